This is an optimization exercise on Yosys and OpenROAD, whose aim is small area and a short achievable clock period, not a production implementation. RTL that was checked went through simulation tests only; none was proved equivalent to the original. The runs stand in the order in which they began. Some may have run side by side, so a run need not build on the results above it, and the first need not be the original design. The series may have gaps, and a smaller design here may also do less where the tests do not look. No functional check of the RTL was part of runs 2, 3, 5, 6, 9 to 14, 18, 20, 21, 23 to 26, 50, 51 and 53 to 55. Power and IR drop assume default switching activity.

==> design/flow/run.sh <==
#!/bin/bash
# synth_recipe.tcl (not shown) runs the flow's synth.tcl, then flattens the netlist and writes it again
# the make line also repeats each setting of config.mk as NAME=value (left out here)
make -C /OpenROAD-flow-scripts/flow DESIGN_CONFIG=/design/flow/config.mk WORK_HOME=/design/flow/orfs CLKGATE_MAP_FILE= SYNTH_SCRIPT=/design/flow/synth_recipe.tcl finish
==> design/flow/config.mk <==
export PLATFORM = sky130hd
export DESIGN_NAME = work_zyq
export DESIGN_NICKNAME = work_zyq
export VERILOG_FILES = /design/flow/design.v
export SDC_FILE = /design/flow/constraint.sdc
export NUM_CORES = 8
export LEC_CHECK = 0
export CAP_MARGIN = 20
export CORE_MARGIN = 2
export CORE_UTILIZATION = 40
export SLEW_MARGIN = 20
==> design/flow/constraint.sdc <==
create_clock -name core_clock -period 220.0 [get_ports {CLK}]
set_input_delay 44.0000 -clock core_clock [delete_from_list [all_inputs] [get_ports {CLK}]]
set_output_delay 44.0000 -clock core_clock [all_outputs]
set_load 0.01 [all_outputs]
==> design/flow/design.v <==
module work_zyq(CLK,rst,keystat,dataout);
	input CLK;
	input rst;
	input [4:0]keystat;
	output [31:0]dataout;
	reg [31:0]dataout;
	reg [3:0]preop;
	reg [4:0]prestat;
	reg err,neg;
	integer first,second,ans;
	integer i ;
	always@(posedge CLK)
	begin
		if(rst)
		begin
			dataout = 32'b00000000000000000000000000000000;
			preop = 4'b0000;
			prestat = 5'b10000;
			first = 0;
		end
		else if((keystat!=prestat))
		begin
			prestat <= keystat;
				if(keystat==5'b01110)
				begin
					dataout = 32'b00000000000000000000000000000000;
				end
				else if(keystat==5'h0||keystat==5'h1||keystat==5'h2||keystat==5'h3||keystat==5'h4||keystat==5'h5||keystat==5'h6||keystat==5'h7||keystat==5'h8||keystat==5'h9)
				begin
					dataout[31:4] = dataout[27:0];
					dataout[3:0] = keystat[3:0];
				end
				else if(keystat==5'b01010||keystat==5'b01011||keystat == 5'b01100||keystat==5'b01101) 
				begin
					first = 0 ;
					for(i=0;i<4;i=i+1) begin
						first = first * 10;
						first = first + {dataout[15-4*i],dataout[14-4*i],dataout[13-4*i],dataout[12-4*i]};
					end
					dataout = 32'b00000000000000000000000000000000;
					preop = keystat[3:0];
				end
				else if(keystat==4'b1111)
				begin
					second = 0 ;
					for(i=0;i<4;i=i+1) begin
						second = second * 10;
						second = second + {dataout[15-4*i],dataout[14-4*i],dataout[13-4*i],dataout[12-4*i]};
					end
					dataout = 32'b00000000000000000000000000000000;
					err = 1'b0;
					neg = 1'b0;
					case(preop)
						4'b1010: 
						begin
							ans = first + second;
						end
						4'b1011: 
						begin
							if(first>second)
							begin
								ans = first - second;
							end
							else 
							begin
								ans = second-first;
								neg = 1'b1;
							end
						end
						4'b1100: 
						begin
							ans = first * second;
						end
						4'b1101: 
						begin
							if(second==0)
							begin
								err=1'b1;
							end
							else 
							begin
								ans = first/second;
							end
						end
						default:ans = first;
					endcase
					dataout = 32'b00000000000000000000000000000000;
					case(err)
					1'b0:
					begin
						for(i = 0 ; i < 8 ; i = i + 1)
						begin
							{dataout[4*i+3],dataout[4*i+2],dataout[4*i+1],dataout[4*i]} = ans%10;
							ans=ans/10;
						end
						ans = 0 ;
						for(i = 0 ; i < 8 ; i = i + 1)
						begin
							if({dataout[4*i+3],dataout[4*i+2],dataout[4*i+1],dataout[4*i]}!=4'b0000)	
							begin
								ans = i;
							end
						end
						if(neg==1'b1&&ans<7)
						begin
							ans = ans+1;
							dataout[4*ans +: 4] = 4'b1111;
						end
					end
					1'b1:
						dataout = {4'b0000,4'b0000,4'b0000,4'b0000,4'b0000,4'b1110,4'b1101,4'b1101};
					default:dataout=dataout;
					endcase
				end
		end
	end
endmodule
==> results of run 1 <==
-- cells in the mapped netlist, types with 108 or more instances --
| master | count |
|---|---|
| a211oi_1 | 227 |
| a21o_1 | 135 |
| a21o_2 | 135 |
| a21oi_1 | 1132 |
| a21oi_2 | 166 |
| a31oi_1 | 290 |
| and2_1 | 132 |
| and2_2 | 151 |
| and3_1 | 114 |
| and3_2 | 144 |
| buf_6 | 406 |
| clkbuf_8 | 257 |
| fa_1 | 280 |
| ha_1 | 711 |
| inv_1 | 719 |
| mux2_2 | 131 |
| mux2i_1 | 232 |
| nand2_1 | 1782 |
| nand3_1 | 636 |
| nand4_1 | 348 |
| nor2_1 | 1842 |
| nor2_2 | 132 |
| nor3_1 | 710 |
| nor4_1 | 245 |
| o2111ai_1 | 151 |
| o211ai_1 | 212 |
| o21a_1 | 225 |
| o21ai_0 | 735 |
| o21ai_1 | 225 |
| o22ai_1 | 120 |
| o31ai_1 | 210 |
| or2_2 | 118 |
| or3_1 | 116 |
| or3_2 | 108 |
| xnor2_1 | 961 |
| xnor2_2 | 127 |
| xor2_1 | 416 |
-- metal layers --
layer / vias up / routed length [um]
li1: 79911 / -
met5: - / 54
met4: 8 / 18700
met2: 6756 / 274000
met1: 82547 / 271000
met3: 1059 / 40200
-- sequential cells by signal, summed over array words and instances, names as in the netlist --
signal,count
preop,4
dataout,32
ans,32
prestat,5
first,19
-- timing repair --
| item | 4_1_cts | 5_1_grt |
|---|---|---|
| pin swaps | 28 | 615 |
| setup endpoints to repair | 32 | 32 |
| setup buffers | 33 | 693 |
| hold buffers | 0 | 0 |
| cloned | 1 | 33 |
| gates resized for setup | 119 | 1386 |
-- logic make-up after synthesis --
family | Yosys count | share of synthesized area [%]
adder cells (fa/ha/maj) | 1027 | 9.41
AO/OA/AOI/OAI | 6705 | 35.2
multiplexers | 442 | 3.12
buffers and inverters | 1947 | 10.6
XOR/XNOR | 1573 | 9.79
other | 2 | 0.00475
AND/OR/NAND/NOR | 8301 | 30.5
flip-flops | 92 | 1.37
-- cell usage in the layout (no fill, tap or decap), types with 232 or more instances in the layout --
cell,n
nor2_1,1797
o21ai_1,234
nor3_1,670
a21oi_2,232
o21ai_0,691
nand3_1,613
xor2_1,382
fa_1,278
inv_1,711
buf_4,2372
a21oi_1,1045
xnor2_1,869
nand2_1,1756
nand4_1,348
a31oi_1,266
ha_1,689
-- per-stage QoR --
| stage | utilization (%) | setup WS [ps] | cell area (um^2) |
|---|---|---|---|
| floorplan | - | 17.9 | 158000 |
| global placement | 42.1 | -4080 | 166000 |
| detailed placement | 42.1 | -5290 | 166000 |
| CTS | 42.5 | 36.4 | 167000 |
| global route | 46.0 | -1960 | 181000 |
| finish | 46.0 | 7780 | 181000 |
-- area by class of cell --
cell class | count | area (um^2)
clock inverter | 7 | 66.3
fill | 39565 | 212000
antenna | 2 | 5.00
tap | 5220 | 6530
timing repair buffer | 2529 | 19900
inverter | 785 | 3120
clock buffer | 9 | 225
sequential | 92 | 2160
multi-input combinational | 18120 | 149000
==> metrics.md, run 1 <==
| Metric | Value |
|---|---|
| MaxCap Viol Count | `0` |
| Vias in the first global route | `154683` |
| CTS Buffer Depth | `2` |
| CP bufs+invs | `96` |
| Ys Warns | `1` |
| Hold WS | `479 ps` |
| Initial antenna violation count | `9` |
| Post-synthesis cell type count | `260` |
| Htree depth | `3` |
| CTS tree | `done` |
| Starting Density | `40.2%` |
| Via Count | `170281` |
| Critical Path Start | `dataout[13]$_SDFFE_PP0P_` |
| Reg2reg end | `dataout[9]$_SDFFE_PP0P_` |
| Clock root cell | `clkbuf_16` |
| CP Data Required Time | `220300 ps` |
| Register bit total from synthesis | `92` |
| Final hold vios | `0` |
| Fin crit share | `96.5%` |
| Critical path's top delay family | `compound AO/OA/AOI/OAI gates` |
| Rel. slew slack | `7.97%` |
| Worst Setup End Kind | `flop` |
| Area of the mapped netlist | `158000 um^2` |
| TNS Setup | `0 ps` |
| Element type at the critical path start | `flop` |
| Ports | `39` |
| Clk sinks | `92` |
| Tmin final | `212220 ps` |
| Overall routing resource usage | `27.6%` |
| Die Wd | `633 um` |
| Net count, final | `22535` |
| Hold path endpoint | `preop[2]$_SDFFE_PP0P_` |
| Clock transition at path regs | `90 ps` |
| Largest net degree at the start of global routing | `58` |
| CP most frequent cell | `o21a_1` |
| Sequential area share after synthesis | `1.37%` |
| Final clock skew | `19.8 ps` |
| Worst-Skew Late Latency | `400 ps` |
| First-pass GRT wire length | `911 mm` |
| Hold path depth | `2` |
| CP Max Fanout | `16` |
| GRT overflow | `0` |
| Wire per inst | `22.6 um` |
| Area leader, netlist | `ha_1` |
| Global placer's final weighted congestion | `0.988` |
| Placed insts | `25986` |
| Cell Rows | `230` |
| Critical path class | `flop to flop` |
| I/O Buffers | `38` |
| Routed Antenna Nets | `0` |
| Worst EP arrival | `212520 ps` |
| CP max stage cell | `or4_4` |
| Pre-antenna DRT Iters | `9` |
| GR peak layer | `met2` |
| Max Clock Freq | `4.71 MHz` |
| Setup violations, final | `0` |
| HP Class | `flop to flop` |
| Met2 usage | `45.0%` |
| Syn Area/Cell | `7.87 um^2` |
| Mapped Cells | `20089` |
| CP endpoint | `dataout[9]$_SDFFE_PP0P_` |
| GRT met3 Usage | `2.68%` |
| Die Y-Extent | `633 um` |
| RR Startpoint | `dataout[13]$_SDFFE_PP0P_` |
| Die area | `400000 um^2` |
| Via-to-Cell Ratio | `6.36` |
| FF-to-FF setup slack | `7780 ps` |
| Met1 usage | `38.8%` |
| Post-route DRC violation count | `0` |
| CP Depth | `890` |
| Dominant synthesized flop cell | `dfxtp_1` |
| Status | `complete, no violations` |
| Core Area | `393000 um^2` |
| DRT iter0 DRCs | `16728` |
| Final wirelength | `604 mm` |
| Top cell type's share of synthesized area | `5.63%` |
| Worst hold start | `preop[2]$_SDFFE_PP0P_` |
| Dpl hpwl | `469 mm` |
| Register-to-Register Path Depth | `948` |
| Slowest stage delay, CP | `660 ps` |
| Area contributors post-synth | `ha_1 (5.6%), xnor2_1 (5.3%), nor2_1 (4.4%), nand2_1 (4.2%), a21oi_1 (3.6%)` |
| Slew of the pin with the lowest slew margin | `1380 ps` |
| Share of cells above drive strength 1 | `33.8%` |
| Num CTS Buffers | `9` |
| EDFF count, synth | `32` |
| Fin cells | `26764` |
| Area growth syn-to-layout | `14.3%` |
| Final Max Tran Viols | `0` |
| Ys async rst share | `0%` |
Power of run 1 is not shown: the default activity estimate is doubtful for this run.
==> inputs of run 2 (changes only) <==
==> design/flow/design.v (replaced) <==
module work_zyq(CLK,rst,keystat,dataout);
	input CLK;
	input rst;
	input [4:0]keystat;
	output [31:0]dataout;
	reg [31:0]dataout;
	reg [14:0]first;       
	reg [2:0]preop;        
	reg [4:0]prestat;      
	wire [14:0] second;
	zq_v4 uv(.d(dataout[15:0]), .v(second));
	wire [15:0] t;
	wire tco;
	zq_rca #(15) usub(.a(first), .b(~second), .ci(1'b1), .s(t[14:0]), .co(tco));
	wire tz = ~|t[14:0];
	wire gt = tco & ~tz;
	wire [14:0] mag;       
	zq_cneg #(15) uneg(.x(t[14:0]), .n(~tco), .y(mag));
	wire [15:0] sum;
	zq_rca #(15) uadd(.a(first), .b(second), .ci(1'b0), .s(sum[14:0]), .co(sum[15]));
	wire [28:0] prod;
	zq_mul15 umul(.a(first), .b(second), .p(prod));
	wire [14:0] quo;
	zq_div15 udiv(.n(first), .d(second), .q(quo));
	wire is_add = preop == 3'b110;
	wire is_sub = preop == 3'b111;
	wire is_mul = preop == 3'b100;
	wire is_div = preop == 3'b101;
	wire is_none = ~preop[2];
	wire [28:0] ans = ({29{is_add}} & {13'd0, sum}) |
	                  ({29{is_sub}} & {14'd0, mag}) |
	                  ({29{is_mul}} & prod) |
	                  ({29{is_div}} & {14'd0, quo}) |
	                  ({29{is_none}} & {14'd0, first});
	wire [31:0] bcd;
	zq_bcd29 ubcd(.b(ans), .d(bcd));
	wire neg = is_sub & ~gt;
	wire ge10    = mag >= 15'd10;
	wire ge100   = mag >= 15'd100;
	wire ge1000  = mag >= 15'd1000;
	wire ge10000 = mag >= 15'd10000;
	wire [5:1] sgn;
	assign sgn[1] = neg & ~ge10;
	assign sgn[2] = neg & ge10 & ~ge100;
	assign sgn[3] = neg & ge100 & ~ge1000;
	assign sgn[4] = neg & ge1000 & ~ge10000;
	assign sgn[5] = neg & ge10000;
	wire dz = is_div & ~|second;
	wire [31:0] res = dz ? 32'h00000EDD :
		bcd | {8'd0, {4{sgn[5]}}, {4{sgn[4]}}, {4{sgn[3]}}, {4{sgn[2]}}, {4{sgn[1]}}, 4'd0};
	wire edge_ = keystat != prestat;
	wire k_dig = keystat <= 5'd9;
	wire k_op  = keystat[4:1] == 4'b0101 || keystat[4:1] == 4'b0110;
	wire k_clr = keystat == 5'h0E;
	wire k_eq  = keystat == 5'h0F;
	always @(posedge CLK) begin
		if (rst) begin
			dataout <= 32'd0;
			preop <= 3'd0;
			prestat <= 5'h10;
			first <= 15'd0;
		end else if (edge_) begin
			prestat <= keystat;
			if (k_clr)
				dataout <= 32'd0;
			else if (k_dig)
				dataout <= {dataout[27:0], keystat[3:0]};
			else if (k_op) begin
				first <= second;
				dataout <= 32'd0;
				preop <= {1'b1, keystat[1:0]};
			end else if (k_eq)
				dataout <= res;
		end
	end
endmodule
module zq_fa(a, b, c, s, co);
	input a, b, c;
	output s, co;
	assign s = a ^ b ^ c;
	assign co = (a & b) | (a & c) | (b & c);
endmodule
module zq_rca(a, b, ci, s, co);
	parameter W = 8;
	input [W-1:0] a, b;
	input ci;
	output [W-1:0] s;
	output co;
	wire [W:0] c;
	assign c[0] = ci;
	genvar i;
	generate for (i = 0; i < W; i = i + 1) begin : g
		zq_fa f(.a(a[i]), .b(b[i]), .c(c[i]), .s(s[i]), .co(c[i+1]));
	end endgenerate
	assign co = c[W];
endmodule
module zq_cneg(x, n, y);
	parameter W = 8;
	input [W-1:0] x;
	input n;
	output [W-1:0] y;
	wire [W:0] c;
	assign c[0] = n;
	genvar i;
	generate for (i = 0; i < W; i = i + 1) begin : g
		wire xi = x[i] ^ n;
		assign y[i] = xi ^ c[i];
		assign c[i+1] = xi & c[i];
	end endgenerate
endmodule
module zq_v4(d, v);
	input [15:0] d;
	output [14:0] v;
	wire [7:0] x, y;    
	assign x = {1'b0, d[15:12], 3'b0} + {3'b0, d[15:12], 1'b0} + {4'b0, d[11:8]};
	assign y = {1'b0, d[7:4], 3'b0} + {3'b0, d[7:4], 1'b0} + {4'b0, d[3:0]};
	assign v = {x, 6'b0} + {1'b0, x, 5'b0} + {4'b0, x, 2'b0} + {7'b0, y};
endmodule
module zq_mul15(a, b, p);
	input [14:0] a, b;
	output [28:0] p;
	reg [29:0] s, c, pp;
	reg [29:0] ns, nc;
	integer i;
	always @* begin
		s = {15'd0, a & {15{b[0]}}};
		c = 30'd0;
		for (i = 1; i < 15; i = i + 1) begin
			pp = {15'd0, a & {15{b[i]}}} << i;
			ns = s ^ c ^ pp;
			nc = ((s & c) | (s & pp) | (c & pp)) << 1;
			s = ns;
			c = nc;
		end
	end
	wire co;
	zq_rca #(29) uf(.a(s[28:0]), .b(c[28:0]), .ci(1'b0), .s(p), .co(co));
endmodule
module zq_div15(n, d, q);
	input [14:0] n, d;
	output [14:0] q;
	wire [14:0] r [15:0];
	assign r[15] = n;
	genvar j;
	generate for (j = 14; j >= 0; j = j - 1) begin : row
		localparam W = 15 - j;
		wire [W-1:0] t;
		wire co;
		zq_rca #(W) u(.a(r[j+1][14:j]), .b(~d[W-1:0]), .ci(1'b1), .s(t), .co(co));
		if (j == 0) begin : last
			assign q[j] = co;
		end else begin : mid
			assign q[j] = co & ~|d[14:W];
		end
		if (j > 0) begin : nx
			assign r[j] = {q[j] ? t : r[j+1][14:j], r[j+1][j-1:0]};
		end else begin : nx0
			assign r[j] = 15'd0;
		end
	end endgenerate
endmodule
module zq_bcd29(b, d);
	input [28:0] b;
	output [31:0] d;
	function [3:0] add3;
		input [3:0] a;
		begin
			add3[3] = a[3] | (a[2] & (a[1] | a[0]));
			add3[2] = add3[3] ? (a[3] & a[0]) : a[2];
			add3[1] = add3[3] ? ~(a[1] ^ a[0]) : a[1];
			add3[0] = a[0] ^ add3[3];
		end
	endfunction
	function [31:0] conv;
		input [28:0] b;
		reg [35:0] x;
		integer i, k;
		begin
			x = 36'd0;
			for (i = 28; i >= 0; i = i - 1) begin
				for (k = 0; k < 8; k = k + 1)
					x[4*k +: 4] = add3(x[4*k +: 4]);
				x = {x[34:0], b[i]};
			end
			conv = x[31:0];
		end
	endfunction
	assign d = conv(b);
endmodule
--- a/design/flow/config.mk
+++ b/design/flow/config.mk
@@ -5,6 +5,7 @@
 export SDC_FILE = /design/flow/constraint.sdc
 export NUM_CORES = 8
 export LEC_CHECK = 0
+export ABC_AREA = 1
 export CAP_MARGIN = 20
 export CORE_MARGIN = 2
 export CORE_UTILIZATION = 40
==> metrics.md, run 2 <==
| Metric | Value |
|---|---|
| Status | `complete, no violations` |
| Share of cells above drive strength 1 | `17.0% (-17 points)` |
| Pre-antenna DRT Iters | `5 (-4)` |
| EDFF count, synth | `0 (-100%)` |
| Top cell type's share of synthesized area | `26.1% (+20 points)` |
| TNS Setup | `0 ps (unchanged)` |
| Clk sinks | `55 (-40%)` |
| FF-to-FF setup slack | `164780 ps (+156990 ps)` |
| Clock transition at path regs | `70 ps (-20 ps)` |
| Via Count | `20475 (-88%)` |
| Die area | `63300 um^2 (-84%)` |
| Htree depth | `2 (-1)` |
| Ys Warns | `4 (+3)` |
| Rel. slew slack | `33.8% (+26 points)` |
| Mapped Cells | `3408 (-83%)` |
| Dpl hpwl | `47.2 mm (-90%)` |
| Ports | `39 (unchanged)` |
| Area of the mapped netlist | `24500 um^2 (-84%)` |
| Worst-Skew Late Latency | `320 ps (-80 ps)` |
| GRT overflow | `0 (unchanged)` |
| CP most frequent cell | `fa_1` |
| Element type at the critical path start | `flop` |
| Cell Rows | `90 (-61%)` |
| Core Area | `60500 um^2 (-85%)` |
| Finished Core Util | `42.8% (-3.2 points)` |
| Hold_buf cts | `0 (unchanged)` |
| Fill cells | `6339 (-84%)` |
| Post-synthesis cell type count | `74 (-72%)` |
| Net count, final | `3963 (-82%)` |
| HP Class | `flop to flop` |
| Overall routing resource usage | `18.1% (-9.6 points)` |
| Dominant synthesized flop cell | `dfxtp_1` |
| Starting Density | `40.6% (+0.34 points)` |
| Routed Antenna Nets | `0 (unchanged)` |
| MaxCap Viol Count | `0 (unchanged)` |
| Most frequent cells after synthesis | `nand2_1 (977), inv_1 (457), fa_1 (320), ha_1 (234), nand3_1 (202)` |
| Syn Area/Cell | `7.20 um^2 (-8.6%)` |
| Final clock skew | `12.6 ps (-7.15 ps)` |
| Die Wd | `252 um (-60%)` |
| Slew of the pin with the lowest slew margin | `968 ps (-412 ps)` |
| Vias in the first global route | `20301 (-87%)` |
| Worst Setup End Kind | `flop` |
| Post-route DRC violation count | `0 (unchanged)` |
| Cts repair resizes | `0 (-100%)` |
| First-pass GRT wire length | `96.2 mm (-89%)` |
| Final hold vios | `0 (unchanged)` |
| Biggest register | `dataout` |
| Sequential area share after synthesis | `4.49% (+3.1 points)` |
| Most common library cell in the layout ignoring fill and taps | `nand2_1` |
| Setup repair bufs after CTS | `0 (-100%)` |
| Largest register FFs | `32` |
| Placed cell areas | `25700 um^2 (-84%)` |
| Hold WS | `468 ps (-11.0 ps)` |
| Diode count | `0 (-2)` |
| Setup violations, final | `0 (unchanged)` |
| Area contributors post-synth | `fa_1 (26%), nand2_1 (15%), ha_1 (12%), inv_1 (7.0%), nand2_2 (4.7%)` |
| Wire per inst | `13.3 um (-41%)` |
| Unrepaired setup endpoints after global routing | `no` |
| CP Max Fanout | `23 (+7)` |
| Final instance area | `25900 um^2 (-86%)` |
| CP Data Required Time | `220240 ps (-60 ps)` |
| Most frequent cell after synthesis | `nand2_1` |
| Largest net degree at the start of global routing | `42 (-28%)` |
| Area leader, netlist | `fa_1` |
| Tmin final | `55220 ps (-156990 ps)` |
| Final Max Tran Viols | `0 (unchanged)` |
| Most frequent cells in the layout | `nand2_1 (977), inv_1 (457), fa_1 (320), ha_1 (234), nand3_1 (202)` |
| Area growth syn-to-layout | `5.58%` |
| Slowest stage delay, CP | `600 ps (-60 ps)` |
| Max Clock Freq | `18.1 MHz (+280%)` |
| Via-to-Cell Ratio | `4.89 (-23%)` |
| DRT iter0 DRCs | `1055 (-94%)` |
| I/O Buffers | `38 (unchanged)` |
| Clock root cell | `clkbuf_16` |
| Global placer's final weighted congestion | `0.899 (-9.0%)` |
| Fin crit share | `25.1% (-71 points)` |
| Initial antenna violation count | `1 (-8)` |
| CTS Buffer Depth | `2 (unchanged)` |
| CP max stage cell | `fa_1` |
| Die Y-Extent | `252 um (-60%)` |
| Num CTS Buffers | `5 (-4)` |
| Worst EP arrival | `55460 ps (-157060 ps)` |
| Register bit total from synthesis | `55 (-40%)` |
| Critical path class | `flop to flop` |
| CTS tree | `done` |
| Ys async rst share | `0% (unchanged)` |
| Final wirelength | `55.5 mm (-91%)` |
## run 2: path summary, 6_finish.rpt
path | startpoint | end | depth (start not counted)
worst max-delay path | dataout[11]$_SDFFE_PP0P_ | dataout[0]$_SDFFE_PP0P_ | 179
worst min-delay path | dataout[28]$_SDFFE_PP0P_ | dataout[28]$_SDFFE_PP0P_ | 2
worst max register to register | dataout[11]$_SDFFE_PP0P_ | dataout[0]$_SDFFE_PP0P_ | 179
worst min register to register | dataout[28]$_SDFFE_PP0P_ | dataout[28]$_SDFFE_PP0P_ | 2
## run 2: cell families after synthesis
logic type | share of synthesized area, %
buffers and inverters | 11.2
muxes | 0.719
and+or+nand+nor | 34.9
AOI/OAI and AO/OA | 7.41
adders and majority gates | 38.4
xor gates and xnor gates | 2.86
DFF | 4.49
## run 2: cell type report
class                   count  area, um^2  share of cell area, %
repair buffers             67         593                   2.29
flip-flops and latches     55        1100                   4.25
multi-input cells        2666       20700                   79.9
clock buffers               6         129                  0.498
clock inverters             2        60.1                  0.232
well taps                 782         978                   3.78
inverters                 607        2340                   9.03
## run 2: layer usage
metal | part of all wire [%] | global-route usage (%)
met1 | 49 | 24.6
met2 | 46 | 31.3
met3 | 3.7 | 2.36
met4 | 1.5 | 2.36
met5 | 0.016 | 0
## run 2: critical path, delay by kind of cell (launching register included)
family,cells,cell delay [ps]
buf+inv,12,1500
flops,1,350
compound gates,34,6020
simple gates,29,6740
fa+ha+maj,104,40480
## run 2: through the flow
| step | std cells | worst slack [ps] |
|---|---|---|
| global route | 4185 | 161520 |
| CTS | 4185 | 164980 |
| detailed placement | 4177 | 165120 |
| floorplan | 3408 | 170980 |
| finish | 4185 | 164780 |
| global placement | 4177 | 165870 |
Power of run 2 is not shown: default switching activity piles up to over one toggle a cycle in this logic, so the estimate is an artifact.
==> inputs of run 3 (changes only) <==
--- a/design/flow/config.mk
+++ b/design/flow/config.mk
@@ -5,7 +5,6 @@
 export SDC_FILE = /design/flow/constraint.sdc
 export NUM_CORES = 8
 export LEC_CHECK = 0
-export ABC_AREA = 1
 export CAP_MARGIN = 20
 export CORE_MARGIN = 2
 export CORE_UTILIZATION = 40
==> metrics.md, run 3 <==
| Metric | Value |
|---|---|
| Top cell type's share of synthesized area | `25.4% (-0.69 points)` |
| Most frequent cells after synthesis | `fa_1 (320), nand2_1 (311), inv_1 (273), ha_1 (234), nor2_1 (220)` |
| CP max stage cell | `nor4_1` |
| I/O Buffers | `38 (unchanged)` |
| CTS Buffer Depth | `2 (unchanged)` |
| Worst Setup End Kind | `flop` |
| Cts repair resizes | `0 (unchanged)` |
| Post-synthesis cell type count | `154 (+110%)` |
| Area contributors post-synth | `fa_1 (25%), ha_1 (12%), mux2_2 (4.6%), nand2_1 (4.6%), dfxtp_1 (4.4%)` |
| Worst-Skew Late Latency | `320 ps (about the same)` |
| Die Y-Extent | `255 um (+1.3%)` |
| Via Count | `21942 (+7.2%)` |
| CP Data Required Time | `220250 ps (about the same)` |
| Share of cells above drive strength 1 | `10.7% (-6.2 points)` |
| Via-to-Cell Ratio | `5.85 (+20%)` |
| CP most frequent cell | `fa_1` |
| Dpl hpwl | `55.6 mm (+18%)` |
| Die Wd | `255 um (+1.3%)` |
| Setup repair bufs after CTS | `0 (unchanged)` |
| Die area | `65000 um^2 (+2.7%)` |
| Ports | `39 (unchanged)` |
| Register-to-Register Path Depth | `172 (-3.9%)` |
| Post-route DRC violation count | `0 (unchanged)` |
| Htree depth | `2 (unchanged)` |
| Final Max Tran Viols | `0 (unchanged)` |
| Area of the mapped netlist | `25200 um^2 (+2.7%)` |
| Most frequent cells in the layout | `fa_1 (320), nand2_1 (311), inv_1 (273), ha_1 (234), nor2_1 (220)` |
| Num CTS Buffers | `5 (unchanged)` |
| Critical path class | `flop to flop` |
| Setup violations, final | `0 (unchanged)` |
| Vias in the first global route | `22091 (+8.8%)` |
| Slew of the pin with the lowest slew margin | `1040 ps (+73.8 ps)` |
| Mapped Cells | `2926 (-14%)` |
| Cell Rows | `91 (+1.1%)` |
| Final hold vios | `0 (unchanged)` |
| Starting Density | `40.7% (+0.11 points)` |
| Overall routing resource usage | `21.1% (+3.0 points)` |
| Status | `complete, no violations` |
| Tmin final | `56800 ps (+1570 ps)` |
| Area growth syn-to-layout | `5.89%` |
| Global placer's final weighted congestion | `0.944 (+5.0%)` |
| Syn Area/Cell | `8.61 um^2 (+20%)` |
| EDFF count, synth | `0 (unchanged)` |
| Max Clock Freq | `17.6 MHz (-2.8%)` |
| Clock transition at path regs | `80 ps (about the same)` |
| Hold path depth | `2 (unchanged)` |
| FF-to-FF setup slack | `163200 ps (-1570 ps)` |
| HP Class | `flop to flop` |
| Largest register FFs | `32 (unchanged)` |
| Final wirelength | `68.7 mm (+24%)` |
| Initial antenna violation count | `0 (-1)` |
| GRT overflow | `0 (unchanged)` |
| Area leader, netlist | `fa_1` |
| CP Max Fanout | `24 (+4.3%)` |
| Clock root cell | `clkbuf_16` |
| MaxCap Viol Count | `0 (unchanged)` |
| Final clock skew | `5.05 ps (-7.58 ps)` |
| Core Area | `61900 um^2 (+2.4%)` |
| Worst EP arrival | `57050 ps (+1590 ps)` |
| Sequential area share after synthesis | `4.37% (-0.12 points)` |
| CTS tree | `done` |
| Unrepaired setup endpoints after global routing | `no` |
| Clk sinks | `55 (unchanged)` |
| Rel. slew slack | `30.4% (-3.4 points)` |
| Net count, final | `3473 (-12%)` |
| Most common library cell in the layout ignoring fill and taps | `fa_1` |
| Biggest register | `dataout` |
| First-pass GRT wire length | `113 mm (+17%)` |
| Register bit total from synthesis | `55 (unchanged)` |
| Ys Warns | `4 (unchanged)` |
| Diode count | `0 (unchanged)` |
| Dominant synthesized flop cell | `dfxtp_1` |
| Fin crit share | `25.8% (+0.72 points)` |
| Pre-antenna DRT Iters | `6 (+1)` |
| Most frequent cell after synthesis | `fa_1` |
| Slowest stage delay, CP | `780 ps (+180 ps)` |
| Hold_buf cts | `0 (unchanged)` |
| Routed Antenna Nets | `0 (unchanged)` |
| TNS Setup | `0 ps (unchanged)` |
| Wire per inst | `18.3 um (+38%)` |
| Element type at the critical path start | `flop` |
| Largest net degree at the start of global routing | `49 (+17%)` |
| Ys async rst share | `0% (unchanged)` |
| DRT iter0 DRCs | `1544 (+46%)` |
-- run 3: cell types whose count changed in the layout (fill, tap and decap cells not counted), moves of 123 or more --
cell	before	now
nand3_1	202	48
inv_1	457	273
nand2_2	186	2
nand2_1	977	311
nor2_1	97	220
-- run 3: cells by family after synthesis --
family | count (synthesis) | synth area share (%)
buf+inv | 393 | 6.36
compound gates | 715 | 21.6
simple gates | 861 | 16.7
mux | 187 | 8.05
flops | 55 | 4.37
xor+xnor | 149 | 5.42
fa+ha+maj | 566 | 37.5
-- run 3: final timing paths --
path | to | startpoint
setup reg to reg | dataout[0]$_SDFFE_PP0P_ | dataout[12]$_SDFFE_PP0P_
hold / removal | dataout[30]$_SDFFE_PP0P_ | dataout[30]$_SDFFE_PP0P_
setup / recovery | dataout[0]$_SDFFE_PP0P_ | dataout[12]$_SDFFE_PP0P_
hold reg to reg | dataout[30]$_SDFFE_PP0P_ | dataout[30]$_SDFFE_PP0P_
-- run 3: critical path: cells and delay by family, from the launching register on --
kind            cells  cell delay, ps
xor+xnor            1              90
buf+inv             9             820
flops               1             440
simple gates       24            7750
compound gates     30            6220
fa+ha+maj         108           41440
-- run 3: final cells by class --
| type | instances | area (um^2) |
|---|---|---|
| Clock buffer | 5 | 125 |
| Clock inverter | 3 | 33.8 |
| Fill cell | 6102 | 35300 |
| Inverter | 292 | 1100 |
| Multi-Input combinational cell | 2478 | 22600 |
| Sequential cell | 55 | 1100 |
| Tap cell | 837 | 1050 |
| Timing Repair Buffer | 80 | 691 |
-- run 3: metrics by stage --
stage,cells,setup WS [ps],hold WS (ps),cell area (um^2),util [%]
floorplan,2926,169120,524,25200,-
finish,3750,163200,498,26700,43.1
global route,3750,160170,536,26700,43.1
detailed placement,3742,163390,480,26500,42.8
global placement,3742,165140,468,26500,42.8
CTS,3750,163230,501,26700,43.1
-- run 3: metal layers --
layer / global-route usage (%) / vias to the layer above / part of all wire (%)
li1: - / 10386 / -
met1: 28.0 / 10922 / 45
met3: 1.98 / 85 / 4.5
met5: 0 / - / 0
met4: 5.35 / 0 / 2.3
met2: 36.8 / 549 / 48
Power of run 3 is left out for the same reason.
--- run 4: outline of the changes from run 3 ---
design/flow/design.v: 189 -> 1715 lines; modules unchanged: 2
  work_zyq: edited, 76 -> 75 lines, not shown
  zq_rca: edited, 14 -> 15 lines
  zq_v4: edited, 8 -> 166 lines, not shown
  zq_mul15: edited, 20 -> 691 lines, not shown
  zq_div15: edited, 23 -> 726 lines, not shown
  removed: zq_fa
==> module zq_rca as of run 4 <==
module zq_rca(a, b, ci, s, co);
	parameter W = 8;
	input [W-1:0] a, b;
	input ci;
	output [W-1:0] s;
	output co;
	wire [W:0] c;
	assign c[0] = ci;
	genvar i;
	generate for (i = 0; i < W; i = i + 1) begin : g
		assign s[i] = a[i] ^ b[i] ^ c[i];
		assign c[i+1] = (a[i] & b[i]) | (a[i] & c[i]) | (b[i] & c[i]);
	end endgenerate
	assign co = c[W];
endmodule
==> metrics.md, run 4 <==
| Metric | Value |
|---|---|
| Die Wd | `261 um (+2.3%)` |
| Via Count | `23486 (+7.0%)` |
| Die Y-Extent | `261 um (+2.3%)` |
| Syn Area/Cell | `7.97 um^2 (-7.5%)` |
| Dpl hpwl | `58.9 mm (+6.0%)` |
| TNS Setup | `0 ps (unchanged)` |
| Top cell type's share of synthesized area | `22.1% (-3.3 points)` |
| Most frequent cell after synthesis | `inv_1` |
| Element type at the critical path start | `input pin` |
| Via-to-Cell Ratio | `5.66 (-3.3%)` |
| CTS tree | `done` |
| Sequential area share after synthesis | `4.17% (-0.20 points)` |
| Share of cells above drive strength 1 | `8.40% (-2.3 points)` |
| Final instance area | `27900 um^2 (+4.4%)` |
| Fin cells | `4151 (+11%)` |
| First-pass GRT wire length | `121 mm (+7.5%)` |
| Area leader, netlist | `fa_1` |
| Die area | `68000 um^2 (+4.6%)` |
| Placed insts | `4144 (+11%)` |
| Largest register FFs | `32 (unchanged)` |
| Max Clock Freq | `21.4 MHz (+21%)` |
| Area growth syn-to-layout | `5.64%` |
| Pre-antenna DRT Iters | `7 (+1)` |
| Starting Density | `40.3% (-0.41 points)` |
| Clk sinks | `55 (unchanged)` |
| Register bit total from synthesis | `55 (unchanged)` |
| Mapped Cells | `3310 (+13%)` |
| Final hold vios | `0 (unchanged)` |
| FF-to-FF setup slack | `174940 ps (+11740 ps)` |
| Cts repair resizes | `0 (unchanged)` |
| CP Data Required Time | `220190 ps (-60 ps)` |
| Clock root cell | `clkbuf_16` |
| Wire per inst | `18.0 um (-1.9%)` |
| Worst EP arrival | `46950 ps (-10100 ps)` |
| Global placer's final weighted congestion | `0.908 (-3.8%)` |
| Setup repair bufs after CTS | `0 (unchanged)` |
| Num CTS Buffers | `5 (unchanged)` |
| Tmin final | `46760 ps (-10040 ps)` |
| Overall routing resource usage | `22.0% (+0.89 points)` |
| MaxCap Viol Count | `0 (unchanged)` |
| Largest net degree at the start of global routing | `43 (-12%)` |
| Vias in the first global route | `22874 (+3.5%)` |
| Ports | `39 (unchanged)` |
| Post-route DRC violation count | `0 (unchanged)` |
| CP Max Fanout | `24 (unchanged)` |
| Final Max Tran Viols | `0 (unchanged)` |
| Critical path class | `input pin to flop` |
| Hold WS | `476 ps (-21.5 ps)` |
| Htree depth | `2 (unchanged)` |
| Slew of the pin with the lowest slew margin | `1040 ps (+2.71 ps)` |
| Unrepaired setup endpoints after global routing | `no` |
| Ys async rst share | `0% (unchanged)` |
| Diode count | `0 (unchanged)` |
| Most frequent cells in the layout | `inv_1 (462), nor2_1 (360), fa_1 (290), ha_1 (280), nand2_1 (242)` |
| EDFF count, synth | `0 (unchanged)` |
| Rel. slew slack | `29.7% (-0.69 points)` |
| Most frequent cells after synthesis | `inv_1 (462), nor2_1 (361), fa_1 (291), ha_1 (280), nand2_1 (242)` |
| Net count, final | `3865 (+11%)` |
| I/O Buffers | `38 (unchanged)` |
| HP Class | `flop to flop` |
| DRT iter0 DRCs | `1633 (+5.8%)` |
| Area contributors post-synth | `fa_1 (22%), ha_1 (13%), inv_1 (6.6%), nor2_1 (5.1%), dfxtp_1 (4.2%)` |
| Worst Setup End Kind | `flop` |
| Placed cell areas | `27700 um^2 (+4.5%)` |
| Dominant synthesized flop cell | `dfxtp_1` |
| GRT overflow | `0 (unchanged)` |
| Cell Rows | `94 (+3.3%)` |
| Final clock skew | `12.9 ps (+7.85 ps)` |
| Hold_buf cts | `0 (unchanged)` |
| Core Area | `65500 um^2 (+5.8%)` |
| Ys Warns | `2 (-2)` |
| Post-synthesis cell type count | `128 (-17%)` |
| Biggest register | `dataout` |
| Fin crit share | `21.3% (-4.6 points)` |
| Clock transition at path regs | `80 ps (about the same)` |
| Worst-Skew Late Latency | `300 ps (-20 ps)` |
| Most common library cell in the layout ignoring fill and taps | `inv_1` |
| Status | `complete, no violations` |
| CTS Buffer Depth | `2 (unchanged)` |
| Final wirelength | `74.7 mm (+8.6%)` |
| Routed Antenna Nets | `0 (unchanged)` |
| Area of the mapped netlist | `26400 um^2 (+4.7%)` |
| Setup violations, final | `0 (unchanged)` |
| Initial antenna violation count | `2 (+2)` |
==> run 4: cell types whose count changed after synthesis, sizes merged, moves of 12 or more <==
cell   delta
a21oi    +57
a31oi    +16
fa       -29
ha       +46
inv     +192
mux2     -45
nand2    -71
nor2    +140
nor2b    +12
o21ai    +19
xor2     +18
==> run 4: worst max-delay path, stage by stage <==
cell and delay (ps):
clkdlybuf4s50_1 710, xnor2_1 180, a41o_1 750, inv_1 220
o21ai_1 510, nor2_1 120, nand2_1 140, a21oi_1 50
a221o_1 260
==> run 4: path summary, 6_finish.rpt <==
check,from,end,cells after the start
max,keystat[1],dataout[4]$_SDFFE_PP0P_,9
min,dataout[21]$_SDFFE_PP0P_,dataout[21]$_SDFFE_PP0P_,2
max reg2reg,dataout[14]$_SDFFE_PP0P_,dataout[0]$_SDFFE_PP0P_,172
min reg2reg,dataout[21]$_SDFFE_PP0P_,dataout[21]$_SDFFE_PP0P_,2
==> run 4: cell families (layout without fill, tap and decap cells) <==
kind of cell	count (synthesis)	after routing	synth area share (%)
multiplexers	152	152	6.19
buffers and inverters	601	578	8.93
flip-flops	55	55	4.17
AO/OA/AOI/OAI	814	814	22.4
adder cells (fa/ha/maj)	572	572	35.4
AND/OR/NAND/NOR	941	941	16.7
XOR/XNOR	175	175	6.16
==> run 4: final cells by class <==
| class | instances | area, um^2 |
|---|---|---|
| Clock buffer | 6 | 139 |
| Inverter | 487 | 1830 |
| Clock inverter | 1 | 8.76 |
| Fill cell | 6777 | 37600 |
| Sequential cell | 55 | 1100 |
| Tap cell | 864 | 1080 |
| Timing Repair Buffer | 84 | 726 |
| Multi-Input combinational cell | 2654 | 23000 |
==> run 4: stage by stage <==
stage | utilization (%) | setup WS, ps
finish | 42.5 | 173240
global route | 42.5 | 171960
CTS | 42.5 | 173040
detailed placement | 42.3 | 172730
global placement | 42.3 | 172780
floorplan | - | 174260
==> run 4: metal layers <==
layer	global-route usage, %	routed length (um)	vias to the layer above
met5	0	27	-
li1	-	-	11399
met2	36.4	33800	667
met3	2.32	4510	117
met1	30.4	34000	11299
met4	5.97	2310	4
Power of run 4 is left out for the same reason.
--- run 5: outline of the changes from run 4 ---
design/flow/design.v: 1715 -> 1487 lines; modules unchanged: 6
  zq_div15: edited, 726 -> 498 lines, shown in part
==> module zq_div15 as of run 5, first 11 of 498 lines <==
module zq_div15(n, d, q);
	input [14:0] n, d;
	output [14:0] q;
	wire q_1, q_2, q_3, q_4, q_5, q_6, q_7, q_8, q_9, q_10, q_11, q_12, q_13, q_14, q_15, q_16;
	wire q_17, q_18, q_19, q_20, q_21, q_22, q_23, q_24, q_25, q_26, q_27, q_28, q_29, q_30, q_31, q_32;
	wire q_33, q_34, q_35, q_36, q_37, q_38, q_39, q_40, q_41, q_42, q_43, q_44, q_45, q_46, q_47, q_48;
	wire q_49, q_50, q_51, q_52, q_53, q_54, q_55, q_56, q_57, q_58, q_59, q_60, q_61, q_62, q_63, q_64;
	wire q_65, q_66, q_67, q_68, q_69, q_70, q_71, q_72, q_73, q_74, q_75, q_76, q_77, q_78, q_79, q_80;
	wire q_81, q_82, q_83, q_84, q_85, q_86, q_87, q_88, q_89, q_90, q_91, q_92, q_93, q_94, q_95, q_96;
	wire q_97, q_98, q_99, q_100, q_101, q_102, q_103, q_104, q_105, q_106, q_107, q_108, q_109, q_110, q_111, q_112;
	wire q_113, q_114, q_115, q_116, q_117, q_118, q_119, q_120, q_121, q_122, q_123, q_124, q_125, q_126, q_127, q_128;
==> metrics.md, run 5 <==
| Metric | Value |
|---|---|
| Met1 usage | `31.4% (+1.0 points)` |
| Area of the mapped netlist | `25700 um^2 (-2.6%)` |
| Max Clock Freq | `19.0 MHz (-11%)` |
| HP Class | `flop to flop` |
| Pre-antenna DRT Iters | `5 (-2)` |
| Rel. slew slack | `24.7% (-5.0 points)` |
| Dpl hpwl | `57.5 mm (-2.4%)` |
| Net count, final | `3657 (-5.4%)` |
| Tmin final | `52730 ps (+5980 ps)` |
| Post-route DRC violation count | `0 (unchanged)` |
| Area contributors post-synth | `fa_1 (26%), ha_1 (11%), inv_1 (6.8%), nor2_1 (4.8%), dfxtp_1 (4.3%)` |
| First-pass GRT wire length | `119 mm (-2.0%)` |
| Dominant synthesized flop cell | `dfxtp_1` |
| Setup violations, final | `0 (unchanged)` |
| GRT met3 Usage | `2.41% (+0.092 points)` |
| Die Y-Extent | `257 um (-1.3%)` |
| CP max stage cell | `fa_1` |
| Via Count | `22347 (-4.8%)` |
| Fin crit share | `24.0% (+2.7 points)` |
| Diode count | `0 (unchanged)` |
| Wire per inst | `18.2 um (+1.4%)` |
| Register bit total from synthesis | `55 (unchanged)` |
| Ys async rst share | `0% (unchanged)` |
| EDFF count, synth | `0 (unchanged)` |
| Sequential area share after synthesis | `4.28% (+0.11 points)` |
| Hold_buf cts | `0 (unchanged)` |
| Post-synthesis cell type count | `142 (+11%)` |
| Area growth syn-to-layout | `6.06%` |
| Htree depth | `2 (unchanged)` |
| GR peak layer | `met2` |
| Core Area | `63300 um^2 (-3.4%)` |
| Clock root cell | `clkbuf_16` |
| Ys Warns | `2 (unchanged)` |
| Final hold vios | `0 (unchanged)` |
| GRT overflow | `0 (unchanged)` |
| CP Max Fanout | `17 (-29%)` |
| Via-to-Cell Ratio | `5.67 (+0.20%)` |
| Die area | `66300 um^2 (-2.5%)` |
| Area leader, netlist | `fa_1` |
| CTS tree | `done` |
| Most common library cell in the layout ignoring fill and taps | `inv_1` |
| TNS Setup | `0 ps (unchanged)` |
| Biggest register | `dataout` |
| Footprint of the multi-input gates | `22400 um^2 (-2.4%)` |
| Setup repair bufs after CTS | `0 (unchanged)` |
| Worst EP arrival | `52980 ps (+6030 ps)` |
| Cts repair resizes | `0 (unchanged)` |
| DRT iter0 DRCs | `1633 (unchanged)` |
| Routed Antenna Nets | `0 (unchanged)` |
| Fill cells | `6514 (-3.9%)` |
| Final Max Tran Viols | `0 (unchanged)` |
| Met2 usage | `35.5% (-0.82 points)` |
| Sequential Area | `1100 um^2 (unchanged)` |
| Share of cells above drive strength 1 | `9.82% (+1.4 points)` |
| Critical path's top delay family | `adder cells` |
| Most frequent cell after synthesis | `inv_1` |
| Overall routing resource usage | `21.9% (-0.11 points)` |
| Starting Density | `40.6% (+0.34 points)` |
| Element type at the critical path start | `flop` |
| Vias in the first global route | `22014 (-3.8%)` |
| Final clock skew | `21.9 ps (+9.03 ps)` |
| Global placer's final weighted congestion | `0.937 (+3.1%)` |
| Status | `complete, no violations` |
| Largest register FFs | `32 (unchanged)` |
| Initial antenna violation count | `0 (-2)` |
| Slew of the pin with the lowest slew margin | `1120 ps (+72.1 ps)` |
| Unrepaired setup endpoints after global routing | `no` |
| Slowest stage delay, CP | `560 ps (-190 ps)` |
| CP most frequent cell | `fa_1` |
| CP Data Required Time | `220250 ps (+60 ps)` |
| I/O Buffers | `38 (unchanged)` |
| CP bufs+invs | `9 (+7)` |
| Largest net degree at the start of global routing | `39 (-9.3%)` |
| Worst Setup End Kind | `flop` |
| Most frequent cells in the layout | `inv_1 (463), nor2_1 (329), fa_1 (329), ha_1 (225), nand2_1 (217)` |
| MaxCap Viol Count | `0 (unchanged)` |
| Num CTS Buffers | `5 (unchanged)` |
| Ports | `39 (unchanged)` |
| Cell Rows | `92 (-2.1%)` |
| Worst-Skew Late Latency | `330 ps (+30 ps)` |
| Syn Area/Cell | `8.28 um^2 (+3.9%)` |
| Mapped Cells | `3105 (-6.2%)` |
| CTS Buffer Depth | `2 (unchanged)` |
| Top cell type's share of synthesized area | `25.7% (+3.6 points)` |
| Die Wd | `257 um (-1.3%)` |
| Most frequent cells after synthesis | `inv_1 (463), fa_1 (330), nor2_1 (329), ha_1 (225), nand2_1 (217)` |
| Clk sinks | `55 (unchanged)` |
| Clock transition at path regs | `90 ps (about the same)` |
| Critical path class | `flop to flop` |
| Final wirelength | `71.9 mm (-3.7%)` |
[run 5: cell count changes in the layout (fill, tap and decap cells not counted), moves of 25 or more]
cell,delta
ha_1,-55
nand2_1,-25
mux2_2,+31
a21oi_1,-39
nor2_1,-31
fa_1,+39
[run 5: layer usage]
metal  wire length (um)  vias up
met5                  0        -
li1                   -    10721
met2              32400      633
met3               4340       95
met4               1580        0
met1              33600    10898
[run 5: layout make-up]
type                            instances  share of cell area [%]
Sequential cell                        55                    4.04
Clock inverter                          3                   0.101
Clock buffer                            5                   0.459
Timing Repair Buffer                   78                    2.50
Multi-Input combinational cell       2464                    82.3
Tap cell                              846                    3.88
Inverter                              491                    6.77
[run 5: path summary, 6_finish.rpt]
kind | startpoint | to | slack [ps] | cells after the start
max | dataout[12]$_SDFFE_PP0P_ | dataout[0]$_SDFFE_PP0P_ | 167270 | 168
min | dataout[26]$_SDFFE_PP0P_ | dataout[26]$_SDFFE_PP0P_ | 490 | 2
max reg2reg | dataout[12]$_SDFFE_PP0P_ | dataout[0]$_SDFFE_PP0P_ | 167270 | 168
min reg2reg | dataout[26]$_SDFFE_PP0P_ | dataout[26]$_SDFFE_PP0P_ | 490 | 2
[run 5: cells by family (layout without fill, tap and decap cells)]
kind of cell | Yosys count | count (layout) | synth area share (%)
xor+xnor | 145 | 145 | 5.13
buf+inv | 586 | 577 | 8.73
flops | 55 | 55 | 4.28
compound gates | 726 | 726 | 21.6
simple gates | 855 | 855 | 15.9
fa+ha+maj | 563 | 563 | 37.0
mux | 175 | 175 | 7.38
[run 5: worst min-delay path: cells and delay by family (launching register included)]
family	cells	cell delay, ps
flops	1	330
compound gates	1	60
simple gates	1	50
[run 5: metrics by stage]
stage	instance area, um^2	utilization [%]	cells	hold WS (ps)	worst slack [ps]
floorplan	25700	-	3105	487	172580
global placement	27100	42.8	3934	474	168470
detailed placement	27100	42.8	3934	478	167510
CTS	27300	43.1	3942	493	167400
global route	27300	43.1	3942	531	164560
finish	27300	43.1	3942	492	167270
Power of run 5 is left out for the same reason.
==> inputs of run 6 (changes only) <==
==> design/flow/flow/run.sh (new file) <==
#!/bin/bash
# Own layout flow: the standard synthesis and layout, except that Yosys maps the
# logic with the area-oriented ABC script in flow/abc.script (no gate upsizing), then
# the standard layout (standard.sh) from floorplan to finish.
# Each tool's full output goes to a log file in the work folder.
set -euo pipefail
WORK=$(pwd)
FL=$WORK/flow

# synthesis script: synth_recipe.tcl with ORFS's synth.tcl swapped for a copy whose
# ABC call uses flow/abc.script
sed "s#^source \$::env(SCRIPTS_DIR)/synth_preamble.tcl#source \$::env(SCRIPTS_DIR)/synth_preamble.tcl\nset abc_args [lreplace \$abc_args 1 1 $FL/abc.script]#" \
  "$FLOW_HOME/scripts/synth.tcl" > "$WORK/own_synth.tcl"
grep -q "lreplace \$abc_args 1 1" "$WORK/own_synth.tcl"
sed "s#\$::env(SCRIPTS_DIR)/synth.tcl#$WORK/own_synth.tcl#" "$WORK/synth_recipe.tcl" > "$WORK/own_synth_recipe.tcl"
grep -q "own_synth.tcl" "$WORK/own_synth_recipe.tcl"
sed "s#SYNTH_SCRIPT=[^ ]*#SYNTH_SCRIPT=$WORK/own_synth_recipe.tcl#" "$WORK/standard.sh" > "$WORK/own_synth.sh"
grep -q "own_synth_recipe.tcl" "$WORK/own_synth.sh"

bash "$WORK/own_synth.sh" synth > "$WORK/synth.log" 2>&1
bash "$WORK/standard.sh" > "$WORK/layout.log" 2>&1
test -f "$WORK/out/final.def"
==> design/flow/flow/abc.script (new file) <==
strash
dch
amap
topo
==> design/flow/standard.sh (new file) <==
#!/bin/bash
# synth_recipe.tcl (not shown) runs the flow's synth.tcl, then flattens the netlist and writes it again
# the make line also repeats each setting of config.mk as NAME=value (left out here)
make -C /OpenROAD-flow-scripts/flow DESIGN_CONFIG=/design/flow/config.mk WORK_HOME=/design/flow/orfs CLKGATE_MAP_FILE= SYNTH_SCRIPT=/design/flow/synth_recipe.tcl "${@:-finish}"
removed: design/flow/run.sh
==> metrics.md, run 6 <==
| Metric | Value |
|---|---|
| I/O Buffers | `38 (unchanged)` |
| Max Clock Freq | `18.2 MHz (-4.1%)` |
| Vias in the first global route | `17994 (-18%)` |
| Most frequent cells in the layout | `clkinv_1 (491), nor2_1 (338), fa_1 (329), o22a_1 (232), ha_1 (225)` |
| Via-to-Cell Ratio | `5.72 (+0.92%)` |
| Slowest stage delay, CP | `550 ps (about the same)` |
| TNS Setup | `0 ps (unchanged)` |
| Slew of the pin with the lowest slew margin | `1170 ps (+48.1 ps)` |
| Biggest register | `dataout` |
| GRT overflow | `0 (unchanged)` |
| Syn Area/Cell | `8.27 um^2 (-0.12%)` |
| Cell Rows | `81 (-12%)` |
| Clock root cell | `clkbuf_16` |
| Die area | `51500 um^2 (-22%)` |
| HP Class | `flop to flop` |
| Diode count | `0 (unchanged)` |
| Setup violations, final | `0 (unchanged)` |
| Worst Setup End Kind | `flop` |
| Dpl hpwl | `46.6 mm (-19%)` |
| Ys async rst share | `0% (unchanged)` |
| Post-synthesis cell type count | `39 (-73%)` |
| Most frequent cells after synthesis | `clkinv_1 (491), nor2_1 (338), fa_1 (330), o22a_1 (232), ha_1 (225)` |
| RR Startpoint | `dataout[12]$_SDFFE_PP0P_` |
| Final wirelength | `59.7 mm (-17%)` |
| Routed Antenna Nets | `0 (unchanged)` |
| Worst hold start | `dataout[28]$_SDFFE_PP0P_` |
| DRT iter0 DRCs | `1177 (-28%)` |
| Mapped Cells | `2403 (-23%)` |
| CTS tree | `done` |
| Critical Path Start | `dataout[12]$_SDFFE_PP0P_` |
| Rel. slew slack | `22.3% (-2.4 points)` |
| Dominant synthesized flop cell | `dfxtp_1` |
| Share of cells above drive strength 1 | `2.33% (-7.5 points)` |
| CP most frequent cell | `fa_1` |
| Core Area | `49000 um^2 (-23%)` |
| Fill cells | `4888 (-25%)` |
| Starting Density | `40.6% (about the same)` |
| Largest net degree at the start of global routing | `56 (+44%)` |
| Critical path class | `flop to flop` |
| Final hold vios | `0 (unchanged)` |
| Ports | `39 (unchanged)` |
| Tmin final | `55000 ps (+2260 ps)` |
| CP Data Required Time | `220250 ps (about the same)` |
| Top cell type's share of synthesized area | `33.3% (+7.5 points)` |
| Post-route DRC violation count | `0 (unchanged)` |
| Final Max Tran Viols | `0 (unchanged)` |
| Die Wd | `227 um (-12%)` |
| MaxCap Viol Count | `0 (unchanged)` |
| Cts repair resizes | `0 (unchanged)` |
| Unrepaired setup endpoints after global routing | `no` |
| Final clock skew | `8.06 ps (-13.9 ps)` |
| Largest register FFs | `32 (unchanged)` |
| Global placer's final weighted congestion | `0.949 (+1.3%)` |
| Initial antenna violation count | `0 (unchanged)` |
| Ys Warns | `2 (unchanged)` |
| Area leader, netlist | `fa_1` |
| Area of the mapped netlist | `19900 um^2 (-23%)` |
| First-pass GRT wire length | `97.0 mm (-18%)` |
| Worst-Skew Late Latency | `310 ps (-20 ps)` |
| Pre-antenna DRT Iters | `5 (unchanged)` |
| CTS Buffer Depth | `2 (unchanged)` |
| Hold_buf cts | `0 (unchanged)` |
| CP Max Fanout | `22 (+5)` |
| CP max stage cell | `fa_1` |
| Setup repair bufs after CTS | `0 (unchanged)` |
| Net count, final | `3053 (-17%)` |
| Num CTS Buffers | `5 (unchanged)` |
| Worst EP arrival | `55240 ps (+2260 ps)` |
| Fin crit share | `25.0% (+1.0 points)` |
| Element type at the critical path start | `flop` |
| Most frequent cell after synthesis | `clkinv_1` |
| Overall routing resource usage | `24.0% (+2.2 points)` |
| Via Count | `18056 (-19%)` |
| Area growth syn-to-layout | `8.63%` |
| Wire per inst | `18.9 um (+3.7%)` |
| Clock transition at path regs | `80 ps (about the same)` |
| Status | `complete, no violations` |
| Clk sinks | `55 (unchanged)` |
| Die Y-Extent | `227 um (-12%)` |
| Register bit total from synthesis | `55 (unchanged)` |
| Area contributors post-synth | `fa_1 (33%), ha_1 (14%), o22a_1 (10%), clkinv_1 (9.3%), nor2_1 (6.4%)` |
| Htree depth | `2 (unchanged)` |
| Most common library cell in the layout ignoring fill and taps | `clkinv_1` |
| EDFF count, synth | `0 (unchanged)` |
| Sequential area share after synthesis | `5.54% (+1.3 points)` |
run 6: cell count changes in the layout (fill, tap and decap cells not counted), moves of 71 or more:
| cell | before | now |
|---|---|---|
| xnor2_1 | 114 | 0 |
| mux2i_1 | 71 | 0 |
| o22ai_1 | 13 | 133 |
| inv_1 | 463 | 0 |
| mux2_2 | 93 | 0 |
| clkinv_1 | 11 | 491 |
| nand2_1 | 217 | 131 |
| o22a_1 | 5 | 232 |
run 6: worst max-delay path, delay by kind of cell, from the launching register on:
family	cells	cell delay, ps
compound gates	42	6800
buf+inv	16	3820
flops	1	430
fa+ha+maj	90	34680
simple gates	48	9180
run 6: logic make-up after synthesis:
| group | share of synthesized area [%] |
|---|---|
| AOI/OAI and AO/OA | 27.1 |
| xor gates and xnor gates | 0.0441 |
| adders and majority gates | 47.4 |
| buffers and inverters | 9.28 |
| DFF | 5.54 |
| and+or+nand+nor | 10.6 |
run 6: path summary, 6_finish.rpt:
path	to	slack, ps	cells past startpoint
setup / recovery	dataout[0]$_SDFFE_PP0P_	165000	196
hold / removal	dataout[28]$_SDFFE_PP0P_	500	2
setup reg to reg	dataout[0]$_SDFFE_PP0P_	165000	196
hold reg to reg	dataout[28]$_SDFFE_PP0P_	500	2
run 6: layout make-up:
| class | count | area [um^2] | share of cell area (%) |
|---|---|---|---|
| repair buffers | 81 | 701 | 3.25 |
| clock buffers | 5 | 125 | 0.580 |
| flip-flops and latches | 55 | 1100 | 5.10 |
| clock inverters | 3 | 22.5 | 0.104 |
| multi-input cells | 1857 | 17000 | 78.6 |
| well taps | 664 | 831 | 3.85 |
| inverters | 491 | 1840 | 8.54 |
run 6: layer usage:
metal / part of all wire [%] / wire (um) / global-route usage [%] / vias up
met1: 45 / 26700 / 33.6 / 8781
li1: - / - / - / 8564
met2: 44 / 26500 / 38.5 / 574
met5: 0 / 0 / 0 / -
met4: 4.0 / 2390 / 7.89 / 0
met3: 6.8 / 4090 / 2.99 / 137
run 6: per-stage QoR:
stage | util (%) | setup slack (ps) | cells | hold slack, ps | area, um^2
floorplan | - | 169490 | 2403 | 457 | 19900
global placement | 43.8 | 166770 | 3148 | 468 | 21400
detailed placement | 43.8 | 165620 | 3148 | 485 | 21400
CTS | 44.1 | 165490 | 3156 | 503 | 21600
global route | 44.1 | 161730 | 3156 | 533 | 21600
finish | 44.1 | 165000 | 3156 | 502 | 21600
Power of run 6 is left out for the same reason.
==> inputs of run 7 (changes only) <==
==> design/flow/design.v: back to that of run 4 <==
==> metrics.md, run 7 <==
| Metric | Value |
|---|---|
| Status | `complete, no violations` |
| Core Area | `52300 um^2 (+6.9%)` |
| Cts repair resizes | `0 (unchanged)` |
| TNS Setup | `0 ps (unchanged)` |
| CP max stage cell | `clkdlybuf4s50_1` |
| Worst Setup End Kind | `flop` |
| First-pass GRT wire length | `102 mm (+5.5%)` |
| Fin crit share | `21.3% (-3.7 points)` |
| Most frequent cells after synthesis | `clkinv_1 (521), nor2_1 (457), fa_1 (291), ha_1 (280), o22a_1 (254)` |
| Unrepaired setup endpoints after global routing | `no` |
| Critical path class | `input pin to flop` |
| Critical-path cell list | `clkdlybuf4s50_1 -> clkinv_1 -> nor2_1 -> nor3_1 -> or2_0 -> nor2_1 -> clkinv_1 -> a221oi_1 -> a21oi_1 -> nor2_1 -> a21oi_1 -> nor2_1` |
| Via-to-Cell Ratio | `5.83 (+1.9%)` |
| Largest net degree at the start of global routing | `56 (unchanged)` |
| Initial antenna violation count | `0 (unchanged)` |
| Setup violations, final | `0 (unchanged)` |
| Fin cells | `3463 (+9.7%)` |
| Area leader, netlist | `fa_1` |
| DRT iter0 DRCs | `1205 (+2.4%)` |
| I/O Buffers | `38 (unchanged)` |
| GRT overflow | `0 (unchanged)` |
| CTS tree | `done` |
| Post-route DRC violation count | `0 (unchanged)` |
| Register bit total from synthesis | `55 (unchanged)` |
| Area growth syn-to-layout | `8.37%` |
| Mapped Cells | `2687 (+12%)` |
| CP most frequent cell | `nor2_1` |
| Critical path's top delay family | `simple AND/OR/NAND/NOR gates` |
| CTS Buffer Depth | `2 (unchanged)` |
| Final wirelength | `62.2 mm (+4.2%)` |
| Rel. slew slack | `28.4% (+6.1 points)` |
| Clk sinks | `55 (unchanged)` |
| HP Class | `flop to flop` |
| Post-synthesis cell type count | `46 (+18%)` |
| Area of the mapped netlist | `21100 um^2 (+6.0%)` |
| CP Max Fanout | `16 (-27%)` |
| Diode count | `0 (unchanged)` |
| Starting Density | `40.2% (-0.36 points)` |
| Global placer's final weighted congestion | `0.903 (-4.9%)` |
| Routed Antenna Nets | `0 (unchanged)` |
| Final clock skew | `15.8 ps (+7.74 ps)` |
| Most common library cell in the layout ignoring fill and taps | `clkinv_1` |
| Area contributors post-synth | `fa_1 (28%), ha_1 (17%), o22a_1 (11%), clkinv_1 (9.3%), nor2_1 (8.1%)` |
| MaxCap Viol Count | `0 (unchanged)` |
| Overall routing resource usage | `23.3% (-0.74 points)` |
| Ys Warns | `2 (unchanged)` |
| Clock root cell | `clkbuf_16` |
| Worst-Skew Late Latency | `320 ps (about the same)` |
| Hold_buf cts | `0 (unchanged)` |
| Tmin final | `46760 ps (-8230 ps)` |
| Dominant synthesized flop cell | `dfxtp_1` |
| Dpl hpwl | `48.5 mm (+4.0%)` |
| Worst EP arrival | `47020 ps (-8220 ps)` |
| CP Data Required Time | `220250 ps (about the same)` |
| Slowest stage delay, CP | `500 ps (-50 ps)` |
| Biggest register | `dataout` |
| Most frequent cell after synthesis | `clkinv_1` |
| Num CTS Buffers | `5 (unchanged)` |
| Hold WS | `498 ps (-3.27 ps)` |
| Die Wd | `233 um (+2.9%)` |
| Setup repair bufs after CTS | `0 (unchanged)` |
| Cell Rows | `84 (+3.7%)` |
| Most frequent cells in the layout | `clkinv_1 (521), nor2_1 (457), fa_1 (290), ha_1 (280), o22a_1 (254)` |
| Htree depth | `2 (unchanged)` |
| Final Max Tran Viols | `0 (unchanged)` |
| Slew of the pin with the lowest slew margin | `1060 ps (-102 ps)` |
| Share of cells above drive strength 1 | `2.05% (-0.27 points)` |
| Sequential area share after synthesis | `5.23% (-0.31 points)` |
| Net count, final | `3352 (+9.8%)` |
| Die area | `54500 um^2 (+5.9%)` |
| Die Y-Extent | `233 um (+2.9%)` |
| Element type at the critical path start | `input pin` |
| Ys async rst share | `0% (unchanged)` |
| CP bufs+invs | `3 (-13)` |
| Wire per inst | `18.0 um (-5.1%)` |
| Syn Area/Cell | `7.84 um^2 (-5.2%)` |
| Pre-antenna DRT Iters | `5 (unchanged)` |
| Ports | `39 (unchanged)` |
| Max Clock Freq | `21.4 MHz (+18%)` |
| Placed insts | `3455 (+9.8%)` |
| Via Count | `20179 (+12%)` |
| Vias in the first global route | `20176 (+12%)` |
| Largest register FFs | `32 (unchanged)` |
| Clock transition at path regs | `80 ps (about the same)` |
| Final hold vios | `0 (unchanged)` |
| EDFF count, synth | `0 (unchanged)` |
| Fill cells | `5321 (+8.9%)` |
| Top cell type's share of synthesized area | `27.7% (-5.6 points)` |
==> run 7: cell count changes after synthesis, moves of 6 or more <==
cell / before / now
fa_1: 330 / 291
clkinv_1: 491 / 521
nor2_1: 338 / 457
o22a_1: 232 / 254
a22o_1: 52 / 23
ha_1: 225 / 280
o22ai_1: 133 / 180
nor3_1: 17 / 27
or4_1: 1 / 7
a211oi_1: 7 / 13
a21oi_1: 104 / 140
nand2_1: 132 / 126
==> run 7: worst min-delay path, cell delays in order (launching register included) <==
cell and delay, ps:
dfxtp_1 340, a21oi_1 60, nor2_1 70
==> run 7: final timing paths <==
| check | from | end | slack (ps) | cells past startpoint |
|---|---|---|---|---|
| hold reg to reg | dataout[29]$_SDFFE_PP0P_ | dataout[29]$_SDFFE_PP0P_ | 500 | 2 |
| hold / removal | dataout[29]$_SDFFE_PP0P_ | dataout[29]$_SDFFE_PP0P_ | 500 | 2 |
| setup reg to reg | dataout[12]$_SDFFE_PP0P_ | dataout[2]$_SDFFE_PP0P_ | 175850 | 162 |
| setup / recovery | keystat[1] | dataout[1]$_SDFFE_PP0P_ | 173240 | 12 |
==> run 7: kinds of logic (layout without fill, tap and decap cells) <==
family	Yosys count	in the layout	share of synthesized area (%)
and+or+nand+nor	665	665	12.7
DFF	55	55	5.23
adders and majority gates	571	571	44.3
buffers and inverters	521	609	9.29
xor gates and xnor gates	1	1	0.0416
AOI/OAI and AO/OA	874	874	28.4
==> run 7: area by class of cell <==
type                            count  area, um^2  area share, %
Clock buffer                        5         125          0.548
Clock inverter                      3        46.3          0.203
Inverter                          521        1960           8.57
Multi-Input combinational cell   2111       18000           79.0
Sequential cell                    55        1100           4.83
Tap cell                          688         861           3.77
Timing Repair Buffer               80         693           3.04
==> run 7: through the flow <==
step / cell area [um^2] / setup WS (ps) / utilization (%)
floorplan: 21100 / 172790 / -
global placement: 22600 / 172940 / 43.3
detailed placement: 22600 / 172850 / 43.3
CTS: 22800 / 173170 / 43.6
global route: 22800 / 170810 / 43.6
finish: 22800 / 173240 / 43.6
==> run 7: routing by layer <==
| layer | GRT usage (%) | part of all wire, % |
|---|---|---|
| met1 | 30.4 | 43 |
| met2 | 40.0 | 47 |
| met3 | 3.25 | 6.8 |
| met4 | 6.84 | 2.8 |
| met5 | 0 | 0 |
Power of run 7 is left out for the same reason.
==> inputs of run 8 (changes only) <==
--- a/design/flow/flow/run.sh
+++ b/design/flow/flow/run.sh
@@ -1,7 +1,7 @@
 #!/bin/bash
 # Own layout flow: the standard synthesis and layout, except that Yosys maps the
 # logic with the area-oriented ABC script in flow/abc.script (no gate upsizing), then
-# the standard layout (standard.sh) from floorplan to finish.
+# the standard layout (standard.sh) from floorplan to finish, with buf_2 port buffers.
 # Each tool's full output goes to a log file in the work folder.
 set -euo pipefail
 WORK=$(pwd)
@@ -18,5 +18,6 @@
 grep -q "own_synth_recipe.tcl" "$WORK/own_synth.sh"
 
 bash "$WORK/own_synth.sh" synth > "$WORK/synth.log" 2>&1
+export BUFFER_PORTS_ARGS="-buffer_cell sky130_fd_sc_hd__buf_2"
 bash "$WORK/standard.sh" > "$WORK/layout.log" 2>&1
 test -f "$WORK/out/final.def"
==> metrics.md, run 8 <==
| Metric | Value |
|---|---|
| Status | `complete, no violations` |
| Critical path's top delay family | `simple AND/OR/NAND/NOR gates` |
| Setup repair bufs after CTS | `0 (unchanged)` |
| Starting Density | `40.2% (unchanged)` |
| Hold path endpoint | `dataout[31]$_SDFFE_PP0P_` |
| Top cell type's share of synthesized area | `27.7% (unchanged)` |
| Area leader, netlist | `fa_1` |
| RR Startpoint | `dataout[12]$_SDFFE_PP0P_` |
| Net count, final | `3351 (-0.030%)` |
| Critical path class | `input pin to flop` |
| Hold_buf cts | `0 (unchanged)` |
| Simple-Gate Fraction of Synth Area | `12.7% (unchanged)` |
| Most frequent cells after synthesis | `clkinv_1 (521), nor2_1 (457), fa_1 (291), ha_1 (280), o22a_1 (254)` |
| Placed cell areas | `22500 um^2 (-0.85%)` |
| CP most frequent cell | `nor2_1` |
| Setup violations, final | `0 (unchanged)` |
| Mapped Cells | `2687 (unchanged)` |
| Fill cells | `5334 (+0.24%)` |
| Adder-cell area share of the yosys netlist | `44.3% (unchanged)` |
| Die Wd | `233 um (unchanged)` |
| Post-synthesis cell type count | `46 (unchanged)` |
| Worst Setup End Kind | `flop` |
| Slowest stage delay, CP | `450 ps (-50 ps)` |
| Global placer's final weighted congestion | `0.905 (+0.28%)` |
| CP bufs+invs | `3 (unchanged)` |
| MaxCap Viol Count | `0 (unchanged)` |
| CP Depth | `12 (unchanged)` |
| Clk sinks | `55 (unchanged)` |
| CP Max Fanout | `16 (unchanged)` |
| Die Y-Extent | `233 um (unchanged)` |
| Die area | `54500 um^2 (unchanged)` |
| Dominant synthesized flop cell | `dfxtp_1` |
| Hold path depth | `2 (unchanged)` |
| CTS Buffer Depth | `2 (unchanged)` |
| CP max stage cell | `clkinv_1` |
| Ports | `39 (unchanged)` |
| Num CTS Buffers | `5 (unchanged)` |
| Most frequent cells in the layout | `clkinv_1 (521), nor2_1 (457), fa_1 (290), ha_1 (280), o22a_1 (254)` |
| Area growth syn-to-layout | `7.45%` |
| Cell Rows | `84 (unchanged)` |
| Dpl hpwl | `47.4 mm (-2.2%)` |
| First-pass GRT wire length | `102 mm (-0.49%)` |
| Syn Area/Cell | `7.84 um^2 (unchanged)` |
| Sequential area share after synthesis | `5.23% (unchanged)` |
| Area contributors post-synth | `fa_1 (28%), ha_1 (17%), o22a_1 (11%), clkinv_1 (9.3%), nor2_1 (8.1%)` |
| DRT iter0 DRCs | `1136 (-5.7%)` |
| Via Count | `19858 (-1.6%)` |
| Share of cells above drive strength 1 | `3.35% (+1.3 points)` |
| Diode count | `0 (unchanged)` |
| Final clock skew | `15.5 ps (-0.332 ps)` |
| Via-to-Cell Ratio | `5.74 (-1.6%)` |
| Ys async rst share | `0% (unchanged)` |
| Largest register FFs | `32 (unchanged)` |
| Rel. slew slack | `20.2% (-8.3 points)` |
| Clock transition at path regs | `80 ps (about the same)` |
| Largest net degree at the start of global routing | `56 (unchanged)` |
| Register bit total from synthesis | `55 (unchanged)` |
| Max Clock Freq | `21.6 MHz (+0.87%)` |
| Register-to-Register Path Depth | `161 (-0.62%)` |
| EDFF count, synth | `0 (unchanged)` |
| Placed insts | `3454 (-0.029%)` |
| GRT overflow | `0 (unchanged)` |
| Area of the mapped netlist | `21100 um^2 (unchanged)` |
| Ys Warns | `2 (unchanged)` |
| I/O Buffers | `38 (unchanged)` |
| Unrepaired setup endpoints after global routing | `no` |
| Vias in the first global route | `19845 (-1.6%)` |
| Xor and xnor area share after synthesis | `0.0416% (unchanged)` |
| Mux share of post-synthesis cell area | `0% (unchanged)` |
| Pre-antenna DRT Iters | `6 (+1)` |
| Htree depth | `2 (unchanged)` |
| Reg2reg end | `dataout[9]$_SDFFE_PP0P_` |
| Biggest register | `dataout` |
| Fin cells | `3462 (-0.029%)` |
| Final instance area | `22600 um^2 (-0.86%)` |
| Routed Antenna Nets | `0 (unchanged)` |
| CP Data Required Time | `220240 ps (about the same)` |
| Fin crit share | `21.1% (-0.18 points)` |
| Initial antenna violation count | `0 (unchanged)` |
| Most common library cell in the layout ignoring fill and taps | `clkinv_1` |
| Element type at the critical path start | `input pin` |
| Overall routing resource usage | `23.1% (-0.14 points)` |
| Core Area | `52300 um^2 (unchanged)` |
| Final hold vios | `0 (unchanged)` |
| Worst-Skew Late Latency | `310 ps (about the same)` |
| Worst hold start | `dataout[31]$_SDFFE_PP0P_` |
| Slew of the pin with the lowest slew margin | `1190 ps (+123 ps)` |
| Most frequent cell after synthesis | `clkinv_1` |
| Tmin final | `46360 ps (-401 ps)` |
| Critical-path cell list | `buf_2 -> clkinv_1 -> nor2_1 -> nor3_1 -> or2_0 -> nor2_1 -> clkinv_1 -> a221oi_1 -> a21oi_1 -> nor2_1 -> a21oi_1 -> nor2_1` |
| Worst EP arrival | `46610 ps (-410 ps)` |
| TNS Setup | `0 ps (unchanged)` |
| CTS tree | `done` |
| HP Class | `flop to flop` |
| Clock root cell | `clkbuf_16` |
| Final wirelength | `60.8 mm (-2.3%)` |
| Cts repair resizes | `0 (unchanged)` |
| Post-synthesis compound-gate area fraction | `28.4% (unchanged)` |
| Post-route DRC violation count | `0 (unchanged)` |
| Wire per inst | `17.5 um (-2.3%)` |
| Combinational family with the most area after synthesis | `adder cells` |
| FF-to-FF setup slack | `175390 ps (-460 ps)` |
| Final Max Tran Viols | `0 (unchanged)` |
==> run 8: worst min-delay path, delay by kind of cell (launching register included) <==
kind | cells | cell delay, ps
DFF | 1 | 330
and+or+nand+nor | 1 | 70
AOI/OAI and AO/OA | 1 | 60
==> run 8: worst max path at each step <==
stage,start,to
after detailed placement,keystat[1],dataout[1]$_SDFFE_PP0P_
after CTS,keystat[1],dataout[1]$_SDFFE_PP0P_
final,keystat[1],dataout[1]$_SDFFE_PP0P_
after global placement,keystat[1],dataout[30]$_SDFFE_PP0P_
after global routing,dataout[12]$_SDFFE_PP0P_,dataout[5]$_SDFFE_PP0P_
after floorplan,keystat[0],first[1]$_SDFFE_PP0P_
==> run 8: logic make-up after synthesis <==
kind of cell,Yosys count
buf+inv,521
xor+xnor,1
compound gates,874
fa+ha+maj,571
simple gates,665
flops,55
==> run 8: per-stage QoR <==
| step | utilization, % | setup WS, ps | hold slack [ps] |
|---|---|---|---|
| after floorplan | - | 172790 | 457 |
| after global placement | 42.9 | 173380 | 469 |
| after detailed placement | 42.9 | 173270 | 483 |
| after CTS | 43.2 | 173600 | 503 |
| after global routing | 43.2 | 169610 | 521 |
| final | 43.2 | 173640 | 495 |
==> run 8: metal layers <==
layer	share of wire, %	global-route usage [%]	vias to the layer above
met3	6.7	3.81	123
met4	2.9	6.35	0
li1	-	-	9655
met2	46	38.9	544
met1	44	30.7	9536
met5	0	0	-
==> run 8: final cells by class <==
type                       instances  area [um^2]  area share (%)
clock inverter                     3         46.3           0.205
multi-input combinational       2111        18000            79.7
clock buffer                       5          125           0.553
tap                              688          861            3.81
sequential                        55         1100            4.87
timing repair buffer              79          498            2.20
inverter                         521         1960            8.64
Power of run 8 is left out for the same reason.
==> inputs of run 9 (changes only) <==
--- a/design/flow/design.v
+++ b/design/flow/design.v
@@ -48,29 +48,22 @@
 	wire [31:0] res = dz ? 32'h00000EDD :
 		bcd | {8'd0, {4{sgn[5]}}, {4{sgn[4]}}, {4{sgn[3]}}, {4{sgn[2]}}, {4{sgn[1]}}, 4'd0};
 	wire kedge = keystat != prestat;
-	wire k_dig = keystat <= 5'd9;
-	wire k_op  = keystat[4:1] == 4'b0101 || keystat[4:1] == 4'b0110;
-	wire k_clr = keystat == 5'h0E;
+	wire k_num = ~keystat[4];                         
+	wire k_dig = k_num & ~(keystat[3] & (keystat[2] | keystat[1]));
+	wire k_op  = k_num & keystat[3] & (keystat[2] ^ keystat[1]);
 	wire k_eq  = keystat == 5'h0F;
+	wire run = ~rst & kedge;
+	wire d_keep  = ~rst & ~(kedge & k_num);
+	wire d_shift = run & k_dig;
+	wire d_res   = run & k_eq;
+	wire f_load  = run & k_op;
+	wire f_keep  = ~rst & ~f_load;
 	always @(posedge CLK) begin
-		if (rst) begin
-			dataout <= 32'd0;
-			preop <= 3'd0;
-			prestat <= 5'h10;
-			first <= 15'd0;
-		end else if (kedge) begin
-			prestat <= keystat;
-			if (k_clr)
-				dataout <= 32'd0;
-			else if (k_dig)
-				dataout <= {dataout[27:0], keystat[3:0]};
-			else if (k_op) begin
-				first <= second;
-				dataout <= 32'd0;
-				preop <= {1'b1, keystat[1:0]};
-			end else if (k_eq)
-				dataout <= res;
-		end
+		dataout <= ({32{d_keep}} & dataout) | ({32{d_shift}} & {dataout[27:0], keystat[3:0]}) |
+		           ({32{d_res}} & res);
+		first <= ({15{f_keep}} & first) | ({15{f_load}} & second);
+		preop <= ({3{f_keep}} & preop) | ({3{f_load}} & {1'b1, keystat[1:0]});
+		prestat <= rst ? 5'h10 : keystat;
 	end
 endmodule
 module zq_rca(a, b, ci, s, co);
==> metrics.md, run 9 <==
| Metric | Value |
|---|---|
| Ys Warns | `2 (unchanged)` |
| CTS Buffer Depth | `2 (unchanged)` |
| Slew of the pin with the lowest slew margin | `967 ps (-219 ps)` |
| Most common library cell in the layout ignoring fill and taps | `clkinv_1` |
| Met1 usage | `30.4% (-0.28 points)` |
| Ports | `39 (unchanged)` |
| Starting Density | `40.4% (+0.19 points)` |
| Worst EP arrival | `46840 ps (+230 ps)` |
| Setup repair bufs after CTS | `0 (unchanged)` |
| GRT overflow | `0 (unchanged)` |
| Area leader, netlist | `fa_1` |
| Cts repair resizes | `0 (unchanged)` |
| Die Wd | `232 um (-0.75%)` |
| First-pass GRT wire length | `98.8 mm (-3.0%)` |
| Syn Area/Cell | `7.96 um^2 (+1.5%)` |
| Tmin final | `46610 ps (+251 ps)` |
| HP Class | `flop to flop` |
| Core Area | `51300 um^2 (-2.0%)` |
| Vias in the first global route | `19057 (-4.0%)` |
| Slowest stage delay, CP | `490 ps (+40 ps)` |
| TNS Setup | `0 ps (unchanged)` |
| FF-to-FF setup slack | `175390 ps (about the same)` |
| Status | `complete, no violations` |
| Area growth syn-to-layout | `7.36% (about the same)` |
| Sequential Area | `1100 um^2 (unchanged)` |
| Initial antenna violation count | `1 (+1)` |
| Register bit total from synthesis | `55 (unchanged)` |
| Cell Rows | `83 (-1.2%)` |
| Via-to-Cell Ratio | `5.75 (+0.28%)` |
| Area contributors post-synth | `fa_1 (28%), ha_1 (17%), o22a_1 (11%), clkinv_1 (9.5%), nor2_1 (6.6%)` |
| Fill cells | `5283 (-0.96%)` |
| Max Clock Freq | `21.5 MHz (-0.54%)` |
| DRT iter0 DRCs | `1281 (+13%)` |
| GRT met3 Usage | `2.41% (-1.4 points)` |
| Final clock skew | `12.2 ps (-3.24 ps)` |
| Clock root cell | `clkbuf_16` |
| Num CTS Buffers | `5 (unchanged)` |
| Final hold vios | `0 (unchanged)` |
| Clk sinks | `55 (unchanged)` |
| Routed Antenna Nets | `0 (unchanged)` |
| Largest register FFs | `32 (unchanged)` |
| Critical path's top delay family | `simple AND/OR/NAND/NOR gates` |
| Element type at the critical path start | `input pin` |
| Worst Setup End Kind | `flop` |
| MaxCap Viol Count | `0 (unchanged)` |
| Sequential area share after synthesis | `5.31% (+0.081 points)` |
| Dominant synthesized flop cell | `dfxtp_1` |
| Final Max Tran Viols | `0 (unchanged)` |
| Wire per inst | `17.6 um (+0.51%)` |
| Mapped Cells | `2606 (-3.0%)` |
| Setup violations, final | `0 (unchanged)` |
| Biggest register | `dataout` |
| Htree depth | `2 (unchanged)` |
| CP bufs+invs | `4 (+1)` |
| Largest net degree at the start of global routing | `33 (-41%)` |
| Worst-Skew Late Latency | `310 ps (about the same)` |
| Via Count | `19378 (-2.4%)` |
| CP max stage cell | `clkinv_1` |
| Net count, final | `3266 (-2.5%)` |
| Dpl hpwl | `46.6 mm (-1.6%)` |
| Die area | `53700 um^2 (-1.5%)` |
| Fin crit share | `21.2% (+0.11 points)` |
| Critical-path cell list | `buf_2 -> clkinv_1 -> nor2_1 -> a21oi_1 -> o211ai_1 -> nor4_1 -> or2_0 -> nor3_1 -> clkinv_1 -> nor2_1 -> clkinv_1 -> nor2_1 -> a222oi_1 -> o31ai_1` |
| Pre-antenna DRT Iters | `8 (+2)` |
| CP Data Required Time | `220220 ps (-20 ps)` |
| I/O Buffers | `38 (unchanged)` |
| Share of cells above drive strength 1 | `3.46% (+0.11 points)` |
| Hold_buf cts | `0 (unchanged)` |
| Ys async rst share | `0% (unchanged)` |
| Clock transition at path regs | `80 ps (about the same)` |
| Overall routing resource usage | `22.7% (-0.40 points)` |
| EDFF count, synth | `0 (unchanged)` |
| Most frequent cell after synthesis | `clkinv_1` |
| Most frequent cells in the layout | `clkinv_1 (524), nor2_1 (364), fa_1 (290), ha_1 (280), o22a_1 (254)` |
| Rel. slew slack | `34.9% (+15 points)` |
| Global placer's final weighted congestion | `0.917 (+1.3%)` |
| CP Depth | `14 (+2)` |
| Most frequent cells after synthesis | `clkinv_1 (524), nor2_1 (364), fa_1 (291), ha_1 (280), o22a_1 (254)` |
| CP Max Fanout | `18 (+2)` |
| Footprint of the multi-input gates | `17700 um^2 (-1.7%)` |
| Die Y-Extent | `232 um (-0.75%)` |
| Hold path depth | `1 (-1)` |
| Area of the mapped netlist | `20700 um^2 (-1.5%)` |
| Critical path class | `input pin to flop` |
| Post-route DRC violation count | `0 (unchanged)` |
| Unrepaired setup endpoints after global routing | `no` |
| Diode count | `0 (unchanged)` |
| CTS tree | `done` |
| Top cell type's share of synthesized area | `28.1% (+0.43 points)` |
| Post-synthesis cell type count | `43 (-6.5%)` |
| GR peak layer | `met2` |
| Register-to-Register Path Depth | `171 (+6.2%)` |
| Final wirelength | `59.4 mm (-2.2%)` |
| Met2 usage | `39.1% (+0.26 points)` |
-- run 9: path summary, 6_finish.rpt --
kind / startpoint / to
hold / removal: dataout[30]$_DFF_P_ / dataout[30]$_DFF_P_
setup reg to reg: dataout[12]$_DFF_P_ / dataout[0]$_DFF_P_
hold reg to reg: dataout[30]$_DFF_P_ / dataout[30]$_DFF_P_
setup / recovery: keystat[1] / dataout[25]$_DFF_P_
-- run 9: layer usage --
layer	vias to the layer above	wire (um)
li1	9398	-
met1	9370	26500
met2	509	27800
met3	101	3400
met4	0	1730
met5	-	0
-- run 9: area by class of cell --
| type | instances | area share [%] |
|---|---|---|
| clock inverter | 3 | 0.124 |
| sequential | 55 | 4.95 |
| timing repair buffer | 75 | 2.09 |
| inverter | 524 | 8.84 |
| tap | 680 | 3.82 |
| clock buffer | 5 | 0.562 |
| multi-input combinational | 2027 | 79.6 |
-- run 9: kinds of logic (layout without fill, tap and decap cells) --
logic type	count (synthesis)	after routing	synth area share (%)
AO/OA/AOI/OAI	855	855	28.4
XOR/XNOR	1	1	0.0422
flip-flops	55	55	5.31
adder cells (fa/ha/maj)	571	571	45.0
AND/OR/NAND/NOR	600	600	11.8
buffers and inverters	524	607	9.49
-- run 9: stage by stage --
| stage | util, % | hold WS (ps) | std cells | setup slack, ps | area [um^2] |
|---|---|---|---|---|---|
| finish | 43.4 | 497 | 3369 | 173390 | 22300 |
| global route | 43.4 | 505 | 3369 | 171760 | 22300 |
| CTS | 43.4 | 495 | 3368 | 173390 | 22300 |
| detailed placement | 43.1 | 478 | 3360 | 173100 | 22100 |
| global placement | 43.1 | 465 | 3360 | 173200 | 22100 |
| floorplan | - | 466 | 2606 | 173160 | 20700 |
Power of run 9 is not shown: the default activity estimate is doubtful for this run.
==> inputs of run 10 (changes only) <==
--- a/design/flow/flow/run.sh
+++ b/design/flow/flow/run.sh
@@ -19,5 +19,7 @@
 
 bash "$WORK/own_synth.sh" synth > "$WORK/synth.log" 2>&1
 export BUFFER_PORTS_ARGS="-buffer_cell sky130_fd_sc_hd__buf_2"
+# repair timing toward a 45.0 ns period (the SDC's 220 ns clock is unchanged)
+export SETUP_SLACK_MARGIN=175.0
 bash "$WORK/standard.sh" > "$WORK/layout.log" 2>&1
 test -f "$WORK/out/final.def"
==> metrics.md, run 10 <==
| Metric | Value |
|---|---|
| Worst EP arrival | `45710 ps (-1130 ps)` |
| Die Y-Extent | `232 um (unchanged)` |
| Via-to-Cell Ratio | `5.79 (+0.75%)` |
| Register-to-Register Path Depth | `172 (+0.58%)` |
| Fill cells | `5095 (-3.6%)` |
| Core Area | `51300 um^2 (unchanged)` |
| Hold WS | `490 ps (-6.91 ps)` |
| Area contributors post-synth | `fa_1 (28%), ha_1 (17%), o22a_1 (11%), clkinv_1 (9.5%), nor2_1 (6.6%)` |
| Setup violations, final | `0 (unchanged)` |
| Hold path endpoint | `dataout[30]$_DFF_P_` |
| Met2 wire len | `28.9 mm (+4.3%)` |
| Initial antenna violation count | `0 (-1)` |
| Syn Area/Cell | `7.96 um^2 (unchanged)` |
| Clock transition at path regs | `70 ps (about the same)` |
| CTS Buffer Depth | `2 (unchanged)` |
| CP max stage cell | `or3_4` |
| CP Data Required Time | `220260 ps (+40 ps)` |
| Global placer's final weighted congestion | `0.909 (-0.81%)` |
| Top layer in use | `met4` |
| Final Max Tran Viols | `0 (unchanged)` |
| Largest net degree at the start of global routing | `35 (+6.1%)` |
| Area growth syn-to-layout | `12.1%` |
| Slowest stage delay, CP | `350 ps (-140 ps)` |
| Dpl hpwl | `47.2 mm (+1.1%)` |
| CP Max Fanout | `11 (-7)` |
| Via Count | `19737 (+1.9%)` |
| Top cell type's share of synthesized area | `28.1% (unchanged)` |
| Dominant synthesized flop cell | `dfxtp_1` |
| Tmin final | `45450 ps (-1160 ps)` |
| Die Wd | `232 um (unchanged)` |
| TNS Setup | `0 ps (unchanged)` |
| EDFF count, synth | `0 (unchanged)` |
| Hold path depth | `1 (unchanged)` |
| DRT iter0 DRCs | `1212 (-5.4%)` |
| Element type at the critical path start | `input pin` |
| Most frequent cell after synthesis | `clkinv_1` |
| Ports | `39 (unchanged)` |
| Footprint of the multi-input gates | `18100 um^2 (+2.2%)` |
| Worst-Skew Late Latency | `310 ps (about the same)` |
| Htree depth | `2 (unchanged)` |
| Wire per inst | `18.3 um (+3.5%)` |
| Sequential Area | `1100 um^2 (+0.34%)` |
| Share of cells above drive strength 1 | `7.67% (+4.2 points)` |
| DRT met1 WL | `27.4 mm (+3.2%)` |
| Die area | `53700 um^2 (unchanged)` |
| Rel. slew slack | `27.3% (-7.7 points)` |
| Final clock skew | `10.3 ps (-1.91 ps)` |
| Worst hold start | `dataout[30]$_DFF_P_` |
| HP Class | `flop to flop` |
| Area leader, netlist | `fa_1` |
| Biggest register | `dataout` |
| Final wirelength | `62.2 mm (+4.6%)` |
| Reg2reg end | `dataout[0]$_DFF_P_` |
| Post-synthesis cell type count | `43 (unchanged)` |
| Unrepaired setup endpoints after global routing | `yes` |
| Status | `complete, no violations` |
| Critical-path cell list | `buf_8 -> clkinv_8 -> or2_0 -> or3_4 -> nor3_4 -> clkinv_4 -> buf_4 -> buf_12 -> a221oi_1 -> a221o_1` |
| Pre-antenna DRT Iters | `5 (-3)` |
| Most common library cell in the layout ignoring fill and taps | `clkinv_1` |
| Max Clock Freq | `22.0 MHz (+2.6%)` |
| Num CTS Buffers | `5 (unchanged)` |
| GRT overflow | `0 (unchanged)` |
| FF-to-FF setup slack | `177740 ps (+2350 ps)` |
| Starting Density | `40.4% (unchanged)` |
| Routed Antenna Nets | `0 (unchanged)` |
| First-pass GRT wire length | `102 mm (+2.9%)` |
| Net count, final | `3303 (+1.1%)` |
| I/O Buffers | `38 (unchanged)` |
| Final hold vios | `0 (unchanged)` |
| Post-route DRC violation count | `0 (unchanged)` |
| Overall routing resource usage | `23.5% (+0.76 points)` |
| MaxCap Viol Count | `0 (unchanged)` |
| Clk sinks | `55 (unchanged)` |
| Critical path class | `input pin to flop` |
| Sequential area share after synthesis | `5.31% (unchanged)` |
| CTS tree | `done` |
| Ys Warns | `2 (unchanged)` |
| Largest register FFs | `32 (unchanged)` |
| Slew of the pin with the lowest slew margin | `1080 ps (+114 ps)` |
| Most frequent cells in the layout | `clkinv_1 (511), nor2_1 (357), fa_1 (290), ha_1 (280), o22a_1 (254)` |
| Mapped Cells | `2606 (unchanged)` |
| Ys async rst share | `0% (unchanged)` |
| Fin crit share | `20.7% (-0.53 points)` |
| RR Startpoint | `dataout[13]$_DFF_P_` |
| Vias in the first global route | `19717 (+3.5%)` |
| Cell Rows | `83 (unchanged)` |
| Diode count | `0 (unchanged)` |
| Clock root cell | `clkbuf_16` |
| Most frequent cells after synthesis | `clkinv_1 (524), nor2_1 (364), fa_1 (291), ha_1 (280), o22a_1 (254)` |
| Met3 wire length | `3.66 mm (+7.4%)` |
| Worst Setup End Kind | `flop` |
| Area of the mapped netlist | `20700 um^2 (unchanged)` |
| Register bit total from synthesis | `55 (unchanged)` |
[run 10: worst max path at each step]
stage	to	start	slack, ps
2_1_floorplan	dataout[3]$_DFF_P_	keystat[1]	174330
3_3_place_gp	dataout[25]$_DFF_P_	keystat[1]	173880
4_1_cts	dataout[27]$_DFF_P_	keystat[3]	174530
5_1_grt	dataout[25]$_DFF_P_	keystat[3]	174440
6_report	dataout[30]$_DFF_P_	keystat[3]	174550
3_5_place_dp	dataout[25]$_DFF_P_	keystat[1]	173830
[run 10: per-stage QoR]
stage	cell area (um^2)	util (%)	worst slack, ps	instances
floorplan	20900	-	174330	2606
global placement	22200	43.3	173880	3361
detailed placement	22200	43.3	173830	3361
CTS	22800	44.4	174530	3387
global route	23200	45.3	174440	3406
finish	23200	45.3	174550	3406
[run 10: metal layers]
layer | vias up | global-route usage, %
li1 | 9485 | -
met1 | 9527 | 30.6
met2 | 585 | 40.0
met3 | 140 | 2.99
met4 | 0 | 8.17
met5 | - | 0
[run 10: cells by family (layout without fill, tap and decap cells)]
| kind of cell | Yosys count | count (layout) | synth area share, % |
|---|---|---|---|
| fa+ha+maj | 571 | 571 | 45.0 |
| flops | 55 | 55 | 5.31 |
| buf+inv | 524 | 643 | 9.49 |
| compound gates | 855 | 855 | 28.4 |
| xor+xnor | 1 | 1 | 0.0422 |
| simple gates | 600 | 601 | 11.8 |
[run 10: timing repair]
action / CTS / global route
pin swaps: 18 / 12
hold buffers: 0 / 0
resized for setup: 51 / 122
cloned: 4 / 3
setup buffers: 14 / 16
setup endpoints to repair: 52 / 51
[run 10: critical path, delay by kind of cell]
kind / cells / cell delay (ps)
buffers and inverters: 5 / 520
AO/OA/AOI/OAI: 2 / 390
AND/OR/NAND/NOR: 3 / 790
[run 10: cell type report]
| type | count | share of cell area [%] |
|---|---|---|
| Tap cell | 680 | 3.66 |
| Clock buffer | 5 | 0.538 |
| Timing Repair inverter | 2 | 0.118 |
| Clock inverter | 3 | 0.199 |
| Sequential cell | 55 | 4.75 |
| Inverter | 524 | 8.83 |
| Timing Repair Buffer | 109 | 3.97 |
| Multi-Input combinational cell | 2028 | 77.9 |
Power of run 10 is not shown: the default activity estimate is doubtful for this run.
==> inputs of run 11 (changes only) <==
--- a/design/flow/flow/run.sh
+++ b/design/flow/flow/run.sh
@@ -19,7 +19,7 @@
 
 bash "$WORK/own_synth.sh" synth > "$WORK/synth.log" 2>&1
 export BUFFER_PORTS_ARGS="-buffer_cell sky130_fd_sc_hd__buf_2"
-# repair timing toward a 45.0 ns period (the SDC's 220 ns clock is unchanged)
-export SETUP_SLACK_MARGIN=175.0
+# repair timing toward a 46.0 ns period (the SDC's 220 ns clock is unchanged)
+export SETUP_SLACK_MARGIN=174.0
 bash "$WORK/standard.sh" > "$WORK/layout.log" 2>&1
 test -f "$WORK/out/final.def"
==> metrics.md, run 11 <==
| Metric | Value |
|---|---|
| Adder-cell area share of the yosys netlist | `45.0% (unchanged)` |
| Element type at the critical path start | `input pin` |
| Final clock skew | `11.3 ps (+1.02 ps)` |
| Die Y-Extent | `232 um (unchanged)` |
| Largest net degree at the start of global routing | `35 (unchanged)` |
| TNS Setup | `0 ps (unchanged)` |
| Starting Density | `40.4% (unchanged)` |
| HP Class | `flop to flop` |
| Share of cells above drive strength 1 | `4.34% (-3.3 points)` |
| Clock transition at path regs | `80 ps (about the same)` |
| Post-synthesis cell type count | `43 (unchanged)` |
| Sequential area share after synthesis | `5.31% (unchanged)` |
| Hold WS | `491 ps (+1.14 ps)` |
| Mapped Cells | `2606 (unchanged)` |
| Xor and xnor area share after synthesis | `0.0422% (unchanged)` |
| RR Startpoint | `dataout[12]$_DFF_P_` |
| Via-to-Cell Ratio | `5.77 (-0.35%)` |
| Setup violations, final | `0 (unchanged)` |
| Register bit total from synthesis | `55 (unchanged)` |
| CTS tree | `done` |
| Fill cells | `5260 (+3.2%)` |
| Unrepaired setup endpoints after global routing | `yes` |
| CP Data Required Time | `220170 ps (-90 ps)` |
| Cell Rows | `83 (unchanged)` |
| Net count, final | `3272 (-0.94%)` |
| DRT iter0 DRCs | `1211 (-0.083%)` |
| Worst-Skew Late Latency | `310 ps (about the same)` |
| Post-synthesis compound-gate area fraction | `28.4% (unchanged)` |
| Critical path class | `input pin to flop` |
| GRT overflow | `0 (unchanged)` |
| Status | `complete, no violations` |
| Most frequent cell after synthesis | `clkinv_1` |
| Biggest register | `dataout` |
| Most frequent cells in the layout | `clkinv_1 (516), nor2_1 (361), fa_1 (290), ha_1 (280), o22a_1 (254)` |
| Global placer's final weighted congestion | `0.897 (-1.4%)` |
| Combinational family with the most area after synthesis | `adder cells` |
| Wire per inst | `18.0 um (-1.5%)` |
| Diode count | `0 (unchanged)` |
| Most frequent cells after synthesis | `clkinv_1 (524), nor2_1 (364), fa_1 (291), ha_1 (280), o22a_1 (254)` |
| Simple-Gate Fraction of Synth Area | `11.8% (unchanged)` |
| MaxCap Viol Count | `0 (unchanged)` |
| Reg2reg end | `dataout[0]$_DFF_P_` |
| Clock root cell | `clkbuf_16` |
| Largest register FFs | `32 (unchanged)` |
| Critical Path Start | `keystat[1]` |
| Vias in the first global route | `19253 (-2.4%)` |
| Worst hold start | `dataout[30]$_DFF_P_` |
| Post-route DRC violation count | `0 (unchanged)` |
| Rel. slew slack | `34.7% (+7.5 points)` |
| CP Max Fanout | `19 (+8)` |
| Area contributors post-synth | `fa_1 (28%), ha_1 (17%), o22a_1 (11%), clkinv_1 (9.5%), nor2_1 (6.6%)` |
| CTS Buffer Depth | `2 (unchanged)` |
| Dpl hpwl | `47.0 mm (-0.27%)` |
| Initial antenna violation count | `0 (unchanged)` |
| Area leader, netlist | `fa_1` |
| Dominant synthesized flop cell | `dfxtp_1` |
| Final hold vios | `0 (unchanged)` |
| Area of the mapped netlist | `20700 um^2 (unchanged)` |
| Fin crit share | `20.8% (+0.15 points)` |
| Via Count | `19488 (-1.3%)` |
| I/O Buffers | `38 (unchanged)` |
| Slew of the pin with the lowest slew margin | `970 ps (-111 ps)` |
| CP endpoint | `first[10]$_DFF_P_` |
| Routed Antenna Nets | `0 (unchanged)` |
| Most common library cell in the layout ignoring fill and taps | `clkinv_1` |
| Final Max Tran Viols | `0 (unchanged)` |
| Top cell type's share of synthesized area | `28.1% (unchanged)` |
| Pre-antenna DRT Iters | `5 (unchanged)` |
| Htree depth | `2 (unchanged)` |
| Max Clock Freq | `21.8 MHz (-0.70%)` |
| Clk sinks | `55 (unchanged)` |
| FF-to-FF setup slack | `177070 ps (-670 ps)` |
| Overall routing resource usage | `23.0% (-0.53 points)` |
| Ys async rst share | `0% (unchanged)` |
| Die area | `53700 um^2 (unchanged)` |
| Ports | `39 (unchanged)` |
| Die Wd | `232 um (unchanged)` |
| Syn Area/Cell | `7.96 um^2 (unchanged)` |
| Ys Warns | `2 (unchanged)` |
| Worst Setup End Kind | `flop` |
| Worst EP arrival | `45940 ps (+230 ps)` |
| Final wirelength | `60.7 mm (-2.4%)` |
| Mux share of post-synthesis cell area | `0% (unchanged)` |
| Register-to-Register Path Depth | `171 (-0.58%)` |
| Num CTS Buffers | `5 (unchanged)` |
| Area growth syn-to-layout | `8.16%` |
| First-pass GRT wire length | `99.0 mm (-2.6%)` |
| EDFF count, synth | `0 (unchanged)` |
| Tmin final | `45770 ps (+320 ps)` |
| Core Area | `51300 um^2 (unchanged)` |
==> run 11: changes by cell type in the layout (fill, tap and decap cells not counted), sizes merged <==
cell    delta
buf       -26
inv        -3
clkbuf     -2
clkinv     +1
nand2      -1
==> run 11: how the worst min path moves through the flow <==
stage | endpoint | cells past startpoint
detailed placement | dataout[30]$_DFF_P_ | 1
floorplan | preop[1]$_DFF_P_ | 2
global route | dataout[30]$_DFF_P_ | 1
CTS | dataout[30]$_DFF_P_ | 1
global placement | dataout[29]$_DFF_P_ | 2
finish | dataout[30]$_DFF_P_ | 1
==> run 11: kinds of logic after synthesis <==
kind of cell	after synthesis
AOI/OAI and AO/OA	855
and+or+nand+nor	600
adders and majority gates	571
buffers and inverters	524
DFF	55
xor gates and xnor gates	1
==> run 11: repair_timing <==
item | in CTS | in global routing
gates resized for setup | 6 | 54
hold buffers | 0 | 0
endpoints found under the setup margin | 44 | 50
pin swaps | 0 | 1
buffers inserted | 1 | 6
==> run 11: per-stage QoR <==
step           setup slack (ps)  util (%)  instances  area (um^2)
2_1_floorplan            174010         -       2606        20700
3_3_place_gp             173400      43.1       3360        22100
3_5_place_dp             173270      43.1       3360        22100
4_1_cts                  174050      43.5       3369        22300
5_1_grt                  173870      43.7       3375        22400
6_report                 174230      43.7       3375        22400
==> run 11: critical path: stages <==
cell	delay [ps]
buf_2	100
clkinvlp_4	150
nor2_1	140
a21oi_1	50
o211ai_1	110
nor4_2	90
or2_1	280
or3b_4	540
nand2_2	340
o22ai_1	120
==> run 11: layout make-up <==
type	instances	area [um^2]	area share [%]
clock buffers	5	125	0.558
clock inverters	3	47.5	0.212
inverters	524	1990	8.87
multi-input cells	2027	17800	79.4
flip-flops and latches	55	1100	4.91
well taps	680	851	3.79
repair buffers	81	513	2.29
==> run 11: per-layer routing <==
| metal | part of all wire [%] | track usage, % |
|---|---|---|
| met3 | 5.7 | 2.72 |
| met5 | 0 | 0 |
| met4 | 3.1 | 6.85 |
| met2 | 47 | 39.8 |
| met1 | 44 | 29.9 |
Power of run 11 is not shown: the default activity estimate is doubtful for this run.
==> inputs of run 12 (changes only) <==
--- a/design/flow/design.v
+++ b/design/flow/design.v
@@ -9,14 +9,14 @@
 	reg [4:0]prestat;      
 	wire [14:0] second;
 	zq_v4 uv(.d(dataout[15:0]), .v(second));
-	wire [14:0] t;
-	wire tco;              
-	zq_rca #(15) usub(.a(first), .b(~second), .ci(1'b1), .s(t), .co(tco));
-	wire gt = tco & |t;
+	wire subm = preop[0];
+	wire [14:0] u;
+	wire uco;              
+	zq_rca #(15) uas(.a(first), .b(second ^ {15{subm}}), .ci(subm), .s(u), .co(uco));
+	wire gt = uco & |u;
 	wire [14:0] mag;       
-	zq_cneg #(15) uneg(.x(t), .n(~tco), .y(mag));
-	wire [15:0] sum;
-	zq_rca #(15) uadd(.a(first), .b(second), .ci(1'b0), .s(sum[14:0]), .co(sum[15]));
+	zq_cneg #(15) uneg(.x(u), .n(~uco), .y(mag));
+	wire [15:0] sum = {uco, u};
 	wire [28:0] prod;
 	zq_mul15 umul(.a(first), .b(second), .p(prod));
 	wire [14:0] quo;
==> metrics.md, run 12 <==
| Metric | Value |
|---|---|
| Final instance area | `22000 um^2 (-2.0%)` |
| CP Data Required Time | `220250 ps (+80 ps)` |
| Simple-Gate Fraction of Synth Area | `11.9% (+0.068 points)` |
| Via-to-Cell Ratio | `5.78 (+0.17%)` |
| Overall routing resource usage | `22.7% (-0.24 points)` |
| Most frequent cell after synthesis | `clkinv_1` |
| Worst EP arrival | `46060 ps (+120 ps)` |
| Post-route DRC violation count | `0 (unchanged)` |
| Max Clock Freq | `21.8 MHz (about the same)` |
| DRT iter0 DRCs | `1377 (+14%)` |
| Critical-path cell list | `buf_2 -> clkinv_1 -> o22ai_1 -> a2111oi_2 -> o2111a_1 -> or2_4 -> nor3_4 -> inv_4 -> nor2_2 -> clkinv_4 -> a221oi_1 -> a221o_1` |
| Final hold vios | `0 (unchanged)` |
| CTS tree | `done` |
| Dpl hpwl | `46.9 mm (-0.32%)` |
| Final wirelength | `59.1 mm (-2.6%)` |
| Mapped Cells | `2607 (+0.038%)` |
| Area growth syn-to-layout | `7.96%` |
| Post-synthesis compound-gate area fraction | `29.5% (+1.2 points)` |
| Diode count | `0 (unchanged)` |
| HP Class | `flop to flop` |
| Final Max Tran Viols | `0 (unchanged)` |
| CP bufs+invs | `4 (+2)` |
| Slowest stage delay, CP | `270 ps (-270 ps)` |
| Sequential area share after synthesis | `5.41% (+0.097 points)` |
| Ys Warns | `2 (unchanged)` |
| EDFF count, synth | `0 (unchanged)` |
| Ports | `39 (unchanged)` |
| Clk sinks | `55 (unchanged)` |
| Via Count | `19475 (-0.067%)` |
| Hold WS | `485 ps (-5.75 ps)` |
| Worst Setup End Kind | `flop` |
| CTS Buffer Depth | `2 (unchanged)` |
| Area leader, netlist | `fa_1` |
| Num CTS Buffers | `5 (unchanged)` |
| Biggest register | `dataout` |
| Die Wd | `230 um (-0.88%)` |
| Area of the mapped netlist | `20400 um^2 (-1.8%)` |
| Global placer's final weighted congestion | `0.917 (+2.2%)` |
| Slew of the pin with the lowest slew margin | `912 ps (-58.2 ps)` |
| Critical path class | `input pin to flop` |
| Core Area | `50200 um^2 (-2.2%)` |
| Vias in the first global route | `19444 (+0.99%)` |
| Routed Antenna Nets | `0 (unchanged)` |
| Setup violations, final | `0 (unchanged)` |
| Status | `complete, no violations` |
| Die Y-Extent | `230 um (-0.88%)` |
| CP Max Fanout | `21 (+2)` |
| Pre-antenna DRT Iters | `5 (unchanged)` |
| Fin crit share | `20.8% (about the same)` |
| Rel. slew slack | `39.1% (+4.3 points)` |
| Die area | `52700 um^2 (-1.8%)` |
| Xor and xnor area share after synthesis | `0.0860% (+0.044 points)` |
| Worst-Skew Late Latency | `310 ps (about the same)` |
| Clock transition at path regs | `70 ps (about the same)` |
| Element type at the critical path start | `input pin` |
| Hold_buf cts | `0 (unchanged)` |
| CP max stage cell | `or2_4` |
| Syn Area/Cell | `7.81 um^2 (-1.8%)` |
| Finished Core Util | `43.8% (+0.10 points)` |
| Largest register FFs | `32 (unchanged)` |
| Final clock skew | `9.57 ps (-1.77 ps)` |
| Net count, final | `3243 (-0.89%)` |
| GRT overflow | `0 (unchanged)` |
| Unrepaired setup endpoints after global routing | `no` |
| TNS Setup | `0 ps (unchanged)` |
| Top cell type's share of synthesized area | `27.2% (-0.86 points)` |
| I/O Buffers | `38 (unchanged)` |
| Largest net degree at the start of global routing | `37 (+5.7%)` |
| Most common library cell in the layout ignoring fill and taps | `clkinv_1` |
| Ys async rst share | `0% (unchanged)` |
| Critical path's top delay family | `compound AO/OA/AOI/OAI gates` |
| Most frequent cells in the layout | `clkinv_1 (515), nor2_1 (372), fa_1 (275), ha_1 (265), o22a_1 (254)` |
| Adder-cell area share of the yosys netlist | `43.5% (-1.5 points)` |
| Htree depth | `2 (unchanged)` |
| Most frequent cells after synthesis | `clkinv_1 (520), nor2_1 (375), fa_1 (277), ha_1 (265), o22a_1 (254)` |
| Starting Density | `40.6% (+0.17 points)` |
| Dominant synthesized flop cell | `dfxtp_1` |
| Share of cells above drive strength 1 | `4.12% (-0.22 points)` |
| MaxCap Viol Count | `0 (unchanged)` |
| Post-synthesis cell type count | `46 (+7.0%)` |
| Placed cell areas | `21700 um^2 (-1.6%)` |
| Wire per inst | `17.6 um (-2.4%)` |
| Combinational family with the most area after synthesis | `adder cells` |
| Mux share of post-synthesis cell area | `0% (unchanged)` |
| Cell Rows | `82 (-1.2%)` |
| First-pass GRT wire length | `98.6 mm (-0.40%)` |
| Register bit total from synthesis | `55 (unchanged)` |
| Tmin final | `45810 ps (+42.0 ps)` |
| Area contributors post-synth | `fa_1 (27%), ha_1 (16%), o22a_1 (11%), clkinv_1 (9.6%), nor2_1 (6.9%)` |
| Clock root cell | `clkbuf_16` |
| Initial antenna violation count | `0 (unchanged)` |
==> run 12: routing by layer <==
layer / wire, um / track usage [%]
met5: 0 / 0
met4: 1700 / 6.57
met2: 27600 / 39.0
met1: 26100 / 30.1
met3: 3650 / 2.49
==> run 12: cell families (layout without fill, tap and decap cells) <==
family / Yosys count / after routing
buffers and inverters: 520 / 608
and+or+nand+nor: 603 / 603
xor gates and xnor gates: 2 / 2
AOI/OAI and AO/OA: 885 / 885
DFF: 55 / 55
adders and majority gates: 542 / 542
==> run 12: path summary, 6_finish.rpt <==
kind | start | to | slack, ps | cells after the start
worst max-delay path | keystat[3] | dataout[26]$_DFF_P_ | 174190 | 12
worst min-delay path | dataout[29]$_DFF_P_ | dataout[29]$_DFF_P_ | 490 | 2
worst max register to register | dataout[12]$_DFF_P_ | dataout[0]$_DFF_P_ | 177250 | 173
worst min register to register | dataout[29]$_DFF_P_ | dataout[29]$_DFF_P_ | 490 | 2
==> run 12: stage by stage <==
| stage | setup slack [ps] | instances |
|---|---|---|
| after floorplan | 174000 | 2607 |
| after global placement | 173100 | 3355 |
| after detailed placement | 172970 | 3355 |
| after CTS | 174040 | 3363 |
| after global routing | 174030 | 3367 |
| final | 174190 | 3367 |
==> run 12: layout make-up <==
type                            instances  area (um^2)
Sequential cell                        55         1100
Clock buffer                            5          125
Fill cell                            5055        28200
Clock inverter                          3         28.8
Tap cell                              672          841
Timing Repair Buffer                   80          503
Inverter                              520         1970
Multi-Input combinational cell       2032        17400
==> run 12: tightest hold or removal path, delay by kind of cell, from the launching register on <==
family / cells / cell delay (ps)
AO/OA/AOI/OAI: 2 / 130
flip-flops: 1 / 330
==> run 12: what timing repair did <==
item                                    in CTS  in global routing
pin swaps                                    0                  2
endpoints found under the setup margin      49                 32
buffers inserted                             0                  3
gates resized for setup                     13                 43
Power of run 12 is not shown: the default activity estimate is doubtful for this run.
==> inputs of run 13 (changes only) <==
--- a/design/flow/design.v
+++ b/design/flow/design.v
@@ -47,23 +47,18 @@
 	wire dz = is_div & ~|second;
 	wire [31:0] res = dz ? 32'h00000EDD :
 		bcd | {8'd0, {4{sgn[5]}}, {4{sgn[4]}}, {4{sgn[3]}}, {4{sgn[2]}}, {4{sgn[1]}}, 4'd0};
-	wire kedge = keystat != prestat;
-	wire k_num = ~keystat[4];                         
-	wire k_dig = k_num & ~(keystat[3] & (keystat[2] | keystat[1]));
-	wire k_op  = k_num & keystat[3] & (keystat[2] ^ keystat[1]);
-	wire k_eq  = keystat == 5'h0F;
-	wire run = ~rst & kedge;
-	wire d_keep  = ~rst & ~(kedge & k_num);
-	wire d_shift = run & k_dig;
-	wire d_res   = run & k_eq;
-	wire f_load  = run & k_op;
-	wire f_keep  = ~rst & ~f_load;
+	wire [31:0] d_nx;
+	wire [14:0] f_nx;
+	wire [2:0] p_nx;
+	wire [4:0] k_nx;
+	zq_ctl uctl(.rst(rst), .keystat(keystat), .prestat(prestat), .dataout(dataout), .res(res),
+		.first(first), .second(second), .preop(preop),
+		.d_nx(d_nx), .f_nx(f_nx), .p_nx(p_nx), .k_nx(k_nx));
 	always @(posedge CLK) begin
-		dataout <= ({32{d_keep}} & dataout) | ({32{d_shift}} & {dataout[27:0], keystat[3:0]}) |
-		           ({32{d_res}} & res);
-		first <= ({15{f_keep}} & first) | ({15{f_load}} & second);
-		preop <= ({3{f_keep}} & preop) | ({3{f_load}} & {1'b1, keystat[1:0]});
-		prestat <= rst ? 5'h10 : keystat;
+		dataout <= d_nx;
+		first <= f_nx;
+		preop <= p_nx;
+		prestat <= k_nx;
 	end
 endmodule
 module zq_rca(a, b, ci, s, co);
@@ -123,6 +118,33 @@
 	endfunction
 	assign d = conv(b);
 endmodule
+module zq_ctl(rst, keystat, prestat, dataout, res, first, second, preop, d_nx, f_nx, p_nx, k_nx);
+	input rst;
+	input [4:0] keystat, prestat;
+	input [31:0] dataout, res;
+	input [14:0] first, second;
+	input [2:0] preop;
+	output [31:0] d_nx;
+	output [14:0] f_nx;
+	output [2:0] p_nx;
+	output [4:0] k_nx;
+	wire kedge = keystat != prestat;
+	wire k_num = ~keystat[4];                         
+	wire k_dig = k_num & ~(keystat[3] & (keystat[2] | keystat[1]));
+	wire k_op  = k_num & keystat[3] & (keystat[2] ^ keystat[1]);
+	wire k_eq  = keystat == 5'h0F;
+	wire run = ~rst & kedge;
+	wire d_keep  = ~rst & ~(kedge & k_num);
+	wire d_shift = run & k_dig;
+	wire d_res   = run & k_eq;
+	wire f_load  = run & k_op;
+	wire f_keep  = ~rst & ~f_load;
+	assign d_nx = ({32{d_keep}} & dataout) | ({32{d_shift}} & {dataout[27:0], keystat[3:0]}) |
+	              ({32{d_res}} & res);
+	assign f_nx = ({15{f_keep}} & first) | ({15{f_load}} & second);
+	assign p_nx = ({3{f_keep}} & preop) | ({3{f_load}} & {1'b1, keystat[1:0]});
+	assign k_nx = rst ? 5'h10 : keystat;
+endmodule
 module zq_v4(d, v);
 	input [15:0] d;
 	output [14:0] v;
==> design/flow/flow/run.sh (replaced) <==
#!/bin/bash
# Own layout flow: the standard synthesis and layout, except that
#  - Yosys maps the logic with the area-oriented ABC script in flow/abc.script (no gate
#    upsizing), and the next-state logic module zq_ctl (kept apart during mapping, then
#    flattened like the rest) with ORFS's speed script;
#  - port buffers are buf_2 cells;
#  - the resizer's repair_timing aims at slack SETUP_SLACK_MARGIN below (the SDC's clock is
#    unchanged).
# Each tool's full output goes to a log file in the work folder.
set -euo pipefail
WORK=$(pwd)
FL=$WORK/flow
MARGIN=$(cat "$FL/margin.txt")

sed -e "s#^source \$::env(SCRIPTS_DIR)/synth_preamble.tcl#source \$::env(SCRIPTS_DIR)/synth_preamble.tcl\nset abc_fast \$abc_args\nset abc_args [lreplace \$abc_args 1 1 $FL/abc.script]#" \
    -e "s#^  log_cmd abc {\*}\$abc_args\$#  log_cmd abc {*}\$abc_fast zq_ctl\n  log_cmd abc {*}\$abc_args \$::env(DESIGN_NAME)#" \
  "$FLOW_HOME/scripts/synth.tcl" > "$WORK/own_synth.tcl"
grep -q "lreplace \$abc_args 1 1" "$WORK/own_synth.tcl"
grep -q "abc_fast zq_ctl" "$WORK/own_synth.tcl"
sed "s#\$::env(SCRIPTS_DIR)/synth.tcl#$WORK/own_synth.tcl#" "$WORK/synth_recipe.tcl" > "$WORK/own_synth_recipe.tcl"
grep -q "own_synth.tcl" "$WORK/own_synth_recipe.tcl"
sed "s#SYNTH_SCRIPT=[^ ]*#SYNTH_SCRIPT=$WORK/own_synth_recipe.tcl#" "$WORK/standard.sh" > "$WORK/own_synth.sh"
grep -q "own_synth_recipe.tcl" "$WORK/own_synth.sh"

SYNTH_KEEP_MODULES=zq_ctl bash "$WORK/own_synth.sh" synth > "$WORK/synth.log" 2>&1
export BUFFER_PORTS_ARGS="-buffer_cell sky130_fd_sc_hd__buf_2"
export SETUP_SLACK_MARGIN=$MARGIN
bash "$WORK/standard.sh" > "$WORK/layout.log" 2>&1
test -f "$WORK/out/final.def"
==> design/flow/flow/margin.txt (new file) <==
174.0
==> metrics.md, run 13 <==
| Metric | Value |
|---|---|
| Status | `complete, no violations` |
| EDFF count, synth | `0 (unchanged)` |
| Num CTS Buffers | `5 (unchanged)` |
| Net count, final | `3371 (+3.9%)` |
| Clock root cell | `clkbuf_16` |
| Share of cells above drive strength 1 | `4.71% (+0.59 points)` |
| Register bit total from synthesis | `55 (unchanged)` |
| Dpl hpwl | `48.8 mm (+4.1%)` |
| TNS Setup | `0 ps (unchanged)` |
| Die area | `55700 um^2 (+5.6%)` |
| Initial antenna violation count | `0 (unchanged)` |
| Mapped Cells | `2762 (+5.9%)` |
| Element type at the critical path start | `input pin` |
| I/O Buffers | `38 (unchanged)` |
| Final instance area | `23200 um^2 (+5.3%)` |
| Dominant synthesized flop cell | `dfxtp_1` |
| CTS Buffer Depth | `2 (unchanged)` |
| Placed cell areas | `22900 um^2 (+5.2%)` |
| Clock transition at path regs | `90 ps (+20 ps)` |
| Core Area | `53500 um^2 (+6.6%)` |
| Ports | `39 (unchanged)` |
| Ys Warns | `2 (unchanged)` |
| HP Class | `flop to flop` |
| Max Clock Freq | `21.9 MHz (+0.28%)` |
| Worst EP arrival | `45870 ps (-190 ps)` |
| CTS tree | `done` |
| Largest register FFs | `32 (unchanged)` |
| DRT iter0 DRCs | `1212 (-12%)` |
| Biggest register | `dataout` |
| Area of the mapped netlist | `21500 um^2 (+5.7%)` |
| Rel. slew slack | `32.2% (-6.9 points)` |
| Syn Area/Cell | `7.80 um^2 (-0.20%)` |
| Area leader, netlist | `fa_1` |
| Ys async rst share | `0% (unchanged)` |
| Largest net degree at the start of global routing | `57 (+54%)` |
| Global placer's final weighted congestion | `0.926 (+1.0%)` |
| Sequential area share after synthesis | `5.11% (-0.29 points)` |
| Worst Setup End Kind | `flop` |
| Wire per inst | `18.1 um (+3.2%)` |
| Via Count | `20860 (+7.1%)` |
| GRT overflow | `0 (unchanged)` |
| Most common library cell in the layout ignoring fill and taps | `clkinv_1` |
| Starting Density | `40.3% (-0.34 points)` |
| Via-to-Cell Ratio | `5.93 (+2.5%)` |
| Vias in the first global route | `20653 (+6.2%)` |
| Critical path class | `input pin to flop` |
| Slew of the pin with the lowest slew margin | `1000 ps (+91.9 ps)` |
| Unrepaired setup endpoints after global routing | `no` |
| Fill cells | `5404 (+6.9%)` |
| Overall routing resource usage | `22.8% (+0.062 points)` |
| Most frequent cell after synthesis | `clkinv_1` |
| Post-route DRC violation count | `0 (unchanged)` |
| Most frequent cells in the layout | `clkinv_1 (502), nor2_1 (383), fa_1 (276), ha_1 (266), o22a_1 (249)` |
| Final clock skew | `16.0 ps (+6.38 ps)` |
| Top cell type's share of synthesized area | `25.8% (-1.5 points)` |
| Final wirelength | `63.7 mm (+7.8%)` |
| Pre-antenna DRT Iters | `5 (unchanged)` |
| Final Max Tran Viols | `0 (unchanged)` |
| CP Data Required Time | `220180 ps (-70 ps)` |
| Final hold vios | `0 (unchanged)` |
| Die Wd | `236 um (+2.8%)` |
| Tmin final | `45690 ps (-127 ps)` |
| Worst-Skew Late Latency | `310 ps (about the same)` |
| Die Y-Extent | `236 um (+2.8%)` |
| Most frequent cells after synthesis | `clkinv_1 (506), nor2_1 (388), fa_1 (277), ha_1 (266), o22a_1 (249)` |
| Routed Antenna Nets | `0 (unchanged)` |
| Cell Rows | `85 (+3.7%)` |
| CP Max Fanout | `48 (+130%)` |
| MaxCap Viol Count | `0 (unchanged)` |
| Post-synthesis cell type count | `52 (+13%)` |
| Area contributors post-synth | `fa_1 (26%), ha_1 (15%), o22a_1 (10%), clkinv_1 (8.8%), nor2_1 (6.8%)` |
| First-pass GRT wire length | `104 mm (+5.9%)` |
| Hold WS | `545 ps (+59.9 ps)` |
| Diode count | `0 (unchanged)` |
| Fin crit share | `20.8% (-0.058 points)` |
| Clk sinks | `55 (unchanged)` |
| Area growth syn-to-layout | `7.54%` |
| Htree depth | `2 (unchanged)` |
| Setup violations, final | `0 (unchanged)` |
## run 13: worst paths after layout
check,from,to,slack [ps],cells past startpoint
worst max-delay path,keystat[0],dataout[9]$_DFF_P_,174310,6
worst min-delay path,dataout[27]$_DFF_P_,dataout[31]$_DFF_P_,550,2
worst max register to register,dataout[13]$_DFF_P_,dataout[0]$_DFF_P_,177110,164
worst min register to register,dataout[27]$_DFF_P_,dataout[31]$_DFF_P_,550,2
## run 13: area by class of cell
cell class / count / area (um^2) / share of cell area [%]
multi-input combinational: 2156 / 18500 / 79.8
inverter: 512 / 1930 / 8.35
sequential: 55 / 1100 / 4.76
tap: 696 / 871 / 3.76
timing repair buffer: 91 / 621 / 2.68
clock buffer: 5 / 125 / 0.540
clock inverter: 3 / 28.8 / 0.124
## run 13: Yosys stat by module (local to each module, per instance)
module / cells inside / copies in the design
work_zyq: 2500 / 1
zq_ctl: 262 / 1
## run 13: kinds of logic (layout without fill, tap and decap cells)
kind of cell               Yosys count  after routing  share of synthesized area [%]
and+or+nand+nor                    651            651                           12.8
muxes                               17             17                          0.883
DFF                                 55             55                           5.11
xor gates and xnor gates             6              6                          0.244
AOI/OAI and AO/OA                  939            939                           30.1
buffers and inverters              551            611                           9.66
adders and majority gates          543            543                           41.2
## run 13: stage by stage
step	util, %	setup slack, ps	instances
global placement	42.7	173550	3504
floorplan	-	174670	2762
CTS	43.0	174120	3512
detailed placement	42.7	173880	3504
finish	43.3	174310	3518
global route	43.3	174010	3518
## run 13: what timing repair did
action / CTS / global route
buffers inserted: 0 / 4
resized for setup: 1 / 43
cloned: 0 / 0
hold buffers: 0 / 0
endpoints found under the setup margin: 1 / 32
## run 13: per-layer routing
metal | vias to the layer above | part of all wire [%] | GRT usage (%)
met3 | 148 | 7.2 | 3.98
met5 | - | 0 | 0
met1 | 10098 | 43 | 29.4
li1 | 9990 | - | -
met2 | 624 | 46 | 38.9
met4 | 0 | 3.2 | 6.66
## run 13: worst max-delay path, cell delays in order
cell and delay, ps:
buf_2 150, xnor2_1 210, nand4_1 580, buf_4 530, o211ai_1 270, o211ai_1 110
Power of run 13 is not shown: the default activity estimate is doubtful for this run.
==> run 14: too many edits to list; what changed since run 13 <==
design/flow/design.v: 1730 -> 1595 lines; modules unchanged: 7
  zq_div15: edited, 726 -> 591 lines, shown in part
==> module zq_div15 as of run 14, first 10 of 591 lines <==
module zq_div15(n, d, q);
	input [14:0] n, d;
	output [14:0] q;
	wire q_1, q_2, q_3, q_4, q_5, q_6, q_7, q_8, q_9, q_10, q_11, q_12, q_13, q_14, q_15, q_16;
	wire q_17, q_18, q_19, q_20, q_21, q_22, q_23, q_24, q_25, q_26, q_27, q_28, q_29, q_30, q_31, q_32;
	wire q_33, q_34, q_35, q_36, q_37, q_38, q_39, q_40, q_41, q_42, q_43, q_44, q_45, q_46, q_47, q_48;
	wire q_49, q_50, q_51, q_52, q_53, q_54, q_55, q_56, q_57, q_58, q_59, q_60, q_61, q_62, q_63, q_64;
	wire q_65, q_66, q_67, q_68, q_69, q_70, q_71, q_72, q_73, q_74, q_75, q_76, q_77, q_78, q_79, q_80;
	wire q_81, q_82, q_83, q_84, q_85, q_86, q_87, q_88, q_89, q_90, q_91, q_92, q_93, q_94, q_95, q_96;
	wire q_97, q_98, q_99, q_100, q_101, q_102, q_103, q_104, q_105, q_106, q_107, q_108, q_109, q_110, q_111, q_112;
changed, not shown: design/flow/flow/run.sh
==> design/flow/flow/fa_modules.txt (new file) <==
zq_mul15 zq_v4
==> metrics.md, run 14 <==
| Metric | Value |
|---|---|
| Status | `complete, no violations` |
| Placed cell areas | `18600 um^2 (-19%)` |
| Most frequent cells in the layout | `nor2_1 (674), o21ai_0 (269), clkinv_1 (255), fa_1 (218), a21oi_1 (194)` |
| Routed Antenna Nets | `0 (unchanged)` |
| Final Power | `0.139 mW` |
| Fin cells | `3285 (-6.6%)` |
| Clk sinks | `55 (unchanged)` |
| Hold WS | `477 ps (-68.6 ps)` |
| Fin crit share | `20.8% (about the same)` |
| Syn Area/Cell | `6.71 um^2 (-14%)` |
| Post-synthesis cell type count | `61 (+17%)` |
| Via Count | `18979 (-9.0%)` |
| DRT iter0 DRCs | `1192 (-1.7%)` |
| Max VDD drop | `0.0124 mV` |
| Final instance area | `19400 um^2 (-16%)` |
| CP Max Fanout | `56 (+17%)` |
| GRT overflow | `0 (unchanged)` |
| I/O Buffers | `38 (unchanged)` |
| Largest net degree at the start of global routing | `57 (unchanged)` |
| Sequential area share after synthesis | `6.17% (+1.1 points)` |
| Hold_buf cts | `0 (unchanged)` |
| Die Y-Extent | `215 um (-8.8%)` |
| Post-route DRC violation count | `0 (unchanged)` |
| Gate power share | `86.5%` |
| Max Clock Freq | `21.9 MHz (about the same)` |
| Ys async rst share | `0% (unchanged)` |
| Most frequent cell after synthesis | `nor2_1` |
| Mapped Cells | `2657 (-3.8%)` |
| Area growth syn-to-layout | `8.74%` |
| Die area | `46300 um^2 (-17%)` |
| Wire per inst | `16.7 um (-7.9%)` |
| Register bit total from synthesis | `55 (unchanged)` |
| Htree depth | `2 (unchanged)` |
| Cts repair resizes | `9 (+8)` |
| HP Class | `flop to flop` |
| MaxCap Viol Count | `0 (unchanged)` |
| Core Area | `44100 um^2 (-18%)` |
| Die Wd | `215 um (-8.8%)` |
| Via-to-Cell Ratio | `5.78 (-2.6%)` |
| Critical path class | `input pin to flop` |
| TNS Setup | `0 ps (unchanged)` |
| Clock share of power | `6.0%` |
| Net switching power | `0.0811 mW` |
| Net count, final | `2954 (-12%)` |
| Ys Warns | `2 (unchanged)` |
| Clock root cell | `clkbuf_16` |
| Final hold vios | `0 (unchanged)` |
| EDFF count, synth | `0 (unchanged)` |
| CTS tree | `done` |
| Share of cells above drive strength 1 | `8.58% (+3.9 points)` |
| Most frequent cells after synthesis | `nor2_1 (686), o21ai_0 (295), clkinv_1 (257), a21oi_1 (225), fa_1 (218)` |
| Most common library cell in the layout ignoring fill and taps | `nor2_1` |
| Unrepaired setup endpoints after global routing | `no` |
| Dpl hpwl | `41.2 mm (-16%)` |
| Setup WS post-layout | `174270 ps (-41.0 ps)` |
| Final wirelength | `54.8 mm (-14%)` |
| Area contributors post-synth | `fa_1 (24%), nor2_1 (14%), o21ai_0 (8.3%), a21oi_1 (6.3%), dfxtp_1 (6.2%)` |
| Biggest register | `dataout` |
| Tmin final | `45730 ps (+41.0 ps)` |
| Overall routing resource usage | `23.0% (+0.21 points)` |
| PwrDens | `7.16 nW/um^2` |
| Finished Core Util | `43.9% (+0.66 points)` |
| Largest register FFs | `32 (unchanged)` |
| CP Data Required Time | `220130 ps (-50 ps)` |
| Setup repair bufs after CTS | `1 (+1)` |
| Pre-CTS setup slack | `172530 ps (-1350 ps)` |
| Rel. slew slack | `31.6% (-0.66 points)` |
| Ports | `39 (unchanged)` |
| First-pass GRT wire length | `88.5 mm (-15%)` |
| CTS Buffer Depth | `2 (unchanged)` |
| Cell Rows | `77 (-9.4%)` |
| Pre-antenna DRT Iters | `5 (unchanged)` |
| Vias in the first global route | `18176 (-12%)` |
| P_leak | `7.74 nW` |
| Slew of the pin with the lowest slew margin | `1030 ps (+23.0 ps)` |
| Top cell type's share of synthesized area | `24.5% (-1.3 points)` |
| Diode count | `0 (unchanged)` |
| Area leader, netlist | `fa_1` |
| Clock transition at path regs | `70 ps (-20 ps)` |
| Area of the mapped netlist | `17800 um^2 (-17%)` |
| Worst Setup End Kind | `flop` |
| Dominant synthesized flop cell | `dfxtp_1` |
| Element type at the critical path start | `input pin` |
| Sw Ratio | `58.4%` |
| Int Pwr | `0.0578 mW` |
| Placed insts | `3252 (-7.2%)` |
| Global placer's final weighted congestion | `0.887 (-4.2%)` |
| Worst-Skew Late Latency | `300 ps (about the same)` |
| Final clock skew | `9.01 ps (-6.95 ps)` |
| FF-to-FF setup slack | `178180 ps (+1070 ps)` |
| Final Max Tran Viols | `0 (unchanged)` |
| Setup violations, final | `0 (unchanged)` |
| Worst EP arrival | `45860 ps (about the same)` |
| Initial antenna violation count | `0 (unchanged)` |
| Starting Density | `40.4% (+0.17 points)` |
| Num CTS Buffers | `5 (unchanged)` |
| Reg power frac | `7.5%` |
==> run 14: cell count changes in the layout (fill, tap and decap cells not counted), sizes merged, moves of 76 or more <==
cell and delta:
a211oi +76, clkinv -248, o22a -197, o21ai +111, o211ai -91, nor2 +300
a21oi +119, ha -229, o22ai -91
==> run 14: final timing paths <==
kind                       startpoint  cells after the start                  end
setup / recovery                  rst                      5  dataout[14]$_DFF_P_
hold / removal    dataout[28]$_DFF_P_                      2  dataout[28]$_DFF_P_
setup reg to reg  dataout[12]$_DFF_P_                    287   dataout[0]$_DFF_P_
hold reg to reg   dataout[28]$_DFF_P_                      2  dataout[28]$_DFF_P_
==> run 14: final cells by class <==
type | instances | area [um^2]
multi-input combinational | 2247 | 15700
timing repair buffer | 93 | 603
clock buffer | 5 | 125
inverter | 290 | 1100
clock inverter | 3 | 27.5
sequential | 55 | 1110
fill | 4596 | 24700
tap | 592 | 741
==> run 14: power by group through the flow <==
stage / Clock, mW / Sequential (mW) / Combinational (mW)
after CTS: 0.00849 / 0.0105 / 0.108
after detailed placement: 0 / 0.0107 / 0.107
after floorplan: 0 / 0.0107 / 0.0853
after global placement: 0 / 0.0107 / 0.104
after global routing: 0.00889 / 0.0105 / 0.135
final: 0.00828 / 0.0105 / 0.120
==> run 14: metal layers <==
layer	wire, um	track usage, %	vias to the layer above
met5	0	0	-
met4	1540	7.75	0
met3	2650	2.05	102
met2	26000	39.5	516
met1	24600	30.4	9009
li1	-	-	9352
==> run 14: modules after synthesis, one instance, submodules excluded <==
module / times used / cells / area (um^2) / flip-flops and latches
zq_ctl: 1 / 175 / 1270 / 0
zq_v4: 1 / 108 / 1090 / 0
work_zyq: 1 / 1878 / 10200 / 55
zq_mul15: 1 / 496 / 5260 / 0
==> run 14: cells by family (layout without fill, tap and decap cells) <==
group           Yosys count  in the layout  share of synthesized area, %
flops                    55             55                          6.17
buf+inv                 355            391                          8.58
mux                      17             17                          1.26
simple gates           1003           1003                          22.6
compound gates          910            910                          31.3
xor+xnor                 62             62                          3.04
fa+ha+maj               255            255                          27.1
==> run 14: critical path: stages <==
cell and delay, ps:
buf_2 750, and4bb_2 320, and3_2 420, a22oi_1 230, o32ai_1 120
--- run 15: outline of the changes from run 14 ---
design/flow/design.v: 1595 -> 1642 lines; modules unchanged: 7
  zq_div15: edited, 591 -> 638 lines, shown in part
==> module zq_div15, changes in run 15, first 10 of 450 lines <==
@@ -35,7 +35,10 @@
 	wire q_497, q_498, q_499, q_500, q_501, q_502, q_503, q_504, q_505, q_506, q_507, q_508, q_509, q_510, q_511, q_512;
 	wire q_513, q_514, q_515, q_516, q_517, q_518, q_519, q_520, q_521, q_522, q_523, q_524, q_525, q_526, q_527, q_528;
 	wire q_529, q_530, q_531, q_532, q_533, q_534, q_535, q_536, q_537, q_538, q_539, q_540, q_541, q_542, q_543, q_544;
-	wire q_545, q_546, q_547, q_548, q_549, q_550, q_551;
+	wire q_545, q_546, q_547, q_548, q_549, q_550, q_551, q_552, q_553, q_554, q_555, q_556, q_557, q_558, q_559, q_560;
+	wire q_561, q_562, q_563, q_564, q_565, q_566, q_567, q_568, q_569, q_570, q_571, q_572, q_573, q_574, q_575, q_576;
+	wire q_577, q_578, q_579, q_580, q_581, q_582, q_583, q_584, q_585, q_586, q_587, q_588, q_589, q_590, q_591, q_592;
+	wire q_593, q_594, q_595;
 	assign q_1 = ~d[0];
==> design/flow/flow/fa_modules.txt (replaced) <==
zq_mul15
==> metrics.md, run 15 <==
| Metric | Value |
|---|---|
| Int Pwr | `0.0653 mW (+13%)` |
| Slew of the pin with the lowest slew margin | `999 ps (-27.4 ps)` |
| Biggest register | `dataout` |
| Mapped Cells | `2804 (+5.5%)` |
| Placed cell areas | `18600 um^2 (+0.38%)` |
| Final instance area | `19000 um^2 (-2.0%)` |
| Simple-Gate Fraction of Synth Area | `24.6% (+2.0 points)` |
| Core Area | `44100 um^2 (unchanged)` |
| Most common library cell in the layout ignoring fill and taps | `nor2_1` |
| Mux share of post-synthesis cell area | `1.26% (about the same)` |
| Setup WS post-layout | `174280 ps (+5.00 ps)` |
| Unrepaired setup endpoints after global routing | `no` |
| P_leak | `7.32 nW (-5.4%)` |
| Sw Ratio | `60.2% (+1.8 points)` |
| First-pass GRT wire length | `91.6 mm (+3.5%)` |
| Footprint of the multi-input gates | `15300 um^2 (-2.2%)` |
| Global placer's final weighted congestion | `0.884 (-0.43%)` |
| Ys Warns | `2 (unchanged)` |
| Rel. slew slack | `33.4% (+1.8 points)` |
| Status | `complete, no violations` |
| Post-route DRC violation count | `0 (unchanged)` |
| Initial antenna violation count | `0 (unchanged)` |
| Sequential area share after synthesis | `6.18% (about the same)` |
| Largest net degree at the start of global routing | `57 (unchanged)` |
| CTS Buffer Depth | `2 (unchanged)` |
| Routed Antenna Nets | `0 (unchanged)` |
| Tmin final | `45720 ps (-5.00 ps)` |
| Net count, final | `3051 (+3.3%)` |
| EDFF count, synth | `0 (unchanged)` |
| CTS tree | `done` |
| Critical path's top delay family | `buffers and inverters` |
| Final wirelength | `55.0 mm (+0.36%)` |
| Pre-CTS setup slack | `173740 ps (+1210 ps)` |
| I/O Buffers | `38 (unchanged)` |
| PwrDens | `8.63 nW/um^2 (+20%)` |
| GRT overflow | `0 (unchanged)` |
| Die Y-Extent | `215 um (about the same)` |
| Adder-cell area share of the yosys netlist | `22.8% (-4.2 points)` |
| Reg power frac | `6.4% (-1.1 points)` |
| Sequential Area | `1100 um^2 (-1.1%)` |
| CP max stage cell | `buf_2` |
| Overall routing resource usage | `23.5% (+0.51 points)` |
| Critical-path cell list | `buf_2 -> and4bb_2 -> and3_2 -> a22oi_1 -> o32ai_1` |
| Register bit total from synthesis | `55 (unchanged)` |
| Final hold vios | `0 (unchanged)` |
| Syn Area/Cell | `6.36 um^2 (-5.3%)` |
| Ys async rst share | `0% (unchanged)` |
| Critical path class | `input pin to flop` |
| Fill cells | `4641 (+0.98%)` |
| Setup violations, final | `0 (unchanged)` |
| Worst Setup End Kind | `flop` |
| Final Max Tran Viols | `0 (unchanged)` |
| CP Max Fanout | `56 (unchanged)` |
| Placed insts | `3407 (+4.8%)` |
| Net switching power | `0.0987 mW (+22%)` |
| Element type at the critical path start | `input pin` |
| Pre-antenna DRT Iters | `8 (+3)` |
| Die area | `46300 um^2 (about the same)` |
| Area leader, netlist | `fa_1` |
| Dominant synthesized flop cell | `dfxtp_1` |
| Dpl hpwl | `41.9 mm (+1.6%)` |
| Most frequent cell after synthesis | `nor2_1` |
| Combinational family with the most area after synthesis | `compound AO/OA/AOI/OAI gates` |
| MaxCap Viol Count | `0 (unchanged)` |
| Hold_buf cts | `0 (unchanged)` |
| Worst-Skew Late Latency | `290 ps (about the same)` |
| Htree depth | `2 (unchanged)` |
| HP Class | `flop to flop` |
| Clock root cell | `clkbuf_16` |
| Register-to-Register Path Depth | `255 (-11%)` |
| Worst EP arrival | `45860 ps (about the same)` |
run 15: cell types whose count changed after synthesis, moves of 8 or more:
cell | previous run | this run
nor2_1 | 686 | 780
o21ai_0 | 295 | 314
xor2_1 | 51 | 43
a21oi_1 | 225 | 274
a211oi_1 | 79 | 71
clkinv_1 | 257 | 289
ha_1 | 37 | 15
o21a_1 | 20 | 5
nor3_1 | 54 | 32
nand2_1 | 191 | 212
o22ai_1 | 99 | 127
fa_1 | 218 | 194
o22a_1 | 52 | 39
buf_4 | 44 | 29
run 15: repair_timing:
action / 4_1_cts / 5_1_grt
setup buffers: 0 / 13
setup endpoints to repair: 0 / 5
gates resized for setup: 0 / 33
run 15: metal layers:
| layer | routed length [um] | share of wire [%] | track usage, % |
|---|---|---|---|
| met5 | 0 | 0 | 0 |
| met2 | 25600 | 46 | 40.2 |
| met3 | 3320 | 6.0 | 2.15 |
| met1 | 24800 | 45 | 31.8 |
| met4 | 1300 | 2.4 | 6.46 |
run 15: power groups by stage:
| stage | Clock, mW | Sequential (mW) | Combinational [mW] |
|---|---|---|---|
| final | 0.00912 | 0.0105 | 0.144 |
| after CTS | 0.00922 | 0.0105 | 0.138 |
| after global placement | 0 | 0.0107 | 0.133 |
| after floorplan | 0 | 0.0107 | 0.110 |
| after detailed placement | 0 | 0.0107 | 0.137 |
| after global routing | 0.00965 | 0.0106 | 0.164 |
run 15: layout make-up:
class | count | share of cell area, %
clock buffers | 6 | 0.678
inverters | 322 | 6.38
clock inverters | 2 | 0.204
flip-flops and latches | 55 | 5.80
multi-input cells | 2377 | 80.6
repair buffers | 74 | 2.42
well taps | 592 | 3.90
run 15: worst paths after layout:
| check | from | slack [ps] | to |
|---|---|---|---|
| worst max-delay path | rst | 174280 | dataout[27]$_DFF_P_ |
| worst min-delay path | dataout[31]$_DFF_P_ | 480 | dataout[31]$_DFF_P_ |
| worst max register to register | dataout[13]$_DFF_P_ | 179860 | dataout[0]$_DFF_P_ |
| worst min register to register | dataout[31]$_DFF_P_ | 480 | dataout[31]$_DFF_P_ |
run 15: modules after synthesis, one instance, submodules excluded:
module	cells	cell area [um^2]
work_zyq	2133	11300
zq_ctl	175	1270
zq_mul15	496	5260
run 15: worst min-delay path, delay by kind of cell, from the launching register on:
family                 cells  cell delay, ps
buffers and inverters      1              50
DFF                        1             310
AOI/OAI and AO/OA          1              70
==> inputs of run 16 (changes only) <==
==> design/flow/flow/margin.txt (replaced) <==
174.6
==> metrics.md, run 16 <==
| Metric | Value |
|---|---|
| Status | `complete, no violations` |
| Ports | `39` |
| Hold WS | `479 ps` |
| Critical path's top delay family | `simple AND/OR/NAND/NOR gates` |
| Max VDD drop | `0.0145 mV` |
| Rel. slew slack | `46.8% (+13 points)` |
| Fin crit share | `20.6%` |
| MaxCap Viol Count | `0 (unchanged)` |
| Met2 usage | `40.2% (about the same)` |
| Most frequent cell after synthesis | `nor2_1` |
| I/O Buffers | `38 (unchanged)` |
| Num CTS Buffers | `5` |
| CTS tree | `done` |
| Setup violations, final | `0 (unchanged)` |
| Die Y-Extent | `215 um (unchanged)` |
| Final Max Tran Viols | `0 (unchanged)` |
| Top cell type's share of synthesized area | `21.8%` |
| DRT iter0 DRCs | `1519` |
| P_leak | `7.39 nW (+0.93%)` |
| Largest register FFs | `32` |
| GRT overflow | `0 (unchanged)` |
| Routed Antenna Nets | `0 (unchanged)` |
| Final clock skew | `9.65 ps` |
| Hold path depth | `2` |
| EDFF count, synth | `0 (unchanged)` |
| Worst-Skew Late Latency | `300 ps (about the same)` |
| Clock root cell | `clkbuf_16` |
| Largest net degree at the start of global routing | `57 (unchanged)` |
| Critical path class | `input pin to flop` |
| Share of cells above drive strength 1 | `5.31%` |
| Htree depth | `2 (unchanged)` |
| TNS Setup | `0 ps` |
| Hold_buf cts | `0 (unchanged)` |
| Mapped Cells | `2804 (unchanged)` |
| Overall routing resource usage | `23.5% (about the same)` |
| Cell Rows | `77` |
| First-pass GRT wire length | `91.7 mm (about the same)` |
| CP bufs+invs | `1` |
| Area leader, netlist | `fa_1` |
| Starting Density | `40.4%` |
| Pre-antenna DRT Iters | `8 (unchanged)` |
| Wire per inst | `16.1 um` |
| Global placer's final weighted congestion | `0.884 (unchanged)` |
| Unrepaired setup endpoints after global routing | `no` |
| Worst EP arrival | `45550 ps (-310 ps)` |
| Dpl hpwl | `41.9 mm (unchanged)` |
| Die Wd | `215 um` |
| Most frequent cells in the layout | `nor2_1 (778), o21ai_0 (302), clkinv_1 (285), a21oi_1 (267), nand2_1 (212)` |
| Area of the mapped netlist | `17800 um^2` |
| Via Count | `19750` |
| PwrDens | `8.63 nW/um^2 (about the same)` |
| Tmin final | `45350 ps (-367 ps)` |
| FF-to-FF setup slack | `180450 ps (+590 ps)` |
| Most frequent cells after synthesis | `nor2_1 (780), o21ai_0 (314), clkinv_1 (289), a21oi_1 (274), nand2_1 (212)` |
| Most common library cell in the layout ignoring fill and taps | `nor2_1` |
| Initial antenna violation count | `0 (unchanged)` |
| Max Clock Freq | `22.0 MHz` |
| Post-synthesis cell type count | `65` |
| Via-to-Cell Ratio | `5.74` |
| Vias in the first global route | `18746` |
| Diode count | `0` |
| CTS Buffer Depth | `2 (unchanged)` |
| Dominant synthesized flop cell | `dfxtp_1` |
| Clock transition at path regs | `70 ps` |
| Ys async rst share | `0% (unchanged)` |
| Syn Area/Cell | `6.36 um^2 (unchanged)` |
| Biggest register | `dataout` |
| Final hold vios | `0 (unchanged)` |
| CP Max Fanout | `56 (unchanged)` |
| CP max stage cell | `nor2_2` |
| Register bit total from synthesis | `55 (unchanged)` |
| CP Data Required Time | `220190 ps` |
| Register-to-Register Path Depth | `259 (+1.6%)` |
| CP Depth | `5` |
| Setup WS post-layout | `174650 ps (+367 ps)` |
| Final Power | `0.165 mW` |
| Die area | `46300 um^2 (unchanged)` |
| Clk sinks | `55` |
| GR peak layer | `met2` |
| GRT met3 Usage | `2.15% (unchanged)` |
| Finished Core Util | `43.4%` |
| Met1 usage | `31.8% (about the same)` |
| Fill cells | `4627 (-0.30%)` |
| Final wirelength | `55.3 mm (+0.51%)` |
| Slowest stage delay, CP | `610 ps` |
| Slew of the pin with the lowest slew margin | `793 ps (-207 ps)` |
| Sequential area share after synthesis | `6.18% (unchanged)` |
| Ys Warns | `2 (unchanged)` |
| HP Class | `flop to flop` |
| Pre-CTS setup slack | `173740 ps (unchanged)` |
| Net count, final | `3061 (+0.33%)` |
| Worst Setup End Kind | `flop` |
| Critical-path cell list | `buf_6 -> or2_4 -> nor2_2 -> a22oi_1 -> o32ai_1` |
| Core Area | `44100 um^2 (unchanged)` |
| Area growth syn-to-layout | `7.54%` |
| Element type at the critical path start | `input pin` |
| Post-route DRC violation count | `0 (unchanged)` |
| Area contributors post-synth | `fa_1 (22%), nor2_1 (16%), o21ai_0 (8.8%), a21oi_1 (7.7%), dfxtp_1 (6.2%)` |
run 16: cell count changes in the layout (fill, tap and decap cells not counted), sizes merged:
cell	previous run	this run
clkinv	287	285
buf	74	83
clkinvlp	1	3
nor2	782	783
run 16: per-module statistics from Yosys, one instance, submodules excluded:
module / times used / cell area, um^2 / flip-flops and latches
zq_ctl: 1 / 1270 / 0
zq_mul15: 1 / 5260 / 0
work_zyq: 1 / 11300 / 55
run 16: layout make-up:
type	instances	area [um^2]	area share (%)
Clock buffer	6	129	0.672
Clock inverter	2	38.8	0.202
Inverter	322	1220	6.36
Multi-Input combinational cell	2378	15400	80.3
Sequential cell	55	1100	5.75
Tap cell	592	741	3.86
Timing Repair Buffer	83	551	2.87
run 16: kinds of logic (layout without fill, tap and decap cells):
| group | Yosys count | in the layout | share of synthesized area [%] |
|---|---|---|---|
| AOI/OAI and AO/OA | 992 | 992 | 33.6 |
| xor gates and xnor gates | 59 | 59 | 2.90 |
| adders and majority gates | 209 | 209 | 22.8 |
| buffers and inverters | 372 | 413 | 8.63 |
| DFF | 55 | 55 | 6.18 |
| muxes | 17 | 17 | 1.26 |
| and+or+nand+nor | 1100 | 1101 | 24.6 |
run 16: power by group:
part / switching, mW / internal [mW]
registers: 0.000379 / 0.0102
clock network: 0.00371 / 0.00543
logic: 0.0953 / 0.0505
total: 0.0994 / 0.0661
run 16: final timing paths:
kind	start	end
hold reg to reg	dataout[31]$_DFF_P_	dataout[31]$_DFF_P_
setup / recovery	rst	dataout[27]$_DFF_P_
hold / removal	dataout[31]$_DFF_P_	dataout[31]$_DFF_P_
setup reg to reg	dataout[12]$_DFF_P_	dataout[0]$_DFF_P_
run 16: per-layer routing:
| metal | vias up | part of all wire (%) |
|---|---|---|
| li1 | 9888 | - |
| met1 | 9185 | 45 |
| met2 | 589 | 47 |
| met3 | 88 | 5.6 |
| met4 | 0 | 2.0 |
| met5 | - | 0 |
run 16: per-stage QoR:
step                      cells  cell area [um^2]
after floorplan            2804             17800
after global placement     3407             18600
after detailed placement   3407             18600
after CTS                  3416             18800
after global routing       3438             19200
final                      3438             19200
run 16: timing repair:
item,CTS,global route
pin swaps,2,10
setup endpoints to repair,50,12
cloned,0,1
hold endpoints to repair,0,0
setup buffers,1,21
resized for setup,3,46
==> inputs of run 17 (changes only) <==
==> design/flow/flow/margin.txt (replaced) <==
175.0
==> metrics.md, run 17 <==
| Metric | Value |
|---|---|
| Htree depth | `2 (unchanged)` |
| Final Power | `0.167 mW (+1.1%)` |
| Status | `complete, no violations` |
| Critical Path Start | `keystat[3]` |
| Net count, final | `3089 (+0.91%)` |
| Vias in the first global route | `19085 (+1.8%)` |
| Starting Density | `40.4% (unchanged)` |
| CP Max Fanout | `6 (-89%)` |
| Most frequent cells in the layout | `nor2_1 (778), o21ai_0 (300), clkinv_1 (286), a21oi_1 (268), nand2_1 (211)` |
| Dpl hpwl | `42.3 mm (+0.90%)` |
| I/O Buffers | `38 (unchanged)` |
| GRT overflow | `0 (unchanged)` |
| Global placer's final weighted congestion | `0.886 (+0.26%)` |
| Mapped Cells | `2804 (unchanged)` |
| Ys Warns | `2 (unchanged)` |
| Ports | `39 (unchanged)` |
| Share of cells above drive strength 1 | `7.83% (+2.5 points)` |
| Via-to-Cell Ratio | `5.78 (+0.68%)` |
| Wire per inst | `16.7 um (+3.7%)` |
| Slew of the pin with the lowest slew margin | `787 ps (-5.83 ps)` |
| Sequential area share after synthesis | `6.18% (unchanged)` |
| Final instance area | `20000 um^2 (+4.4%)` |
| TNS Setup | `0 ps (unchanged)` |
| Final Max Tran Viols | `0 (unchanged)` |
| Area contributors post-synth | `fa_1 (22%), nor2_1 (16%), o21ai_0 (8.8%), a21oi_1 (7.7%), dfxtp_1 (6.2%)` |
| Cell Rows | `77 (unchanged)` |
| Setup violations, final | `0 (unchanged)` |
| Register-to-Register Path Depth | `254 (-1.9%)` |
| Die area | `46300 um^2 (unchanged)` |
| Hold_buf cts | `0 (unchanged)` |
| Top cell type's share of synthesized area | `21.8% (unchanged)` |
| Finished Core Util | `45.3% (+1.9 points)` |
| RR Startpoint | `dataout[14]$_DFF_P_` |
| Via Count | `20046 (+1.5%)` |
| FF-to-FF setup slack | `180390 ps (-60 ps)` |
| Clock root cell | `clkbuf_16` |
| Worst EP arrival | `45310 ps (-240 ps)` |
| Diode count | `0 (unchanged)` |
| Clock transition at path regs | `70 ps (about the same)` |
| Tmin final | `45130 ps (-230 ps)` |
| Die Y-Extent | `215 um (unchanged)` |
| Routed Antenna Nets | `0 (unchanged)` |
| Area leader, netlist | `fa_1` |
| Register bit total from synthesis | `55 (unchanged)` |
| EDFF count, synth | `0 (unchanged)` |
| Ys async rst share | `0% (unchanged)` |
| Area growth syn-to-layout | `12.2%` |
| Placed cell areas | `18800 um^2 (+0.83%)` |
| Worst-Skew Late Latency | `300 ps (about the same)` |
| CTS tree | `done` |
| First-pass GRT wire length | `93.7 mm (+2.2%)` |
| Largest register FFs | `32 (unchanged)` |
| Most frequent cells after synthesis | `nor2_1 (780), o21ai_0 (314), clkinv_1 (289), a21oi_1 (274), nand2_1 (212)` |
| Core Area | `44100 um^2 (unchanged)` |
| Most frequent cell after synthesis | `nor2_1` |
| Max Clock Freq | `22.2 MHz (+0.51%)` |
| Reg2reg end | `dataout[0]$_DFF_P_` |
| Post-route DRC violation count | `0 (unchanged)` |
| Setup WS post-layout | `174880 ps (+230 ps)` |
| CP Data Required Time | `220180 ps (about the same)` |
| Num CTS Buffers | `5 (unchanged)` |
| Max VDD drop | `0.0139 mV (-4.2%)` |
| Worst hold start | `dataout[30]$_DFF_P_` |
| MaxCap Viol Count | `0 (unchanged)` |
| Biggest register | `dataout` |
| Final clock skew | `6.50 ps (-3.15 ps)` |
| P_leak | `7.71 nW (+4.3%)` |
| Die Wd | `215 um (unchanged)` |
| Overall routing resource usage | `24.2% (+0.70 points)` |
| Post-synthesis cell type count | `65 (unchanged)` |
| Clk sinks | `55 (unchanged)` |
| Pre-antenna DRT Iters | `6 (-2)` |
| Syn Area/Cell | `6.36 um^2 (unchanged)` |
| Largest net degree at the start of global routing | `40 (-30%)` |
| Area of the mapped netlist | `17800 um^2 (unchanged)` |
| CTS Buffer Depth | `2 (unchanged)` |
| Pre-CTS setup slack | `173680 ps (-52.0 ps)` |
| Hold WS | `479 ps (+0.421 ps)` |
| Worst Setup End Kind | `flop` |
| Placed insts | `3407 (unchanged)` |
| Fin crit share | `20.5% (-0.10 points)` |
| Fin cells | `3466 (+0.81%)` |
| Rel. slew slack | `47.0% (+0.16 points)` |
| Final wirelength | `57.8 mm (+4.5%)` |
| CP endpoint | `first[8]$_DFF_P_` |
| Initial antenna violation count | `0 (unchanged)` |
| Fill cells | `4541 (-1.9%)` |
| PwrDens | `8.36 nW/um^2 (-3.1%)` |
| Final hold vios | `0 (unchanged)` |
| Element type at the critical path start | `input pin` |
| Dominant synthesized flop cell | `dfxtp_1` |
| Critical path class | `input pin to flop` |
| HP Class | `flop to flop` |
| Unrepaired setup endpoints after global routing | `yes` |
| DRT iter0 DRCs | `1520 (+0.066%)` |
| Most common library cell in the layout ignoring fill and taps | `nor2_1` |
## run 17: cell counts after synthesis
Identical to the previous run, type by type.
## run 17: where the power goes
group / internal (mW) / switching [mW]
clock: 0.00573 / 0.00384
sequential: 0.0102 / 0.000433
combinational: 0.0511 / 0.0961
## run 17: logic make-up (layout without fill, tap and decap cells)
| group | count (synthesis) | in the layout | share of synthesized area (%) |
|---|---|---|---|
| mux | 17 | 17 | 1.26 |
| compound gates | 992 | 992 | 33.6 |
| xor+xnor | 59 | 59 | 2.90 |
| buf+inv | 372 | 440 | 8.63 |
| simple gates | 1100 | 1102 | 24.6 |
| flops | 55 | 55 | 6.18 |
| fa+ha+maj | 209 | 209 | 22.8 |
## run 17: critical path, cell delays in order
cell      delay, ps
buf_12          120
xnor2_4         180
nand3_4         120
o211ai_4        210
buf_6           170
buf_12          110
buf_16          110
mux2_4          290
## run 17: how the worst min path moves through the flow
| stage | to | slack (ps) | cells after the start |
|---|---|---|---|
| after floorplan | preop[2]$_DFF_P_ | 490 | 2 |
| final | dataout[30]$_DFF_P_ | 480 | 2 |
| after global placement | dataout[31]$_DFF_P_ | 460 | 2 |
| after detailed placement | dataout[31]$_DFF_P_ | 470 | 2 |
| after CTS | dataout[31]$_DFF_P_ | 480 | 2 |
| after global routing | dataout[30]$_DFF_P_ | 500 | 2 |
## run 17: modules after synthesis (local to each module, per instance)
module / cells / times used / cell area, um^2
work_zyq: 2133 / 1 / 11300
zq_ctl: 175 / 1 / 1270
zq_mul15: 496 / 1 / 5260
## run 17: final cells by class
type                            count  area (um^2)  share of cell area (%)
Multi-Input combinational cell   2379        15700                    78.6
Inverter                          322         1220                    6.08
Sequential cell                    55         1110                    5.57
Timing Repair Buffer              109         1030                    5.17
Tap cell                          592          741                    3.70
Clock buffer                        6          139                   0.694
Clock inverter                      2         38.8                   0.194
Timing Repair inverter              1         7.51                  0.0375
## run 17: per-layer routing
layer	vias up	share of wire, %	track usage (%)
met3	93	6.0	2.35
met4	0	2.2	5.68
met5	-	0	0
li1	9936	-	-
met2	585	47	43.1
met1	9432	44	31.6
## run 17: timing repair
item                       CTS  global route
cloned                       6             2
pin swaps                   12            15
setup endpoints to repair   59            51
setup buffers               22            21
hold endpoints to repair     0             0
resized for setup           43            74
==> inputs of run 18 (changes only) <==
==> design/flow/design.v: back to that of run 14 <==
==> design/flow/flow/margin.txt (replaced) <==
174.0
==> metrics.md, run 18 <==
| Metric | Value |
|---|---|
| Worst hold start | `dataout[29]$_DFF_P_` |
| HP Class | `flop to flop` |
| Post-route DRC violation count | `0 (unchanged)` |
| Die Wd | `214 um (-0.65%)` |
| Vias in the first global route | `18161 (-4.8%)` |
| GRT overflow | `0 (unchanged)` |
| Clock transition at path regs | `70 ps (about the same)` |
| Most frequent cells in the layout | `nor2_1 (732), clkinv_1 (280), o21ai_0 (274), a21oi_1 (233), nand2_1 (210)` |
| Max VDD drop | `0.00954 mV (-31%)` |
| Htree depth | `2 (unchanged)` |
| Area growth syn-to-layout | `9.66%` |
| Post-synthesis compound-gate area fraction | `33.5% (-0.079 points)` |
| Fin cells | `3388 (-2.3%)` |
| Gate power share | `85.0% (-2.9 points)` |
| DRT iter0 DRCs | `1343 (-12%)` |
| Ys Warns | `2 (unchanged)` |
| Combinational family with the most area after synthesis | `compound AO/OA/AOI/OAI gates` |
| Final hold vios | `0 (unchanged)` |
| Starting Density | `40.7% (+0.26 points)` |
| Slew of the pin with the lowest slew margin | `1010 ps (+226 ps)` |
| CTS Buffer Depth | `2 (unchanged)` |
| Worst Setup End Kind | `flop` |
| Share of cells above drive strength 1 | `8.38% (+0.56 points)` |
| Final Max Tran Viols | `0 (unchanged)` |
| Num CTS Buffers | `5 (unchanged)` |
| Hold path endpoint | `dataout[29]$_DFF_P_` |
| Net switching power | `0.0754 mW (-25%)` |
| Die Y-Extent | `214 um (-0.65%)` |
| Dpl hpwl | `41.9 mm (-0.76%)` |
| Area of the mapped netlist | `17600 um^2 (-1.3%)` |
| Syn Area/Cell | `6.41 um^2 (+0.85%)` |
| Placed insts | `3341 (-1.9%)` |
| RR Startpoint | `dataout[12]$_DFF_P_` |
| CP Max Fanout | `56 (+50)` |
| Setup WS post-layout | `174240 ps (-638 ps)` |
| Biggest register | `dataout` |
| Initial antenna violation count | `0 (unchanged)` |
| Mapped Cells | `2744 (-2.1%)` |
| Post-synthesis cell type count | `60 (-7.7%)` |
| Ports | `39 (unchanged)` |
| Worst EP arrival | `45900 ps (+590 ps)` |
| Die area | `45700 um^2 (-1.3%)` |
| Fin crit share | `20.8% (+0.29 points)` |
| Status | `complete, no violations` |
| Core Area | `43300 um^2 (-1.9%)` |
| Largest net degree at the start of global routing | `57 (+43%)` |
| Reg2reg end | `dataout[0]$_DFF_P_` |
| Net count, final | `3018 (-2.3%)` |
| Largest register FFs | `32 (unchanged)` |
| Most frequent cell after synthesis | `nor2_1` |
| Max Clock Freq | `21.9 MHz (-1.4%)` |
| Overall routing resource usage | `24.1% (-0.12 points)` |
| Simple-Gate Fraction of Synth Area | `24.1% (-0.52 points)` |
| Final clock skew | `8.66 ps (+2.16 ps)` |
| Via Count | `19656 (-1.9%)` |
| Setup violations, final | `0 (unchanged)` |
| CP Data Required Time | `220130 ps (-50 ps)` |
| Via-to-Cell Ratio | `5.80 (+0.31%)` |
| Global placer's final weighted congestion | `0.906 (+2.2%)` |
| Tmin final | `45760 ps (+638 ps)` |
| PwrDens | `6.84 nW/um^2 (-18%)` |
| Critical path class | `input pin to flop` |
| Unrepaired setup endpoints after global routing | `no` |
| Hold path depth | `2 (unchanged)` |
| Register-to-Register Path Depth | `291 (+15%)` |
| Final Power | `0.132 mW (-21%)` |
| Routed Antenna Nets | `0 (unchanged)` |
| CTS tree | `done` |
| First-pass GRT wire length | `89.9 mm (-4.1%)` |
| P_leak | `7.47 nW (-3.1%)` |
| Area contributors post-synth | `fa_1 (22%), nor2_1 (16%), o21ai_0 (8.7%), a21oi_1 (7.4%), dfxtp_1 (6.3%)` |
-- run 18: changes by cell type after synthesis, moves of 9 or more --
cell,change
a21oi_1,-14
a211oi_1,+11
o22a_1,+11
nor2_1,-35
o21ai_0,-9
o22ai_1,-15
-- run 18: area by class of cell --
type | instances | area [um^2]
clock buffer | 6 | 139
clock inverter | 2 | 35.0
fill | 4487 | 24000
inverter | 317 | 1200
multi-input combinational | 2322 | 15400
sequential | 55 | 1110
tap | 585 | 732
timing repair buffer | 101 | 663
-- run 18: what timing repair did --
action,CTS,global route
pin swaps,1,38
setup buffers,1,38
setup endpoints to repair,4,9
gates resized for setup,6,126
-- run 18: Yosys stat by module (local to each module, per instance) --
module    copies in the design  cells inside  flops+latches
work_zyq                     1          2073             55
zq_mul15                     1           496              0
zq_ctl                       1           175              0
-- run 18: critical path, cell delays in order --
cell	delay [ps]
buf_2	750
and4bb_2	320
and3_2	410
a22oi_1	270
o32ai_1	120
-- run 18: routing by layer --
layer	up-vias	wire (um)	GRT usage [%]
met1	9297	24900	32.1
met3	91	3190	1.99
met5	-	0	0
met4	0	1460	6.87
met2	559	26200	41.8
li1	9709	-	-
-- run 18: kinds of logic after synthesis --
family          count (synthesis)
flops                          55
simple gates                 1065
compound gates                969
mux                            17
fa+ha+maj                     209
xor+xnor                       62
buf+inv                       367
-- run 18: metrics by stage --
stage	cell area, um^2	utilization, %
floorplan	17600	-
global placement	18400	42.5
detailed placement	18400	42.5
CTS	18600	43.0
global route	19300	44.6
finish	19300	44.6
-- run 18: worst max-delay path by stage --
stage                              from             endpoint  slack, ps  cells after the start
CTS                 dataout[12]$_DFF_P_   dataout[0]$_DFF_P_     174010                    287
global placement                    rst   dataout[3]$_DFF_P_     173730                      5
detailed placement  dataout[12]$_DFF_P_   dataout[0]$_DFF_P_     173090                    286
finish                              rst  dataout[13]$_DFF_P_     174240                      5
global route        dataout[12]$_DFF_P_   dataout[0]$_DFF_P_     173730                    291
floorplan                    keystat[1]     first[7]$_DFF_P_     174690                      6
-- run 18: power groups by stage --
stage | sequential (mW) | clock, mW | combinational (mW)
finish | 0.0106 | 0.00918 | 0.112
global route | 0.0106 | 0.00972 | 0.126
CTS | 0.0106 | 0.00926 | 0.101
detailed placement | 0.0108 | 0 | 0.100
global placement | 0.0108 | 0 | 0.0980
floorplan | 0.0107 | 0 | 0.0804
--- run 19: outline of the changes from run 18 ---
design/flow/design.v: 1595 -> 1598 lines; modules unchanged: 4
  work_zyq: edited, 63 -> 65 lines, not shown
  zq_bcd29: edited, 28 -> 66 lines, not shown
  zq_mul15: edited, 691 -> 607 lines, shown in part
  zq_div15: edited, 591 -> 638 lines, not shown
==> module zq_mul15 as of run 19, first 9 of 607 lines <==
module zq_mul15(a, b, p);
	input [14:0] a, b;
	output [28:0] p;
	wire m_1, m_2, m_3, m_4, m_5, m_6, m_7, m_8, m_9, m_10, m_11, m_12, m_13, m_14, m_15, m_16;
	wire m_17, m_18, m_19, m_20, m_21, m_22, m_23, m_24, m_25, m_26, m_27, m_28, m_29, m_30, m_31, m_32;
	wire m_33, m_34, m_35, m_36, m_37, m_38, m_39, m_40, m_41, m_42, m_43, m_44, m_45, m_46, m_47, m_48;
	wire m_49, m_50, m_51, m_52, m_53, m_54, m_55, m_56, m_57, m_58, m_59, m_60, m_61, m_62, m_63, m_64;
	wire m_65, m_66, m_67, m_68, m_69, m_70, m_71, m_72, m_73, m_74, m_75, m_76, m_77, m_78, m_79, m_80;
	wire m_81, m_82, m_83, m_84, m_85, m_86, m_87, m_88, m_89, m_90, m_91, m_92, m_93, m_94, m_95, m_96;
changed, not shown: design/flow/flow/run.sh
==> design/flow/flow/fast_modules.txt (new file) <==
==> design/flow/flow/margin.txt (replaced) <==
174.6
==> metrics.md, run 19 <==
| Metric | Value |
|---|---|
| Status | `complete, no violations` |
| Dpl hpwl | `40.5 mm (-3.3%)` |
| Clk sinks | `55` |
| Max Clock Freq | `22.0 MHz (+0.76%)` |
| CP Max Fanout | `9 (-84%)` |
| Area leader, netlist | `fa_1` |
| Rel. slew slack | `43.7%` |
| Area growth syn-to-layout | `11.8%` |
| Wire per inst | `16.5 um` |
| Final instance area | `18300 um^2 (-5.1%)` |
| Syn Area/Cell | `6.20 um^2 (-3.3%)` |
| Pre-antenna DRT Iters | `5` |
| Ys Warns | `2 (unchanged)` |
| Placed insts | `3208 (-4.0%)` |
| Cell Rows | `74` |
| Most frequent cells in the layout | `nor2_1 (721), clkinv_1 (289), o21ai_0 (279), a21oi_1 (247), nand2_1 (219)` |
| Area contributors post-synth | `fa_1 (21%), nor2_1 (17%), o21ai_0 (9.3%), a21oi_1 (8.4%), clkinv_1 (7.1%)` |
| Biggest register | `dataout` |
| Unrepaired setup endpoints after global routing | `yes` |
| Clock root cell | `clkbuf_16` |
| Slew of the pin with the lowest slew margin | `837 ps (-175 ps)` |
| Most frequent cells after synthesis | `nor2_1 (736), clkinv_1 (308), o21ai_0 (303), a21oi_1 (274), nand2_1 (221)` |
| Setup violations, final | `0 (unchanged)` |
| Area of the mapped netlist | `16400 um^2 (-6.9%)` |
| Die Wd | `206 um (-3.4%)` |
| Pre-CTS setup slack | `173790 ps` |
| Dominant synthesized flop cell | `dfxtp_1` |
| Fin crit share | `20.6% (-0.16 points)` |
| Largest register FFs | `32 (unchanged)` |
| Overall routing resource usage | `24.5% (+0.38 points)` |
| GRT overflow | `0 (unchanged)` |
| Finished Core Util | `45.0% (+0.46 points)` |
| Hold WS | `485 ps` |
| Top cell type's share of synthesized area | `20.5%` |
| Global placer's final weighted congestion | `0.908 (+0.22%)` |
| Most common library cell in the layout ignoring fill and taps | `nor2_1` |
| Net count, final | `2913 (-3.5%)` |
| Fill cells | `4245 (-5.4%)` |
| Die area | `42600 um^2 (-6.8%)` |
| Starting Density | `40.3% (-0.36 points)` |
| Final clock skew | `15.7 ps (+7.03 ps)` |
| PwrDens | `9.04 nW/um^2 (+32%)` |
| CTS tree | `done` |
| Fin cells | `3258 (-3.8%)` |
| TNS Setup | `0 ps` |
| Final hold vios | `0 (unchanged)` |
| Worst Setup End Kind | `flop` |
| Tmin final | `45420 ps (-345 ps)` |
| Ys async rst share | `0%` |
| HP Class | `flop to flop` |
| P_leak | `6.96 nW (-6.9%)` |
| Element type at the critical path start | `input pin` |
| First-pass GRT wire length | `84.9 mm (-5.5%)` |
| Clock transition at path regs | `80 ps (about the same)` |
| DRT iter0 DRCs | `1499 (+12%)` |
| Post-synthesis cell type count | `45 (-25%)` |
| Sequential area share after synthesis | `6.72%` |
| Footprint of the multi-input gates | `14400 um^2 (-6.3%)` |
| Die Y-Extent | `206 um (-3.4%)` |
| I/O Buffers | `38` |
| Worst EP arrival | `45600 ps (-300 ps)` |
| Num CTS Buffers | `5 (unchanged)` |
| Mapped Cells | `2641 (-3.8%)` |
| Vias in the first global route | `17380 (-4.3%)` |
| Critical path class | `input pin to flop` |
| Via Count | `19015 (-3.3%)` |
| Worst-Skew Late Latency | `310 ps` |
| Post-route DRC violation count | `0 (unchanged)` |
| EDFF count, synth | `0` |
| Via-to-Cell Ratio | `5.84 (+0.60%)` |
| Final Power | `0.166 mW (+25%)` |
| CTS Buffer Depth | `2 (unchanged)` |
| MaxCap Viol Count | `0` |
| Placed cell areas | `17300 um^2 (-5.8%)` |
| Final wirelength | `53.7 mm` |
| Setup WS post-layout | `174580 ps (+345 ps)` |
| Max VDD drop | `0.0104 mV (+9.3%)` |
| Share of cells above drive strength 1 | `8.08% (-0.31 points)` |
| Ports | `39 (unchanged)` |
| Most frequent cell after synthesis | `nor2_1` |
| Initial antenna violation count | `2 (+2)` |
| Htree depth | `2 (unchanged)` |
| Routed Antenna Nets | `0 (unchanged)` |
| Largest net degree at the start of global routing | `39 (-32%)` |
| Sequential Area | `1110 um^2 (+0.57%)` |
| CP Data Required Time | `220180 ps (+50 ps)` |
| Core Area | `40600 um^2 (-6.1%)` |
| Register bit total from synthesis | `55` |
| Final Max Tran Viols | `0 (unchanged)` |
## run 19: layout make-up
type | instances | share of cell area, %
antenna | 2 | 0.0273
clock buffer | 5 | 0.683
clock inverter | 3 | 0.130
inverter | 308 | 6.62
multi-input combinational | 2252 | 78.9
sequential | 55 | 6.08
tap | 532 | 3.64
timing repair buffer | 101 | 3.95
## run 19: repair_timing
action,CTS,global route
hold buffers,0,0
pin swaps,5,23
endpoints found under the hold margin,0,0
setup buffers,8,29
gates cloned,1,2
setup endpoints to repair,50,47
gates resized for setup,7,132
## run 19: power breakdown
part / switching, mW / internal, mW / leakage [nW]
registers: 0.000434 / 0.0101 / 0.448
clock network: 0.00412 / 0.00428 / 0.0665
logic: 0.0946 / 0.0520 / 6.44
total: 0.0991 / 0.0664 / 6.96
## run 19: worst paths after layout
check,startpoint,endpoint,slack [ps],cells after the start
max,keystat[0],dataout[3]$_DFF_P_,174580,11
min,dataout[29]$_DFF_P_,dataout[29]$_DFF_P_,490,2
max reg2reg,dataout[10]$_DFF_P_,dataout[0]$_DFF_P_,179230,286
min reg2reg,dataout[29]$_DFF_P_,dataout[29]$_DFF_P_,490,2
## run 19: modules after synthesis, one instance, submodules excluded
module	cell area, um^2	flip-flops and latches	times used	cells
zq_mul15	4720	0	1	445
work_zyq	11700	55	1	2196
## run 19: cells by family after synthesis
family	synth area share [%]
flops	6.72
buf+inv	8.39
simple gates	24.6
compound gates	36.3
xor+xnor	2.30
fa+ha+maj	21.7
## run 19: worst max-delay path: stages
cell and delay [ps]:
buf_12 100, clkinv_16 60, nand2_8 60, o21ai_4 60
a2111oi_4 390, a31oi_4 180, nand4_1 210, buf_4 220
a31oi_1 70, a21oi_1 120, o21ai_0 100
## run 19: routing by layer
metal / vias up / routed length (um) / part of all wire, % / GRT usage [%]
met2: 545 / 24800 / 46 / 41.1
met4: 0 / 1530 / 2.9 / 7.83
met5: - / 0 / 0 / 0
met1: 8854 / 23500 / 44 / 31.5
met3: 103 / 3880 / 7.2 / 4.89
li1: 9513 / - / - / -
## Run 20: large edit since run 19, in outline
design/flow/design.v: 1598 -> 1551 lines; modules unchanged: 7
  zq_div15: edited, 638 -> 591 lines, shown in part
==> module zq_div15, changes in run 20, first 11 of 450 lines <==
@@ -35,10 +35,7 @@
 	wire q_497, q_498, q_499, q_500, q_501, q_502, q_503, q_504, q_505, q_506, q_507, q_508, q_509, q_510, q_511, q_512;
 	wire q_513, q_514, q_515, q_516, q_517, q_518, q_519, q_520, q_521, q_522, q_523, q_524, q_525, q_526, q_527, q_528;
 	wire q_529, q_530, q_531, q_532, q_533, q_534, q_535, q_536, q_537, q_538, q_539, q_540, q_541, q_542, q_543, q_544;
-	wire q_545, q_546, q_547, q_548, q_549, q_550, q_551, q_552, q_553, q_554, q_555, q_556, q_557, q_558, q_559, q_560;
-	wire q_561, q_562, q_563, q_564, q_565, q_566, q_567, q_568, q_569, q_570, q_571, q_572, q_573, q_574, q_575, q_576;
-	wire q_577, q_578, q_579, q_580, q_581, q_582, q_583, q_584, q_585, q_586, q_587, q_588, q_589, q_590, q_591, q_592;
-	wire q_593, q_594, q_595;
+	wire q_545, q_546, q_547, q_548, q_549, q_550, q_551;
 	assign q_1 = ~d[0];
 	assign q_2 = n[14] ^ q_1 ^ 1'b1;
==> metrics.md, run 20 <==
| Metric | Value |
|---|---|
| Biggest register | `dataout` |
| Max VDD drop | `0.00878 mV (-16%)` |
| Tmin final | `45400 ps (-20.0 ps)` |
| RR Startpoint | `dataout[12]$_DFF_P_` |
| Hold path depth | `2 (unchanged)` |
| Register-to-Register Path Depth | `313 (+9.4%)` |
| Unrepaired setup endpoints after global routing | `no` |
| CP max stage cell | `or2_2` |
| PwrDens | `7.67 nW/um^2 (-15%)` |
| TNS Setup | `0 ps (unchanged)` |
| Largest net degree at the start of global routing | `45 (+15%)` |
| Area of the mapped netlist | `16100 um^2 (-1.5%)` |
| Post-route DRC violation count | `0 (unchanged)` |
| I/O Buffers | `38 (unchanged)` |
| Share of cells above drive strength 1 | `12.0% (+3.9 points)` |
| CP Max Fanout | `5 (-4)` |
| Starting Density | `40.5% (+0.22 points)` |
| CTS Buffer Depth | `2 (unchanged)` |
| CP Depth | `9 (-2)` |
| Most frequent cells after synthesis | `nor2_1 (725), o21ai_0 (285), clkinv_1 (275), a21oi_1 (265), nand2_1 (210)` |
| Fill cells | `4131 (-2.7%)` |
| Status | `complete, no violations` |
| Critical path's top delay family | `simple AND/OR/NAND/NOR gates` |
| Wire per inst | `16.3 um (-0.72%)` |
| Clock share of power | `6.3% (+1.2 points)` |
| Top cell type's share of synthesized area | `20.8% (+0.31 points)` |
| Initial antenna violation count | `0 (-2)` |
| Gate power share | `86.4% (-2.1 points)` |
| Core Area | `39800 um^2 (-2.0%)` |
| Via-to-Cell Ratio | `5.80 (-0.54%)` |
| Ports | `39 (unchanged)` |
| Die Wd | `205 um (-0.73%)` |
| Final clock skew | `16.8 ps (+1.14 ps)` |
| Slowest stage delay, CP | `370 ps (-20 ps)` |
| Worst-Skew Late Latency | `320 ps (about the same)` |
| DRT iter0 DRCs | `1156 (-23%)` |
| Overall routing resource usage | `24.2% (-0.23 points)` |
| FF-to-FF setup slack | `178090 ps (-1140 ps)` |
| Fin cells | `3212 (-1.4%)` |
| Placed cell areas | `17100 um^2 (-1.4%)` |
| Max Clock Freq | `22.0 MHz (about the same)` |
| Worst EP arrival | `45630 ps (+30 ps)` |
| Ys Warns | `2 (unchanged)` |
| Final hold vios | `0 (unchanged)` |
| Hold path endpoint | `dataout[28]$_DFF_P_` |
| First-pass GRT wire length | `83.7 mm (-1.4%)` |
| Cell Rows | `73 (-1.4%)` |
| Element type at the critical path start | `input pin` |
| Placed insts | `3130 (-2.4%)` |
| Reg2reg end | `dataout[0]$_DFF_P_` |
| Critical path class | `input pin to flop` |
| Net switching power | `0.0800 mW (-19%)` |
| Mapped Cells | `2571 (-2.7%)` |
| Clock root cell | `clkbuf_16` |
| Most frequent cell after synthesis | `nor2_1` |
| Vias in the first global route | `17051 (-1.9%)` |
| Global placer's final weighted congestion | `0.888 (-2.2%)` |
| Die Y-Extent | `205 um (-0.73%)` |
| Htree depth | `2 (unchanged)` |
| Area contributors post-synth | `fa_1 (21%), nor2_1 (17%), o21ai_0 (8.8%), a21oi_1 (8.2%), dfxtp_1 (6.8%)` |
| Pre-antenna DRT Iters | `6 (+1)` |
| Setup violations, final | `0 (unchanged)` |
| Final wirelength | `52.5 mm (-2.1%)` |
| Net count, final | `2876 (-1.3%)` |
| Sequential area share after synthesis | `6.82% (+0.10 points)` |
| Worst Setup End Kind | `flop` |
| Via Count | `18645 (-1.9%)` |
| Num CTS Buffers | `5 (unchanged)` |
| Dominant synthesized flop cell | `dfxtp_1` |
| GRT overflow | `0 (unchanged)` |
| Int Pwr | `0.0628 mW (-5.5%)` |
==> run 20: timing repair <==
action,in CTS,in global routing
cloned,4,0
setup endpoints to repair,50,35
pin swaps,6,53
setup buffers,7,63
hold buffers,0,0
gates resized for setup,23,194
==> run 20: worst reg2reg max path: cells and delay by family (launching register included) <==
family	cells	cell delay, ps
AOI/OAI and AO/OA	127	18520
buffers and inverters	40	4610
DFF	1	410
and+or+nand+nor	146	18310
==> run 20: cell type report <==
class,count,area share [%]
clock buffer,5,0.673
multi-input combinational,2216,78.4
inverter,275,5.98
tap,525,3.53
clock inverter,3,0.182
timing repair buffer,133,5.19
sequential,55,6.04
==> run 20: cell families (layout without fill, tap and decap cells) <==
family | after synthesis | count (layout) | synth area share (%)
AOI/OAI and AO/OA | 961 | 961 | 36.0
xor gates and xnor gates | 52 | 52 | 2.82
and+or+nand+nor | 1016 | 1020 | 24.6
DFF | 55 | 55 | 6.82
buffers and inverters | 304 | 416 | 7.74
adders and majority gates | 183 | 183 | 22.0
==> run 20: power by group through the flow <==
stage	Combinational (mW)	Clock [mW]	Sequential, mW
floorplan	0.0872	0	0.0107
global placement	0.104	0	0.0107
detailed placement	0.107	0	0.0107
CTS	0.108	0.00898	0.0105
global route	0.137	0.00927	0.0105
finish	0.123	0.00893	0.0105
==> run 20: through the flow <==
step,util [%],setup slack [ps],hold slack [ps]
floorplan,-,174410,488
global placement,42.9,173900,456
detailed placement,42.9,173080,475
CTS,43.8,174610,494
global route,46.7,173840,516
finish,46.7,174600,486
==> run 20: routing by layer <==
layer  track usage (%)  up-vias  wire length, um
li1                  -     9359                -
met1              32.1     8760            23600
met2              41.8      436            25000
met3              2.64       90             2430
met4              6.65        0             1520
met5                 0        -                0
==> run 20: modules after synthesis, one instance, submodules excluded <==
| module | copies in the design | flops+latches | cells inside | area [um^2] |
|---|---|---|---|---|
| work_zyq | 1 | 55 | 2126 | 11400 |
| zq_mul15 | 1 | 0 | 445 | 4720 |
==> inputs of run 21 (changes only) <==
==> design/flow/flow/run.sh (replaced) <==
#!/bin/bash
# Own layout flow: the standard synthesis and layout, except that
#  - Yosys skips the quick ABC pass inside synth (-noabc), extracts full/half adder
#    cells only in the modules listed in flow/fa_modules.txt (kept apart until mapping,
#    then flattened like the rest), and maps the logic with the area-oriented ABC script
#    in flow/abc.script (no gate upsizing); the next-state module zq_ctl is mapped with
#    ORFS's speed script;
#  - port buffers are buf_2 cells;
#  - the resizer's repair_timing aims at the slack in flow/margin.txt (the SDC's clock is
#    unchanged).
# Each tool's full output goes to a log file in the work folder.
set -euo pipefail
WORK=$(pwd)
FL=$WORK/flow
MARGIN=$(cat "$FL/margin.txt")
FAMODS=$(cat "$FL/fa_modules.txt")

sed -e "s#^source \$::env(SCRIPTS_DIR)/synth_preamble.tcl#source \$::env(SCRIPTS_DIR)/synth_preamble.tcl\nset abc_fast \$abc_args\nset abc_args [lreplace \$abc_args 1 1 $FL/abc.script]#" \
    -e "s#^  extract_fa {\*}\[dont_use_extract_fa_args\]\$#  extract_fa {*}[dont_use_extract_fa_args] $FAMODS#" \
    -e "s#^  log_cmd abc {\*}\$abc_args\$#  log_cmd abc {*}\$abc_fast zq_ctl\n  log_cmd abc {*}\$abc_args \$::env(DESIGN_NAME) $FAMODS#" \
  "$FLOW_HOME/scripts/synth.tcl" > "$WORK/own_synth.tcl"
grep -q "lreplace \$abc_args 1 1" "$WORK/own_synth.tcl"
grep -q "abc_fast zq_ctl" "$WORK/own_synth.tcl"
grep -q "extract_fa {\*}\[dont_use_extract_fa_args\] $FAMODS" "$WORK/own_synth.tcl"
sed "s#\$::env(SCRIPTS_DIR)/synth.tcl#$WORK/own_synth.tcl#" "$WORK/synth_recipe.tcl" > "$WORK/own_synth_recipe.tcl"
grep -q "own_synth.tcl" "$WORK/own_synth_recipe.tcl"
sed "s#SYNTH_SCRIPT=[^ ]*#SYNTH_SCRIPT=$WORK/own_synth_recipe.tcl#" "$WORK/standard.sh" > "$WORK/own_synth.sh"
grep -q "own_synth_recipe.tcl" "$WORK/own_synth.sh"

SYNTH_KEEP_MODULES="zq_ctl $FAMODS" SYNTH_ARGS=-noabc bash "$WORK/own_synth.sh" synth > "$WORK/synth.log" 2>&1
export BUFFER_PORTS_ARGS="-buffer_cell sky130_fd_sc_hd__buf_2"
export SETUP_SLACK_MARGIN=$MARGIN
bash "$WORK/standard.sh" > "$WORK/layout.log" 2>&1
test -f "$WORK/out/final.def"
removed: design/flow/flow/fast_modules.txt
==> metrics.md, run 21 <==
| Metric | Value |
|---|---|
| Largest net degree at the start of global routing | `57 (+27%)` |
| Fill cells | `4227 (+2.3%)` |
| Ports | `39 (unchanged)` |
| PwrDens | `7.51 nW/um^2 (-2.2%)` |
| Share of cells above drive strength 1 | `10.8% (-1.2 points)` |
| Die Wd | `208 um (+1.7%)` |
| Pre-CTS setup slack | `173550 ps (+473 ps)` |
| CP Data Required Time | `220150 ps` |
| Worst Setup End Kind | `flop` |
| Leading cell kind | `multi-input combinational cells` |
| Hold_buf cts | `0 (unchanged)` |
| Biggest register | `dataout` |
| Seq area share | `6.01% (-0.030 points)` |
| TNS Setup | `0 ps (unchanged)` |
| Final hold vios | `0 (unchanged)` |
| Overall routing resource usage | `23.7% (-0.55 points)` |
| Tapcell count | `532 (+1.3%)` |
| Fraction of area in multi-input gates | `79.3% (+0.89 points)` |
| Dominant synthesized flop cell | `dfxtp_1` |
| Global placer's final weighted congestion | `0.925 (+4.2%)` |
| Vias in the first global route | `17219 (+0.99%)` |
| Mapped Cells | `2631 (+2.3%)` |
| CP Max Fanout | `56 (+51)` |
| Unrepaired setup endpoints after global routing | `yes` |
| Final wirelength | `54.3 mm (+3.3%)` |
| Wire per inst | `16.8 um (+2.8%)` |
| Inverters | `303 (+10%)` |
| Num sequential | `55 (unchanged)` |
| Most frequent cell after synthesis | `nor2_1` |
| Ys Warns | `2 (unchanged)` |
| Area of the mapped netlist | `16700 um^2 (+3.6%)` |
| Met2 usage | `41.5% (-0.27 points)` |
| Register-to-Register Path Depth | `291 (-7.0%)` |
| RR Startpoint | `dataout[12]$_DFF_P_` |
| Initial antenna violation count | `1 (+1)` |
| Top cell type's share of synthesized area | `20.1% (-0.72 points)` |
| Non-clk bufs | `108 (-19%)` |
| I/O Buffers | `38 (unchanged)` |
| Post-route DRC violation count | `0 (unchanged)` |
| Most frequent cells after synthesis | `nor2_1 (687), o21ai_0 (295), clkinv_1 (270), a21oi_1 (255), nand2_1 (208)` |
| Max VDD drop | `0.00975 mV (+11%)` |
| Sequential area share after synthesis | `6.59% (-0.24 points)` |
| Element type at the critical path start | `input pin` |
| Clock transition at path regs | `70 ps` |
| Via-to-Cell Ratio | `5.86 (+1.0%)` |
| Net count, final | `2886 (+0.35%)` |
| Buffer share of cell area | `3.96% (-1.2 points)` |
| Finished Core Util | `45.5% (-1.2 points)` |
| Count of multi-input gates | `2223 (+0.32%)` |
| GR peak layer | `met2` |
| Htree depth | `2 (unchanged)` |
| DRT iter0 DRCs | `1428 (+24%)` |
| Setup WS post-layout | `174680 ps (+82.0 ps)` |
| GRT overflow | `0 (unchanged)` |
| Reg2reg end | `dataout[0]$_DFF_P_` |
| First-pass GRT wire length | `85.7 mm (+2.3%)` |
| Pre-antenna DRT Iters | `7 (+1)` |
| Placed cell areas | `17500 um^2 (+2.4%)` |
| Die Y-Extent | `208 um (+1.7%)` |
| Status | `complete, no violations` |
| Clock root cell | `clkbuf_16` |
| FF-to-FF setup slack | `178220 ps (+130 ps)` |
| Max Clock Freq | `22.1 MHz (+0.18%)` |
| Cell Rows | `74 (+1.4%)` |
| Area contributors post-synth | `fa_1 (20%), nor2_1 (15%), o21ai_0 (8.8%), a21oi_1 (7.6%), dfxtp_1 (6.6%)` |
| Num CTS Buffers | `5 (unchanged)` |
| Worst EP arrival | `45470 ps (-160 ps)` |
| GRT met3 Usage | `2.51% (-0.14 points)` |
| Final clock skew | `12.2 ps (-4.64 ps)` |
| Tmin final | `45320 ps (-82.0 ps)` |
| Met1 usage | `31.1% (-1.0 points)` |
==> run 21: changes by cell type after synthesis, sizes merged, moves of 17 or more <==
cell	previous run	this run
a22oi	21	48
inv	0	33
mux2	0	17
nor2	725	689
o221ai	29	7
o32ai	1	33
==> run 21: metrics by stage <==
stage,total power [mW],hold WS (ps),std cells
floorplan,0.0948,492,2631
global placement,0.114,460,3180
detailed placement,0.117,463,3180
CTS,0.126,474,3189
global route,0.153,498,3228
finish,0.140,472,3228
==> run 21: timing repair <==
item	in CTS	in global routing
resized for setup	11	197
buffers inserted	2	39
setup endpoints to repair	50	33
pin swaps	2	55
==> run 21: where the power goes <==
group	internal (mW)	switching, mW	total [mW]
Sequential	0.0101	0.000381	0.0105
Combinational	0.0443	0.0761	0.120
Clock	0.00532	0.00378	0.00910
Total	0.0598	0.0803	0.140
==> run 21: cell families (layout without fill, tap and decap cells) <==
group	Yosys count	in the layout	synth area share, %
xor+xnor	60	60	3.14
fa+ha+maj	183	183	21.2
compound gates	961	961	35.0
mux	17	17	1.35
buf+inv	353	418	8.77
flops	55	55	6.59
simple gates	1002	1002	23.9
==> run 21: critical path, stage by stage <==
cell and delay [ps]:
buf_6 340, and4bb_2 290, and3_2 410, a22oi_1 280, o32ai_1 120
==> run 21: layer usage <==
| metal | up-vias | wire length, um |
|---|---|---|
| li1 | 9393 | - |
| met1 | 8900 | 23600 |
| met2 | 534 | 26200 |
| met3 | 97 | 3190 |
| met4 | 2 | 1240 |
| met5 | - | 12 |
==> run 21: worst min path at each step <==
stage / startpoint / end / cells past startpoint / slack (ps)
4_1_cts: dataout[28]$_DFF_P_ / dataout[28]$_DFF_P_ / 2 / 470
6_report: dataout[28]$_DFF_P_ / dataout[28]$_DFF_P_ / 2 / 470
3_5_place_dp: dataout[28]$_DFF_P_ / dataout[28]$_DFF_P_ / 2 / 460
3_3_place_gp: dataout[31]$_DFF_P_ / dataout[31]$_DFF_P_ / 2 / 460
5_1_grt: dataout[28]$_DFF_P_ / dataout[28]$_DFF_P_ / 2 / 500
2_1_floorplan: preop[2]$_DFF_P_ / preop[2]$_DFF_P_ / 2 / 490
==> run 21: Yosys stat by module (local to each module, per instance) <==
module / cells / area [um^2] / times used
zq_mul15: 445 / 4720 / 1
work_zyq: 2011 / 10700 / 1
zq_ctl: 175 / 1270 / 1
==> inputs of run 22 (changes only) <==
==> design/flow/design.v: back to that of run 19 <==
==> metrics.md, run 22 <==
| Metric | Value |
|---|---|
| Status | `complete, no violations` |
| Cell Rows | `75 (+1.4%)` |
| Via-to-Cell Ratio | `5.80 (-1.0%)` |
| Biggest register | `dataout` |
| Pre-antenna DRT Iters | `6 (-1)` |
| PwrDens | `8.82 nW/um^2 (+17%)` |
| Register-to-Register Path Depth | `262 (-10%)` |
| Most frequent cells in the layout | `nor2_1 (704), o21ai_0 (295), clkinv_1 (270), a21oi_1 (255), nand2_1 (206)` |
| HP Class | `flop to flop` |
| Via Count | `18898` |
| Final wirelength | `51.7 mm (-4.7%)` |
| Wire per inst | `15.9 um (-5.5%)` |
| Final Max Tran Viols | `0` |
| Area growth syn-to-layout | `7.27%` |
| Most frequent cell after synthesis | `nor2_1` |
| Final hold vios | `0 (unchanged)` |
| Most common library cell in the layout ignoring fill and taps | `nor2_1` |
| Num CTS Buffers | `5 (unchanged)` |
| Area of the mapped netlist | `17000 um^2 (+1.4%)` |
| P_leak | `6.97 nW` |
| Critical-path cell list | `buf_2` |
| Ports | `39 (unchanged)` |
| Share of cells above drive strength 1 | `5.41% (-5.4 points)` |
| Global placer's final weighted congestion | `0.886 (-4.3%)` |
| CP max stage cell | `dfxtp_1` |
| DRT iter0 DRCs | `1400 (-2.0%)` |
| Hold path depth | `2 (unchanged)` |
| Worst-Skew Late Latency | `300 ps` |
| I/O Buffers | `38 (unchanged)` |
| Clk sinks | `55` |
| Dpl hpwl | `39.9 mm` |
| RR Startpoint | `dataout[11]$_DFF_P_` |
| Element type at the critical path start | `flop` |
| Clock transition at path regs | `80 ps (about the same)` |
| Hold path endpoint | `dataout[29]$_DFF_P_` |
| Fin cells | `3257 (+0.90%)` |
| Syn Area/Cell | `6.32 um^2` |
| FF-to-FF setup slack | `180250 ps (+2030 ps)` |
| Final clock skew | `10.6 ps (-1.55 ps)` |
| Clock root cell | `clkbuf_16` |
| Fin crit share | `20.6%` |
| Worst EP arrival | `1240 ps (-44230 ps)` |
| Ys async rst share | `0%` |
| Tmin final | `45240 ps (-78.0 ps)` |
| MaxCap Viol Count | `0` |
| CP bufs+invs | `1 (unchanged)` |
| Max Clock Freq | `22.1 MHz (+0.17%)` |
| Net count, final | `2907 (+0.73%)` |
| Worst Setup End Kind | `primary output` |
| Mapped Cells | `2680 (+1.9%)` |
| Dominant synthesized flop cell | `dfxtp_1` |
| Post-synthesis cell type count | `59` |
| Area contributors post-synth | `fa_1 (20%), nor2_1 (16%), o21ai_0 (9.2%), a21oi_1 (7.6%), dfxtp_1 (6.5%)` |
| Diode count | `0` |
| Starting Density | `40.5%` |
| Pre-CTS setup slack | `173690 ps (+137 ps)` |
| CP Max Fanout | `11 (-80%)` |
| First-pass GRT wire length | `84.6 mm (-1.2%)` |
| CP Data Required Time | `176000 ps (-44150 ps)` |
| CTS tree | `done` |
| Worst hold start | `dataout[29]$_DFF_P_` |
| Core Area | `41900 um^2` |
| Slew of the pin with the lowest slew margin | `889 ps` |
| EDFF count, synth | `0` |
| Placed cell areas | `17700 um^2 (+1.3%)` |
| Die area | `44000 um^2` |
| Critical path's top delay family | `flip-flops` |
| Max VDD drop | `0.0131 mV (+35%)` |
| Die Y-Extent | `210 um (+0.68%)` |
| Unrepaired setup endpoints after global routing | `no` |
| Rel. slew slack | `40.5%` |
| Overall routing resource usage | `23.1% (-0.60 points)` |
| Critical path class | `flop to primary output` |
| Hold_buf cts | `0 (unchanged)` |
| Ys Warns | `2 (unchanged)` |
| Post-route DRC violation count | `0 (unchanged)` |
| Largest register FFs | `32` |
| Final instance area | `18200 um^2` |
| CTS Buffer Depth | `2` |
| TNS Setup | `0 ps (unchanged)` |
| Htree depth | `2 (unchanged)` |
| Slowest stage delay, CP | `670 ps (+260 ps)` |
| Initial antenna violation count | `0 (-1)` |
| Top cell type's share of synthesized area | `19.8% (-0.27 points)` |
| Placed insts | `3235 (+1.7%)` |
| Routed Antenna Nets | `0` |
| GRT overflow | `0 (unchanged)` |
| Setup WS post-layout | `174760 ps (+78.0 ps)` |
| Sequential area share after synthesis | `6.50% (-0.090 points)` |
| Final Power | `0.160 mW (+14%)` |
| Area leader, netlist | `fa_1` |
| Most frequent cells after synthesis | `nor2_1 (707), o21ai_0 (310), clkinv_1 (273), a21oi_1 (259), nand2_1 (206)` |
| Vias in the first global route | `17304 (+0.49%)` |
| Register bit total from synthesis | `55` |
| Setup violations, final | `0` |
| Reg2reg end | `dataout[0]$_DFF_P_` |
| Largest net degree at the start of global routing | `57 (unchanged)` |
| Die Wd | `210 um (+0.68%)` |
## run 22: cell count changes in the layout (fill, tap and decap cells not counted), moves of 16 or more
cell     delta
o22ai_1    +17
nor2_2     -17
o21ai_0    +37
o21ai_2    -16
a21oi_2    -29
buf_4      -27
nor2_1     +39
a21oi_1    +33
## run 22: routing by layer
| layer | vias to the layer above | part of all wire, % | track usage [%] |
|---|---|---|---|
| met1 | 8821 | 45 | 31.3 |
| met4 | 0 | 2.1 | 5.62 |
| li1 | 9503 | - | - |
| met5 | - | 0 | 0 |
| met3 | 78 | 5.0 | 1.35 |
| met2 | 496 | 48 | 40.3 |
## run 22: modules after synthesis, one instance, submodules excluded
module	area, um^2	cells inside
work_zyq	11000	2060
zq_mul15	4720	445
zq_ctl	1270	175
## run 22: metrics by stage
step	hold slack (ps)	util [%]
global route	498	43.4
floorplan	481	-
global placement	460	42.3
CTS	475	42.7
detailed placement	463	42.3
finish	474	43.4
## run 22: kinds of logic after synthesis
logic type	Yosys count	share of synthesized area, %
buffers and inverters	356	8.72
XOR/XNOR	58	3.00
flip-flops	55	6.50
AND/OR/NAND/NOR	1032	24.5
multiplexers	17	1.33
AO/OA/AOI/OAI	979	35.0
adder cells (fa/ha/maj)	183	20.9
## run 22: layout make-up
type | count | area [um^2]
Fill cell | 4327 | 23700
Multi-Input combinational cell | 2269 | 14600
Inverter | 306 | 1150
Sequential cell | 55 | 1110
Tap cell | 539 | 674
Timing Repair Buffer | 80 | 524
Clock buffer | 6 | 139
Clock inverter | 2 | 20.0
## run 22: worst max path at each step
stage               slack, ps  cells past startpoint                  end               start
floorplan              174690                      6    first[10]$_DFF_P_          keystat[1]
finish                 174760                      1           dataout[0]  dataout[0]$_DFF_P_
detailed placement     173690                      5  dataout[26]$_DFF_P_                 rst
CTS                    174640                      5     first[3]$_DFF_P_          keystat[3]
global route           174470                    263   dataout[0]$_DFF_P_  dataout[9]$_DFF_P_
global placement       173780                      5  dataout[30]$_DFF_P_                 rst
## run 22: what timing repair did
item / CTS / global route
resized for setup: 3 / 52
setup buffers: 0 / 14
cloned: 0 / 0
pin swaps: 0 / 12
setup endpoints to repair: 50 / 25
## run 22: power by group
| part | internal, mW | switching, mW |
|---|---|---|
| Combinational | 0.0506 | 0.0904 |
| Clock | 0.00465 | 0.00409 |
| Sequential | 0.0101 | 0.000394 |
--- run 23: outline of the changes from run 22 ---
design/flow/design.v: 1598 -> 1618 lines; modules unchanged: 6
  work_zyq: edited, 65 -> 65 lines, not shown
  zq_div15: edited, 638 -> 658 lines, shown in part
==> module zq_div15, changes in run 23, first 13 of 615 lines <==
@@ -38,7 +38,8 @@
 	wire q_545, q_546, q_547, q_548, q_549, q_550, q_551, q_552, q_553, q_554, q_555, q_556, q_557, q_558, q_559, q_560;
 	wire q_561, q_562, q_563, q_564, q_565, q_566, q_567, q_568, q_569, q_570, q_571, q_572, q_573, q_574, q_575, q_576;
 	wire q_577, q_578, q_579, q_580, q_581, q_582, q_583, q_584, q_585, q_586, q_587, q_588, q_589, q_590, q_591, q_592;
-	wire q_593, q_594, q_595;
+	wire q_593, q_594, q_595, q_596, q_597, q_598, q_599, q_600, q_601, q_602, q_603, q_604, q_605, q_606, q_607, q_608;
+	wire q_609, q_610, q_611, q_612, q_613, q_614;
 	assign q_1 = ~d[0];
 	assign q_2 = n[14] ^ q_1 ^ 1'b1;
 	assign q_3 = (n[14] & q_1) | (n[14] & 1'b1) | (q_1 & 1'b1);
@@ -338,8 +339,8 @@
 	assign q_297 = (q_268 & q_280) | (q_268 & q_295) | (q_280 & q_295);
 	assign q_298 = q_269 ^ q_281 ^ q_297;
==> metrics.md, run 23 <==
| Metric | Value |
|---|---|
| Status | `complete, no violations` |
| Die Y-Extent | `210 um (about the same)` |
| Starting Density | `40.5% (-0.043 points)` |
| Most frequent cell after synthesis | `nor2_1` |
| Net count, final | `2913 (+0.21%)` |
| Rel. slew slack | `37.0% (-3.6 points)` |
| Most frequent cells in the layout | `nor2_1 (681), o21ai_0 (322), clkinv_1 (278), a21oi_1 (245), nand2_1 (227)` |
| CTS Buffer Depth | `2 (unchanged)` |
| EDFF count, synth | `0 (unchanged)` |
| Worst Setup End Kind | `flop` |
| Initial antenna violation count | `0 (unchanged)` |
| GRT overflow | `0 (unchanged)` |
| Diode count | `0 (unchanged)` |
| Clock root cell | `clkbuf_16` |
| Overall routing resource usage | `23.4% (+0.34 points)` |
| CTS tree | `done` |
| Syn Area/Cell | `6.29 um^2 (-0.48%)` |
| Num CTS Buffers | `5 (unchanged)` |
| CP Max Fanout | `32 (+21)` |
| Core Area | `41900 um^2 (+0.22%)` |
| Area contributors post-synth | `fa_1 (20%), nor2_1 (15%), o21ai_0 (9.9%), a21oi_1 (7.3%), dfxtp_1 (6.5%)` |
| P_leak | `6.77 nW (-3.0%)` |
| DRT iter0 DRCs | `1506 (+7.6%)` |
| Critical path class | `input pin to flop` |
| Final clock skew | `10.3 ps (-0.380 ps)` |
| Slew of the pin with the lowest slew margin | `922 ps (+32.8 ps)` |
| Dominant synthesized flop cell | `dfxtp_1` |
| MaxCap Viol Count | `0 (unchanged)` |
| Die area | `44100 um^2 (+0.12%)` |
| Biggest register | `dataout` |
| Reg2reg end | `dataout[0]$_DFF_P_` |
| Area of the mapped netlist | `17000 um^2 (+0.12%)` |
| Final hold vios | `0 (unchanged)` |
| Via-to-Cell Ratio | `5.83 (+0.42%)` |
| Register-to-Register Path Depth | `249 (-5.0%)` |
| Ports | `39 (unchanged)` |
| Htree depth | `2 (unchanged)` |
| Post-synthesis cell type count | `61 (+3.4%)` |
| Unrepaired setup endpoints after global routing | `no` |
| Via Count | `19013 (+0.61%)` |
| Worst-Skew Late Latency | `290 ps (about the same)` |
| Sequential area share after synthesis | `6.49% (-0.0077 points)` |
| Worst hold start | `dataout[29]$_DFF_P_` |
| Ys Warns | `2 (unchanged)` |
| Pre-antenna DRT Iters | `6 (unchanged)` |
| Element type at the critical path start | `input pin` |
| Mapped Cells | `2696 (+0.60%)` |
| Worst EP arrival | `45360 ps (+44120 ps)` |
| Clk sinks | `55 (unchanged)` |
| Cell Rows | `75 (unchanged)` |
| Max VDD drop | `0.0124 mV (-5.8%)` |
| Ys async rst share | `0% (unchanged)` |
| Share of cells above drive strength 1 | `4.63% (-0.78 points)` |
| TNS Setup | `0 ps (unchanged)` |
| Global placer's final weighted congestion | `0.884 (-0.21%)` |
| Hold path endpoint | `dataout[29]$_DFF_P_` |
| FF-to-FF setup slack | `180390 ps (+140 ps)` |
| Final Power | `0.161 mW (+0.18%)` |
| Area growth syn-to-layout | `6.21%` |
| Most common library cell in the layout ignoring fill and taps | `nor2_1` |
| I/O Buffers | `38 (unchanged)` |
| Most frequent cells after synthesis | `nor2_1 (683), o21ai_0 (337), clkinv_1 (281), a21oi_1 (248), nand2_1 (228)` |
| Largest net degree at the start of global routing | `57 (unchanged)` |
| Hold WS | `478 ps (+3.42 ps)` |
| Max Clock Freq | `22.1 MHz (+0.13%)` |
| Die Wd | `210 um (about the same)` |
| Final Max Tran Viols | `0 (unchanged)` |
| First-pass GRT wire length | `86.0 mm (+1.6%)` |
| Dpl hpwl | `40.4 mm (+1.4%)` |
| Tmin final | `45180 ps (-61.0 ps)` |
| Setup violations, final | `0 (unchanged)` |
| RR Startpoint | `dataout[9]$_DFF_P_` |
| Fin crit share | `20.5% (-0.028 points)` |
| Hold path depth | `2 (unchanged)` |
| PwrDens | `8.91 nW/um^2 (+1.1%)` |
| Vias in the first global route | `17808 (+2.9%)` |
| HP Class | `flop to flop` |
| Register bit total from synthesis | `55 (unchanged)` |
| Post-route DRC violation count | `0 (unchanged)` |
| Largest register FFs | `32 (unchanged)` |
| Hold_buf cts | `0 (unchanged)` |
| Top cell type's share of synthesized area | `19.8% (-0.023 points)` |
| Area leader, netlist | `fa_1` |
| Final wirelength | `52.3 mm (+1.0%)` |
| Clock transition at path regs | `70 ps (about the same)` |
| Routed Antenna Nets | `0 (unchanged)` |
| CP Data Required Time | `220180 ps (+44180 ps)` |
| Fill cells | `4343 (+0.37%)` |
| Wire per inst | `16.0 um (+0.86%)` |
-- run 23: layer usage --
metal	routed length (um)	vias up	GRT usage, %
met4	1260	0	5.89
met2	24900	537	41.8
met5	0	-	0
met1	23000	8840	30.5
li1	-	9551	-
met3	3160	85	2.16
-- run 23: cell families after synthesis --
group,share of synthesized area [%]
buf+inv,8.88
mux,1.33
simple gates,24.4
xor+xnor,2.63
flops,6.49
compound gates,35.3
fa+ha+maj,20.9
-- run 23: cell type report --
class	count	area, um^2	area share, %
clock buffer	7	133	0.736
clock inverter	1	5.00	0.0278
tap	539	674	3.74
multi-input combinational	2277	14500	80.3
timing repair buffer	70	449	2.49
inverter	314	1180	6.54
sequential	55	1100	6.12
-- run 23: worst max path at each step --
stage / slack, ps / to / depth (start not counted) / start
finish: 174820 / dataout[22]$_DFF_P_ / 5 / keystat[2]
global route: 174600 / dataout[0]$_DFF_P_ / 250 / dataout[9]$_DFF_P_
CTS: 174710 / dataout[22]$_DFF_P_ / 5 / rst
detailed placement: 173690 / dataout[22]$_DFF_P_ / 5 / rst
global placement: 173770 / dataout[30]$_DFF_P_ / 5 / rst
floorplan: 174690 / first[10]$_DFF_P_ / 6 / keystat[1]
-- run 23: power breakdown --
part | total, mW | internal (mW) | leakage (nW) | switching (mW)
Combinational | 0.142 | 0.0491 | 6.25 | 0.0934
Clock | 0.00770 | 0.00422 | 0.0679 | 0.00348
Sequential | 0.0105 | 0.0102 | 0.446 | 0.000340
-- run 23: Yosys stat by module, one instance, submodules excluded --
module,flops+latches,copies in the design,cell area (um^2),cells
work_zyq,55,1,11000,2076
zq_ctl,0,1,1270,175
zq_mul15,0,1,4720,445
-- run 23: through the flow --
step / cell area [um^2] / worst slack (ps) / std cells / utilization (%)
4_1_cts: 17900 / 174710 / 3258 / 42.6
6_report: 18000 / 174820 / 3263 / 43.0
5_1_grt: 18000 / 174600 / 3263 / 43.0
3_3_place_gp: 17700 / 173770 / 3249 / 42.2
3_5_place_dp: 17700 / 173690 / 3249 / 42.2
2_1_floorplan: 17000 / 174690 / 2696 / -
-- run 23: timing repair --
item                       CTS  global route
pin swaps                    1             4
setup buffers                1             5
resized for setup            3            37
setup endpoints to repair   50            17
-- run 23: critical path, cell delays in order --
cell	delay, ps
buf_2	140
xnor2_1	220
nand3_2	160
o21ba_2	470
o32ai_1	350
--- run 24: outline of the changes from run 23 ---
design/flow/design.v: 1618 -> 1598 lines; modules unchanged: 7
  zq_div15: edited, 658 -> 638 lines, shown in part
==> module zq_div15 as of run 24, first 11 of 638 lines <==
module zq_div15(n, d, q);
	input [14:0] n, d;
	output [14:0] q;
	wire q_1, q_2, q_3, q_4, q_5, q_6, q_7, q_8, q_9, q_10, q_11, q_12, q_13, q_14, q_15, q_16;
	wire q_17, q_18, q_19, q_20, q_21, q_22, q_23, q_24, q_25, q_26, q_27, q_28, q_29, q_30, q_31, q_32;
	wire q_33, q_34, q_35, q_36, q_37, q_38, q_39, q_40, q_41, q_42, q_43, q_44, q_45, q_46, q_47, q_48;
	wire q_49, q_50, q_51, q_52, q_53, q_54, q_55, q_56, q_57, q_58, q_59, q_60, q_61, q_62, q_63, q_64;
	wire q_65, q_66, q_67, q_68, q_69, q_70, q_71, q_72, q_73, q_74, q_75, q_76, q_77, q_78, q_79, q_80;
	wire q_81, q_82, q_83, q_84, q_85, q_86, q_87, q_88, q_89, q_90, q_91, q_92, q_93, q_94, q_95, q_96;
	wire q_97, q_98, q_99, q_100, q_101, q_102, q_103, q_104, q_105, q_106, q_107, q_108, q_109, q_110, q_111, q_112;
	wire q_113, q_114, q_115, q_116, q_117, q_118, q_119, q_120, q_121, q_122, q_123, q_124, q_125, q_126, q_127, q_128;
==> metrics.md, run 24 <==
| Metric | Value |
|---|---|
| Die Y-Extent | `209 um (-0.31%)` |
| Worst Setup End Kind | `primary output` |
| Sequential area share after synthesis | `6.53% (+0.041 points)` |
| Element type at the critical path start | `flop` |
| Area contributors post-synth | `fa_1 (20%), nor2_1 (16%), o21ai_0 (9.4%), a21oi_1 (7.6%), dfxtp_1 (6.5%)` |
| First-pass GRT wire length | `85.3 mm (-0.81%)` |
| Worst-Skew Late Latency | `300 ps (about the same)` |
| Clk sinks | `55 (unchanged)` |
| Rel. slew slack | `36.1% (-0.87 points)` |
| Die area | `43800 um^2 (-0.62%)` |
| Pre-antenna DRT Iters | `6 (unchanged)` |
| Post-synthesis cell type count | `63 (+3.3%)` |
| Most frequent cell after synthesis | `nor2_1` |
| Starting Density | `40.4% (-0.073 points)` |
| Post-route DRC violation count | `0 (unchanged)` |
| Hold_buf cts | `0 (unchanged)` |
| Mapped Cells | `2666 (-1.1%)` |
| Initial antenna violation count | `0 (unchanged)` |
| Final instance area | `18000 um^2 (-0.12%)` |
| Vias in the first global route | `17500 (-1.7%)` |
| Wire per inst | `16.2 um (+1.1%)` |
| Hold WS | `477 ps (-0.716 ps)` |
| Ys async rst share | `0% (unchanged)` |
| Via Count | `18922 (-0.48%)` |
| Ys Warns | `2 (unchanged)` |
| Final hold vios | `0 (unchanged)` |
| TNS Setup | `0 ps (unchanged)` |
| Tmin final | `45230 ps (+53.0 ps)` |
| Finished Core Util | `43.1% (+0.14 points)` |
| Gate power share | `88.1% (-0.6 points)` |
| Placed insts | `3218 (-0.95%)` |
| GRT overflow | `0 (unchanged)` |
| Critical-path cell list | `buf_2` |
| Clock share of power | `5.3% (+0.5 points)` |
| Fin crit share | `20.6% (+0.024 points)` |
| Net switching power | `0.0961 mW (-1.1%)` |
| Routed Antenna Nets | `0 (unchanged)` |
| Clock root cell | `clkbuf_16` |
| Syn Area/Cell | `6.33 um^2 (+0.49%)` |
| Final Power | `0.160 mW (-0.50%)` |
| Cell Rows | `75 (unchanged)` |
| Max VDD drop | `0.0107 mV (-13%)` |
| Most common library cell in the layout ignoring fill and taps | `nor2_1` |
| Unrepaired setup endpoints after global routing | `yes` |
| Area of the mapped netlist | `16900 um^2 (-0.63%)` |
| Fill cells | `4343 (unchanged)` |
| P_leak | `6.83 nW (+0.95%)` |
| CP max stage cell | `dfxtp_1` |
| Clock transition at path regs | `70 ps (about the same)` |
| Slew of the pin with the lowest slew margin | `934 ps (+12.7 ps)` |
| Num CTS Buffers | `5 (unchanged)` |
| Reg power frac | `6.6% (about the same)` |
| Register bit total from synthesis | `55 (unchanged)` |
| Share of cells above drive strength 1 | `5.07% (+0.45 points)` |
| Critical path class | `flop to primary output` |
| Global placer's final weighted congestion | `0.881 (-0.25%)` |
| Final clock skew | `7.38 ps (-2.88 ps)` |
| Ports | `39 (unchanged)` |
| Most frequent cells in the layout | `nor2_1 (696), o21ai_0 (302), clkinv_1 (276), a21oi_1 (249), nand2_1 (206)` |
| Slowest stage delay, CP | `660 ps (+190 ps)` |
| Dominant synthesized flop cell | `dfxtp_1` |
| Area leader, netlist | `fa_1` |
| Biggest register | `dataout` |
| Status | `complete, no violations` |
| CTS Buffer Depth | `2 (unchanged)` |
| Largest register FFs | `32 (unchanged)` |
| CP bufs+invs | `1 (unchanged)` |
| Most frequent cells after synthesis | `nor2_1 (699), o21ai_0 (318), clkinv_1 (280), a21oi_1 (255), nand2_1 (206)` |
| I/O Buffers | `38 (unchanged)` |
| CTS tree | `done` |
| Max Clock Freq | `22.1 MHz (-0.12%)` |
run 24: changes by cell type after synthesis, sizes merged, moves of 4 or more:
cell    change
a31oi       -5
nor2       +16
a311oi      +4
nor3        -7
o31ai       -4
nand2      -22
o22ai       -4
o21ai      -19
a21oi       +7
run 24: power groups by stage:
stage / registers, mW / clock network (mW) / logic [mW]
final: 0.0105 / 0.00845 / 0.141
after global routing: 0.0105 / 0.00889 / 0.159
after CTS: 0.0105 / 0.00854 / 0.136
after detailed placement: 0.0107 / 0 / 0.136
after global placement: 0.0107 / 0 / 0.131
after floorplan: 0.0107 / 0 / 0.109
run 24: tightest hold or removal path, stage by stage (launching register included):
cell and delay [ps]:
dfxtp_1 310, inv_1 50, o32ai_1 70
run 24: kinds of logic after synthesis:
group | synth area share [%]
XOR/XNOR | 2.70
AO/OA/AOI/OAI | 35.4
multiplexers | 1.34
buffers and inverters | 8.92
adder cells (fa/ha/maj) | 21.1
AND/OR/NAND/NOR | 24.0
flip-flops | 6.53
run 24: worst paths after layout:
| kind | start | end | cells after the start |
|---|---|---|---|
| worst min register to register | dataout[29]$_DFF_P_ | dataout[29]$_DFF_P_ | 2 |
| worst max-delay path | dataout[0]$_DFF_P_ | dataout[0] | 1 |
| worst max register to register | dataout[12]$_DFF_P_ | dataout[0]$_DFF_P_ | 257 |
| worst min-delay path | dataout[29]$_DFF_P_ | dataout[29]$_DFF_P_ | 2 |
run 24: metal layers:
metal	vias up	part of all wire, %	track usage [%]
met3	104	5.9	2.50
met2	564	47	41.2
li1	9476	-	-
met5	-	0	0
met1	8778	44	30.3
met4	0	2.7	7.24
run 24: per-module statistics from Yosys, one instance, submodules excluded:
module / cells inside / flip-flops and latches
work_zyq: 2046 / 55
zq_ctl: 175 / 0
zq_mul15: 445 / 0
run 24: layout make-up:
type	count	area [um^2]	share of cell area, %
clock buffers	6	139	0.771
clock inverters	2	16.3	0.0904
inverters	313	1170	6.53
multi-input cells	2248	14400	79.9
flip-flops and latches	55	1100	6.13
well taps	539	674	3.75
repair buffers	77	502	2.79
run 24: timing repair:
action | 4_1_cts | 5_1_grt
gates resized for setup | 2 | 43
pin swaps | 0 | 8
setup endpoints to repair | 49 | 40
setup buffers | 0 | 14
--- run 25: outline of the changes from run 24 ---
design/flow/design.v: 1598 -> 1574 lines; modules unchanged: 7
  zq_div15: edited, 638 -> 614 lines, shown in part
==> module zq_div15, changes in run 25, first 12 of 471 lines <==
@@ -36,9 +36,7 @@
 	wire q_513, q_514, q_515, q_516, q_517, q_518, q_519, q_520, q_521, q_522, q_523, q_524, q_525, q_526, q_527, q_528;
 	wire q_529, q_530, q_531, q_532, q_533, q_534, q_535, q_536, q_537, q_538, q_539, q_540, q_541, q_542, q_543, q_544;
 	wire q_545, q_546, q_547, q_548, q_549, q_550, q_551, q_552, q_553, q_554, q_555, q_556, q_557, q_558, q_559, q_560;
-	wire q_561, q_562, q_563, q_564, q_565, q_566, q_567, q_568, q_569, q_570, q_571, q_572, q_573, q_574, q_575, q_576;
-	wire q_577, q_578, q_579, q_580, q_581, q_582, q_583, q_584, q_585, q_586, q_587, q_588, q_589, q_590, q_591, q_592;
-	wire q_593, q_594, q_595;
+	wire q_561, q_562, q_563, q_564, q_565, q_566, q_567, q_568, q_569, q_570, q_571, q_572, q_573;
 	assign q_1 = ~d[0];
 	assign q_2 = n[14] ^ q_1 ^ 1'b1;
 	assign q_3 = (n[14] & q_1) | (n[14] & 1'b1) | (q_1 & 1'b1);
@@ -388,8 +386,8 @@
==> metrics.md, run 25 <==
| Metric | Value |
|---|---|
| Final clock skew | `9.31 ps (+1.93 ps)` |
| CP bufs+invs | `1 (unchanged)` |
| Register bit total from synthesis | `55 (unchanged)` |
| Placed insts | `3191 (-0.84%)` |
| Dominant synthesized flop cell | `dfxtp_1` |
| Area of the mapped netlist | `16800 um^2 (-0.53%)` |
| Pre-antenna DRT Iters | `6 (unchanged)` |
| Overall routing resource usage | `23.2%` |
| Post-synthesis cell type count | `64 (+1.6%)` |
| Area contributors post-synth | `fa_1 (20%), nor2_1 (15%), o21ai_0 (9.1%), a21oi_1 (7.5%), dfxtp_1 (6.6%)` |
| Critical path class | `input pin to flop` |
| Slowest stage delay, CP | `420 ps (-240 ps)` |
| Num CTS Buffers | `5 (unchanged)` |
| Hold_buf cts | `0 (unchanged)` |
| Biggest register | `dataout` |
| Rel. slew slack | `39.4% (+3.3 points)` |
| MaxCap Viol Count | `0` |
| CP max stage cell | `and3_2` |
| I/O Buffers | `38 (unchanged)` |
| Dpl hpwl | `39.6 mm` |
| Largest net degree at the start of global routing | `57` |
| Via-to-Cell Ratio | `5.81` |
| Footprint of the multi-input gates | `14400 um^2 (+0.18%)` |
| Sequential area share after synthesis | `6.56% (+0.035 points)` |
| Starting Density | `40.3% (-0.12 points)` |
| Finished Core Util | `43.4% (+0.27 points)` |
| EDFF count, synth | `0` |
| GRT overflow | `0 (unchanged)` |
| Final wirelength | `51.9 mm` |
| Status | `complete, no violations` |
| Final Max Tran Viols | `0` |
| Vias in the first global route | `17324 (-1.0%)` |
| Mapped Cells | `2645 (-0.79%)` |
| Element type at the critical path start | `input pin` |
| Initial antenna violation count | `2 (+2)` |
| First-pass GRT wire length | `84.4 mm (-0.97%)` |
| TNS Setup | `0 ps (unchanged)` |
| Worst EP arrival | `45450 ps` |
| Clock root cell | `clkbuf_16` |
| Area growth syn-to-layout | `7.73%` |
| Cell Rows | `75 (unchanged)` |
| Sequential Area | `1110 um^2 (+0.34%)` |
| DRT iter0 DRCs | `1395` |
| Unrepaired setup endpoints after global routing | `yes` |
| Area leader, netlist | `fa_1` |
| Critical path's top delay family | `simple AND/OR/NAND/NOR gates` |
| Critical-path cell list | `buf_6 -> and4bb_2 -> and3_2 -> a22oi_1 -> o32ai_1` |
| Max Clock Freq | `22.1 MHz (-0.17%)` |
| Final Power | `0.137 mW (-14%)` |
| Post-route DRC violation count | `0 (unchanged)` |
| Syn Area/Cell | `6.34 um^2 (+0.26%)` |
| Ys Warns | `2 (unchanged)` |
| Most frequent cells after synthesis | `nor2_1 (686), o21ai_0 (305), clkinv_1 (279), a21oi_1 (253), nand2_1 (202)` |
| Share of cells above drive strength 1 | `6.26% (+1.2 points)` |
| Fin crit share | `20.6% (+0.036 points)` |
| Slew of the pin with the lowest slew margin | `907 ps (-27.2 ps)` |
| PwrDens | `7.57 nW/um^2` |
| Clk sinks | `55 (unchanged)` |
| Fill cells | `4382 (+0.90%)` |
| P_leak | `6.92 nW (+1.3%)` |
| Die Wd | `209 um` |
| CP Data Required Time | `220140 ps` |
| Most frequent cells in the layout | `nor2_1 (680), clkinv_1 (275), o21ai_0 (270), a21oi_1 (244), nand2_1 (200)` |
| Core Area | `41700 um^2` |
| Worst-Skew Late Latency | `300 ps (about the same)` |
| Final hold vios | `0 (unchanged)` |
| Fin cells | `3223` |
| Via Count | `18710 (-1.1%)` |
| CP Max Fanout | `56` |
| Worst Setup End Kind | `flop` |
| Htree depth | `2` |
| Die area | `43600 um^2 (-0.52%)` |
| Most common library cell in the layout ignoring fill and taps | `nor2_1` |
| CTS tree | `done` |
| Ys async rst share | `0% (unchanged)` |
| Routed Antenna Nets | `0 (unchanged)` |
| Most frequent cell after synthesis | `nor2_1` |
| Largest register FFs | `32 (unchanged)` |
| Net count, final | `2872` |
| Max VDD drop | `0.00988 mV (-8.0%)` |
| Ports | `39 (unchanged)` |
| Top cell type's share of synthesized area | `20.0%` |
| CTS Buffer Depth | `2 (unchanged)` |
| Die Y-Extent | `209 um (-0.26%)` |
| Final instance area | `18100 um^2 (+0.39%)` |
| Placed cell areas | `17500 um^2` |
| Tmin final | `45310 ps (+79.0 ps)` |
| Setup violations, final | `0` |
| Clock transition at path regs | `70 ps (about the same)` |
| Wire per inst | `16.1 um (-0.62%)` |
| Global placer's final weighted congestion | `0.925 (+4.9%)` |
| HP Class | `flop to flop` |
run 25: worst register-to-register path, delay by kind of cell, from the launching register on:
kind / cells / cell delay [ps]
flops: 1 / 390
simple gates: 107 / 13260
xor+xnor: 4 / 1040
compound gates: 118 / 20780
buf+inv: 39 / 4900
run 25: area by class of cell:
type	count	area share, %
timing repair buffer	79	2.86
inverter	312	6.50
antenna	1	0.0138
clock buffer	6	0.768
multi-input combinational	2229	79.8
clock inverter	2	0.215
tap	539	3.73
sequential	55	6.13
run 25: path summary, 6_finish.rpt:
path / from / endpoint / slack, ps / cells after the start
worst max-delay path: rst / dataout[28]$_DFF_P_ / 174690 / 5
worst min-delay path: dataout[31]$_DFF_P_ / dataout[31]$_DFF_P_ / 480 / 2
worst max register to register: dataout[12]$_DFF_P_ / dataout[0]$_DFF_P_ / 179430 / 268
worst min register to register: dataout[31]$_DFF_P_ / dataout[31]$_DFF_P_ / 480 / 2
run 25: Yosys stat by module (local to each module, per instance):
module | area [um^2] | flops+latches
work_zyq | 10800 | 55
zq_ctl | 1270 | 0
zq_mul15 | 4720 | 0
run 25: cells by family (layout without fill, tap and decap cells):
kind of cell    after synthesis  count (layout)  share of synthesized area [%]
simple gates                997             998                           23.8
other cells                   0               1                              0
xor+xnor                     64              64                           3.34
flops                        55              55                           6.56
compound gates              967             967                           34.9
fa+ha+maj                   183             183                           21.2
buf+inv                     362             399                           8.94
mux                          17              17                           1.34
run 25: power by group:
group	switching (mW)	internal [mW]
registers	0.000319	0.0102
clock network	0.00368	0.00573
logic	0.0756	0.0413
total	0.0796	0.0572
run 25: routing by layer:
layer	vias up	GRT usage (%)	wire length (um)
met1	8776	30.4	23200
met5	-	0	0
li1	9388	-	-
met4	0	5.47	1110
met3	83	2.43	2600
met2	463	40.9	25000
run 25: repair_timing:
action                                  4_1_cts  5_1_grt
hold endpoints to repair                      0        0
gates cloned                                  0        1
pin swaps                                     2       17
endpoints found under the setup margin       50       38
setup buffers                                 0       22
gates resized for setup                       7       84
run 25: stage by stage:
stage	hold slack [ps]	setup WS (ps)
after floorplan	495	174690
after global placement	465	173690
after detailed placement	469	173710
after CTS	480	174610
after global routing	514	174200
final	476	174690
==> run 26: too many edits to list; what changed since run 25 <==
design/flow/design.v: 1574 -> 1598 lines; modules unchanged: 6
  work_zyq: edited, 65 -> 65 lines
  zq_div15: edited, 614 -> 638 lines, shown in part
==> module work_zyq, changes in run 26 <==
@@ -30,7 +30,7 @@
 	                  ({29{is_add | is_sub}} & {14'd0, mag}) |
 	                  ({29{is_mul}} & prod) |
 	                  ({29{is_div}} & {14'd0, quo}) |
-	                  ({29{is_none}} & {14'd0, first});
+	                  29'd0;    
 	wire [31:0] bcd;
 	zq_bcd29 ubcd(.b(ans), .d(bcd));
 	wire neg = is_sub & ~gt;
==> module zq_div15, changes in run 26, first 5 of 471 lines <==
@@ -36,7 +36,9 @@
 	wire q_513, q_514, q_515, q_516, q_517, q_518, q_519, q_520, q_521, q_522, q_523, q_524, q_525, q_526, q_527, q_528;
 	wire q_529, q_530, q_531, q_532, q_533, q_534, q_535, q_536, q_537, q_538, q_539, q_540, q_541, q_542, q_543, q_544;
 	wire q_545, q_546, q_547, q_548, q_549, q_550, q_551, q_552, q_553, q_554, q_555, q_556, q_557, q_558, q_559, q_560;
-	wire q_561, q_562, q_563, q_564, q_565, q_566, q_567, q_568, q_569, q_570, q_571, q_572, q_573;
==> metrics.md, run 26 <==
| Metric | Value |
|---|---|
| Most common library cell in the layout ignoring fill and taps | `nor2_1` |
| Reg power frac | `7.2% (-0.5 points)` |
| Fin cells | `3227 (+0.12%)` |
| Ys async rst share | `0% (unchanged)` |
| Mapped Cells | `2662 (+0.64%)` |
| Share of cells above drive strength 1 | `4.65% (-1.6 points)` |
| CP max stage cell | `and3_2` |
| Core Area | `41800 um^2 (+0.23%)` |
| Max VDD drop | `0.0122 mV (+24%)` |
| GRT overflow | `0 (unchanged)` |
| Max Clock Freq | `22.1 MHz (about the same)` |
| Critical path class | `input pin to flop` |
| Most frequent cells in the layout | `nor2_1 (668), o21ai_0 (306), clkinv_1 (268), a21oi_1 (245), nand2_1 (229)` |
| Area contributors post-synth | `fa_1 (20%), nor2_1 (15%), o21ai_0 (9.5%), a21oi_1 (7.5%), dfxtp_1 (6.5%)` |
| Via-to-Cell Ratio | `5.77 (-0.68%)` |
| Gate power share | `86.6% (+1.1 points)` |
| Clock transition at path regs | `70 ps (about the same)` |
| Diode count | `0 (-1)` |
| Biggest register | `dataout` |
| CP Max Fanout | `56 (unchanged)` |
| Die Y-Extent | `209 um (+0.18%)` |
| Most frequent cells after synthesis | `nor2_1 (669), o21ai_0 (320), clkinv_1 (269), a21oi_1 (252), nand2_1 (229)` |
| Status | `complete, no violations` |
| DRT iter0 DRCs | `1400 (+0.36%)` |
| Overall routing resource usage | `23.3% (+0.094 points)` |
| Area growth syn-to-layout | `6.37%` |
| First-pass GRT wire length | `85.3 mm (+0.98%)` |
| Unrepaired setup endpoints after global routing | `yes` |
| Htree depth | `2 (unchanged)` |
| Finished Core Util | `42.9% (-0.49 points)` |
| Worst-Skew Late Latency | `300 ps (about the same)` |
| Area leader, netlist | `fa_1` |
| Area of the mapped netlist | `16800 um^2 (+0.37%)` |
| Net count, final | `2878 (+0.21%)` |
| CTS Buffer Depth | `2 (unchanged)` |
| Initial antenna violation count | `0 (-2)` |
| Via Count | `18605 (-0.56%)` |
| Largest net degree at the start of global routing | `57 (unchanged)` |
| Cell Rows | `75 (unchanged)` |
| Placed insts | `3215 (+0.75%)` |
| EDFF count, synth | `0 (unchanged)` |
| Dominant synthesized flop cell | `dfxtp_1` |
| Comb power | `0.125 mW (+7%)` |
| TNS Setup | `0 ps (unchanged)` |
| Clock share of power | `6.2% (-0.7 points)` |
| Dpl hpwl | `39.2 mm (-1.2%)` |
| Net switching power | `0.0858 mW (+7.8%)` |
| Worst EP arrival | `45450 ps (about the same)` |
| Num CTS Buffers | `5 (unchanged)` |
| Final Max Tran Viols | `0 (unchanged)` |
| CTS tree | `done` |
| Largest power group | `combinational logic` |
| Slew of the pin with the lowest slew margin | `940 ps (+32.6 ps)` |
| Setup violations, final | `0 (unchanged)` |
| Final clock skew | `7.60 ps (-1.70 ps)` |
| Sequential area share after synthesis | `6.54% (-0.024 points)` |
| Wire per inst | `15.9 um (-1.0%)` |
| Worst Setup End Kind | `flop` |
| Placed cell areas | `17600 um^2 (+0.64%)` |
| P_seq | `0.0104 mW (about the same)` |
| Sw Ratio | `59.2% (+1.0 points)` |
| Final wirelength | `51.4 mm (-0.90%)` |
| Element type at the critical path start | `input pin` |
| Final instance area | `17900 um^2 (-0.91%)` |
| Syn Area/Cell | `6.32 um^2 (-0.28%)` |
| Setup WS post-layout | `174710 ps (+22.0 ps)` |
| Register-to-Register Path Depth | `250 (-6.7%)` |
| I/O Buffers | `38 (unchanged)` |
| Die Wd | `209 um (+0.18%)` |
| Rel. slew slack | `37.1% (-2.3 points)` |
| Tmin final | `45290 ps (-22.0 ps)` |
[run 26: cell count changes in the layout (fill, tap and decap cells not counted), moves of 11 or more]
| cell | previous run | this run |
|---|---|---|
| o21ai_0 | 270 | 306 |
| nand2_1 | 200 | 229 |
| o21ai_1 | 23 | 10 |
| nor2_1 | 680 | 668 |
| nor2b_1 | 28 | 40 |
| buf_4 | 40 | 29 |
[run 26: layer usage]
metal / vias up / share of wire (%) / GRT usage [%]
li1: 9426 / - / -
met1: 8589 / 45 / 31.3
met2: 528 / 47 / 40.5
met3: 62 / 6.3 / 2.86
met4: 0 / 1.6 / 4.11
met5: - / 0 / 0
[run 26: final timing paths]
path / from / to / slack (ps)
max: rst / dataout[1]$_DFF_P_ / 174710
min reg2reg: preop[2]$_DFF_P_ / preop[2]$_DFF_P_ / 470
max reg2reg: dataout[12]$_DFF_P_ / dataout[0]$_DFF_P_ / 180330
min: preop[2]$_DFF_P_ / preop[2]$_DFF_P_ / 470
[run 26: critical path, delay by kind of cell]
family          cells  cell delay (ps)
compound gates      2              380
simple gates        2              710
buf+inv             1              340
[run 26: cell families after synthesis]
kind of cell               Yosys count  synth area share, %
adders and majority gates          183                 21.1
AOI/OAI and AO/OA                  976                 35.0
buffers and inverters              352                 8.69
xor gates and xnor gates            52                 2.71
muxes                               17                 1.34
DFF                                 55                 6.54
and+or+nand+nor                   1027                 24.6
[run 26: area by class of cell]
type	instances	area (um^2)	area share, %
tap	539	674	3.77
timing repair buffer	68	434	2.42
sequential	55	1100	6.16
inverter	302	1130	6.33
clock inverter	2	37.5	0.210
multi-input combinational	2256	14400	80.4
clock buffer	5	125	0.699
[run 26: timing repair]
action | CTS | global route
setup buffers | 0 | 4
gates cloned | 0 | 1
gates resized for setup | 2 | 35
pin swaps | 0 | 4
endpoints found under the setup margin | 50 | 40
hold buffers | 0 | 0
[run 26: stage by stage]
| step | power (mW) | hold WS [ps] |
|---|---|---|
| finish | 0.145 | 465 |
| detailed placement | 0.132 | 451 |
| global route | 0.163 | 490 |
| floorplan | 0.109 | 434 |
| CTS | 0.142 | 466 |
| global placement | 0.129 | 456 |
[run 26: modules after synthesis, one instance, submodules excluded]
module / flops+latches / cell area, um^2
work_zyq: 55 / 10800
zq_ctl: 0 / 1270
zq_mul15: 0 / 4720
==> inputs of run 27 (changes only) <==
--- a/design/flow/design.v
+++ b/design/flow/design.v
@@ -49,17 +49,15 @@
 	wire dz = is_div & ~|second;
 	wire [31:0] res = dz ? 32'h00000EDD :
 		bcd | {8'd0, {4{sgn[5]}}, {4{sgn[4]}}, {4{sgn[3]}}, {4{sgn[2]}}, {4{sgn[1]}}, 4'd0};
-	wire [31:0] d_nx;
-	wire [14:0] f_nx;
-	wire [2:0] p_nx;
+	wire d_keep, d_shift, d_res, f_load, f_keep;
 	wire [4:0] k_nx;
-	zq_ctl uctl(.rst(rst), .keystat(keystat), .prestat(prestat), .dataout(dataout), .res(res),
-		.first(first), .second(second), .preop(preop),
-		.d_nx(d_nx), .f_nx(f_nx), .p_nx(p_nx), .k_nx(k_nx));
+	zq_ctl uctl(.rst(rst), .keystat(keystat), .prestat(prestat),
+		.d_keep(d_keep), .d_shift(d_shift), .d_res(d_res), .f_load(f_load), .f_keep(f_keep), .k_nx(k_nx));
 	always @(posedge CLK) begin
-		dataout <= d_nx;
-		first <= f_nx;
-		preop <= p_nx;
+		dataout <= ({32{d_keep}} & dataout) | ({32{d_shift}} & {dataout[27:0], keystat[3:0]}) |
+		           ({32{d_res}} & res);
+		first <= ({15{f_keep}} & first) | ({15{f_load}} & second);
+		preop <= ({3{f_keep}} & preop) | ({3{f_load}} & {1'b1, keystat[1:0]});
 		prestat <= k_nx;
 	end
 endmodule
@@ -158,15 +156,10 @@
 	endfunction
 	assign d = conv(b);
 endmodule
-module zq_ctl(rst, keystat, prestat, dataout, res, first, second, preop, d_nx, f_nx, p_nx, k_nx);
+module zq_ctl(rst, keystat, prestat, d_keep, d_shift, d_res, f_load, f_keep, k_nx);
 	input rst;
 	input [4:0] keystat, prestat;
-	input [31:0] dataout, res;
-	input [14:0] first, second;
-	input [2:0] preop;
-	output [31:0] d_nx;
-	output [14:0] f_nx;
-	output [2:0] p_nx;
+	output d_keep, d_shift, d_res, f_load, f_keep;
 	output [4:0] k_nx;
 	wire kedge = keystat != prestat;
 	wire k_num = ~keystat[4];                         
@@ -174,15 +167,11 @@
 	wire k_op  = k_num & keystat[3] & (keystat[2] ^ keystat[1]);
 	wire k_eq  = keystat == 5'h0F;
 	wire run = ~rst & kedge;
-	wire d_keep  = ~rst & ~(kedge & k_num);
-	wire d_shift = run & k_dig;
-	wire d_res   = run & k_eq;
-	wire f_load  = run & k_op;
-	wire f_keep  = ~rst & ~f_load;
-	assign d_nx = ({32{d_keep}} & dataout) | ({32{d_shift}} & {dataout[27:0], keystat[3:0]}) |
-	              ({32{d_res}} & res);
-	assign f_nx = ({15{f_keep}} & first) | ({15{f_load}} & second);
-	assign p_nx = ({3{f_keep}} & preop) | ({3{f_load}} & {1'b1, keystat[1:0]});
+	assign d_keep  = ~rst & ~(kedge & k_num);
+	assign d_shift = run & k_dig;
+	assign d_res   = run & k_eq;
+	assign f_load  = run & k_op;
+	assign f_keep  = ~rst & ~f_load;
 	assign k_nx = rst ? 5'h10 : keystat;
 endmodule
 module zq_v4(d, v);
==> design/flow/flow/run.sh (replaced) <==
#!/bin/bash
# Own layout flow: the standard synthesis and layout, except that
#  - Yosys skips the quick ABC pass inside synth (-noabc) and extracts full/half adder
#    cells only in the modules listed in flow/fa_modules.txt (kept apart until mapping,
#    then flattened like the rest);
#  - ABC maps the logic with the area-oriented script flow/abc.script (no gate upsizing),
#    except the modules in flow/fast_modules.txt (if any), mapped with ORFS's speed script;
#  - port buffers are buf_2 cells;
#  - the resizer's repair_timing aims at the slack in flow/margin.txt (the SDC's clock is
#    unchanged).
# Each tool's full output goes to a log file in the work folder.
set -euo pipefail
WORK=$(pwd)
FL=$WORK/flow
MARGIN=$(cat "$FL/margin.txt")
FAMODS=$(cat "$FL/fa_modules.txt")
FASTMODS=$(cat "$FL/fast_modules.txt" 2>/dev/null || true)

ABCCALL="  log_cmd abc {*}\$abc_args \$::env(DESIGN_NAME) $FAMODS"
if [[ -n "$FASTMODS" ]]; then
  ABCCALL="  log_cmd abc {*}\$abc_fast $FASTMODS\n$ABCCALL"
fi
sed -e "s#^source \$::env(SCRIPTS_DIR)/synth_preamble.tcl#source \$::env(SCRIPTS_DIR)/synth_preamble.tcl\nset abc_fast \$abc_args\nset abc_args [lreplace \$abc_args 1 1 $FL/abc.script]#" \
    -e "s#^  extract_fa {\*}\[dont_use_extract_fa_args\]\$#  extract_fa {*}[dont_use_extract_fa_args] $FAMODS#" \
    -e "s#^  log_cmd abc {\*}\$abc_args\$#$ABCCALL#" \
  "$FLOW_HOME/scripts/synth.tcl" > "$WORK/own_synth.tcl"
grep -q "lreplace \$abc_args 1 1" "$WORK/own_synth.tcl"
grep -q "log_cmd abc {\*}\$abc_args \$::env(DESIGN_NAME)" "$WORK/own_synth.tcl"
grep -q "extract_fa {\*}\[dont_use_extract_fa_args\] $FAMODS" "$WORK/own_synth.tcl"
sed "s#\$::env(SCRIPTS_DIR)/synth.tcl#$WORK/own_synth.tcl#" "$WORK/synth_recipe.tcl" > "$WORK/own_synth_recipe.tcl"
grep -q "own_synth.tcl" "$WORK/own_synth_recipe.tcl"
sed "s#SYNTH_SCRIPT=[^ ]*#SYNTH_SCRIPT=$WORK/own_synth_recipe.tcl#" "$WORK/standard.sh" > "$WORK/own_synth.sh"
grep -q "own_synth_recipe.tcl" "$WORK/own_synth.sh"

SYNTH_KEEP_MODULES="$FASTMODS $FAMODS" SYNTH_ARGS=-noabc bash "$WORK/own_synth.sh" synth > "$WORK/synth.log" 2>&1
export BUFFER_PORTS_ARGS="-buffer_cell sky130_fd_sc_hd__buf_2"
export SETUP_SLACK_MARGIN=$MARGIN
bash "$WORK/standard.sh" > "$WORK/layout.log" 2>&1
test -f "$WORK/out/final.def"
==> metrics.md, run 27 <==
| Metric | Value |
|---|---|
| Hold path endpoint | `dataout[31]$_DFF_P_` |
| Area growth syn-to-layout | `11.5%` |
| HP Class | `flop to flop` |
| Slew of the pin with the lowest slew margin | `986 ps (+46.5 ps)` |
| Clk sinks | `55` |
| Max Clock Freq | `22.0 MHz (-0.35%)` |
| Post-route DRC violation count | `0` |
| Met2 usage | `42.5% (+2.0 points)` |
| Diode count | `0 (unchanged)` |
| Vias in the first global route | `17259` |
| Setup violations, final | `0 (unchanged)` |
| Syn Area/Cell | `6.20 um^2 (-2.0%)` |
| Met1 usage | `32.1% (+0.85 points)` |
| TNS Setup | `0 ps (unchanged)` |
| Ports | `39` |
| Area of the mapped netlist | `16300 um^2 (-2.9%)` |
| Pre-antenna DRT Iters | `6` |
| Final Max Tran Viols | `0 (unchanged)` |
| Dominant synthesized flop cell | `dfxtp_1` |
| Area contributors post-synth | `fa_1 (21%), nor2_1 (17%), o21ai_0 (9.9%), a21oi_1 (7.5%), clkinv_1 (7.0%)` |
| Unrepaired setup endpoints after global routing | `yes` |
| Core Area | `40600 um^2 (-2.9%)` |
| Top layer in use | `met4` |
| Global placer's final weighted congestion | `0.876` |
| Max VDD drop | `0.0183 mV (+50%)` |
| First-pass GRT wire length | `85.1 mm (-0.19%)` |
| Initial antenna violation count | `0 (unchanged)` |
| Routed Antenna Nets | `0` |
| Starting Density | `40.3%` |
| Fin crit share | `20.7%` |
| CTS Buffer Depth | `2 (unchanged)` |
| Most frequent cell after synthesis | `nor2_1` |
| Most frequent cells after synthesis | `nor2_1 (723), o21ai_0 (324), clkinv_1 (307), a21oi_1 (245), nand2_1 (206)` |
| Num CTS Buffers | `5 (unchanged)` |
| Hold_buf cts | `0 (unchanged)` |
| Biggest register | `dataout` |
| Die area | `42500 um^2` |
| Met3 wire length | `3.16 mm (-2.8%)` |
| Die Wd | `206 um (-1.4%)` |
| Overall routing resource usage | `24.5% (+1.2 points)` |
| Most frequent cells in the layout | `nor2_1 (719), o21ai_0 (297), clkinv_1 (295), a21oi_1 (238), nand2_1 (200)` |
| Largest register FFs | `32` |
| FF-to-FF setup slack | `179780 ps (-550 ps)` |
| Sequential area share after synthesis | `6.74% (+0.20 points)` |
| EDFF count, synth | `0 (unchanged)` |
| Met2 wire len | `25.4 mm (+4.8%)` |
| Share of cells above drive strength 1 | `6.95% (+2.3 points)` |
| Status | `complete, no violations` |
| GRT met3 Usage | `2.96% (+0.11 points)` |
| Post-synthesis cell type count | `47` |
| Worst Setup End Kind | `flop` |
| Clock transition at path regs | `70 ps (about the same)` |
| Largest net degree at the start of global routing | `38 (-33%)` |
| Cell Rows | `74 (-1.3%)` |
| Reg2reg end | `dataout[0]$_DFF_P_` |
| Clock root cell | `clkbuf_16` |
| DRT met1 WL | `23.6 mm (+2.2%)` |
| I/O Buffers | `38 (unchanged)` |
| CP Max Fanout | `5 (-91%)` |
| MaxCap Viol Count | `0` |
| CP Data Required Time | `220210 ps` |
| Register bit total from synthesis | `55` |
| Top cell type's share of synthesized area | `20.6%` |
| Most common library cell in the layout ignoring fill and taps | `nor2_1` |
| Htree depth | `2 (unchanged)` |
| Net count, final | `2909 (+1.1%)` |
| Ys Warns | `2` |
| Via-to-Cell Ratio | `5.82 (+0.95%)` |
| Mapped Cells | `2638 (-0.90%)` |
| Dpl hpwl | `40.1 mm (+2.3%)` |
| Hold path depth | `2` |
| Worst-Skew Late Latency | `300 ps (about the same)` |
| Die Y-Extent | `206 um (-1.4%)` |
| CTS tree | `done` |
| Register-to-Register Path Depth | `263 (+5.2%)` |
| Wire per inst | `16.4 um (+2.6%)` |
| Worst EP arrival | `45650 ps (+200 ps)` |
| Rel. slew slack | `34.0% (-3.1 points)` |
| Via Count | `18922 (+1.7%)` |
| Ys async rst share | `0% (unchanged)` |
| PwrDens | `10.9 nW/um^2` |
| Critical path class | `input pin to flop` |
| Tmin final | `45440 ps (+157 ps)` |
| Area leader, netlist | `fa_1` |
| P_leak | `6.89 nW` |
| DRT iter0 DRCs | `1468 (+4.9%)` |
| GR peak layer | `met2` |
| Final Power | `0.198 mW (+37%)` |
| Element type at the critical path start | `input pin` |
| Worst hold start | `dataout[31]$_DFF_P_` |
| Final clock skew | `6.29 ps (-1.32 ps)` |
| Final hold vios | `0` |
| Final wirelength | `53.2 mm (+3.4%)` |
| GRT overflow | `0 (unchanged)` |
| RR Startpoint | `dataout[13]$_DFF_P_` |
[run 27: worst max-delay path, cell delays in order]
cell,delay [ps]
buf_12,100
clkinv_16,50
nand2_4,40
o21ai_2,50
a221oi_2,180
o221ai_2,150
a2111oi_4,230
or3_4,240
nor3_4,80
or2_4,340
o22ai_1,160
[run 27: worst max-delay path by stage]
stage | startpoint | to | slack (ps)
after floorplan | keystat[1] | dataout[28]$_DFF_P_ | 174360
after global placement | keystat[1] | dataout[28]$_DFF_P_ | 173790
after detailed placement | keystat[1] | dataout[25]$_DFF_P_ | 173720
after CTS | keystat[1] | dataout[25]$_DFF_P_ | 174580
after global routing | dataout[13]$_DFF_P_ | dataout[0]$_DFF_P_ | 174160
final | keystat[1] | first[3]$_DFF_P_ | 174560
[run 27: area by class of cell]
class                      count  area [um^2]
timing repair inverter         3         36.3
fill                        4154        22300
clock inverter                 2         13.8
sequential                    55         1100
clock buffer                   5          125
multi-input combinational   2255        14300
timing repair buffer          92          718
tap                          532          666
inverter                     307         1220
[run 27: where the power goes]
part / switching (mW) / internal (mW)
Combinational: 0.117 / 0.0625
Sequential: 0.000380 / 0.0102
Clock: 0.00400 / 0.00418
[run 27: modules after synthesis (local to each module, per instance)]
module	flops+latches	cells	times used	cell area, um^2
work_zyq	55	2193	1	11600
zq_mul15	0	445	1	4720
[run 27: timing repair]
| action | CTS | global route |
|---|---|---|
| gates resized for setup | 29 | 100 |
| pin swaps | 6 | 25 |
| buffers inserted | 10 | 18 |
| setup endpoints to repair | 50 | 50 |
| cloned | 6 | 7 |
[run 27: logic make-up (layout without fill, tap and decap cells)]
| group | after synthesis | after routing | share of synthesized area, % |
|---|---|---|---|
| and+or+nand+nor | 1037 | 1045 | 25.0 |
| AOI/OAI and AO/OA | 979 | 979 | 35.6 |
| xor gates and xnor gates | 48 | 48 | 2.57 |
| DFF | 55 | 55 | 6.74 |
| buffers and inverters | 336 | 409 | 8.38 |
| adders and majority gates | 183 | 183 | 21.7 |
[run 27: stage by stage]
step	hold WS (ps)	utilization (%)	worst slack (ps)	instance area, um^2	cells
6_report	487	44.9	174560	18200	3251
5_1_grt	509	44.9	174160	18200	3251
4_1_cts	479	43.5	174580	17700	3226
3_5_place_dp	463	42.6	173720	17300	3203
3_3_place_gp	452	42.6	173790	17300	3203
2_1_floorplan	471	-	174360	16400	2638
==> inputs of run 28 (changes only) <==
==> design/flow/flow/run.sh (replaced) <==
#!/bin/bash
# Own layout flow: the standard synthesis and layout, except that
#  - Yosys skips the quick ABC pass inside synth (-noabc), extracts full/half adder
#    cells only in the modules listed in flow/fa_modules.txt (kept apart until mapping,
#    then flattened like the rest), and maps the logic with the area-oriented ABC script
#    in flow/abc.script (no gate upsizing); the next-state module zq_ctl is mapped with
#    ORFS's speed script;
#  - port buffers are buf_2 cells;
#  - the resizer's repair_timing aims at the slack in flow/margin.txt (the SDC's clock is
#    unchanged).
# Each tool's full output goes to a log file in the work folder.
set -euo pipefail
WORK=$(pwd)
FL=$WORK/flow
MARGIN=$(cat "$FL/margin.txt")
FAMODS=$(cat "$FL/fa_modules.txt")

sed -e "s#^source \$::env(SCRIPTS_DIR)/synth_preamble.tcl#source \$::env(SCRIPTS_DIR)/synth_preamble.tcl\nset abc_fast \$abc_args\nset abc_args [lreplace \$abc_args 1 1 $FL/abc.script]#" \
    -e "s#^  extract_fa {\*}\[dont_use_extract_fa_args\]\$#  extract_fa {*}[dont_use_extract_fa_args] $FAMODS#" \
    -e "s#^  log_cmd abc {\*}\$abc_args\$#  log_cmd abc {*}\$abc_fast zq_ctl\n  log_cmd abc {*}\$abc_args \$::env(DESIGN_NAME) $FAMODS#" \
  "$FLOW_HOME/scripts/synth.tcl" > "$WORK/own_synth.tcl"
grep -q "lreplace \$abc_args 1 1" "$WORK/own_synth.tcl"
grep -q "abc_fast zq_ctl" "$WORK/own_synth.tcl"
grep -q "extract_fa {\*}\[dont_use_extract_fa_args\] $FAMODS" "$WORK/own_synth.tcl"
sed "s#\$::env(SCRIPTS_DIR)/synth.tcl#$WORK/own_synth.tcl#" "$WORK/synth_recipe.tcl" > "$WORK/own_synth_recipe.tcl"
grep -q "own_synth.tcl" "$WORK/own_synth_recipe.tcl"
sed "s#SYNTH_SCRIPT=[^ ]*#SYNTH_SCRIPT=$WORK/own_synth_recipe.tcl#" "$WORK/standard.sh" > "$WORK/own_synth.sh"
grep -q "own_synth_recipe.tcl" "$WORK/own_synth.sh"

SYNTH_KEEP_MODULES="zq_ctl $FAMODS" SYNTH_ARGS=-noabc bash "$WORK/own_synth.sh" synth > "$WORK/synth.log" 2>&1
export BUFFER_PORTS_ARGS="-buffer_cell sky130_fd_sc_hd__buf_2"
export SETUP_SLACK_MARGIN=$MARGIN
bash "$WORK/standard.sh" > "$WORK/layout.log" 2>&1
test -f "$WORK/out/final.def"
==> metrics.md, run 28 <==
| Metric | Value |
|---|---|
| Status | `complete, no violations` |
| Net count, final | `2878 (-1.1%)` |
| Clock transition at path regs | `80 ps (about the same)` |
| Tmin final | `45360 ps (-84.0 ps)` |
| Via-to-Cell Ratio | `5.83 (+0.15%)` |
| Register-to-Register Path Depth | `259 (-1.5%)` |
| CTS Buffer Depth | `2 (unchanged)` |
| Ys async rst share | `0% (unchanged)` |
| Dominant synthesized flop cell | `dfxtp_1` |
| Reg2reg end | `dataout[0]$_DFF_P_` |
| Most frequent cell after synthesis | `nor2_1` |
| GRT overflow | `0 (unchanged)` |
| Clk sinks | `55 (unchanged)` |
| EDFF count, synth | `0 (unchanged)` |
| Footprint of the multi-input gates | `14100 um^2 (-1.3%)` |
| Xor and xnor area share after synthesis | `2.73% (+0.16 points)` |
| Int Pwr | `0.0566 mW (-26%)` |
| Pre-CTS setup slack | `173790 ps (+73.0 ps)` |
| Register bit total from synthesis | `55 (unchanged)` |
| Share of cells above drive strength 1 | `5.43% (-1.5 points)` |
| HP Class | `flop to flop` |
| CP endpoint | `dataout[29]$_DFF_P_` |
| FF-to-FF setup slack | `179830 ps (+50 ps)` |
| Fin crit share | `20.6% (-0.038 points)` |
| Final Power | `0.139 mW (-30%)` |
| Sequential Area | `1100 um^2 (-0.11%)` |
| Worst-Skew Late Latency | `300 ps (about the same)` |
| Overall routing resource usage | `24.9% (+0.43 points)` |
| Rel. slew slack | `41.6% (+7.6 points)` |
| Clock root cell | `clkbuf_16` |
| Critical Path Start | `keystat[1]` |
| Final instance area | `17700 um^2 (-2.7%)` |
| RR Startpoint | `dataout[12]$_DFF_P_` |
| Biggest register | `dataout` |
| Critical path class | `input pin to flop` |
| Die Y-Extent | `206 um (-0.14%)` |
| Mux share of post-synthesis cell area | `0% (unchanged)` |
| Cell Rows | `73 (-1.4%)` |
| Most frequent cells in the layout | `nor2_1 (701), o21ai_0 (328), clkinv_1 (280), a21oi_1 (255), nand2_1 (225)` |
| Sw Ratio | `59.1% (-2.1 points)` |
| Die area | `42400 um^2 (-0.29%)` |
| Ys Warns | `2 (unchanged)` |
| DRT iter0 DRCs | `1582 (+7.8%)` |
| Max Clock Freq | `22.0 MHz (+0.18%)` |
| Final Max Tran Viols | `0 (unchanged)` |
| Hold_buf cts | `0 (unchanged)` |
| Top cell type's share of synthesized area | `20.6% (+0.060 points)` |
| Die Wd | `206 um (-0.14%)` |
| CP Max Fanout | `7 (+2)` |
| Clock share of power | `5.9% (+1.8 points)` |
| Fill cells | `4148 (-0.14%)` |
| Pre-antenna DRT Iters | `8 (+2)` |
| Sequential area share after synthesis | `6.76% (+0.020 points)` |
| CTS tree | `done` |
| Ports | `39 (unchanged)` |
| Most frequent cells after synthesis | `nor2_1 (703), o21ai_0 (341), clkinv_1 (290), a21oi_1 (261), nand2_1 (228)` |
| Largest net degree at the start of global routing | `38 (unchanged)` |
| Most common library cell in the layout ignoring fill and taps | `nor2_1` |
| Routed Antenna Nets | `0 (unchanged)` |
| Final hold vios | `0 (unchanged)` |
| Post-synthesis compound-gate area fraction | `36.0% (+0.40 points)` |
| Reg power frac | `7.6% (+2.3 points)` |
| CP Data Required Time | `220240 ps (+30 ps)` |
| Core Area | `40000 um^2 (-1.4%)` |
| Adder-cell area share of the yosys netlist | `21.8% (+0.063 points)` |
| Final clock skew | `7.51 ps (+1.23 ps)` |
| Gate power share | `86.5% (-4.0 points)` |
| Num CTS Buffers | `5 (unchanged)` |
| Element type at the critical path start | `input pin` |
| PwrDens | `7.81 nW/um^2 (-28%)` |
| I/O Buffers | `38 (unchanged)` |
[run 28: what timing repair did]
action | in CTS | in global routing
setup endpoints to repair | 50 | 47
setup buffers | 4 | 18
resized for setup | 10 | 57
pin swaps | 3 | 6
cloned | 3 | 0
[run 28: stage by stage]
step	hold slack, ps	instances
floorplan	455	2623
global placement	460	3181
detailed placement	472	3181
CTS	490	3196
global route	507	3214
finish	488	3214
[run 28: cell type report]
type | instances | area share, %
Multi-Input combinational cell | 2250 | 79.8
Inverter | 291 | 6.31
Sequential cell | 55 | 6.23
Tap cell | 525 | 3.71
Timing Repair Buffer | 84 | 3.09
Clock buffer | 6 | 0.727
Clock inverter | 2 | 0.0918
Timing Repair inverter | 1 | 0.0423
[run 28: modules after synthesis, one instance, submodules excluded]
module    cell area, um^2  flip-flops and latches
work_zyq            11400                      55
zq_ctl                173                       0
zq_mul15             4720                       0
[run 28: power by group through the flow]
stage	logic (mW)	clock network (mW)	registers, mW
2_1_floorplan	0.0926	0	0.0106
6_report	0.120	0.00822	0.0105
4_1_cts	0.115	0.00824	0.0104
3_3_place_gp	0.111	0	0.0107
5_1_grt	0.136	0.00867	0.0105
3_5_place_dp	0.114	0	0.0107
[run 28: worst min path at each step]
stage,start,to,slack [ps],depth (start not counted)
after floorplan,preop[2]$_DFF_P_,preop[2]$_DFF_P_,460,2
after global placement,dataout[31]$_DFF_P_,dataout[31]$_DFF_P_,460,2
after detailed placement,dataout[28]$_DFF_P_,dataout[28]$_DFF_P_,470,2
after CTS,dataout[28]$_DFF_P_,dataout[28]$_DFF_P_,490,2
after global routing,preop[2]$_DFF_P_,preop[2]$_DFF_P_,510,2
final,dataout[28]$_DFF_P_,dataout[28]$_DFF_P_,490,2
[run 28: logic make-up after synthesis]
kind of cell | count (synthesis)
adders and majority gates | 183
xor gates and xnor gates | 50
DFF | 55
buffers and inverters | 320
and+or+nand+nor | 1024
AOI/OAI and AO/OA | 991
[run 28: worst max-delay path, stage by stage]
cell      delay, ps
buf_2           250
xnor2_2         130
and3_4          210
a211oi_4        370
nand2_2         200
a211oi_1        270
a221o_1         150
[run 28: per-layer routing]
metal / track usage, % / vias to the layer above / routed length (um)
met5: 0 / - / 0
met4: 7.19 / 0 / 1450
met3: 3.42 / 93 / 3660
met2: 41.7 / 570 / 24400
met1: 33.5 / 8713 / 23600
li1: - / 9359 / -
==> inputs of run 29 (changes only) <==
--- a/design/flow/flow/run.sh
+++ b/design/flow/flow/run.sh
@@ -5,6 +5,7 @@
 #    then flattened like the rest), and maps the logic with the area-oriented ABC script
 #    in flow/abc.script (no gate upsizing); the next-state module zq_ctl is mapped with
 #    ORFS's speed script;
+#  - no buffers for module pass-through wires (modules are flattened after mapping);
 #  - port buffers are buf_2 cells;
 #  - the resizer's repair_timing aims at the slack in flow/margin.txt (the SDC's clock is
 #    unchanged).
@@ -27,7 +28,7 @@
 sed "s#SYNTH_SCRIPT=[^ ]*#SYNTH_SCRIPT=$WORK/own_synth_recipe.tcl#" "$WORK/standard.sh" > "$WORK/own_synth.sh"
 grep -q "own_synth_recipe.tcl" "$WORK/own_synth.sh"
 
-SYNTH_KEEP_MODULES="zq_ctl $FAMODS" SYNTH_ARGS=-noabc bash "$WORK/own_synth.sh" synth > "$WORK/synth.log" 2>&1
+SYNTH_KEEP_MODULES="zq_ctl $FAMODS" SYNTH_ARGS=-noabc SYNTH_INSBUF=0 bash "$WORK/own_synth.sh" synth > "$WORK/synth.log" 2>&1
 export BUFFER_PORTS_ARGS="-buffer_cell sky130_fd_sc_hd__buf_2"
 export SETUP_SLACK_MARGIN=$MARGIN
 bash "$WORK/standard.sh" > "$WORK/layout.log" 2>&1
==> metrics.md, run 29 <==
| Metric | Value |
|---|---|
| Sequential area share after synthesis | `6.85% (+0.091 points)` |
| Most frequent cell after synthesis | `nor2_1` |
| Clock root cell | `clkbuf_16` |
| Setup WS post-layout | `174640 ps` |
| CP Data Required Time | `220250 ps (about the same)` |
| Wire per inst | `16.5 um` |
| CTS Buffer Depth | `2 (unchanged)` |
| Slew of the pin with the lowest slew margin | `889 ps` |
| Via Count | `18743` |
| Pre-CTS setup slack | `173780 ps (-10.0 ps)` |
| Hold_buf cts | `0 (unchanged)` |
| Routed Antenna Nets | `0 (unchanged)` |
| Num CTS Buffers | `5 (unchanged)` |
| Die Y-Extent | `205 um (-0.66%)` |
| First-pass GRT wire length | `87.0 mm` |
| Dominant synthesized flop cell | `dfxtp_1` |
| Cell Rows | `73 (unchanged)` |
| EDFF count, synth | `0 (unchanged)` |
| HP Class | `flop to flop` |
| Clock transition at path regs | `80 ps (about the same)` |
| Register bit total from synthesis | `55 (unchanged)` |
| DRT met1 WL | `24.0 mm (+2.0%)` |
| Diode count | `0` |
| Clk sinks | `55 (unchanged)` |
| Initial antenna violation count | `0` |
| Final instance area | `17700 um^2 (-0.32%)` |
| Status | `complete, no violations` |
| Most frequent cells after synthesis | `nor2_1 (703), o21ai_0 (341), clkinv_1 (290), a21oi_1 (261), nand2_1 (228)` |
| Worst-Skew Late Latency | `300 ps (about the same)` |
| P_leak | `6.64 nW` |
| Fill cells | `4186 (+0.92%)` |
| Global placer's final weighted congestion | `0.893` |
| Hold path depth | `1 (-1)` |
| Area growth syn-to-layout | `9.88%` |
| Overall routing resource usage | `25.3% (+0.42 points)` |
| Max VDD drop | `0.00989 mV` |
| CTS tree | `done` |
| Largest net degree at the start of global routing | `38 (unchanged)` |
| CP Max Fanout | `7 (unchanged)` |
| Area leader, netlist | `fa_1` |
| Net count, final | `2872 (-0.21%)` |
| Setup violations, final | `0` |
| Area of the mapped netlist | `16100 um^2` |
| Fin crit share | `20.6% (about the same)` |
| Final wirelength | `53.0 mm` |
| Mapped Cells | `2594` |
| Rel. slew slack | `40.5% (-1.1 points)` |
| Worst Setup End Kind | `flop` |
| Element type at the critical path start | `input pin` |
| Die area | `41800 um^2 (-1.3%)` |
| Share of cells above drive strength 1 | `4.96% (-0.47 points)` |
| Placed cell areas | `17100 um^2` |
| Most frequent cells in the layout | `nor2_1 (702), o21ai_0 (322), clkinv_1 (279), a21oi_1 (257), nand2_1 (225)` |
| Final Max Tran Viols | `0 (unchanged)` |
| Die Wd | `205 um (-0.66%)` |
| Ys Warns | `2 (unchanged)` |
| Dpl hpwl | `40.9 mm` |
| Via-to-Cell Ratio | `5.84 (+0.23%)` |
| Vias in the first global route | `17622` |
| Final clock skew | `11.0 ps (+3.47 ps)` |
| Core Area | `39700 um^2 (-0.68%)` |
| Largest register FFs | `32` |
| Footprint of the multi-input gates | `14100 um^2 (-0.14%)` |
| Unrepaired setup endpoints after global routing | `yes` |
| Htree depth | `2` |
| Final hold vios | `0 (unchanged)` |
| Sequential Area | `1100 um^2 (unchanged)` |
| Max Clock Freq | `22.0 MHz (about the same)` |
| MaxCap Viol Count | `0` |
| Pre-antenna DRT Iters | `6 (-2)` |
| PwrDens | `7.85 nW/um^2 (+0.42%)` |
| Area contributors post-synth | `fa_1 (21%), nor2_1 (16%), o21ai_0 (11%), a21oi_1 (8.1%), dfxtp_1 (6.8%)` |
| Tmin final | `45360 ps (-2.00 ps)` |
| Biggest register | `dataout` |
| Post-synthesis cell type count | `53` |
| GRT overflow | `0 (unchanged)` |
| Ports | `39 (unchanged)` |
| Worst EP arrival | `45610 ps` |
| Most common library cell in the layout ignoring fill and taps | `nor2_1` |
| Critical path class | `input pin to flop` |
| TNS Setup | `0 ps` |
| Met2 wire len | `24.9 mm (+2.1%)` |
| DRT iter0 DRCs | `1537 (-2.8%)` |
| Starting Density | `40.5%` |
| Top cell type's share of synthesized area | `20.9% (+0.28 points)` |
| I/O Buffers | `38 (unchanged)` |
| Top layer in use | `met4` |
| Register-to-Register Path Depth | `258 (-0.39%)` |
| Met3 wire length | `3.22 mm (-12%)` |
| Post-route DRC violation count | `0` |
| Syn Area/Cell | `6.20 um^2` |
| Ys async rst share | `0% (unchanged)` |
-- run 29: power breakdown --
part	total [mW]	internal, mW	leakage [nW]	switching [mW]
Combinational	0.120	0.0419	6.12	0.0779
Sequential	0.0105	0.0101	0.446	0.000318
Clock	0.00837	0.00429	0.0675	0.00408
Total	0.139	0.0563	6.64	0.0823
-- run 29: worst paths after layout --
| kind | startpoint | endpoint | slack, ps |
|---|---|---|---|
| worst max-delay path | keystat[1] | dataout[29]$_DFF_P_ | 174640 |
| worst min-delay path | dataout[30]$_DFF_P_ | dataout[30]$_DFF_P_ | 490 |
| worst max register to register | dataout[12]$_DFF_P_ | dataout[0]$_DFF_P_ | 180120 |
| worst min register to register | dataout[30]$_DFF_P_ | dataout[30]$_DFF_P_ | 490 |
-- run 29: cell families after synthesis --
logic type | count (synthesis) | synth area share, %
simple gates | 1024 | 25.0
compound gates | 991 | 36.5
buf+inv | 291 | 6.79
fa+ha+maj | 183 | 22.1
flops | 55 | 6.85
xor+xnor | 50 | 2.77
-- run 29: worst max-delay path, cell delays in order --
cell	delay, ps
buf_2	260
xnor2_2	140
and3_4	210
a211oi_4	370
nand2_2	220
a211oi_1	260
a221o_1	130
-- run 29: per-stage QoR --
step / hold WS [ps] / utilization, % / power (mW) / std cells
floorplan: 455 / - / 0.103 / 2594
global placement: 462 / 43.1 / 0.122 / 3178
finish: 487 / 44.5 / 0.139 / 3208
CTS: 487 / 43.8 / 0.134 / 3195
detailed placement: 470 / 43.1 / 0.125 / 3179
global route: 520 / 44.5 / 0.155 / 3208
-- run 29: final cells by class --
class / count / share of cell area (%)
clock buffer: 6 / 0.729
sequential: 55 / 6.25
tap: 525 / 3.72
timing repair buffer: 79 / 2.94
inverter: 291 / 6.33
clock inverter: 2 / 0.0920
multi-input combinational: 2250 / 79.9
-- run 29: Yosys stat by module (local to each module, per instance) --
module,copies in the design,area [um^2]
zq_mul15,1,4500
work_zyq,1,11400
zq_ctl,1,173
-- run 29: what timing repair did --
item	in CTS	in global routing
gates resized for setup	9	60
pin swaps	2	8
setup buffers	6	13
endpoints found under the setup margin	50	46
cloned	2	0
hold endpoints to repair	0	0
-- run 29: routing by layer --
layer  vias up  track usage (%)
met5         -                0
met4         0             5.31
met3        64             2.47
met2       543             43.8
met1      8751             34.2
li1       9385                -
==> inputs of run 30 (changes only) <==
--- a/design/flow/config.mk
+++ b/design/flow/config.mk
@@ -8,4 +8,5 @@
 export CAP_MARGIN = 20
 export CORE_MARGIN = 2
 export CORE_UTILIZATION = 40
+export CTS_BUF_LIST = sky130_fd_sc_hd__clkbuf_8
 export SLEW_MARGIN = 20
==> metrics.md, run 30 <==
| Metric | Value |
|---|---|
| Status | `complete, no violations` |
| Ports | `39 (unchanged)` |
| Final clock skew | `16.1 ps (+5.10 ps)` |
| Area leader, netlist | `fa_1` |
| HP Class | `flop to flop` |
| Fin crit share | `20.6% (about the same)` |
| Via Count | `18742 (-0.0053%)` |
| Global placer's final weighted congestion | `0.893 (unchanged)` |
| Post-route DRC violation count | `0 (unchanged)` |
| Max VDD drop | `0.00993 mV (+0.38%)` |
| Setup violations, final | `0 (unchanged)` |
| Fill cells | `4207 (+0.50%)` |
| Clock transition at path regs | `110 ps (+30 ps)` |
| Max Clock Freq | `22.1 MHz (about the same)` |
| Element type at the critical path start | `input pin` |
| FF-to-FF setup slack | `180040 ps (-80 ps)` |
| Sequential area share after synthesis | `6.85% (unchanged)` |
| Num CTS Buffers | `5 (unchanged)` |
| Mapped Cells | `2594 (unchanged)` |
| Vias in the first global route | `17637 (+0.085%)` |
| Largest net degree at the start of global routing | `38 (unchanged)` |
| Die Wd | `205 um (unchanged)` |
| GRT overflow | `0 (unchanged)` |
| Most common library cell in the layout ignoring fill and taps | `nor2_1` |
| Hold WS | `497 ps (+9.99 ps)` |
| Most frequent cells in the layout | `nor2_1 (702), o21ai_0 (322), clkinv_1 (279), a21oi_1 (257), nand2_1 (225)` |
| MaxCap Viol Count | `0 (unchanged)` |
| Worst EP arrival | `45600 ps (about the same)` |
| Ys Warns | `2 (unchanged)` |
| Critical path class | `input pin to flop` |
| Starting Density | `40.5% (unchanged)` |
| Post-synthesis cell type count | `53 (unchanged)` |
| Slowest stage delay, CP | `520 ps (+150 ps)` |
| Met3 wire length | `2.97 mm (-7.9%)` |
| Worst hold start | `dataout[30]$_DFF_P_` |
| TNS Setup | `0 ps (unchanged)` |
| Top layer in use | `met4` |
| DRT iter0 DRCs | `1524 (-0.85%)` |
| Register-to-Register Path Depth | `259 (+0.39%)` |
| Hold path endpoint | `dataout[30]$_DFF_P_` |
| Unrepaired setup endpoints after global routing | `yes` |
| Dominant synthesized flop cell | `dfxtp_1` |
| Clk sinks | `55 (unchanged)` |
| CP Data Required Time | `220260 ps (about the same)` |
| Biggest register | `dataout` |
| Core Area | `39700 um^2 (unchanged)` |
| Hold path depth | `1 (unchanged)` |
| Setup WS post-layout | `174670 ps (+24.0 ps)` |
| Final hold vios | `0 (unchanged)` |
| Cell Rows | `73 (unchanged)` |
| Share of cells above drive strength 1 | `4.92% (-0.035 points)` |
| Syn Area/Cell | `6.20 um^2 (unchanged)` |
| Worst Setup End Kind | `flop` |
| Top cell type's share of synthesized area | `20.9% (unchanged)` |
| DRT met1 WL | `24.2 mm (+0.48%)` |
| Overall routing resource usage | `25.2% (-0.065 points)` |
| CTS tree | `done` |
| Final Max Tran Viols | `0 (unchanged)` |
| Area growth syn-to-layout | `9.44%` |
| Die Y-Extent | `205 um (unchanged)` |
| Final instance area | `17600 um^2 (-0.40%)` |
| Rel. slew slack | `41.8% (+1.3 points)` |
| RR Startpoint | `dataout[12]$_DFF_P_` |
| Clock root cell | `clkbuf_8` |
| Die area | `41800 um^2 (unchanged)` |
| Initial antenna violation count | `0 (unchanged)` |
| Register bit total from synthesis | `55 (unchanged)` |
| Slew of the pin with the lowest slew margin | `869 ps (-19.5 ps)` |
| Via-to-Cell Ratio | `5.84 (about the same)` |
| Most frequent cell after synthesis | `nor2_1` |
| Tmin final | `45330 ps (-24.0 ps)` |
-- run 30: Yosys stat by module, one instance, submodules excluded --
module,cell area (um^2),copies in the design,cells inside,flops+latches
work_zyq,11400,1,2154,55
zq_ctl,173,1,24,0
zq_mul15,4500,1,416,0
-- run 30: report_power, final --
part	leakage, nW	internal, mW	switching, mW
logic	6.11	0.0419	0.0778
registers	0.447	0.0101	0.000315
clock network	0.0460	0.00226	0.00379
total	6.61	0.0543	0.0819
-- run 30: timing repair --
item	CTS	global route
pin swaps	2	8
buffers inserted	4	14
setup endpoints to repair	48	43
gates resized for setup	9	59
cloned	2	0
hold buffers	0	0
-- run 30: worst max-delay path: cells and delay by family --
family / cells / cell delay (ps)
compound gates: 3 / 760
xor+xnor: 1 / 190
buf+inv: 1 / 150
simple gates: 1 / 500
-- run 30: through the flow --
step,util [%],total power [mW],std cells
after floorplan,-,0.103,2594
after global placement,43.1,0.122,3178
after detailed placement,43.1,0.125,3179
after CTS,43.6,0.132,3193
after global routing,44.3,0.153,3207
final,44.3,0.136,3207
-- run 30: kinds of logic after synthesis --
| logic type | after synthesis | share of synthesized area, % |
|---|---|---|
| flops | 55 | 6.85 |
| xor+xnor | 50 | 2.77 |
| buf+inv | 291 | 6.79 |
| fa+ha+maj | 183 | 22.1 |
| simple gates | 1024 | 25.0 |
| compound gates | 991 | 36.5 |
-- run 30: worst max-delay path by stage --
| stage | startpoint | end | slack [ps] |
|---|---|---|---|
| final | keystat[2] | dataout[15]$_DFF_P_ | 174670 |
| after global routing | dataout[13]$_DFF_P_ | dataout[0]$_DFF_P_ | 174490 |
| after CTS | keystat[2] | first[9]$_DFF_P_ | 174540 |
| after detailed placement | keystat[1] | dataout[17]$_DFF_P_ | 173780 |
| after global placement | keystat[1] | dataout[3]$_DFF_P_ | 173800 |
| after floorplan | keystat[2] | first[1]$_DFF_P_ | 174590 |
-- run 30: cell type report --
cell class              instances  area (um^2)  share of cell area [%]
inverters                     291         1120                    6.36
well taps                     525          657                    3.73
clock buffers                   5         68.8                   0.391
repair buffers                 78          512                    2.91
clock inverters                 3         20.0                   0.114
multi-input cells            2250        14100                    80.2
flip-flops and latches         55         1100                    6.28
-- run 30: per-layer routing --
layer | track usage [%] | up-vias
li1 | - | 9375
met5 | 0 | -
met1 | 33.9 | 8779
met2 | 43.7 | 524
met3 | 2.53 | 64
met4 | 5.62 | 0
==> inputs of run 31 (changes only) <==
--- a/design/flow/design.v
+++ b/design/flow/design.v
@@ -7,6 +7,11 @@
 	reg [14:0]first;       
 	reg [2:0]preop;        
 	reg [4:0]prestat;      
+	wire is_add = preop == 3'b110;
+	wire is_sub = preop == 3'b111;
+	wire is_mul = preop == 3'b100;
+	wire is_div = preop == 3'b101;
+	wire is_none = ~preop[2];
 	wire [14:0] second;
 	zq_v4 uv(.d(dataout[15:0]), .v(second));
 	wire subm = preop[0];
@@ -18,17 +23,12 @@
 	zq_cneg #(15) uneg(.x(u), .n(subm & ~uco), .y(mag));
 	wire [15:0] sum = {uco, mag};
 	wire [28:0] prod;
-	zq_mul15 umul(.a(first), .b(second), .p(prod));
+	zq_mul15 umul(.a(first), .b(second & {15{is_mul}}), .p(prod));
 	wire [14:0] quo;
 	zq_div15 udiv(.n(first), .d(second), .q(quo));
-	wire is_add = preop == 3'b110;
-	wire is_sub = preop == 3'b111;
-	wire is_mul = preop == 3'b100;
-	wire is_div = preop == 3'b101;
-	wire is_none = ~preop[2];
 	wire [28:0] ans = ({29{is_add}} & {13'd0, uco, 15'd0}) |
 	                  ({29{is_add | is_sub}} & {14'd0, mag}) |
-	                  ({29{is_mul}} & prod) |
+	                  prod |
 	                  ({29{is_div}} & {14'd0, quo}) |
 	                  29'd0;    
 	wire [31:0] bcd;
@@ -47,15 +47,14 @@
 	assign sgn[4] = neg & nz[3] & ~nz[4];
 	assign sgn[5] = neg & nz[4];
 	wire dz = is_div & ~|second;
-	wire [31:0] res = dz ? 32'h00000EDD :
-		bcd | {8'd0, {4{sgn[5]}}, {4{sgn[4]}}, {4{sgn[3]}}, {4{sgn[2]}}, {4{sgn[1]}}, 4'd0};
-	wire d_keep, d_shift, d_res, f_load, f_keep;
+	wire [31:0] res = bcd | {8'd0, {4{sgn[5]}}, {4{sgn[4]}}, {4{sgn[3]}}, {4{sgn[2]}}, {4{sgn[1]}}, 4'd0};
+	wire d_keep, d_shift, d_res, d_err, f_load, f_keep;
 	wire [4:0] k_nx;
-	zq_ctl uctl(.rst(rst), .keystat(keystat), .prestat(prestat),
-		.d_keep(d_keep), .d_shift(d_shift), .d_res(d_res), .f_load(f_load), .f_keep(f_keep), .k_nx(k_nx));
+	zq_ctl uctl(.rst(rst), .keystat(keystat), .prestat(prestat), .dz(dz),
+		.d_keep(d_keep), .d_shift(d_shift), .d_res(d_res), .d_err(d_err), .f_load(f_load), .f_keep(f_keep), .k_nx(k_nx));
 	always @(posedge CLK) begin
 		dataout <= ({32{d_keep}} & dataout) | ({32{d_shift}} & {dataout[27:0], keystat[3:0]}) |
-		           ({32{d_res}} & res);
+		           ({32{d_res}} & res) | ({32{d_err}} & 32'h00000EDD);
 		first <= ({15{f_keep}} & first) | ({15{f_load}} & second);
 		preop <= ({3{f_keep}} & preop) | ({3{f_load}} & {1'b1, keystat[1:0]});
 		prestat <= k_nx;
@@ -156,10 +155,11 @@
 	endfunction
 	assign d = conv(b);
 endmodule
-module zq_ctl(rst, keystat, prestat, d_keep, d_shift, d_res, f_load, f_keep, k_nx);
+module zq_ctl(rst, keystat, prestat, dz, d_keep, d_shift, d_res, d_err, f_load, f_keep, k_nx);
 	input rst;
 	input [4:0] keystat, prestat;
-	output d_keep, d_shift, d_res, f_load, f_keep;
+	input dz;
+	output d_keep, d_shift, d_res, d_err, f_load, f_keep;
 	output [4:0] k_nx;
 	wire kedge = keystat != prestat;
 	wire k_num = ~keystat[4];                         
@@ -169,7 +169,8 @@
 	wire run = ~rst & kedge;
 	assign d_keep  = ~rst & ~(kedge & k_num);
 	assign d_shift = run & k_dig;
-	assign d_res   = run & k_eq;
+	assign d_res   = run & k_eq & ~dz;
+	assign d_err   = run & k_eq & dz;
 	assign f_load  = run & k_op;
 	assign f_keep  = ~rst & ~f_load;
 	assign k_nx = rst ? 5'h10 : keystat;
@@ -178,167 +179,164 @@
 	input [15:0] d;
 	output [14:0] v;
 	wire [3:0] d3 = d[15:12], d2 = d[11:8], d1 = d[7:4], d0 = d[3:0];
+	wire [7:0] x, y;
+	wire x_1, x_2, x_3, x_4, x_5, x_6, x_7, x_8, x_9, x_10, x_11, x_12, x_13, x_14, x_15, x_16;
+	wire x_17, x_18;
+	assign x_1 = d3[2] ^ d3[0];
+	assign x_2 = d3[2] & d3[0];
+	assign x_3 = d3[3] ^ d3[1];
+	assign x_4 = d3[3] & d3[1];
+	assign x_5 = d3[0] ^ d2[1];
+	assign x_6 = d3[0] & d2[1];
+	assign x_7 = d3[1] ^ d2[2] ^ x_6;
+	assign x_8 = (d3[1] & d2[2]) | (d3[1] & x_6) | (d2[2] & x_6);
+	assign x_9 = x_1 ^ d2[3] ^ x_8;
+	assign x_10 = (x_1 & d2[3]) | (x_1 & x_8) | (d2[3] & x_8);
+	assign x_11 = x_3 ^ x_2 ^ x_10;
+	assign x_12 = (x_3 & x_2) | (x_3 & x_10) | (x_2 & x_10);
+	assign x_13 = d3[2] ^ x_4 ^ x_12;
+	assign x_14 = (d3[2] & x_4) | (d3[2] & x_12) | (x_4 & x_12);
+	assign x_15 = d3[3] ^ x_14;
+	assign x_16 = d3[3] & x_14;
+	assign x_17 = 1'b0 ^ x_16;
+	assign x_18 = 1'b0 & x_16;
+	assign x = {x_17, x_15, x_13, x_11, x_9, x_7, x_5, d2[0]};
+	wire y_1, y_2, y_3, y_4, y_5, y_6, y_7, y_8, y_9, y_10, y_11, y_12, y_13, y_14, y_15, y_16;
+	wire y_17, y_18;
+	assign y_1 = d1[2] ^ d1[0];
+	assign y_2 = d1[2] & d1[0];
+	assign y_3 = d1[3] ^ d1[1];
+	assign y_4 = d1[3] & d1[1];
+	assign y_5 = d1[0] ^ d0[1];
+	assign y_6 = d1[0] & d0[1];
+	assign y_7 = d1[1] ^ d0[2] ^ y_6;
+	assign y_8 = (d1[1] & d0[2]) | (d1[1] & y_6) | (d0[2] & y_6);
+	assign y_9 = y_1 ^ d0[3] ^ y_8;
+	assign y_10 = (y_1 & d0[3]) | (y_1 & y_8) | (d0[3] & y_8);
+	assign y_11 = y_3 ^ y_2 ^ y_10;
+	assign y_12 = (y_3 & y_2) | (y_3 & y_10) | (y_2 & y_10);
+	assign y_13 = d1[2] ^ y_4 ^ y_12;
+	assign y_14 = (d1[2] & y_4) | (d1[2] & y_12) | (y_4 & y_12);
+	assign y_15 = d1[3] ^ y_14;
+	assign y_16 = d1[3] & y_14;
+	assign y_17 = 1'b0 ^ y_16;
+	assign y_18 = 1'b0 & y_16;
+	assign y = {y_17, y_15, y_13, y_11, y_9, y_7, y_5, d0[0]};
 	wire v_1, v_2, v_3, v_4, v_5, v_6, v_7, v_8, v_9, v_10, v_11, v_12, v_13, v_14, v_15, v_16;
 	wire v_17, v_18, v_19, v_20, v_21, v_22, v_23, v_24, v_25, v_26, v_27, v_28, v_29, v_30, v_31, v_32;
 	wire v_33, v_34, v_35, v_36, v_37, v_38, v_39, v_40, v_41, v_42, v_43, v_44, v_45, v_46, v_47, v_48;
 	wire v_49, v_50, v_51, v_52, v_53, v_54, v_55, v_56, v_57, v_58, v_59, v_60, v_61, v_62, v_63, v_64;
 	wire v_65, v_66, v_67, v_68, v_69, v_70, v_71, v_72, v_73, v_74, v_75, v_76, v_77, v_78, v_79, v_80;
 	wire v_81, v_82, v_83, v_84, v_85, v_86, v_87, v_88, v_89, v_90, v_91, v_92, v_93, v_94, v_95, v_96;
-	wire v_97, v_98, v_99, v_100, v_101, v_102, v_103, v_104, v_105, v_106, v_107, v_108, v_109, v_110, v_111, v_112;
-	wire v_113, v_114, v_115, v_116, v_117, v_118, v_119, v_120, v_121, v_122, v_123, v_124, v_125, v_126, v_127, v_128;
-	wire v_129, v_130, v_131, v_132, v_133, v_134, v_135, v_136, v_137, v_138, v_139, v_140, v_141, v_142, v_143, v_144;
-	wire v_145, v_146, v_147, v_148, v_149, v_150;
-	assign v_1 = d3[0] ^ d2[1];
-	assign v_2 = d3[0] & d2[1];
-	assign v_3 = d3[1] ^ d2[2];
-	assign v_4 = d3[1] & d2[2];
-	assign v_5 = d3[2] ^ d3[0] ^ d2[3];
-	assign v_6 = (d3[2] & d3[0]) | (d3[2] & d2[3]) | (d3[0] & d2[3]);
-	assign v_7 = d3[3] ^ d3[1] ^ d3[0];
-	assign v_8 = (d3[3] & d3[1]) | (d3[3] & d3[0]) | (d3[1] & d3[0]);
-	assign v_9 = d2[1] ^ d2[0];
-	assign v_10 = d2[1] & d2[0];
-	assign v_11 = d3[2] ^ d3[1] ^ d3[0];
-	assign v_12 = (d3[2] & d3[1]) | (d3[2] & d3[0]) | (d3[1] & d3[0]);
-	assign v_13 = d2[2] ^ d2[1];
-	assign v_14 = d2[2] & d2[1];
-	assign v_15 = d3[3] ^ d3[2] ^ d3[1];
-	assign v_16 = (d3[3] & d3[2]) | (d3[3] & d3[1]) | (d3[2] & d3[1]);
-	assign v_17 = d3[0] ^ d2[3] ^ d2[2];
-	assign v_18 = (d3[0] & d2[3]) | (d3[0] & d2[2]) | (d2[3] & d2[2]);
-	assign v_19 = d3[3] ^ d3[2] ^ d3[1];
-	assign v_20 = (d3[3] & d3[2]) | (d3[3] & d3[1]) | (d3[2] & d3[1]);
-	assign v_21 = d3[0] ^ d2[3];
-	assign v_22 = d3[0] & d2[3];
-	assign v_23 = d3[3] ^ d3[2];
-	assign v_24 = d3[3] & d3[2];
-	assign v_25 = v_1 ^ d1[2];
-	assign v_26 = v_1 & d1[2];
-	assign v_27 = v_3 ^ d1[3] ^ d1[1];
-	assign v_28 = (v_3 & d1[3]) | (v_3 & d1[1]) | (d1[3] & d1[1]);
-	assign v_29 = v_5 ^ d2[0] ^ d1[2];
-	assign v_30 = (v_5 & d2[0]) | (v_5 & d1[2]) | (d2[0] & d1[2]);
-	assign v_31 = v_7 ^ v_9 ^ d1[3];
-	assign v_32 = (v_7 & v_9) | (v_7 & d1[3]) | (v_9 & d1[3]);
-	assign v_33 = v_11 ^ v_13 ^ v_8;
-	assign v_34 = (v_11 & v_13) | (v_11 & v_8) | (v_13 & v_8);
-	assign v_35 = v_15 ^ v_17 ^ v_12;
-	assign v_36 = (v_15 & v_17) | (v_15 & v_12) | (v_17 & v_12);
-	assign v_37 = v_19 ^ v_21 ^ v_16;
-	assign v_38 = (v_19 & v_21) | (v_19 & v_16) | (v_21 & v_16);
-	assign v_39 = v_23 ^ d3[1] ^ v_20;
-	assign v_40 = (v_23 & d3[1]) | (v_23 & v_20) | (d3[1] & v_20);
-	assign v_41 = d3[3] ^ d3[2];
-	assign v_42 = d3[3] & d3[2];
-	assign v_43 = d2[0] ^ d1[1];
-	assign v_44 = d2[0] & d1[1];
-	assign v_45 = v_25 ^ d1[0] ^ d0[3];
-	assign v_46 = (v_25 & d1[0]) | (v_25 & d0[3]) | (d1[0] & d0[3]);
-	assign v_47 = v_27 ^ v_2 ^ v_26;
-	assign v_48 = (v_27 & v_2) | (v_27 & v_26) | (v_2 & v_26);
-	assign v_49 = v_29 ^ v_4 ^ v_28;
-	assign v_50 = (v_29 & v_4) | (v_29 & v_28) | (v_4 & v_28);
-	assign v_51 = v_31 ^ v_6 ^ v_30;
-	assign v_52 = (v_31 & v_6) | (v_31 & v_30) | (v_6 & v_30);
-	assign v_53 = v_33 ^ v_10 ^ v_32;
-	assign v_54 = (v_33 & v_10) | (v_33 & v_32) | (v_10 & v_32);
-	assign v_55 = v_35 ^ v_14 ^ v_34;
-	assign v_56 = (v_35 & v_14) | (v_35 & v_34) | (v_14 & v_34);
-	assign v_57 = v_37 ^ v_18 ^ v_36;
-	assign v_58 = (v_37 & v_18) | (v_37 & v_36) | (v_18 & v_36);
-	assign v_59 = v_39 ^ v_22 ^ v_38;
-	assign v_60 = (v_39 & v_22) | (v_39 & v_38) | (v_22 & v_38);
-	assign v_61 = v_41 ^ v_24 ^ v_40;
-	assign v_62 = (v_41 & v_24) | (v_41 & v_40) | (v_24 & v_40);
-	assign v_63 = d3[3] ^ v_42;
-	assign v_64 = d3[3] & v_42;
-	assign v_65 = d1[0] & d0[1];
-	assign v_66 = d1[0] ^ d0[1];
-	assign v_67 = v_43 & d0[2];
-	assign v_68 = v_43 ^ d0[2];
-	assign v_69 = v_45 & v_44;
-	assign v_70 = v_45 ^ v_44;
-	assign v_71 = v_47 & v_46;
-	assign v_72 = v_47 ^ v_46;
-	assign v_73 = v_49 & v_48;
-	assign v_74 = v_49 ^ v_48;
-	assign v_75 = v_51 & v_50;
-	assign v_76 = v_51 ^ v_50;
-	assign v_77 = v_53 & v_52;
-	assign v_78 = v_53 ^ v_52;
-	assign v_79 = v_55 & v_54;
-	assign v_80 = v_55 ^ v_54;
-	assign v_81 = v_57 & v_56;
-	assign v_82 = v_57 ^ v_56;
-	assign v_83 = v_59 & v_58;
-	assign v_84 = v_59 ^ v_58;
-	assign v_85 = v_61 & v_60;
-	assign v_86 = v_61 ^ v_60;
-	assign v_87 = v_63 & v_62;
-	assign v_88 = v_63 ^ v_62;
-	assign v_89 = v_66 & d0[0];
-	assign v_90 = v_69 | (v_70 & v_67);
-	assign v_91 = v_70 & v_68;
-	assign v_92 = v_73 | (v_74 & v_71);
-	assign v_93 = v_74 & v_72;
-	assign v_94 = v_77 | (v_78 & v_75);
-	assign v_95 = v_78 & v_76;
-	assign v_96 = v_81 | (v_82 & v_79);
-	assign v_97 = v_82 & v_80;
-	assign v_98 = v_85 | (v_86 & v_83);
-	assign v_99 = v_86 & v_84;
-	assign v_100 = v_64 & v_87;
-	assign v_101 = v_64 & v_88;
-	assign v_102 = v_67 | (v_68 & v_65);
-	assign v_103 = v_68 & v_89;
-	assign v_104 = v_90 | (v_91 & v_65);
-	assign v_105 = v_91 & v_89;
-	assign v_106 = v_75 | (v_76 & v_92);
-	assign v_107 = v_76 & v_93;
-	assign v_108 = v_94 | (v_95 & v_92);
-	assign v_109 = v_95 & v_93;
-	assign v_110 = v_83 | (v_84 & v_96);
-	assign v_111 = v_84 & v_97;
-	assign v_112 = v_98 | (v_99 & v_96);
-	assign v_113 = v_99 & v_97;
-	assign v_114 = v_71 | (v_72 & v_104);
-	assign v_115 = v_72 & v_105;
-	assign v_116 = v_92 | (v_93 & v_104);
-	assign v_117 = v_93 & v_105;
-	assign v_118 = v_106 | (v_107 & v_104);
-	assign v_119 = v_107 & v_105;
-	assign v_120 = v_108 | (v_109 & v_104);
-	assign v_121 = v_109 & v_105;
-	assign v_122 = v_87 | (v_88 & v_112);
-	assign v_123 = v_88 & v_113;
-	assign v_124 = v_100 | (v_101 & v_112);
-	assign v_125 = v_101 & v_113;
-	assign v_126 = v_79 | (v_80 & v_120);
-	assign v_127 = v_80 & v_121;
-	assign v_128 = v_96 | (v_97 & v_120);
-	assign v_129 = v_97 & v_121;
-	assign v_130 = v_110 | (v_111 & v_120);
-	assign v_131 = v_111 & v_121;
-	assign v_132 = v_112 | (v_113 & v_120);
-	assign v_133 = v_113 & v_121;
-	assign v_134 = v_122 | (v_123 & v_120);
-	assign v_135 = v_123 & v_121;
-	assign v_136 = v_124 | (v_125 & v_120);
-	assign v_137 = v_125 & v_121;
-	assign v_138 = v_68 ^ v_65;
-	assign v_139 = v_70 ^ v_102;
-	assign v_140 = v_72 ^ v_104;
-	assign v_141 = v_74 ^ v_114;
-	assign v_142 = v_76 ^ v_116;
-	assign v_143 = v_78 ^ v_118;
-	assign v_144 = v_80 ^ v_120;
-	assign v_145 = v_82 ^ v_126;
-	assign v_146 = v_84 ^ v_128;
-	assign v_147 = v_86 ^ v_130;
-	assign v_148 = v_88 ^ v_132;
-	assign v_149 = v_64 ^ v_134;
-	assign v_150 = 1'b0 ^ v_136;
-	assign v = {v_150, v_149, v_148, v_147, v_146, v_145, v_144, v_143, v_142, v_141, v_140, v_139, v_138, v_66, d0[0]};
+	wire v_97, v_98, v_99, v_100, v_101, v_102, v_103, v_104, v_105, v_106, v_107;
+	assign v_1 = x[4] ^ x[1];
+	assign v_2 = x[4] & x[1];
+	assign v_3 = x[5] ^ x[2] ^ x[1];
+	assign v_4 = (x[5] & x[2]) | (x[5] & x[1]) | (x[2] & x[1]);
+	assign v_5 = x[6] ^ x[3];
+	assign v_6 = x[6] & x[3];
+	assign v_7 = x[7] ^ x[4];
+	assign v_8 = x[7] & x[4];
+	assign v_9 = x[3] ^ x[0];
+	assign v_10 = x[3] & x[0];
+	assign v_11 = v_1 ^ x[0] ^ y[6];
+	assign v_12 = (v_1 & x[0]) | (v_1 & y[6]) | (x[0] & y[6]);
+	assign v_13 = v_3 ^ y[7] ^ v_2;
+	assign v_14 = (v_3 & y[7]) | (v_3 & v_2) | (y[7] & v_2);
+	assign v_15 = v_5 ^ x[2] ^ v_4;
+	assign v_16 = (v_5 & x[2]) | (v_5 & v_4) | (x[2] & v_4);
+	assign v_17 = v_7 ^ x[3] ^ v_6;
+	assign v_18 = (v_7 & x[3]) | (v_7 & v_6) | (x[3] & v_6);
+	assign v_19 = x[5] ^ x[4] ^ v_8;
+	assign v_20 = (x[5] & x[4]) | (x[5] & v_8) | (x[4] & v_8);
+	assign v_21 = x[6] ^ x[5];
+	assign v_22 = x[6] & x[5];
+	assign v_23 = x[7] ^ x[6];
+	assign v_24 = x[7] & x[6];
+	assign v_25 = x[0] & y[2];
+	assign v_26 = x[0] ^ y[2];
+	assign v_27 = x[1] & y[3];
+	assign v_28 = x[1] ^ y[3];
+	assign v_29 = x[2] & y[4];
+	assign v_30 = x[2] ^ y[4];
+	assign v_31 = v_9 & y[5];
+	assign v_32 = v_9 ^ y[5];
+	assign v_33 = v_11 & v_10;
+	assign v_34 = v_11 ^ v_10;
+	assign v_35 = v_13 & v_12;
+	assign v_36 = v_13 ^ v_12;
+	assign v_37 = v_15 & v_14;
+	assign v_38 = v_15 ^ v_14;
+	assign v_39 = v_17 & v_16;
+	assign v_40 = v_17 ^ v_16;
+	assign v_41 = v_19 & v_18;
+	assign v_42 = v_19 ^ v_18;
+	assign v_43 = v_21 & v_20;
+	assign v_44 = v_21 ^ v_20;
+	assign v_45 = v_23 & v_22;
+	assign v_46 = v_23 ^ v_22;
+	assign v_47 = x[7] & v_24;
+	assign v_48 = x[7] ^ v_24;
+	assign v_49 = y[1] & y[0];
+	assign v_50 = v_27 | (v_28 & v_25);
+	assign v_51 = v_28 & v_26;
+	assign v_52 = v_31 | (v_32 & v_29);
+	assign v_53 = v_32 & v_30;
+	assign v_54 = v_35 | (v_36 & v_33);
+	assign v_55 = v_36 & v_34;
+	assign v_56 = v_39 | (v_40 & v_37);
+	assign v_57 = v_40 & v_38;
+	assign v_58 = v_43 | (v_44 & v_41);
+	assign v_59 = v_44 & v_42;
+	assign v_60 = v_47 | (v_48 & v_45);
+	assign v_61 = v_48 & v_46;
+	assign v_62 = v_26 & v_49;
+	assign v_63 = v_51 & v_49;
+	assign v_64 = v_33 | (v_34 & v_52);
+	assign v_65 = v_34 & v_53;
+	assign v_66 = v_54 | (v_55 & v_52);
+	assign v_67 = v_55 & v_53;
+	assign v_68 = v_41 | (v_42 & v_56);
+	assign v_69 = v_42 & v_57;
+	assign v_70 = v_58 | (v_59 & v_56);
+	assign v_71 = v_59 & v_57;
+	assign v_72 = v_29 | (v_30 & v_50);
+	assign v_73 = v_30 & v_63;
+	assign v_74 = v_52 | (v_53 & v_50);
+	assign v_75 = v_53 & v_63;
+	assign v_76 = v_64 | (v_65 & v_50);
+	assign v_77 = v_65 & v_63;
+	assign v_78 = v_66 | (v_67 & v_50);
+	assign v_79 = v_67 & v_63;
+	assign v_80 = v_45 | (v_46 & v_70);
+	assign v_81 = v_46 & v_71;
+	assign v_82 = v_60 | (v_61 & v_70);
+	assign v_83 = v_61 & v_71;
+	assign v_84 = v_37 | (v_38 & v_78);
+	assign v_85 = v_38 & v_79;
+	assign v_86 = v_56 | (v_57 & v_78);
+	assign v_87 = v_57 & v_79;
+	assign v_88 = v_68 | (v_69 & v_78);
+	assign v_89 = v_69 & v_79;
+	assign v_90 = v_70 | (v_71 & v_78);
+	assign v_91 = v_71 & v_79;
+	assign v_92 = v_80 | (v_81 & v_78);
+	assign v_93 = v_81 & v_79;
+	assign v_94 = v_82 | (v_83 & v_78);
+	assign v_95 = v_83 & v_79;
+	assign v_96 = v_28 ^ v_25;
+	assign v_97 = v_30 ^ v_50;
+	assign v_98 = v_32 ^ v_72;
+	assign v_99 = v_34 ^ v_74;
+	assign v_100 = v_36 ^ v_76;
+	assign v_101 = v_38 ^ v_78;
+	assign v_102 = v_40 ^ v_84;
+	assign v_103 = v_42 ^ v_86;
+	assign v_104 = v_44 ^ v_88;
+	assign v_105 = v_46 ^ v_90;
+	assign v_106 = v_48 ^ v_92;
+	assign v_107 = 1'b0 ^ v_94;
+	assign v = {v_107, v_106, v_105, v_104, v_103, v_102, v_101, v_100, v_99, v_98, v_97, v_96, v_26, y[1], y[0]};
 endmodule
 module zq_mul15(a, b, p);
 	input [14:0] a, b;
--- a/design/flow/config.mk
+++ b/design/flow/config.mk
@@ -7,6 +7,6 @@
 export LEC_CHECK = 0
 export CAP_MARGIN = 20
 export CORE_MARGIN = 2
-export CORE_UTILIZATION = 40
-export CTS_BUF_LIST = sky130_fd_sc_hd__clkbuf_8
+export CORE_UTILIZATION = 55
+export PLACE_DENSITY = 0.7
 export SLEW_MARGIN = 20
==> metrics.md, run 31 <==
| Metric | Value |
|---|---|
| Setup repair bufs after CTS | `1 (-3)` |
| Fin cells | `3038 (-5.3%)` |
| Slew of the pin with the lowest slew margin | `1070 ps (+204 ps)` |
| Starting Density | `55.7% (+15 points)` |
| Clock transition at path regs | `70 ps (-40 ps)` |
| Area leader, netlist | `fa_1` |
| Finished Core Util | `60.9% (+17 points)` |
| Slowest stage delay, CP | `450 ps (-70 ps)` |
| DRT iter0 DRCs | `1616 (+6.0%)` |
| Tmin final | `45350 ps (+11.0 ps)` |
| Biggest register | `dataout` |
| Final hold vios | `0 (unchanged)` |
| Critical path's top delay family | `compound AO/OA/AOI/OAI gates` |
| Vias in the first global route | `16764 (-4.9%)` |
| Via Count | `18705 (-0.20%)` |
| Max VDD drop | `0.0203 mV (+100%)` |
| Ports | `39 (unchanged)` |
| Placed insts | `2996 (-5.8%)` |
| Dominant synthesized flop cell | `dfxtp_1` |
| CP bufs+invs | `2 (+1)` |
| HP Class | `flop to flop` |
| Via-to-Cell Ratio | `6.16 (+5.4%)` |
| Die Y-Extent | `174 um (-15%)` |
| FF-to-FF setup slack | `179090 ps (-950 ps)` |
| Hold WS | `473 ps (-24.3 ps)` |
| Reg power frac | `7.4% (-0.3 points)` |
| CP Data Required Time | `220220 ps (-40 ps)` |
| Hold path depth | `2 (+1)` |
| Register bit total from synthesis | `55 (unchanged)` |
| Sw Ratio | `59.1% (-1.0 points)` |
| Int Pwr | `0.0575 mW (+6.0%)` |
| Post-synthesis cell type count | `49 (-7.5%)` |
| Net switching power | `0.0832 mW (+1.5%)` |
| Mapped Cells | `2559 (-1.3%)` |
| Cts repair resizes | `1 (-8)` |
| Gate power share | `87.1% (-0.8 points)` |
| RR Startpoint | `dataout[12]$_DFF_P_` |
| Worst EP arrival | `45560 ps (-40 ps)` |
| Clock share of power | `5.5% (+1.1 points)` |
| Critical path class | `input pin to flop` |
| Max Clock Freq | `22.1 MHz (about the same)` |
| Die area | `30400 um^2 (-27%)` |
| Final clock skew | `7.59 ps (-8.50 ps)` |
| Rel. slew slack | `28.0% (-14 points)` |
| Sequential area share after synthesis | `6.91% (+0.063 points)` |
| Worst Setup End Kind | `flop` |
| Setup WS post-layout | `174660 ps (-11.0 ps)` |
| Core Area | `28600 um^2 (-28%)` |
| Die Wd | `174 um (-15%)` |
| Final Max Tran Viols | `0 (unchanged)` |
| Worst hold start | `dataout[29]$_DFF_P_` |
| Top cell type's share of synthesized area | `21.1% (+0.19 points)` |
| Overall routing resource usage | `31.8% (+6.5 points)` |
| Clk sinks | `55 (unchanged)` |
| Element type at the critical path start | `input pin` |
| Global placer's final weighted congestion | `0.957 (+7.2%)` |
| CTS tree | `done` |
| Share of cells above drive strength 1 | `5.88% (+0.96 points)` |
| TNS Setup | `0 ps (unchanged)` |
| Setup violations, final | `0 (unchanged)` |
| Unrepaired setup endpoints after global routing | `yes` |
| Largest net degree at the start of global routing | `38 (unchanged)` |
| GRT overflow | `0 (unchanged)` |
| Hold_buf cts | `0 (unchanged)` |
| Status | `complete, no violations` |
| Area growth syn-to-layout | `9.41% (about the same)` |
| Syn Area/Cell | `6.23 um^2 (+0.44%)` |
| Post-route DRC violation count | `0 (unchanged)` |
| Most common library cell in the layout ignoring fill and taps | `nor2_1` |
| Fill cells | `2766 (-34%)` |
| Hold path endpoint | `dataout[29]$_DFF_P_` |
==> run 31: worst max-delay path by stage <==
| stage | startpoint | end | depth (start not counted) |
|---|---|---|---|
| CTS | keystat[2] | dataout[24]$_DFF_P_ | 7 |
| finish | keystat[0] | first[14]$_DFF_P_ | 6 |
| detailed placement | keystat[0] | dataout[11]$_DFF_P_ | 6 |
| global placement | keystat[0] | dataout[11]$_DFF_P_ | 6 |
| global route | dataout[12]$_DFF_P_ | dataout[0]$_DFF_P_ | 271 |
| floorplan | keystat[0] | dataout[10]$_DFF_P_ | 5 |
==> run 31: cell families after synthesis <==
logic type               after synthesis  synth area share (%)
AO/OA/AOI/OAI                        963                  35.9
flip-flops                            55                  6.91
XOR/XNOR                              62                  3.41
AND/OR/NAND/NOR                     1003                  24.6
adder cells (fa/ha/maj)              183                  22.3
buffers and inverters                293                  6.90
==> run 31: final cells by class <==
class	count	area (um^2)	area share, %
Clock buffer	6	129	0.739
Timing Repair inverter	1	5.00	0.0287
Sequential cell	55	1100	6.32
Clock inverter	2	12.5	0.0718
Tap cell	384	480	2.76
Inverter	293	1130	6.46
Timing Repair Buffer	83	528	3.03
Multi-Input combinational cell	2214	14100	80.6
==> run 31: worst reg2reg max path, delay by kind of cell, from the launching register on <==
family                    cells  cell delay [ps]
AOI/OAI and AO/OA           120            21330
and+or+nand+nor             114            13690
buffers and inverters        36             4590
xor gates and xnor gates      3              790
DFF                           1              380
==> run 31: metal layers <==
| layer | share of wire [%] | global-route usage (%) | vias to the layer above |
|---|---|---|---|
| met1 | 43 | 42.7 | 8585 |
| li1 | - | - | 9247 |
| met3 | 8.2 | 4.81 | 123 |
| met5 | 0 | 0 | - |
| met4 | 3.1 | 9.31 | 0 |
| met2 | 46 | 52.9 | 750 |
==> run 31: power groups by stage <==
stage	Combinational, mW	Sequential (mW)	Clock [mW]
floorplan	0.0926	0.0106	0
global placement	0.110	0.0106	0
detailed placement	0.114	0.0106	0
CTS	0.115	0.0104	0.00775
global route	0.139	0.0105	0.00813
finish	0.123	0.0104	0.00773
==> run 31: metrics by stage <==
stage	total power, mW	instance area [um^2]
2_1_floorplan	0.103	16000
3_3_place_gp	0.121	16800
3_5_place_dp	0.125	16800
4_1_cts	0.133	17000
5_1_grt	0.157	17400
6_report	0.141	17400
==> inputs of run 32 (changes only) <==
--- a/design/flow/config.mk
+++ b/design/flow/config.mk
@@ -7,6 +7,6 @@
 export LEC_CHECK = 0
 export CAP_MARGIN = 20
 export CORE_MARGIN = 2
-export CORE_UTILIZATION = 55
-export PLACE_DENSITY = 0.7
+export CORE_UTILIZATION = 40
+export CTS_BUF_LIST = sky130_fd_sc_hd__clkbuf_8
 export SLEW_MARGIN = 20
==> metrics.md, run 32 <==
| Metric | Value |
|---|---|
| Worst-Skew Late Latency | `320 ps` |
| CP most frequent cell | `buf_4` |
| Cell Rows | `73` |
| Via Count | `18266 (-2.3%)` |
| Ys async rst share | `0%` |
| Slew of the pin with the lowest slew margin | `902 ps (-171 ps)` |
| P_leak | `6.68 nW` |
| Worst Setup End Kind | `flop` |
| Mapped Cells | `2559 (unchanged)` |
| PwrDens | `8.05 nW/um^2` |
| Critical path's top delay family | `buffers and inverters` |
| Final instance area | `17600 um^2 (+0.98%)` |
| Dominant synthesized flop cell | `dfxtp_1` |
| Final clock skew | `10.7 ps (+3.14 ps)` |
| Final wirelength | `50.1 mm` |
| Finished Core Util | `44.5% (-16 points)` |
| Most common library cell in the layout ignoring fill and taps | `nor2_1` |
| Worst EP arrival | `45550 ps (about the same)` |
| Largest power group | `combinational logic` |
| Net count, final | `2847` |
| Comb power | `0.124 mW (about the same)` |
| Initial antenna violation count | `0` |
| CTS Buffer Depth | `2` |
| Fill cells | `4122 (+49%)` |
| Clock root cell | `clkbuf_8` |
| CP bufs+invs | `4 (+2)` |
| Sequential area share after synthesis | `6.91% (unchanged)` |
| Critical path class | `input pin to flop` |
| Die Wd | `204 um (+17%)` |
| Wire per inst | `15.7 um` |
| Sw Ratio | `59.6% (+0.55 points)` |
| Core Area | `39500 um^2 (+38%)` |
| Vias in the first global route | `16998 (+1.4%)` |
| Setup violations, final | `0 (unchanged)` |
| Clock share of power | `5.0% (-0.5 points)` |
| Ys Warns | `2` |
| Clk sinks | `55 (unchanged)` |
| Largest net degree at the start of global routing | `38 (unchanged)` |
| Max Clock Freq | `22.0 MHz (about the same)` |
| Die Y-Extent | `204 um (+17%)` |
| Syn Area/Cell | `6.23 um^2 (unchanged)` |
| Area of the mapped netlist | `15900 um^2` |
| Max VDD drop | `0.0171 mV (-16%)` |
| Final Power | `0.142 mW (+0.76%)` |
| Fin crit share | `20.6%` |
| Largest register FFs | `32` |
| Die area | `41500 um^2 (+37%)` |
| I/O Buffers | `38` |
| Diode count | `0` |
| Dpl hpwl | `38.5 mm` |
| Post-synthesis cell type count | `49 (unchanged)` |
| Share of cells above drive strength 1 | `5.83% (-0.044 points)` |
| Starting Density | `40.3% (-15 points)` |
| Area growth syn-to-layout | `10.5%` |
| Tmin final | `45350 ps (+10.0 ps)` |
| CP Max Fanout | `7` |
| Global placer's final weighted congestion | `0.928 (-3.0%)` |
| Biggest register | `dataout` |
| P_seq | `0.0104 mW (about the same)` |
| TNS Setup | `0 ps (unchanged)` |
| Top cell type's share of synthesized area | `21.1% (unchanged)` |
| Gate power share | `87.7% (+0.6 points)` |
| Htree depth | `2` |
| CP max stage cell | `a222oi_1` |
| Placed cell areas | `17000 um^2 (+1.2%)` |
| Clock-net power | `0.00702 mW (-9.2%)` |
| Overall routing resource usage | `23.8% (-8.0 points)` |
| First-pass GRT wire length | `81.4 mm` |
| CP Data Required Time | `220200 ps (-20 ps)` |
| DRT iter0 DRCs | `1098 (-32%)` |
| FF-to-FF setup slack | `179230 ps (+140 ps)` |
| Register bit total from synthesis | `55 (unchanged)` |
| Unrepaired setup endpoints after global routing | `yes` |
| Net switching power | `0.0846 mW (+1.7%)` |
| Ports | `39 (unchanged)` |
| MaxCap Viol Count | `0` |
| Reg power frac | `7.3% (about the same)` |
| Post-route DRC violation count | `0 (unchanged)` |
| Most frequent cells after synthesis | `nor2_1 (726), o21ai_0 (319), clkinv_1 (291), a21oi_1 (258), nand2_1 (198)` |
| Routed Antenna Nets | `0` |
| EDFF count, synth | `0` |
| GRT overflow | `0 (unchanged)` |
| Most frequent cells in the layout | `nor2_1 (720), o21ai_0 (302), clkinv_1 (281), a21oi_1 (250), nand2_1 (196)` |
| Slowest stage delay, CP | `310 ps (-140 ps)` |
| Footprint of the multi-input gates | `14100 um^2 (about the same)` |
| Via-to-Cell Ratio | `5.74 (-6.8%)` |
| Num CTS Buffers | `5` |
| Final hold vios | `0 (unchanged)` |
| CTS tree | `done` |
| Rel. slew slack | `39.3% (+11 points)` |
| Most frequent cell after synthesis | `nor2_1` |
| Final Max Tran Viols | `0 (unchanged)` |
| Int Pwr | `0.0572 mW (-0.58%)` |
| Element type at the critical path start | `input pin` |
| HP Class | `flop to flop` |
| Area leader, netlist | `fa_1` |
| Hold WS | `495 ps (+22.2 ps)` |
| Clock transition at path regs | `100 ps (+30 ps)` |
| Critical-path cell list | `buf_2 -> xnor2_1 -> and3_4 -> a2111oi_4 -> buf_4 -> buf_4 -> a222oi_1 -> clkinv_1` |
| Status | `complete, no violations` |
| Sequential Area | `1100 um^2 (-0.11%)` |
| Hold_buf cts | `0 (unchanged)` |
run 32: cell count changes in the layout (fill, tap and decap cells not counted), sizes merged:
cell / delta
buf: +4
clkinv: +4
inv: -2
clkbuf: -1
clkinvlp: -1
nand2: -1
run 32: tightest hold or removal path: stages (launching register included):
cell and delay, ps:
dfxtp_1 340, a22oi_1 60, o21ai_0 60
run 32: what timing repair did:
action / in CTS / in global routing
gates cloned: 4 / 0
endpoints found under the hold margin: 0 / 0
pin swaps: 3 / 14
resized for setup: 2 / 71
setup endpoints to repair: 40 / 47
setup buffers: 3 / 28
run 32: stage by stage:
| stage | worst slack (ps) | cells |
|---|---|---|
| after floorplan | 174590 | 2559 |
| after global placement | 174060 | 3140 |
| after detailed placement | 174000 | 3140 |
| after CTS | 174580 | 3154 |
| after global routing | 174060 | 3182 |
| final | 174650 | 3182 |
run 32: final cells by class:
type	count	area share, %
clock buffer	5	0.391
clock inverter	2	0.213
inverter	293	6.35
multi-input combinational	2213	79.8
sequential	55	6.25
tap	525	3.73
timing repair buffer	87	3.17
timing repair inverter	2	0.0640
run 32: path summary, 6_finish.rpt:
| check | endpoint | depth (start not counted) | from |
|---|---|---|---|
| worst max-delay path | dataout[28]$_DFF_P_ | 8 | keystat[1] |
| worst min-delay path | dataout[30]$_DFF_P_ | 2 | dataout[30]$_DFF_P_ |
| worst max register to register | dataout[0]$_DFF_P_ | 271 | dataout[12]$_DFF_P_ |
| worst min register to register | dataout[30]$_DFF_P_ | 2 | dataout[30]$_DFF_P_ |
run 32: modules after synthesis, one instance, submodules excluded:
module,times used,area (um^2),cells inside,flip-flops and latches
zq_ctl,1,191,29,0
zq_mul15,1,4500,416,0
work_zyq,1,11200,2114,55
run 32: routing by layer:
layer	track usage [%]	share of wire, %	vias up
met5	0	0	-
met4	5.16	1.5	0
met3	2.83	5.8	54
met2	42.0	47	444
met1	31.1	45	8518
li1	-	-	9250
run 32: cells by family (layout without fill, tap and decap cells):
group | after synthesis | after routing | synth area share, %
xor gates and xnor gates | 62 | 62 | 3.41
AOI/OAI and AO/OA | 963 | 965 | 35.9
DFF | 55 | 55 | 6.91
adders and majority gates | 183 | 183 | 22.3
and+or+nand+nor | 1003 | 1003 | 24.6
buffers and inverters | 293 | 389 | 6.90
==> inputs of run 33 (changes only) <==
--- a/design/flow/config.mk
+++ b/design/flow/config.mk
@@ -8,5 +8,4 @@
 export CAP_MARGIN = 20
 export CORE_MARGIN = 2
 export CORE_UTILIZATION = 40
-export CTS_BUF_LIST = sky130_fd_sc_hd__clkbuf_8
 export SLEW_MARGIN = 20
==> metrics.md, run 33 <==
| Metric | Value |
|---|---|
| Post-route DRC violation count | `0 (unchanged)` |
| Clock root cell | `clkbuf_16` |
| GRT overflow | `0 (unchanged)` |
| Max Clock Freq | `22.0 MHz (about the same)` |
| Ys async rst share | `0% (unchanged)` |
| Cell Rows | `73 (unchanged)` |
| Pre-CTS setup slack | `174000 ps (unchanged)` |
| Area growth syn-to-layout | `10.9%` |
| CTS tree | `done` |
| Finished Core Util | `44.7% (+0.17 points)` |
| Hold path endpoint | `dataout[29]$_DFF_P_` |
| Most frequent cells after synthesis | `nor2_1 (726), o21ai_0 (319), clkinv_1 (291), a21oi_1 (258), nand2_1 (198)` |
| Hold WS | `489 ps (-6.34 ps)` |
| FF-to-FF setup slack | `179390 ps (+160 ps)` |
| Gate power share | `86.3% (-1.4 points)` |
| Worst hold start | `dataout[29]$_DFF_P_` |
| Overall routing resource usage | `23.7% (-0.031 points)` |
| Hold path depth | `2 (unchanged)` |
| Die area | `41500 um^2 (unchanged)` |
| Setup violations, final | `0 (unchanged)` |
| Rel. slew slack | `41.5% (+2.2 points)` |
| Placed insts | `3140 (unchanged)` |
| Final Power | `0.144 mW (+1.5%)` |
| Area of the mapped netlist | `15900 um^2 (unchanged)` |
| Area leader, netlist | `fa_1` |
| Net switching power | `0.0848 mW (+0.21%)` |
| DRT iter0 DRCs | `1123 (+2.3%)` |
| Final wirelength | `50.0 mm (-0.15%)` |
| I/O Buffers | `38 (unchanged)` |
| Fin crit share | `20.6% (about the same)` |
| Worst EP arrival | `45560 ps (about the same)` |
| Mux share of post-synthesis cell area | `0% (unchanged)` |
| Worst Setup End Kind | `flop` |
| RR Startpoint | `dataout[13]$_DFF_P_` |
| First-pass GRT wire length | `81.3 mm (-0.14%)` |
| EDFF count, synth | `0 (unchanged)` |
| Wire per inst | `15.7 um (about the same)` |
| Register-to-Register Path Depth | `273 (+0.74%)` |
| Initial antenna violation count | `0 (unchanged)` |
| Register bit total from synthesis | `55 (unchanged)` |
| Global placer's final weighted congestion | `0.928 (unchanged)` |
| Most frequent cell after synthesis | `nor2_1` |
| Dominant synthesized flop cell | `dfxtp_1` |
| Slowest stage delay, CP | `310 ps (about the same)` |
| Vias in the first global route | `17002 (+0.024%)` |
| Unrepaired setup endpoints after global routing | `yes` |
| Final clock skew | `6.39 ps (-4.34 ps)` |
| Top cell type's share of synthesized area | `21.1% (unchanged)` |
| CP Max Fanout | `7 (unchanged)` |
| Core Area | `39500 um^2 (unchanged)` |
| Clock share of power | `6.4% (+1.4 points)` |
| Setup WS post-layout | `174610 ps (-33.0 ps)` |
| Int Pwr | `0.0592 mW (+3.5%)` |
| CP Data Required Time | `220180 ps (-20 ps)` |
| Starting Density | `40.3% (unchanged)` |
| Fin cells | `3180 (-0.063%)` |
| CP max stage cell | `a222oi_1` |
| Die Y-Extent | `204 um (unchanged)` |
| Status | `complete, no violations` |
| Xor and xnor area share after synthesis | `3.41% (unchanged)` |
| Most frequent cells in the layout | `nor2_1 (718), o21ai_0 (298), clkinv_1 (281), a21oi_1 (249), nand2_1 (196)` |
| Syn Area/Cell | `6.23 um^2 (unchanged)` |
| CTS Buffer Depth | `2 (unchanged)` |
| Net count, final | `2845 (-0.070%)` |
| Post-synthesis compound-gate area fraction | `35.9% (unchanged)` |
| Critical path class | `input pin to flop` |
| Placed cell areas | `17000 um^2 (unchanged)` |
| Sw Ratio | `58.9% (-0.78 points)` |
| Die Wd | `204 um (unchanged)` |
| Ys Warns | `2 (unchanged)` |
| HP Class | `flop to flop` |
## run 33: power groups by stage
stage,logic (mW),registers (mW),clock network [mW]
2_1_floorplan,0.0926,0.0106,0
3_3_place_gp,0.112,0.0106,0
3_5_place_dp,0.116,0.0106,0
4_1_cts,0.117,0.0104,0.00932
5_1_grt,0.140,0.0104,0.00975
6_report,0.124,0.0104,0.00925
## run 33: worst max-delay path by stage
stage / to / cells past startpoint / slack, ps
2_1_floorplan: dataout[10]$_DFF_P_ / 5 / 174590
3_3_place_gp: dataout[0]$_DFF_P_ / 8 / 174060
3_5_place_dp: dataout[0]$_DFF_P_ / 8 / 174000
4_1_cts: dataout[24]$_DFF_P_ / 8 / 174540
5_1_grt: dataout[0]$_DFF_P_ / 276 / 174160
6_report: dataout[28]$_DFF_P_ / 8 / 174610
## run 33: repair_timing
| action | 4_1_cts | 5_1_grt |
|---|---|---|
| gates resized for setup | 4 | 79 |
| setup endpoints to repair | 40 | 49 |
| gates cloned | 3 | 0 |
| pin swaps | 3 | 12 |
| buffers inserted | 4 | 26 |
## run 33: layer usage
metal / wire [um] / share of wire, % / GRT usage, % / vias up
li1: - / - / - / 9255
met1: 22500 / 45 / 30.8 / 8491
met2: 23900 / 48 / 41.9 / 408
met3: 2840 / 5.7 / 3.13 / 56
met4: 788 / 1.6 / 5.27 / 0
met5: 0 / 0 / 0 / -
## run 33: final cells by class
| class | instances | area (um^2) |
|---|---|---|
| fill | 4110 | 21900 |
| multi-input combinational | 2213 | 14100 |
| inverter | 293 | 1120 |
| sequential | 55 | 1100 |
| tap | 525 | 657 |
| timing repair buffer | 86 | 554 |
| clock buffer | 5 | 125 |
| clock inverter | 2 | 37.5 |
| timing repair inverter | 1 | 6.26 |
## run 33: critical path: cells and delay by family
kind,cells,cell delay [ps]
simple gates,1,300
compound gates,2,400
xor+xnor,1,250
buf+inv,4,600
## run 33: Yosys stat by module (local to each module, per instance)
module	cell area, um^2	times used	cells
zq_mul15	4500	1	416
work_zyq	11200	1	2114
zq_ctl	191	1	29
## run 33: cell families (layout without fill, tap and decap cells)
group,count (synthesis),in the layout
buf+inv,293,387
fa+ha+maj,183,183
xor+xnor,62,62
simple gates,1003,1003
flops,55,55
compound gates,963,965
==> inputs of run 34 (changes only) <==
==> design/flow/flow/margin.txt (replaced) <==
173.8
==> metrics.md, run 34 <==
| Metric | Value |
|---|---|
| Status | `complete, no violations` |
| Area leader, netlist | `fa_1` |
| Fill cells | `4131 (+0.51%)` |
| Worst hold start | `dataout[30]$_DFF_P_` |
| GRT overflow | `0 (unchanged)` |
| Ports | `39` |
| Area of the mapped netlist | `15900 um^2 (unchanged)` |
| Num CTS Buffers | `5` |
| Slowest stage delay, CP | `930 ps (+620 ps)` |
| Die Wd | `204 um (unchanged)` |
| Routed Antenna Nets | `0` |
| PwrDens | `8.14 nW/um^2` |
| Finished Core Util | `44.4% (-0.25 points)` |
| Mapped Cells | `2559` |
| Overall routing resource usage | `23.4% (-0.34 points)` |
| Register-to-Register Path Depth | `277 (+1.5%)` |
| Syn Area/Cell | `6.23 um^2 (unchanged)` |
| Final hold vios | `0` |
| Hold path depth | `2 (unchanged)` |
| Vias in the first global route | `16939 (-0.37%)` |
| Tmin final | `45820 ps` |
| Area contributors post-synth | `fa_1 (21%), nor2_1 (17%), o21ai_0 (10%), a21oi_1 (8.1%), dfxtp_1 (6.9%)` |
| Final clock skew | `9.34 ps (+2.95 ps)` |
| Starting Density | `40.3% (unchanged)` |
| I/O Buffers | `38 (unchanged)` |
| Rel. slew slack | `25.7% (-16 points)` |
| Largest register FFs | `32` |
| Largest net degree at the start of global routing | `38` |
| Final wirelength | `49.1 mm (-1.8%)` |
| Slew of the pin with the lowest slew margin | `1110 ps` |
| Clk sinks | `55` |
| Gate power share | `86.3% (about the same)` |
| Final Power | `0.143 mW (-0.66%)` |
| Sw Ratio | `58.6% (-0.25 points)` |
| Worst EP arrival | `46060 ps (+500 ps)` |
| Setup WS post-layout | `174180 ps (-430 ps)` |
| Most frequent cells after synthesis | `nor2_1 (726), o21ai_0 (319), clkinv_1 (291), a21oi_1 (258), nand2_1 (198)` |
| Via-to-Cell Ratio | `5.74` |
| Sequential area share after synthesis | `6.91%` |
| Most frequent cells in the layout | `nor2_1 (722), o21ai_0 (302), clkinv_1 (282), a21oi_1 (249), nand2_1 (196)` |
| Global placer's final weighted congestion | `0.931 (+0.32%)` |
| Die area | `41500 um^2 (unchanged)` |
| Reg power frac | `7.3%` |
| Element type at the critical path start | `input pin` |
| TNS Setup | `0 ps` |
| Wire per inst | `15.5 um (-1.7%)` |
| RR Startpoint | `dataout[12]$_DFF_P_` |
| Met2 usage | `41.0% (-0.94 points)` |
| Biggest register | `dataout` |
| Most frequent cell after synthesis | `nor2_1` |
| Clock root cell | `clkbuf_16` |
| Unrepaired setup endpoints after global routing | `no` |
| Ys Warns | `2 (unchanged)` |
| Met1 usage | `30.7% (about the same)` |
| GRT met3 Usage | `2.46% (-0.67 points)` |
| Int Pwr | `0.0592 mW (about the same)` |
| Dominant synthesized flop cell | `dfxtp_1` |
| Final Max Tran Viols | `0` |
| Pre-antenna DRT Iters | `8` |
| GR peak layer | `met2` |
| Worst Setup End Kind | `flop` |
| CTS Buffer Depth | `2 (unchanged)` |
| Top cell type's share of synthesized area | `21.1% (unchanged)` |
| CP Data Required Time | `220240 ps (+60 ps)` |
| Net switching power | `0.0838 mW (-1.1%)` |
| Critical path class | `input pin to flop` |
| CP Max Fanout | `28 (+21)` |
| P_leak | `6.70 nW` |
| Area growth syn-to-layout | `10.3%` |
| Htree depth | `2` |
| Pre-CTS setup slack | `173270 ps (-729 ps)` |
| HP Class | `flop to flop` |
| Initial antenna violation count | `0 (unchanged)` |
| Max VDD drop | `0.0163 mV` |
| MaxCap Viol Count | `0` |
| First-pass GRT wire length | `80.7 mm (-0.70%)` |
| Worst-Skew Late Latency | `300 ps` |
| Most common library cell in the layout ignoring fill and taps | `nor2_1` |
| Net count, final | `2840 (-0.18%)` |
| Cell Rows | `73 (unchanged)` |
| Critical Path Start | `keystat[2]` |
| DRT iter0 DRCs | `1295 (+15%)` |
| Clock transition at path regs | `70 ps` |
| Clock share of power | `6.4% (about the same)` |
| Fin crit share | `20.8% (+0.20 points)` |
| Max Clock Freq | `21.8 MHz (-0.94%)` |
| CP max stage cell | `a2111oi_2` |
| Hold_buf cts | `0` |
| Critical-path cell list | `buf_2 -> xor2_1 -> nor2_1 -> a2111oi_2 -> inv_4 -> nor2b_1 -> a221oi_1 -> nand2b_1` |
| Setup violations, final | `0 (unchanged)` |
| EDFF count, synth | `0 (unchanged)` |
| Post-route DRC violation count | `0 (unchanged)` |
| Diode count | `0` |
| Dpl hpwl | `38.1 mm` |
| Ys async rst share | `0% (unchanged)` |
| Via Count | `18238` |
| FF-to-FF setup slack | `179200 ps (-190 ps)` |
| CTS tree | `done` |
| Die Y-Extent | `204 um (unchanged)` |
| Register bit total from synthesis | `55 (unchanged)` |
| Share of cells above drive strength 1 | `5.74%` |
| Post-synthesis cell type count | `49` |
| Core Area | `39500 um^2 (unchanged)` |
-- run 34: cell counts after synthesis --
No cell type changed its count.
-- run 34: logic make-up after synthesis --
kind of cell               count (synthesis)  synth area share [%]
buffers and inverters                    293                  6.90
AOI/OAI and AO/OA                        963                  35.9
adders and majority gates                183                  22.3
xor gates and xnor gates                  62                  3.41
and+or+nand+nor                         1003                  24.6
DFF                                       55                  6.91
-- run 34: layout make-up --
type / count / area (um^2) / area share [%]
Tap cell: 525 / 657 / 3.74
Clock buffer: 6 / 129 / 0.733
Sequential cell: 55 / 1100 / 6.27
Inverter: 293 / 1110 / 6.31
Multi-Input combinational cell: 2211 / 14000 / 79.7
Clock inverter: 1 / 30.0 / 0.171
Timing Repair Buffer: 84 / 536 / 3.05
-- run 34: final timing paths --
path                         end
max           dataout[0]$_DFF_P_
min          dataout[30]$_DFF_P_
max reg2reg   dataout[0]$_DFF_P_
min reg2reg  dataout[30]$_DFF_P_
-- run 34: per-stage QoR --
step / cell area (um^2) / hold slack [ps] / instances
finish: 17600 / 494 / 3175
global route: 17600 / 531 / 3175
CTS: 17100 / 484 / 3148
detailed placement: 16900 / 464 / 3141
global placement: 16900 / 458 / 3141
floorplan: 15900 / 480 / 2559
-- run 34: modules after synthesis, one instance, submodules excluded --
module,cells,flops+latches,area (um^2)
work_zyq,2114,55,11200
zq_ctl,29,0,191
zq_mul15,416,0,4500
-- run 34: critical path, delay by kind of cell --
kind	cells	cell delay, ps
compound gates	2	990
simple gates	3	430
buf+inv	2	450
xor+xnor	1	180
-- run 34: layer usage --
layer,vias up,share of wire [%]
met4,0,2.0
met3,62,4.8
met2,439,48
met1,8515,45
met5,-,0
li1,9222,-
-- run 34: power groups by stage --
stage	registers (mW)	logic, mW	clock network, mW
after floorplan	0.0106	0.0925	0
after global placement	0.0106	0.112	0
after detailed placement	0.0106	0.115	0
after CTS	0.0104	0.116	0.00915
after global routing	0.0104	0.140	0.00956
final	0.0104	0.124	0.00912
-- run 34: timing repair --
action | 4_1_cts | 5_1_grt
setup endpoints to repair | 28 | 29
setup buffers | 0 | 27
resized for setup | 1 | 78
pin swaps | 0 | 13
==> inputs of run 35 (changes only) <==
==> design/flow/flow/margin.txt (replaced) <==
0
==> metrics.md, run 35 <==
| Metric | Value |
|---|---|
| Register-to-Register Path Depth | `276 (-0.36%)` |
| First-pass GRT wire length | `81.2 mm (+0.51%)` |
| Most frequent cell after synthesis | `nor2_1` |
| Area leader, netlist | `fa_1` |
| Post-route DRC violation count | `0 (unchanged)` |
| Ys Warns | `2 (unchanged)` |
| Unrepaired setup endpoints after global routing | `no` |
| Via Count | `18111 (-0.70%)` |
| Final clock skew | `9.22 ps (-0.122 ps)` |
| Final wirelength | `48.8 mm (-0.57%)` |
| Cell Rows | `73 (unchanged)` |
| Share of cells above drive strength 1 | `2.74% (-3.0 points)` |
| Sequential area share after synthesis | `6.91% (unchanged)` |
| Area contributors post-synth | `fa_1 (21%), nor2_1 (17%), o21ai_0 (10%), a21oi_1 (8.1%), dfxtp_1 (6.9%)` |
| Worst hold start | `dataout[30]$_DFF_P_` |
| Setup WS post-layout | `173510 ps (-672 ps)` |
| DRT iter0 DRCs | `1218 (-5.9%)` |
| Htree depth | `2 (unchanged)` |
| CTS Buffer Depth | `2 (unchanged)` |
| Die Wd | `204 um (unchanged)` |
| PwrDens | `7.89 nW/um^2 (-3.1%)` |
| Placed cell areas | `16900 um^2 (about the same)` |
| Ports | `39 (unchanged)` |
| EDFF count, synth | `0 (unchanged)` |
| Register bit total from synthesis | `55 (unchanged)` |
| RR Startpoint | `dataout[12]$_DFF_P_` |
| TNS Setup | `0 ps (unchanged)` |
| Fin crit share | `21.1% (+0.31 points)` |
| Rel. slew slack | `25.5% (-0.20 points)` |
| CTS tree | `done` |
| Critical path class | `input pin to flop` |
| Worst-Skew Late Latency | `310 ps (about the same)` |
| Via-to-Cell Ratio | `5.75 (+0.12%)` |
| Most common library cell in the layout ignoring fill and taps | `nor2_1` |
| Post-synthesis cell type count | `49 (unchanged)` |
| Area growth syn-to-layout | `7.32%` |
| Area of the mapped netlist | `15900 um^2 (unchanged)` |
| Most frequent cells after synthesis | `nor2_1 (726), o21ai_0 (319), clkinv_1 (291), a21oi_1 (258), nand2_1 (198)` |
| Initial antenna violation count | `0 (unchanged)` |
| Overall routing resource usage | `23.4% (+0.046 points)` |
| Wire per inst | `15.5 um (+0.25%)` |
| Core Area | `39500 um^2 (unchanged)` |
| Die area | `41500 um^2 (unchanged)` |
| Clock transition at path regs | `70 ps (about the same)` |
| Vias in the first global route | `16963 (+0.14%)` |
| CP Data Required Time | `220210 ps (-30 ps)` |
| Global placer's final weighted congestion | `0.906 (-2.8%)` |
| Hold_buf cts | `0 (unchanged)` |
| CP Max Fanout | `28 (unchanged)` |
| I/O Buffers | `38 (unchanged)` |
| Reg2reg end | `dataout[0]$_DFF_P_` |
| Net count, final | `2812 (-0.99%)` |
| Clk sinks | `55 (unchanged)` |
| Final hold vios | `0 (unchanged)` |
| Pre-CTS setup slack | `173250 ps (-29.0 ps)` |
| Mapped Cells | `2559 (unchanged)` |
| Routed Antenna Nets | `0 (unchanged)` |
| Setup repair bufs after CTS | `0 (unchanged)` |
| Dominant synthesized flop cell | `dfxtp_1` |
| MaxCap Viol Count | `0 (unchanged)` |
| Starting Density | `40.3% (unchanged)` |
| Hold path depth | `2 (unchanged)` |
| Element type at the critical path start | `input pin` |
| Max Clock Freq | `21.5 MHz (-1.4%)` |
| P_leak | `6.47 nW (-3.5%)` |
| Ys async rst share | `0% (unchanged)` |
| Biggest register | `dataout` |
| Status | `complete, no violations` |
| Final Max Tran Viols | `0 (unchanged)` |
| HP Class | `flop to flop` |
| Final instance area | `17100 um^2 (-2.7%)` |
| Die Y-Extent | `204 um (unchanged)` |
| Largest net degree at the start of global routing | `38 (unchanged)` |
| FF-to-FF setup slack | `174510 ps (-4690 ps)` |
| GRT overflow | `0 (unchanged)` |
| Syn Area/Cell | `6.23 um^2 (unchanged)` |
| Final Power | `0.135 mW (-5.7%)` |
| Top cell type's share of synthesized area | `21.1% (unchanged)` |
| Most frequent cells in the layout | `nor2_1 (726), o21ai_0 (318), clkinv_1 (291), a21oi_1 (254), nand2_1 (198)` |
| Pre-antenna DRT Iters | `5 (-3)` |
| Clock root cell | `clkbuf_16` |
| Num CTS Buffers | `5 (unchanged)` |
| Cts repair resizes | `0 (-1)` |
| Max VDD drop | `0.0161 mV (-1.1%)` |
| Hold path endpoint | `dataout[30]$_DFF_P_` |
| Setup violations, final | `0 (unchanged)` |
| Dpl hpwl | `38.0 mm (-0.23%)` |
| Worst Setup End Kind | `flop` |
| Worst EP arrival | `46700 ps (+640 ps)` |
| Tmin final | `46490 ps (+672 ps)` |
| Slew of the pin with the lowest slew margin | `1120 ps (+9.70 ps)` |
| Largest register FFs | `32 (unchanged)` |
## run 35: Yosys stat by module, one instance, submodules excluded
module / copies in the design / flops+latches
zq_mul15: 1 / 0
zq_ctl: 1 / 0
work_zyq: 1 / 55
## run 35: through the flow
step / cells / hold WS (ps) / util (%)
finish: 3149 / 489 / 43.2
global route: 3148 / 542 / 43.2
CTS: 3148 / 495 / 43.2
detailed placement: 3140 / 474 / 42.8
global placement: 3140 / 458 / 42.8
floorplan: 2559 / 480 / -
## run 35: cells by family (layout without fill, tap and decap cells)
group	count (synthesis)	count (layout)	synth area share [%]
simple gates	1003	1003	24.6
compound gates	963	963	35.9
buf+inv	293	357	6.90
fa+ha+maj	183	183	22.3
xor+xnor	62	62	3.41
flops	55	55	6.91
other cells	0	1	0
## run 35: how the worst max path moves through the flow
| stage | startpoint | to | slack (ps) | cells past startpoint |
|---|---|---|---|---|
| after CTS | keystat[2] | dataout[0]$_DFF_P_ | 173560 | 8 |
| after floorplan | keystat[0] | dataout[10]$_DFF_P_ | 173770 | 5 |
| after global routing | dataout[12]$_DFF_P_ | dataout[0]$_DFF_P_ | 168360 | 277 |
| final | keystat[2] | dataout[17]$_DFF_P_ | 173510 | 6 |
| after global placement | keystat[2] | dataout[0]$_DFF_P_ | 173310 | 8 |
| after detailed placement | keystat[2] | dataout[0]$_DFF_P_ | 173250 | 8 |
## run 35: cell type report
class                           instances  area, um^2
Antenna cell                            1        2.50
Clock buffer                            5         125
Clock inverter                          3        22.5
Fill cell                            4179       22400
Inverter                              293        1100
Multi-Input combinational cell       2211       13800
Sequential cell                        55        1100
Tap cell                              525         657
Timing Repair Buffer                   56         325
## run 35: power by group
part	switching, mW	leakage [nW]	internal [mW]
combinational	0.0763	5.95	0.0398
sequential	0.000257	0.445	0.0101
clock	0.00406	0.0746	0.00430
total	0.0806	6.47	0.0542
## run 35: worst max-delay path, stage by stage
cell and delay [ps]:
buf_2 170, xor2_1 190, nor2_1 150, a2111oi_2 830
clkinv_1 900, o221ai_1 440
## run 35: metal layers
layer  GRT usage [%]  part of all wire, %  vias up
li1                -                    -     9177
met1            30.9                   46     8474
met2            41.1                   47      392
met3            2.29                  4.5       68
met4            5.66                  2.1        0
met5               0                    0        -
==> inputs of run 36 (changes only) <==
==> design/flow/flow/margin.txt (replaced) <==
174.2
==> metrics.md, run 36 <==
| Metric | Value |
|---|---|
| Max VDD drop | `0.0143 mV (-11%)` |
| Tmin final | `45620 ps (-867 ps)` |
| Vias in the first global route | `17063 (+0.59%)` |
| Pre-CTS setup slack | `173310 ps (+67.0 ps)` |
| Clock root cell | `clkbuf_16` |
| Starting Density | `40.3% (unchanged)` |
| GRT overflow | `0 (unchanged)` |
| Rel. slew slack | `41.3% (+16 points)` |
| Share of cells above drive strength 1 | `5.60% (+2.9 points)` |
| Top cell type's share of synthesized area | `21.1% (unchanged)` |
| Diode count | `0 (-1)` |
| Hold_buf cts | `0 (unchanged)` |
| Area contributors post-synth | `fa_1 (21%), nor2_1 (17%), o21ai_0 (10%), a21oi_1 (8.1%), dfxtp_1 (6.9%)` |
| CP Max Fanout | `25 (-11%)` |
| Element type at the critical path start | `input pin` |
| Biggest register | `dataout` |
| Final Max Tran Viols | `0 (unchanged)` |
| PwrDens | `8.17 nW/um^2 (+3.6%)` |
| Routed Antenna Nets | `0 (unchanged)` |
| Die area | `41500 um^2 (unchanged)` |
| Placed cell areas | `16900 um^2 (about the same)` |
| Area of the mapped netlist | `15900 um^2 (unchanged)` |
| Status | `complete, no violations` |
| Die Wd | `204 um (unchanged)` |
| DRT iter0 DRCs | `1304 (+7.1%)` |
| Syn Area/Cell | `6.23 um^2 (unchanged)` |
| Initial antenna violation count | `0 (unchanged)` |
| Num CTS Buffers | `5 (unchanged)` |
| Most common library cell in the layout ignoring fill and taps | `nor2_1` |
| Reg power frac | `7.3% (-0.4 points)` |
| Register bit total from synthesis | `55 (unchanged)` |
| Critical path class | `input pin to flop` |
| Fin cells | `3167 (+0.57%)` |
| CTS Buffer Depth | `2 (unchanged)` |
| Net switching power | `0.0841 mW (+4.3%)` |
| Fin crit share | `20.7% (-0.39 points)` |
| Ys Warns | `2 (unchanged)` |
| Core Area | `39500 um^2 (unchanged)` |
| TNS Setup | `0 ps (unchanged)` |
| Most frequent cells after synthesis | `nor2_1 (726), o21ai_0 (319), clkinv_1 (291), a21oi_1 (258), nand2_1 (198)` |
| HP Class | `flop to flop` |
| Cell Rows | `73 (unchanged)` |
| Final clock skew | `9.38 ps (+0.165 ps)` |
| Clock transition at path regs | `70 ps (about the same)` |
| P_leak | `6.66 nW (+2.9%)` |
| Mapped Cells | `2559 (unchanged)` |
| Overall routing resource usage | `23.4% (about the same)` |
| Ys async rst share | `0% (unchanged)` |
| Dpl hpwl | `37.8 mm (-0.70%)` |
| Post-synthesis cell type count | `49 (unchanged)` |
| Unrepaired setup endpoints after global routing | `yes` |
| Setup violations, final | `0 (unchanged)` |
| Largest net degree at the start of global routing | `38 (unchanged)` |
| MaxCap Viol Count | `0 (unchanged)` |
| Worst-Skew Late Latency | `300 ps (about the same)` |
| Clock share of power | `6.3% (about the same)` |
| CP bufs+invs | `2 (unchanged)` |
| Final instance area | `17500 um^2 (+2.6%)` |
| Dominant synthesized flop cell | `dfxtp_1` |
| Setup WS post-layout | `174380 ps (+867 ps)` |
| I/O Buffers | `38 (unchanged)` |
| Most frequent cells in the layout | `nor2_1 (720), o21ai_0 (300), clkinv_1 (282), a21oi_1 (249), nand2_1 (195)` |
| CP max stage cell | `a21oi_4` |
| Gate power share | `86.4% (+0.3 points)` |
| Critical-path cell list | `buf_2 -> xor2_1 -> nor2_1 -> a21oi_4 -> clkinv_1 -> o221ai_1` |
| Max Clock Freq | `21.9 MHz (+1.9%)` |
| CTS tree | `done` |
| Largest register FFs | `32 (unchanged)` |
| Global placer's final weighted congestion | `0.914 (+0.89%)` |
| Via Count | `18108 (-0.017%)` |
| Int Pwr | `0.0592 mW (+9.1%)` |
==> run 36: cell counts after synthesis <==
Identical to the previous run, type by type.
==> run 36: cells by family (layout without fill, tap and decap cells) <==
family                     count (synthesis)  in the layout  share of synthesized area, %
and+or+nand+nor                         1003           1003                          24.6
AOI/OAI and AO/OA                        963            963                          35.9
buffers and inverters                    293            376                          6.90
adders and majority gates                183            183                          22.3
xor gates and xnor gates                  62             62                          3.41
DFF                                       55             55                          6.91
==> run 36: final cells by class <==
type,count,area (um^2)
clock buffers,6,129
clock inverters,1,30.0
fillers,4153,22000
inverters,293,1110
multi-input cells,2211,14000
flip-flops and latches,55,1100
well taps,525,657
repair buffers,76,475
==> run 36: worst paths after layout <==
check	cells after the start	slack (ps)	start	endpoint
worst max register to register	269	179280	dataout[12]$_DFF_P_	dataout[0]$_DFF_P_
worst min register to register	2	500	dataout[29]$_DFF_P_	dataout[29]$_DFF_P_
worst max-delay path	6	174380	keystat[2]	dataout[17]$_DFF_P_
worst min-delay path	2	500	dataout[29]$_DFF_P_	dataout[29]$_DFF_P_
==> run 36: per-stage QoR <==
step	power, mW	hold slack (ps)
after global placement	0.122	459
after floorplan	0.103	480
after detailed placement	0.126	477
after CTS	0.135	497
after global routing	0.160	533
final	0.143	496
==> run 36: tightest hold or removal path, cell delays in order (launching register included) <==
cell and delay, ps:
dfxtp_1 340, a22oi_1 60, o21ai_0 70
==> run 36: power groups by stage <==
stage	clock [mW]	combinational [mW]	sequential [mW]
after floorplan	0	0.0926	0.0106
after global placement	0	0.112	0.0106
after detailed placement	0	0.115	0.0106
after CTS	0.00915	0.116	0.0104
after global routing	0.00942	0.140	0.0104
final	0.00909	0.124	0.0104
==> run 36: what timing repair did <==
| item | CTS | global route |
|---|---|---|
| gates resized for setup | 3 | 82 |
| setup buffers | 0 | 19 |
| pin swaps | 0 | 9 |
| setup endpoints to repair | 28 | 40 |
==> run 36: per-module statistics from Yosys, one instance, submodules excluded <==
module,cells,flops+latches,times used,cell area (um^2)
work_zyq,2114,55,1,11200
zq_ctl,29,0,1,191
zq_mul15,416,0,1,4500
==> run 36: layer usage <==
metal / track usage (%) / up-vias / share of wire [%]
met3: 1.90 / 74 / 4.4
met1: 31.4 / 8408 / 46
met4: 6.23 / 0 / 2.3
li1: - / 9203 / -
met2: 40.6 / 423 / 47
met5: 0 / - / 0
==> inputs of run 37 (changes only) <==
==> design/flow/flow/margin.txt (replaced) <==
174.6
--- a/design/flow/config.mk
+++ b/design/flow/config.mk
@@ -5,7 +5,7 @@
 export SDC_FILE = /design/flow/constraint.sdc
 export NUM_CORES = 8
 export LEC_CHECK = 0
-export CAP_MARGIN = 20
+export CAP_MARGIN = 0
 export CORE_MARGIN = 2
 export CORE_UTILIZATION = 40
-export SLEW_MARGIN = 20
+export SLEW_MARGIN = 0
==> metrics.md, run 37 <==
| Metric | Value |
|---|---|
| Cell Rows | `73 (unchanged)` |
| Reg2reg end | `dataout[0]$_DFF_P_` |
| Top cell type's share of synthesized area | `21.1% (unchanged)` |
| First-pass GRT wire length | `81.3 mm` |
| CP endpoint | `dataout[28]$_DFF_P_` |
| Most common library cell in the layout ignoring fill and taps | `nor2_1` |
| Worst-Skew Late Latency | `300 ps (about the same)` |
| Ys async rst share | `0% (unchanged)` |
| Slew of the pin with the lowest slew margin | `869 ps` |
| Max VDD drop | `0.0171 mV (+20%)` |
| Net count, final | `2845` |
| Critical path class | `input pin to flop` |
| Unrepaired setup endpoints after global routing | `yes` |
| MaxCap Viol Count | `0 (unchanged)` |
| Die Y-Extent | `204 um` |
| RR Startpoint | `dataout[13]$_DFF_P_` |
| Area growth syn-to-layout | `10.9%` |
| Hold path endpoint | `dataout[29]$_DFF_P_` |
| Dpl hpwl | `38.5 mm (+2.0%)` |
| Ys Warns | `2 (unchanged)` |
| Clock root cell | `clkbuf_16` |
| Overall routing resource usage | `23.7% (+0.29 points)` |
| Routed Antenna Nets | `0 (unchanged)` |
| Area leader, netlist | `fa_1` |
| Largest register FFs | `32 (unchanged)` |
| CP Max Fanout | `7 (-72%)` |
| Area contributors post-synth | `fa_1 (21%), nor2_1 (17%), o21ai_0 (10%), a21oi_1 (8.1%), dfxtp_1 (6.9%)` |
| Register-to-Register Path Depth | `273 (+1.5%)` |
| DRT iter0 DRCs | `1123 (-14%)` |
| Rel. slew slack | `41.5% (+0.23 points)` |
| Initial antenna violation count | `0 (unchanged)` |
| Critical Path Start | `keystat[1]` |
| Ports | `39` |
| Global placer's final weighted congestion | `0.928 (+1.6%)` |
| Area of the mapped netlist | `15900 um^2 (unchanged)` |
| TNS Setup | `0 ps (unchanged)` |
| GRT overflow | `0 (unchanged)` |
| CP Data Required Time | `220180 ps` |
| Diode count | `0 (unchanged)` |
| Most frequent cell after synthesis | `nor2_1` |
| Net switching power | `0.0848 mW (+0.76%)` |
| I/O Buffers | `38 (unchanged)` |
| Via Count | `18210 (+0.56%)` |
| Hold_buf cts | `0 (unchanged)` |
| Gate power share | `86.3% (about the same)` |
| Element type at the critical path start | `input pin` |
| Tmin final | `45390 ps (-235 ps)` |
| Biggest register | `dataout` |
| Die Wd | `204 um (unchanged)` |
| Final hold vios | `0` |
| P_leak | `6.70 nW (+0.68%)` |
| Reg power frac | `7.2% (about the same)` |
| Most frequent cells after synthesis | `nor2_1 (726), o21ai_0 (319), clkinv_1 (291), a21oi_1 (258), nand2_1 (198)` |
| Clock share of power | `6.4% (about the same)` |
| Worst EP arrival | `45560 ps` |
| Wire per inst | `15.7 um` |
| Core Area | `39500 um^2 (unchanged)` |
| CTS Buffer Depth | `2 (unchanged)` |
| Post-synthesis cell type count | `49 (unchanged)` |
| CTS tree | `done` |
| Worst Setup End Kind | `flop` |
| Int Pwr | `0.0592 mW (about the same)` |
| Pre-antenna DRT Iters | `5` |
| Htree depth | `2` |
| Mapped Cells | `2559 (unchanged)` |
| Largest net degree at the start of global routing | `38 (unchanged)` |
| Status | `complete, no violations` |
| Max Clock Freq | `22.0 MHz (+0.52%)` |
| Syn Area/Cell | `6.23 um^2 (unchanged)` |
| Clock transition at path regs | `70 ps (about the same)` |
| Final Power | `0.144 mW (+0.49%)` |
| Post-route DRC violation count | `0` |
| Worst hold start | `dataout[29]$_DFF_P_` |
| Num CTS Buffers | `5 (unchanged)` |
| Setup violations, final | `0 (unchanged)` |
| Starting Density | `40.3% (unchanged)` |
| Clk sinks | `55` |
| FF-to-FF setup slack | `179390 ps (+110 ps)` |
| Hold WS | `489 ps (-7.38 ps)` |
| PwrDens | `8.15 nW/um^2 (-0.25%)` |
| Most frequent cells in the layout | `nor2_1 (718), o21ai_0 (298), clkinv_1 (281), a21oi_1 (249), nand2_1 (196)` |
| Final wirelength | `50.0 mm` |
| Hold path depth | `2 (unchanged)` |
| EDFF count, synth | `0` |
| Sequential area share after synthesis | `6.91%` |
| Sw Ratio | `58.9%` |
| Register bit total from synthesis | `55 (unchanged)` |
| Share of cells above drive strength 1 | `5.95% (+0.35 points)` |
| Final Max Tran Viols | `0 (unchanged)` |
| Final clock skew | `6.39 ps (-2.99 ps)` |
| Finished Core Util | `44.7%` |
| Vias in the first global route | `17002 (-0.36%)` |
| Die area | `41500 um^2 (unchanged)` |
| HP Class | `flop to flop` |
| Fin crit share | `20.6% (-0.11 points)` |
| Via-to-Cell Ratio | `5.73` |
| Dominant synthesized flop cell | `dfxtp_1` |
==> run 37: Yosys stat by module (local to each module, per instance) <==
| module | cell area, um^2 | flip-flops and latches | cells |
|---|---|---|---|
| zq_ctl | 191 | 0 | 29 |
| work_zyq | 11200 | 55 | 2114 |
| zq_mul15 | 4500 | 0 | 416 |
==> run 37: what timing repair did <==
| item | CTS | global route |
|---|---|---|
| endpoints found under the setup margin | 40 | 49 |
| gates cloned | 3 | 0 |
| resized for setup | 4 | 79 |
| buffers inserted | 4 | 26 |
| pin swaps | 3 | 12 |
==> run 37: per-layer routing <==
metal | vias up | track usage [%] | wire, um
met1 | 8491 | 30.8 | 22500
met4 | 0 | 5.27 | 788
met3 | 56 | 3.13 | 2840
met5 | - | 0 | 0
li1 | 9255 | - | -
met2 | 408 | 41.9 | 23900
==> run 37: metrics by stage <==
stage                     area [um^2]  worst slack, ps  std cells
after floorplan                 16000           174590       2559
after global placement          17000           174060       3140
final                           17700           174610       3180
after global routing            17700           174160       3180
after detailed placement        17000           174000       3140
after CTS                       17200           174540       3154
==> run 37: power by group through the flow <==
stage / Sequential, mW / Clock, mW / Combinational, mW
CTS: 0.0104 / 0.00932 / 0.117
floorplan: 0.0106 / 0 / 0.0926
detailed placement: 0.0106 / 0 / 0.116
global placement: 0.0106 / 0 / 0.112
global route: 0.0104 / 0.00975 / 0.140
finish: 0.0104 / 0.00925 / 0.124
==> run 37: cell type report <==
| class | count | area, um^2 |
|---|---|---|
| flip-flops and latches | 55 | 1100 |
| clock inverters | 2 | 37.5 |
| inverters | 293 | 1120 |
| repair buffers | 86 | 554 |
| multi-input cells | 2213 | 14100 |
| repair inverters | 1 | 6.26 |
| clock buffers | 5 | 125 |
| well taps | 525 | 657 |
| fillers | 4110 | 21900 |
==> run 37: worst max-delay path, cell delays in order <==
cell and delay [ps]:
buf_2 160, xnor2_1 250, and3_4 300, a2111oi_4 90, buf_6 180, buf_4 150
a222oi_1 310, clkinv_1 110
==> run 37: logic make-up (layout without fill, tap and decap cells) <==
group / after synthesis / after routing / share of synthesized area, %
AND/OR/NAND/NOR: 1003 / 1003 / 24.6
AO/OA/AOI/OAI: 963 / 965 / 35.9
buffers and inverters: 293 / 387 / 6.90
adder cells (fa/ha/maj): 183 / 183 / 22.3
XOR/XNOR: 62 / 62 / 3.41
flip-flops: 55 / 55 / 6.91
==> inputs of run 38 (changes only) <==
==> design/flow/flow/run.sh (replaced) <==
#!/bin/bash
# Own layout flow: the standard synthesis and layout, except that
#  - Yosys skips the quick ABC pass inside synth (-noabc), extracts full/half adder
#    cells only in the modules listed in flow/fa_modules.txt (kept apart until mapping,
#    then flattened like the rest), and maps the logic with the area-oriented ABC script
#    in flow/abc.script (no gate upsizing); the modules in flow/fast_modules.txt (the key
#    decoder zq_ctl) are mapped with ORFS's speed script;
#  - no buffers for module pass-through wires (modules are flattened after mapping);
#  - port buffers are buf_2 cells;
#  - the resizer's repair_timing in each stage aims at the slack given for that stage in
#    flow/margins.txt (the SDC's clock is unchanged).
# Each tool's full output goes to a log file in the work folder.
set -euo pipefail
WORK=$(pwd)
FL=$WORK/flow
FAMODS=$(cat "$FL/fa_modules.txt")
FASTMODS=$(cat "$FL/fast_modules.txt")

sed -e "s#^source \$::env(SCRIPTS_DIR)/synth_preamble.tcl#source \$::env(SCRIPTS_DIR)/synth_preamble.tcl\nset abc_fast \$abc_args\nset abc_args [lreplace \$abc_args 1 1 $FL/abc.script]#" \
    -e "s#^  extract_fa {\*}\[dont_use_extract_fa_args\]\$#  extract_fa {*}[dont_use_extract_fa_args] $FAMODS#" \
    -e "s#^  log_cmd abc {\*}\$abc_args\$#  log_cmd abc {*}\$abc_fast $FASTMODS\n  log_cmd abc {*}\$abc_args \$::env(DESIGN_NAME) $FAMODS#" \
  "$FLOW_HOME/scripts/synth.tcl" > "$WORK/own_synth.tcl"
grep -q "lreplace \$abc_args 1 1" "$WORK/own_synth.tcl"
grep -q "abc_fast $FASTMODS" "$WORK/own_synth.tcl"
grep -q "extract_fa {\*}\[dont_use_extract_fa_args\] $FAMODS" "$WORK/own_synth.tcl"
sed "s#\$::env(SCRIPTS_DIR)/synth.tcl#$WORK/own_synth.tcl#" "$WORK/synth_recipe.tcl" > "$WORK/own_synth_recipe.tcl"
grep -q "own_synth.tcl" "$WORK/own_synth_recipe.tcl"
sed "s#SYNTH_SCRIPT=[^ ]*#SYNTH_SCRIPT=$WORK/own_synth_recipe.tcl#" "$WORK/standard.sh" > "$WORK/own_synth.sh"
grep -q "own_synth_recipe.tcl" "$WORK/own_synth.sh"

SYNTH_KEEP_MODULES="$FASTMODS $FAMODS" SYNTH_ARGS=-noabc SYNTH_INSBUF=0 bash "$WORK/own_synth.sh" synth > "$WORK/synth.log" 2>&1
export BUFFER_PORTS_ARGS="-buffer_cell sky130_fd_sc_hd__buf_2"
# the layout in stages, each stage's repair_timing with its own margin from
# flow/margins.txt (lines: stage margin)
: > "$WORK/layout.log"
while read -r STAGE M; do
  [[ -z "$STAGE" ]] && continue
  SETUP_SLACK_MARGIN=$M bash "$WORK/standard.sh" $STAGE >> "$WORK/layout.log" 2>&1 < /dev/null
done < "$FL/margins.txt"
bash "$WORK/standard.sh" >> "$WORK/layout.log" 2>&1
test -f "$WORK/out/final.def"
==> design/flow/flow/fast_modules.txt (new file) <==
zq_ctl
==> design/flow/flow/margins.txt (new file) <==
floorplan 0
place 0
cts 0
grt 174.6
--- a/design/flow/config.mk
+++ b/design/flow/config.mk
@@ -5,7 +5,8 @@
 export SDC_FILE = /design/flow/constraint.sdc
 export NUM_CORES = 8
 export LEC_CHECK = 0
-export CAP_MARGIN = 0
+export CAP_MARGIN = 20
 export CORE_MARGIN = 2
 export CORE_UTILIZATION = 40
-export SLEW_MARGIN = 0
+export CTS_BUF_LIST = sky130_fd_sc_hd__clkbuf_8
+export SLEW_MARGIN = 20
removed: design/flow/flow/margin.txt
==> metrics.md, run 38 <==
| Metric | Value |
|---|---|
| Final Max Tran Viols | `0 (unchanged)` |
| Unrepaired setup endpoints after global routing | `no` |
| CP Max Fanout | `14 (+7)` |
| Pre-antenna DRT Iters | `5 (unchanged)` |
| CTS tree | `done` |
| P_seq | `0.0104 mW (about the same)` |
| Placed cell areas | `16900 um^2 (-0.25%)` |
| Clock-net power | `0.00627 mW (-32%)` |
| MaxCap Viol Count | `0 (unchanged)` |
| Max Clock Freq | `22.0 MHz (about the same)` |
| EDFF count, synth | `0 (unchanged)` |
| Net count, final | `2860 (+0.53%)` |
| Int Pwr | `0.0569 mW (-4.0%)` |
| Area leader, netlist | `fa_1` |
| Largest register FFs | `32 (unchanged)` |
| Post-route DRC violation count | `0 (unchanged)` |
| Syn Area/Cell | `6.23 um^2 (unchanged)` |
| Sequential area share after synthesis | `6.91% (unchanged)` |
| Diode count | `0 (unchanged)` |
| CP most frequent cell | `buf_4` |
| Critical path class | `input pin to flop` |
| GRT overflow | `0 (unchanged)` |
| Post-synthesis cell type count | `49 (unchanged)` |
| Slowest stage delay, CP | `290 ps (-20 ps)` |
| Critical path's top delay family | `buffers and inverters` |
| Final clock skew | `9.83 ps (+3.44 ps)` |
| Critical Path Start | `rst` |
| CP max stage cell | `a2111oi_4` |
| Max VDD drop | `0.0162 mV (-4.8%)` |
| Register bit total from synthesis | `55 (unchanged)` |
| Largest net degree at the start of global routing | `38 (unchanged)` |
| Register-to-Register Path Depth | `274 (+0.37%)` |
| Most frequent cells in the layout | `nor2_1 (721), o21ai_0 (297), clkinv_1 (280), a21oi_1 (249), nand2_1 (195)` |
| Area growth syn-to-layout | `11.5%` |
| Via-to-Cell Ratio | `5.75 (+0.34%)` |
| Ys Warns | `2 (unchanged)` |
| CP Data Required Time | `220250 ps (+70 ps)` |
| PwrDens | `7.91 nW/um^2 (-2.9%)` |
| Die area | `41500 um^2 (unchanged)` |
| Via Count | `18364 (+0.85%)` |
| Clock transition at path regs | `110 ps (+40 ps)` |
| Slew of the pin with the lowest slew margin | `1060 ps (+186 ps)` |
| Tmin final | `45380 ps (-5.00 ps)` |
| Final Power | `0.141 mW (-2.4%)` |
| Area contributors post-synth | `fa_1 (21%), nor2_1 (17%), o21ai_0 (10%), a21oi_1 (8.1%), dfxtp_1 (6.9%)` |
| Biggest register | `dataout` |
| Worst EP arrival | `45630 ps (+70 ps)` |
| I/O Buffers | `38 (unchanged)` |
| Sw Ratio | `59.5% (+0.66 points)` |
| Htree depth | `2 (unchanged)` |
| TNS Setup | `0 ps (unchanged)` |
| Status | `complete, no violations` |
| Routed Antenna Nets | `0 (unchanged)` |
| Final wirelength | `50.3 mm (+0.53%)` |
| Worst-Skew Late Latency | `330 ps (+30 ps)` |
| Reg power frac | `7.4% (+0.2 points)` |
| Most common library cell in the layout ignoring fill and taps | `nor2_1` |
| Reg2reg end | `dataout[0]$_DFF_P_` |
| Core Area | `39500 um^2 (unchanged)` |
| P_leak | `6.78 nW (+1.2%)` |
| Setup violations, final | `0 (unchanged)` |
| Post-synthesis compound-gate area fraction | `35.9% (unchanged)` |
| Dominant synthesized flop cell | `dfxtp_1` |
| Final hold vios | `0 (unchanged)` |
| Largest power group | `combinational logic` |
| Cell Rows | `73 (unchanged)` |
| Hold_buf cts | `0 (unchanged)` |
| CTS Buffer Depth | `2 (unchanged)` |
| Element type at the critical path start | `input pin` |
| RR Startpoint | `dataout[12]$_DFF_P_` |
| Ys async rst share | `0% (unchanged)` |
run 38: cell count changes in the layout (fill, tap and decap cells not counted), moves of 3 or more:
cell        delta
buf_4         +16
clkbuf_16      -5
clkbuf_8       +5
xnor2_1        -4
xnor2_2        +4
buf_2          -3
clkinvlp_4     +3
nor2_1         +3
nor2_2         -3
o21ai_2        +3
run 38: kinds of logic (layout without fill, tap and decap cells):
| kind of cell | count (synthesis) | after routing |
|---|---|---|
| flip-flops | 55 | 55 |
| adder cells (fa/ha/maj) | 183 | 183 |
| AO/OA/AOI/OAI | 963 | 965 |
| AND/OR/NAND/NOR | 1003 | 1003 |
| XOR/XNOR | 62 | 62 |
| buffers and inverters | 293 | 403 |
run 38: stage by stage:
step	cells	hold WS (ps)	setup WS [ps]	util, %
finish	3196	501	174620	44.9
global route	3196	551	174250	44.9
CTS	3148	503	173590	43.1
detailed placement	3140	474	173250	42.8
global placement	3140	458	173310	42.8
floorplan	2559	480	173770	-
run 38: timing repair:
item	CTS	global route
buffers inserted	0	44
setup endpoints to repair	0	45
resized for setup	0	101
run 38: modules after synthesis, one instance, submodules excluded:
module | times used | cell area (um^2) | flops+latches
zq_mul15 | 1 | 4500 | 0
work_zyq | 1 | 11200 | 55
zq_ctl | 1 | 191 | 0
run 38: how the worst max path moves through the flow:
stage                                to  cells after the start
floorplan           dataout[10]$_DFF_P_                      5
global placement     dataout[0]$_DFF_P_                      8
detailed placement   dataout[0]$_DFF_P_                      8
CTS                  dataout[0]$_DFF_P_                      8
global route         dataout[0]$_DFF_P_                    275
finish              dataout[15]$_DFF_P_                      9
run 38: final cells by class:
class	instances	area (um^2)	area share, %
Timing Repair inverter	2	15.0	0.0845
Clock inverter	3	22.5	0.127
Sequential cell	55	1100	6.20
Timing Repair Buffer	100	679	3.82
Multi-Input combinational cell	2213	14100	79.4
Inverter	293	1120	6.30
Clock buffer	5	68.8	0.387
Tap cell	525	657	3.70
run 38: layer usage:
metal / global-route usage, % / vias up / wire, um
met3: 2.33 / 76 / 2520
met2: 41.2 / 452 / 23800
met1: 30.9 / 8557 / 22900
met5: 0 / - / 0
met4: 5.40 / 0 / 1030
li1: - / 9279 / -
==> inputs of run 39 (changes only) <==
==> design/flow/flow/margins.txt (replaced) <==
floorplan 174.6
place 174.6
cts 174.6
grt 174.6
==> metrics.md, run 39 <==
| Metric | Value |
|---|---|
| Status | `complete, no violations` |
| Starting Density | `40.3%` |
| Reg power frac | `7.3% (about the same)` |
| Overall routing resource usage | `23.8%` |
| Sw Ratio | `59.6% (+0.12 points)` |
| Worst EP arrival | `45550 ps (-80 ps)` |
| CTS Buffer Depth | `2 (unchanged)` |
| Final Power | `0.142 mW (+0.90%)` |
| Pre-antenna DRT Iters | `5 (unchanged)` |
| Placed insts | `3140 (unchanged)` |
| MaxCap Viol Count | `0 (unchanged)` |
| Int Pwr | `0.0572 mW (+0.61%)` |
| Net switching power | `0.0846 mW` |
| Syn Area/Cell | `6.23 um^2 (unchanged)` |
| Fin crit share | `20.6%` |
| Setup WS post-layout | `174650 ps (+28.0 ps)` |
| Hold_buf cts | `0 (unchanged)` |
| Final clock skew | `10.7 ps (+0.895 ps)` |
| Clock share of power | `5.0%` |
| Gate power share | `87.7%` |
| Via-to-Cell Ratio | `5.74 (about the same)` |
| Critical path class | `input pin to flop` |
| Via Count | `18266 (-0.53%)` |
| Dominant synthesized flop cell | `dfxtp_1` |
| Clock root cell | `clkbuf_8` |
| Diode count | `0 (unchanged)` |
| Area contributors post-synth | `fa_1 (21%), nor2_1 (17%), o21ai_0 (10%), a21oi_1 (8.1%), dfxtp_1 (6.9%)` |
| Num CTS Buffers | `5` |
| Largest power group | `combinational logic` |
| TNS Setup | `0 ps (unchanged)` |
| Comb power | `0.124 mW` |
| EDFF count, synth | `0 (unchanged)` |
| GRT overflow | `0 (unchanged)` |
| Clock transition at path regs | `100 ps (about the same)` |
| Element type at the critical path start | `input pin` |
| Slew of the pin with the lowest slew margin | `902 ps (-153 ps)` |
| Placed cell areas | `17000 um^2 (+0.25%)` |
| Max Clock Freq | `22.0 MHz (about the same)` |
| Most common library cell in the layout ignoring fill and taps | `nor2_1` |
| PwrDens | `8.05 nW/um^2 (+1.8%)` |
| Most frequent cell after synthesis | `nor2_1` |
| Ys async rst share | `0% (unchanged)` |
| Die area | `41500 um^2 (unchanged)` |
| Top cell type's share of synthesized area | `21.1%` |
| CP Max Fanout | `7 (-7)` |
| Wire per inst | `15.7 um` |
| Routed Antenna Nets | `0 (unchanged)` |
| Clk sinks | `55` |
| Max VDD drop | `0.0171 mV (+5.0%)` |
| Post-synthesis cell type count | `49 (unchanged)` |
| Sequential area share after synthesis | `6.91% (unchanged)` |
| Rel. slew slack | `39.3%` |
| I/O Buffers | `38 (unchanged)` |
| DRT iter0 DRCs | `1098` |
| Most frequent cells after synthesis | `nor2_1 (726), o21ai_0 (319), clkinv_1 (291), a21oi_1 (258), nand2_1 (198)` |
| Largest register FFs | `32 (unchanged)` |
| Final Max Tran Viols | `0 (unchanged)` |
| Net count, final | `2847 (-0.45%)` |
| Vias in the first global route | `16998` |
| Final instance area | `17600 um^2` |
| Worst-Skew Late Latency | `320 ps (about the same)` |
| Largest net degree at the start of global routing | `38 (unchanged)` |
| Ys Warns | `2 (unchanged)` |
| First-pass GRT wire length | `81.4 mm` |
| Cell Rows | `73 (unchanged)` |
| Core Area | `39500 um^2 (unchanged)` |
| Setup violations, final | `0 (unchanged)` |
| Hold WS | `495 ps (-6.12 ps)` |
| P_seq | `0.0104 mW (about the same)` |
| CTS tree | `done` |
| Fin cells | `3182 (-0.44%)` |
| Global placer's final weighted congestion | `0.928` |
| Final hold vios | `0 (unchanged)` |
| Area growth syn-to-layout | `10.5%` |
| Unrepaired setup endpoints after global routing | `yes` |
| Pre-CTS setup slack | `174000 ps (+758 ps)` |
| Most frequent cells in the layout | `nor2_1 (720), o21ai_0 (302), clkinv_1 (281), a21oi_1 (250), nand2_1 (196)` |
| Area of the mapped netlist | `15900 um^2` |
| Htree depth | `2 (unchanged)` |
| Area leader, netlist | `fa_1` |
| Finished Core Util | `44.5% (-0.40 points)` |
| Mapped Cells | `2559` |
| Final wirelength | `50.1 mm (-0.37%)` |
| Register bit total from synthesis | `55 (unchanged)` |
| HP Class | `flop to flop` |
| Die Y-Extent | `204 um` |
| Post-route DRC violation count | `0 (unchanged)` |
| Die Wd | `204 um` |
| Biggest register | `dataout` |
| Tmin final | `45350 ps (-28.0 ps)` |
| Clock-net power | `0.00702 mW (+12%)` |
| Ports | `39` |
| Dpl hpwl | `38.5 mm` |
| CP Data Required Time | `220200 ps (-50 ps)` |
| P_leak | `6.68 nW (-1.5%)` |
| Fill cells | `4122` |
| Share of cells above drive strength 1 | `5.83%` |
| Initial antenna violation count | `0` |
| Worst Setup End Kind | `flop` |
==> run 39: cell counts after synthesis <==
No cell type changed its count.
==> run 39: worst max-delay path: stages <==
cell,delay (ps)
buf_2,160
xnor2_1,220
and3_4,300
a2111oi_4,80
buf_4,200
buf_4,160
a222oi_1,310
clkinv_1,110
==> run 39: Yosys stat by module (local to each module, per instance) <==
| module | times used | flip-flops and latches | area, um^2 |
|---|---|---|---|
| work_zyq | 1 | 55 | 11200 |
| zq_mul15 | 1 | 0 | 4500 |
| zq_ctl | 1 | 0 | 191 |
==> run 39: layout make-up <==
type / count / area [um^2] / share of cell area (%)
Multi-Input combinational cell: 2213 / 14100 / 79.8
Clock buffer: 5 / 68.8 / 0.391
Inverter: 293 / 1120 / 6.35
Sequential cell: 55 / 1100 / 6.25
Tap cell: 525 / 657 / 3.73
Timing Repair inverter: 2 / 11.3 / 0.0640
Timing Repair Buffer: 87 / 558 / 3.17
Clock inverter: 2 / 37.5 / 0.213
==> run 39: logic make-up (layout without fill, tap and decap cells) <==
kind of cell             after synthesis  in the layout  share of synthesized area (%)
flip-flops                            55             55                           6.91
AO/OA/AOI/OAI                        963            965                           35.9
AND/OR/NAND/NOR                     1003           1003                           24.6
adder cells (fa/ha/maj)              183            183                           22.3
XOR/XNOR                              62             62                           3.41
buffers and inverters                293            389                           6.90
==> run 39: path summary, 6_finish.rpt <==
kind                  startpoint                  end  slack, ps  cells past startpoint
max                   keystat[1]  dataout[28]$_DFF_P_     174650                      8
max reg2reg  dataout[12]$_DFF_P_   dataout[0]$_DFF_P_     179230                    271
min          dataout[30]$_DFF_P_  dataout[30]$_DFF_P_        490                      2
min reg2reg  dataout[30]$_DFF_P_  dataout[30]$_DFF_P_        490                      2
==> run 39: repair_timing <==
action                     CTS  global route
cloned                       4             0
setup buffers                3            28
pin swaps                    3            14
gates resized for setup      2            71
setup endpoints to repair   40            47
==> run 39: routing by layer <==
layer  wire length (um)  global-route usage, %  vias to the layer above
li1                   -                      -                     9250
met1              22700                   31.1                     8518
met2              23800                   42.0                      444
met3               2880                   2.83                       54
met4                750                   5.16                        0
met5                  0                      0                        -
==> inputs of run 40 (changes only) <==
==> design/flow/flow/margins.txt (replaced) <==
floorplan 0
place 0
cts 174.6
grt 174.6
==> metrics.md, run 40 <==
| Metric | Value |
|---|---|
| Status | `complete, no violations` |
| Hold WS | `495 ps (-0.197 ps)` |
| Net count, final | `2847 (unchanged)` |
| Reg2reg end | `dataout[0]$_DFF_P_` |
| Most frequent cells in the layout | `nor2_1 (721), o21ai_0 (298), clkinv_1 (279), a21oi_1 (249), nand2_1 (195)` |
| Global placer's final weighted congestion | `0.906 (-2.5%)` |
| DRT met1 WL | `22.8 mm (+0.70%)` |
| Dpl hpwl | `38.0 mm (-1.3%)` |
| Net switching power | `0.0836 mW (-1.2%)` |
| Area of the mapped netlist | `15900 um^2 (unchanged)` |
| Starting Density | `40.3% (unchanged)` |
| Met1 usage | `31.7% (+0.61 points)` |
| Fin crit share | `20.6% (about the same)` |
| Critical-path cell list | `buf_2 -> xor2_1 -> or3_4 -> o22ai_4 -> buf_4 -> a222oi_1 -> clkinv_1` |
| Clock root cell | `clkbuf_8` |
| Most common library cell in the layout ignoring fill and taps | `nor2_1` |
| FF-to-FF setup slack | `179270 ps (+40 ps)` |
| Clk sinks | `55 (unchanged)` |
| Clock share of power | `4.4% (-0.6 points)` |
| Largest net degree at the start of global routing | `38 (unchanged)` |
| Final wirelength | `50.0 mm (-0.19%)` |
| Ys async rst share | `0% (unchanged)` |
| PwrDens | `7.96 nW/um^2 (-1.1%)` |
| Most frequent cells after synthesis | `nor2_1 (726), o21ai_0 (319), clkinv_1 (291), a21oi_1 (258), nand2_1 (198)` |
| Top layer in use | `met4` |
| Mapped Cells | `2559 (unchanged)` |
| Most frequent cell after synthesis | `nor2_1` |
| Worst EP arrival | `45590 ps (+40 ps)` |
| Die Wd | `204 um (unchanged)` |
| Sequential area share after synthesis | `6.91% (unchanged)` |
| Unrepaired setup endpoints after global routing | `yes` |
| HP Class | `flop to flop` |
| Worst-Skew Late Latency | `330 ps (about the same)` |
| CP Max Fanout | `10 (+3)` |
| Element type at the critical path start | `input pin` |
| Pre-antenna DRT Iters | `5 (unchanged)` |
| CP Data Required Time | `220210 ps (about the same)` |
| Critical path's top delay family | `buffers and inverters` |
| Final Power | `0.140 mW (-1.1%)` |
| Post-route DRC violation count | `0 (unchanged)` |
| Worst hold start | `dataout[30]$_DFF_P_` |
| Via-to-Cell Ratio | `5.77 (+0.51%)` |
| CP bufs+invs | `3 (-1)` |
| Area leader, netlist | `fa_1` |
| Share of cells above drive strength 1 | `6.06% (+0.22 points)` |
| TNS Setup | `0 ps (unchanged)` |
| Tmin final | `45380 ps (+27.0 ps)` |
| Dominant synthesized flop cell | `dfxtp_1` |
| GRT overflow | `0 (unchanged)` |
| Worst Setup End Kind | `flop` |
| Hold_buf cts | `0 (unchanged)` |
| Hold path endpoint | `dataout[30]$_DFF_P_` |
| Slew of the pin with the lowest slew margin | `1020 ps (+113 ps)` |
| Cell Rows | `73 (unchanged)` |
| Clock transition at path regs | `100 ps (about the same)` |
| Final clock skew | `16.0 ps (+5.28 ps)` |
| GR peak layer | `met2` |
| Hold path depth | `2 (unchanged)` |
| Num CTS Buffers | `5 (unchanged)` |
| Area contributors post-synth | `fa_1 (21%), nor2_1 (17%), o21ai_0 (10%), a21oi_1 (8.1%), dfxtp_1 (6.9%)` |
| CTS tree | `done` |
| I/O Buffers | `38 (unchanged)` |
| CP Depth | `7 (-1)` |
| Die Y-Extent | `204 um (unchanged)` |
| P_leak | `6.71 nW (+0.42%)` |
| Gate power share | `88.2% (+0.5 points)` |
| Max VDD drop | `0.0163 mV (-4.6%)` |
| Routed Antenna Nets | `0 (unchanged)` |
| Syn Area/Cell | `6.23 um^2 (unchanged)` |
| Die area | `41500 um^2 (unchanged)` |
| RR Startpoint | `dataout[12]$_DFF_P_` |
run 40: cell counts after synthesis:
No cell type changed its count.
run 40: kinds of logic after synthesis:
family / synth area share (%)
AND/OR/NAND/NOR: 24.6
flip-flops: 6.91
adder cells (fa/ha/maj): 22.3
buffers and inverters: 6.90
AO/OA/AOI/OAI: 35.9
XOR/XNOR: 3.41
run 40: power by group through the flow:
stage / clock network [mW] / registers [mW] / logic, mW
floorplan: 0 / 0.0106 / 0.0925
global placement: 0 / 0.0106 / 0.111
detailed placement: 0 / 0.0106 / 0.114
CTS: 0.00625 / 0.0104 / 0.115
global route: 0.00660 / 0.0104 / 0.140
finish: 0.00617 / 0.0104 / 0.124
run 40: area by class of cell:
| cell class | count | area, um^2 |
|---|---|---|
| sequential | 55 | 1100 |
| clock buffer | 5 | 68.8 |
| inverter | 293 | 1130 |
| multi-input combinational | 2213 | 14100 |
| tap | 525 | 657 |
| fill | 4142 | 21900 |
| timing repair buffer | 89 | 573 |
| clock inverter | 3 | 22.5 |
| antenna | 1 | 2.50 |
run 40: how the worst max path moves through the flow:
stage | slack, ps | startpoint | end
final | 174620 | keystat[2] | dataout[26]$_DFF_P_
after global routing | 174120 | dataout[2]$_DFF_P_ | dataout[0]$_DFF_P_
after CTS | 174620 | keystat[0] | dataout[18]$_DFF_P_
after detailed placement | 173250 | keystat[2] | dataout[0]$_DFF_P_
after global placement | 173310 | keystat[2] | dataout[0]$_DFF_P_
after floorplan | 173770 | keystat[0] | dataout[10]$_DFF_P_
run 40: stage by stage:
step	setup slack, ps	util (%)	cell area, um^2
finish	174620	44.5	17600
global route	174120	44.5	17600
CTS	174620	43.3	17100
detailed placement	173250	42.8	16900
global placement	173310	42.8	16900
floorplan	173770	-	15900
run 40: timing repair:
| action | in CTS | in global routing |
|---|---|---|
| setup endpoints to repair | 43 | 36 |
| setup buffers | 3 | 30 |
| pin swaps | 2 | 15 |
| gates resized for setup | 11 | 79 |
| cloned | 2 | 0 |
run 40: per-module statistics from Yosys (local to each module, per instance):
module | times used | area, um^2 | cells inside | flops+latches
work_zyq | 1 | 11200 | 2114 | 55
zq_mul15 | 1 | 4500 | 416 | 0
zq_ctl | 1 | 191 | 29 | 0
==> inputs of run 41 (changes only) <==
==> design/flow/flow/run.sh (replaced) <==
#!/bin/bash
# Own layout flow: the standard synthesis and layout, except that
#  - Yosys skips the quick ABC pass inside synth (-noabc), extracts full/half adder
#    cells only in the modules listed in flow/fa_modules.txt (kept apart until mapping,
#    then flattened like the rest), and maps the logic with the area-oriented ABC script
#    in flow/abc.script (no gate upsizing); the next-state module zq_ctl is mapped with
#    ORFS's speed script;
#  - no buffers for module pass-through wires (modules are flattened after mapping);
#  - port buffers are buf_2 cells;
#  - the resizer's repair_timing aims at the slack in flow/margin.txt (the SDC's clock is
#    unchanged).
# Each tool's full output goes to a log file in the work folder.
set -euo pipefail
WORK=$(pwd)
FL=$WORK/flow
MARGIN=$(cat "$FL/margin.txt")
FAMODS=$(cat "$FL/fa_modules.txt")

sed -e "s#^source \$::env(SCRIPTS_DIR)/synth_preamble.tcl#source \$::env(SCRIPTS_DIR)/synth_preamble.tcl\nset abc_fast \$abc_args\nset abc_args [lreplace \$abc_args 1 1 $FL/abc.script]#" \
    -e "s#^  extract_fa {\*}\[dont_use_extract_fa_args\]\$#  extract_fa {*}[dont_use_extract_fa_args] $FAMODS#" \
    -e "s#^  log_cmd abc {\*}\$abc_args\$#  log_cmd abc {*}\$abc_fast zq_ctl\n  log_cmd abc {*}\$abc_args \$::env(DESIGN_NAME) $FAMODS#" \
  "$FLOW_HOME/scripts/synth.tcl" > "$WORK/own_synth.tcl"
grep -q "lreplace \$abc_args 1 1" "$WORK/own_synth.tcl"
grep -q "abc_fast zq_ctl" "$WORK/own_synth.tcl"
grep -q "extract_fa {\*}\[dont_use_extract_fa_args\] $FAMODS" "$WORK/own_synth.tcl"
sed "s#\$::env(SCRIPTS_DIR)/synth.tcl#$WORK/own_synth.tcl#" "$WORK/synth_recipe.tcl" > "$WORK/own_synth_recipe.tcl"
grep -q "own_synth.tcl" "$WORK/own_synth_recipe.tcl"
sed "s#SYNTH_SCRIPT=[^ ]*#SYNTH_SCRIPT=$WORK/own_synth_recipe.tcl#" "$WORK/standard.sh" > "$WORK/own_synth.sh"
grep -q "own_synth_recipe.tcl" "$WORK/own_synth.sh"

SYNTH_KEEP_MODULES="zq_ctl $FAMODS" SYNTH_ARGS=-noabc SYNTH_INSBUF=0 bash "$WORK/own_synth.sh" synth > "$WORK/synth.log" 2>&1
export BUFFER_PORTS_ARGS="-buffer_cell sky130_fd_sc_hd__buf_2"
export SETUP_SLACK_MARGIN=$MARGIN
bash "$WORK/standard.sh" > "$WORK/layout.log" 2>&1
test -f "$WORK/out/final.def"
==> design/flow/flow/margin.txt (new file) <==
174.6
--- a/design/flow/config.mk
+++ b/design/flow/config.mk
@@ -7,6 +7,7 @@
 export LEC_CHECK = 0
 export CAP_MARGIN = 20
 export CORE_MARGIN = 2
-export CORE_UTILIZATION = 40
+export CORE_UTILIZATION = 55
 export CTS_BUF_LIST = sky130_fd_sc_hd__clkbuf_8
+export PLACE_DENSITY = 0.7
 export SLEW_MARGIN = 20
removed: design/flow/flow/fast_modules.txt
removed: design/flow/flow/margins.txt
==> metrics.md, run 41 <==
| Metric | Value |
|---|---|
| Hold WS | `482 ps (-12.9 ps)` |
| Sequential area share after synthesis | `6.91% (unchanged)` |
| Most frequent cells in the layout | `nor2_1 (719), o21ai_0 (300), clkinv_1 (280), a21oi_1 (251), nand2_1 (196)` |
| CP Max Fanout | `28 (+18)` |
| Die Y-Extent | `174 um (-14%)` |
| First-pass GRT wire length | `80.0 mm` |
| Critical Path Start | `keystat[2]` |
| Diode count | `0 (-1)` |
| Status | `complete, no violations` |
| Critical-path cell list | `buf_2 -> xor2_2 -> nor2_2 -> a2111oi_4 -> bufinv_8 -> nor2b_1 -> a221oi_1 -> nand2b_1` |
| Cell Rows | `62 (-15%)` |
| Clk sinks | `55 (unchanged)` |
| Most common library cell in the layout ignoring fill and taps | `nor2_1` |
| Fill cells | `2773 (-33%)` |
| Worst-Skew Late Latency | `310 ps (-20 ps)` |
| Element type at the critical path start | `input pin` |
| Slowest stage delay, CP | `350 ps` |
| RR Startpoint | `dataout[12]$_DFF_P_` |
| Setup WS post-layout | `174660 ps (+42.0 ps)` |
| GRT overflow | `0 (unchanged)` |
| Unrepaired setup endpoints after global routing | `yes` |
| Final instance area | `17400 um^2 (-1.4%)` |
| CP Depth | `8 (+1)` |
| CP bufs+invs | `2 (-1)` |
| Dominant synthesized flop cell | `dfxtp_1` |
| Hold_buf cts | `0 (unchanged)` |
| Placed cell areas | `16800 um^2 (-0.92%)` |
| Finished Core Util | `60.7% (+16 points)` |
| Global placer's final weighted congestion | `0.957 (+5.7%)` |
| Post-route DRC violation count | `0 (unchanged)` |
| Dpl hpwl | `37.5 mm (-1.4%)` |
| Area of the mapped netlist | `15900 um^2 (unchanged)` |
| Fin crit share | `20.6% (about the same)` |
| PwrDens | `7.97 nW/um^2 (+0.14%)` |
| CP Data Required Time | `220200 ps (about the same)` |
| Area growth syn-to-layout | `8.96%` |
| Via-to-Cell Ratio | `6.17 (+6.9%)` |
| Worst Setup End Kind | `flop` |
| Routed Antenna Nets | `0 (unchanged)` |
| Starting Density | `55.7% (+15 points)` |
| Mapped Cells | `2559 (unchanged)` |
| Final clock skew | `11.1 ps (-4.88 ps)` |
| Max VDD drop | `0.0202 mV (+24%)` |
| Pre-CTS setup slack | `174090 ps (+846 ps)` |
| Syn Area/Cell | `6.23 um^2 (unchanged)` |
| Share of cells above drive strength 1 | `5.77% (-0.29 points)` |
| Critical path's top delay family | `simple AND/OR/NAND/NOR gates` |
| P_leak | `6.67 nW (-0.59%)` |
| Final Power | `0.138 mW (-1.2%)` |
| Gate power share | `88.5% (+0.3 points)` |
| CP endpoint | `dataout[0]$_DFF_P_` |
| Worst EP arrival | `45540 ps (-50 ps)` |
| Pre-antenna DRT Iters | `7 (+2)` |
| Clock transition at path regs | `90 ps (about the same)` |
| CTS tree | `done` |
| Die Wd | `174 um (-14%)` |
| TNS Setup | `0 ps (unchanged)` |
| Largest net degree at the start of global routing | `38 (unchanged)` |
| Net switching power | `0.0829 mW (-0.76%)` |
| Net count, final | `2842 (-0.18%)` |
| Most frequent cells after synthesis | `nor2_1 (726), o21ai_0 (319), clkinv_1 (291), a21oi_1 (258), nand2_1 (198)` |
| Final wirelength | `49.5 mm (-0.99%)` |
| Ys async rst share | `0% (unchanged)` |
| Area contributors post-synth | `fa_1 (21%), nor2_1 (17%), o21ai_0 (10%), a21oi_1 (8.1%), dfxtp_1 (6.9%)` |
| Clock share of power | `4.0% (-0.4 points)` |
| Tmin final | `45340 ps (-42.0 ps)` |
| I/O Buffers | `38 (unchanged)` |
| Clock root cell | `clkbuf_8` |
| Num CTS Buffers | `5 (unchanged)` |
| Slew of the pin with the lowest slew margin | `1110 ps (+89.8 ps)` |
| Htree depth | `2` |
[run 41: how the worst min path moves through the flow]
| stage | from | to | cells past startpoint |
|---|---|---|---|
| final | dataout[29]$_DFF_P_ | dataout[29]$_DFF_P_ | 2 |
| after global routing | dataout[28]$_DFF_P_ | dataout[28]$_DFF_P_ | 2 |
| after CTS | dataout[29]$_DFF_P_ | dataout[29]$_DFF_P_ | 2 |
| after detailed placement | dataout[29]$_DFF_P_ | dataout[29]$_DFF_P_ | 2 |
| after global placement | dataout[29]$_DFF_P_ | dataout[29]$_DFF_P_ | 2 |
| after floorplan | preop[1]$_DFF_P_ | preop[1]$_DFF_P_ | 2 |
[run 41: area by class of cell]
class / count / area (um^2) / share of cell area [%]
inverters: 293 / 1120 / 6.46
clock buffers: 5 / 68.8 / 0.396
well taps: 384 / 480 / 2.77
repair inverters: 1 / 7.51 / 0.0432
multi-input cells: 2214 / 14000 / 80.9
clock inverters: 3 / 16.3 / 0.0937
flip-flops and latches: 55 / 1100 / 6.35
repair buffers: 82 / 520 / 3.00
[run 41: repair_timing]
item                                    in CTS  in global routing
setup buffers                                1                 28
cloned                                       2                  2
pin swaps                                    2                 13
resized for setup                            1                 77
endpoints found under the setup margin      40                 50
[run 41: kinds of logic after synthesis]
| kind of cell | Yosys count | synth area share, % |
|---|---|---|
| and+or+nand+nor | 1003 | 24.6 |
| AOI/OAI and AO/OA | 963 | 35.9 |
| adders and majority gates | 183 | 22.3 |
| buffers and inverters | 293 | 6.90 |
| xor gates and xnor gates | 62 | 3.41 |
| DFF | 55 | 6.91 |
[run 41: modules after synthesis, one instance, submodules excluded]
| module | copies in the design | area [um^2] | flip-flops and latches |
|---|---|---|---|
| zq_ctl | 1 | 191 | 0 |
| work_zyq | 1 | 11200 | 55 |
| zq_mul15 | 1 | 4500 | 0 |
[run 41: power by group through the flow]
stage	Sequential, mW	Combinational (mW)	Clock, mW
4_1_cts	0.0104	0.115	0.00550
5_1_grt	0.0105	0.139	0.00588
2_1_floorplan	0.0106	0.0926	0
3_5_place_dp	0.0106	0.114	0
3_3_place_gp	0.0106	0.110	0
6_report	0.0104	0.123	0.00550
[run 41: per-layer routing]
metal	track usage [%]	routed length [um]	up-vias
met5	0	0	-
met4	9.28	1520	0
met3	4.62	4180	131
met2	52.7	22500	766
met1	42.7	21300	8593
li1	-	-	9249
==> inputs of run 42 (changes only) <==
==> design/flow/flow/run.sh (replaced) <==
#!/bin/bash
# Own layout flow: the standard synthesis and layout, except that
#  - Yosys skips the quick ABC pass inside synth (-noabc), extracts full/half adder
#    cells only in the modules listed in flow/fa_modules.txt (kept apart until mapping,
#    then flattened like the rest), and maps the logic with the area-oriented ABC script
#    in flow/abc.script (no gate upsizing); the modules in flow/fast_modules.txt (the key
#    decoder zq_ctl) are mapped with ORFS's speed script;
#  - no buffers for module pass-through wires (modules are flattened after mapping);
#  - port buffers are buf_2 cells;
#  - the resizer's repair_timing aims at the slack in flow/margin.txt (the SDC's clock is
#    unchanged).
# Each tool's full output goes to a log file in the work folder.
set -euo pipefail
WORK=$(pwd)
FL=$WORK/flow
MARGIN=$(cat "$FL/margin.txt")
FAMODS=$(cat "$FL/fa_modules.txt")
FASTMODS=$(cat "$FL/fast_modules.txt")

sed -e "s#^source \$::env(SCRIPTS_DIR)/synth_preamble.tcl#source \$::env(SCRIPTS_DIR)/synth_preamble.tcl\nset abc_fast \$abc_args\nset abc_args [lreplace \$abc_args 1 1 $FL/abc.script]#" \
    -e "s#^  extract_fa {\*}\[dont_use_extract_fa_args\]\$#  extract_fa {*}[dont_use_extract_fa_args] $FAMODS#" \
    -e "s#^  log_cmd abc {\*}\$abc_args\$#  log_cmd abc {*}\$abc_fast $FASTMODS\n  log_cmd abc {*}\$abc_args \$::env(DESIGN_NAME) $FAMODS#" \
  "$FLOW_HOME/scripts/synth.tcl" > "$WORK/own_synth.tcl"
grep -q "lreplace \$abc_args 1 1" "$WORK/own_synth.tcl"
grep -q "abc_fast $FASTMODS" "$WORK/own_synth.tcl"
grep -q "extract_fa {\*}\[dont_use_extract_fa_args\] $FAMODS" "$WORK/own_synth.tcl"
sed "s#\$::env(SCRIPTS_DIR)/synth.tcl#$WORK/own_synth.tcl#" "$WORK/synth_recipe.tcl" > "$WORK/own_synth_recipe.tcl"
grep -q "own_synth.tcl" "$WORK/own_synth_recipe.tcl"
sed "s#SYNTH_SCRIPT=[^ ]*#SYNTH_SCRIPT=$WORK/own_synth_recipe.tcl#" "$WORK/standard.sh" > "$WORK/own_synth.sh"
grep -q "own_synth_recipe.tcl" "$WORK/own_synth.sh"

SYNTH_KEEP_MODULES="$FASTMODS $FAMODS" SYNTH_ARGS=-noabc SYNTH_INSBUF=0 bash "$WORK/own_synth.sh" synth > "$WORK/synth.log" 2>&1
export BUFFER_PORTS_ARGS="-buffer_cell sky130_fd_sc_hd__buf_2"
export SETUP_SLACK_MARGIN=$MARGIN
bash "$WORK/standard.sh" > "$WORK/layout.log" 2>&1
test -f "$WORK/out/final.def"
==> design/flow/flow/fast_modules.txt (new file) <==
zq_ctl
--- a/design/flow/config.mk
+++ b/design/flow/config.mk
@@ -7,7 +7,7 @@
 export LEC_CHECK = 0
 export CAP_MARGIN = 20
 export CORE_MARGIN = 2
-export CORE_UTILIZATION = 55
+export CORE_UTILIZATION = 65
 export CTS_BUF_LIST = sky130_fd_sc_hd__clkbuf_8
-export PLACE_DENSITY = 0.7
+export PLACE_DENSITY = 0.8
 export SLEW_MARGIN = 20
==> metrics.md, run 42 <==
| Metric | Value |
|---|---|
| Hold WS | `498 ps (+16.0 ps)` |
| Net count, final | `2840 (-0.070%)` |
| CTS tree | `done` |
| GRT overflow | `0 (unchanged)` |
| Most frequent cells after synthesis | `nor2_1 (726), o21ai_0 (319), clkinv_1 (291), a21oi_1 (258), nand2_1 (198)` |
| Post-route DRC violation count | `0 (unchanged)` |
| Area growth syn-to-layout | `8.55%` |
| Ys async rst share | `0% (unchanged)` |
| Slew of the pin with the lowest slew margin | `1160 ps (+51.0 ps)` |
| Syn Area/Cell | `6.23 um^2 (unchanged)` |
| Most frequent cells in the layout | `nor2_1 (720), o21ai_0 (304), clkinv_1 (284), a21oi_1 (249), nand2_1 (195)` |
| Initial antenna violation count | `1` |
| Die Wd | `161 um (-7.8%)` |
| Worst EP arrival | `45560 ps (+20 ps)` |
| Hold_buf cts | `0 (unchanged)` |
| Fin crit share | `20.6% (about the same)` |
| CP Max Fanout | `28 (unchanged)` |
| Htree depth | `2 (unchanged)` |
| Global placer's final weighted congestion | `0.935 (-2.3%)` |
| Area of the mapped netlist | `15900 um^2 (unchanged)` |
| CTS Buffer Depth | `2` |
| First-pass GRT wire length | `80.2 mm (+0.21%)` |
| Via-to-Cell Ratio | `6.41 (+3.9%)` |
| Fill cells | `2088 (-25%)` |
| Tmin final | `45340 ps (+3.00 ps)` |
| Ports | `39` |
| Critical path class | `input pin to flop` |
| Num CTS Buffers | `5 (unchanged)` |
| Worst hold start | `dataout[28]$_DFF_P_` |
| RR Startpoint | `dataout[12]$_DFF_P_` |
| Critical-path cell list | `buf_2 -> xor2_1 -> nor2_2 -> a2111oi_4 -> bufinv_8 -> nor2b_1 -> a221oi_1 -> nand2b_1` |
| Footprint of the multi-input gates | `14100 um^2 (about the same)` |
| Share of cells above drive strength 1 | `5.81% (+0.042 points)` |
| Most frequent cell after synthesis | `nor2_1` |
| HP Class | `flop to flop` |
| CP max stage cell | `nor2_2` |
| Ys Warns | `2` |
| Routed Antenna Nets | `0 (unchanged)` |
| MaxCap Viol Count | `0` |
| Worst-Skew Late Latency | `330 ps (+20 ps)` |
| Area contributors post-synth | `fa_1 (21%), nor2_1 (17%), o21ai_0 (10%), a21oi_1 (8.1%), dfxtp_1 (6.9%)` |
| Die area | `25800 um^2` |
| Post-synthesis cell type count | `49` |
| Slowest stage delay, CP | `370 ps (+20 ps)` |
| Clock transition at path regs | `110 ps (+20 ps)` |
| Largest net degree at the start of global routing | `38 (unchanged)` |
| PwrDens | `8.14 nW/um^2 (+2.1%)` |
| P_leak | `6.67 nW (about the same)` |
| Starting Density | `65.9% (+10 points)` |
| Register bit total from synthesis | `55` |
| Unrepaired setup endpoints after global routing | `yes` |
| Worst Setup End Kind | `flop` |
| Top cell type's share of synthesized area | `21.1%` |
| Clock root cell | `clkbuf_8` |
| EDFF count, synth | `0` |
| Mapped Cells | `2559 (unchanged)` |
| Area leader, netlist | `fa_1` |
| Final Power | `0.141 mW (+1.7%)` |
| CP endpoint | `dataout[0]$_DFF_P_` |
| Dominant synthesized flop cell | `dfxtp_1` |
| Biggest register | `dataout` |
| Max Clock Freq | `22.1 MHz` |
| Critical Path Start | `keystat[2]` |
| Placed cell areas | `16700 um^2 (-0.36%)` |
| Final hold vios | `0` |
| Vias in the first global route | `17332` |
| Largest register FFs | `32` |
| Most common library cell in the layout ignoring fill and taps | `nor2_1` |
| Setup violations, final | `0` |
| TNS Setup | `0 ps (unchanged)` |
| Rel. slew slack | `22.4%` |
| Final instance area | `17300 um^2 (-0.37%)` |
| Status | `complete, no violations` |
| Clk sinks | `55 (unchanged)` |
| Element type at the critical path start | `input pin` |
| Via Count | `19081` |
| Max VDD drop | `0.0295 mV (+46%)` |
| Sequential Area | `1100 um^2 (-0.11%)` |
| FF-to-FF setup slack | `178600 ps` |
| Core Area | `24200 um^2` |
| Reg2reg end | `dataout[0]$_DFF_P_` |
| Overall routing resource usage | `37.4%` |
| Final Max Tran Viols | `0` |
| Final clock skew | `14.4 ps (+3.31 ps)` |
| Pre-antenna DRT Iters | `8 (+1)` |
| Wire per inst | `16.7 um` |
| I/O Buffers | `38 (unchanged)` |
| DRT iter0 DRCs | `1677` |
| Final wirelength | `49.7 mm (+0.52%)` |
| Dpl hpwl | `37.5 mm (about the same)` |
| Sequential area share after synthesis | `6.91% (unchanged)` |
| Cell Rows | `57 (-8.1%)` |
| Register-to-Register Path Depth | `269` |
| Die Y-Extent | `161 um (-7.8%)` |
| CP Data Required Time | `220220 ps (+20 ps)` |
[run 42: cell counts after synthesis]
No cell type changed its count.
[run 42: per-module statistics from Yosys (local to each module, per instance)]
module    cells inside  cell area, um^2  flops+latches  times used
zq_ctl              29              191              0           1
zq_mul15           416             4500              0           1
work_zyq          2114            11200             55           1
[run 42: stage by stage]
stage / instances / util, % / setup slack, ps
floorplan: 2559 / - / 174590
global placement: 2938 / 69.2 / 174190
detailed placement: 2938 / 69.2 / 174090
CTS: 2949 / 69.7 / 174520
global route: 2975 / 71.5 / 174070
finish: 2976 / 71.5 / 174660
[run 42: worst min-delay path by stage]
stage,to,cells past startpoint
finish,dataout[28]$_DFF_P_,2
global route,dataout[30]$_DFF_P_,2
CTS,dataout[28]$_DFF_P_,2
detailed placement,dataout[28]$_DFF_P_,2
global placement,dataout[30]$_DFF_P_,2
floorplan,preop[1]$_DFF_P_,2
[run 42: kinds of logic after synthesis]
| family | Yosys count | share of synthesized area [%] |
|---|---|---|
| flip-flops | 55 | 6.91 |
| AND/OR/NAND/NOR | 1003 | 24.6 |
| buffers and inverters | 293 | 6.90 |
| AO/OA/AOI/OAI | 963 | 35.9 |
| adder cells (fa/ha/maj) | 183 | 22.3 |
| XOR/XNOR | 62 | 3.41 |
[run 42: final cells by class]
class | instances | area share, %
inverters | 293 | 6.47
flip-flops and latches | 55 | 6.37
clock inverters | 3 | 0.159
multi-input cells | 2213 | 81.2
diodes | 1 | 0.0145
repair buffers | 82 | 3.01
clock buffers | 5 | 0.398
well taps | 324 | 2.34
[run 42: layer usage]
layer	global-route usage [%]	part of all wire, %
met1	48.9	41
met4	12.2	3.5
met5	0	0
met2	63.0	46
met3	6.56	9.9
[run 42: power breakdown]
group	switching, mW	total, mW	internal (mW)	leakage [nW]
Sequential	0.000254	0.0104	0.0101	0.445
Clock	0.00373	0.00608	0.00235	0.0463
Combinational	0.0812	0.124	0.0432	6.18
Total	0.0852	0.141	0.0557	6.67
[run 42: repair_timing]
item                                    CTS  global route
setup buffers                             1            26
cloned                                    2             0
endpoints found under the setup margin   29            48
gates resized for setup                   0            72
pin swaps                                 3            13
[run 42: critical path: cells and delay by family]
kind / cells / cell delay [ps]
simple gates: 3 / 520
buf+inv: 2 / 480
compound gates: 2 / 350
xor+xnor: 1 / 200
==> inputs of run 43 (changes only) <==
--- a/design/flow/config.mk
+++ b/design/flow/config.mk
@@ -7,7 +7,7 @@
 export LEC_CHECK = 0
 export CAP_MARGIN = 20
 export CORE_MARGIN = 2
-export CORE_UTILIZATION = 65
+export CORE_UTILIZATION = 75
 export CTS_BUF_LIST = sky130_fd_sc_hd__clkbuf_8
-export PLACE_DENSITY = 0.8
+export PLACE_DENSITY = 0.88
 export SLEW_MARGIN = 20
==> metrics.md, run 43 <==
| Metric | Value |
|---|---|
| Status | `complete, no violations` |
| Die area | `22400 um^2 (-13%)` |
| Ys async rst share | `0% (unchanged)` |
| Adder-cell area share of the yosys netlist | `22.3% (unchanged)` |
| Most frequent cell after synthesis | `nor2_1` |
| Fin crit share | `20.6% (about the same)` |
| Post-route DRC violation count | `0 (unchanged)` |
| Register bit total from synthesis | `55 (unchanged)` |
| Comb power | `0.125 mW (about the same)` |
| Mapped Cells | `2559 (unchanged)` |
| Clock root cell | `clkbuf_8` |
| Max VDD drop | `0.0277 mV (-6.3%)` |
| Max Clock Freq | `22.1 MHz (about the same)` |
| Vias in the first global route | `18047 (+4.1%)` |
| Global placer's final weighted congestion | `0.951 (+1.7%)` |
| Simple-Gate Fraction of Synth Area | `24.6% (unchanged)` |
| Ys Warns | `2 (unchanged)` |
| Htree depth | `2 (unchanged)` |
| Clock-net power | `0.00605 mW (about the same)` |
| Biggest register | `dataout` |
| Net count, final | `2846 (+0.21%)` |
| Worst-Skew Late Latency | `330 ps (about the same)` |
| Largest power group | `combinational logic` |
| Critical path class | `input pin to flop` |
| Most common library cell in the layout ignoring fill and taps | `nor2_1` |
| Overall routing resource usage | `44.0% (+6.6 points)` |
| TNS Setup | `0 ps (unchanged)` |
| Largest register FFs | `32 (unchanged)` |
| PwrDens | `8.21 nW/um^2 (+0.83%)` |
| Via Count | `19841 (+4.0%)` |
| Final Power | `0.142 mW (+0.78%)` |
| Int Pwr | `0.0565 mW (+1.4%)` |
| Hold path depth | `2 (unchanged)` |
| Most frequent cells after synthesis | `nor2_1 (726), o21ai_0 (319), clkinv_1 (291), a21oi_1 (258), nand2_1 (198)` |
| Dominant synthesized flop cell | `dfxtp_1` |
| Final clock skew | `11.6 ps (-2.85 ps)` |
| Wire per inst | `17.6 um (+5.4%)` |
| Area leader, netlist | `fa_1` |
| Met2 wire len | `23.5 mm (+3.6%)` |
| Net switching power | `0.0855 mW (+0.36%)` |
| Tmin final | `45340 ps (-2.00 ps)` |
| P_leak | `6.71 nW (+0.57%)` |
| Area of the mapped netlist | `15900 um^2 (unchanged)` |
| Area contributors post-synth | `fa_1 (21%), nor2_1 (17%), o21ai_0 (10%), a21oi_1 (8.1%), dfxtp_1 (6.9%)` |
| EDFF count, synth | `0 (unchanged)` |
| Num CTS Buffers | `5 (unchanged)` |
| Sequential area share after synthesis | `6.91% (unchanged)` |
| Met3 wire length | `6.14 mm (+24%)` |
| Clk sinks | `55 (unchanged)` |
| Pre-antenna DRT Iters | `8 (unchanged)` |
| Gate power share | `88.4% (about the same)` |
| Most frequent cells in the layout | `nor2_1 (718), o21ai_0 (296), clkinv_1 (283), a21oi_1 (248), nand2_1 (195)` |
| P_seq | `0.0104 mW (about the same)` |
| CP Data Required Time | `220240 ps (+20 ps)` |
| Combinational family with the most area after synthesis | `compound AO/OA/AOI/OAI gates` |
| Fill cells | `1470 (-30%)` |
| Element type at the critical path start | `input pin` |
| Dpl hpwl | `38.0 mm (+1.4%)` |
| Sw Ratio | `60.2% (-0.25 points)` |
| Die Y-Extent | `150 um (-6.7%)` |
| I/O Buffers | `38 (unchanged)` |
| Worst EP arrival | `45580 ps (+20 ps)` |
| Reg power frac | `7.4% (about the same)` |
| Slew of the pin with the lowest slew margin | `1130 ps (-29.1 ps)` |
| Hold_buf cts | `0 (unchanged)` |
| Share of cells above drive strength 1 | `6.17% (+0.36 points)` |
| Via-to-Cell Ratio | `6.76 (+5.5%)` |
| Initial antenna violation count | `1 (unchanged)` |
| CP Max Fanout | `28 (unchanged)` |
| Core Area | `21000 um^2 (-13%)` |
| Die Wd | `150 um (-6.7%)` |
==> run 43: cells by family (layout without fill, tap and decap cells) <==
family | after synthesis | count (layout)
flip-flops | 55 | 55
adder cells (fa/ha/maj) | 183 | 183
AND/OR/NAND/NOR | 1003 | 1003
XOR/XNOR | 62 | 62
AO/OA/AOI/OAI | 963 | 965
buffers and inverters | 293 | 389
other | 0 | 1
==> run 43: worst max-delay path, cell delays in order <==
cell and delay (ps):
buf_2 160, xnor2_1 150, and3_4 230, a2111oi_4 410, bufinv_8 300, nor2_1 140
a21oi_1 60, o21ai_0 110
==> run 43: cell type report <==
cell class / count / area, um^2 / area share [%]
sequential: 55 / 1100 / 6.38
clock inverter: 3 / 23.8 / 0.138
clock buffer: 5 / 68.8 / 0.398
antenna: 1 / 2.50 / 0.0145
tap: 275 / 344 / 1.99
timing repair buffer: 88 / 566 / 3.27
inverter: 293 / 1120 / 6.48
multi-input combinational: 2213 / 14100 / 81.3
==> run 43: metrics by stage <==
step                utilization (%)  setup WS, ps  std cells  hold slack, ps  cell area [um^2]
finish                         82.5        174660       2933             506             17300
floorplan                         -        174590       2559             480             16000
detailed placement             79.4        174090       2886             477             16600
global route                   82.5        173230       2932             531             17300
global placement               79.4        174180       2886             454             16600
CTS                            80.0        174620       2897             502             16800
==> run 43: path summary, 6_finish.rpt <==
| kind | slack, ps | from | end |
|---|---|---|---|
| worst max register to register | 177440 | dataout[12]$_DFF_P_ | dataout[0]$_DFF_P_ |
| worst max-delay path | 174660 | keystat[1] | dataout[12]$_DFF_P_ |
| worst min register to register | 510 | dataout[20]$_DFF_P_ | dataout[24]$_DFF_P_ |
| worst min-delay path | 510 | dataout[20]$_DFF_P_ | dataout[24]$_DFF_P_ |
==> run 43: what timing repair did <==
item / 4_1_cts / 5_1_grt
pin swaps: 3 / 20
buffers inserted: 1 / 35
resized for setup: 3 / 83
setup endpoints to repair: 39 / 29
gates cloned: 2 / 0
==> run 43: metal layers <==
layer	vias to the layer above	track usage, %
met5	-	0
met4	0	18.6
met3	346	10.3
met2	1315	73.6
met1	8920	54.7
li1	9260	-
==> run 43: modules after synthesis, one instance, submodules excluded <==
module / flip-flops and latches / cell area, um^2 / times used
work_zyq: 55 / 11200 / 1
zq_ctl: 0 / 191 / 1
zq_mul15: 0 / 4500 / 1
==> inputs of run 44 (changes only) <==
--- a/design/flow/config.mk
+++ b/design/flow/config.mk
@@ -7,7 +7,6 @@
 export LEC_CHECK = 0
 export CAP_MARGIN = 20
 export CORE_MARGIN = 2
-export CORE_UTILIZATION = 75
-export CTS_BUF_LIST = sky130_fd_sc_hd__clkbuf_8
-export PLACE_DENSITY = 0.88
+export CORE_UTILIZATION = 65
+export PLACE_DENSITY = 0.8
 export SLEW_MARGIN = 20
==> metrics.md, run 44 <==
| Metric | Value |
|---|---|
| Clk sinks | `55 (unchanged)` |
| Combinational family with the most area after synthesis | `compound AO/OA/AOI/OAI gates` |
| Most common library cell in the layout ignoring fill and taps | `nor2_1` |
| Final Power | `0.143 mW (+0.67%)` |
| CP Max Fanout | `10 (-64%)` |
| Fill cells | `2080 (+41%)` |
| Sequential Area | `1100 um^2 (-0.11%)` |
| Area leader, netlist | `fa_1` |
| Wire per inst | `16.8 um (-4.7%)` |
| Most frequent cells in the layout | `nor2_1 (719), o21ai_0 (303), clkinv_1 (284), a21oi_1 (249), nand2_1 (195)` |
| Setup WS post-layout | `174640 ps (-18.0 ps)` |
| Share of cells above drive strength 1 | `5.85% (-0.33 points)` |
| Via Count | `19003 (-4.2%)` |
| Element type at the critical path start | `input pin` |
| Tmin final | `45360 ps (+18.0 ps)` |
| Worst-Skew Late Latency | `300 ps (-30 ps)` |
| Global placer's final weighted congestion | `0.935 (-1.7%)` |
| Finished Core Util | `71.8% (-11 points)` |
| Vias in the first global route | `17361 (-3.8%)` |
| Post-route DRC violation count | `0 (unchanged)` |
| I/O Buffers | `38 (unchanged)` |
| Worst EP arrival | `45540 ps (-40 ps)` |
| Die area | `25800 um^2 (+15%)` |
| Final clock skew | `7.17 ps (-4.43 ps)` |
| Hold WS | `488 ps (-18.3 ps)` |
| Dpl hpwl | `37.5 mm (-1.4%)` |
| Die Y-Extent | `161 um (+7.2%)` |
| Fin crit share | `20.6% (about the same)` |
| FF-to-FF setup slack | `178650 ps (+1210 ps)` |
| Simple-Gate Fraction of Synth Area | `24.6% (unchanged)` |
| Ys Warns | `2 (unchanged)` |
| PwrDens | `8.23 nW/um^2 (+0.21%)` |
| CP Data Required Time | `220180 ps (-60 ps)` |
| Mapped Cells | `2559 (unchanged)` |
| Max VDD drop | `0.0295 mV (+6.6%)` |
| Biggest register | `dataout` |
| RR Startpoint | `dataout[12]$_DFF_P_` |
| Footprint of the multi-input gates | `14100 um^2 (about the same)` |
| Via-to-Cell Ratio | `6.39 (-5.6%)` |
| Largest register FFs | `32 (unchanged)` |
| Net count, final | `2840 (-0.21%)` |
| Status | `complete, no violations` |
| Die Wd | `161 um (+7.2%)` |
| Dominant synthesized flop cell | `dfxtp_1` |
| Most frequent cells after synthesis | `nor2_1 (726), o21ai_0 (319), clkinv_1 (291), a21oi_1 (258), nand2_1 (198)` |
| Slowest stage delay, CP | `370 ps (-40 ps)` |
| Critical path class | `input pin to flop` |
| Pre-CTS setup slack | `174090 ps (+7.00 ps)` |
| Max Clock Freq | `22.0 MHz (about the same)` |
| Reg2reg end | `dataout[0]$_DFF_P_` |
| Num CTS Buffers | `5 (unchanged)` |
| Core Area | `24200 um^2 (+15%)` |
| EDFF count, synth | `0 (unchanged)` |
| Most frequent cell after synthesis | `nor2_1` |
| Sequential area share after synthesis | `6.91% (unchanged)` |
| Placed cell areas | `16700 um^2 (+0.50%)` |
| Placed insts | `2938 (+1.8%)` |
| P_leak | `6.70 nW (about the same)` |
| Final instance area | `17400 um^2 (+0.46%)` |
| DRT iter0 DRCs | `2117` |
| Register bit total from synthesis | `55 (unchanged)` |
| Clock root cell | `clkbuf_16` |
| Pre-antenna DRT Iters | `7 (-1)` |
| Initial antenna violation count | `1 (unchanged)` |
| Post-synthesis cell type count | `49` |
| Adder-cell area share of the yosys netlist | `22.3% (unchanged)` |
| Critical Path Start | `keystat[3]` |
| Critical-path cell list | `buf_2 -> xnor2_2 -> nand3_1 -> o22ai_4 -> buf_4 -> a222oi_1 -> clkinv_1` |
| Ys async rst share | `0% (unchanged)` |
| Area contributors post-synth | `fa_1 (21%), nor2_1 (17%), o21ai_0 (10%), a21oi_1 (8.1%), dfxtp_1 (6.9%)` |
| TNS Setup | `0 ps (unchanged)` |
==> run 44: changes by cell type in the layout (fill, tap and decap cells not counted), moves of 2 or more <==
cell / before / now
o21ai_2: 10 / 8
o21ai_0: 296 / 303
o21ai_1: 13 / 8
a211oi_1: 74 / 72
clkbuf_16: 0 / 5
clkbuf_8: 5 / 0
a211oi_2: 5 / 7
nor2_2: 7 / 5
buf_4: 50 / 44
==> run 44: critical path: cells and delay by family <==
kind / cells / cell delay, ps
AOI/OAI and AO/OA: 2 / 520
xor gates and xnor gates: 1 / 180
buffers and inverters: 3 / 480
and+or+nand+nor: 1 / 360
==> run 44: kinds of logic after synthesis <==
group	Yosys count
AO/OA/AOI/OAI	963
XOR/XNOR	62
adder cells (fa/ha/maj)	183
buffers and inverters	293
flip-flops	55
AND/OR/NAND/NOR	1003
==> run 44: metal layers <==
metal  track usage (%)  wire length [um]
met1              49.2             20600
met2              63.2             22800
met3              5.91              4700
met4              12.2              1920
met5                 0                 0
==> run 44: where the power goes <==
part / switching [mW] / total [mW] / leakage, nW / internal (mW)
Sequential: 0.000259 / 0.0104 / 0.445 / 0.0101
Clock: 0.00392 / 0.00825 / 0.0719 / 0.00433
Combinational: 0.0810 / 0.124 / 6.19 / 0.0432
==> run 44: worst min-delay path by stage <==
stage	depth (start not counted)	startpoint	endpoint	slack, ps
2_1_floorplan	2	preop[1]$_DFF_P_	preop[1]$_DFF_P_	480
3_3_place_gp	2	dataout[30]$_DFF_P_	dataout[30]$_DFF_P_	450
3_5_place_dp	2	dataout[28]$_DFF_P_	dataout[28]$_DFF_P_	470
4_1_cts	2	dataout[28]$_DFF_P_	dataout[28]$_DFF_P_	490
5_1_grt	2	dataout[30]$_DFF_P_	dataout[30]$_DFF_P_	540
6_report	2	dataout[28]$_DFF_P_	dataout[28]$_DFF_P_	490
==> run 44: repair_timing <==
item	CTS	global route
resized for setup	3	73
buffers inserted	1	26
pin swaps	3	13
cloned	2	0
endpoints found under the setup margin	33	49
hold buffers	0	0
==> run 44: final cells by class <==
class,count,share of cell area [%]
multi-input cells,2213,81.0
inverters,293,6.43
flip-flops and latches,55,6.34
repair buffers,82,3.00
well taps,324,2.33
clock buffers,5,0.720
clock inverters,3,0.158
diodes,1,0.0144
==> inputs of run 45 (changes only) <==
--- a/design/flow/design.v
+++ b/design/flow/design.v
@@ -15,22 +15,19 @@
 	wire [14:0] second;
 	zq_v4 uv(.d(dataout[15:0]), .v(second));
 	wire subm = preop[0];
-	wire [14:0] u;
-	wire uco;              
-	zq_rca #(15) uas(.a(first), .b(second ^ {15{subm}}), .ci(subm), .s(u), .co(uco));
+	wire addsub = is_add | is_sub;
+	wire [28:0] prod;
+	zq_mul15 umul(.a(first), .b(second & {15{is_mul}}), .ea(first & {15{addsub}}),
+		.eb((second ^ {15{subm}}) & {15{addsub}}), .ci(addsub & subm), .p(prod));
+	wire [14:0] u = prod[14:0];
+	wire uco = prod[15];   
 	wire gt = uco & |u;
 	wire [14:0] mag;       
-	zq_cneg #(15) uneg(.x(u), .n(subm & ~uco), .y(mag));
-	wire [15:0] sum = {uco, mag};
-	wire [28:0] prod;
-	zq_mul15 umul(.a(first), .b(second & {15{is_mul}}), .p(prod));
+	zq_cneg #(15) uneg(.x(u), .n(~uco), .y(mag));
 	wire [14:0] quo;
 	zq_div15 udiv(.n(first), .d(second), .q(quo));
-	wire [28:0] ans = ({29{is_add}} & {13'd0, uco, 15'd0}) |
-	                  ({29{is_add | is_sub}} & {14'd0, mag}) |
-	                  prod |
-	                  ({29{is_div}} & {14'd0, quo}) |
-	                  29'd0;    
+	wire [28:0] ans = {prod[28:16], prod[15] & ~is_sub, is_sub ? mag : prod[14:0]} |
+	                  {14'd0, {15{is_div}} & quo};
 	wire [31:0] bcd;
 	zq_bcd29 ubcd(.b(ans), .d(bcd));
 	wire neg = is_sub & ~gt;
@@ -338,8 +335,9 @@
 	assign v_107 = 1'b0 ^ v_94;
 	assign v = {v_107, v_106, v_105, v_104, v_103, v_102, v_101, v_100, v_99, v_98, v_97, v_96, v_26, y[1], y[0]};
 endmodule
-module zq_mul15(a, b, p);
-	input [14:0] a, b;
+module zq_mul15(a, b, ea, eb, ci, p);
+	input [14:0] a, b, ea, eb;
+	input ci;
 	output [28:0] p;
 	wire m_1, m_2, m_3, m_4, m_5, m_6, m_7, m_8, m_9, m_10, m_11, m_12, m_13, m_14, m_15, m_16;
 	wire m_17, m_18, m_19, m_20, m_21, m_22, m_23, m_24, m_25, m_26, m_27, m_28, m_29, m_30, m_31, m_32;
@@ -376,7 +374,9 @@
 	wire m_513, m_514, m_515, m_516, m_517, m_518, m_519, m_520, m_521, m_522, m_523, m_524, m_525, m_526, m_527, m_528;
 	wire m_529, m_530, m_531, m_532, m_533, m_534, m_535, m_536, m_537, m_538, m_539, m_540, m_541, m_542, m_543, m_544;
 	wire m_545, m_546, m_547, m_548, m_549, m_550, m_551, m_552, m_553, m_554, m_555, m_556, m_557, m_558, m_559, m_560;
-	wire m_561, m_562, m_563, m_564, m_565, m_566;
+	wire m_561, m_562, m_563, m_564, m_565, m_566, m_567, m_568, m_569, m_570, m_571, m_572, m_573, m_574, m_575, m_576;
+	wire m_577, m_578, m_579, m_580, m_581, m_582, m_583, m_584, m_585, m_586, m_587, m_588, m_589, m_590, m_591, m_592;
+	wire m_593, m_594, m_595, m_596, m_597;
 	assign m_1 = (a[0] & b[0]);
 	assign m_2 = (a[0] & b[1]);
 	assign m_3 = (a[1] & b[0]);
@@ -887,63 +887,94 @@
 	assign m_508 = (m_461 & m_418) | (m_461 & m_460) | (m_418 & m_460);
 	assign m_509 = m_194 ^ m_195 ^ m_462;
 	assign m_510 = (m_194 & m_195) | (m_194 & m_462) | (m_195 & m_462);
-	assign m_511 = m_2 ^ m_3;
-	assign m_512 = m_2 & m_3;
-	assign m_513 = m_463 ^ m_6 ^ m_512;
-	assign m_514 = (m_463 & m_6) | (m_463 & m_512) | (m_6 & m_512);
-	assign m_515 = m_465 ^ m_464 ^ m_514;
-	assign m_516 = (m_465 & m_464) | (m_465 & m_514) | (m_464 & m_514);
-	assign m_517 = m_467 ^ m_466 ^ m_516;
-	assign m_518 = (m_467 & m_466) | (m_467 & m_516) | (m_466 & m_516);
-	assign m_519 = m_469 ^ m_468 ^ m_518;
-	assign m_520 = (m_469 & m_468) | (m_469 & m_518) | (m_468 & m_518);
-	assign m_521 = m_471 ^ m_470 ^ m_520;
-	assign m_522 = (m_471 & m_470) | (m_471 & m_520) | (m_470 & m_520);
-	assign m_523 = m_473 ^ m_472 ^ m_522;
-	assign m_524 = (m_473 & m_472) | (m_473 & m_522) | (m_472 & m_522);
-	assign m_525 = m_475 ^ m_474 ^ m_524;
-	assign m_526 = (m_475 & m_474) | (m_475 & m_524) | (m_474 & m_524);
-	assign m_527 = m_477 ^ m_476 ^ m_526;
-	assign m_528 = (m_477 & m_476) | (m_477 & m_526) | (m_476 & m_526);
-	assign m_529 = m_479 ^ m_478 ^ m_528;
-	assign m_530 = (m_479 & m_478) | (m_479 & m_528) | (m_478 & m_528);
-	assign m_531 = m_481 ^ m_480 ^ m_530;
-	assign m_532 = (m_481 & m_480) | (m_481 & m_530) | (m_480 & m_530);
-	assign m_533 = m_483 ^ m_482 ^ m_532;
-	assign m_534 = (m_483 & m_482) | (m_483 & m_532) | (m_482 & m_532);
-	assign m_535 = m_485 ^ m_484 ^ m_534;
-	assign m_536 = (m_485 & m_484) | (m_485 & m_534) | (m_484 & m_534);
-	assign m_537 = m_487 ^ m_486 ^ m_536;
-	assign m_538 = (m_487 & m_486) | (m_487 & m_536) | (m_486 & m_536);
-	assign m_539 = m_489 ^ m_488 ^ m_538;
-	assign m_540 = (m_489 & m_488) | (m_489 & m_538) | (m_488 & m_538);
-	assign m_541 = m_491 ^ m_490 ^ m_540;
-	assign m_542 = (m_491 & m_490) | (m_491 & m_540) | (m_490 & m_540);
-	assign m_543 = m_493 ^ m_492 ^ m_542;
-	assign m_544 = (m_493 & m_492) | (m_493 & m_542) | (m_492 & m_542);
-	assign m_545 = m_495 ^ m_494 ^ m_544;
-	assign m_546 = (m_495 & m_494) | (m_495 & m_544) | (m_494 & m_544);
-	assign m_547 = m_497 ^ m_496 ^ m_546;
-	assign m_548 = (m_497 & m_496) | (m_497 & m_546) | (m_496 & m_546);
-	assign m_549 = m_499 ^ m_498 ^ m_548;
-	assign m_550 = (m_499 & m_498) | (m_499 & m_548) | (m_498 & m_548);
-	assign m_551 = m_501 ^ m_500 ^ m_550;
-	assign m_552 = (m_501 & m_500) | (m_501 & m_550) | (m_500 & m_550);
-	assign m_553 = m_503 ^ m_502 ^ m_552;
-	assign m_554 = (m_503 & m_502) | (m_503 & m_552) | (m_502 & m_552);
-	assign m_555 = m_505 ^ m_504 ^ m_554;
-	assign m_556 = (m_505 & m_504) | (m_505 & m_554) | (m_504 & m_554);
-	assign m_557 = m_507 ^ m_506 ^ m_556;
-	assign m_558 = (m_507 & m_506) | (m_507 & m_556) | (m_506 & m_556);
-	assign m_559 = m_509 ^ m_508 ^ m_558;
-	assign m_560 = (m_509 & m_508) | (m_509 & m_558) | (m_508 & m_558);
-	assign m_561 = m_196 ^ m_510 ^ m_560;
-	assign m_562 = (m_196 & m_510) | (m_196 & m_560) | (m_510 & m_560);
-	assign m_563 = m_197 ^ m_562;
-	assign m_564 = m_197 & m_562;
-	assign m_565 = m_198 ^ m_564;
-	assign m_566 = m_198 & m_564;
-	assign p = {m_565, m_563, m_561, m_559, m_557, m_555, m_553, m_551, m_549, m_547, m_545, m_543, m_541, m_539, m_537, m_535, m_533, m_531, m_529, m_527, m_525, m_523, m_521, m_519, m_517, m_515, m_513, m_511, m_1};
+	assign m_511 = m_1 | ea[0];
+	assign m_512 = m_2 | ea[1];
+	assign m_513 = m_3 | eb[1];
+	assign m_514 = m_463 | ea[2];
+	assign m_515 = m_6 | eb[2];
+	assign m_516 = m_465 | ea[3];
+	assign m_517 = m_464 | eb[3];
+	assign m_518 = m_467 | ea[4];
+	assign m_519 = m_466 | eb[4];
+	assign m_520 = m_469 | ea[5];
+	assign m_521 = m_468 | eb[5];
+	assign m_522 = m_471 | ea[6];
+	assign m_523 = m_470 | eb[6];
+	assign m_524 = m_473 | ea[7];
+	assign m_525 = m_472 | eb[7];
+	assign m_526 = m_475 | ea[8];
+	assign m_527 = m_474 | eb[8];
+	assign m_528 = m_477 | ea[9];
+	assign m_529 = m_476 | eb[9];
+	assign m_530 = m_479 | ea[10];
+	assign m_531 = m_478 | eb[10];
+	assign m_532 = m_481 | ea[11];
+	assign m_533 = m_480 | eb[11];
+	assign m_534 = m_483 | ea[12];
+	assign m_535 = m_482 | eb[12];
+	assign m_536 = m_485 | ea[13];
+	assign m_537 = m_484 | eb[13];
+	assign m_538 = m_487 | ea[14];
+	assign m_539 = m_486 | eb[14];
+	assign m_540 = m_511 ^ eb[0] ^ ci;
+	assign m_541 = (m_511 & eb[0]) | (m_511 & ci) | (eb[0] & ci);
+	assign m_542 = m_512 ^ m_513 ^ m_541;
+	assign m_543 = (m_512 & m_513) | (m_512 & m_541) | (m_513 & m_541);
+	assign m_544 = m_514 ^ m_515 ^ m_543;
+	assign m_545 = (m_514 & m_515) | (m_514 & m_543) | (m_515 & m_543);
+	assign m_546 = m_516 ^ m_517 ^ m_545;
+	assign m_547 = (m_516 & m_517) | (m_516 & m_545) | (m_517 & m_545);
+	assign m_548 = m_518 ^ m_519 ^ m_547;
+	assign m_549 = (m_518 & m_519) | (m_518 & m_547) | (m_519 & m_547);
+	assign m_550 = m_520 ^ m_521 ^ m_549;
+	assign m_551 = (m_520 & m_521) | (m_520 & m_549) | (m_521 & m_549);
+	assign m_552 = m_522 ^ m_523 ^ m_551;
+	assign m_553 = (m_522 & m_523) | (m_522 & m_551) | (m_523 & m_551);
+	assign m_554 = m_524 ^ m_525 ^ m_553;
+	assign m_555 = (m_524 & m_525) | (m_524 & m_553) | (m_525 & m_553);
+	assign m_556 = m_526 ^ m_527 ^ m_555;
+	assign m_557 = (m_526 & m_527) | (m_526 & m_555) | (m_527 & m_555);
+	assign m_558 = m_528 ^ m_529 ^ m_557;
+	assign m_559 = (m_528 & m_529) | (m_528 & m_557) | (m_529 & m_557);
+	assign m_560 = m_530 ^ m_531 ^ m_559;
+	assign m_561 = (m_530 & m_531) | (m_530 & m_559) | (m_531 & m_559);
+	assign m_562 = m_532 ^ m_533 ^ m_561;
+	assign m_563 = (m_532 & m_533) | (m_532 & m_561) | (m_533 & m_561);
+	assign m_564 = m_534 ^ m_535 ^ m_563;
+	assign m_565 = (m_534 & m_535) | (m_534 & m_563) | (m_535 & m_563);
+	assign m_566 = m_536 ^ m_537 ^ m_565;
+	assign m_567 = (m_536 & m_537) | (m_536 & m_565) | (m_537 & m_565);
+	assign m_568 = m_538 ^ m_539 ^ m_567;
+	assign m_569 = (m_538 & m_539) | (m_538 & m_567) | (m_539 & m_567);
+	assign m_570 = m_489 ^ m_488 ^ m_569;
+	assign m_571 = (m_489 & m_488) | (m_489 & m_569) | (m_488 & m_569);
+	assign m_572 = m_491 ^ m_490 ^ m_571;
+	assign m_573 = (m_491 & m_490) | (m_491 & m_571) | (m_490 & m_571);
+	assign m_574 = m_493 ^ m_492 ^ m_573;
+	assign m_575 = (m_493 & m_492) | (m_493 & m_573) | (m_492 & m_573);
+	assign m_576 = m_495 ^ m_494 ^ m_575;
+	assign m_577 = (m_495 & m_494) | (m_495 & m_575) | (m_494 & m_575);
+	assign m_578 = m_497 ^ m_496 ^ m_577;
+	assign m_579 = (m_497 & m_496) | (m_497 & m_577) | (m_496 & m_577);
+	assign m_580 = m_499 ^ m_498 ^ m_579;
+	assign m_581 = (m_499 & m_498) | (m_499 & m_579) | (m_498 & m_579);
+	assign m_582 = m_501 ^ m_500 ^ m_581;
+	assign m_583 = (m_501 & m_500) | (m_501 & m_581) | (m_500 & m_581);
+	assign m_584 = m_503 ^ m_502 ^ m_583;
+	assign m_585 = (m_503 & m_502) | (m_503 & m_583) | (m_502 & m_583);
+	assign m_586 = m_505 ^ m_504 ^ m_585;
+	assign m_587 = (m_505 & m_504) | (m_505 & m_585) | (m_504 & m_585);
+	assign m_588 = m_507 ^ m_506 ^ m_587;
+	assign m_589 = (m_507 & m_506) | (m_507 & m_587) | (m_506 & m_587);
+	assign m_590 = m_509 ^ m_508 ^ m_589;
+	assign m_591 = (m_509 & m_508) | (m_509 & m_589) | (m_508 & m_589);
+	assign m_592 = m_196 ^ m_510 ^ m_591;
+	assign m_593 = (m_196 & m_510) | (m_196 & m_591) | (m_510 & m_591);
+	assign m_594 = m_197 ^ m_593;
+	assign m_595 = m_197 & m_593;
+	assign m_596 = m_198 ^ m_595;
+	assign m_597 = m_198 & m_595;
+	assign p = {m_596, m_594, m_592, m_590, m_588, m_586, m_584, m_582, m_580, m_578, m_576, m_574, m_572, m_570, m_568, m_566, m_564, m_562, m_560, m_558, m_556, m_554, m_552, m_550, m_548, m_546, m_544, m_542, m_540};
 endmodule
 module zq_div15(n, d, q);
 	input [14:0] n, d;
--- a/design/flow/config.mk
+++ b/design/flow/config.mk
@@ -7,6 +7,6 @@
 export LEC_CHECK = 0
 export CAP_MARGIN = 20
 export CORE_MARGIN = 2
-export CORE_UTILIZATION = 65
-export PLACE_DENSITY = 0.8
+export CORE_UTILIZATION = 55
+export PLACE_DENSITY = 0.7
 export SLEW_MARGIN = 20
==> metrics.md, run 45 <==
| Metric | Value |
|---|---|
| Dpl hpwl | `37.2 mm (-0.75%)` |
| Wire per inst | `16.3 um (-3.0%)` |
| Register-to-Register Path Depth | `264` |
| Buffer share of cell area | `3.00% (+0.0080 points)` |
| Reg2reg end | `dataout[0]$_DFF_P_` |
| Most frequent cell after synthesis | `nor2_1` |
| Dominant synthesized flop cell | `dfxtp_1` |
| CP Data Required Time | `220230 ps (+50 ps)` |
| Initial antenna violation count | `0 (-1)` |
| Final clock skew | `11.9 ps (+4.77 ps)` |
| Pre-CTS setup slack | `174070 ps (-20.0 ps)` |
| Core Area | `28500 um^2 (+18%)` |
| Net switching power | `0.0830 mW (-2.6%)` |
| Int Pwr | `0.0568 mW (-1.6%)` |
| Net count, final | `2816 (-0.85%)` |
| Critical-path cell list | `buf_2 -> xor2_4 -> or3_4 -> o21bai_1 -> clkinv_2 -> o22ai_1` |
| I/O Buffers | `38 (unchanged)` |
| Most common library cell in the layout ignoring fill and taps | `nor2_1` |
| Share of cells above drive strength 1 | `5.22% (-0.63 points)` |
| Seq area share | `6.37% (+0.032 points)` |
| Tmin final | `45370 ps (+6.00 ps)` |
| Post-synthesis cell type count | `46 (-6.1%)` |
| Vias in the first global route | `17315 (-0.26%)` |
| Clock share of power | `6.2% (+0.4 points)` |
| Fraction of area in multi-input gates | `80.3% (-0.68 points)` |
| Num sequential | `55 (unchanged)` |
| Reg power frac | `7.4% (about the same)` |
| Footprint of the multi-input gates | `13900 um^2 (-1.3%)` |
| Fill cells | `2839 (+36%)` |
| Non-clk bufs | `81 (-1.2%)` |
| Critical path class | `input pin to flop` |
| Ys Warns | `2 (unchanged)` |
| Tapcell count | `384 (+19%)` |
| Most frequent cells in the layout | `nor2_1 (724), clkinv_1 (292), o21ai_0 (286), a21oi_1 (238), nand2_1 (179)` |
| Max VDD drop | `0.0241 mV (-18%)` |
| Fin crit share | `20.6% (about the same)` |
| Sw Ratio | `59.4% (-0.26 points)` |
| Area contributors post-synth | `fa_1 (21%), nor2_1 (17%), o21ai_0 (9.7%), a21oi_1 (7.7%), clkinv_1 (7.1%)` |
| Die Y-Extent | `174 um (+8.2%)` |
| Num CTS Buffers | `5 (unchanged)` |
| Register bit total from synthesis | `55 (unchanged)` |
| Die Wd | `174 um (+8.2%)` |
| Hold WS | `483 ps (-4.49 ps)` |
| Via Count | `18429 (-3.0%)` |
| Global placer's final weighted congestion | `0.910 (-2.6%)` |
| Worst EP arrival | `45600 ps (+60 ps)` |
| CLK BUF | `5 (unchanged)` |
| Pre-antenna DRT Iters | `6 (-1)` |
| Max Clock Freq | `22.0 MHz (about the same)` |
| Most frequent cells after synthesis | `nor2_1 (730), o21ai_0 (307), clkinv_1 (299), a21oi_1 (244), nand2_1 (180)` |
| Via-to-Cell Ratio | `6.12 (-4.1%)` |
| Die area | `30200 um^2 (+17%)` |
| Clock root cell | `clkbuf_16` |
| DRT iter0 DRCs | `1799 (-15%)` |
| Post-route DRC violation count | `0 (unchanged)` |
| TNS Setup | `0 ps (unchanged)` |
| P_leak | `6.55 nW (-2.2%)` |
| Slowest stage delay, CP | `430 ps (+60 ps)` |
| FF-to-FF setup slack | `180020 ps (+1370 ps)` |
| Largest register FFs | `32 (unchanged)` |
| Mapped Cells | `2534 (-0.98%)` |
| Status | `complete, no violations` |
| Ys async rst share | `0% (unchanged)` |
| Sequential area share after synthesis | `6.94% (+0.035 points)` |
| RR Startpoint | `dataout[12]$_DFF_P_` |
| Diode count | `0 (-1)` |
| Clk sinks | `55 (unchanged)` |
| Setup WS post-layout | `174640 ps (-6.00 ps)` |
| Placed insts | `2981 (+1.5%)` |
| PwrDens | `8.09 nW/um^2 (-1.7%)` |
| Inverters | `302 (+3.1%)` |
-- run 45: routing by layer --
layer / GRT usage [%] / routed length, um
met1: 42.3 / 21000
met2: 54.9 / 23000
met3: 4.85 / 3950
met4: 8.72 / 1090
met5: 0 / 0
-- run 45: what timing repair did --
action	in CTS	in global routing
hold buffers	0	0
pin swaps	2	10
buffers inserted	3	15
cloned	3	0
endpoints found under the setup margin	48	44
gates resized for setup	2	61
-- run 45: how the worst min path moves through the flow --
stage	start	end	slack [ps]	depth (start not counted)
3_5_place_dp	preop[2]$_DFF_P_	preop[2]$_DFF_P_	470	2
2_1_floorplan	preop[2]$_DFF_P_	preop[2]$_DFF_P_	450	2
5_1_grt	dataout[30]$_DFF_P_	dataout[30]$_DFF_P_	520	1
3_3_place_gp	dataout[31]$_DFF_P_	dataout[31]$_DFF_P_	460	2
4_1_cts	preop[2]$_DFF_P_	preop[2]$_DFF_P_	480	2
6_report	dataout[29]$_DFF_P_	dataout[29]$_DFF_P_	480	1
-- run 45: kinds of logic (layout without fill, tap and decap cells) --
| group | after synthesis | after routing | share of synthesized area, % |
|---|---|---|---|
| buffers and inverters | 301 | 391 | 7.13 |
| DFF | 55 | 55 | 6.94 |
| xor gates and xnor gates | 58 | 58 | 3.20 |
| adders and majority gates | 184 | 184 | 22.6 |
| and+or+nand+nor | 1018 | 1018 | 25.6 |
| AOI/OAI and AO/OA | 918 | 920 | 34.6 |
-- run 45: per-stage QoR --
stage               total power [mW]  util (%)  area, um^2
floorplan                      0.103         -       15900
global placement               0.121      58.8       16800
detailed placement             0.125      58.8       16800
CTS                            0.134      59.5       17000
global route                   0.157      60.5       17300
finish                         0.140      60.5       17300
-- run 45: power by group through the flow --
stage	sequential (mW)	combinational, mW	clock [mW]
6_report	0.0104	0.121	0.00869
5_1_grt	0.0104	0.137	0.00917
4_1_cts	0.0103	0.115	0.00868
3_5_place_dp	0.0106	0.114	0
3_3_place_gp	0.0106	0.110	0
2_1_floorplan	0.0106	0.0920	0
-- run 45: modules after synthesis (local to each module, per instance) --
module / cell area [um^2] / flip-flops and latches / copies in the design
work_zyq: 11000 / 55 / 1
zq_mul15: 4700 / 0 / 1
zq_ctl: 191 / 0 / 1
-- run 45: critical path, delay by kind of cell --
kind	cells	cell delay, ps
buffers and inverters	2	460
AOI/OAI and AO/OA	2	530
and+or+nand+nor	1	430
xor gates and xnor gates	1	170
==> inputs of run 46 (changes only) <==
--- a/design/flow/config.mk
+++ b/design/flow/config.mk
@@ -7,6 +7,5 @@
 export LEC_CHECK = 0
 export CAP_MARGIN = 20
 export CORE_MARGIN = 2
-export CORE_UTILIZATION = 55
-export PLACE_DENSITY = 0.7
+export CORE_UTILIZATION = 40
 export SLEW_MARGIN = 20
==> metrics.md, run 46 <==
| Metric | Value |
|---|---|
| Status | `complete, no violations` |
| Post-synthesis compound-gate area fraction | `34.6% (unchanged)` |
| Routed Antenna Nets | `0` |
| Clock network area share | `0.810%` |
| Setup violations, final | `0` |
| Worst EP arrival | `45550 ps (-50 ps)` |
| Buffer share of cell area | `3.15% (+0.14 points)` |
| Max Clock Freq | `22.1 MHz (about the same)` |
| Clk sinks | `55 (unchanged)` |
| Worst-Skew Late Latency | `310 ps` |
| CTS tree | `done` |
| CP Max Fanout | `17` |
| Reg power frac | `7.4% (about the same)` |
| Area leader, netlist | `fa_1` |
| Clock share of power | `6.0% (-0.2 points)` |
| Register bit total from synthesis | `55 (unchanged)` |
| Ys async rst share | `0% (unchanged)` |
| Hold_buf cts | `0 (unchanged)` |
| Tapcell count | `518 (+35%)` |
| Num sequential | `55 (unchanged)` |
| Count of multi-input gates | `2180` |
| Element type at the critical path start | `input pin` |
| Non-clk bufs | `85 (+4.9%)` |
| Die Y-Extent | `203 um (+17%)` |
| Adder-cell area share of the yosys netlist | `22.6% (unchanged)` |
| Largest register FFs | `32 (unchanged)` |
| Initial antenna violation count | `0 (unchanged)` |
| Global placer's final weighted congestion | `0.870 (-4.5%)` |
| Overall routing resource usage | `24.3%` |
| Ys Warns | `2 (unchanged)` |
| Combinational family with the most area after synthesis | `compound AO/OA/AOI/OAI gates` |
| Gate power share | `86.6%` |
| Diode count | `0 (unchanged)` |
| Share of cells above drive strength 1 | `5.17% (-0.046 points)` |
| Hold WS | `484 ps (+0.267 ps)` |
| Worst Setup End Kind | `flop` |
| Tmin final | `45340 ps (-30.0 ps)` |
| Via Count | `18150 (-1.5%)` |
| Critical path class | `input pin to flop` |
| EDFF count, synth | `0` |
| Sequential area share after synthesis | `6.94% (unchanged)` |
| Clock root cell | `clkbuf_16` |
| DRT iter0 DRCs | `1426 (-21%)` |
| P_leak | `6.57 nW (+0.22%)` |
| Area of the mapped netlist | `15900 um^2` |
| MaxCap Viol Count | `0` |
| Post-route DRC violation count | `0 (unchanged)` |
| CTS Buffer Depth | `2` |
| Final hold vios | `0` |
| Rel. slew slack | `36.3%` |
| Htree depth | `2` |
| Post-synthesis cell type count | `46 (unchanged)` |
| I/O Buffers | `38 (unchanged)` |
| PwrDens | `8.00 nW/um^2 (-1.2%)` |
| Die area | `41200 um^2 (+37%)` |
| Final Max Tran Viols | `0` |
| Pre-antenna DRT Iters | `6 (unchanged)` |
| Mapped Cells | `2534 (unchanged)` |
| Syn Area/Cell | `6.26 um^2` |
| Footprint of the multi-input gates | `13900 um^2 (about the same)` |
| Simple-Gate Fraction of Synth Area | `25.6% (unchanged)` |
| Largest net degree at the start of global routing | `38` |
| Xor and xnor area share after synthesis | `3.20% (unchanged)` |
| Via-to-Cell Ratio | `5.77 (-5.8%)` |
| Top cell type's share of synthesized area | `21.5%` |
| Ports | `39` |
| Fin crit share | `20.6% (about the same)` |
| Final wirelength | `50.6 mm` |
| Seq area share | `6.31% (-0.064 points)` |
| Die Wd | `203 um (+17%)` |
| Most common library cell in the layout ignoring fill and taps | `nor2_1` |
| Most frequent cell after synthesis | `nor2_1` |
| Unrepaired setup endpoints after global routing | `no` |
| Inverters | `302 (unchanged)` |
| Final clock skew | `10.2 ps (-1.70 ps)` |
| TNS Setup | `0 ps (unchanged)` |
| Clock transition at path regs | `80 ps` |
| Dominant synthesized flop cell | `dfxtp_1` |
| Int Pwr | `0.0561 mW (-1.2%)` |
| Net count, final | `2820 (+0.14%)` |
| Vias in the first global route | `17288 (-0.16%)` |
| Core Area | `38900 um^2 (+36%)` |
| Num CTS Buffers | `5 (unchanged)` |
| Net switching power | `0.0835 mW (+0.61%)` |
| HP Class | `flop to flop` |
| Wire per inst | `16.1 um (-1.4%)` |
| Mux share of post-synthesis cell area | `0% (unchanged)` |
| Fraction of area in multi-input gates | `79.4% (-0.89 points)` |
| CP Data Required Time | `220210 ps (-20 ps)` |
| Leading cell kind | `multi-input combinational cells` |
| Finished Core Util | `44.9% (-16 points)` |
| Sw Ratio | `59.8% (+0.45 points)` |
| Placed cell areas | `17000 um^2 (+1.1%)` |
| CLK BUF | `6 (+1)` |
| Fill cells | `4143 (+46%)` |
| Most frequent cells in the layout | `nor2_1 (725), clkinv_1 (292), o21ai_0 (292), a21oi_1 (239), nand2_1 (179)` |
| Final instance area | `17500 um^2 (+1.0%)` |
| Area contributors post-synth | `fa_1 (21%), nor2_1 (17%), o21ai_0 (9.7%), a21oi_1 (7.7%), clkinv_1 (7.1%)` |
| Dpl hpwl | `38.5 mm (+3.5%)` |
| Most frequent cells after synthesis | `nor2_1 (730), o21ai_0 (307), clkinv_1 (299), a21oi_1 (244), nand2_1 (180)` |
| Biggest register | `dataout` |
| Max VDD drop | `0.0196 mV (-19%)` |
[run 46: cell counts after synthesis]
No cell type changed its count.
[run 46: what timing repair did]
action	4_1_cts	5_1_grt
endpoints found under the setup margin	48	40
pin swaps	4	11
gates cloned	3	0
buffers inserted	8	13
resized for setup	7	45
[run 46: power by group through the flow]
| stage | combinational (mW) | sequential (mW) | clock [mW] |
|---|---|---|---|
| after detailed placement | 0.116 | 0.0106 | 0 |
| after global routing | 0.137 | 0.0104 | 0.00877 |
| after global placement | 0.112 | 0.0106 | 0 |
| final | 0.121 | 0.0104 | 0.00831 |
| after floorplan | 0.0920 | 0.0106 | 0 |
| after CTS | 0.116 | 0.0104 | 0.00832 |
[run 46: worst paths after layout]
kind	start	end	slack [ps]	cells past startpoint
worst max-delay path	keystat[0]	preop[0]$_DFF_P_	174670	6
worst min-delay path	preop[2]$_DFF_P_	preop[2]$_DFF_P_	480	2
worst max register to register	dataout[12]$_DFF_P_	dataout[0]$_DFF_P_	179750	260
worst min register to register	preop[2]$_DFF_P_	preop[2]$_DFF_P_	480	2
[run 46: metal layers]
layer  up-vias  track usage [%]  share of wire [%]
met2       487             42.0                 46
met5         -                0                  0
li1       9120                -                  -
met4         0             6.52                2.1
met3        82             3.07                6.5
met1      8461             32.0                 45
[run 46: worst max-delay path: stages]
cell and delay (ps):
buf_2 160, xor2_4 170, or3_4 440, o21bai_1 250
clkinv_2 280, o21ai_0 230
[run 46: cell families after synthesis]
group	Yosys count
AND/OR/NAND/NOR	1018
AO/OA/AOI/OAI	918
buffers and inverters	301
adder cells (fa/ha/maj)	184
XOR/XNOR	58
flip-flops	55
[run 46: Yosys stat by module (local to each module, per instance)]
module	cells	flops+latches	times used	cell area, um^2
work_zyq	2063	55	1	11000
zq_mul15	442	0	1	4700
zq_ctl	29	0	1	191
[run 46: stage by stage]
stage | power [mW] | setup slack [ps] | cells
4_1_cts | 0.135 | 174620 | 3135
5_1_grt | 0.156 | 174500 | 3148
2_1_floorplan | 0.103 | 174590 | 2534
6_report | 0.140 | 174670 | 3148
3_5_place_dp | 0.126 | 174060 | 3116
3_3_place_gp | 0.123 | 174100 | 3116
==> inputs of run 47 (changes only) <==
--- a/design/flow/config.mk
+++ b/design/flow/config.mk
@@ -8,4 +8,6 @@
 export CAP_MARGIN = 20
 export CORE_MARGIN = 2
 export CORE_UTILIZATION = 40
+export CTS_CLUSTER_DIAMETER = 400
+export CTS_CLUSTER_SIZE = 60
 export SLEW_MARGIN = 20
==> metrics.md, run 47 <==
| Metric | Value |
|---|---|
| Element type at the critical path start | `input pin` |
| Clock transition at path regs | `80 ps (about the same)` |
| MaxCap Viol Count | `0 (unchanged)` |
| CTS tree | `done` |
| Global placer's final weighted congestion | `0.870 (unchanged)` |
| Num CTS Buffers | `5 (unchanged)` |
| Largest register FFs | `32 (unchanged)` |
| Setup WS post-layout | `174670 ps (unchanged)` |
| Most frequent cells after synthesis | `nor2_1 (730), o21ai_0 (307), clkinv_1 (299), a21oi_1 (244), nand2_1 (180)` |
| Fin crit share | `20.6% (unchanged)` |
| Clock root cell | `clkbuf_16` |
| Gate power share | `86.6% (about the same)` |
| Finished Core Util | `44.9% (unchanged)` |
| Dominant synthesized flop cell | `dfxtp_1` |
| Top layer in use | `met4` |
| Worst-Skew Late Latency | `310 ps (about the same)` |
| Net count, final | `2820 (unchanged)` |
| Syn Area/Cell | `6.26 um^2 (unchanged)` |
| Tmin final | `45340 ps (unchanged)` |
| Area of the mapped netlist | `15900 um^2 (unchanged)` |
| Reg2reg end | `dataout[0]$_DFF_P_` |
| Dpl hpwl | `38.5 mm (unchanged)` |
| Via-to-Cell Ratio | `5.77 (unchanged)` |
| Clk sinks | `55 (unchanged)` |
| Sw Ratio | `59.8% (unchanged)` |
| Most common library cell in the layout ignoring fill and taps | `nor2_1` |
| Register bit total from synthesis | `55 (unchanged)` |
| Placed insts | `3116 (unchanged)` |
| Top cell type's share of synthesized area | `21.5% (unchanged)` |
| Biggest register | `dataout` |
| CP bufs+invs | `2 (unchanged)` |
| Post-synthesis cell type count | `46 (unchanged)` |
| Worst Setup End Kind | `flop` |
| TNS Setup | `0 ps (unchanged)` |
| Die area | `41200 um^2 (unchanged)` |
| Post-route DRC violation count | `0 (unchanged)` |
| Register-to-Register Path Depth | `260 (unchanged)` |
| Status | `complete, no violations` |
| Met2 wire len | `23.4 mm (unchanged)` |
| Final clock skew | `10.2 ps (unchanged)` |
| Max VDD drop | `0.0196 mV (unchanged)` |
| Fill cells | `4143 (unchanged)` |
| Via Count | `18150 (unchanged)` |
| Clock share of power | `6.0% (about the same)` |
| P_leak | `6.57 nW (unchanged)` |
| Area contributors post-synth | `fa_1 (21%), nor2_1 (17%), o21ai_0 (9.7%), a21oi_1 (7.7%), clkinv_1 (7.1%)` |
| Hold path endpoint | `preop[2]$_DFF_P_` |
| Pre-antenna DRT Iters | `6 (unchanged)` |
| Final instance area | `17500 um^2 (unchanged)` |
| Die Y-Extent | `203 um (unchanged)` |
| FF-to-FF setup slack | `179750 ps (about the same)` |
| CP Max Fanout | `17 (unchanged)` |
| Worst hold start | `preop[2]$_DFF_P_` |
| Fin cells | `3148 (unchanged)` |
| Hold path depth | `2 (unchanged)` |
| Worst EP arrival | `45550 ps (about the same)` |
| CTS Buffer Depth | `2 (unchanged)` |
| Rel. slew slack | `36.3% (unchanged)` |
| Final Power | `0.140 mW (unchanged)` |
| Final hold vios | `0 (unchanged)` |
| Htree depth | `2 (unchanged)` |
| EDFF count, synth | `0 (unchanged)` |
| Int Pwr | `0.0561 mW (unchanged)` |
| Mapped Cells | `2534 (unchanged)` |
| Final Max Tran Viols | `0 (unchanged)` |
| PwrDens | `8.00 nW/um^2 (unchanged)` |
| Unrepaired setup endpoints after global routing | `no` |
| Met3 wire length | `3.29 mm (unchanged)` |
| Most frequent cells in the layout | `nor2_1 (725), clkinv_1 (292), o21ai_0 (292), a21oi_1 (239), nand2_1 (179)` |
| Pre-CTS setup slack | `174060 ps (unchanged)` |
| DRT met1 WL | `22.8 mm (unchanged)` |
## run 47: cell counts in the layout (fill, tap and decap cells not counted)
Identical to the previous run, type by type.
## run 47: metal layers
metal	global-route usage (%)	vias to the layer above
met3	3.07	82
met2	42.0	487
li1	-	9120
met5	0	-
met4	6.52	0
met1	32.0	8461
## run 47: worst min-delay path, delay by kind of cell (launching register included)
family / cells / cell delay, ps
compound gates: 1 / 60
buf+inv: 1 / 60
flops: 1 / 320
## run 47: final cells by class
type,instances,area [um^2],area share [%]
Timing Repair Buffer,85,549,3.15
Clock buffer,6,129,0.738
Tap cell,518,648,3.71
Clock inverter,2,12.5,0.0717
Inverter,301,1140,6.54
Sequential cell,55,1100,6.31
Timing Repair inverter,1,8.76,0.0502
Multi-Input combinational cell,2180,13900,79.4
## run 47: logic make-up (layout without fill, tap and decap cells)
group | Yosys count | in the layout | synth area share [%]
fa+ha+maj | 184 | 184 | 22.6
buf+inv | 301 | 395 | 7.13
flops | 55 | 55 | 6.94
xor+xnor | 58 | 58 | 3.20
compound gates | 918 | 920 | 34.6
simple gates | 1018 | 1018 | 25.6
## run 47: power groups by stage
stage                     Clock (mW)  Combinational, mW  Sequential [mW]
after floorplan                    0             0.0920           0.0106
after global placement             0              0.112           0.0106
after detailed placement           0              0.116           0.0106
after CTS                    0.00832              0.116           0.0104
after global routing         0.00877              0.137           0.0104
final                        0.00831              0.121           0.0104
## run 47: worst max path at each step
stage                   startpoint                  end  slack (ps)  cells past startpoint
2_1_floorplan           keystat[0]  dataout[10]$_DFF_P_      174590                      5
3_3_place_gp            keystat[0]  dataout[10]$_DFF_P_      174100                      6
3_5_place_dp            keystat[0]  dataout[17]$_DFF_P_      174060                      6
4_1_cts                 keystat[0]   dataout[0]$_DFF_P_      174620                     10
5_1_grt        dataout[12]$_DFF_P_   dataout[0]$_DFF_P_      174500                    264
6_report                keystat[0]     preop[0]$_DFF_P_      174670                      6
## run 47: what timing repair did
action / in CTS / in global routing
cloned: 3 / 0
pin swaps: 4 / 11
gates resized for setup: 7 / 45
endpoints found under the hold margin: 0 / 0
hold buffers: 0 / 0
buffers inserted: 8 / 13
endpoints found under the setup margin: 48 / 40
## run 47: per-module statistics from Yosys (local to each module, per instance)
module    times used  cells  area [um^2]  flops+latches
work_zyq           1   2063        11000             55
zq_ctl             1     29          191              0
zq_mul15           1    442         4700              0
==> inputs of run 48 (changes only) <==
--- a/design/flow/config.mk
+++ b/design/flow/config.mk
@@ -8,6 +8,6 @@
 export CAP_MARGIN = 20
 export CORE_MARGIN = 2
 export CORE_UTILIZATION = 40
-export CTS_CLUSTER_DIAMETER = 400
-export CTS_CLUSTER_SIZE = 60
+export CTS_CLUSTER_DIAMETER = 200
+export CTS_CLUSTER_SIZE = 30
 export SLEW_MARGIN = 20
==> metrics.md, run 48 <==
| Metric | Value |
|---|---|
| Status | `complete, no violations` |
| Final hold vios | `0 (unchanged)` |
| Routed Antenna Nets | `0` |
| Worst-Skew Late Latency | `310 ps (about the same)` |
| Wire per inst | `16.1 um` |
| Vias in the first global route | `17288` |
| Adder-cell area share of the yosys netlist | `22.6% (unchanged)` |
| Area of the mapped netlist | `15900 um^2 (unchanged)` |
| Max Clock Freq | `22.1 MHz` |
| Clock root cell | `clkbuf_16` |
| Net count, final | `2820 (unchanged)` |
| Core Area | `38900 um^2` |
| CP Data Required Time | `220210 ps` |
| Via Count | `18150 (unchanged)` |
| Initial antenna violation count | `0` |
| Element type at the critical path start | `input pin` |
| Rel. slew slack | `36.3% (unchanged)` |
| Ys async rst share | `0%` |
| Most common library cell in the layout ignoring fill and taps | `nor2_1` |
| GRT overflow | `0` |
| Htree depth | `2 (unchanged)` |
| Sequential area share after synthesis | `6.94%` |
| Syn Area/Cell | `6.26 um^2 (unchanged)` |
| Ys Warns | `2` |
| Largest register FFs | `32 (unchanged)` |
| Slew of the pin with the lowest slew margin | `949 ps` |
| Dominant synthesized flop cell | `dfxtp_1` |
| Mux share of post-synthesis cell area | `0% (unchanged)` |
| TNS Setup | `0 ps (unchanged)` |
| Die Wd | `203 um` |
| Most frequent cell after synthesis | `nor2_1` |
| Worst EP arrival | `45550 ps (about the same)` |
| Diode count | `0` |
| Top cell type's share of synthesized area | `21.5% (unchanged)` |
| Clock transition at path regs | `80 ps (about the same)` |
| Combinational family with the most area after synthesis | `compound AO/OA/AOI/OAI gates` |
| Starting Density | `40.7%` |
| Post-route DRC violation count | `0 (unchanged)` |
| Ports | `39` |
| Pre-antenna DRT Iters | `6 (unchanged)` |
| Mapped Cells | `2534 (unchanged)` |
| Hold_buf cts | `0 (unchanged)` |
| Final Max Tran Viols | `0 (unchanged)` |
| MaxCap Viol Count | `0 (unchanged)` |
| CTS tree | `done` |
| Fin crit share | `20.6% (unchanged)` |
| Final wirelength | `50.6 mm` |
| Register bit total from synthesis | `55 (unchanged)` |
| Area contributors post-synth | `fa_1 (21%), nor2_1 (17%), o21ai_0 (9.7%), a21oi_1 (7.7%), clkinv_1 (7.1%)` |
| Post-synthesis cell type count | `46 (unchanged)` |
| Die area | `41200 um^2 (unchanged)` |
| Most frequent cells in the layout | `nor2_1 (725), clkinv_1 (292), o21ai_0 (292), a21oi_1 (239), nand2_1 (179)` |
| Most frequent cells after synthesis | `nor2_1 (730), o21ai_0 (307), clkinv_1 (299), a21oi_1 (244), nand2_1 (180)` |
| CP bufs+invs | `2 (unchanged)` |
| CP Max Fanout | `17 (unchanged)` |
| Overall routing resource usage | `24.3%` |
| Post-synthesis compound-gate area fraction | `34.6% (unchanged)` |
| P_leak | `6.57 nW (unchanged)` |
| Critical-path cell list | `buf_2 -> xor2_4 -> or3_4 -> o21bai_1 -> clkinv_2 -> o21ai_0` |
| Xor and xnor area share after synthesis | `3.20% (unchanged)` |
| Num CTS Buffers | `5 (unchanged)` |
| CTS Buffer Depth | `2 (unchanged)` |
| HP Class | `flop to flop` |
| Final clock skew | `10.2 ps (unchanged)` |
| Tmin final | `45340 ps (unchanged)` |
| Area growth syn-to-layout | `10.1%` |
| DRT iter0 DRCs | `1426` |
| Unrepaired setup endpoints after global routing | `no` |
| Largest net degree at the start of global routing | `38` |
| Dpl hpwl | `38.5 mm (unchanged)` |
| Simple-Gate Fraction of Synth Area | `25.6% (unchanged)` |
| Biggest register | `dataout` |
| Fill cells | `4143 (unchanged)` |
| Pre-CTS setup slack | `174060 ps (unchanged)` |
| Cts repair resizes | `7 (unchanged)` |
| Die Y-Extent | `203 um (unchanged)` |
| Via-to-Cell Ratio | `5.77 (unchanged)` |
| Worst Setup End Kind | `flop` |
| Critical path's top delay family | `compound AO/OA/AOI/OAI gates` |
| First-pass GRT wire length | `82.9 mm` |
| Cell Rows | `72` |
| I/O Buffers | `38` |
| Global placer's final weighted congestion | `0.870 (unchanged)` |
| Setup violations, final | `0` |
| Finished Core Util | `44.9% (unchanged)` |
| EDFF count, synth | `0 (unchanged)` |
| Setup WS post-layout | `174670 ps (unchanged)` |
| Area leader, netlist | `fa_1` |
| CP max stage cell | `or3_4` |
| Clk sinks | `55 (unchanged)` |
| PwrDens | `8.00 nW/um^2 (unchanged)` |
| Setup repair bufs after CTS | `8 (unchanged)` |
| Share of cells above drive strength 1 | `5.17%` |
| Critical path class | `input pin to flop` |
| Slowest stage delay, CP | `440 ps` |
| Max VDD drop | `0.0196 mV (unchanged)` |
-- run 48: cell counts in the layout (fill, tap and decap cells not counted) --
Identical to the previous run, type by type.
-- run 48: modules after synthesis (local to each module, per instance) --
module	copies in the design	area, um^2	cells inside
work_zyq	1	11000	2063
zq_mul15	1	4700	442
zq_ctl	1	191	29
-- run 48: per-stage QoR --
| step | std cells | hold WS (ps) | total power [mW] | instance area, um^2 |
|---|---|---|---|---|
| floorplan | 2534 | 449 | 0.103 | 15900 |
| global placement | 3116 | 458 | 0.123 | 17000 |
| detailed placement | 3116 | 468 | 0.126 | 17000 |
| CTS | 3135 | 483 | 0.135 | 17200 |
| global route | 3148 | 525 | 0.156 | 17500 |
| finish | 3148 | 484 | 0.140 | 17500 |
-- run 48: layer usage --
layer	part of all wire [%]	global-route usage (%)	wire [um]	vias to the layer above
li1	-	-	-	9120
met1	45	32.0	22800	8461
met2	46	42.0	23400	487
met3	6.5	3.07	3290	82
met4	2.1	6.52	1080	0
met5	0	0	0	-
-- run 48: area by class of cell --
| class | instances | area, um^2 | share of cell area [%] |
|---|---|---|---|
| repair buffers | 85 | 549 | 3.15 |
| clock inverters | 2 | 12.5 | 0.0717 |
| inverters | 301 | 1140 | 6.54 |
| flip-flops and latches | 55 | 1100 | 6.31 |
| well taps | 518 | 648 | 3.71 |
| repair inverters | 1 | 8.76 | 0.0502 |
| multi-input cells | 2180 | 13900 | 79.4 |
| clock buffers | 6 | 129 | 0.738 |
-- run 48: kinds of logic (layout without fill, tap and decap cells) --
logic type,Yosys count,after routing
buf+inv,301,395
simple gates,1018,1018
flops,55,55
compound gates,918,920
xor+xnor,58,58
fa+ha+maj,184,184
-- run 48: final timing paths --
path                            start            endpoint  slack [ps]  cells after the start
setup / recovery           keystat[0]    preop[0]$_DFF_P_      174670                      6
hold / removal       preop[2]$_DFF_P_    preop[2]$_DFF_P_         480                      2
setup reg to reg  dataout[12]$_DFF_P_  dataout[0]$_DFF_P_      179750                    260
hold reg to reg      preop[2]$_DFF_P_    preop[2]$_DFF_P_         480                      2
-- run 48: power breakdown --
part / leakage, nW / total, mW / switching (mW) / internal, mW
Sequential: 0.445 / 0.0104 / 0.000248 / 0.0101
Clock: 0.0669 / 0.00831 / 0.00408 / 0.00423
Combinational: 6.06 / 0.121 / 0.0792 / 0.0417
Total: 6.57 / 0.140 / 0.0835 / 0.0561
==> inputs of run 49 (changes only) <==
==> design/flow/flow/margin.txt (replaced) <==
174.8
--- a/design/flow/config.mk
+++ b/design/flow/config.mk
@@ -8,6 +8,4 @@
 export CAP_MARGIN = 20
 export CORE_MARGIN = 2
 export CORE_UTILIZATION = 40
-export CTS_CLUSTER_DIAMETER = 200
-export CTS_CLUSTER_SIZE = 30
 export SLEW_MARGIN = 20
==> metrics.md, run 49 <==
| Metric | Value |
|---|---|
| Share of cells above drive strength 1 | `6.38% (+1.2 points)` |
| Tmin final | `45230 ps (-103 ps)` |
| Final clock skew | `10.6 ps (+0.352 ps)` |
| P_leak | `6.64 nW (+1.1%)` |
| Dominant synthesized flop cell | `dfxtp_1` |
| Htree depth | `2 (unchanged)` |
| Most common library cell in the layout ignoring fill and taps | `nor2_1` |
| Num CTS Buffers | `5 (unchanged)` |
| HP Class | `flop to flop` |
| CTS Buffer Depth | `2 (unchanged)` |
| Max VDD drop | `0.0196 mV (+0.37%)` |
| Wire per inst | `16.0 um (-0.48%)` |
| CP Max Fanout | `8 (-9)` |
| Mapped Cells | `2534 (unchanged)` |
| Top cell type's share of synthesized area | `21.5% (unchanged)` |
| Overall routing resource usage | `24.1% (-0.19 points)` |
| Most frequent cells after synthesis | `nor2_1 (730), o21ai_0 (307), clkinv_1 (299), a21oi_1 (244), nand2_1 (180)` |
| Worst EP arrival | `45470 ps (-80 ps)` |
| Critical path's top delay family | `compound AO/OA/AOI/OAI gates` |
| Die Wd | `203 um (unchanged)` |
| Unrepaired setup endpoints after global routing | `yes` |
| I/O Buffers | `38 (unchanged)` |
| Die Y-Extent | `203 um (unchanged)` |
| Initial antenna violation count | `0 (unchanged)` |
| CP max stage cell | `a2111oi_4` |
| Net count, final | `2822 (+0.071%)` |
| Pre-antenna DRT Iters | `6 (unchanged)` |
| Dpl hpwl | `38.3 mm (-0.46%)` |
| Critical-path cell list | `buf_12 -> xnor2_4 -> and3_4 -> a2111oi_4 -> buf_6 -> clkinv_8 -> a211oi_2 -> a221o_1` |
| Global placer's final weighted congestion | `0.870 (about the same)` |
| Element type at the critical path start | `input pin` |
| Slew of the pin with the lowest slew margin | `905 ps (-43.8 ps)` |
| Clk sinks | `55 (unchanged)` |
| Ports | `39 (unchanged)` |
| Worst-Skew Late Latency | `300 ps (about the same)` |
| Diode count | `0 (unchanged)` |
| Vias in the first global route | `16938 (-2.0%)` |
| Setup WS post-layout | `174770 ps (+103 ps)` |
| Worst Setup End Kind | `flop` |
| Setup violations, final | `0 (unchanged)` |
| GRT overflow | `0 (unchanged)` |
| CTS tree | `done` |
| Register bit total from synthesis | `55 (unchanged)` |
| Setup repair bufs after CTS | `5 (-3)` |
| Area of the mapped netlist | `15900 um^2 (unchanged)` |
| Via-to-Cell Ratio | `5.75 (-0.23%)` |
| DRT iter0 DRCs | `1336 (-6.3%)` |
| Final Max Tran Viols | `0 (unchanged)` |
| Core Area | `38900 um^2 (unchanged)` |
| Ys Warns | `2 (unchanged)` |
| Footprint of the multi-input gates | `14100 um^2 (+1.5%)` |
| Final hold vios | `0 (unchanged)` |
| Sequential Area | `1100 um^2 (unchanged)` |
| MaxCap Viol Count | `0 (unchanged)` |
| Status | `complete, no violations` |
| EDFF count, synth | `0 (unchanged)` |
| Post-synthesis cell type count | `46 (unchanged)` |
| CP bufs+invs | `3 (+1)` |
| Largest net degree at the start of global routing | `38 (unchanged)` |
| Final wirelength | `50.4 mm (-0.42%)` |
| Cts repair resizes | `14 (+7)` |
| Post-route DRC violation count | `0 (unchanged)` |
| CP Data Required Time | `220240 ps (+30 ps)` |
| Slowest stage delay, CP | `380 ps (-60 ps)` |
| Area leader, netlist | `fa_1` |
| Starting Density | `40.7% (unchanged)` |
| First-pass GRT wire length | `82.4 mm (-0.52%)` |
| Syn Area/Cell | `6.26 um^2 (unchanged)` |
| Pre-CTS setup slack | `174100 ps (+34.0 ps)` |
| Rel. slew slack | `39.2% (+2.9 points)` |
| TNS Setup | `0 ps (unchanged)` |
| Via Count | `18119 (-0.17%)` |
| Die area | `41200 um^2 (unchanged)` |
| Most frequent cells in the layout | `nor2_1 (720), clkinv_1 (291), o21ai_0 (274), a21oi_1 (236), nand2_1 (179)` |
| Sequential area share after synthesis | `6.94% (unchanged)` |
| Max Clock Freq | `22.1 MHz (+0.23%)` |
| Ys async rst share | `0% (unchanged)` |
| Hold_buf cts | `0 (unchanged)` |
| Clock root cell | `clkbuf_16` |
| Critical path class | `input pin to flop` |
| PwrDens | `7.95 nW/um^2 (-0.55%)` |
| Most frequent cell after synthesis | `nor2_1` |
| Fin crit share | `20.6% (-0.047 points)` |
| Biggest register | `dataout` |
| Cell Rows | `72 (unchanged)` |
| Routed Antenna Nets | `0 (unchanged)` |
| Area growth syn-to-layout | `12.0%` |
| Clock transition at path regs | `80 ps (about the same)` |
| Fill cells | `3966 (-4.3%)` |
| Area contributors post-synth | `fa_1 (21%), nor2_1 (17%), o21ai_0 (9.7%), a21oi_1 (7.7%), clkinv_1 (7.1%)` |
| Largest register FFs | `32 (unchanged)` |
-- run 49: path summary, 6_finish.rpt --
| check | startpoint | endpoint | slack, ps | cells past startpoint |
|---|---|---|---|---|
| worst max-delay path | keystat[3] | dataout[29]$_DFF_P_ | 174770 | 8 |
| worst min-delay path | preop[2]$_DFF_P_ | preop[2]$_DFF_P_ | 480 | 2 |
| worst max register to register | dataout[12]$_DFF_P_ | dataout[0]$_DFF_P_ | 180180 | 268 |
| worst min register to register | preop[2]$_DFF_P_ | preop[2]$_DFF_P_ | 480 | 2 |
-- run 49: logic make-up after synthesis --
logic type,share of synthesized area (%)
xor+xnor,3.20
fa+ha+maj,22.6
compound gates,34.6
simple gates,25.6
buf+inv,7.13
flops,6.94
-- run 49: layout make-up --
| cell class | instances | share of cell area [%] |
|---|---|---|
| Multi-Input combinational cell | 2180 | 79.3 |
| Inverter | 301 | 6.56 |
| Sequential cell | 55 | 6.20 |
| Tap cell | 518 | 3.65 |
| Timing Repair Buffer | 86 | 3.42 |
| Clock buffer | 6 | 0.726 |
| Timing Repair inverter | 2 | 0.113 |
| Clock inverter | 2 | 0.0705 |
-- run 49: where the power goes --
part	internal (mW)	switching, mW
Sequential	0.0101	0.000278
Combinational	0.0424	0.0802
Clock	0.00423	0.00395
-- run 49: metrics by stage --
step	hold slack [ps]	power, mW	instance area [um^2]	utilization (%)	std cells
5_1_grt	518	0.158	17800	45.6	3150
6_report	480	0.141	17800	45.6	3150
2_1_floorplan	449	0.103	16000	-	2534
3_5_place_dp	468	0.126	17000	43.7	3115
3_3_place_gp	460	0.123	17000	43.7	3115
4_1_cts	482	0.135	17300	44.4	3131
-- run 49: Yosys stat by module, one instance, submodules excluded --
module    area (um^2)  flops+latches  times used  cells
zq_mul15         4700              0           1    442
zq_ctl            191              0           1     29
work_zyq        11000             55           1   2063
-- run 49: worst reg2reg max path: cells and delay by family (launching register included) --
family / cells / cell delay (ps)
xor+xnor: 2 / 540
flops: 1 / 430
compound gates: 117 / 19930
simple gates: 110 / 13830
buf+inv: 39 / 5040
-- run 49: layer usage --
layer	routed length, um	GRT usage (%)	vias up
met2	23600	42.1	483
met1	22800	31.9	8420
met3	3130	2.99	82
met5	0	0	-
met4	912	5.34	0
li1	-	-	9134
## Run 50: large edit since run 49, in outline
design/flow/design.v: 1616 -> 1656 lines; modules unchanged: 7
  zq_div15: edited, 638 -> 678 lines, shown in part
==> module zq_div15, changes in run 50, first 12 of 731 lines <==
@@ -38,7 +38,9 @@
 	wire q_545, q_546, q_547, q_548, q_549, q_550, q_551, q_552, q_553, q_554, q_555, q_556, q_557, q_558, q_559, q_560;
 	wire q_561, q_562, q_563, q_564, q_565, q_566, q_567, q_568, q_569, q_570, q_571, q_572, q_573, q_574, q_575, q_576;
 	wire q_577, q_578, q_579, q_580, q_581, q_582, q_583, q_584, q_585, q_586, q_587, q_588, q_589, q_590, q_591, q_592;
-	wire q_593, q_594, q_595;
+	wire q_593, q_594, q_595, q_596, q_597, q_598, q_599, q_600, q_601, q_602, q_603, q_604, q_605, q_606, q_607, q_608;
+	wire q_609, q_610, q_611, q_612, q_613, q_614, q_615, q_616, q_617, q_618, q_619, q_620, q_621, q_622, q_623, q_624;
+	wire q_625, q_626, q_627, q_628, q_629, q_630, q_631, q_632, q_633;
 	assign q_1 = ~d[0];
 	assign q_2 = n[14] ^ q_1 ^ 1'b1;
 	assign q_3 = (n[14] & q_1) | (n[14] & 1'b1) | (q_1 & 1'b1);
@@ -290,8 +292,8 @@
==> design/flow/flow/margin.txt (replaced) <==
174.6
==> metrics.md, run 50 <==
| Metric | Value |
|---|---|
| Overall routing resource usage | `24.2% (+0.037 points)` |
| Worst-Skew Late Latency | `300 ps (about the same)` |
| Critical path's top delay family | `compound AO/OA/AOI/OAI gates` |
| Hold WS | `479 ps (-1.31 ps)` |
| Clk sinks | `55 (unchanged)` |
| Most frequent cell after synthesis | `nor2_1` |
| Area of the mapped netlist | `16100 um^2 (+1.3%)` |
| Status | `complete, no violations` |
| Slowest stage delay, CP | `360 ps (-20 ps)` |
| Final instance area | `17600 um^2 (-1.1%)` |
| Fin cells | `3185 (+1.1%)` |
| Htree depth | `2 (unchanged)` |
| CP max stage cell | `a2111oi_4` |
| Final hold vios | `0 (unchanged)` |
| Top cell type's share of synthesized area | `21.2% (-0.27 points)` |
| Unrepaired setup endpoints after global routing | `yes` |
| Placed insts | `3158 (+1.4%)` |
| PwrDens | `8.06 nW/um^2 (+1.4%)` |
| Die Y-Extent | `204 um (+0.62%)` |
| First-pass GRT wire length | `83.4 mm (+1.2%)` |
| Final Max Tran Viols | `0 (unchanged)` |
| HP Class | `flop to flop` |
| CP Max Fanout | `6 (-2)` |
| CTS Buffer Depth | `2 (unchanged)` |
| Num CTS Buffers | `5 (unchanged)` |
| Most common library cell in the layout ignoring fill and taps | `nor2_1` |
| Dominant synthesized flop cell | `dfxtp_1` |
| Element type at the critical path start | `input pin` |
| Max VDD drop | `0.0197 mV (+0.29%)` |
| Die area | `41800 um^2 (+1.2%)` |
| Clock root cell | `clkbuf_16` |
| Diode count | `0 (unchanged)` |
| I/O Buffers | `38 (unchanged)` |
| Post-route DRC violation count | `0 (unchanged)` |
| Reg2reg end | `dataout[0]$_DFF_P_` |
| Mapped Cells | `2576 (+1.7%)` |
| MaxCap Viol Count | `0 (unchanged)` |
| Ys Warns | `2 (unchanged)` |
| Share of cells above drive strength 1 | `4.59% (-1.8 points)` |
| Hold path depth | `2 (unchanged)` |
| Most frequent cells in the layout | `nor2_1 (728), o21ai_0 (313), clkinv_1 (306), a21oi_1 (240), nand2_1 (179)` |
| Post-synthesis cell type count | `50 (+8.7%)` |
| Global placer's final weighted congestion | `0.856 (-1.6%)` |
| Tmin final | `45340 ps (+111 ps)` |
| Register-to-Register Path Depth | `237 (-12%)` |
| Sequential area share after synthesis | `6.86% (-0.087 points)` |
| Most frequent cells after synthesis | `nor2_1 (731), o21ai_0 (321), clkinv_1 (316), a21oi_1 (246), nand2_1 (179)` |
| Die Wd | `204 um (+0.62%)` |
| Worst EP arrival | `45590 ps (+120 ps)` |
| Setup WS post-layout | `174660 ps (-111 ps)` |
| Via Count | `18270 (+0.83%)` |
| Via-to-Cell Ratio | `5.74 (-0.27%)` |
| Final clock skew | `9.99 ps (-0.592 ps)` |
| TNS Setup | `0 ps (unchanged)` |
| RR Startpoint | `dataout[13]$_DFF_P_` |
| Worst hold start | `dataout[28]$_DFF_P_` |
| EDFF count, synth | `0 (unchanged)` |
| Top layer in use | `met4` |
| Max Clock Freq | `22.1 MHz (-0.24%)` |
| Final wirelength | `50.3 mm (-0.16%)` |
| Area contributors post-synth | `fa_1 (21%), nor2_1 (17%), o21ai_0 (10%), a21oi_1 (7.7%), clkinv_1 (7.4%)` |
| Met2 wire len | `23.5 mm (-0.27%)` |
| Initial antenna violation count | `1 (+1)` |
| FF-to-FF setup slack | `179570 ps (-610 ps)` |
| Area leader, netlist | `fa_1` |
| CP bufs+invs | `4 (+1)` |
| Rel. slew slack | `34.1% (-5.1 points)` |
| Hold path endpoint | `dataout[28]$_DFF_P_` |
| Syn Area/Cell | `6.23 um^2 (-0.39%)` |
| Hold_buf cts | `0 (unchanged)` |
| CTS tree | `done` |
## run 50: cell count changes in the layout (fill, tap and decap cells not counted), moves of 7 or more
cell / change
o221ai_2: -7
clkinv_1: +15
o22ai_1: +17
o21ai_0: +39
nor2_1: +8
xor2_1: -7
o221ai_1: +7
buf_4: -15
o21ai_1: -19
a211oi_1: -7
## run 50: report_power, final
group          switching [mW]  leakage (nW)  internal, mW
Combinational          0.0812          6.06        0.0415
Sequential           0.000250         0.445        0.0101
Clock                 0.00420        0.0742       0.00429
## run 50: cells by family after synthesis
group,after synthesis,synth area share [%]
buffers and inverters,318,7.43
adders and majority gates,184,22.3
and+or+nand+nor,1018,25.3
xor gates and xnor gates,52,2.84
DFF,55,6.86
AOI/OAI and AO/OA,949,35.3
## run 50: worst max path at each step
stage,startpoint,end,slack (ps),cells past startpoint
after floorplan,keystat[0],dataout[10]$_DFF_P_,174590,5
after global routing,dataout[13]$_DFF_P_,dataout[0]$_DFF_P_,174400,238
after detailed placement,keystat[0],dataout[10]$_DFF_P_,174050,6
after CTS,keystat[0],dataout[0]$_DFF_P_,174550,10
after global placement,keystat[0],dataout[11]$_DFF_P_,174050,6
final,keystat[2],dataout[29]$_DFF_P_,174660,9
## run 50: per-layer routing
metal	GRT usage [%]	vias to the layer above
met4	5.62	0
li1	-	9267
met1	32.0	8477
met2	41.4	459
met5	0	-
met3	3.65	67
## run 50: tightest hold or removal path: cells and delay by family, from the launching register on
kind	cells	cell delay, ps
AO/OA/AOI/OAI	2	120
flip-flops	1	330
## run 50: final cells by class
type | count | area (um^2)
clock buffers | 5 | 125
clock inverters | 3 | 22.5
fillers | 4163 | 22100
inverters | 318 | 1210
multi-input cells | 2205 | 14000
flip-flops and latches | 55 | 1100
well taps | 525 | 657
repair buffers | 73 | 457
repair inverters | 1 | 8.76
## run 50: timing repair
item / CTS / global route
pin swaps: 3 / 4
gates resized for setup: 4 / 36
cloned: 3 / 0
hold endpoints to repair: 0 / 0
setup endpoints to repair: 48 / 43
buffers inserted: 5 / 11
## run 50: modules after synthesis (local to each module, per instance)
module    cells  area [um^2]  copies in the design  flip-flops and latches
zq_mul15    442         4700                     1                       0
work_zyq   2105        11200                     1                      55
zq_ctl       29          191                     1                       0
==> inputs of run 51 (changes only) <==
==> design/flow/flow/margin.txt (replaced) <==
0
==> metrics.md, run 51 <==
| Metric | Value |
|---|---|
| Cts repair resizes | `0 (-4)` |
| Adder-cell area share of the yosys netlist | `22.3% (unchanged)` |
| Initial antenna violation count | `0 (-1)` |
| Mux share of post-synthesis cell area | `0% (unchanged)` |
| Area leader, netlist | `fa_1` |
| Overall routing resource usage | `23.5% (-0.67 points)` |
| Global placer's final weighted congestion | `0.862 (+0.72%)` |
| Area contributors post-synth | `fa_1 (21%), nor2_1 (17%), o21ai_0 (10%), a21oi_1 (7.7%), clkinv_1 (7.4%)` |
| PwrDens | `8.13 nW/um^2 (+0.86%)` |
| Post-route DRC violation count | `0 (unchanged)` |
| Die Y-Extent | `204 um (unchanged)` |
| Num CTS Buffers | `5 (unchanged)` |
| Most frequent cells after synthesis | `nor2_1 (731), o21ai_0 (321), clkinv_1 (316), a21oi_1 (246), nand2_1 (179)` |
| HP Class | `flop to flop` |
| Fill cells | `4137 (-0.62%)` |
| CTS tree | `done` |
| Footprint of the multi-input gates | `13800 um^2 (-1.4%)` |
| Top cell type's share of synthesized area | `21.2% (unchanged)` |
| Max VDD drop | `0.0189 mV (-4.1%)` |
| Gate power share | `85.8% (-0.9 points)` |
| Hold_buf cts | `0 (unchanged)` |
| Element type at the critical path start | `input pin` |
| Share of cells above drive strength 1 | `2.87% (-1.7 points)` |
| Reg power frac | `7.4% (about the same)` |
| Final hold vios | `0 (unchanged)` |
| Routed Antenna Nets | `0` |
| MaxCap Viol Count | `0 (unchanged)` |
| Max Clock Freq | `21.6 MHz (-2.2%)` |
| Syn Area/Cell | `6.23 um^2 (unchanged)` |
| Rel. slew slack | `27.2% (-7.0 points)` |
| Tmin final | `46360 ps (+1010 ps)` |
| Sequential Area | `1100 um^2 (unchanged)` |
| Mapped Cells | `2576 (unchanged)` |
| Net switching power | `0.0845 mW (-1.3%)` |
| Htree depth | `2 (unchanged)` |
| Clock root cell | `clkbuf_16` |
| CP bufs+invs | `2 (-2)` |
| Final Max Tran Viols | `0 (unchanged)` |
| Final instance area | `17300 um^2 (-1.7%)` |
| Ys Warns | `2 (unchanged)` |
| Simple-Gate Fraction of Synth Area | `25.3% (unchanged)` |
| Via-to-Cell Ratio | `5.76 (+0.40%)` |
| Critical path's top delay family | `compound AO/OA/AOI/OAI gates` |
| Most frequent cells in the layout | `nor2_1 (731), o21ai_0 (318), clkinv_1 (316), a21oi_1 (242), nand2_1 (179)` |
| Most common library cell in the layout ignoring fill and taps | `nor2_1` |
| Unrepaired setup endpoints after global routing | `no` |
| CP max stage cell | `clkinv_1` |
| Sw Ratio | `60.2% (-0.32 points)` |
| Final clock skew | `12.1 ps (+2.14 ps)` |
| Dominant synthesized flop cell | `dfxtp_1` |
| Post-synthesis compound-gate area fraction | `35.3% (unchanged)` |
| EDFF count, synth | `0 (unchanged)` |
| I/O Buffers | `38 (unchanged)` |
| Biggest register | `dataout` |
| First-pass GRT wire length | `81.7 mm (-2.1%)` |
| Worst-Skew Late Latency | `310 ps (about the same)` |
| Area of the mapped netlist | `16100 um^2 (unchanged)` |
| Int Pwr | `0.0559 mW (about the same)` |
| Clock share of power | `6.9% (+0.9 points)` |
| Diode count | `0 (unchanged)` |
| Final wirelength | `48.7 mm (-3.2%)` |
| CTS Buffer Depth | `2 (unchanged)` |
| Combinational family with the most area after synthesis | `compound AO/OA/AOI/OAI gates` |
| Post-synthesis cell type count | `50 (unchanged)` |
| Setup repair bufs after CTS | `0 (-5)` |
| Status | `complete, no violations` |
| Register bit total from synthesis | `55` |
| Clk sinks | `55 (unchanged)` |
| Die area | `41800 um^2 (unchanged)` |
| Slowest stage delay, CP | `840 ps (+480 ps)` |
| Sequential area share after synthesis | `6.86% (unchanged)` |
[run 51: cell counts after synthesis]
Identical to the previous run, type by type.
[run 51: per-stage QoR]
step	power, mW	cells	utilization [%]	worst slack [ps]	hold WS, ps
finish	0.140	3169	43.6	173640	479
global route	0.159	3169	43.6	168810	509
floorplan	0.106	2576	-	173760	449
detailed placement	0.129	3160	43.1	173330	465
global placement	0.125	3160	43.1	173370	459
CTS	0.139	3168	43.5	173600	480
[run 51: worst register-to-register path: cells and delay by family (launching register included)]
kind	cells	cell delay, ps
AO/OA/AOI/OAI	111	25060
buffers and inverters	38	6970
flip-flops	1	410
AND/OR/NAND/NOR	98	12280
[run 51: per-layer routing]
layer  part of all wire [%]  track usage, %
met1                     46            31.9
met2                     47            40.5
met3                    5.2            2.46
met4                    1.5            4.68
met5                      0               0
[run 51: final timing paths]
check	start	to	slack, ps	cells past startpoint
min reg2reg	preop[2]$_DFF_P_	preop[2]$_DFF_P_	480	2
min	preop[2]$_DFF_P_	preop[2]$_DFF_P_	480	2
max reg2reg	dataout[13]$_DFF_P_	dataout[0]$_DFF_P_	175130	247
max	keystat[2]	dataout[29]$_DFF_P_	173640	7
[run 51: logic make-up (layout without fill, tap and decap cells)]
kind of cell             Yosys count  in the layout
XOR/XNOR                          52             52
AO/OA/AOI/OAI                    949            949
flip-flops                        55             55
AND/OR/NAND/NOR                 1018           1018
adder cells (fa/ha/maj)          184            184
buffers and inverters            318            386
[run 51: power by group through the flow]
stage | clock (mW) | sequential, mW | combinational, mW
final | 0.00964 | 0.0104 | 0.120
after global routing | 0.0101 | 0.0104 | 0.138
after CTS | 0.00979 | 0.0104 | 0.119
after detailed placement | 0 | 0.0106 | 0.118
after global placement | 0 | 0.0106 | 0.115
after floorplan | 0 | 0.0106 | 0.0953
[run 51: Yosys stat by module, one instance, submodules excluded]
module    times used  cells  area, um^2
zq_ctl             1     29         191
work_zyq           1   2105       11200
zq_mul15           1    442        4700
[run 51: cell type report]
| cell class | count | share of cell area [%] |
|---|---|---|
| Multi-Input combinational cell | 2203 | 79.9 |
| Inverter | 318 | 6.91 |
| Clock inverter | 3 | 0.275 |
| Tap cell | 525 | 3.80 |
| Timing Repair Buffer | 60 | 2.04 |
| Sequential cell | 55 | 6.38 |
| Clock buffer | 5 | 0.725 |
==> inputs of run 52 (changes only) <==
==> design/flow/design.v: back to that of run 45 <==
==> design/flow/flow/margin.txt (replaced) <==
174.4
==> metrics.md, run 52 <==
| Metric | Value |
|---|---|
| HP Class | `flop to flop` |
| Clock root cell | `clkbuf_16` |
| Ys Warns | `2 (unchanged)` |
| Diode count | `0 (unchanged)` |
| Hold_buf cts | `0 (unchanged)` |
| Final wirelength | `49.8 mm (+2.1%)` |
| PwrDens | `8.04 nW/um^2 (-1.2%)` |
| DRT met1 WL | `22.7 mm (+1.0%)` |
| I/O Buffers | `38 (unchanged)` |
| Gate power share | `86.6% (+0.8 points)` |
| Slew of the pin with the lowest slew margin | `946 ps` |
| Element type at the critical path start | `input pin` |
| Worst-Skew Late Latency | `310 ps (about the same)` |
| CP endpoint | `dataout[0]$_DFF_P_` |
| Most frequent cells after synthesis | `nor2_1 (730), o21ai_0 (307), clkinv_1 (299), a21oi_1 (244), nand2_1 (180)` |
| Area leader, netlist | `fa_1` |
| Slowest stage delay, CP | `560 ps (-280 ps)` |
| Most common library cell in the layout ignoring fill and taps | `nor2_1` |
| Most frequent cells in the layout | `nor2_1 (728), clkinv_1 (294), o21ai_0 (290), a21oi_1 (239), nand2_1 (179)` |
| Final clock skew | `11.3 ps (-0.860 ps)` |
| MaxCap Viol Count | `0 (unchanged)` |
| Final Power | `0.139 mW (-1.2%)` |
| CTS tree | `done` |
| Biggest register | `dataout` |
| Die Y-Extent | `203 um (-0.61%)` |
| Final hold vios | `0 (unchanged)` |
| Hold WS | `477 ps (-2.89 ps)` |
| Register-to-Register Path Depth | `260 (+5.3%)` |
| Num CTS Buffers | `5 (unchanged)` |
| Cts repair resizes | `2 (+2)` |
| Htree depth | `2 (unchanged)` |
| Sequential area share after synthesis | `6.94% (+0.087 points)` |
| Area of the mapped netlist | `15900 um^2 (-1.2%)` |
| Int Pwr | `0.0556 mW (-0.60%)` |
| CTS Buffer Depth | `2 (unchanged)` |
| Post-synthesis cell type count | `46 (-8.0%)` |
| First-pass GRT wire length | `82.4 mm (+0.88%)` |
| Overall routing resource usage | `24.1% (+0.59 points)` |
| Register bit total from synthesis | `55 (unchanged)` |
| Net switching power | `0.0831 mW (-1.7%)` |
| CP bufs+invs | `3 (+1)` |
| CP Depth | `9 (+2)` |
| Final instance area | `17300 um^2 (about the same)` |
| Sw Ratio | `59.9% (-0.26 points)` |
| Via-to-Cell Ratio | `5.80 (+0.74%)` |
| Critical Path Start | `keystat[2]` |
| Reg2reg end | `dataout[0]$_DFF_P_` |
| Syn Area/Cell | `6.26 um^2 (+0.39%)` |
| Met2 wire len | `23.0 mm (+0.16%)` |
| Fin cells | `3135 (-1.1%)` |
| Post-route DRC violation count | `0 (unchanged)` |
| Rel. slew slack | `36.4% (+9.3 points)` |
| Tmin final | `45670 ps (-687 ps)` |
| Die area | `41200 um^2 (-1.2%)` |
| Top layer in use | `met4` |
| Global placer's final weighted congestion | `0.852 (-1.2%)` |
| Met3 wire length | `2.98 mm (+17%)` |
| RR Startpoint | `dataout[12]$_DFF_P_` |
| Top cell type's share of synthesized area | `21.5% (+0.27 points)` |
| Unrepaired setup endpoints after global routing | `yes` |
| FF-to-FF setup slack | `179490 ps (+4360 ps)` |
| Area contributors post-synth | `fa_1 (21%), nor2_1 (17%), o21ai_0 (9.7%), a21oi_1 (7.7%), clkinv_1 (7.1%)` |
| EDFF count, synth | `0 (unchanged)` |
| Setup repair bufs after CTS | `1 (+1)` |
| Mapped Cells | `2534 (-1.6%)` |
| Clock share of power | `5.9% (-1.0 points)` |
| Dominant synthesized flop cell | `dfxtp_1` |
| Die Wd | `203 um` |
| Status | `complete, no violations` |
| Final Max Tran Viols | `0 (unchanged)` |
| Placed insts | `3117 (-1.4%)` |
[run 52: metrics by stage]
stage / worst slack [ps] / util [%]
floorplan: 174470 / -
global placement: 173750 / 43.5
detailed placement: 173690 / 43.5
CTS: 174410 / 43.9
global route: 174240 / 44.3
finish: 174330 / 44.3
[run 52: metal layers]
metal | vias to the layer above | GRT usage (%)
met3 | 83 | 2.92
met4 | 0 | 6.33
met2 | 513 | 41.1
li1 | 9111 | -
met5 | - | 0
met1 | 8481 | 32.2
[run 52: power by group through the flow]
| stage | sequential [mW] | clock [mW] | combinational [mW] |
|---|---|---|---|
| after floorplan | 0.0106 | 0 | 0.0919 |
| after global placement | 0.0106 | 0 | 0.112 |
| after detailed placement | 0.0106 | 0 | 0.115 |
| after CTS | 0.0104 | 0.00825 | 0.116 |
| after global routing | 0.0104 | 0.00863 | 0.137 |
| final | 0.0104 | 0.00819 | 0.120 |
[run 52: cell type report]
class / count / area (um^2)
Fill cell: 4107 / 21700
Multi-Input combinational cell: 2180 / 13800
Inverter: 301 / 1140
Sequential cell: 55 / 1100
Tap cell: 518 / 648
Timing Repair Buffer: 73 / 453
Clock buffer: 6 / 129
Clock inverter: 2 / 12.5
[run 52: worst min path at each step]
stage	start	to	slack, ps	cells past startpoint
after floorplan	preop[2]$_DFF_P_	preop[2]$_DFF_P_	450	2
after global routing	dataout[29]$_DFF_P_	dataout[29]$_DFF_P_	510	1
after detailed placement	dataout[28]$_DFF_P_	dataout[28]$_DFF_P_	460	2
after global placement	dataout[28]$_DFF_P_	dataout[28]$_DFF_P_	460	2
after CTS	dataout[28]$_DFF_P_	dataout[28]$_DFF_P_	480	2
final	dataout[28]$_DFF_P_	dataout[28]$_DFF_P_	480	2
[run 52: logic make-up after synthesis]
| logic type | share of synthesized area [%] |
|---|---|
| AOI/OAI and AO/OA | 34.6 |
| xor gates and xnor gates | 3.20 |
| adders and majority gates | 22.6 |
| buffers and inverters | 7.13 |
| DFF | 6.94 |
| and+or+nand+nor | 25.6 |
[run 52: worst reg2reg max path: cells and delay by family, from the launching register on]
| family | cells | cell delay (ps) |
|---|---|---|
| XOR/XNOR | 5 | 1330 |
| AO/OA/AOI/OAI | 111 | 19550 |
| AND/OR/NAND/NOR | 105 | 13810 |
| buffers and inverters | 39 | 5300 |
| flip-flops | 1 | 450 |
--- run 53: outline of the changes from run 52 ---
design/flow/design.v: 1616 -> 1913 lines; modules unchanged: 7
  zq_bcd29: edited, 66 -> 363 lines, not shown
--- a/design/flow/flow/run.sh
+++ b/design/flow/flow/run.sh
@@ -32,5 +32,7 @@
 SYNTH_KEEP_MODULES="$FASTMODS $FAMODS" SYNTH_ARGS=-noabc SYNTH_INSBUF=0 bash "$WORK/own_synth.sh" synth > "$WORK/synth.log" 2>&1
 export BUFFER_PORTS_ARGS="-buffer_cell sky130_fd_sc_hd__buf_2"
 export SETUP_SLACK_MARGIN=$MARGIN
+# the resizer moves repair_timing may use
+export SETUP_MOVE_SEQUENCE=$(cat "$FL/move_sequence.txt")
 bash "$WORK/standard.sh" > "$WORK/layout.log" 2>&1
 test -f "$WORK/out/final.def"
==> design/flow/flow/move_sequence.txt (new file) <==
sizeup,swap
==> metrics.md, run 53 <==
| Metric | Value |
|---|---|
| Most frequent cell after synthesis | `nor2_1` |
| Die Y-Extent | `203 um (unchanged)` |
| Htree depth | `2 (unchanged)` |
| Sequential area share after synthesis | `6.94% (unchanged)` |
| Slew of the pin with the lowest slew margin | `936 ps (-10.6 ps)` |
| Max Clock Freq | `22.0 MHz` |
| Mapped Cells | `2534 (unchanged)` |
| Register bit total from synthesis | `55 (unchanged)` |
| DRT iter0 DRCs | `1138` |
| Worst-Skew Late Latency | `300 ps (about the same)` |
| Hold_buf cts | `0 (unchanged)` |
| Area leader, netlist | `fa_1` |
| Biggest register | `dataout` |
| Routed Antenna Nets | `0` |
| P_leak | `6.51 nW` |
| Via-to-Cell Ratio | `5.72 (-1.4%)` |
| Share of cells above drive strength 1 | `5.49%` |
| Finished Core Util | `44.9% (+0.56 points)` |
| CP Max Fanout | `25` |
| Ys Warns | `2 (unchanged)` |
| RR Startpoint | `dataout[6]$_DFF_P_` |
| Core Area | `38900 um^2` |
| Post-route DRC violation count | `0 (unchanged)` |
| Rel. slew slack | `37.2% (+0.72 points)` |
| Setup violations, final | `0` |
| Area of the mapped netlist | `15900 um^2 (unchanged)` |
| Global placer's final weighted congestion | `0.866 (+1.6%)` |
| Final clock skew | `10.6 ps (-0.695 ps)` |
| HP Class | `flop to flop` |
| Worst hold start | `preop[2]$_DFF_P_` |
| Footprint of the multi-input gates | `14000 um^2 (+1.7%)` |
| Tmin final | `45540 ps (-130 ps)` |
| Area growth syn-to-layout | `10.2%` |
| Via Count | `17873` |
| Syn Area/Cell | `6.26 um^2 (unchanged)` |
| Diode count | `0 (unchanged)` |
| Clock root cell | `clkbuf_16` |
| Net count, final | `2797` |
| Setup repair bufs after CTS | `0 (-1)` |
| Largest register FFs | `32` |
| Element type at the critical path start | `input pin` |
| Clock transition at path regs | `80 ps` |
| CP Data Required Time | `220220 ps` |
| Die area | `41200 um^2 (unchanged)` |
| Area contributors post-synth | `fa_1 (21%), nor2_1 (17%), o21ai_0 (9.7%), a21oi_1 (7.7%), clkinv_1 (7.1%)` |
| Max VDD drop | `0.0165 mV` |
| Initial antenna violation count | `0` |
| Clk sinks | `55` |
| Pre-antenna DRT Iters | `7` |
| Num CTS Buffers | `5 (unchanged)` |
| Starting Density | `40.7%` |
| Sequential Area | `1100 um^2 (unchanged)` |
| Post-synthesis cell type count | `46 (unchanged)` |
| Most common library cell in the layout ignoring fill and taps | `nor2_1` |
| CTS Buffer Depth | `2 (unchanged)` |
| Most frequent cells in the layout | `nor2_1 (723), clkinv_1 (292), o21ai_0 (282), a21oi_1 (235), nand2_1 (179)` |
| Ys async rst share | `0%` |
| Overall routing resource usage | `23.4% (-0.65 points)` |
| First-pass GRT wire length | `80.8 mm (-1.9%)` |
| Most frequent cells after synthesis | `nor2_1 (730), o21ai_0 (307), clkinv_1 (299), a21oi_1 (244), nand2_1 (180)` |
| I/O Buffers | `38 (unchanged)` |
| Final wirelength | `48.6 mm (-2.3%)` |
| TNS Setup | `0 ps` |
| Worst Setup End Kind | `flop` |
| Die Wd | `203 um (unchanged)` |
| Vias in the first global route | `16718` |
| GRT overflow | `0` |
| Wire per inst | `15.5 um` |
| EDFF count, synth | `0 (unchanged)` |
| Unrepaired setup endpoints after global routing | `yes` |
| Hold WS | `486 ps (+9.95 ps)` |
| Final Power | `0.139 mW (+0.51%)` |
| Critical path class | `input pin to flop` |
| Top cell type's share of synthesized area | `21.5% (unchanged)` |
| CTS tree | `done` |
| Fin crit share | `20.7%` |
| Dpl hpwl | `38.0 mm` |
| Status | `complete, no violations` |
| Critical Path Start | `keystat[3]` |
| PwrDens | `7.98 nW/um^2 (-0.75%)` |
| Dominant synthesized flop cell | `dfxtp_1` |
| MaxCap Viol Count | `0 (unchanged)` |
| Largest net degree at the start of global routing | `38` |
| Worst EP arrival | `45760 ps` |
| Cell Rows | `72` |
| Final Max Tran Viols | `0 (unchanged)` |
| Fill cells | `4087 (-0.49%)` |
| Final hold vios | `0 (unchanged)` |
| Ports | `39` |
[run 53: cell counts after synthesis]
Identical to the previous run, type by type.
[run 53: power breakdown]
group          switching [mW]  internal, mW  leakage (nW)
logic                  0.0796        0.0413          6.00
registers            0.000258        0.0101         0.445
clock network         0.00386       0.00422        0.0669
total                  0.0837        0.0557          6.51
[run 53: layout make-up]
class / instances / area share [%]
multi-input combinational: 2178 / 80.1
clock buffer: 6 / 0.738
timing repair buffer: 65 / 2.51
sequential: 55 / 6.30
inverter: 301 / 6.54
tap: 518 / 3.71
clock inverter: 2 / 0.0716
[run 53: logic make-up (layout without fill, tap and decap cells)]
| logic type | count (synthesis) | after routing | synth area share, % |
|---|---|---|---|
| buffers and inverters | 301 | 374 | 7.13 |
| adders and majority gates | 184 | 184 | 22.6 |
| AOI/OAI and AO/OA | 918 | 918 | 34.6 |
| DFF | 55 | 55 | 6.94 |
| and+or+nand+nor | 1018 | 1018 | 25.6 |
| xor gates and xnor gates | 58 | 58 | 3.20 |
[run 53: final timing paths]
kind                               to  slack, ps  cells past startpoint
hold / removal       preop[2]$_DFF_P_        490                      2
hold reg to reg      preop[2]$_DFF_P_        490                      2
setup / recovery  dataout[15]$_DFF_P_     174460                      6
setup reg to reg   dataout[0]$_DFF_P_     179800                    267
[run 53: timing repair]
action / CTS / global route
resized for setup: 4 / 110
pin swaps: 1 / 27
endpoints found under the setup margin: 18 / 21
[run 53: worst max-delay path, stage by stage]
cell        delay, ps
buf_12            120
xnor2_4           120
and3_4            220
a21oi_4           620
clkinvlp_4        460
o221ai_2          220
[run 53: stage by stage]
| step | std cells | setup WS [ps] | area (um^2) |
|---|---|---|---|
| 3_5_place_dp | 3117 | 173680 | 16900 |
| 4_1_cts | 3125 | 174460 | 17100 |
| 2_1_floorplan | 2534 | 174470 | 15900 |
| 3_3_place_gp | 3117 | 173730 | 16900 |
| 6_report | 3125 | 174460 | 17500 |
| 5_1_grt | 3125 | 174220 | 17500 |
[run 53: per-layer routing]
| metal | up-vias | share of wire (%) | track usage (%) | routed length [um] |
|---|---|---|---|---|
| met4 | 0 | 1.1 | 3.81 | 527 |
| met3 | 47 | 4.7 | 2.60 | 2260 |
| met1 | 8322 | 46 | 31.5 | 22400 |
| li1 | 9069 | - | - | - |
| met5 | - | 0 | 0 | 0 |
| met2 | 435 | 48 | 41.1 | 23400 |
==> inputs of run 54 (changes only) <==
==> design/flow/flow/move_sequence.txt (replaced) <==
sizeup,swap,buffer
==> metrics.md, run 54 <==
| Metric | Value |
|---|---|
| Via-to-Cell Ratio | `5.71 (-0.13%)` |
| Ports | `39 (unchanged)` |
| Status | `complete, no violations` |
| Largest register FFs | `32 (unchanged)` |
| Register-to-Register Path Depth | `256 (-4.1%)` |
| Footprint of the multi-input gates | `13800 um^2 (-1.3%)` |
| Placed cell areas | `16900 um^2 (unchanged)` |
| Area leader, netlist | `fa_1` |
| Area contributors post-synth | `fa_1 (21%), nor2_1 (17%), o21ai_0 (9.7%), a21oi_1 (7.7%), clkinv_1 (7.1%)` |
| CP Data Required Time | `220220 ps (about the same)` |
| Reg power frac | `7.4% (about the same)` |
| I/O Buffers | `38 (unchanged)` |
| Ys Warns | `2 (unchanged)` |
| Initial antenna violation count | `0 (unchanged)` |
| Final wirelength | `48.6 mm (about the same)` |
| Worst EP arrival | `45750 ps (about the same)` |
| Top cell type's share of synthesized area | `21.5% (unchanged)` |
| CTS tree | `done` |
| Max VDD drop | `0.0164 mV (-0.55%)` |
| Biggest register | `dataout` |
| First-pass GRT wire length | `80.8 mm (unchanged)` |
| Most frequent cells in the layout | `nor2_1 (726), clkinv_1 (293), o21ai_0 (287), a21oi_1 (239), nand2_1 (179)` |
| FF-to-FF setup slack | `180000 ps (+200 ps)` |
| Cell Rows | `72 (unchanged)` |
| Register bit total from synthesis | `55 (unchanged)` |
| Final clock skew | `9.56 ps (-1.02 ps)` |
| MaxCap Viol Count | `0 (unchanged)` |
| Int Pwr | `0.0561 mW (+0.69%)` |
| DRT iter0 DRCs | `1284 (+13%)` |
| Vias in the first global route | `16718 (unchanged)` |
| Final hold vios | `0 (unchanged)` |
| Pre-antenna DRT Iters | `7 (unchanged)` |
| Critical path class | `input pin to flop` |
| Fill cells | `4109 (+0.54%)` |
| CP max stage cell | `a21oi_4` |
| Placed insts | `3117 (unchanged)` |
| Routed Antenna Nets | `0 (unchanged)` |
| Area growth syn-to-layout | `9.36%` |
| Sequential Area | `1100 um^2 (unchanged)` |
| Die Wd | `203 um (unchanged)` |
| TNS Setup | `0 ps (unchanged)` |
| Most frequent cell after synthesis | `nor2_1` |
| Mapped Cells | `2534 (unchanged)` |
| Ys async rst share | `0% (unchanged)` |
| Critical-path cell list | `buf_2 -> xnor2_2 -> and3_4 -> a21oi_4 -> clkinvlp_4 -> buf_6 -> o221ai_1` |
| Dpl hpwl | `38.0 mm (unchanged)` |
| Clock transition at path regs | `80 ps (about the same)` |
| Die Y-Extent | `203 um (unchanged)` |
| Core Area | `38900 um^2 (unchanged)` |
| Share of cells above drive strength 1 | `4.70% (-0.79 points)` |
| CTS Buffer Depth | `2 (unchanged)` |
| Clock root cell | `clkbuf_16` |
| Rel. slew slack | `36.6% (-0.59 points)` |
| Via Count | `17913 (+0.22%)` |
| Hold path depth | `2 (unchanged)` |
| PwrDens | `8.05 nW/um^2 (+0.90%)` |
| Sequential area share after synthesis | `6.94% (unchanged)` |
| Slowest stage delay, CP | `610 ps (about the same)` |
| Net switching power | `0.0835 mW (-0.27%)` |
| Worst-Skew Late Latency | `300 ps (about the same)` |
| Net count, final | `2808 (+0.39%)` |
| Max Clock Freq | `22.0 MHz (about the same)` |
| Final instance area | `17300 um^2 (-0.77%)` |
| Element type at the critical path start | `input pin` |
| Unrepaired setup endpoints after global routing | `yes` |
| Overall routing resource usage | `23.4% (unchanged)` |
| Wire per inst | `15.5 um (-0.37%)` |
| Clk sinks | `55 (unchanged)` |
| Post-synthesis cell type count | `46 (unchanged)` |
| Starting Density | `40.7% (unchanged)` |
| GRT overflow | `0 (unchanged)` |
## run 54: power groups by stage
stage	combinational (mW)	clock [mW]	sequential, mW
4_1_cts	0.116	0.00827	0.0104
3_3_place_gp	0.112	0	0.0106
5_1_grt	0.137	0.00871	0.0104
3_5_place_dp	0.115	0	0.0106
2_1_floorplan	0.0919	0	0.0106
6_report	0.121	0.00814	0.0104
## run 54: repair_timing
item / in CTS / in global routing
pin swaps: 1 / 10
resized for setup: 4 / 57
setup buffers: 0 / 11
hold buffers: 0 / 0
hold endpoints to repair: 0 / 0
endpoints found under the setup margin: 18 / 21
## run 54: kinds of logic (layout without fill, tap and decap cells)
| kind of cell | Yosys count | count (layout) | share of synthesized area [%] |
|---|---|---|---|
| buf+inv | 301 | 385 | 7.13 |
| xor+xnor | 58 | 58 | 3.20 |
| flops | 55 | 55 | 6.94 |
| fa+ha+maj | 184 | 184 | 22.6 |
| simple gates | 1018 | 1018 | 25.6 |
| compound gates | 918 | 918 | 34.6 |
## run 54: final timing paths
check,start,endpoint
max,keystat[1],dataout[15]$_DFF_P_
min,preop[2]$_DFF_P_,preop[2]$_DFF_P_
max reg2reg,dataout[5]$_DFF_P_,dataout[0]$_DFF_P_
min reg2reg,preop[2]$_DFF_P_,preop[2]$_DFF_P_
## run 54: cell type report
cell class,count,area share (%)
Multi-Input combinational cell,2178,79.7
Timing Repair Buffer,76,2.80
Sequential cell,55,6.35
Inverter,301,6.60
Clock buffer,6,0.743
Tap cell,518,3.74
Clock inverter,2,0.0722
## run 54: metal layers
metal | vias to the layer above | share of wire, % | GRT usage (%) | wire [um]
met5 | - | 0 | 0 | 0
met4 | 0 | 1.1 | 3.81 | 549
met3 | 49 | 5.0 | 2.60 | 2440
met2 | 451 | 48 | 41.1 | 23200
met1 | 8331 | 46 | 31.5 | 22400
li1 | 9082 | - | - | -
## run 54: critical path: cells and delay by family
kind,cells,cell delay [ps]
compound gates,2,770
xor+xnor,1,160
simple gates,1,210
buf+inv,3,580
## run 54: metrics by stage
step / hold WS [ps] / power (mW) / worst slack, ps / util, %
floorplan: 449 / 0.102 / 174470 / -
global placement: 457 / 0.122 / 173730 / 43.5
detailed placement: 471 / 0.126 / 173680 / 43.5
CTS: 482 / 0.135 / 174460 / 43.9
global route: 503 / 0.156 / 174260 / 44.6
finish: 486 / 0.140 / 174470 / 44.6
==> inputs of run 55 (changes only) <==
--- a/design/flow/flow/run.sh
+++ b/design/flow/flow/run.sh
@@ -32,7 +32,5 @@
 SYNTH_KEEP_MODULES="$FASTMODS $FAMODS" SYNTH_ARGS=-noabc SYNTH_INSBUF=0 bash "$WORK/own_synth.sh" synth > "$WORK/synth.log" 2>&1
 export BUFFER_PORTS_ARGS="-buffer_cell sky130_fd_sc_hd__buf_2"
 export SETUP_SLACK_MARGIN=$MARGIN
-# the resizer moves repair_timing may use
-export SETUP_MOVE_SEQUENCE=$(cat "$FL/move_sequence.txt")
 bash "$WORK/standard.sh" > "$WORK/layout.log" 2>&1
 test -f "$WORK/out/final.def"
removed: design/flow/flow/move_sequence.txt
==> metrics.md, run 55 <==
| Metric | Value |
|---|---|
| Setup violations, final | `0` |
| CP Max Fanout | `16` |
| Critical-path cell list | `buf_2 -> xor2_1 -> or3_1 -> o21bai_1 -> clkinvlp_4 -> buf_12 -> o22ai_1` |
| Ys Warns | `2 (unchanged)` |
| Final hold vios | `0 (unchanged)` |
| Met2 usage | `41.2% (+0.073 points)` |
| Via Count | `17987 (+0.41%)` |
| Clock transition at path regs | `80 ps (about the same)` |
| Most frequent cells in the layout | `nor2_1 (725), clkinv_1 (294), o21ai_0 (290), a21oi_1 (239), nand2_1 (179)` |
| Max Clock Freq | `22.0 MHz (about the same)` |
| Share of cells above drive strength 1 | `4.50% (-0.20 points)` |
| First-pass GRT wire length | `81.3 mm (+0.63%)` |
| Status | `complete, no violations` |
| Mapped Cells | `2534 (unchanged)` |
| DRT iter0 DRCs | `1399 (+9.0%)` |
| Htree depth | `2` |
| Setup WS post-layout | `174450 ps (-16.0 ps)` |
| Worst-Skew Late Latency | `300 ps (about the same)` |
| Area leader, netlist | `fa_1` |
| GR peak layer | `met2` |
| Most common library cell in the layout ignoring fill and taps | `nor2_1` |
| Most frequent cells after synthesis | `nor2_1 (730), o21ai_0 (307), clkinv_1 (299), a21oi_1 (244), nand2_1 (180)` |
| Net count, final | `2811 (+0.11%)` |
| GRT met3 Usage | `2.60% (unchanged)` |
| Placed insts | `3117 (unchanged)` |
| Clock-net power | `0.00810 mW (-0.5%)` |
| Unrepaired setup endpoints after global routing | `yes` |
| Met1 usage | `32.1% (+0.54 points)` |
| Largest register FFs | `32 (unchanged)` |
| CP max stage cell | `or3_1` |
| Die area | `41200 um^2` |
| Vias in the first global route | `16745 (+0.16%)` |
| Starting Density | `40.7% (unchanged)` |
| Comb power | `0.121 mW (about the same)` |
| PwrDens | `8.06 nW/um^2 (+0.19%)` |
| Footprint of the multi-input gates | `13800 um^2 (-0.21%)` |
| Wire per inst | `15.7 um (+1.3%)` |
| Num CTS Buffers | `5` |
| Int Pwr | `0.0561 mW (about the same)` |
| Tmin final | `45550 ps` |
| Sequential Area | `1100 um^2 (unchanged)` |
| Clock share of power | `5.8%` |
| CP Data Required Time | `220210 ps (about the same)` |
| Cell Rows | `72 (unchanged)` |
| Fin cells | `3139` |
| Fill cells | `4110 (+0.024%)` |
| Syn Area/Cell | `6.26 um^2` |
| Final Power | `0.140 mW (about the same)` |
| CTS Buffer Depth | `2 (unchanged)` |
| Reg power frac | `7.4% (about the same)` |
| Element type at the critical path start | `input pin` |
| Post-synthesis cell type count | `46 (unchanged)` |
| CTS tree | `done` |
| Biggest register | `dataout` |
| Pre-antenna DRT Iters | `8 (+1)` |
| TNS Setup | `0 ps (unchanged)` |
| Slew of the pin with the lowest slew margin | `943 ps` |
| Placed cell areas | `16900 um^2 (unchanged)` |
| Rel. slew slack | `36.7% (+0.12 points)` |
| Die Wd | `203 um (unchanged)` |
| I/O Buffers | `38 (unchanged)` |
| Largest net degree at the start of global routing | `38` |
| Final wirelength | `49.3 mm (+1.4%)` |
| Net switching power | `0.0836 mW (about the same)` |
| Most frequent cell after synthesis | `nor2_1` |
| Initial antenna violation count | `0 (unchanged)` |
| Slowest stage delay, CP | `520 ps (-90 ps)` |
| Worst EP arrival | `45750 ps (about the same)` |
| Sequential area share after synthesis | `6.94% (unchanged)` |
| Clk sinks | `55 (unchanged)` |
| Ports | `39 (unchanged)` |
| Core Area | `38900 um^2 (unchanged)` |
| Critical path class | `input pin to flop` |
| Area growth syn-to-layout | `9.23%` |
| Pre-CTS setup slack | `173680 ps (unchanged)` |
| Sw Ratio | `59.8%` |
| Dominant synthesized flop cell | `dfxtp_1` |
| P_seq | `0.0104 mW (about the same)` |
| Worst Setup End Kind | `flop` |
| Max VDD drop | `0.0163 mV (-0.65%)` |
| Area contributors post-synth | `fa_1 (21%), nor2_1 (17%), o21ai_0 (9.7%), a21oi_1 (7.7%), clkinv_1 (7.1%)` |
| Via-to-Cell Ratio | `5.73 (+0.32%)` |
| Largest power group | `combinational logic` |
| MaxCap Viol Count | `0 (unchanged)` |
| Global placer's final weighted congestion | `0.866` |
| Area of the mapped netlist | `15900 um^2` |
| Die Y-Extent | `203 um (unchanged)` |
| Final instance area | `17300 um^2 (-0.12%)` |
| Routed Antenna Nets | `0 (unchanged)` |
| Top cell type's share of synthesized area | `21.5% (unchanged)` |
| Dpl hpwl | `38.0 mm (unchanged)` |
| GRT overflow | `0 (unchanged)` |
| Gate power share | `86.8%` |
| Final clock skew | `8.78 ps (-0.782 ps)` |
| Register bit total from synthesis | `55 (unchanged)` |
| Ys async rst share | `0% (unchanged)` |
| Hold WS | `485 ps (-0.183 ps)` |
| Finished Core Util | `44.5% (-0.055 points)` |
| Clock root cell | `clkbuf_16` |
| P_leak | `6.51 nW` |
| Overall routing resource usage | `23.7% (+0.21 points)` |
| HP Class | `flop to flop` |
-- run 55: cell type report --
| cell class | instances | share of cell area (%) |
|---|---|---|
| inverters | 301 | 6.59 |
| repair buffers | 77 | 2.86 |
| flip-flops and latches | 55 | 6.36 |
| well taps | 518 | 3.74 |
| clock inverters | 2 | 0.0722 |
| multi-input cells | 2180 | 79.6 |
| clock buffers | 6 | 0.744 |
-- run 55: critical path: cells and delay by family --
kind,cells,cell delay (ps)
compound gates,2,540
xor+xnor,1,180
buf+inv,3,490
simple gates,1,520
-- run 55: Yosys stat by module, one instance, submodules excluded --
| module | cells inside | cell area (um^2) | times used | flip-flops and latches |
|---|---|---|---|---|
| work_zyq | 2063 | 11000 | 1 | 55 |
| zq_ctl | 29 | 191 | 1 | 0 |
| zq_mul15 | 442 | 4700 | 1 | 0 |
-- run 55: kinds of logic after synthesis --
group | after synthesis | synth area share, %
AND/OR/NAND/NOR | 1018 | 25.6
AO/OA/AOI/OAI | 918 | 34.6
buffers and inverters | 301 | 7.13
adder cells (fa/ha/maj) | 184 | 22.6
XOR/XNOR | 58 | 3.20
flip-flops | 55 | 6.94
-- run 55: timing repair --
| item | CTS | global route |
|---|---|---|
| resized for setup | 2 | 43 |
| pin swaps | 1 | 5 |
| hold buffers | 0 | 0 |
| endpoints found under the setup margin | 18 | 37 |
| cloned | 1 | 1 |
| setup buffers | 1 | 11 |
-- run 55: routing by layer --
metal / share of wire [%] / vias to the layer above / routed length, um
met5: 0 / - / 0
met4: 1.2 / 0 / 567
met3: 5.6 / 47 / 2750
met2: 47 / 481 / 23300
met1: 46 / 8354 / 22600
li1: - / 9105 / -
-- run 55: worst paths after layout --
path                                    startpoint            endpoint  slack [ps]  depth (start not counted)
worst max-delay path                    keystat[0]   first[13]$_DFF_P_      174450                          7
worst min-delay path              preop[2]$_DFF_P_    preop[2]$_DFF_P_         490                          2
worst max register to register  dataout[5]$_DFF_P_  dataout[0]$_DFF_P_      179810                        254
worst min register to register    preop[2]$_DFF_P_    preop[2]$_DFF_P_         490                          2

port drivers added, routing unchanged:
The results above use ideal ports. As a check the final layouts listed here were re-extracted and re-timed, cells and wires unchanged.
Step 1: set_driving_cell puts a clkbuf_16 on CLK and a buf_2 on each other input, an assumption about the parent block.
Step 2, shift: input delay + t, output delay - t, t = (earliest + latest rising clock arrival at the registers) / 2. This alone moves slack from input paths to output paths.
a / b / c = ideal ports / drivers / drivers and shift; a / b = the first two.
run | t (ns) | slack for setup (ns) | latest minus earliest clock arrival (ns)
run 1 | 0.475 | 7.783 / 7.783 / 7.783 | 0.021 / 0.021
run 2 | 0.354 | 164.777 / 164.777 / 164.777 | 0.013 / 0.012
run 3 | 0.356 | 163.202 / 163.202 / 163.202 | 0.005 / 0.005
run 4 | 0.331 | 173.242 / 173.231 / 172.900 | 0.013 / 0.013
run 5 | 0.358 | 167.266 / 167.266 / 167.266 | 0.022 / 0.022
run 6 | 0.349 | 165.004 / 165.004 / 165.004 | 0.008 / 0.008
run 7 | 0.354 | 173.237 / 173.255 / 172.901 | 0.015 / 0.016
run 8 | 0.350 | 173.638 / 173.658 / 173.308 | 0.015 / 0.015
run 9 | 0.349 | 173.387 / 173.412 / 173.063 | 0.012 / 0.012
run 10 | 0.360 | 174.549 / 174.551 / 174.190 | 0.010 / 0.011
run 11 | 0.359 | 174.229 / 174.260 / 173.901 | 0.011 / 0.012
run 12 | 0.355 | 174.188 / 174.209 / 173.854 | 0.009 / 0.010
run 13 | 0.344 | 174.314 / 174.315 / 173.971 | 0.016 / 0.016
run 14 | 0.346 | 174.273 / 174.294 / 173.949 | 0.009 / 0.009
run 15 | 0.331 | 174.278 / 174.286 / 173.955 | 0.009 / 0.009
run 16 | 0.331 | 174.645 / 174.649 / 174.319 | 0.009 / 0.009
run 17 | 0.335 | 174.875 / 174.858 / 174.523 | 0.006 / 0.006
run 18 | 0.324 | 174.237 / 174.254 / 173.930 | 0.009 / 0.009
run 19 | 0.348 | 174.582 / 174.503 / 174.155 | 0.015 / 0.016
run 20 | 0.358 | 174.602 / 174.583 / 174.225 | 0.018 / 0.018
run 21 | 0.343 | 174.684 / 174.695 / 174.352 | 0.012 / 0.012
run 22 | 0.342 | 174.762 / 174.715 / 174.474 | 0.010 / 0.010
run 23 | 0.324 | 174.823 / 174.822 / 174.518 | 0.010 / 0.010
run 24 | 0.346 | 174.770 / 174.721 / 174.559 | 0.008 / 0.008
run 25 | 0.338 | 174.691 / 174.684 / 174.347 | 0.009 / 0.009
run 26 | 0.332 | 174.713 / 174.715 / 174.383 | 0.008 / 0.008
run 27 | 0.344 | 174.556 / 174.536 / 174.193 | 0.006 / 0.007
run 28 | 0.340 | 174.640 / 174.657 / 174.317 | 0.007 / 0.008
run 29 | 0.344 | 174.642 / 174.661 / 174.317 | 0.011 / 0.011
run 30 | 0.361 | 174.666 / 174.685 / 174.324 | 0.016 / 0.016
run 31 | 0.335 | 174.655 / 174.681 / 174.346 | 0.008 / 0.008
run 32 | 0.355 | 174.645 / 174.669 / 174.314 | 0.010 / 0.010
run 33 | 0.340 | 174.612 / 174.639 / 174.299 | 0.006 / 0.006
run 34 | 0.339 | 174.182 / 174.203 / 173.864 | 0.009 / 0.009
run 35 | 0.346 | 173.510 / 173.531 / 173.185 | 0.009 / 0.009
run 36 | 0.343 | 174.377 / 174.402 / 174.059 | 0.010 / 0.010
run 37 | 0.340 | 174.612 / 174.639 / 174.299 | 0.006 / 0.006
run 38 | 0.367 | 174.617 / 174.636 / 174.269 | 0.010 / 0.010
run 39 | 0.355 | 174.645 / 174.669 / 174.314 | 0.010 / 0.010
run 40 | 0.364 | 174.618 / 174.639 / 174.275 | 0.016 / 0.016
run 41 | 0.345 | 174.660 / 174.681 / 174.336 | 0.011 / 0.011
run 42 | 0.353 | 174.657 / 174.655 / 174.301 | 0.015 / 0.015
run 43 | 0.357 | 174.659 / 174.671 / 174.314 | 0.012 / 0.012
run 44 | 0.338 | 174.641 / 174.655 / 174.317 | 0.007 / 0.007
run 45 | 0.341 | 174.635 / 174.654 / 174.313 | 0.012 / 0.012
run 46 | 0.348 | 174.665 / 174.692 / 174.344 | 0.010 / 0.010
run 47 | 0.348 | 174.665 / 174.692 / 174.344 | 0.010 / 0.010
run 48 | 0.348 | 174.665 / 174.692 / 174.344 | 0.010 / 0.010
run 49 | 0.347 | 174.768 / 174.770 / 174.423 | 0.010 / 0.010
run 50 | 0.349 | 174.657 / 174.688 / 174.339 | 0.010 / 0.010
run 51 | 0.359 | 173.643 / 173.669 / 173.310 | 0.012 / 0.012
run 52 | 0.352 | 174.330 / 174.356 / 174.004 | 0.012 / 0.012
run 53 | 0.347 | 174.460 / 174.462 / 174.116 | 0.011 / 0.011
run 54 | 0.348 | 174.470 / 174.497 / 174.149 | 0.010 / 0.010
run 55 | 0.346 | 174.454 / 174.481 / 174.135 | 0.009 / 0.008
After both steps every run listed still meets setup and hold. For run 19, which loses most, drivers alone change the setup slack by -0.079 ns; drivers and shift together by -0.427 ns.
